Source: an optimization exercise on an open RTL-to-GDS flow (aim: small area, a short achievable clock period and few clock cycles per item). Production flows keep margins and buffers that such runs may drop. At most, simulation tests tie the RTL to the original design; equivalence was not proved. Order is by start time. A run may have started before the one above it ended, and the first run may already hold edits. Some runs may be left out. An edit can pass the tests and still lose a function that they never use. Only the layout flow was run in runs 3, 4, 10 and 15; the RTL was not checked for function there. Power figures rest on the tool's default switching activity, not on a simulated workload.

--- design.v ---
module prime_finder(
	input              clk,
	input              rst,
	input              start,
	input      [15:0]  n,
	output             done,
	output             is_prime,
	output     [15:0]  prime
);
wire [12:0] h = n[15:3];
wire [29:0] hm = h * 17'd8739;
wire [9:0]  a_c = hm[26:17];                
wire [3:0]  r15 = h - a_c * 4'd15;           
wire [6:0]  m = {r15, n[2:0]};               
reg  [4:0]  p_c;    
reg         rc_c;   
always @(*) begin
	case (m)
		7'd0: begin p_c = 5'd0; rc_c = 1'b0; end
		7'd1: begin p_c = 5'd0; rc_c = 1'b1; end
		7'd2: begin p_c = 5'd1; rc_c = 1'b0; end
		7'd3: begin p_c = 5'd1; rc_c = 1'b0; end
		7'd4: begin p_c = 5'd1; rc_c = 1'b0; end
		7'd5: begin p_c = 5'd1; rc_c = 1'b0; end
		7'd6: begin p_c = 5'd1; rc_c = 1'b0; end
		7'd7: begin p_c = 5'd1; rc_c = 1'b1; end
		7'd8: begin p_c = 5'd2; rc_c = 1'b0; end
		7'd9: begin p_c = 5'd2; rc_c = 1'b0; end
		7'd10: begin p_c = 5'd2; rc_c = 1'b0; end
		7'd11: begin p_c = 5'd2; rc_c = 1'b1; end
		7'd12: begin p_c = 5'd3; rc_c = 1'b0; end
		7'd13: begin p_c = 5'd3; rc_c = 1'b1; end
		7'd14: begin p_c = 5'd4; rc_c = 1'b0; end
		7'd15: begin p_c = 5'd4; rc_c = 1'b0; end
		7'd16: begin p_c = 5'd4; rc_c = 1'b0; end
		7'd17: begin p_c = 5'd4; rc_c = 1'b1; end
		7'd18: begin p_c = 5'd5; rc_c = 1'b0; end
		7'd19: begin p_c = 5'd5; rc_c = 1'b1; end
		7'd20: begin p_c = 5'd6; rc_c = 1'b0; end
		7'd21: begin p_c = 5'd6; rc_c = 1'b0; end
		7'd22: begin p_c = 5'd6; rc_c = 1'b0; end
		7'd23: begin p_c = 5'd6; rc_c = 1'b1; end
		7'd24: begin p_c = 5'd7; rc_c = 1'b0; end
		7'd25: begin p_c = 5'd7; rc_c = 1'b0; end
		7'd26: begin p_c = 5'd7; rc_c = 1'b0; end
		7'd27: begin p_c = 5'd7; rc_c = 1'b0; end
		7'd28: begin p_c = 5'd7; rc_c = 1'b0; end
		7'd29: begin p_c = 5'd7; rc_c = 1'b1; end
		7'd30: begin p_c = 5'd8; rc_c = 1'b0; end
		7'd31: begin p_c = 5'd8; rc_c = 1'b1; end
		7'd32: begin p_c = 5'd9; rc_c = 1'b0; end
		7'd33: begin p_c = 5'd9; rc_c = 1'b0; end
		7'd34: begin p_c = 5'd9; rc_c = 1'b0; end
		7'd35: begin p_c = 5'd9; rc_c = 1'b0; end
		7'd36: begin p_c = 5'd9; rc_c = 1'b0; end
		7'd37: begin p_c = 5'd9; rc_c = 1'b1; end
		7'd38: begin p_c = 5'd10; rc_c = 1'b0; end
		7'd39: begin p_c = 5'd10; rc_c = 1'b0; end
		7'd40: begin p_c = 5'd10; rc_c = 1'b0; end
		7'd41: begin p_c = 5'd10; rc_c = 1'b1; end
		7'd42: begin p_c = 5'd11; rc_c = 1'b0; end
		7'd43: begin p_c = 5'd11; rc_c = 1'b1; end
		7'd44: begin p_c = 5'd12; rc_c = 1'b0; end
		7'd45: begin p_c = 5'd12; rc_c = 1'b0; end
		7'd46: begin p_c = 5'd12; rc_c = 1'b0; end
		7'd47: begin p_c = 5'd12; rc_c = 1'b1; end
		7'd48: begin p_c = 5'd13; rc_c = 1'b0; end
		7'd49: begin p_c = 5'd13; rc_c = 1'b1; end
		7'd50: begin p_c = 5'd14; rc_c = 1'b0; end
		7'd51: begin p_c = 5'd14; rc_c = 1'b0; end
		7'd52: begin p_c = 5'd14; rc_c = 1'b0; end
		7'd53: begin p_c = 5'd14; rc_c = 1'b1; end
		7'd54: begin p_c = 5'd15; rc_c = 1'b0; end
		7'd55: begin p_c = 5'd15; rc_c = 1'b0; end
		7'd56: begin p_c = 5'd15; rc_c = 1'b0; end
		7'd57: begin p_c = 5'd15; rc_c = 1'b0; end
		7'd58: begin p_c = 5'd15; rc_c = 1'b0; end
		7'd59: begin p_c = 5'd15; rc_c = 1'b1; end
		7'd60: begin p_c = 5'd16; rc_c = 1'b0; end
		7'd61: begin p_c = 5'd16; rc_c = 1'b1; end
		7'd62: begin p_c = 5'd17; rc_c = 1'b0; end
		7'd63: begin p_c = 5'd17; rc_c = 1'b0; end
		7'd64: begin p_c = 5'd17; rc_c = 1'b0; end
		7'd65: begin p_c = 5'd17; rc_c = 1'b0; end
		7'd66: begin p_c = 5'd17; rc_c = 1'b0; end
		7'd67: begin p_c = 5'd17; rc_c = 1'b1; end
		7'd68: begin p_c = 5'd18; rc_c = 1'b0; end
		7'd69: begin p_c = 5'd18; rc_c = 1'b0; end
		7'd70: begin p_c = 5'd18; rc_c = 1'b0; end
		7'd71: begin p_c = 5'd18; rc_c = 1'b1; end
		7'd72: begin p_c = 5'd19; rc_c = 1'b0; end
		7'd73: begin p_c = 5'd19; rc_c = 1'b1; end
		7'd74: begin p_c = 5'd20; rc_c = 1'b0; end
		7'd75: begin p_c = 5'd20; rc_c = 1'b0; end
		7'd76: begin p_c = 5'd20; rc_c = 1'b0; end
		7'd77: begin p_c = 5'd20; rc_c = 1'b1; end
		7'd78: begin p_c = 5'd21; rc_c = 1'b0; end
		7'd79: begin p_c = 5'd21; rc_c = 1'b1; end
		7'd80: begin p_c = 5'd22; rc_c = 1'b0; end
		7'd81: begin p_c = 5'd22; rc_c = 1'b0; end
		7'd82: begin p_c = 5'd22; rc_c = 1'b0; end
		7'd83: begin p_c = 5'd22; rc_c = 1'b1; end
		7'd84: begin p_c = 5'd23; rc_c = 1'b0; end
		7'd85: begin p_c = 5'd23; rc_c = 1'b0; end
		7'd86: begin p_c = 5'd23; rc_c = 1'b0; end
		7'd87: begin p_c = 5'd23; rc_c = 1'b0; end
		7'd88: begin p_c = 5'd23; rc_c = 1'b0; end
		7'd89: begin p_c = 5'd23; rc_c = 1'b1; end
		7'd90: begin p_c = 5'd24; rc_c = 1'b0; end
		7'd91: begin p_c = 5'd24; rc_c = 1'b1; end
		7'd92: begin p_c = 5'd25; rc_c = 1'b0; end
		7'd93: begin p_c = 5'd25; rc_c = 1'b0; end
		7'd94: begin p_c = 5'd25; rc_c = 1'b0; end
		7'd95: begin p_c = 5'd25; rc_c = 1'b0; end
		7'd96: begin p_c = 5'd25; rc_c = 1'b0; end
		7'd97: begin p_c = 5'd25; rc_c = 1'b1; end
		7'd98: begin p_c = 5'd26; rc_c = 1'b0; end
		7'd99: begin p_c = 5'd26; rc_c = 1'b0; end
		7'd100: begin p_c = 5'd26; rc_c = 1'b0; end
		7'd101: begin p_c = 5'd26; rc_c = 1'b1; end
		7'd102: begin p_c = 5'd27; rc_c = 1'b0; end
		7'd103: begin p_c = 5'd27; rc_c = 1'b1; end
		7'd104: begin p_c = 5'd28; rc_c = 1'b0; end
		7'd105: begin p_c = 5'd28; rc_c = 1'b0; end
		7'd106: begin p_c = 5'd28; rc_c = 1'b0; end
		7'd107: begin p_c = 5'd28; rc_c = 1'b1; end
		7'd108: begin p_c = 5'd29; rc_c = 1'b0; end
		7'd109: begin p_c = 5'd29; rc_c = 1'b1; end
		7'd110: begin p_c = 5'd30; rc_c = 1'b0; end
		7'd111: begin p_c = 5'd30; rc_c = 1'b0; end
		7'd112: begin p_c = 5'd30; rc_c = 1'b0; end
		7'd113: begin p_c = 5'd30; rc_c = 1'b1; end
		7'd114: begin p_c = 5'd31; rc_c = 1'b0; end
		7'd115: begin p_c = 5'd31; rc_c = 1'b0; end
		7'd116: begin p_c = 5'd31; rc_c = 1'b0; end
		7'd117: begin p_c = 5'd31; rc_c = 1'b0; end
		7'd118: begin p_c = 5'd31; rc_c = 1'b0; end
		7'd119: begin p_c = 5'd31; rc_c = 1'b1; end
		default: begin p_c = 5'd0; rc_c = 1'b0; end
	endcase
end
wire       nsmall = (n < 16'd6);
wire       nwrap  = (n > 16'd65521);
wire [1:0] sp_c  = nwrap ? 2'd1 : !nsmall ? 2'd0 : (n <= 16'd2) ? 2'd1 : (n == 16'd3) ? 2'd2 : 2'd3;
wire       spp_c = (n == 16'd2) | (n == 16'd3) | (n == 16'd5);
reg [9:0] A;
reg [4:0] p;
reg       rc;
reg [1:0] sp;
reg       spp;
reg       busy;
reg       done_q, isp_q;
reg [15:0] prime_q;
always @(posedge clk) begin
	if (start) begin
		A   <= a_c;
		p   <= p_c;
		rc  <= rc_c;
		sp  <= sp_c;
		spp <= spp_c;
	end
end
wire [1:0] s = p[4:3];
wire [9:0] A1 = A + 10'd1;
wire [9:0] row0 = (s > 2'd0) ? A1 : A;
wire [9:0] row1 = (s > 2'd1) ? A1 : A;
wire [9:0] row2 = (s > 2'd2) ? A1 : A;
wire [9:0] row3 = A;
wire [7:0] w0, w1, w2, w3;
prime_rom0 rom0(.a(row0), .d(w0));
prime_rom1 rom1(.a(row1), .d(w1));
prime_rom2 rom2(.a(row2), .d(w2));
prime_rom3 rom3(.a(row3), .d(w3));
wire [31:0] v = {w3, w2, w1, w0};
wire [31:0] vm = v & ({32{1'b1}} << p);    
function [5:0] ffs32(input [31:0] x);
	integer i;
	begin
		ffs32 = 6'd0;
		for (i = 31; i >= 0; i = i - 1)
			if (x[i]) ffs32 = {1'b1, i[4:0]};
	end
endfunction
wire [5:0] f1 = ffs32(vm);
wire [5:0] f0 = ffs32(v);
wire [4:0] k  = f1[5] ? f1[4:0] : f0[4:0];
wire [1:0] kb = k[4:3];
wire       wk = (kb < s);                   
reg  [6:0] c;                                
always @(*) begin
	case (k)
		5'd0: c = 7'd1;
		5'd1: c = 7'd7;
		5'd2: c = 7'd11;
		5'd3: c = 7'd13;
		5'd4: c = 7'd17;
		5'd5: c = 7'd19;
		5'd6: c = 7'd23;
		5'd7: c = 7'd29;
		5'd8: c = 7'd31;
		5'd9: c = 7'd37;
		5'd10: c = 7'd41;
		5'd11: c = 7'd43;
		5'd12: c = 7'd47;
		5'd13: c = 7'd49;
		5'd14: c = 7'd53;
		5'd15: c = 7'd59;
		5'd16: c = 7'd61;
		5'd17: c = 7'd67;
		5'd18: c = 7'd71;
		5'd19: c = 7'd73;
		5'd20: c = 7'd77;
		5'd21: c = 7'd79;
		5'd22: c = 7'd83;
		5'd23: c = 7'd89;
		5'd24: c = 7'd91;
		5'd25: c = 7'd97;
		5'd26: c = 7'd101;
		5'd27: c = 7'd103;
		5'd28: c = 7'd107;
		5'd29: c = 7'd109;
		5'd30: c = 7'd113;
		5'd31: c = 7'd119;
	endcase
end
wire [12:0] a15 = {A, 4'd0} - {4'd0, A};    
wire [12:0] hi = a15 + {8'd0, c[6:3]} + (wk ? 13'd15 : 13'd0);
wire [15:0] prime_c = (sp == 2'd0) ? {hi, c[2:0]} : (sp == 2'd1) ? 16'd2 : (sp == 2'd2) ? 16'd3 : 16'd5;
wire        isp_c = (sp == 2'd0) ? (rc & f1[5] & (f1[4:0] == p)) : spp;
always @(posedge clk) begin
	busy    <= start & ~rst;
	done_q  <= rst ? 1'b0 : start ? 1'b0 : (done_q | busy);
	prime_q <= prime_c;
	isp_q   <= isp_c;
end
assign done = done_q;
assign is_prime = isp_q;
assign prime = prime_q;
endmodule
module prime_rom0(input [9:0] a, output reg [7:0] d);
always @(*) begin
	case (a)
		10'd0: d = 8'hfe;
		10'd1: d = 8'hb6;
		10'd2: d = 8'hd5;
		10'd3: d = 8'hea;
		10'd4: d = 8'he6;
		10'd5: d = 8'h3b;
		10'd6: d = 8'h6a;
		10'd7: d = 8'h78;
		10'd8: d = 8'h56;
		10'd9: d = 8'hde;
		10'd10: d = 8'hd9;
		10'd11: d = 8'h03;
		10'd12: d = 8'h2e;
		10'd13: d = 8'h66;
		10'd14: d = 8'hb8;
		10'd15: d = 8'h45;
		10'd16: d = 8'h8c;
		10'd17: d = 8'hc8;
		10'd18: d = 8'h21;
		10'd19: d = 8'h9b;
		10'd20: d = 8'h54;
		10'd21: d = 8'he5;
		10'd22: d = 8'h72;
		10'd23: d = 8'h92;
		10'd24: d = 8'hd2;
		10'd25: d = 8'h65;
		10'd26: d = 8'h11;
		10'd27: d = 8'h3c;
		10'd28: d = 8'h8d;
		10'd29: d = 8'h24;
		10'd30: d = 8'h5a;
		10'd31: d = 8'h2a;
		10'd32: d = 8'h4e;
		10'd33: d = 8'h82;
		10'd34: d = 8'h2c;
		10'd35: d = 8'hb5;
		10'd36: d = 8'hb2;
		10'd37: d = 8'h57;
		10'd38: d = 8'h43;
		10'd39: d = 8'h44;
		10'd40: d = 8'h19;
		10'd41: d = 8'h5c;
		10'd42: d = 8'h24;
		10'd43: d = 8'ha6;
		10'd44: d = 8'hd1;
		10'd45: d = 8'h3a;
		10'd46: d = 8'h07;
		10'd47: d = 8'hbf;
		10'd48: d = 8'h60;
		10'd49: d = 8'h51;
		10'd50: d = 8'h86;
		10'd51: d = 8'h4d;
		10'd52: d = 8'hd2;
		10'd53: d = 8'hab;
		10'd54: d = 8'h05;
		10'd55: d = 8'h22;
		10'd56: d = 8'h18;
		10'd57: d = 8'hd1;
		10'd58: d = 8'h57;
		10'd59: d = 8'hc0;
		10'd60: d = 8'hae;
		10'd61: d = 8'h8d;
		10'd62: d = 8'h34;
		10'd63: d = 8'hd9;
		10'd64: d = 8'h67;
		10'd65: d = 8'hd0;
		10'd66: d = 8'h9a;
		10'd67: d = 8'ha8;
		10'd68: d = 8'h27;
		10'd69: d = 8'h1e;
		10'd70: d = 8'he0;
		10'd71: d = 8'h73;
		10'd72: d = 8'hc3;
		10'd73: d = 8'h61;
		10'd74: d = 8'h0a;
		10'd75: d = 8'h8f;
		10'd76: d = 8'h1a;
		10'd77: d = 8'h11;
		10'd78: d = 8'h14;
		10'd79: d = 8'h14;
		10'd80: d = 8'he9;
		10'd81: d = 8'he9;
		10'd82: d = 8'h34;
		10'd83: d = 8'h0a;
		10'd84: d = 8'h6c;
		10'd85: d = 8'h44;
		10'd86: d = 8'h5d;
		10'd87: d = 8'h78;
		10'd88: d = 8'h82;
		10'd89: d = 8'h86;
		10'd90: d = 8'h00;
		10'd91: d = 8'hb0;
		10'd92: d = 8'hb2;
		10'd93: d = 8'h1d;
		10'd94: d = 8'h22;
		10'd95: d = 8'h44;
		10'd96: d = 8'h82;
		10'd97: d = 8'h10;
		10'd98: d = 8'hf0;
		10'd99: d = 8'hd2;
		10'd100: d = 8'h06;
		10'd101: d = 8'hc0;
		10'd102: d = 8'hcd;
		10'd103: d = 8'h38;
		10'd104: d = 8'h56;
		10'd105: d = 8'h2d;
		10'd106: d = 8'h61;
		10'd107: d = 8'h09;
		10'd108: d = 8'h6a;
		10'd109: d = 8'he8;
		10'd110: d = 8'hb0;
		10'd111: d = 8'h36;
		10'd112: d = 8'hd5;
		10'd113: d = 8'h12;
		10'd114: d = 8'h9f;
		10'd115: d = 8'h82;
		10'd116: d = 8'h0d;
		10'd117: d = 8'h14;
		10'd118: d = 8'h18;
		10'd119: d = 8'h49;
		10'd120: d = 8'h67;
		10'd121: d = 8'hd8;
		10'd122: d = 8'h98;
		10'd123: d = 8'h66;
		10'd124: d = 8'h16;
		10'd125: d = 8'h18;
		10'd126: d = 8'hb5;
		10'd127: d = 8'he1;
		10'd128: d = 8'h59;
		10'd129: d = 8'h18;
		10'd130: d = 8'ha3;
		10'd131: d = 8'hbe;
		10'd132: d = 8'h20;
		10'd133: d = 8'h0c;
		10'd134: d = 8'h56;
		10'd135: d = 8'hd0;
		10'd136: d = 8'ha8;
		10'd137: d = 8'h0e;
		10'd138: d = 8'h0b;
		10'd139: d = 8'h6c;
		10'd140: d = 8'hc4;
		10'd141: d = 8'h57;
		10'd142: d = 8'h0b;
		10'd143: d = 8'hc2;
		10'd144: d = 8'h2c;
		10'd145: d = 8'h31;
		10'd146: d = 8'h20;
		10'd147: d = 8'hb0;
		10'd148: d = 8'hc1;
		10'd149: d = 8'hc5;
		10'd150: d = 8'h08;
		10'd151: d = 8'hcf;
		10'd152: d = 8'h9c;
		10'd153: d = 8'h26;
		10'd154: d = 8'h49;
		10'd155: d = 8'h10;
		10'd156: d = 8'hc4;
		10'd157: d = 8'ha0;
		10'd158: d = 8'h28;
		10'd159: d = 8'h03;
		10'd160: d = 8'h2e;
		10'd161: d = 8'h08;
		10'd162: d = 8'hd3;
		10'd163: d = 8'h54;
		10'd164: d = 8'hb3;
		10'd165: d = 8'h29;
		10'd166: d = 8'h92;
		10'd167: d = 8'h46;
		10'd168: d = 8'h59;
		10'd169: d = 8'h12;
		10'd170: d = 8'h06;
		10'd171: d = 8'hc9;
		10'd172: d = 8'h41;
		10'd173: d = 8'h8c;
		10'd174: d = 8'h72;
		10'd175: d = 8'h7d;
		10'd176: d = 8'he1;
		10'd177: d = 8'h82;
		10'd178: d = 8'h70;
		10'd179: d = 8'h6f;
		10'd180: d = 8'h1d;
		10'd181: d = 8'h32;
		10'd182: d = 8'h65;
		10'd183: d = 8'h11;
		10'd184: d = 8'h8c;
		10'd185: d = 8'h80;
		10'd186: d = 8'hc0;
		10'd187: d = 8'h8b;
		10'd188: d = 8'h0e;
		10'd189: d = 8'hb4;
		10'd190: d = 8'h16;
		10'd191: d = 8'h51;
		10'd192: d = 8'h79;
		10'd193: d = 8'h8a;
		10'd194: d = 8'h1c;
		10'd195: d = 8'h10;
		10'd196: d = 8'hb4;
		10'd197: d = 8'hc0;
		10'd198: d = 8'h8b;
		10'd199: d = 8'haa;
		10'd200: d = 8'he3;
		10'd201: d = 8'h19;
		10'd202: d = 8'h06;
		10'd203: d = 8'h2c;
		10'd204: d = 8'ha1;
		10'd205: d = 8'h44;
		10'd206: d = 8'h88;
		10'd207: d = 8'h27;
		10'd208: d = 8'hb6;
		10'd209: d = 8'h12;
		10'd210: d = 8'ha0;
		10'd211: d = 8'he1;
		10'd212: d = 8'hda;
		10'd213: d = 8'hf1;
		10'd214: d = 8'h48;
		10'd215: d = 8'h21;
		10'd216: d = 8'h6c;
		10'd217: d = 8'h09;
		10'd218: d = 8'hd5;
		10'd219: d = 8'h98;
		10'd220: d = 8'h52;
		10'd221: d = 8'h20;
		10'd222: d = 8'h83;
		10'd223: d = 8'h50;
		10'd224: d = 8'h4d;
		10'd225: d = 8'h14;
		10'd226: d = 8'h42;
		10'd227: d = 8'h29;
		10'd228: d = 8'h03;
		10'd229: d = 8'h83;
		10'd230: d = 8'h14;
		10'd231: d = 8'hf8;
		10'd232: d = 8'h06;
		10'd233: d = 8'h43;
		10'd234: d = 8'hb3;
		10'd235: d = 8'ha5;
		10'd236: d = 8'h80;
		10'd237: d = 8'h42;
		10'd238: d = 8'h2c;
		10'd239: d = 8'h52;
		10'd240: d = 8'h1a;
		10'd241: d = 8'h8b;
		10'd242: d = 8'h60;
		10'd243: d = 8'h2a;
		10'd244: d = 8'h52;
		10'd245: d = 8'hc5;
		10'd246: d = 8'h16;
		10'd247: d = 8'hc1;
		10'd248: d = 8'h81;
		10'd249: d = 8'h01;
		10'd250: d = 8'h8c;
		10'd251: d = 8'h38;
		10'd252: d = 8'ha9;
		10'd253: d = 8'h82;
		10'd254: d = 8'h9c;
		10'd255: d = 8'h00;
		10'd256: d = 8'h02;
		10'd257: d = 8'had;
		10'd258: d = 8'h54;
		10'd259: d = 8'h05;
		10'd260: d = 8'h60;
		10'd261: d = 8'h1b;
		10'd262: d = 8'h80;
		10'd263: d = 8'h4a;
		10'd264: d = 8'h22;
		10'd265: d = 8'h10;
		10'd266: d = 8'h00;
		10'd267: d = 8'hf4;
		10'd268: d = 8'hc8;
		10'd269: d = 8'hf0;
		10'd270: d = 8'hcd;
		10'd271: d = 8'h1c;
		10'd272: d = 8'h0a;
		10'd273: d = 8'he4;
		10'd274: d = 8'h82;
		10'd275: d = 8'hc8;
		10'd276: d = 8'h80;
		10'd277: d = 8'h02;
		10'd278: d = 8'h10;
		10'd279: d = 8'h4a;
		10'd280: d = 8'hf9;
		10'd281: d = 8'ha1;
		10'd282: d = 8'h54;
		10'd283: d = 8'h03;
		10'd284: d = 8'h00;
		10'd285: d = 8'h1c;
		10'd286: d = 8'h12;
		10'd287: d = 8'h90;
		10'd288: d = 8'hc0;
		10'd289: d = 8'h4a;
		10'd290: d = 8'h22;
		10'd291: d = 8'ha0;
		10'd292: d = 8'hac;
		10'd293: d = 8'h04;
		10'd294: d = 8'h05;
		10'd295: d = 8'h63;
		10'd296: d = 8'h5f;
		10'd297: d = 8'h00;
		10'd298: d = 8'h04;
		10'd299: d = 8'h30;
		10'd300: d = 8'h1e;
		10'd301: d = 8'h14;
		10'd302: d = 8'hc5;
		10'd303: d = 8'hc8;
		10'd304: d = 8'h18;
		10'd305: d = 8'h82;
		10'd306: d = 8'ha1;
		10'd307: d = 8'h12;
		10'd308: d = 8'h28;
		10'd309: d = 8'h12;
		10'd310: d = 8'h51;
		10'd311: d = 8'h31;
		10'd312: d = 8'h43;
		10'd313: d = 8'haf;
		10'd314: d = 8'h2c;
		10'd315: d = 8'h0c;
		10'd316: d = 8'h00;
		10'd317: d = 8'h8a;
		10'd318: d = 8'hd2;
		10'd319: d = 8'h63;
		10'd320: d = 8'h00;
		10'd321: d = 8'h40;
		10'd322: d = 8'h8c;
		10'd323: d = 8'h42;
		10'd324: d = 8'h44;
		10'd325: d = 8'h60;
		10'd326: d = 8'h28;
		10'd327: d = 8'h05;
		10'd328: d = 8'h4e;
		10'd329: d = 8'he0;
		10'd330: d = 8'h62;
		10'd331: d = 8'h8a;
		10'd332: d = 8'hd3;
		10'd333: d = 8'he4;
		10'd334: d = 8'h2a;
		10'd335: d = 8'h08;
		10'd336: d = 8'h40;
		10'd337: d = 8'h20;
		10'd338: d = 8'h50;
		10'd339: d = 8'hb8;
		10'd340: d = 8'he9;
		10'd341: d = 8'haa;
		10'd342: d = 8'h16;
		10'd343: d = 8'hf1;
		10'd344: d = 8'h21;
		10'd345: d = 8'h0c;
		10'd346: d = 8'he1;
		10'd347: d = 8'ha7;
		10'd348: d = 8'h15;
		10'd349: d = 8'h5a;
		10'd350: d = 8'h78;
		10'd351: d = 8'h24;
		10'd352: d = 8'h10;
		10'd353: d = 8'h28;
		10'd354: d = 8'ha6;
		10'd355: d = 8'h04;
		10'd356: d = 8'h52;
		10'd357: d = 8'h69;
		10'd358: d = 8'ha3;
		10'd359: d = 8'h48;
		10'd360: d = 8'h43;
		10'd361: d = 8'h05;
		10'd362: d = 8'h15;
		10'd363: d = 8'h38;
		10'd364: d = 8'h04;
		10'd365: d = 8'h01;
		10'd366: d = 8'h48;
		10'd367: d = 8'h29;
		10'd368: d = 8'ha4;
		10'd369: d = 8'h09;
		10'd370: d = 8'h10;
		10'd371: d = 8'hdc;
		10'd372: d = 8'h17;
		10'd373: d = 8'h9c;
		10'd374: d = 8'h8a;
		10'd375: d = 8'h0a;
		10'd376: d = 8'h37;
		10'd377: d = 8'h62;
		10'd378: d = 8'h91;
		10'd379: d = 8'h55;
		10'd380: d = 8'h08;
		10'd381: d = 8'h10;
		10'd382: d = 8'hc9;
		10'd383: d = 8'ha4;
		10'd384: d = 8'h6c;
		10'd385: d = 8'ha0;
		10'd386: d = 8'h92;
		10'd387: d = 8'h17;
		10'd388: d = 8'h8a;
		10'd389: d = 8'h47;
		10'd390: d = 8'hb6;
		10'd391: d = 8'h08;
		10'd392: d = 8'h35;
		10'd393: d = 8'h81;
		10'd394: d = 8'hda;
		10'd395: d = 8'h32;
		10'd396: d = 8'h4b;
		10'd397: d = 8'h38;
		10'd398: d = 8'h30;
		10'd399: d = 8'h41;
		10'd400: d = 8'hd0;
		10'd401: d = 8'h05;
		10'd402: d = 8'h22;
		10'd403: d = 8'h44;
		10'd404: d = 8'h17;
		10'd405: d = 8'h64;
		10'd406: d = 8'h0c;
		10'd407: d = 8'hb2;
		10'd408: d = 8'h88;
		10'd409: d = 8'hc1;
		10'd410: d = 8'h47;
		10'd411: d = 8'h2c;
		10'd412: d = 8'h64;
		10'd413: d = 8'h00;
		10'd414: d = 8'h11;
		10'd415: d = 8'h47;
		10'd416: d = 8'h73;
		10'd417: d = 8'h8e;
		10'd418: d = 8'h10;
		10'd419: d = 8'h06;
		10'd420: d = 8'h54;
		10'd421: d = 8'he2;
		10'd422: d = 8'h06;
		10'd423: d = 8'h9a;
		10'd424: d = 8'h8c;
		10'd425: d = 8'h01;
		10'd426: d = 8'h1c;
		10'd427: d = 8'h51;
		10'd428: d = 8'h41;
		10'd429: d = 8'h43;
		10'd430: d = 8'h0a;
		10'd431: d = 8'h81;
		10'd432: d = 8'ha8;
		10'd433: d = 8'h1c;
		10'd434: d = 8'h41;
		10'd435: d = 8'h41;
		10'd436: d = 8'h01;
		10'd437: d = 8'h18;
		10'd438: d = 8'h67;
		10'd439: d = 8'h94;
		10'd440: d = 8'h1a;
		10'd441: d = 8'h10;
		10'd442: d = 8'h86;
		10'd443: d = 8'h8d;
		10'd444: d = 8'ha1;
		10'd445: d = 8'h27;
		10'd446: d = 8'h82;
		10'd447: d = 8'h18;
		10'd448: d = 8'h58;
		10'd449: d = 8'h37;
		10'd450: d = 8'h0d;
		10'd451: d = 8'h29;
		10'd452: d = 8'h84;
		10'd453: d = 8'h17;
		10'd454: d = 8'h78;
		10'd455: d = 8'hd1;
		10'd456: d = 8'h03;
		10'd457: d = 8'h84;
		10'd458: d = 8'h68;
		10'd459: d = 8'hc0;
		10'd460: d = 8'hbb;
		10'd461: d = 8'h7c;
		10'd462: d = 8'h91;
		10'd463: d = 8'ha0;
		10'd464: d = 8'h15;
		10'd465: d = 8'hfa;
		10'd466: d = 8'h8f;
		10'd467: d = 8'h09;
		10'd468: d = 8'h26;
		10'd469: d = 8'h20;
		10'd470: d = 8'h11;
		10'd471: d = 8'h4e;
		10'd472: d = 8'h60;
		10'd473: d = 8'h6a;
		10'd474: d = 8'h9c;
		10'd475: d = 8'h00;
		10'd476: d = 8'he4;
		10'd477: d = 8'ha5;
		10'd478: d = 8'hca;
		10'd479: d = 8'h4a;
		10'd480: d = 8'h01;
		10'd481: d = 8'h16;
		10'd482: d = 8'h2a;
		10'd483: d = 8'h18;
		10'd484: d = 8'ha0;
		10'd485: d = 8'h96;
		10'd486: d = 8'h11;
		10'd487: d = 8'h0d;
		10'd488: d = 8'h2a;
		10'd489: d = 8'h2a;
		10'd490: d = 8'h00;
		10'd491: d = 8'h51;
		10'd492: d = 8'hcc;
		10'd493: d = 8'h42;
		10'd494: d = 8'h01;
		10'd495: d = 8'h32;
		10'd496: d = 8'h20;
		10'd497: d = 8'he4;
		10'd498: d = 8'h24;
		10'd499: d = 8'h02;
		10'd500: d = 8'h98;
		10'd501: d = 8'haa;
		10'd502: d = 8'h34;
		10'd503: d = 8'h48;
		10'd504: d = 8'h98;
		10'd505: d = 8'h57;
		10'd506: d = 8'h1a;
		10'd507: d = 8'ha0;
		10'd508: d = 8'h01;
		10'd509: d = 8'h24;
		10'd510: d = 8'h44;
		10'd511: d = 8'h6c;
		10'd512: d = 8'hc1;
		10'd513: d = 8'h41;
		10'd514: d = 8'h43;
		10'd515: d = 8'h28;
		10'd516: d = 8'h8a;
		10'd517: d = 8'h1a;
		10'd518: d = 8'h84;
		10'd519: d = 8'h70;
		10'd520: d = 8'h51;
		10'd521: d = 8'ha8;
		10'd522: d = 8'h28;
		10'd523: d = 8'h09;
		10'd524: d = 8'h50;
		10'd525: d = 8'h80;
		10'd526: d = 8'h86;
		10'd527: d = 8'h03;
		10'd528: d = 8'h93;
		10'd529: d = 8'h2a;
		10'd530: d = 8'h97;
		10'd531: d = 8'h52;
		10'd532: d = 8'h59;
		10'd533: d = 8'h10;
		10'd534: d = 8'h85;
		10'd535: d = 8'h50;
		10'd536: d = 8'h0a;
		10'd537: d = 8'h0c;
		10'd538: d = 8'h32;
		10'd539: d = 8'h88;
		10'd540: d = 8'h14;
		10'd541: d = 8'h13;
		10'd542: d = 8'h48;
		10'd543: d = 8'h6e;
		10'd544: d = 8'h8a;
		10'd545: d = 8'h6a;
		10'd546: d = 8'h01;
		default: d = 8'h00;
	endcase
end
endmodule
module prime_rom1(input [9:0] a, output reg [7:0] d);
always @(*) begin
	case (a)
		10'd0: d = 8'hdf;
		10'd1: d = 8'hdb;
		10'd2: d = 8'h4f;
		10'd3: d = 8'ha6;
		10'd4: d = 8'h0c;
		10'd5: d = 8'hdd;
		10'd6: d = 8'h67;
		10'd7: d = 8'h1e;
		10'd8: d = 8'he3;
		10'd9: d = 8'h2a;
		10'd10: d = 8'ha3;
		10'd11: d = 8'h54;
		10'd12: d = 8'hfd;
		10'd13: d = 8'hf6;
		10'd14: d = 8'h4c;
		10'd15: d = 8'h11;
		10'd16: d = 8'hc1;
		10'd17: d = 8'hbc;
		10'd18: d = 8'h58;
		10'd19: d = 8'hc1;
		10'd20: d = 8'h96;
		10'd21: d = 8'h83;
		10'd22: d = 8'hfb;
		10'd23: d = 8'h8f;
		10'd24: d = 8'h92;
		10'd25: d = 8'h26;
		10'd26: d = 8'h38;
		10'd27: d = 8'h81;
		10'd28: d = 8'h51;
		10'd29: d = 8'hf3;
		10'd30: d = 8'h8b;
		10'd31: d = 8'hb4;
		10'd32: d = 8'h26;
		10'd33: d = 8'hdc;
		10'd34: d = 8'hf1;
		10'd35: d = 8'hcd;
		10'd36: d = 8'h4a;
		10'd37: d = 8'h4c;
		10'd38: d = 8'h0b;
		10'd39: d = 8'h6c;
		10'd40: d = 8'h01;
		10'd41: d = 8'h73;
		10'd42: d = 8'h96;
		10'd43: d = 8'h22;
		10'd44: d = 8'h48;
		10'd45: d = 8'h2f;
		10'd46: d = 8'h6a;
		10'd47: d = 8'h68;
		10'd48: d = 8'h55;
		10'd49: d = 8'h98;
		10'd50: d = 8'h5a;
		10'd51: d = 8'h49;
		10'd52: d = 8'h93;
		10'd53: d = 8'h02;
		10'd54: d = 8'h24;
		10'd55: d = 8'hc2;
		10'd56: d = 8'h8c;
		10'd57: d = 8'h89;
		10'd58: d = 8'hc7;
		10'd59: d = 8'h34;
		10'd60: d = 8'h5a;
		10'd61: d = 8'h21;
		10'd62: d = 8'hb6;
		10'd63: d = 8'h19;
		10'd64: d = 8'h1a;
		10'd65: d = 8'h44;
		10'd66: d = 8'h09;
		10'd67: d = 8'h74;
		10'd68: d = 8'ha1;
		10'd69: d = 8'h23;
		10'd70: d = 8'h19;
		10'd71: d = 8'h48;
		10'd72: d = 8'he6;
		10'd73: d = 8'h98;
		10'd74: d = 8'h68;
		10'd75: d = 8'hac;
		10'd76: d = 8'h47;
		10'd77: d = 8'h4e;
		10'd78: d = 8'hcb;
		10'd79: d = 8'hc5;
		10'd80: d = 8'h29;
		10'd81: d = 8'h30;
		10'd82: d = 8'h19;
		10'd83: d = 8'h30;
		10'd84: d = 8'hc1;
		10'd85: d = 8'hd8;
		10'd86: d = 8'h22;
		10'd87: d = 8'h92;
		10'd88: d = 8'h56;
		10'd89: d = 8'he9;
		10'd90: d = 8'hd3;
		10'd91: d = 8'hc2;
		10'd92: d = 8'h59;
		10'd93: d = 8'h42;
		10'd94: d = 8'h27;
		10'd95: d = 8'h1a;
		10'd96: d = 8'h81;
		10'd97: d = 8'ha6;
		10'd98: d = 8'h54;
		10'd99: d = 8'hd8;
		10'd100: d = 8'h2e;
		10'd101: d = 8'h0e;
		10'd102: d = 8'h26;
		10'd103: d = 8'h65;
		10'd104: d = 8'h93;
		10'd105: d = 8'hd6;
		10'd106: d = 8'h0a;
		10'd107: d = 8'he0;
		10'd108: d = 8'h3c;
		10'd109: d = 8'h14;
		10'd110: d = 8'ha4;
		10'd111: d = 8'h10;
		10'd112: d = 8'h92;
		10'd113: d = 8'hc3;
		10'd114: d = 8'h2d;
		10'd115: d = 8'h85;
		10'd116: d = 8'h18;
		10'd117: d = 8'h1d;
		10'd118: d = 8'h12;
		10'd119: d = 8'h1c;
		10'd120: d = 8'h33;
		10'd121: d = 8'h0f;
		10'd122: d = 8'h88;
		10'd123: d = 8'h42;
		10'd124: d = 8'ha8;
		10'd125: d = 8'h41;
		10'd126: d = 8'h44;
		10'd127: d = 8'hb3;
		10'd128: d = 8'h45;
		10'd129: d = 8'h11;
		10'd130: d = 8'h3c;
		10'd131: d = 8'h54;
		10'd132: d = 8'h36;
		10'd133: d = 8'h15;
		10'd134: d = 8'h91;
		10'd135: d = 8'h61;
		10'd136: d = 8'h2c;
		10'd137: d = 8'h56;
		10'd138: d = 8'h98;
		10'd139: d = 8'h20;
		10'd140: d = 8'h09;
		10'd141: d = 8'h88;
		10'd142: d = 8'hc2;
		10'd143: d = 8'h39;
		10'd144: d = 8'h56;
		10'd145: d = 8'h29;
		10'd146: d = 8'he1;
		10'd147: d = 8'h0c;
		10'd148: d = 8'h11;
		10'd149: d = 8'had;
		10'd150: d = 8'hbc;
		10'd151: d = 8'h20;
		10'd152: d = 8'h30;
		10'd153: d = 8'h46;
		10'd154: d = 8'h8e;
		10'd155: d = 8'h02;
		10'd156: d = 8'h42;
		10'd157: d = 8'h80;
		10'd158: d = 8'h64;
		10'd159: d = 8'h84;
		10'd160: d = 8'ha3;
		10'd161: d = 8'hc0;
		10'd162: d = 8'h2b;
		10'd163: d = 8'h2a;
		10'd164: d = 8'h92;
		10'd165: d = 8'h4c;
		10'd166: d = 8'hcc;
		10'd167: d = 8'h21;
		10'd168: d = 8'h84;
		10'd169: d = 8'h58;
		10'd170: d = 8'h0d;
		10'd171: d = 8'h09;
		10'd172: d = 8'h44;
		10'd173: d = 8'h30;
		10'd174: d = 8'ha4;
		10'd175: d = 8'h81;
		10'd176: d = 8'haa;
		10'd177: d = 8'h0a;
		10'd178: d = 8'h97;
		10'd179: d = 8'h2e;
		10'd180: d = 8'h30;
		10'd181: d = 8'h53;
		10'd182: d = 8'h45;
		10'd183: d = 8'h4b;
		10'd184: d = 8'h69;
		10'd185: d = 8'h90;
		10'd186: d = 8'h30;
		10'd187: d = 8'h0c;
		10'd188: d = 8'hc0;
		10'd189: d = 8'h96;
		10'd190: d = 8'hc0;
		10'd191: d = 8'h4c;
		10'd192: d = 8'h95;
		10'd193: d = 8'h2e;
		10'd194: d = 8'hd5;
		10'd195: d = 8'h91;
		10'd196: d = 8'h1e;
		10'd197: d = 8'h33;
		10'd198: d = 8'hc4;
		10'd199: d = 8'h23;
		10'd200: d = 8'h28;
		10'd201: d = 8'ha1;
		10'd202: d = 8'h04;
		10'd203: d = 8'hd1;
		10'd204: d = 8'h52;
		10'd205: d = 8'h81;
		10'd206: d = 8'h18;
		10'd207: d = 8'h22;
		10'd208: d = 8'h40;
		10'd209: d = 8'h17;
		10'd210: d = 8'h5a;
		10'd211: d = 8'h52;
		10'd212: d = 8'h01;
		10'd213: d = 8'h2c;
		10'd214: d = 8'h42;
		10'd215: d = 8'h34;
		10'd216: d = 8'h21;
		10'd217: d = 8'h88;
		10'd218: d = 8'h28;
		10'd219: d = 8'h86;
		10'd220: d = 8'ha3;
		10'd221: d = 8'h46;
		10'd222: d = 8'hdc;
		10'd223: d = 8'h44;
		10'd224: d = 8'h14;
		10'd225: d = 8'h89;
		10'd226: d = 8'h80;
		10'd227: d = 8'h8f;
		10'd228: d = 8'h32;
		10'd229: d = 8'hb0;
		10'd230: d = 8'h51;
		10'd231: d = 8'hd9;
		10'd232: d = 8'h48;
		10'd233: d = 8'h86;
		10'd234: d = 8'h09;
		10'd235: d = 8'h00;
		10'd236: d = 8'h01;
		10'd237: d = 8'hc2;
		10'd238: d = 8'h9b;
		10'd239: d = 8'h29;
		10'd240: d = 8'h8a;
		10'd241: d = 8'h84;
		10'd242: d = 8'h02;
		10'd243: d = 8'h35;
		10'd244: d = 8'hd1;
		10'd245: d = 8'h4a;
		10'd246: d = 8'h70;
		10'd247: d = 8'h09;
		10'd248: d = 8'h88;
		10'd249: d = 8'h16;
		10'd250: d = 8'h90;
		10'd251: d = 8'h24;
		10'd252: d = 8'h41;
		10'd253: d = 8'h09;
		10'd254: d = 8'ha2;
		10'd255: d = 8'h2b;
		10'd256: d = 8'h4a;
		10'd257: d = 8'h45;
		10'd258: d = 8'hc0;
		10'd259: d = 8'h8c;
		10'd260: d = 8'hf3;
		10'd261: d = 8'h82;
		10'd262: d = 8'h26;
		10'd263: d = 8'h14;
		10'd264: d = 8'h3c;
		10'd265: d = 8'hb0;
		10'd266: d = 8'h4a;
		10'd267: d = 8'haa;
		10'd268: d = 8'h49;
		10'd269: d = 8'h1c;
		10'd270: d = 8'h0c;
		10'd271: d = 8'hec;
		10'd272: d = 8'h50;
		10'd273: d = 8'h0e;
		10'd274: d = 8'hc3;
		10'd275: d = 8'h62;
		10'd276: d = 8'h85;
		10'd277: d = 8'h30;
		10'd278: d = 8'h69;
		10'd279: d = 8'h64;
		10'd280: d = 8'h16;
		10'd281: d = 8'h73;
		10'd282: d = 8'h61;
		10'd283: d = 8'h82;
		10'd284: d = 8'h38;
		10'd285: d = 8'hc1;
		10'd286: d = 8'h35;
		10'd287: d = 8'h99;
		10'd288: d = 8'h59;
		10'd289: d = 8'ha4;
		10'd290: d = 8'h3c;
		10'd291: d = 8'h0c;
		10'd292: d = 8'hac;
		10'd293: d = 8'h04;
		10'd294: d = 8'h9b;
		10'd295: d = 8'h32;
		10'd296: d = 8'h60;
		10'd297: d = 8'h03;
		10'd298: d = 8'h2e;
		10'd299: d = 8'h49;
		10'd300: d = 8'h02;
		10'd301: d = 8'h05;
		10'd302: d = 8'hc2;
		10'd303: d = 8'h00;
		10'd304: d = 8'h38;
		10'd305: d = 8'h4a;
		10'd306: d = 8'h94;
		10'd307: d = 8'h93;
		10'd308: d = 8'hca;
		10'd309: d = 8'h8a;
		10'd310: d = 8'h48;
		10'd311: d = 8'hae;
		10'd312: d = 8'h68;
		10'd313: d = 8'h91;
		10'd314: d = 8'h02;
		10'd315: d = 8'h51;
		10'd316: d = 8'h1b;
		10'd317: d = 8'h08;
		10'd318: d = 8'h86;
		10'd319: d = 8'h76;
		10'd320: d = 8'hf1;
		10'd321: d = 8'h36;
		10'd322: d = 8'hc3;
		10'd323: d = 8'h09;
		10'd324: d = 8'h4e;
		10'd325: d = 8'h1c;
		10'd326: d = 8'h0e;
		10'd327: d = 8'h40;
		10'd328: d = 8'ha2;
		10'd329: d = 8'h05;
		10'd330: d = 8'h81;
		10'd331: d = 8'ha4;
		10'd332: d = 8'h1a;
		10'd333: d = 8'h60;
		10'd334: d = 8'h39;
		10'd335: d = 8'h47;
		10'd336: d = 8'h07;
		10'd337: d = 8'hd9;
		10'd338: d = 8'h23;
		10'd339: d = 8'h80;
		10'd340: d = 8'h74;
		10'd341: d = 8'h44;
		10'd342: d = 8'h06;
		10'd343: d = 8'h4c;
		10'd344: d = 8'h40;
		10'd345: d = 8'h48;
		10'd346: d = 8'h80;
		10'd347: d = 8'h14;
		10'd348: d = 8'h64;
		10'd349: d = 8'h11;
		10'd350: d = 8'h08;
		10'd351: d = 8'ha2;
		10'd352: d = 8'hcc;
		10'd353: d = 8'h3b;
		10'd354: d = 8'h40;
		10'd355: d = 8'h2c;
		10'd356: d = 8'h51;
		10'd357: d = 8'h80;
		10'd358: d = 8'hc8;
		10'd359: d = 8'h42;
		10'd360: d = 8'h02;
		10'd361: d = 8'h00;
		10'd362: d = 8'h94;
		10'd363: d = 8'h73;
		10'd364: d = 8'h07;
		10'd365: d = 8'h40;
		10'd366: d = 8'h6d;
		10'd367: d = 8'h31;
		10'd368: d = 8'h1c;
		10'd369: d = 8'h00;
		10'd370: d = 8'h60;
		10'd371: d = 8'h88;
		10'd372: d = 8'h98;
		10'd373: d = 8'ha2;
		10'd374: d = 8'h92;
		10'd375: d = 8'h40;
		10'd376: d = 8'h84;
		10'd377: d = 8'h64;
		10'd378: d = 8'h48;
		10'd379: d = 8'h48;
		10'd380: d = 8'h85;
		10'd381: d = 8'h9b;
		10'd382: d = 8'h50;
		10'd383: d = 8'h00;
		10'd384: d = 8'h40;
		10'd385: d = 8'h02;
		10'd386: d = 8'h01;
		10'd387: d = 8'ha3;
		10'd388: d = 8'h85;
		10'd389: d = 8'h18;
		10'd390: d = 8'h41;
		10'd391: d = 8'h02;
		10'd392: d = 8'h50;
		10'd393: d = 8'h10;
		10'd394: d = 8'h82;
		10'd395: d = 8'h85;
		10'd396: d = 8'h28;
		10'd397: d = 8'h84;
		10'd398: d = 8'hb3;
		10'd399: d = 8'hc3;
		10'd400: d = 8'h20;
		10'd401: d = 8'h8a;
		10'd402: d = 8'h85;
		10'd403: d = 8'h72;
		10'd404: d = 8'hd8;
		10'd405: d = 8'h30;
		10'd406: d = 8'h97;
		10'd407: d = 8'h29;
		10'd408: d = 8'ha9;
		10'd409: d = 8'h8e;
		10'd410: d = 8'h40;
		10'd411: d = 8'h38;
		10'd412: d = 8'h86;
		10'd413: d = 8'h4a;
		10'd414: d = 8'h91;
		10'd415: d = 8'h49;
		10'd416: d = 8'h02;
		10'd417: d = 8'h52;
		10'd418: d = 8'h10;
		10'd419: d = 8'h65;
		10'd420: d = 8'h84;
		10'd421: d = 8'h01;
		10'd422: d = 8'h09;
		10'd423: d = 8'h00;
		10'd424: d = 8'h28;
		10'd425: d = 8'h99;
		10'd426: d = 8'h23;
		10'd427: d = 8'h18;
		10'd428: d = 8'hd0;
		10'd429: d = 8'h87;
		10'd430: d = 8'h93;
		10'd431: d = 8'h30;
		10'd432: d = 8'hc1;
		10'd433: d = 8'h21;
		10'd434: d = 8'h14;
		10'd435: d = 8'he2;
		10'd436: d = 8'hac;
		10'd437: d = 8'h20;
		10'd438: d = 8'h20;
		10'd439: d = 8'h55;
		10'd440: d = 8'h82;
		10'd441: d = 8'h5b;
		10'd442: d = 8'h72;
		10'd443: d = 8'h06;
		10'd444: d = 8'h18;
		10'd445: d = 8'h46;
		10'd446: d = 8'h21;
		10'd447: d = 8'hc4;
		10'd448: d = 8'hc1;
		10'd449: d = 8'h9a;
		10'd450: d = 8'ha2;
		10'd451: d = 8'h19;
		10'd452: d = 8'h52;
		10'd453: d = 8'hec;
		10'd454: d = 8'h86;
		10'd455: d = 8'h11;
		10'd456: d = 8'hd1;
		10'd457: d = 8'h06;
		10'd458: d = 8'h24;
		10'd459: d = 8'h12;
		10'd460: d = 8'ha8;
		10'd461: d = 8'h41;
		10'd462: d = 8'h10;
		10'd463: d = 8'ha8;
		10'd464: d = 8'h47;
		10'd465: d = 8'h2a;
		10'd466: d = 8'h10;
		10'd467: d = 8'hd4;
		10'd468: d = 8'h32;
		10'd469: d = 8'h41;
		10'd470: d = 8'h4b;
		10'd471: d = 8'h20;
		10'd472: d = 8'h15;
		10'd473: d = 8'h70;
		10'd474: d = 8'h2d;
		10'd475: d = 8'h96;
		10'd476: d = 8'hc8;
		10'd477: d = 8'h19;
		10'd478: d = 8'h42;
		10'd479: d = 8'h30;
		10'd480: d = 8'h66;
		10'd481: d = 8'h41;
		10'd482: d = 8'h84;
		10'd483: d = 8'h41;
		10'd484: d = 8'h21;
		10'd485: d = 8'h0b;
		10'd486: d = 8'hb8;
		10'd487: d = 8'h06;
		10'd488: d = 8'h4c;
		10'd489: d = 8'h51;
		10'd490: d = 8'h01;
		10'd491: d = 8'h98;
		10'd492: d = 8'h4a;
		10'd493: d = 8'hb2;
		10'd494: d = 8'h40;
		10'd495: d = 8'h5c;
		10'd496: d = 8'h16;
		10'd497: d = 8'hc1;
		10'd498: d = 8'h23;
		10'd499: d = 8'h24;
		10'd500: d = 8'h06;
		10'd501: d = 8'h34;
		10'd502: d = 8'h61;
		10'd503: d = 8'h42;
		10'd504: d = 8'h94;
		10'd505: d = 8'hb3;
		10'd506: d = 8'hce;
		10'd507: d = 8'hb0;
		10'd508: d = 8'h14;
		10'd509: d = 8'h24;
		10'd510: d = 8'h41;
		10'd511: d = 8'h8a;
		10'd512: d = 8'h59;
		10'd513: d = 8'h68;
		10'd514: d = 8'h2a;
		10'd515: d = 8'h0a;
		10'd516: d = 8'h94;
		10'd517: d = 8'h85;
		10'd518: d = 8'hd5;
		10'd519: d = 8'h19;
		10'd520: d = 8'h80;
		10'd521: d = 8'h08;
		10'd522: d = 8'h18;
		10'd523: d = 8'h85;
		10'd524: d = 8'hb4;
		10'd525: d = 8'h81;
		10'd526: d = 8'h80;
		10'd527: d = 8'h86;
		10'd528: d = 8'ha3;
		10'd529: d = 8'h54;
		10'd530: d = 8'hb0;
		10'd531: d = 8'h44;
		10'd532: d = 8'h00;
		10'd533: d = 8'hd2;
		10'd534: d = 8'h08;
		10'd535: d = 8'h03;
		10'd536: d = 8'h40;
		10'd537: d = 8'ha8;
		10'd538: d = 8'h65;
		10'd539: d = 8'h02;
		10'd540: d = 8'h60;
		10'd541: d = 8'h21;
		10'd542: d = 8'ha1;
		10'd543: d = 8'h48;
		10'd544: d = 8'h18;
		10'd545: d = 8'h32;
		10'd546: d = 8'h00;
		default: d = 8'h00;
	endcase
end
endmodule
module prime_rom2(input [9:0] a, output reg [7:0] d);
always @(*) begin
	case (a)
		10'd0: d = 8'hef;
		10'd1: d = 8'h3d;
		10'd2: d = 8'h1e;
		10'd3: d = 8'hed;
		10'd4: d = 8'hd3;
		10'd5: d = 8'h59;
		10'd6: d = 8'h92;
		10'd7: d = 8'ha6;
		10'd8: d = 8'had;
		10'd9: d = 8'h4c;
		10'd10: d = 8'hf0;
		10'd11: d = 8'ha1;
		10'd12: d = 8'h44;
		10'd13: d = 8'h13;
		10'd14: d = 8'h2b;
		10'd15: d = 8'hbf;
		10'd16: d = 8'h7a;
		10'd17: d = 8'h8c;
		10'd18: d = 8'h71;
		10'd19: d = 8'h17;
		10'd20: d = 8'h1a;
		10'd21: d = 8'h8c;
		10'd22: d = 8'hae;
		10'd23: d = 8'h58;
		10'd24: d = 8'hd8;
		10'd25: d = 8'he3;
		10'd26: d = 8'hc7;
		10'd27: d = 8'heb;
		10'd28: d = 8'h88;
		10'd29: d = 8'h33;
		10'd30: d = 8'h1c;
		10'd31: d = 8'h58;
		10'd32: d = 8'hf6;
		10'd33: d = 8'h83;
		10'd34: d = 8'h38;
		10'd35: d = 8'hcd;
		10'd36: d = 8'h94;
		10'd37: d = 8'h7a;
		10'd38: d = 8'hf1;
		10'd39: d = 8'h24;
		10'd40: d = 8'h95;
		10'd41: d = 8'hea;
		10'd42: d = 8'h2b;
		10'd43: d = 8'h1e;
		10'd44: d = 8'h06;
		10'd45: d = 8'h74;
		10'd46: d = 8'h05;
		10'd47: d = 8'h15;
		10'd48: d = 8'he3;
		10'd49: d = 8'h08;
		10'd50: d = 8'haa;
		10'd51: d = 8'h70;
		10'd52: d = 8'hd5;
		10'd53: d = 8'h83;
		10'd54: d = 8'hce;
		10'd55: d = 8'ha9;
		10'd56: d = 8'h4d;
		10'd57: d = 8'h16;
		10'd58: d = 8'h62;
		10'd59: d = 8'h24;
		10'd60: d = 8'h40;
		10'd61: d = 8'h08;
		10'd62: d = 8'hd2;
		10'd63: d = 8'he1;
		10'd64: d = 8'h39;
		10'd65: d = 8'h7a;
		10'd66: d = 8'h88;
		10'd67: d = 8'h55;
		10'd68: d = 8'h5d;
		10'd69: d = 8'hc8;
		10'd70: d = 8'h03;
		10'd71: d = 8'hb1;
		10'd72: d = 8'h2a;
		10'd73: d = 8'hb5;
		10'd74: d = 8'hc5;
		10'd75: d = 8'h02;
		10'd76: d = 8'he3;
		10'd77: d = 8'h64;
		10'd78: d = 8'h3d;
		10'd79: d = 8'h06;
		10'd80: d = 8'hb1;
		10'd81: d = 8'h47;
		10'd82: d = 8'hc3;
		10'd83: d = 8'h30;
		10'd84: d = 8'he5;
		10'd85: d = 8'h8e;
		10'd86: d = 8'h24;
		10'd87: d = 8'h89;
		10'd88: d = 8'h26;
		10'd89: d = 8'h08;
		10'd90: d = 8'hc3;
		10'd91: d = 8'h4a;
		10'd92: d = 8'h38;
		10'd93: d = 8'h60;
		10'd94: d = 8'h8c;
		10'd95: d = 8'hc6;
		10'd96: d = 8'h1a;
		10'd97: d = 8'h31;
		10'd98: d = 8'h2f;
		10'd99: d = 8'ha9;
		10'd100: d = 8'h0c;
		10'd101: d = 8'h50;
		10'd102: d = 8'hc1;
		10'd103: d = 8'h19;
		10'd104: d = 8'h8b;
		10'd105: d = 8'h84;
		10'd106: d = 8'ha5;
		10'd107: d = 8'h76;
		10'd108: d = 8'hd8;
		10'd109: d = 8'h66;
		10'd110: d = 8'h02;
		10'd111: d = 8'h31;
		10'd112: d = 8'h48;
		10'd113: d = 8'h8a;
		10'd114: d = 8'h74;
		10'd115: d = 8'h78;
		10'd116: d = 8'hb0;
		10'd117: d = 8'h02;
		10'd118: d = 8'hc1;
		10'd119: d = 8'h83;
		10'd120: d = 8'ha1;
		10'd121: d = 8'h0c;
		10'd122: d = 8'h58;
		10'd123: d = 8'h47;
		10'd124: d = 8'h96;
		10'd125: d = 8'h59;
		10'd126: d = 8'h2a;
		10'd127: d = 8'haa;
		10'd128: d = 8'h62;
		10'd129: d = 8'ha5;
		10'd130: d = 8'h67;
		10'd131: d = 8'hd6;
		10'd132: d = 8'h6b;
		10'd133: d = 8'h08;
		10'd134: d = 8'h01;
		10'd135: d = 8'h0a;
		10'd136: d = 8'h01;
		10'd137: d = 8'ha0;
		10'd138: d = 8'h8c;
		10'd139: d = 8'h63;
		10'd140: d = 8'he4;
		10'd141: d = 8'h0b;
		10'd142: d = 8'h52;
		10'd143: d = 8'h24;
		10'd144: d = 8'h25;
		10'd145: d = 8'hd6;
		10'd146: d = 8'hb1;
		10'd147: d = 8'h8a;
		10'd148: d = 8'h32;
		10'd149: d = 8'h30;
		10'd150: d = 8'h91;
		10'd151: d = 8'h25;
		10'd152: d = 8'h8f;
		10'd153: d = 8'h6a;
		10'd154: d = 8'h09;
		10'd155: d = 8'h25;
		10'd156: d = 8'h5a;
		10'd157: d = 8'h3c;
		10'd158: d = 8'h14;
		10'd159: d = 8'h51;
		10'd160: d = 8'h8a;
		10'd161: d = 8'h47;
		10'd162: d = 8'h03;
		10'd163: d = 8'h00;
		10'd164: d = 8'h6c;
		10'd165: d = 8'h83;
		10'd166: d = 8'h1c;
		10'd167: d = 8'hdb;
		10'd168: d = 8'h8c;
		10'd169: d = 8'hbb;
		10'd170: d = 8'h70;
		10'd171: d = 8'h28;
		10'd172: d = 8'h32;
		10'd173: d = 8'h80;
		10'd174: d = 8'h62;
		10'd175: d = 8'h83;
		10'd176: d = 8'h0e;
		10'd177: d = 8'h78;
		10'd178: d = 8'h08;
		10'd179: d = 8'hf0;
		10'd180: d = 8'h49;
		10'd181: d = 8'h62;
		10'd182: d = 8'h84;
		10'd183: d = 8'h36;
		10'd184: d = 8'h3a;
		10'd185: d = 8'h7c;
		10'd186: d = 8'h95;
		10'd187: d = 8'h05;
		10'd188: d = 8'h71;
		10'd189: d = 8'h85;
		10'd190: d = 8'h15;
		10'd191: d = 8'h48;
		10'd192: d = 8'h10;
		10'd193: d = 8'h02;
		10'd194: d = 8'h90;
		10'd195: d = 8'h08;
		10'd196: d = 8'he9;
		10'd197: d = 8'h20;
		10'd198: d = 8'h0e;
		10'd199: d = 8'h10;
		10'd200: d = 8'h55;
		10'd201: d = 8'h51;
		10'd202: d = 8'h90;
		10'd203: d = 8'h61;
		10'd204: d = 8'h06;
		10'd205: d = 8'h54;
		10'd206: d = 8'ha9;
		10'd207: d = 8'h72;
		10'd208: d = 8'h1c;
		10'd209: d = 8'hca;
		10'd210: d = 8'h01;
		10'd211: d = 8'h84;
		10'd212: d = 8'h40;
		10'd213: d = 8'h69;
		10'd214: d = 8'h63;
		10'd215: d = 8'h8a;
		10'd216: d = 8'h71;
		10'd217: d = 8'h2e;
		10'd218: d = 8'h92;
		10'd219: d = 8'h12;
		10'd220: d = 8'ha0;
		10'd221: d = 8'h14;
		10'd222: d = 8'hdd;
		10'd223: d = 8'ha9;
		10'd224: d = 8'h2e;
		10'd225: d = 8'h1b;
		10'd226: d = 8'h14;
		10'd227: d = 8'h80;
		10'd228: d = 8'h96;
		10'd229: d = 8'h05;
		10'd230: d = 8'h88;
		10'd231: d = 8'hec;
		10'd232: d = 8'h31;
		10'd233: d = 8'h06;
		10'd234: d = 8'h44;
		10'd235: d = 8'hf0;
		10'd236: d = 8'hca;
		10'd237: d = 8'h18;
		10'd238: d = 8'hc7;
		10'd239: d = 8'h2c;
		10'd240: d = 8'h26;
		10'd241: d = 8'h80;
		10'd242: d = 8'hc1;
		10'd243: d = 8'h45;
		10'd244: d = 8'h42;
		10'd245: d = 8'h48;
		10'd246: d = 8'h23;
		10'd247: d = 8'h50;
		10'd248: d = 8'h18;
		10'd249: d = 8'h22;
		10'd250: d = 8'h84;
		10'd251: d = 8'h53;
		10'd252: d = 8'h6a;
		10'd253: d = 8'h86;
		10'd254: d = 8'h38;
		10'd255: d = 8'h95;
		10'd256: d = 8'hc1;
		10'd257: d = 8'h04;
		10'd258: d = 8'h28;
		10'd259: d = 8'h2e;
		10'd260: d = 8'h16;
		10'd261: d = 8'h1e;
		10'd262: d = 8'h1c;
		10'd263: d = 8'hc2;
		10'd264: d = 8'h85;
		10'd265: d = 8'h48;
		10'd266: d = 8'hc5;
		10'd267: d = 8'h30;
		10'd268: d = 8'h18;
		10'd269: d = 8'he9;
		10'd270: d = 8'h22;
		10'd271: d = 8'hc2;
		10'd272: d = 8'h3a;
		10'd273: d = 8'h6c;
		10'd274: d = 8'h91;
		10'd275: d = 8'h4c;
		10'd276: d = 8'h65;
		10'd277: d = 8'h95;
		10'd278: d = 8'h02;
		10'd279: d = 8'hc2;
		10'd280: d = 8'h20;
		10'd281: d = 8'h94;
		10'd282: d = 8'h44;
		10'd283: d = 8'h2c;
		10'd284: d = 8'h33;
		10'd285: d = 8'h4b;
		10'd286: d = 8'h41;
		10'd287: d = 8'h2d;
		10'd288: d = 8'h84;
		10'd289: d = 8'h72;
		10'd290: d = 8'h54;
		10'd291: d = 8'h01;
		10'd292: d = 8'h96;
		10'd293: d = 8'h03;
		10'd294: d = 8'h48;
		10'd295: d = 8'h01;
		10'd296: d = 8'h5c;
		10'd297: d = 8'h80;
		10'd298: d = 8'h34;
		10'd299: d = 8'hc4;
		10'd300: d = 8'h4b;
		10'd301: d = 8'h86;
		10'd302: d = 8'h2a;
		10'd303: d = 8'h08;
		10'd304: d = 8'h65;
		10'd305: d = 8'h54;
		10'd306: d = 8'h8f;
		10'd307: d = 8'he9;
		10'd308: d = 8'ha1;
		10'd309: d = 8'h20;
		10'd310: d = 8'h18;
		10'd311: d = 8'h90;
		10'd312: d = 8'h97;
		10'd313: d = 8'hc8;
		10'd314: d = 8'h02;
		10'd315: d = 8'ha5;
		10'd316: d = 8'h1e;
		10'd317: d = 8'h28;
		10'd318: d = 8'h34;
		10'd319: d = 8'h04;
		10'd320: d = 8'h01;
		10'd321: d = 8'hc8;
		10'd322: d = 8'hce;
		10'd323: d = 8'h29;
		10'd324: d = 8'h28;
		10'd325: d = 8'ha0;
		10'd326: d = 8'ha5;
		10'd327: d = 8'h59;
		10'd328: d = 8'h60;
		10'd329: d = 8'hc5;
		10'd330: d = 8'h26;
		10'd331: d = 8'h24;
		10'd332: d = 8'h81;
		10'd333: d = 8'h34;
		10'd334: d = 8'hcc;
		10'd335: d = 8'hd0;
		10'd336: d = 8'h02;
		10'd337: d = 8'ha2;
		10'd338: d = 8'h32;
		10'd339: d = 8'h64;
		10'd340: d = 8'h62;
		10'd341: d = 8'h08;
		10'd342: d = 8'h18;
		10'd343: d = 8'h4f;
		10'd344: d = 8'h15;
		10'd345: d = 8'h22;
		10'd346: d = 8'hd8;
		10'd347: d = 8'ha0;
		10'd348: d = 8'hc0;
		10'd349: d = 8'hbb;
		10'd350: d = 8'hcd;
		10'd351: d = 8'h9b;
		10'd352: d = 8'h42;
		10'd353: d = 8'h58;
		10'd354: d = 8'h90;
		10'd355: d = 8'hd2;
		10'd356: d = 8'h1a;
		10'd357: d = 8'hc1;
		10'd358: d = 8'h90;
		10'd359: d = 8'h24;
		10'd360: d = 8'h45;
		10'd361: d = 8'h74;
		10'd362: d = 8'h10;
		10'd363: d = 8'h8a;
		10'd364: d = 8'h28;
		10'd365: d = 8'h82;
		10'd366: d = 8'h16;
		10'd367: d = 8'he5;
		10'd368: d = 8'h81;
		10'd369: d = 8'h14;
		10'd370: d = 8'h40;
		10'd371: d = 8'h02;
		10'd372: d = 8'h85;
		10'd373: d = 8'h60;
		10'd374: d = 8'h68;
		10'd375: d = 8'h51;
		10'd376: d = 8'h15;
		10'd377: d = 8'hb2;
		10'd378: d = 8'h2a;
		10'd379: d = 8'h99;
		10'd380: d = 8'h1a;
		10'd381: d = 8'h00;
		10'd382: d = 8'h00;
		10'd383: d = 8'h83;
		10'd384: d = 8'h0b;
		10'd385: d = 8'h2d;
		10'd386: d = 8'h21;
		10'd387: d = 8'h46;
		10'd388: d = 8'he8;
		10'd389: d = 8'h96;
		10'd390: d = 8'h93;
		10'd391: d = 8'h18;
		10'd392: d = 8'he4;
		10'd393: d = 8'h11;
		10'd394: d = 8'h4c;
		10'd395: d = 8'h00;
		10'd396: d = 8'ha5;
		10'd397: d = 8'h1d;
		10'd398: d = 8'h50;
		10'd399: d = 8'hc6;
		10'd400: d = 8'h28;
		10'd401: d = 8'h1a;
		10'd402: d = 8'h0c;
		10'd403: d = 8'h90;
		10'd404: d = 8'h41;
		10'd405: d = 8'h39;
		10'd406: d = 8'ha3;
		10'd407: d = 8'h02;
		10'd408: d = 8'h5c;
		10'd409: d = 8'h90;
		10'd410: d = 8'h31;
		10'd411: d = 8'h8c;
		10'd412: d = 8'hc0;
		10'd413: d = 8'h2a;
		10'd414: d = 8'h13;
		10'd415: d = 8'h14;
		10'd416: d = 8'h2c;
		10'd417: d = 8'he5;
		10'd418: d = 8'h07;
		10'd419: d = 8'h61;
		10'd420: d = 8'h01;
		10'd421: d = 8'h2f;
		10'd422: d = 8'h42;
		10'd423: d = 8'ha9;
		10'd424: d = 8'h94;
		10'd425: d = 8'h05;
		10'd426: d = 8'h78;
		10'd427: d = 8'h82;
		10'd428: d = 8'hb7;
		10'd429: d = 8'h44;
		10'd430: d = 8'h68;
		10'd431: d = 8'h52;
		10'd432: d = 8'h8a;
		10'd433: d = 8'h03;
		10'd434: d = 8'h4a;
		10'd435: d = 8'h82;
		10'd436: d = 8'h06;
		10'd437: d = 8'h95;
		10'd438: d = 8'h26;
		10'd439: d = 8'h92;
		10'd440: d = 8'he1;
		10'd441: d = 8'h61;
		10'd442: d = 8'h99;
		10'd443: d = 8'h2c;
		10'd444: d = 8'h28;
		10'd445: d = 8'h20;
		10'd446: d = 8'h9c;
		10'd447: d = 8'h30;
		10'd448: d = 8'h84;
		10'd449: d = 8'h24;
		10'd450: d = 8'h40;
		10'd451: d = 8'h09;
		10'd452: d = 8'h64;
		10'd453: d = 8'hd1;
		10'd454: d = 8'h63;
		10'd455: d = 8'h2a;
		10'd456: d = 8'h22;
		10'd457: d = 8'h32;
		10'd458: d = 8'h81;
		10'd459: d = 8'h42;
		10'd460: d = 8'h00;
		10'd461: d = 8'h21;
		10'd462: d = 8'h85;
		10'd463: d = 8'h2d;
		10'd464: d = 8'h40;
		10'd465: d = 8'h84;
		10'd466: d = 8'hd2;
		10'd467: d = 8'h49;
		10'd468: d = 8'hb0;
		10'd469: d = 8'ha0;
		10'd470: d = 8'hba;
		10'd471: d = 8'h34;
		10'd472: d = 8'h0d;
		10'd473: d = 8'h43;
		10'd474: d = 8'h55;
		10'd475: d = 8'h98;
		10'd476: d = 8'h4c;
		10'd477: d = 8'h81;
		10'd478: d = 8'h02;
		10'd479: d = 8'h30;
		10'd480: d = 8'ha2;
		10'd481: d = 8'hcf;
		10'd482: d = 8'h51;
		10'd483: d = 8'hc6;
		10'd484: d = 8'h8e;
		10'd485: d = 8'h04;
		10'd486: d = 8'h4c;
		10'd487: d = 8'h04;
		10'd488: d = 8'h04;
		10'd489: d = 8'h51;
		10'd490: d = 8'h80;
		10'd491: d = 8'h94;
		10'd492: d = 8'h6a;
		10'd493: d = 8'h69;
		10'd494: d = 8'hb5;
		10'd495: d = 8'h0e;
		10'd496: d = 8'h01;
		10'd497: d = 8'hc2;
		10'd498: d = 8'h08;
		10'd499: d = 8'h14;
		10'd500: d = 8'hd0;
		10'd501: d = 8'h80;
		10'd502: d = 8'h10;
		10'd503: d = 8'hc2;
		10'd504: d = 8'h00;
		10'd505: d = 8'ha1;
		10'd506: d = 8'h08;
		10'd507: d = 8'h79;
		10'd508: d = 8'h46;
		10'd509: d = 8'h8d;
		10'd510: d = 8'h41;
		10'd511: d = 8'hc1;
		10'd512: d = 8'h26;
		10'd513: d = 8'h56;
		10'd514: d = 8'h14;
		10'd515: d = 8'h25;
		10'd516: d = 8'h47;
		10'd517: d = 8'ha0;
		10'd518: d = 8'h08;
		10'd519: d = 8'h06;
		10'd520: d = 8'h5a;
		10'd521: d = 8'h55;
		10'd522: d = 8'h41;
		10'd523: d = 8'h02;
		10'd524: d = 8'h80;
		10'd525: d = 8'h2a;
		10'd526: d = 8'h30;
		10'd527: d = 8'h1c;
		10'd528: d = 8'h61;
		10'd529: d = 8'h21;
		10'd530: d = 8'h86;
		10'd531: d = 8'he9;
		10'd532: d = 8'h8b;
		10'd533: d = 8'h18;
		10'd534: d = 8'h1c;
		10'd535: d = 8'h64;
		10'd536: d = 8'h61;
		10'd537: d = 8'h08;
		10'd538: d = 8'h0b;
		10'd539: d = 8'h42;
		10'd540: d = 8'h34;
		10'd541: d = 8'h50;
		10'd542: d = 8'he5;
		10'd543: d = 8'h20;
		10'd544: d = 8'h18;
		10'd545: d = 8'h20;
		10'd546: d = 8'h00;
		default: d = 8'h00;
	endcase
end
endmodule
module prime_rom3(input [9:0] a, output reg [7:0] d);
always @(*) begin
	case (a)
		10'd0: d = 8'h7e;
		10'd1: d = 8'hf9;
		10'd2: d = 8'hf3;
		10'd3: d = 8'h9e;
		10'd4: d = 8'hd3;
		10'd5: d = 8'ha5;
		10'd6: d = 8'hbd;
		10'd7: d = 8'h56;
		10'd8: d = 8'h2d;
		10'd9: d = 8'h55;
		10'd10: d = 8'h9f;
		10'd11: d = 8'hf8;
		10'd12: d = 8'he9;
		10'd13: d = 8'h3a;
		10'd14: d = 8'h3a;
		10'd15: d = 8'h54;
		10'd16: d = 8'hb3;
		10'd17: d = 8'h4f;
		10'd18: d = 8'h71;
		10'd19: d = 8'hef;
		10'd20: d = 8'h08;
		10'd21: d = 8'h46;
		10'd22: d = 8'h65;
		10'd23: d = 8'h87;
		10'd24: d = 8'h81;
		10'd25: d = 8'ha0;
		10'd26: d = 8'h26;
		10'd27: d = 8'h99;
		10'd28: d = 8'h3e;
		10'd29: d = 8'h4d;
		10'd30: d = 8'ha7;
		10'd31: d = 8'h4c;
		10'd32: d = 8'h19;
		10'd33: d = 8'hc3;
		10'd34: d = 8'h02;
		10'd35: d = 8'h02;
		10'd36: d = 8'h0c;
		10'd37: d = 8'h30;
		10'd38: d = 8'hcb;
		10'd39: d = 8'hf8;
		10'd40: d = 8'ha8;
		10'd41: d = 8'h8d;
		10'd42: d = 8'h50;
		10'd43: d = 8'hc4;
		10'd44: d = 8'hd4;
		10'd45: d = 8'h9c;
		10'd46: d = 8'h88;
		10'd47: d = 8'h2e;
		10'd48: d = 8'hb7;
		10'd49: d = 8'h14;
		10'd50: d = 8'h45;
		10'd51: d = 8'h27;
		10'd52: d = 8'hca;
		10'd53: d = 8'h61;
		10'd54: d = 8'h87;
		10'd55: d = 8'had;
		10'd56: d = 8'h78;
		10'd57: d = 8'hb0;
		10'd58: d = 8'ha2;
		10'd59: d = 8'h52;
		10'd60: d = 8'h32;
		10'd61: d = 8'h43;
		10'd62: d = 8'hb6;
		10'd63: d = 8'h60;
		10'd64: d = 8'h60;
		10'd65: d = 8'h94;
		10'd66: d = 8'h83;
		10'd67: d = 8'h10;
		10'd68: d = 8'h68;
		10'd69: d = 8'h32;
		10'd70: d = 8'h44;
		10'd71: d = 8'h38;
		10'd72: d = 8'h57;
		10'd73: d = 8'h1c;
		10'd74: d = 8'h81;
		10'd75: d = 8'h29;
		10'd76: d = 8'h94;
		10'd77: d = 8'h2e;
		10'd78: d = 8'hdc;
		10'd79: d = 8'h10;
		10'd80: d = 8'h82;
		10'd81: d = 8'he3;
		10'd82: d = 8'h25;
		10'd83: d = 8'hb4;
		10'd84: d = 8'h46;
		10'd85: d = 8'h4c;
		10'd86: d = 8'h70;
		10'd87: d = 8'h81;
		10'd88: d = 8'h1b;
		10'd89: d = 8'ha5;
		10'd90: d = 8'h29;
		10'd91: d = 8'h10;
		10'd92: d = 8'ha1;
		10'd93: d = 8'hc7;
		10'd94: d = 8'hc8;
		10'd95: d = 8'h8b;
		10'd96: d = 8'h46;
		10'd97: d = 8'h09;
		10'd98: d = 8'h18;
		10'd99: d = 8'h15;
		10'd100: d = 8'hf6;
		10'd101: d = 8'h91;
		10'd102: d = 8'h18;
		10'd103: d = 8'hc3;
		10'd104: d = 8'h2a;
		10'd105: d = 8'h4a;
		10'd106: d = 8'h2c;
		10'd107: d = 8'hc4;
		10'd108: d = 8'h08;
		10'd109: d = 8'h1b;
		10'd110: d = 8'h63;
		10'd111: d = 8'h07;
		10'd112: d = 8'h42;
		10'd113: d = 8'ha0;
		10'd114: d = 8'ha4;
		10'd115: d = 8'h5c;
		10'd116: d = 8'h61;
		10'd117: d = 8'he8;
		10'd118: d = 8'h01;
		10'd119: d = 8'h30;
		10'd120: d = 8'h88;
		10'd121: d = 8'hf4;
		10'd122: d = 8'hd7;
		10'd123: d = 8'hb1;
		10'd124: d = 8'h08;
		10'd125: d = 8'h15;
		10'd126: d = 8'h52;
		10'd127: d = 8'ha1;
		10'd128: d = 8'h55;
		10'd129: d = 8'h0c;
		10'd130: d = 8'h00;
		10'd131: d = 8'h0a;
		10'd132: d = 8'h82;
		10'd133: d = 8'h7e;
		10'd134: d = 8'h78;
		10'd135: d = 8'h84;
		10'd136: d = 8'h57;
		10'd137: d = 8'h50;
		10'd138: d = 8'h47;
		10'd139: d = 8'h10;
		10'd140: d = 8'h0c;
		10'd141: d = 8'h75;
		10'd142: d = 8'h82;
		10'd143: d = 8'h02;
		10'd144: d = 8'h7a;
		10'd145: d = 8'ha3;
		10'd146: d = 8'h18;
		10'd147: d = 8'h32;
		10'd148: d = 8'h09;
		10'd149: d = 8'h37;
		10'd150: d = 8'h82;
		10'd151: d = 8'h6b;
		10'd152: d = 8'h44;
		10'd153: d = 8'h07;
		10'd154: d = 8'h58;
		10'd155: d = 8'hc5;
		10'd156: d = 8'h80;
		10'd157: d = 8'h90;
		10'd158: d = 8'he1;
		10'd159: d = 8'h0c;
		10'd160: d = 8'ha4;
		10'd161: d = 8'h7e;
		10'd162: d = 8'hcd;
		10'd163: d = 8'h04;
		10'd164: d = 8'h42;
		10'd165: d = 8'hc1;
		10'd166: d = 8'h2d;
		10'd167: d = 8'h38;
		10'd168: d = 8'h24;
		10'd169: d = 8'he0;
		10'd170: d = 8'h30;
		10'd171: d = 8'h91;
		10'd172: d = 8'hf9;
		10'd173: d = 8'hc2;
		10'd174: d = 8'h0c;
		10'd175: d = 8'h14;
		10'd176: d = 8'h15;
		10'd177: d = 8'h14;
		10'd178: d = 8'h10;
		10'd179: d = 8'hb2;
		10'd180: d = 8'h44;
		10'd181: d = 8'h86;
		10'd182: d = 8'h0a;
		10'd183: d = 8'hd9;
		10'd184: d = 8'h61;
		10'd185: d = 8'h19;
		10'd186: d = 8'h40;
		10'd187: d = 8'h2d;
		10'd188: d = 8'ha1;
		10'd189: d = 8'h1a;
		10'd190: d = 8'h14;
		10'd191: d = 8'hb7;
		10'd192: d = 8'h89;
		10'd193: d = 8'ha1;
		10'd194: d = 8'h81;
		10'd195: d = 8'h22;
		10'd196: d = 8'h78;
		10'd197: d = 8'h5c;
		10'd198: d = 8'he2;
		10'd199: d = 8'h47;
		10'd200: d = 8'h7b;
		10'd201: d = 8'ha8;
		10'd202: d = 8'h82;
		10'd203: d = 8'h60;
		10'd204: d = 8'h41;
		10'd205: d = 8'h23;
		10'd206: d = 8'h04;
		10'd207: d = 8'h48;
		10'd208: d = 8'h42;
		10'd209: d = 8'h29;
		10'd210: d = 8'h3c;
		10'd211: d = 8'h89;
		10'd212: d = 8'h06;
		10'd213: d = 8'hd2;
		10'd214: d = 8'hc1;
		10'd215: d = 8'hc8;
		10'd216: d = 8'h26;
		10'd217: d = 8'h44;
		10'd218: d = 8'h1d;
		10'd219: d = 8'hd1;
		10'd220: d = 8'h46;
		10'd221: d = 8'h50;
		10'd222: d = 8'h83;
		10'd223: d = 8'h8c;
		10'd224: d = 8'h54;
		10'd225: d = 8'h39;
		10'd226: d = 8'h81;
		10'd227: d = 8'h02;
		10'd228: d = 8'h82;
		10'd229: d = 8'h0c;
		10'd230: d = 8'h07;
		10'd231: d = 8'h1a;
		10'd232: d = 8'h5c;
		10'd233: d = 8'h23;
		10'd234: d = 8'h0c;
		10'd235: d = 8'hb2;
		10'd236: d = 8'he1;
		10'd237: d = 8'hb6;
		10'd238: d = 8'h2e;
		10'd239: d = 8'h61;
		10'd240: d = 8'h24;
		10'd241: d = 8'h5e;
		10'd242: d = 8'h53;
		10'd243: d = 8'h21;
		10'd244: d = 8'hb8;
		10'd245: d = 8'h04;
		10'd246: d = 8'h61;
		10'd247: d = 8'hc4;
		10'd248: d = 8'hd9;
		10'd249: d = 8'h28;
		10'd250: d = 8'heb;
		10'd251: d = 8'h09;
		10'd252: d = 8'h14;
		10'd253: d = 8'h30;
		10'd254: d = 8'h42;
		10'd255: d = 8'h5a;
		10'd256: d = 8'ha2;
		10'd257: d = 8'h27;
		10'd258: d = 8'ha9;
		10'd259: d = 8'h6e;
		10'd260: d = 8'h90;
		10'd261: d = 8'h00;
		10'd262: d = 8'h1d;
		10'd263: d = 8'h1a;
		10'd264: d = 8'hc1;
		10'd265: d = 8'h11;
		10'd266: d = 8'h30;
		10'd267: d = 8'h8c;
		10'd268: d = 8'h07;
		10'd269: d = 8'h07;
		10'd270: d = 8'h1b;
		10'd271: d = 8'h45;
		10'd272: d = 8'h20;
		10'd273: d = 8'h20;
		10'd274: d = 8'hd9;
		10'd275: d = 8'hd1;
		10'd276: d = 8'h09;
		10'd277: d = 8'hf9;
		10'd278: d = 8'ha6;
		10'd279: d = 8'hb6;
		10'd280: d = 8'h48;
		10'd281: d = 8'h31;
		10'd282: d = 8'h07;
		10'd283: d = 8'h06;
		10'd284: d = 8'h09;
		10'd285: d = 8'hce;
		10'd286: d = 8'ha4;
		10'd287: d = 8'h2a;
		10'd288: d = 8'hd1;
		10'd289: d = 8'h04;
		10'd290: d = 8'hc2;
		10'd291: d = 8'h18;
		10'd292: d = 8'he4;
		10'd293: d = 8'h93;
		10'd294: d = 8'h44;
		10'd295: d = 8'h31;
		10'd296: d = 8'h02;
		10'd297: d = 8'hd1;
		10'd298: d = 8'ha9;
		10'd299: d = 8'hca;
		10'd300: d = 8'h32;
		10'd301: d = 8'h22;
		10'd302: d = 8'h4c;
		10'd303: d = 8'hf3;
		10'd304: d = 8'h99;
		10'd305: d = 8'h63;
		10'd306: d = 8'h44;
		10'd307: d = 8'h19;
		10'd308: d = 8'h06;
		10'd309: d = 8'ha5;
		10'd310: d = 8'h70;
		10'd311: d = 8'h08;
		10'd312: d = 8'h32;
		10'd313: d = 8'h0a;
		10'd314: d = 8'h8c;
		10'd315: d = 8'h12;
		10'd316: d = 8'h81;
		10'd317: d = 8'h60;
		10'd318: d = 8'h44;
		10'd319: d = 8'h43;
		10'd320: d = 8'h04;
		10'd321: d = 8'ha1;
		10'd322: d = 8'h32;
		10'd323: d = 8'h55;
		10'd324: d = 8'h43;
		10'd325: d = 8'hda;
		10'd326: d = 8'hf2;
		10'd327: d = 8'h8c;
		10'd328: d = 8'h05;
		10'd329: d = 8'h04;
		10'd330: d = 8'ha8;
		10'd331: d = 8'hb4;
		10'd332: d = 8'h42;
		10'd333: d = 8'h08;
		10'd334: d = 8'h62;
		10'd335: d = 8'h00;
		10'd336: d = 8'h78;
		10'd337: d = 8'h89;
		10'd338: d = 8'h00;
		10'd339: d = 8'h11;
		10'd340: d = 8'h0a;
		10'd341: d = 8'h8b;
		10'd342: d = 8'h2d;
		10'd343: d = 8'h2a;
		10'd344: d = 8'hb4;
		10'd345: d = 8'hd1;
		10'd346: d = 8'h17;
		10'd347: d = 8'h82;
		10'd348: d = 8'h89;
		10'd349: d = 8'h8c;
		10'd350: d = 8'h04;
		10'd351: d = 8'h9c;
		10'd352: d = 8'ha3;
		10'd353: d = 8'h5f;
		10'd354: d = 8'h23;
		10'd355: d = 8'hae;
		10'd356: d = 8'ha4;
		10'd357: d = 8'h4a;
		10'd358: d = 8'h19;
		10'd359: d = 8'h22;
		10'd360: d = 8'hc1;
		10'd361: d = 8'h11;
		10'd362: d = 8'h0c;
		10'd363: d = 8'h25;
		10'd364: d = 8'h7e;
		10'd365: d = 8'h41;
		10'd366: d = 8'h36;
		10'd367: d = 8'h81;
		10'd368: d = 8'hfa;
		10'd369: d = 8'h2d;
		10'd370: d = 8'h97;
		10'd371: d = 8'h4e;
		10'd372: d = 8'h44;
		10'd373: d = 8'h91;
		10'd374: d = 8'h19;
		10'd375: d = 8'h80;
		10'd376: d = 8'h40;
		10'd377: d = 8'h0e;
		10'd378: d = 8'h00;
		10'd379: d = 8'hb0;
		10'd380: d = 8'h13;
		10'd381: d = 8'h5e;
		10'd382: d = 8'he8;
		10'd383: d = 8'h45;
		10'd384: d = 8'h9d;
		10'd385: d = 8'h34;
		10'd386: d = 8'h81;
		10'd387: d = 8'ha0;
		10'd388: d = 8'h88;
		10'd389: d = 8'h01;
		10'd390: d = 8'h84;
		10'd391: d = 8'h02;
		10'd392: d = 8'h3a;
		10'd393: d = 8'ha1;
		10'd394: d = 8'h34;
		10'd395: d = 8'h57;
		10'd396: d = 8'ha8;
		10'd397: d = 8'h0e;
		10'd398: d = 8'h22;
		10'd399: d = 8'h06;
		10'd400: d = 8'ha1;
		10'd401: d = 8'h84;
		10'd402: d = 8'h46;
		10'd403: d = 8'hc8;
		10'd404: d = 8'h61;
		10'd405: d = 8'h00;
		10'd406: d = 8'h0e;
		10'd407: d = 8'h50;
		10'd408: d = 8'h22;
		10'd409: d = 8'hc3;
		10'd410: d = 8'h12;
		10'd411: d = 8'h63;
		10'd412: d = 8'hb3;
		10'd413: d = 8'h38;
		10'd414: d = 8'h38;
		10'd415: d = 8'h81;
		10'd416: d = 8'h4c;
		10'd417: d = 8'hd1;
		10'd418: d = 8'h4c;
		10'd419: d = 8'h1a;
		10'd420: d = 8'h4a;
		10'd421: d = 8'h10;
		10'd422: d = 8'h44;
		10'd423: d = 8'h52;
		10'd424: d = 8'h61;
		10'd425: d = 8'h20;
		10'd426: d = 8'ha2;
		10'd427: d = 8'h3c;
		10'd428: d = 8'hc4;
		10'd429: d = 8'hc6;
		10'd430: d = 8'hc1;
		10'd431: d = 8'hb2;
		10'd432: d = 8'h24;
		10'd433: d = 8'h33;
		10'd434: d = 8'h2e;
		10'd435: d = 8'h45;
		10'd436: d = 8'h40;
		10'd437: d = 8'h4c;
		10'd438: d = 8'h50;
		10'd439: d = 8'h08;
		10'd440: d = 8'h8c;
		10'd441: d = 8'h02;
		10'd442: d = 8'h30;
		10'd443: d = 8'hb0;
		10'd444: d = 8'h06;
		10'd445: d = 8'h18;
		10'd446: d = 8'heb;
		10'd447: d = 8'h81;
		10'd448: d = 8'h06;
		10'd449: d = 8'h50;
		10'd450: d = 8'h05;
		10'd451: d = 8'h02;
		10'd452: d = 8'h11;
		10'd453: d = 8'h20;
		10'd454: d = 8'h0e;
		10'd455: d = 8'h60;
		10'd456: d = 8'h60;
		10'd457: d = 8'ha4;
		10'd458: d = 8'hc7;
		10'd459: d = 8'h01;
		10'd460: d = 8'h41;
		10'd461: d = 8'h81;
		10'd462: d = 8'h14;
		10'd463: d = 8'h5c;
		10'd464: d = 8'hd0;
		10'd465: d = 8'h0e;
		10'd466: d = 8'h80;
		10'd467: d = 8'h21;
		10'd468: d = 8'h38;
		10'd469: d = 8'h4a;
		10'd470: d = 8'hac;
		10'd471: d = 8'h61;
		10'd472: d = 8'h13;
		10'd473: d = 8'h42;
		10'd474: d = 8'he8;
		10'd475: d = 8'h92;
		10'd476: d = 8'h0c;
		10'd477: d = 8'h31;
		10'd478: d = 8'h12;
		10'd479: d = 8'h51;
		10'd480: d = 8'he2;
		10'd481: d = 8'ha0;
		10'd482: d = 8'h18;
		10'd483: d = 8'h56;
		10'd484: d = 8'he1;
		10'd485: d = 8'h60;
		10'd486: d = 8'h93;
		10'd487: d = 8'h2a;
		10'd488: d = 8'h86;
		10'd489: d = 8'h31;
		10'd490: d = 8'h76;
		10'd491: d = 8'h2d;
		10'd492: d = 8'ha4;
		10'd493: d = 8'h48;
		10'd494: d = 8'hd2;
		10'd495: d = 8'h62;
		10'd496: d = 8'h37;
		10'd497: d = 8'h58;
		10'd498: d = 8'h88;
		10'd499: d = 8'h85;
		10'd500: d = 8'h1d;
		10'd501: d = 8'h0a;
		10'd502: d = 8'h4b;
		10'd503: d = 8'h02;
		10'd504: d = 8'h20;
		10'd505: d = 8'h88;
		10'd506: d = 8'h05;
		10'd507: d = 8'h4a;
		10'd508: d = 8'h03;
		10'd509: d = 8'h00;
		10'd510: d = 8'h03;
		10'd511: d = 8'h02;
		10'd512: d = 8'hd8;
		10'd513: d = 8'h53;
		10'd514: d = 8'h04;
		10'd515: d = 8'h20;
		10'd516: d = 8'h83;
		10'd517: d = 8'h0f;
		10'd518: d = 8'h40;
		10'd519: d = 8'h08;
		10'd520: d = 8'h16;
		10'd521: d = 8'hd2;
		10'd522: d = 8'h49;
		10'd523: d = 8'h65;
		10'd524: d = 8'h3d;
		10'd525: d = 8'h4a;
		10'd526: d = 8'h01;
		10'd527: d = 8'h53;
		10'd528: d = 8'h58;
		10'd529: d = 8'hb2;
		10'd530: d = 8'hab;
		10'd531: d = 8'h88;
		10'd532: d = 8'h20;
		10'd533: d = 8'h18;
		10'd534: d = 8'h31;
		10'd535: d = 8'h8c;
		10'd536: d = 8'hc0;
		10'd537: d = 8'h40;
		10'd538: d = 8'h9c;
		10'd539: d = 8'h4c;
		10'd540: d = 8'h85;
		10'd541: d = 8'h71;
		10'd542: d = 8'h14;
		10'd543: d = 8'h32;
		10'd544: d = 8'h45;
		10'd545: d = 8'h82;
		10'd546: d = 8'h00;
		default: d = 8'h00;
	endcase
end
endmodule
--- run.sh ---
#!/bin/bash
# synth_recipe.tcl (not shown) runs the flow's synth.tcl, then flattens the netlist and writes it again
# the make line also repeats each setting of config.mk as NAME=value (left out here)
make -C /OpenROAD-flow-scripts/flow DESIGN_CONFIG=/design/flow/config.mk WORK_HOME=/design/flow/orfs CLKGATE_MAP_FILE= SYNTH_SCRIPT=/design/flow/synth_recipe.tcl finish
--- config.mk ---
export PLATFORM = sky130hd
export DESIGN_NAME = prime_finder
export DESIGN_NICKNAME = prime_finder
export VERILOG_FILES = /design/flow/design.v
export SDC_FILE = /design/flow/constraint.sdc
export NUM_CORES = 4
export LEC_CHECK = 0
export CAP_MARGIN = 20
export CORE_MARGIN = 2
export CORE_UTILIZATION = 45
export PLACE_DENSITY = 0.6
export SLEW_MARGIN = 20
--- constraint.sdc ---
create_clock -name core_clock -period 8.0 [get_ports {clk}]
set_input_delay 1.6000 -clock core_clock [delete_from_list [all_inputs] [get_ports {clk}]]
set_output_delay 1.6000 -clock core_clock [all_outputs]
set_load 0.01 [all_outputs]
==> summary.txt, run 1 <==
Status
  – Stopped at: synthesis (1_2_yosys)
  – Error message: ERROR: TCL interpreter returned an error: Source files actually used in the design:
  – Outcome: aborted with a tool error

Synth
  – Yosys warns: 5
Testbench counts, summed over its fixed seeds: cycles 144, items 72.
==> run 2, diff against run 1 <==
==> design.v (replaced) <==
module prime_finder(
	input              clk,
	input              rst,
	input              start,
	input      [15:0]  n,
	output             done,
	output             is_prime,
	output     [15:0]  prime
);
wire [12:0] h = n[15:3];
wire [17:0] ht = {5'd0, h} + {1'b0, h, 4'd0};                
wire [25:0] hu = {8'd0, ht} + {ht, 8'd0} + 26'd1023;    
wire [9:0]  a_c = hu[25:16];                             
wire [3:0]  r15 = h[3:0] + a_c[3:0];                     
wire [6:0]  m = {r15, n[2:0]};               
reg  [4:0]  p_c;    
reg         rc_c;   
always @(*) begin
	case (m)
		7'd0: begin p_c = 5'd0; rc_c = 1'b0; end
		7'd1: begin p_c = 5'd0; rc_c = 1'b1; end
		7'd2: begin p_c = 5'd1; rc_c = 1'b0; end
		7'd3: begin p_c = 5'd1; rc_c = 1'b0; end
		7'd4: begin p_c = 5'd1; rc_c = 1'b0; end
		7'd5: begin p_c = 5'd1; rc_c = 1'b0; end
		7'd6: begin p_c = 5'd1; rc_c = 1'b0; end
		7'd7: begin p_c = 5'd1; rc_c = 1'b1; end
		7'd8: begin p_c = 5'd2; rc_c = 1'b0; end
		7'd9: begin p_c = 5'd2; rc_c = 1'b0; end
		7'd10: begin p_c = 5'd2; rc_c = 1'b0; end
		7'd11: begin p_c = 5'd2; rc_c = 1'b1; end
		7'd12: begin p_c = 5'd3; rc_c = 1'b0; end
		7'd13: begin p_c = 5'd3; rc_c = 1'b1; end
		7'd14: begin p_c = 5'd4; rc_c = 1'b0; end
		7'd15: begin p_c = 5'd4; rc_c = 1'b0; end
		7'd16: begin p_c = 5'd4; rc_c = 1'b0; end
		7'd17: begin p_c = 5'd4; rc_c = 1'b1; end
		7'd18: begin p_c = 5'd5; rc_c = 1'b0; end
		7'd19: begin p_c = 5'd5; rc_c = 1'b1; end
		7'd20: begin p_c = 5'd6; rc_c = 1'b0; end
		7'd21: begin p_c = 5'd6; rc_c = 1'b0; end
		7'd22: begin p_c = 5'd6; rc_c = 1'b0; end
		7'd23: begin p_c = 5'd6; rc_c = 1'b1; end
		7'd24: begin p_c = 5'd7; rc_c = 1'b0; end
		7'd25: begin p_c = 5'd7; rc_c = 1'b0; end
		7'd26: begin p_c = 5'd7; rc_c = 1'b0; end
		7'd27: begin p_c = 5'd7; rc_c = 1'b0; end
		7'd28: begin p_c = 5'd7; rc_c = 1'b0; end
		7'd29: begin p_c = 5'd7; rc_c = 1'b1; end
		7'd30: begin p_c = 5'd8; rc_c = 1'b0; end
		7'd31: begin p_c = 5'd8; rc_c = 1'b1; end
		7'd32: begin p_c = 5'd9; rc_c = 1'b0; end
		7'd33: begin p_c = 5'd9; rc_c = 1'b0; end
		7'd34: begin p_c = 5'd9; rc_c = 1'b0; end
		7'd35: begin p_c = 5'd9; rc_c = 1'b0; end
		7'd36: begin p_c = 5'd9; rc_c = 1'b0; end
		7'd37: begin p_c = 5'd9; rc_c = 1'b1; end
		7'd38: begin p_c = 5'd10; rc_c = 1'b0; end
		7'd39: begin p_c = 5'd10; rc_c = 1'b0; end
		7'd40: begin p_c = 5'd10; rc_c = 1'b0; end
		7'd41: begin p_c = 5'd10; rc_c = 1'b1; end
		7'd42: begin p_c = 5'd11; rc_c = 1'b0; end
		7'd43: begin p_c = 5'd11; rc_c = 1'b1; end
		7'd44: begin p_c = 5'd12; rc_c = 1'b0; end
		7'd45: begin p_c = 5'd12; rc_c = 1'b0; end
		7'd46: begin p_c = 5'd12; rc_c = 1'b0; end
		7'd47: begin p_c = 5'd12; rc_c = 1'b1; end
		7'd48: begin p_c = 5'd13; rc_c = 1'b0; end
		7'd49: begin p_c = 5'd13; rc_c = 1'b1; end
		7'd50: begin p_c = 5'd14; rc_c = 1'b0; end
		7'd51: begin p_c = 5'd14; rc_c = 1'b0; end
		7'd52: begin p_c = 5'd14; rc_c = 1'b0; end
		7'd53: begin p_c = 5'd14; rc_c = 1'b1; end
		7'd54: begin p_c = 5'd15; rc_c = 1'b0; end
		7'd55: begin p_c = 5'd15; rc_c = 1'b0; end
		7'd56: begin p_c = 5'd15; rc_c = 1'b0; end
		7'd57: begin p_c = 5'd15; rc_c = 1'b0; end
		7'd58: begin p_c = 5'd15; rc_c = 1'b0; end
		7'd59: begin p_c = 5'd15; rc_c = 1'b1; end
		7'd60: begin p_c = 5'd16; rc_c = 1'b0; end
		7'd61: begin p_c = 5'd16; rc_c = 1'b1; end
		7'd62: begin p_c = 5'd17; rc_c = 1'b0; end
		7'd63: begin p_c = 5'd17; rc_c = 1'b0; end
		7'd64: begin p_c = 5'd17; rc_c = 1'b0; end
		7'd65: begin p_c = 5'd17; rc_c = 1'b0; end
		7'd66: begin p_c = 5'd17; rc_c = 1'b0; end
		7'd67: begin p_c = 5'd17; rc_c = 1'b1; end
		7'd68: begin p_c = 5'd18; rc_c = 1'b0; end
		7'd69: begin p_c = 5'd18; rc_c = 1'b0; end
		7'd70: begin p_c = 5'd18; rc_c = 1'b0; end
		7'd71: begin p_c = 5'd18; rc_c = 1'b1; end
		7'd72: begin p_c = 5'd19; rc_c = 1'b0; end
		7'd73: begin p_c = 5'd19; rc_c = 1'b1; end
		7'd74: begin p_c = 5'd20; rc_c = 1'b0; end
		7'd75: begin p_c = 5'd20; rc_c = 1'b0; end
		7'd76: begin p_c = 5'd20; rc_c = 1'b0; end
		7'd77: begin p_c = 5'd20; rc_c = 1'b1; end
		7'd78: begin p_c = 5'd21; rc_c = 1'b0; end
		7'd79: begin p_c = 5'd21; rc_c = 1'b1; end
		7'd80: begin p_c = 5'd22; rc_c = 1'b0; end
		7'd81: begin p_c = 5'd22; rc_c = 1'b0; end
		7'd82: begin p_c = 5'd22; rc_c = 1'b0; end
		7'd83: begin p_c = 5'd22; rc_c = 1'b1; end
		7'd84: begin p_c = 5'd23; rc_c = 1'b0; end
		7'd85: begin p_c = 5'd23; rc_c = 1'b0; end
		7'd86: begin p_c = 5'd23; rc_c = 1'b0; end
		7'd87: begin p_c = 5'd23; rc_c = 1'b0; end
		7'd88: begin p_c = 5'd23; rc_c = 1'b0; end
		7'd89: begin p_c = 5'd23; rc_c = 1'b1; end
		7'd90: begin p_c = 5'd24; rc_c = 1'b0; end
		7'd91: begin p_c = 5'd24; rc_c = 1'b1; end
		7'd92: begin p_c = 5'd25; rc_c = 1'b0; end
		7'd93: begin p_c = 5'd25; rc_c = 1'b0; end
		7'd94: begin p_c = 5'd25; rc_c = 1'b0; end
		7'd95: begin p_c = 5'd25; rc_c = 1'b0; end
		7'd96: begin p_c = 5'd25; rc_c = 1'b0; end
		7'd97: begin p_c = 5'd25; rc_c = 1'b1; end
		7'd98: begin p_c = 5'd26; rc_c = 1'b0; end
		7'd99: begin p_c = 5'd26; rc_c = 1'b0; end
		7'd100: begin p_c = 5'd26; rc_c = 1'b0; end
		7'd101: begin p_c = 5'd26; rc_c = 1'b1; end
		7'd102: begin p_c = 5'd27; rc_c = 1'b0; end
		7'd103: begin p_c = 5'd27; rc_c = 1'b1; end
		7'd104: begin p_c = 5'd28; rc_c = 1'b0; end
		7'd105: begin p_c = 5'd28; rc_c = 1'b0; end
		7'd106: begin p_c = 5'd28; rc_c = 1'b0; end
		7'd107: begin p_c = 5'd28; rc_c = 1'b1; end
		7'd108: begin p_c = 5'd29; rc_c = 1'b0; end
		7'd109: begin p_c = 5'd29; rc_c = 1'b1; end
		7'd110: begin p_c = 5'd30; rc_c = 1'b0; end
		7'd111: begin p_c = 5'd30; rc_c = 1'b0; end
		7'd112: begin p_c = 5'd30; rc_c = 1'b0; end
		7'd113: begin p_c = 5'd30; rc_c = 1'b1; end
		7'd114: begin p_c = 5'd31; rc_c = 1'b0; end
		7'd115: begin p_c = 5'd31; rc_c = 1'b0; end
		7'd116: begin p_c = 5'd31; rc_c = 1'b0; end
		7'd117: begin p_c = 5'd31; rc_c = 1'b0; end
		7'd118: begin p_c = 5'd31; rc_c = 1'b0; end
		7'd119: begin p_c = 5'd31; rc_c = 1'b1; end
		default: begin p_c = 5'd0; rc_c = 1'b0; end
	endcase
end
wire       n_small = (n < 16'd6);
wire       n_wrap  = (n > 16'd65521);
wire [1:0] sp_c  = n_wrap ? 2'd1 : !n_small ? 2'd0 : (n <= 16'd2) ? 2'd1 : (n == 16'd3) ? 2'd2 : 2'd3;
wire       spp_c = (n == 16'd2) | (n == 16'd3) | (n == 16'd5);
reg [9:0]  A;
reg [4:0]  p;
reg        rc;
reg [1:0]  sp;
reg        spp;
reg        busy;
reg        done_q, isp_q;
reg [15:0] prime_q;
wire [9:0] ra = {A[0], A[1], A[2], A[3], A[4], A[5], A[6], A[7], A[8], A[9]};
wire [31:0] v;
prime_rom rom(.a(ra), .d(v));
wire [31:0] vm = v & ({32{1'b1}} << p);    
function [5:0] ffs32(input [31:0] x);
	integer i;
	begin
		ffs32 = 6'd0;
		for (i = 31; i >= 0; i = i - 1)
			if (x[i]) ffs32 = {1'b1, i[4:0]};
	end
endfunction
wire [5:0] f = ffs32(vm);
wire       found = f[5] | (sp != 2'd0);
reg  [6:0] c;                                
always @(*) begin
	case (f[4:0])
		5'd0: c = 7'd1;
		5'd1: c = 7'd7;
		5'd2: c = 7'd11;
		5'd3: c = 7'd13;
		5'd4: c = 7'd17;
		5'd5: c = 7'd19;
		5'd6: c = 7'd23;
		5'd7: c = 7'd29;
		5'd8: c = 7'd31;
		5'd9: c = 7'd37;
		5'd10: c = 7'd41;
		5'd11: c = 7'd43;
		5'd12: c = 7'd47;
		5'd13: c = 7'd49;
		5'd14: c = 7'd53;
		5'd15: c = 7'd59;
		5'd16: c = 7'd61;
		5'd17: c = 7'd67;
		5'd18: c = 7'd71;
		5'd19: c = 7'd73;
		5'd20: c = 7'd77;
		5'd21: c = 7'd79;
		5'd22: c = 7'd83;
		5'd23: c = 7'd89;
		5'd24: c = 7'd91;
		5'd25: c = 7'd97;
		5'd26: c = 7'd101;
		5'd27: c = 7'd103;
		5'd28: c = 7'd107;
		5'd29: c = 7'd109;
		5'd30: c = 7'd113;
		5'd31: c = 7'd119;
	endcase
end
wire [13:0] hi = {A, c[6:3]} - {4'd0, A};   
wire [15:0] prime_c = (sp == 2'd0) ? {hi[12:0], c[2:0]} : (sp == 2'd1) ? 16'd2 : (sp == 2'd2) ? 16'd3 : 16'd5;
wire        isp_c = (sp == 2'd0) ? (rc & (f[4:0] == p)) : spp;
always @(posedge clk) begin
	if (start) begin
		A   <= a_c;
		p   <= p_c;
		rc  <= rc_c;
		sp  <= sp_c;
		spp <= spp_c;
	end else if (busy & ~found) begin    
		A   <= A + 10'd1;
		p   <= 5'd0;
		rc  <= 1'b0;
	end
	busy    <= ~rst & (start | (busy & ~found));
	done_q  <= ~rst & ~start & (done_q | (busy & found));
	prime_q <= prime_c;
	isp_q   <= isp_c;
end
assign done = done_q;
assign is_prime = isp_q;
assign prime = prime_q;
endmodule
module prime_rom(input [9:0] a, output reg [31:0] d);
always @(*) begin
	case (a)
		10'd0: d = 32'h7eefdffe;
		10'd512: d = 32'hf93ddbb6;
		10'd256: d = 32'hf31e4fd5;
		10'd768: d = 32'h9eeda6ea;
		10'd128: d = 32'hd3d30ce6;
		10'd640: d = 32'ha559dd3b;
		10'd384: d = 32'hbd92676a;
		10'd896: d = 32'h56a61e78;
		10'd64: d = 32'h2dade356;
		10'd576: d = 32'h554c2ade;
		10'd320: d = 32'h9ff0a3d9;
		10'd832: d = 32'hf8a15403;
		10'd192: d = 32'he944fd2e;
		10'd704: d = 32'h3a13f666;
		10'd448: d = 32'h3a2b4cb8;
		10'd960: d = 32'h54bf1145;
		10'd32: d = 32'hb37ac18c;
		10'd544: d = 32'h4f8cbcc8;
		10'd288: d = 32'h71715821;
		10'd800: d = 32'hef17c19b;
		10'd160: d = 32'h081a9654;
		10'd672: d = 32'h468c83e5;
		10'd416: d = 32'h65aefb72;
		10'd928: d = 32'h87588f92;
		10'd96: d = 32'h81d892d2;
		10'd608: d = 32'ha0e32665;
		10'd352: d = 32'h26c73811;
		10'd864: d = 32'h99eb813c;
		10'd224: d = 32'h3e88518d;
		10'd736: d = 32'h4d33f324;
		10'd480: d = 32'ha71c8b5a;
		10'd992: d = 32'h4c58b42a;
		10'd16: d = 32'h19f6264e;
		10'd528: d = 32'hc383dc82;
		10'd272: d = 32'h0238f12c;
		10'd784: d = 32'h02cdcdb5;
		10'd144: d = 32'h0c944ab2;
		10'd656: d = 32'h307a4c57;
		10'd400: d = 32'hcbf10b43;
		10'd912: d = 32'hf8246c44;
		10'd80: d = 32'ha8950119;
		10'd592: d = 32'h8dea735c;
		10'd336: d = 32'h502b9624;
		10'd848: d = 32'hc41e22a6;
		10'd208: d = 32'hd40648d1;
		10'd720: d = 32'h9c742f3a;
		10'd464: d = 32'h88056a07;
		10'd976: d = 32'h2e1568bf;
		10'd48: d = 32'hb7e35560;
		10'd560: d = 32'h14089851;
		10'd304: d = 32'h45aa5a86;
		10'd816: d = 32'h2770494d;
		10'd176: d = 32'hcad593d2;
		10'd688: d = 32'h618302ab;
		10'd432: d = 32'h87ce2405;
		10'd944: d = 32'hada9c222;
		10'd112: d = 32'h784d8c18;
		10'd624: d = 32'hb01689d1;
		10'd368: d = 32'ha262c757;
		10'd880: d = 32'h522434c0;
		10'd240: d = 32'h32405aae;
		10'd752: d = 32'h4308218d;
		10'd496: d = 32'hb6d2b634;
		10'd1008: d = 32'h60e119d9;
		10'd8: d = 32'h60391a67;
		10'd520: d = 32'h947a44d0;
		10'd264: d = 32'h8388099a;
		10'd776: d = 32'h105574a8;
		10'd136: d = 32'h685da127;
		10'd648: d = 32'h32c8231e;
		10'd392: d = 32'h440319e0;
		10'd904: d = 32'h38b14873;
		10'd72: d = 32'h572ae6c3;
		10'd584: d = 32'h1cb59861;
		10'd328: d = 32'h81c5680a;
		10'd840: d = 32'h2902ac8f;
		10'd200: d = 32'h94e3471a;
		10'd712: d = 32'h2e644e11;
		10'd456: d = 32'hdc3dcb14;
		10'd968: d = 32'h1006c514;
		10'd40: d = 32'h82b129e9;
		10'd552: d = 32'he34730e9;
		10'd296: d = 32'h25c31934;
		10'd808: d = 32'hb430300a;
		10'd168: d = 32'h46e5c16c;
		10'd680: d = 32'h4c8ed844;
		10'd424: d = 32'h7024225d;
		10'd936: d = 32'h81899278;
		10'd104: d = 32'h1b265682;
		10'd616: d = 32'ha508e986;
		10'd360: d = 32'h29c3d300;
		10'd872: d = 32'h104ac2b0;
		10'd232: d = 32'ha13859b2;
		10'd744: d = 32'hc760421d;
		10'd488: d = 32'hc88c2722;
		10'd1000: d = 32'h8bc61a44;
		10'd24: d = 32'h461a8182;
		10'd536: d = 32'h0931a610;
		10'd280: d = 32'h182f54f0;
		10'd792: d = 32'h15a9d8d2;
		10'd152: d = 32'hf60c2e06;
		10'd664: d = 32'h91500ec0;
		10'd408: d = 32'h18c126cd;
		10'd920: d = 32'hc3196538;
		10'd88: d = 32'h2a8b9356;
		10'd600: d = 32'h4a84d62d;
		10'd344: d = 32'h2ca50a61;
		10'd856: d = 32'hc476e009;
		10'd216: d = 32'h08d83c6a;
		10'd728: d = 32'h1b6614e8;
		10'd472: d = 32'h6302a4b0;
		10'd984: d = 32'h07311036;
		10'd56: d = 32'h424892d5;
		10'd568: d = 32'ha08ac312;
		10'd312: d = 32'ha4742d9f;
		10'd824: d = 32'h5c788582;
		10'd184: d = 32'h61b0180d;
		10'd696: d = 32'he8021d14;
		10'd440: d = 32'h01c11218;
		10'd952: d = 32'h30831c49;
		10'd120: d = 32'h88a13367;
		10'd632: d = 32'hf40c0fd8;
		10'd376: d = 32'hd7588898;
		10'd888: d = 32'hb1474266;
		10'd248: d = 32'h0896a816;
		10'd760: d = 32'h15594118;
		10'd504: d = 32'h522a44b5;
		10'd1016: d = 32'ha1aab3e1;
		10'd4: d = 32'h55624559;
		10'd516: d = 32'h0ca51118;
		10'd260: d = 32'h00673ca3;
		10'd772: d = 32'h0ad654be;
		10'd132: d = 32'h826b3620;
		10'd644: d = 32'h7e08150c;
		10'd388: d = 32'h78019156;
		10'd900: d = 32'h840a61d0;
		10'd68: d = 32'h57012ca8;
		10'd580: d = 32'h50a0560e;
		10'd324: d = 32'h478c980b;
		10'd836: d = 32'h1063206c;
		10'd196: d = 32'h0ce409c4;
		10'd708: d = 32'h750b8857;
		10'd452: d = 32'h8252c20b;
		10'd964: d = 32'h022439c2;
		10'd36: d = 32'h7a25562c;
		10'd548: d = 32'ha3d62931;
		10'd292: d = 32'h18b1e120;
		10'd804: d = 32'h328a0cb0;
		10'd164: d = 32'h093211c1;
		10'd676: d = 32'h3730adc5;
		10'd420: d = 32'h8291bc08;
		10'd932: d = 32'h6b2520cf;
		10'd100: d = 32'h448f309c;
		10'd612: d = 32'h076a4626;
		10'd356: d = 32'h58098e49;
		10'd868: d = 32'hc5250210;
		10'd228: d = 32'h805a42c4;
		10'd740: d = 32'h903c80a0;
		10'd484: d = 32'he1146428;
		10'd996: d = 32'h0c518403;
		10'd20: d = 32'ha48aa32e;
		10'd532: d = 32'h7e47c008;
		10'd276: d = 32'hcd032bd3;
		10'd788: d = 32'h04002a54;
		10'd148: d = 32'h426c92b3;
		10'd660: d = 32'hc1834c29;
		10'd404: d = 32'h2d1ccc92;
		10'd916: d = 32'h38db2146;
		10'd84: d = 32'h248c8459;
		10'd596: d = 32'he0bb5812;
		10'd340: d = 32'h30700d06;
		10'd852: d = 32'h912809c9;
		10'd212: d = 32'hf9324441;
		10'd724: d = 32'hc280308c;
		10'd468: d = 32'h0c62a472;
		10'd980: d = 32'h1483817d;
		10'd52: d = 32'h150eaae1;
		10'd564: d = 32'h14780a82;
		10'd308: d = 32'h10089770;
		10'd820: d = 32'hb2f02e6f;
		10'd180: d = 32'h4449301d;
		10'd692: d = 32'h86625332;
		10'd436: d = 32'h0a844565;
		10'd948: d = 32'hd9364b11;
		10'd116: d = 32'h613a698c;
		10'd628: d = 32'h197c9080;
		10'd372: d = 32'h409530c0;
		10'd884: d = 32'h2d050c8b;
		10'd244: d = 32'ha171c00e;
		10'd756: d = 32'h1a8596b4;
		10'd500: d = 32'h1415c016;
		10'd1012: d = 32'hb7484c51;
		10'd12: d = 32'h89109579;
		10'd524: d = 32'ha1022e8a;
		10'd268: d = 32'h8190d51c;
		10'd780: d = 32'h22089110;
		10'd140: d = 32'h78e91eb4;
		10'd652: d = 32'h5c2033c0;
		10'd396: d = 32'he20ec48b;
		10'd908: d = 32'h471023aa;
		10'd76: d = 32'h7b5528e3;
		10'd588: d = 32'ha851a119;
		10'd332: d = 32'h82900406;
		10'd844: d = 32'h6061d12c;
		10'd204: d = 32'h410652a1;
		10'd716: d = 32'h23548144;
		10'd460: d = 32'h04a91888;
		10'd972: d = 32'h48722227;
		10'd44: d = 32'h421c40b6;
		10'd556: d = 32'h29ca1712;
		10'd300: d = 32'h3c015aa0;
		10'd812: d = 32'h898452e1;
		10'd172: d = 32'h064001da;
		10'd684: d = 32'hd2692cf1;
		10'd428: d = 32'hc1634248;
		10'd940: d = 32'hc88a3421;
		10'd108: d = 32'h2671216c;
		10'd620: d = 32'h442e8809;
		10'd364: d = 32'h1d9228d5;
		10'd876: d = 32'hd1128698;
		10'd236: d = 32'h46a0a352;
		10'd748: d = 32'h50144620;
		10'd492: d = 32'h83dddc83;
		10'd1004: d = 32'h8ca94450;
		10'd28: d = 32'h542e144d;
		10'd540: d = 32'h391b8914;
		10'd284: d = 32'h81148042;
		10'd796: d = 32'h02808f29;
		10'd156: d = 32'h82963203;
		10'd668: d = 32'h0c05b083;
		10'd412: d = 32'h07885114;
		10'd924: d = 32'h1aecd9f8;
		10'd92: d = 32'h5c314806;
		10'd604: d = 32'h23068643;
		10'd348: d = 32'h0c4409b3;
		10'd860: d = 32'hb2f000a5;
		10'd220: d = 32'he1ca0180;
		10'd732: d = 32'hb618c242;
		10'd476: d = 32'h2ec79b2c;
		10'd988: d = 32'h612c2952;
		10'd60: d = 32'h24268a1a;
		10'd572: d = 32'h5e80848b;
		10'd316: d = 32'h53c10260;
		10'd828: d = 32'h2145352a;
		10'd188: d = 32'hb842d152;
		10'd700: d = 32'h04484ac5;
		10'd444: d = 32'h61237016;
		10'd956: d = 32'hc45009c1;
		10'd124: d = 32'hd9188881;
		10'd636: d = 32'h28221601;
		10'd380: d = 32'heb84908c;
		10'd892: d = 32'h09532438;
		10'd252: d = 32'h146a41a9;
		10'd764: d = 32'h30860982;
		10'd508: d = 32'h4238a29c;
		10'd1020: d = 32'h5a952b00;
		10'd2: d = 32'ha2c14a02;
		10'd514: d = 32'h270445ad;
		10'd258: d = 32'ha928c054;
		10'd770: d = 32'h6e2e8c05;
		10'd130: d = 32'h9016f360;
		10'd642: d = 32'h001e821b;
		10'd386: d = 32'h1d1c2680;
		10'd898: d = 32'h1ac2144a;
		10'd66: d = 32'hc1853c22;
		10'd578: d = 32'h1148b010;
		10'd322: d = 32'h30c54a00;
		10'd834: d = 32'h8c30aaf4;
		10'd194: d = 32'h071849c8;
		10'd706: d = 32'h07e91cf0;
		10'd450: d = 32'h1b220ccd;
		10'd962: d = 32'h45c2ec1c;
		10'd34: d = 32'h203a500a;
		10'd546: d = 32'h206c0ee4;
		10'd290: d = 32'hd991c382;
		10'd802: d = 32'hd14c62c8;
		10'd162: d = 32'h09658580;
		10'd674: d = 32'hf9953002;
		10'd418: d = 32'ha6026910;
		10'd930: d = 32'hb6c2644a;
		10'd98: d = 32'h482016f9;
		10'd610: d = 32'h319473a1;
		10'd354: d = 32'h07446154;
		10'd866: d = 32'h062c8203;
		10'd226: d = 32'h09333800;
		10'd738: d = 32'hce4bc11c;
		10'd482: d = 32'ha4413512;
		10'd994: d = 32'h2a2d9990;
		10'd18: d = 32'hd18459c0;
		10'd530: d = 32'h0472a44a;
		10'd274: d = 32'hc2543c22;
		10'd786: d = 32'h18010ca0;
		10'd146: d = 32'he496acac;
		10'd658: d = 32'h93030404;
		10'd402: d = 32'h44489b05;
		10'd914: d = 32'h31013263;
		10'd82: d = 32'h025c605f;
		10'd594: d = 32'hd1800300;
		10'd338: d = 32'ha9342e04;
		10'd850: d = 32'hcac44930;
		10'd210: d = 32'h324b021e;
		10'd722: d = 32'h22860514;
		10'd466: d = 32'h4c2ac2c5;
		10'd978: d = 32'hf30800c8;
		10'd50: d = 32'h99653818;
		10'd562: d = 32'h63544a82;
		10'd306: d = 32'h448f94a1;
		10'd818: d = 32'h19e99312;
		10'd178: d = 32'h06a1ca28;
		10'd690: d = 32'ha5208a12;
		10'd434: d = 32'h70184851;
		10'd946: d = 32'h0890ae31;
		10'd114: d = 32'h32976843;
		10'd626: d = 32'h0ac891af;
		10'd370: d = 32'h8c02022c;
		10'd882: d = 32'h12a5510c;
		10'd242: d = 32'h811e1b00;
		10'd754: d = 32'h6028088a;
		10'd498: d = 32'h443486d2;
		10'd1010: d = 32'h43047663;
		10'd10: d = 32'h0401f100;
		10'd522: d = 32'ha1c83640;
		10'd266: d = 32'h32cec38c;
		10'd778: d = 32'h55290942;
		10'd138: d = 32'h43284e44;
		10'd650: d = 32'hdaa01c60;
		10'd394: d = 32'hf2a50e28;
		10'd906: d = 32'h8c594005;
		10'd74: d = 32'h0560a24e;
		10'd586: d = 32'h04c505e0;
		10'd330: d = 32'ha8268162;
		10'd842: d = 32'hb424a48a;
		10'd202: d = 32'h42811ad3;
		10'd714: d = 32'h083460e4;
		10'd458: d = 32'h62cc392a;
		10'd970: d = 32'h00d04708;
		10'd42: d = 32'h78020740;
		10'd554: d = 32'h89a2d920;
		10'd298: d = 32'h00322350;
		10'd810: d = 32'h116480b8;
		10'd170: d = 32'h0a6274e9;
		10'd682: d = 32'h8b0844aa;
		10'd426: d = 32'h2d180616;
		10'd938: d = 32'h2a4f4cf1;
		10'd106: d = 32'hb4154021;
		10'd618: d = 32'hd122480c;
		10'd362: d = 32'h17d880e1;
		10'd874: d = 32'h82a014a7;
		10'd234: d = 32'h89c06415;
		10'd746: d = 32'h8cbb115a;
		10'd490: d = 32'h04cd0878;
		10'd1002: d = 32'h9c9ba224;
		10'd26: d = 32'ha342cc10;
		10'd538: d = 32'h5f583b28;
		10'd282: d = 32'h239040a6;
		10'd794: d = 32'haed22c04;
		10'd154: d = 32'ha41a5152;
		10'd666: d = 32'h4ac18069;
		10'd410: d = 32'h1990c8a3;
		10'd922: d = 32'h22244248;
		10'd90: d = 32'hc1450243;
		10'd602: d = 32'h11740005;
		10'd346: d = 32'h0c109415;
		10'd858: d = 32'h258a7338;
		10'd218: d = 32'h7e280704;
		10'd730: d = 32'h41824001;
		10'd474: d = 32'h36166d48;
		10'd986: d = 32'h81e53129;
		10'd58: d = 32'hfa811ca4;
		10'd570: d = 32'h2d140009;
		10'd314: d = 32'h97406010;
		10'd826: d = 32'h4e0288dc;
		10'd186: d = 32'h44859817;
		10'd698: d = 32'h9160a29c;
		10'd442: d = 32'h1968928a;
		10'd954: d = 32'h8051400a;
		10'd122: d = 32'h40158437;
		10'd634: d = 32'h0eb26462;
		10'd378: d = 32'h002a4891;
		10'd890: d = 32'hb0994855;
		10'd250: d = 32'h131a8508;
		10'd762: d = 32'h5e009b10;
		10'd506: d = 32'he80050c9;
		10'd1018: d = 32'h458300a4;
		10'd6: d = 32'h9d0b406c;
		10'd518: d = 32'h342d02a0;
		10'd262: d = 32'h81210192;
		10'd774: d = 32'ha046a317;
		10'd134: d = 32'h88e8858a;
		10'd646: d = 32'h01961847;
		10'd390: d = 32'h849341b6;
		10'd902: d = 32'h02180208;
		10'd70: d = 32'h3ae45035;
		10'd582: d = 32'ha1111081;
		10'd326: d = 32'h344c82da;
		10'd838: d = 32'h57008532;
		10'd198: d = 32'ha8a5284b;
		10'd710: d = 32'h0e1d8438;
		10'd454: d = 32'h2250b330;
		10'd966: d = 32'h06c6c341;
		10'd38: d = 32'ha12820d0;
		10'd550: d = 32'h841a8a05;
		10'd294: d = 32'h460c8522;
		10'd806: d = 32'hc8907244;
		10'd166: d = 32'h6141d817;
		10'd678: d = 32'h00393064;
		10'd422: d = 32'h0ea3970c;
		10'd934: d = 32'h500229b2;
		10'd102: d = 32'h225ca988;
		10'd614: d = 32'hc3908ec1;
		10'd358: d = 32'h12314047;
		10'd870: d = 32'h638c382c;
		10'd230: d = 32'hb3c08664;
		10'd742: d = 32'h382a4a00;
		10'd486: d = 32'h38139111;
		10'd998: d = 32'h81144947;
		10'd22: d = 32'h4c2c0273;
		10'd534: d = 32'hd1e5528e;
		10'd278: d = 32'h4c071010;
		10'd790: d = 32'h1a616506;
		10'd150: d = 32'h4a018454;
		10'd662: d = 32'h102f01e2;
		10'd406: d = 32'h44420906;
		10'd918: d = 32'h52a9009a;
		10'd86: d = 32'h6194288c;
		10'd598: d = 32'h20059901;
		10'd342: d = 32'ha278231c;
		10'd854: d = 32'h3c821851;
		10'd214: d = 32'hc4b7d041;
		10'd726: d = 32'hc6448743;
		10'd470: d = 32'hc168930a;
		10'd982: d = 32'hb2523081;
		10'd54: d = 32'h248ac1a8;
		10'd566: d = 32'h3303211c;
		10'd310: d = 32'h2e4a1441;
		10'd822: d = 32'h4582e241;
		10'd182: d = 32'h4006ac01;
		10'd694: d = 32'h4c952018;
		10'd438: d = 32'h50262067;
		10'd950: d = 32'h08925594;
		10'd118: d = 32'h8ce1821a;
		10'd630: d = 32'h02615b10;
		10'd374: d = 32'h30997286;
		10'd886: d = 32'hb02c068d;
		10'd246: d = 32'h062818a1;
		10'd758: d = 32'h18204627;
		10'd502: d = 32'heb9c2182;
		10'd1014: d = 32'h8130c418;
		10'd14: d = 32'h0684c158;
		10'd526: d = 32'h50249a37;
		10'd270: d = 32'h0540a20d;
		10'd782: d = 32'h02091929;
		10'd142: d = 32'h11645284;
		10'd654: d = 32'h20d1ec17;
		10'd398: d = 32'h0e638678;
		10'd910: d = 32'h602a11d1;
		10'd78: d = 32'h6022d103;
		10'd590: d = 32'ha4320684;
		10'd334: d = 32'hc7812468;
		10'd846: d = 32'h014212c0;
		10'd206: d = 32'h4100a8bb;
		10'd718: d = 32'h8121417c;
		10'd462: d = 32'h14851091;
		10'd974: d = 32'h5c2da8a0;
		10'd46: d = 32'hd0404715;
		10'd558: d = 32'h0e842afa;
		10'd302: d = 32'h80d2108f;
		10'd814: d = 32'h2149d409;
		10'd174: d = 32'h38b03226;
		10'd686: d = 32'h4aa04120;
		10'd430: d = 32'hacba4b11;
		10'd942: d = 32'h6134204e;
		10'd110: d = 32'h130d1560;
		10'd622: d = 32'h4243706a;
		10'd366: d = 32'he8552d9c;
		10'd878: d = 32'h92989600;
		10'd238: d = 32'h0c4cc8e4;
		10'd750: d = 32'h318119a5;
		10'd494: d = 32'h120242ca;
		10'd1006: d = 32'h5130304a;
		10'd30: d = 32'he2a26601;
		10'd542: d = 32'ha0cf4116;
		10'd286: d = 32'h1851842a;
		10'd798: d = 32'h56c64118;
		10'd158: d = 32'he18e21a0;
		10'd670: d = 32'h60040b96;
		10'd414: d = 32'h934cb811;
		10'd926: d = 32'h2a04060d;
		10'd94: d = 32'h86044c2a;
		10'd606: d = 32'h3151512a;
		10'd350: d = 32'h76800100;
		10'd862: d = 32'h2d949851;
		10'd222: d = 32'ha46a4acc;
		10'd734: d = 32'h4869b242;
		10'd478: d = 32'hd2b54001;
		10'd990: d = 32'h620e5c32;
		10'd62: d = 32'h37011620;
		10'd574: d = 32'h58c2c1e4;
		10'd318: d = 32'h88082324;
		10'd830: d = 32'h85142402;
		10'd190: d = 32'h1dd00698;
		10'd702: d = 32'h0a8034aa;
		10'd446: d = 32'h4b106134;
		10'd958: d = 32'h02c24248;
		10'd126: d = 32'h20009498;
		10'd638: d = 32'h88a1b357;
		10'd382: d = 32'h0508ce1a;
		10'd894: d = 32'h4a79b0a0;
		10'd254: d = 32'h03461401;
		10'd766: d = 32'h008d2424;
		10'd510: d = 32'h03414144;
		10'd1022: d = 32'h02c18a6c;
		10'd1: d = 32'hd82659c1;
		10'd513: d = 32'h53566841;
		10'd257: d = 32'h04142a43;
		10'd769: d = 32'h20250a28;
		10'd129: d = 32'h8347948a;
		10'd641: d = 32'h0fa0851a;
		10'd385: d = 32'h4008d584;
		10'd897: d = 32'h08061970;
		10'd65: d = 32'h165a8051;
		10'd577: d = 32'hd25508a8;
		10'd321: d = 32'h49411828;
		10'd833: d = 32'h65028509;
		10'd193: d = 32'h3d80b450;
		10'd705: d = 32'h4a2a8180;
		10'd449: d = 32'h01308086;
		10'd961: d = 32'h531c8603;
		10'd33: d = 32'h5861a393;
		10'd545: d = 32'hb221542a;
		10'd289: d = 32'hab86b097;
		10'd801: d = 32'h88e94452;
		10'd161: d = 32'h208b0059;
		10'd673: d = 32'h1818d210;
		10'd417: d = 32'h311c0885;
		10'd929: d = 32'h8c640350;
		10'd97: d = 32'hc061400a;
		10'd609: d = 32'h4008a80c;
		10'd353: d = 32'h9c0b6532;
		10'd865: d = 32'h4c420288;
		10'd225: d = 32'h85346014;
		10'd737: d = 32'h71502113;
		10'd481: d = 32'h14e5a148;
		10'd993: d = 32'h3220486e;
		10'd17: d = 32'h4518188a;
		10'd529: d = 32'h8220326a;
		10'd273: d = 32'h00000001;
		default: d = 32'h00000000;
	endcase
end
endmodule
--- a/config.mk
+++ b/config.mk
@@ -10,3 +10,4 @@
 export CORE_UTILIZATION = 45
 export PLACE_DENSITY = 0.6
 export SLEW_MARGIN = 20
+export SYNTH_MEMORY_MAX_BITS = 65536
==> run 2 against run 1 <==
Against the previous run:
- the flow stops in global routing (5_1_grt)
==> summary.txt, run 2 <==
CTS
  – CTS Buf Count: 9
  – H-tree depth: 3
  – Hold buffers post-CTS: 0
  – Clock Tree Buf Depth: 2
  – Clock sinks: 70
  – CTS root buffer: clkbuf_16

Floorplan
  – Effective utilization at floorplan: 45.8%
  – Die Y: 217 microns
  – IO Count: 37
  – Standard-cell row count: 77
  – Horiz. Die Dim: 217 microns

Global routing
  – Global-route wire length before repair: 353000 microns
  – Global Route Usage Sum: 105%
  – Grt ovf: 5450
  – Vias in the first global route: 44800
  – Pin count of the biggest net entering global routing: 59

Status
  – Stopped at: global routing (5_1_grt)
  – Error message: [ERROR GRT-0116] Global routing finished with congestion. Check the congestion regions in the DRC Viewer.
  – Outcome: aborted with a tool error

Place
  – IO Port Bufs: 36
  – Post-placement cell count: 4824
  – Dpl cell area: 0.0314 sq mm
  – Hpwl dp: 163000 microns
  – Gpl congestion: 2.08

Synth
  – #FFs+latches synth: 70
  – Seq/Total Area, Yosys: 7.82%
  – Netlist cell types: 110
  – Syn Inst Count: 3179
  – Syn nets: 3272
  – Synthesized area: 0.0204 sq mm
  – Yosys warns: 2
  – Synth Area per Inst: 6.40 sq um
  – Most common cell in the synthesized netlist: nand2_1
  – Synth async-reset ratio: 0%
  – Synth top area share: 6.37%
  – Top post-synthesis cells by area: a21oi_1, nand2_1, nor2_1
  – Number of synthesized flops with an enable pin: 19
  – Synth top cells by count: nand2_1, nor2_1, a21oi_1
  – Synth area leader: a21oi_1
  – Synth Flop Type: dfxtp_1
-- run 2: worst max path at each step --
stage                        to  slack [ns]  depth (start not counted)
after floorplan           v[10]        0.01                         29
after global placement     v[7]       -1.20                         36
after detailed placement  v[22]       -0.99                         33
after CTS                 v[22]       -0.06                         34
-- run 2: cell families after synthesis --
kind of cell	share of synthesized area (%)
AOI/OAI and AO/OA	47.1
xor gates and xnor gates	1.98
adders and majority gates	4.66
buffers and inverters	7.55
DFF	7.82
muxes	1.32
and+or+nand+nor	29.6
-- run 2: through the flow --
stage | power (mW) | util [%] | worst slack, ns
after CTS | 10.2 | 72.1 | -0.0603
after floorplan | 4.95 | - | 0.0135
after detailed placement | 9.57 | 70.8 | -0.985
after global placement | 9.37 | 70.8 | -1.20
-- run 2: power groups by stage --
stage | clock [mW] | sequential (mW) | combinational [mW]
2_1_floorplan | 0 | 0.601 | 4.35
3_3_place_gp | 0 | 0.723 | 8.65
3_5_place_dp | 0 | 0.728 | 8.84
4_1_cts | 0.435 | 0.721 | 9.01
-- run 2: timing repair --
item / CTS
endpoints found under the setup margin: 32
resized for setup: 58
pin swaps: 7
buffers inserted: 4
-- run 2: routing by layer --
layer / track usage, % / overflow
met5: 84.0 / 115
met3: 94.1 / 676
met1: 98.1 / 1130
met4: 106 / 887
met2: 122 / 2642
Testbench counts for the RTL of run 2, summed over its fixed seeds: cycles 153, items 72.
--- run 3: outline of the changes from run 2 ---
design.v: 783 -> 2670 lines; modules unchanged: 0
  prime_finder: edited, 229 -> 229 lines
  prime_rom: edited, 554 -> 2441 lines, shown in part
==> module prime_finder, changes in run 3 <==
@@ -152,7 +152,7 @@
 reg        busy;
 reg        done_q, isp_q;
 reg [15:0] prime_q;
-wire [9:0] ra = {A[0], A[1], A[2], A[3], A[4], A[5], A[6], A[7], A[8], A[9]};
+wire [9:0] ra = A;
 wire [31:0] v;
 prime_rom rom(.a(ra), .d(v));
 wire [31:0] vm = v & ({32{1'b1}} << p);    
==> module prime_rom as of run 3, first 67 of 2441 lines <==
module prime_rom(input [9:0] a, output [31:0] d);
wire r0 = a[9];
wire r1 = ~a[8] & r0;
wire r2 = ~a[9];
wire r3 = ~a[8] & r2;
wire r4 = a[7] ? r3 : r1;
wire r5 = a[6] ? r3 : r4;
wire r6 = a[8] & r2;
wire r7 = a[7] & r6;
wire r8 = a[7] & r2;
wire r9 = a[6] ? r8 : r7;
wire r10 = a[5] ? r9 : r5;
wire r11 = ~a[7] & r1;
wire r12 = a[7] ? r6 : r3;
wire r13 = a[6] ? r12 : r11;
wire r14 = a[7] & r3;
wire r15 = ~a[7] & r3;
wire r16 = a[6] ? r15 : r14;
wire r17 = a[5] ? r16 : r13;
wire r18 = a[4] ? r17 : r10;
wire r19 = a[7] ? r6 : r1;
wire r20 = a[7] ? r2 : r3;
wire r21 = a[6] ? r20 : r19;
wire r22 = a[7] ? r3 : r2;
wire r23 = ~a[7] & r6;
wire r24 = a[6] ? r23 : r22;
wire r25 = a[5] ? r24 : r21;
wire r26 = a[6] ? r22 : r23;
wire r27 = a[5] ? r26 : r23;
wire r28 = a[4] ? r27 : r25;
wire r29 = a[3] ? r28 : r18;
wire r30 = a[6] & r15;
wire r31 = a[5] ? r14 : r30;
wire r32 = a[7] ? r2 : r1;
wire r33 = a[6] ? r23 : r32;
wire r34 = ~a[7] & r2;
wire r35 = a[6] ? r34 : r8;
wire r36 = a[5] ? r35 : r33;
wire r37 = a[4] ? r36 : r31;
wire r38 = a[7] ? r2 : r6;
wire r39 = a[6] ? r38 : r7;
wire r40 = ~a[6] & r20;
wire r41 = a[5] ? r40 : r39;
wire r42 = a[6] ? r23 : r15;
wire r43 = a[5] ? r9 : r42;
wire r44 = a[4] ? r43 : r41;
wire r45 = a[3] ? r44 : r37;
wire r46 = a[2] ? r45 : r29;
wire r47 = ~a[8];
wire r48 = a[7] ? r3 : r47;
wire r49 = a[6] ? r7 : r48;
wire r50 = ~a[6] & r4;
wire r51 = a[5] ? r50 : r49;
wire r52 = ~a[7] & r47;
wire r53 = a[6] ? r7 : r52;
wire r54 = a[6] ? r15 : r6;
wire r55 = a[5] ? r54 : r53;
wire r56 = a[4] ? r55 : r51;
wire r57 = ~a[6] & r3;
wire r58 = a[6] & r22;
wire r59 = a[5] ? r58 : r57;
wire r60 = a[7] ? r3 : r6;
wire r61 = a[6] ? r60 : r20;
wire r62 = a[5] ? r42 : r61;
wire r63 = a[4] ? r62 : r59;
wire r64 = a[3] ? r63 : r56;
wire r65 = a[6] & r14;
--- a/config.mk
+++ b/config.mk
@@ -7,7 +7,6 @@
 export LEC_CHECK = 0
 export CAP_MARGIN = 20
 export CORE_MARGIN = 2
-export CORE_UTILIZATION = 45
-export PLACE_DENSITY = 0.6
+export CORE_UTILIZATION = 20
+export PLACE_DENSITY = 0.45
 export SLEW_MARGIN = 20
-export SYNTH_MEMORY_MAX_BITS = 65536
==> run 3 against run 2 <==
Against the previous run:
- the flow again stops in global routing (5_1_grt)
- synthesized cell count rose by 15%
- synthesized area rose by 18%
==> summary.txt, run 3 <==
Place
  – Gpl congestion: 1.35
  – Post-placement cell count: 6981
  – Hpwl dp: 365000 microns
  – Place WS: -1.04 ns
  – Dpl cell area: 0.0429 sq mm
  – IO Port Bufs: 36

CTS
  – CTS root buffer: clkbuf_16
  – CTS Buf Count: 5
  – Clock Tree Buf Depth: 2
  – Clock sinks: 38
  – H-tree depth: 2

Synth
  – Syn nets: 3754
  – Synth async-reset ratio: 0%
  – Synth top area share: 7.26%
  – Netlist cell types: 127
  – Top post-synthesis cells by area: a21oi_1, o21ai_0, nand2_1
  – #FFs+latches synth: 38
  – Yosys warns: 1
  – Combinational family with the most area after synthesis: compound AO/OA/AOI/OAI gates
  – Post-synthesis mux area share: 2.04%
  – Fraction of the mapped netlist area in adder cells: 4.05%
  – Synthesized area: 0.0241 sq mm
  – Synth Flop Type: edfxtp_1
  – Seq/Total Area, Yosys: 3.95%
  – Most common cell in the synthesized netlist: a21oi_1
  – Synth area leader: a21oi_1
  – Syn Inst Count: 3659
  – Synth top cells by count: a21oi_1, o21ai_0, nand2_1
  – Simple-Gate Fraction of Synth Area: 28.7%
  – Number of synthesized flops with an enable pin: 19
  – Synth Area per Inst: 6.58 sq um
  – Compound-Gate Fraction of Synth Area: 47.7%
  – Synth Area in XOR/XNOR: 2.10%

Global routing
  – Global Route Usage Sum: 80.4%
  – Pin count of the biggest net entering global routing: 46
  – Vias in the first global route: 56600
  – Global-route wire length before repair: 663000 microns
  – Grt ovf: 2289

Floorplan
  – Standard-cell row count: 127
  – IO Count: 37
  – Die Y: 351 microns
  – Horiz. Die Dim: 351 microns
  – Effective utilization at floorplan: 20.1%

Status
  – Error message: [ERROR GRT-0116] Global routing finished with congestion. Check the congestion regions in the DRC Viewer.
  – Stopped at: global routing (5_1_grt)
  – Outcome: aborted with a tool error
[run 3: changes by cell type after synthesis, sizes merged, moves of 45 or more]
cell	delta
a21oi	+92
buf	+189
nand2	-67
nand2b	+45
nor2	-75
nor3	-62
o21ai	+98
[run 3: per-layer routing]
| metal | overflow | GRT usage, % |
|---|---|---|
| met1 | 79 | 82.3 |
| met2 | 1517 | 90.9 |
| met3 | 86 | 73.9 |
| met4 | 594 | 68.5 |
| met5 | 13 | 56.1 |
[run 3: worst min-delay path by stage]
stage,start,end,slack (ns),cells past startpoint
after floorplan,spp,isp_q,0.42,2
after global placement,done_q,done_q,0.45,2
after detailed placement,done_q,done_q,0.46,2
after CTS,done_q,done_q,0.47,2
[run 3: logic make-up after synthesis]
| kind of cell | count (synthesis) |
|---|---|
| adder cells (fa/ha/maj) | 76 |
| multiplexers | 41 |
| flip-flops | 38 |
| XOR/XNOR | 55 |
| buffers and inverters | 532 |
| AND/OR/NAND/NOR | 1249 |
| AO/OA/AOI/OAI | 1668 |
[run 3: timing repair]
item,4_1_cts
endpoints found under the setup margin,7
gates resized for setup,165
hold endpoints to repair,0
pin swaps,17
hold buffers,0
buffers inserted,7
gates cloned,0
[run 3: power by group through the flow]
stage                     clock network, mW  registers, mW  logic (mW)
after floorplan                           0          0.308        4.30
after global placement                    0          0.317        12.4
after CTS                             0.266          0.314        12.5
after detailed placement                  0          0.318        12.2
==> run 4, diff against run 3 <==
--- a/config.mk
+++ b/config.mk
@@ -7,6 +7,6 @@
 export LEC_CHECK = 0
 export CAP_MARGIN = 20
 export CORE_MARGIN = 2
-export CORE_UTILIZATION = 20
-export PLACE_DENSITY = 0.45
+export CORE_UTILIZATION = 30
+export PLACE_DENSITY = 0.55
 export SLEW_MARGIN = 20
==> run 4 against run 3 <==
Against the previous run:
- the flow again stops in global routing (5_1_grt)
- synthesized area unchanged
- synthesized cell count stayed put
==> summary.txt, run 4 <==
Synth
  – #FFs+latches synth: 38
  – Yosys warns: 1
  – Most common cell in the synthesized netlist: a21oi_1
  – Synth Flop Type: edfxtp_1
  – Syn nets: 3754
  – Netlist cell types: 127
  – Syn Inst Count: 3659
  – Synth Area per Inst: 6.58 sq um
  – Top post-synthesis cells by area: a21oi_1, o21ai_0, nand2_1
  – Synth area leader: a21oi_1
  – Synthesized area: 0.0241 sq mm
  – Number of synthesized flops with an enable pin: 19
  – Synth top area share: 7.26%
  – Synth async-reset ratio: 0%
  – Synth top cells by count: a21oi_1, o21ai_0, nand2_1
  – Seq/Total Area, Yosys: 3.95%

Status
  – Outcome: aborted with a tool error
  – Error message: [ERROR GRT-0116] Global routing finished with congestion. Check the congestion regions in the DRC Viewer.
  – Stopped at: global routing (5_1_grt)

Global routing
  – Global Route Usage Sum: 87.3%
  – Vias in the first global route: 50500
  – Pin count of the biggest net entering global routing: 59
  – Global-route wire length before repair: 492000 microns
  – Grt ovf: 2266

CTS
  – Clock sinks: 38
  – CTS Buf Count: 5
  – CTS root buffer: clkbuf_16
  – H-tree depth: 2
  – Clock Tree Buf Depth: 2
  – Hold buffers post-CTS: 0

Floorplan
  – Effective utilization at floorplan: 30.4%
  – Die Y: 287 microns
  – Horiz. Die Dim: 287 microns
  – Standard-cell row count: 103
  – IO Count: 37

Place
  – IO Port Bufs: 36
  – Dpl cell area: 0.0365 sq mm
  – Hpwl dp: 277000 microns
  – Gpl congestion: 1.55
## run 4: cell counts after synthesis
No cell type changed its count.
## run 4: layer usage
layer / track usage (%) / overflow
met1: 85.8 / 92
met2: 101 / 1465
met3: 75.5 / 94
met4: 87.2 / 605
met5: 62.8 / 10
## run 4: worst max-delay path by stage
stage / cells past startpoint / endpoint / start / slack (ns)
3_5_place_dp: 37 / prime_q[15] / A[9] / -0.36
4_1_cts: 36 / prime_q[15] / A[6] / 0.003
2_1_floorplan: 39 / prime_q[15] / A[9] / 0.63
3_3_place_gp: 36 / prime_q[15] / A[9] / -1.40
## run 4: cells by family after synthesis
group / after synthesis / synth area share [%]
and+or+nand+nor: 1249 / 28.7
xor gates and xnor gates: 55 / 2.10
buffers and inverters: 532 / 11.4
adders and majority gates: 76 / 4.05
DFF: 38 / 3.95
muxes: 41 / 2.04
AOI/OAI and AO/OA: 1668 / 47.7
## run 4: what timing repair did
item                                    4_1_cts
setup buffers                                 6
resized for setup                            28
cloned                                        1
endpoints found under the setup margin        4
pin swaps                                     2
## run 4: metrics by stage
step	instances	setup TNS (ns)	setup WS, ns
CTS	5818	0	0.00287
detailed placement	5803	-0.833	-0.360
global placement	5802	-7.44	-1.40
floorplan	3659	0	0.634
## run 4: power by group through the flow
stage	combinational [mW]	clock (mW)	sequential (mW)
2_1_floorplan	4.30	0	0.308
3_3_place_gp	10.2	0	0.335
3_5_place_dp	10.1	0	0.336
4_1_cts	10.2	0.250	0.333
==> run 5, diff against run 4 <==
--- a/design.v
+++ b/design.v
@@ -7,139 +7,24 @@
 	output             is_prime,
 	output     [15:0]  prime
 );
-wire [12:0] h = n[15:3];
-wire [17:0] ht = {5'd0, h} + {1'b0, h, 4'd0};                
-wire [25:0] hu = {8'd0, ht} + {ht, 8'd0} + 26'd1023;    
-wire [9:0]  a_c = hu[25:16];                             
-wire [3:0]  r15 = h[3:0] + a_c[3:0];                     
-wire [6:0]  m = {r15, n[2:0]};               
-reg  [4:0]  p_c;    
-reg         rc_c;   
-always @(*) begin
-	case (m)
-		7'd0: begin p_c = 5'd0; rc_c = 1'b0; end
-		7'd1: begin p_c = 5'd0; rc_c = 1'b1; end
-		7'd2: begin p_c = 5'd1; rc_c = 1'b0; end
-		7'd3: begin p_c = 5'd1; rc_c = 1'b0; end
-		7'd4: begin p_c = 5'd1; rc_c = 1'b0; end
-		7'd5: begin p_c = 5'd1; rc_c = 1'b0; end
-		7'd6: begin p_c = 5'd1; rc_c = 1'b0; end
-		7'd7: begin p_c = 5'd1; rc_c = 1'b1; end
-		7'd8: begin p_c = 5'd2; rc_c = 1'b0; end
-		7'd9: begin p_c = 5'd2; rc_c = 1'b0; end
-		7'd10: begin p_c = 5'd2; rc_c = 1'b0; end
-		7'd11: begin p_c = 5'd2; rc_c = 1'b1; end
-		7'd12: begin p_c = 5'd3; rc_c = 1'b0; end
-		7'd13: begin p_c = 5'd3; rc_c = 1'b1; end
-		7'd14: begin p_c = 5'd4; rc_c = 1'b0; end
-		7'd15: begin p_c = 5'd4; rc_c = 1'b0; end
-		7'd16: begin p_c = 5'd4; rc_c = 1'b0; end
-		7'd17: begin p_c = 5'd4; rc_c = 1'b1; end
-		7'd18: begin p_c = 5'd5; rc_c = 1'b0; end
-		7'd19: begin p_c = 5'd5; rc_c = 1'b1; end
-		7'd20: begin p_c = 5'd6; rc_c = 1'b0; end
-		7'd21: begin p_c = 5'd6; rc_c = 1'b0; end
-		7'd22: begin p_c = 5'd6; rc_c = 1'b0; end
-		7'd23: begin p_c = 5'd6; rc_c = 1'b1; end
-		7'd24: begin p_c = 5'd7; rc_c = 1'b0; end
-		7'd25: begin p_c = 5'd7; rc_c = 1'b0; end
-		7'd26: begin p_c = 5'd7; rc_c = 1'b0; end
-		7'd27: begin p_c = 5'd7; rc_c = 1'b0; end
-		7'd28: begin p_c = 5'd7; rc_c = 1'b0; end
-		7'd29: begin p_c = 5'd7; rc_c = 1'b1; end
-		7'd30: begin p_c = 5'd8; rc_c = 1'b0; end
-		7'd31: begin p_c = 5'd8; rc_c = 1'b1; end
-		7'd32: begin p_c = 5'd9; rc_c = 1'b0; end
-		7'd33: begin p_c = 5'd9; rc_c = 1'b0; end
-		7'd34: begin p_c = 5'd9; rc_c = 1'b0; end
-		7'd35: begin p_c = 5'd9; rc_c = 1'b0; end
-		7'd36: begin p_c = 5'd9; rc_c = 1'b0; end
-		7'd37: begin p_c = 5'd9; rc_c = 1'b1; end
-		7'd38: begin p_c = 5'd10; rc_c = 1'b0; end
-		7'd39: begin p_c = 5'd10; rc_c = 1'b0; end
-		7'd40: begin p_c = 5'd10; rc_c = 1'b0; end
-		7'd41: begin p_c = 5'd10; rc_c = 1'b1; end
-		7'd42: begin p_c = 5'd11; rc_c = 1'b0; end
-		7'd43: begin p_c = 5'd11; rc_c = 1'b1; end
-		7'd44: begin p_c = 5'd12; rc_c = 1'b0; end
-		7'd45: begin p_c = 5'd12; rc_c = 1'b0; end
-		7'd46: begin p_c = 5'd12; rc_c = 1'b0; end
-		7'd47: begin p_c = 5'd12; rc_c = 1'b1; end
-		7'd48: begin p_c = 5'd13; rc_c = 1'b0; end
-		7'd49: begin p_c = 5'd13; rc_c = 1'b1; end
-		7'd50: begin p_c = 5'd14; rc_c = 1'b0; end
-		7'd51: begin p_c = 5'd14; rc_c = 1'b0; end
-		7'd52: begin p_c = 5'd14; rc_c = 1'b0; end
-		7'd53: begin p_c = 5'd14; rc_c = 1'b1; end
-		7'd54: begin p_c = 5'd15; rc_c = 1'b0; end
-		7'd55: begin p_c = 5'd15; rc_c = 1'b0; end
-		7'd56: begin p_c = 5'd15; rc_c = 1'b0; end
-		7'd57: begin p_c = 5'd15; rc_c = 1'b0; end
-		7'd58: begin p_c = 5'd15; rc_c = 1'b0; end
-		7'd59: begin p_c = 5'd15; rc_c = 1'b1; end
-		7'd60: begin p_c = 5'd16; rc_c = 1'b0; end
-		7'd61: begin p_c = 5'd16; rc_c = 1'b1; end
-		7'd62: begin p_c = 5'd17; rc_c = 1'b0; end
-		7'd63: begin p_c = 5'd17; rc_c = 1'b0; end
-		7'd64: begin p_c = 5'd17; rc_c = 1'b0; end
-		7'd65: begin p_c = 5'd17; rc_c = 1'b0; end
-		7'd66: begin p_c = 5'd17; rc_c = 1'b0; end
-		7'd67: begin p_c = 5'd17; rc_c = 1'b1; end
-		7'd68: begin p_c = 5'd18; rc_c = 1'b0; end
-		7'd69: begin p_c = 5'd18; rc_c = 1'b0; end
-		7'd70: begin p_c = 5'd18; rc_c = 1'b0; end
-		7'd71: begin p_c = 5'd18; rc_c = 1'b1; end
-		7'd72: begin p_c = 5'd19; rc_c = 1'b0; end
-		7'd73: begin p_c = 5'd19; rc_c = 1'b1; end
-		7'd74: begin p_c = 5'd20; rc_c = 1'b0; end
-		7'd75: begin p_c = 5'd20; rc_c = 1'b0; end
-		7'd76: begin p_c = 5'd20; rc_c = 1'b0; end
-		7'd77: begin p_c = 5'd20; rc_c = 1'b1; end
-		7'd78: begin p_c = 5'd21; rc_c = 1'b0; end
-		7'd79: begin p_c = 5'd21; rc_c = 1'b1; end
-		7'd80: begin p_c = 5'd22; rc_c = 1'b0; end
-		7'd81: begin p_c = 5'd22; rc_c = 1'b0; end
-		7'd82: begin p_c = 5'd22; rc_c = 1'b0; end
-		7'd83: begin p_c = 5'd22; rc_c = 1'b1; end
-		7'd84: begin p_c = 5'd23; rc_c = 1'b0; end
-		7'd85: begin p_c = 5'd23; rc_c = 1'b0; end
-		7'd86: begin p_c = 5'd23; rc_c = 1'b0; end
-		7'd87: begin p_c = 5'd23; rc_c = 1'b0; end
-		7'd88: begin p_c = 5'd23; rc_c = 1'b0; end
-		7'd89: begin p_c = 5'd23; rc_c = 1'b1; end
-		7'd90: begin p_c = 5'd24; rc_c = 1'b0; end
-		7'd91: begin p_c = 5'd24; rc_c = 1'b1; end
-		7'd92: begin p_c = 5'd25; rc_c = 1'b0; end
-		7'd93: begin p_c = 5'd25; rc_c = 1'b0; end
-		7'd94: begin p_c = 5'd25; rc_c = 1'b0; end
-		7'd95: begin p_c = 5'd25; rc_c = 1'b0; end
-		7'd96: begin p_c = 5'd25; rc_c = 1'b0; end
-		7'd97: begin p_c = 5'd25; rc_c = 1'b1; end
-		7'd98: begin p_c = 5'd26; rc_c = 1'b0; end
-		7'd99: begin p_c = 5'd26; rc_c = 1'b0; end
-		7'd100: begin p_c = 5'd26; rc_c = 1'b0; end
-		7'd101: begin p_c = 5'd26; rc_c = 1'b1; end
-		7'd102: begin p_c = 5'd27; rc_c = 1'b0; end
-		7'd103: begin p_c = 5'd27; rc_c = 1'b1; end
-		7'd104: begin p_c = 5'd28; rc_c = 1'b0; end
-		7'd105: begin p_c = 5'd28; rc_c = 1'b0; end
-		7'd106: begin p_c = 5'd28; rc_c = 1'b0; end
-		7'd107: begin p_c = 5'd28; rc_c = 1'b1; end
-		7'd108: begin p_c = 5'd29; rc_c = 1'b0; end
-		7'd109: begin p_c = 5'd29; rc_c = 1'b1; end
-		7'd110: begin p_c = 5'd30; rc_c = 1'b0; end
-		7'd111: begin p_c = 5'd30; rc_c = 1'b0; end
-		7'd112: begin p_c = 5'd30; rc_c = 1'b0; end
-		7'd113: begin p_c = 5'd30; rc_c = 1'b1; end
-		7'd114: begin p_c = 5'd31; rc_c = 1'b0; end
-		7'd115: begin p_c = 5'd31; rc_c = 1'b0; end
-		7'd116: begin p_c = 5'd31; rc_c = 1'b0; end
-		7'd117: begin p_c = 5'd31; rc_c = 1'b0; end
-		7'd118: begin p_c = 5'd31; rc_c = 1'b0; end
-		7'd119: begin p_c = 5'd31; rc_c = 1'b1; end
-		default: begin p_c = 5'd0; rc_c = 1'b0; end
-	endcase
-end
+wire       h3 = n[15];
+wire [3:0] h2 = n[14:11];
+wire [3:0] h1 = n[10:7];
+wire [3:0] h0 = n[6:3];
+wire [4:0] t01 = {1'b0, h0} + {1'b0, h1};
+wire [4:0] t23 = {1'b0, h2} + {4'd0, h3};
+wire [5:0] tt = {1'b0, t01} + {1'b0, t23};
+wire [1:0] tu;     
+wire [3:0] mh;     
+tab_t15 t_t15(.a(tt), .d({tu, mh}));
+wire [4:0] b21 = {1'b0, h2} + {1'b0, h1} + {4'd0, h3};
+wire [9:0] nb = {1'b0, h3, 3'd0, h3, 4'd0} + {2'd0, h2, 4'd0} + {5'd0, b21};    
+wire [2:0] alo = {1'b0, nb[1:0]} + {1'b0, tu};
+wire [7:0] abh = nb[9:2] + 8'd1;
+wire [9:0] a_c = {alo[2] ? abh : nb[9:2], alo[1:0]};     
+wire [4:0] p_c;    
+wire       rc_c;   
+tab_pos t_pos(.a({mh, n[2:0]}), .d({rc_c, p_c}));
 wire       n_small = (n < 16'd6);
 wire       n_wrap  = (n > 16'd65521);
 wire [1:0] sp_c  = n_wrap ? 2'd1 : !n_small ? 2'd0 : (n <= 16'd2) ? 2'd1 : (n == 16'd3) ? 2'd2 : 2'd3;
@@ -151,61 +36,41 @@
 reg        spp;
 reg        busy;
 reg        done_q, isp_q;
-reg [15:0] prime_q;
-wire [9:0] ra = A;
+reg [6:0]  c_q;      
 wire [31:0] v;
-prime_rom rom(.a(ra), .d(v));
+prime_rom rom(.a(A), .d(v));
 wire [31:0] vm = v & ({32{1'b1}} << p);    
-function [5:0] ffs32(input [31:0] x);
-	integer i;
-	begin
-		ffs32 = 6'd0;
-		for (i = 31; i >= 0; i = i - 1)
-			if (x[i]) ffs32 = {1'b1, i[4:0]};
+wire [15:0] e1a; wire [15:0] e1i;
+wire [7:0]  e2a; wire [15:0] e2i;
+wire [3:0]  e3a; wire [11:0] e3i;
+wire [1:0]  e4a; wire [7:0]  e4i;
+genvar g;
+generate
+	for (g = 0; g < 16; g = g + 1) begin : l1
+		assign e1a[g] = vm[2*g] | vm[2*g+1];
+		assign e1i[g] = ~vm[2*g];
 	end
-endfunction
-wire [5:0] f = ffs32(vm);
-wire       found = f[5] | (sp != 2'd0);
-reg  [6:0] c;                                
-always @(*) begin
-	case (f[4:0])
-		5'd0: c = 7'd1;
-		5'd1: c = 7'd7;
-		5'd2: c = 7'd11;
-		5'd3: c = 7'd13;
-		5'd4: c = 7'd17;
-		5'd5: c = 7'd19;
-		5'd6: c = 7'd23;
-		5'd7: c = 7'd29;
-		5'd8: c = 7'd31;
-		5'd9: c = 7'd37;
-		5'd10: c = 7'd41;
-		5'd11: c = 7'd43;
-		5'd12: c = 7'd47;
-		5'd13: c = 7'd49;
-		5'd14: c = 7'd53;
-		5'd15: c = 7'd59;
-		5'd16: c = 7'd61;
-		5'd17: c = 7'd67;
-		5'd18: c = 7'd71;
-		5'd19: c = 7'd73;
-		5'd20: c = 7'd77;
-		5'd21: c = 7'd79;
-		5'd22: c = 7'd83;
-		5'd23: c = 7'd89;
-		5'd24: c = 7'd91;
-		5'd25: c = 7'd97;
-		5'd26: c = 7'd101;
-		5'd27: c = 7'd103;
-		5'd28: c = 7'd107;
-		5'd29: c = 7'd109;
-		5'd30: c = 7'd113;
-		5'd31: c = 7'd119;
-	endcase
-end
-wire [13:0] hi = {A, c[6:3]} - {4'd0, A};   
-wire [15:0] prime_c = (sp == 2'd0) ? {hi[12:0], c[2:0]} : (sp == 2'd1) ? 16'd2 : (sp == 2'd2) ? 16'd3 : 16'd5;
-wire        isp_c = (sp == 2'd0) ? (rc & (f[4:0] == p)) : spp;
+	for (g = 0; g < 8; g = g + 1) begin : l2
+		assign e2a[g] = e1a[2*g] | e1a[2*g+1];
+		assign e2i[2*g+1:2*g] = e1a[2*g] ? {1'b0, e1i[2*g]} : {1'b1, e1i[2*g+1]};
+	end
+	for (g = 0; g < 4; g = g + 1) begin : l3
+		assign e3a[g] = e2a[2*g] | e2a[2*g+1];
+		assign e3i[3*g+2:3*g] = e2a[2*g] ? {1'b0, e2i[4*g+1:4*g]} : {1'b1, e2i[4*g+3:4*g+2]};
+	end
+	for (g = 0; g < 2; g = g + 1) begin : l4
+		assign e4a[g] = e3a[2*g] | e3a[2*g+1];
+		assign e4i[4*g+3:4*g] = e3a[2*g] ? {1'b0, e3i[6*g+2:6*g]} : {1'b1, e3i[6*g+5:6*g+3]};
+	end
+endgenerate
+wire       fany = e4a[0] | e4a[1];
+wire [4:0] fk = e4a[0] ? {1'b0, e4i[3:0]} : {1'b1, e4i[7:4]};
+wire       found = fany | (sp != 2'd0);
+wire [6:0] c;                                
+tab_off t_off(.a(fk), .d(c));
+wire        isp_c = (sp == 2'd0) ? (rc & fany & (fk == p)) : spp;
+wire [13:0] phi = {A, c_q[6:3]} - {4'd0, A};    
+wire [15:0] prime_o = (sp == 2'd0) ? {phi[12:0], c_q[2:0]} : (sp == 2'd1) ? 16'd2 : (sp == 2'd2) ? 16'd3 : 16'd5;
 always @(posedge clk) begin
 	if (start) begin
 		A   <= a_c;
@@ -220,12 +85,12 @@
 	end
 	busy    <= ~rst & (start | (busy & ~found));
 	done_q  <= ~rst & ~start & (done_q | (busy & found));
-	prime_q <= prime_c;
+	c_q     <= c;
 	isp_q   <= isp_c;
 end
 assign done = done_q;
 assign is_prime = isp_q;
-assign prime = prime_q;
+assign prime = prime_o;
 endmodule
 module prime_rom(input [9:0] a, output [31:0] d);
 wire r0 = a[9];
@@ -2668,3 +2533,214 @@
 assign d[30] = r2342;
 assign d[31] = r2406;
 endmodule
+module tab_t15(input [5:0] a, output [5:0] d);
+wire t0 = a[4];
+wire t1 = ~a[5];
+wire t2 = a[4] & t1;
+wire t3 = a[3] ? t2 : t0;
+wire t4 = a[2] ? t3 : t0;
+wire t5 = a[5];
+wire t6 = ~a[4] & t5;
+wire t7 = a[3] ? t6 : t0;
+wire t8 = a[2] ? t7 : t0;
+wire t9 = a[1] ? t8 : t4;
+wire t10 = ~a[4];
+wire t11 = a[4] ? t5 : t1;
+wire t12 = a[3] ? t11 : t10;
+wire t13 = a[2] ? t12 : t10;
+wire t14 = a[3] ? t0 : t10;
+wire t15 = a[2] ? t14 : t10;
+wire t16 = a[1] ? t15 : t13;
+wire t17 = a[0] ? t16 : t9;
+wire t18 = a[3] ? t6 : t5;
+wire t19 = a[2] ? t18 : t5;
+wire t20 = a[3] ? t11 : t1;
+wire t21 = a[2] ? t20 : t1;
+wire t22 = a[1] ? t21 : t19;
+wire t23 = a[4] ? t1 : t5;
+wire t24 = a[3] ? t2 : t23;
+wire t25 = a[2] ? t24 : t23;
+wire t26 = a[3] ? t5 : t11;
+wire t27 = a[2] ? t26 : t11;
+wire t28 = a[1] ? t27 : t25;
+wire t29 = a[0] ? t28 : t22;
+wire t30 = ~a[4] | t1;
+wire t31 = ~a[3] | t30;
+wire t32 = a[2] & t31;
+wire t33 = ~a[4] & t1;
+wire t34 = a[3] ? t33 : t1;
+wire t35 = a[2] ? t34 : t5;
+wire t36 = a[1] ? t35 : t32;
+wire t37 = a[4] & t5;
+wire t38 = a[3] ? t1 : t30;
+wire t39 = a[2] ? t38 : t37;
+wire t40 = a[4] | t5;
+wire t41 = ~a[3] & t33;
+wire t42 = a[2] ? t41 : t40;
+wire t43 = a[1] ? t42 : t39;
+wire t44 = a[0] ? t43 : t36;
+wire t45 = a[3];
+wire t46 = a[3] & t30;
+wire t47 = a[2] ? t46 : t45;
+wire t48 = a[3] ? t33 : t5;
+wire t49 = a[2] ? t48 : t45;
+wire t50 = a[1] ? t49 : t47;
+wire t51 = a[3] ? t1 : t37;
+wire t52 = a[2] ? t51 : t45;
+wire t53 = ~a[3] & t40;
+wire t54 = a[2] ? t53 : t45;
+wire t55 = a[1] ? t54 : t52;
+wire t56 = a[0] ? t55 : t50;
+wire t57 = a[3] ? t23 : t0;
+wire t58 = a[2] ? t57 : t0;
+wire t59 = a[3] ? t10 : t0;
+wire t60 = a[2] ? t59 : t0;
+wire t61 = a[1] ? t60 : t58;
+wire t62 = a[0] ? t61 : t9;
+wire t63 = a[3] ? t23 : t5;
+wire t64 = a[2] ? t63 : t5;
+wire t65 = a[1] ? t64 : t19;
+assign d[0] = t17;
+assign d[1] = t29;
+assign d[2] = t44;
+assign d[3] = t56;
+assign d[4] = t62;
+assign d[5] = t65;
+endmodule
+module tab_pos(input [6:0] a, output [5:0] d);
+wire p0 = a[6];
+wire p1 = a[5] | p0;
+wire p2 = ~a[6];
+wire p3 = a[5] & p2;
+wire p4 = a[4] ? p3 : p1;
+wire p5 = ~a[5] & p0;
+wire p6 = ~a[5] | p2;
+wire p7 = a[4] ? p6 : p5;
+wire p8 = a[3] ? p7 : p4;
+wire p9 = a[4] ? p0 : p2;
+wire p10 = a[5] ? p0 : p2;
+wire p11 = ~a[5];
+wire p12 = a[4] ? p11 : p10;
+wire p13 = a[3] ? p12 : p9;
+wire p14 = a[2] ? p13 : p8;
+wire p15 = a[4] ? p10 : p6;
+wire p16 = a[4] ? p2 : p3;
+wire p17 = a[3] ? p16 : p15;
+wire p18 = a[4] ? p1 : p10;
+wire p19 = a[5] ? p2 : p0;
+wire p20 = a[4] ? p19 : p5;
+wire p21 = a[3] ? p20 : p18;
+wire p22 = a[2] ? p21 : p17;
+wire p23 = a[1] ? p22 : p14;
+wire p24 = a[4] & p0;
+wire p25 = a[3] ? p6 : p24;
+wire p26 = a[4] | p0;
+wire p27 = ~a[5] & p2;
+wire p28 = a[3] ? p27 : p26;
+wire p29 = a[2] ? p28 : p25;
+wire p30 = a[5] & p0;
+wire p31 = a[4] ? p1 : p30;
+wire p32 = a[3] ? p2 : p31;
+wire p33 = a[4] | p1;
+wire p34 = ~a[4] & p30;
+wire p35 = a[3] ? p34 : p33;
+wire p36 = a[2] ? p35 : p32;
+wire p37 = a[1] ? p36 : p29;
+wire p38 = a[4];
+wire p39 = a[4] ? p6 : p30;
+wire p40 = a[3] ? p39 : p38;
+wire p41 = a[4] ? p27 : p1;
+wire p42 = a[3] ? p41 : p38;
+wire p43 = a[2] ? p42 : p40;
+wire p44 = a[4] ? p2 : p0;
+wire p45 = a[3] ? p44 : p38;
+wire p46 = ~a[4];
+wire p47 = a[3] ? p46 : p38;
+wire p48 = a[2] ? p47 : p45;
+wire p49 = a[1] ? p48 : p43;
+wire p50 = a[5];
+wire p51 = a[4] ? p3 : p50;
+wire p52 = a[3] ? p51 : p50;
+wire p53 = a[4] ? p5 : p50;
+wire p54 = a[3] ? p53 : p50;
+wire p55 = a[2] ? p54 : p52;
+wire p56 = a[4] ? p19 : p50;
+wire p57 = a[3] ? p56 : p50;
+wire p58 = a[4] ? p11 : p50;
+wire p59 = a[3] ? p58 : p50;
+wire p60 = a[2] ? p59 : p57;
+wire p61 = a[1] ? p60 : p55;
+wire p62 = a[4] ? p5 : p0;
+wire p63 = a[3] ? p62 : p0;
+wire p64 = a[4] ? p19 : p0;
+wire p65 = a[3] ? p64 : p0;
+wire p66 = a[2] ? p65 : p63;
+wire p67 = a[5] | p2;
+wire p68 = a[4] ? p67 : p10;
+wire p69 = a[4] ? p5 : p19;
+wire p70 = a[3] ? p69 : p68;
+wire p71 = ~a[5] | p0;
+wire p72 = a[4] ? p2 : p71;
+wire p73 = a[3] ? p72 : p51;
+wire p74 = a[2] ? p73 : p70;
+wire p75 = a[4] ? p11 : p5;
+wire p76 = a[4] ? p19 : p67;
+wire p77 = a[3] ? p76 : p75;
+wire p78 = a[4] ? p10 : p71;
+wire p79 = a[4] ? p27 : p19;
+wire p80 = a[3] ? p79 : p78;
+wire p81 = a[2] ? p80 : p77;
+wire p82 = a[1] ? p81 : p74;
+wire p83 = a[0] & p82;
+assign d[0] = p23;
+assign d[1] = p37;
+assign d[2] = p49;
+assign d[3] = p61;
+assign d[4] = p66;
+assign d[5] = p83;
+endmodule
+module tab_off(input [4:0] a, output [6:0] d);
+wire c0 = a[3];
+wire c1 = ~a[3];
+wire c2 = a[1] ? c1 : c0;
+wire c3 = a[1] ? c0 : c1;
+wire c4 = a[0] ? c3 : c2;
+wire c5 = a[4];
+wire c6 = ~a[4];
+wire c7 = a[3] ? c6 : c5;
+wire c8 = a[2] ? c6 : c5;
+wire c9 = a[1] ? c8 : c7;
+wire c10 = a[2] ? c5 : c6;
+wire c11 = a[3] ? c5 : c6;
+wire c12 = a[1] ? c11 : c10;
+wire c13 = a[0] ? c12 : c9;
+wire c14 = a[3] | c5;
+wire c15 = ~a[2] & c6;
+wire c16 = a[1] ? c15 : c14;
+wire c17 = a[2] & c5;
+wire c18 = ~a[3] | c6;
+wire c19 = a[1] ? c18 : c17;
+wire c20 = a[0] ? c19 : c16;
+wire c21 = ~a[3] & c6;
+wire c22 = a[2] ? c21 : c14;
+wire c23 = a[2];
+wire c24 = a[1] ? c23 : c22;
+wire c25 = a[2] & c6;
+wire c26 = a[1] ? c23 : c25;
+wire c27 = a[0] ? c26 : c24;
+wire c28 = ~a[3] & c5;
+wire c29 = a[2] ? c0 : c28;
+wire c30 = a[1] ? c0 : c29;
+wire c31 = a[0] ? c0 : c30;
+wire c32 = a[3] & c5;
+wire c33 = a[2] ? c5 : c32;
+wire c34 = a[1] ? c5 : c33;
+wire c35 = a[0] ? c5 : c34;
+assign d[0] = 1'b1;
+assign d[1] = c4;
+assign d[2] = c13;
+assign d[3] = c20;
+assign d[4] = c27;
+assign d[5] = c31;
+assign d[6] = c35;
+endmodule
--- a/config.mk
+++ b/config.mk
@@ -5,8 +5,9 @@
 export SDC_FILE = /design/flow/constraint.sdc
 export NUM_CORES = 4
 export LEC_CHECK = 0
+export ABC_AREA = 1
 export CAP_MARGIN = 20
 export CORE_MARGIN = 2
 export CORE_UTILIZATION = 30
-export PLACE_DENSITY = 0.55
+export PLACE_DENSITY = 0.6
 export SLEW_MARGIN = 20
==> run 5 against run 4 <==
Against the previous run:
- the flow again stops in global routing (5_1_grt)
- synthesized area down 16%
- synthesized cell count up 16%
==> summary.txt, run 5 <==
Status
  – Outcome: aborted with a tool error
  – Stopped at: global routing (5_1_grt)
  – Error message: [ERROR GRT-0116] Global routing finished with congestion. Check the congestion regions in the DRC Viewer.

Synth
  – Number of synthesized flops with an enable pin: 19
  – Synth Area in XOR/XNOR: 0.519%
  – Seq/Total Area, Yosys: 3.71%
  – Combinational family with the most area after synthesis: simple AND/OR/NAND/NOR gates
  – #FFs+latches synth: 28
  – Post-synthesis mux area share: 0%
  – Simple-Gate Fraction of Synth Area: 68.3%
  – Syn nets: 4324
  – Synth top cells by count: nand2_1, nand3_1, nor2_1
  – Synth area leader: nand2_1
  – Synth Flop Type: edfxtp_1
  – Netlist cell types: 59
  – Top post-synthesis cells by area: nand2_1, nand3_1, nor2_1
  – Synth Area per Inst: 4.77 sq um
  – Synthesized area: 0.0203 sq mm
  – Syn Inst Count: 4246
  – Yosys warns: 1
  – Most common cell in the synthesized netlist: nand2_1
  – Fraction of the mapped netlist area in adder cells: 3.98%
  – Synth top area share: 26.7%
  – Synth async-reset ratio: 0%
  – Compound-Gate Fraction of Synth Area: 11.5%

CTS
  – Post-cts sizing count: 0
  – Clock Tree Buf Depth: 2
  – Hold buffers post-CTS: 0
  – CTS Buf Count: 3
  – CTS root buffer: clkbuf_16
  – Clock sinks: 28
  – H-tree depth: 1
  – Setup bufs post-CTS: 0

Global routing
  – Grt ovf: 398
  – Pin count of the biggest net entering global routing: 153
  – Global-route wire length before repair: 409000 microns
  – Global Route Usage Sum: 83.8%
  – Vias in the first global route: 40700

Place
  – Place WS: 1.10 ns
  – Hpwl dp: 195000 microns
  – IO Port Bufs: 36
  – Gpl congestion: 1.43

Floorplan
  – IO Count: 37
  – Die Y: 264 microns
  – Standard-cell row count: 95
  – Horiz. Die Dim: 264 microns
  – Effective utilization at floorplan: 30.2%
==> run 5: cell count changes after synthesis, sizes merged, moves of 104 or more <==
cell,previous run,this run
a21oi,356,223
nand2,250,1493
a31oi,125,9
inv,52,300
nand3,158,1077
o21ai,347,140
buf,294,190
clkbuf,178,68
nor2,236,488
==> run 5: power by group through the flow <==
stage | registers [mW] | logic [mW] | clock network (mW)
after floorplan | 0.225 | 3.30 | 0
after detailed placement | 0.266 | 5.98 | 0
after global placement | 0.266 | 6.08 | 0
after CTS | 0.264 | 6.00 | 0.153
==> run 5: worst min-delay path by stage <==
stage / startpoint / end / slack, ns / depth (start not counted)
after floorplan: spp / isp_q / 0.42 / 2
after CTS: spp / isp_q / 0.45 / 2
after global placement: spp / isp_q / 0.42 / 2
after detailed placement: spp / isp_q / 0.44 / 2
==> run 5: stage by stage <==
| step | cells | area [sq um] | hold WS, ns |
|---|---|---|---|
| floorplan | 4246 | 20300 | 0.419 |
| global placement | 5070 | 21900 | 0.425 |
| detailed placement | 5070 | 21900 | 0.443 |
| CTS | 5074 | 22000 | 0.448 |
==> run 5: cells by family after synthesis <==
group	Yosys count
flops	28
compound gates	429
fa+ha+maj	59
simple gates	3154
xor+xnor	12
buf+inv	564
==> run 5: per-layer routing <==
metal / global-route usage [%] / GRT overflow
met1: 85.1 / 28
met5: 58.0 / 4
met2: 92.2 / 189
met3: 77.7 / 51
met4: 77.9 / 126
Testbench counts for the RTL of run 5, summed over its fixed seeds: cycles 153, items 72.
==> run 6, diff against run 5 <==
--- a/config.mk
+++ b/config.mk
@@ -8,6 +8,7 @@
 export ABC_AREA = 1
 export CAP_MARGIN = 20
 export CORE_MARGIN = 2
-export CORE_UTILIZATION = 30
-export PLACE_DENSITY = 0.6
+export CORE_UTILIZATION = 15
+export GPL_ROUTABILITY_DRIVEN = 1
+export PLACE_DENSITY = 0.22
 export SLEW_MARGIN = 20
==> run 6 against run 5 <==
Against the previous run:
- now clean on timing, DRC and antenna
- synthesized area did not move
- synthesized cell count is the same
==> summary.txt, run 6 <==
Cells and area
  – Post-route insts no fill: 6130
  – Fraction of layout cells with a size suffix above 1: 10.7%
  – Final Cell Area: 0.0243 sq mm
  – Number of fill cells: 16400
  – Most common cell after layout, fill and taps aside: nand2_1
  – Layout area overhead: 19.8%
  – Final Core Density: 18.1%
  – Area occupied by multi-input gates: 0.0172 sq mm
  – Largest register FFs: 10
  – Register area: 751 sq um
  – Largest regs: A: 10 flops, c_q: 6 flops, p: 5 flops
  – Nets: 4391
  – Top reg by flops: A
  – Most frequent cells in the layout: nand2_1, nand3_1, nor2_1

Place
  – Hpwl dp: 273000 microns
  – IO Port Bufs: 36
  – Dpl cell area: 0.0239 sq mm
  – Post-placement cell count: 6073
  – Gpl congestion: 1.16

Status
  – Outcome: finished clean

Power
  – Clock Power Share: 2.0%
  – Internal cell power: 1.85 mW
  – PwrDens: 335 mW/mm^2
  – Comb pwr share: 94.8%
  – Reg power frac: 3.1%
  – Total power: 8.13 mW
  – Worst VDD drop: 0.166 mV
  – Static Leak: 12.6 nW
  – Sw Pwr: 6.29 mW
  – Switching Fraction: 77.3%

Timing
  – Fmax: 0.146 GHz
  – Final TNS setup: 0 ns
  – Min cycle time layout: 6.87 ns
  – Slew Limit Fails: 0
  – Final period utilization: 85.9%
  – Slew margin rel.: 11.8%
  – Final Hold Fails: 0
  – RSZ-0062 raised after global routing: false
  – Tightest Pin Transition: 1.32 ns
  – # setup viols final: 0
  – Layout Skew: 0.0157 ns

CTS
  – Post-cts sizing count: 0
  – Setup bufs post-CTS: 0
  – TritonCTS clock tree: yes
  – CTS root buffer: clkbuf_16
  – Hold buffers post-CTS: 0
  – Clock Tree Buf Depth: 2
  – CTS Buf Count: 3
  – H-tree depth: 1
  – Clk pin slew, worst setup/hold paths: 0.10 ns
  – Clock Latency Late Sink: 0.31 ns
  – Clock sinks: 28

Worst setup path
  – CP max stage cell: inv_1
  – CP Max Fanout: 12
  – CP Launch Type: flip-flop
  – Top Family by Delay on Critical Path: simple AND/OR/NAND/NOR gates
  – Crit path capture type: flip-flop
  – Max stage delay on crit path: 0.90 ns
  – Cell mode on critical path: nand2_1
  – CP required: 8.19 ns
  – Arr. time, crit path: 7.06 ns
  – Crit path kind: flip-flop to flip-flop
  – Buffers & Inverters on Critical Path: 5

Floorplan
  – DIE AREA: 0.138 sq mm
  – Standard-cell row count: 134
  – Die Y: 371 microns
  – Effective utilization at floorplan: 15.1%
  – Core footprint: 0.134 sq mm
  – Horiz. Die Dim: 371 microns
  – IO Count: 37

Synth
  – Synthesized area: 0.0203 sq mm
  – Synth async-reset ratio: 0%
  – Synth top cells by count: nand2_1, nand3_1, nor2_1
  – Netlist cell types: 59
  – Synth Area per Inst: 4.77 sq um
  – Synth area leader: nand2_1
  – Syn Inst Count: 4246
  – Top post-synthesis cells by area: nand2_1, nand3_1, nor2_1
  – Synth top area share: 26.7%
  – Syn nets: 4324
  – Number of synthesized flops with an enable pin: 19
  – Most common cell in the synthesized netlist: nand2_1
  – Seq/Total Area, Yosys: 3.71%
  – Yosys warns: 1
  – #FFs+latches synth: 28
  – Synth Flop Type: edfxtp_1

Detailed routing
  – Drt initial violations: 7124
  – Via/cell ratio: 6.25
  – Vias post-DR: 38300
  – Wire per inst: 57.0 microns
  – DRT Pass-1 Iters: 6
  – # DRC: 0
  – Final WL: 349000 microns
  – Remaining antenna violation count: 0

Global routing
  – Grt ovf: 0
  – Antenna violations before repair: 75
  – Vias in the first global route: 34700
  – Pin count of the biggest net entering global routing: 104
  – Global-route wire length before repair: 429000 microns
  – Global Route Usage Sum: 49.4%

Worst hold path
  – Hold/Removal Path Class: flip-flop to flip-flop

Job
  – Maxcap violations: 0
-- run 6: cell counts after synthesis --
No cell type changed its count.
-- run 6: kinds of logic (layout without fill, tap and decap cells) --
family | count (synthesis) | in the layout | share of synthesized area [%]
AO/OA/AOI/OAI | 429 | 429 | 11.5
XOR/XNOR | 12 | 12 | 0.519
adder cells (fa/ha/maj) | 59 | 59 | 3.98
buffers and inverters | 564 | 630 | 12.1
flip-flops | 28 | 28 | 3.71
other | 0 | 50 | 0
AND/OR/NAND/NOR | 3154 | 3154 | 68.3
-- run 6: final timing paths --
path,startpoint,endpoint,slack [ns],depth (start not counted)
min,spp,isp_q,0.51,2
max,A[8],c_q[2],1.13,27
min reg2reg,spp,isp_q,0.51,2
max reg2reg,A[8],c_q[2],1.13,27
-- run 6: layout make-up --
cell class	count	area share, %
Multi-Input combinational cell	3654	71.0
Antenna cell	50	0.516
Tap cell	1768	9.12
Clock buffer	4	0.413
Timing Repair Buffer	320	11.0
Sequential cell	28	3.09
Inverter	306	4.87
-- run 6: worst reg2reg max path: stages, from the launching register on --
cell      delay [ns]
edfxtp_1        0.33
buf_4           0.20
inv_1           0.28
ha_1            0.32
nand2_1         0.56
inv_2           0.23
nand2_2         0.73
nand2_1         0.24
inv_1           0.90
nand2_1         0.46
nand2_1         0.19
nand2_1         0.08
nand2_1         0.09
nand2_1         0.05
nand3_1         0.18
nand3_1         0.27
nand3_1         0.18
nand2_1         0.10
nor2_2          0.18
nand2_2         0.14
nor2_8          0.18
nand2_1         0.10
nand2_2         0.12
inv_1           0.09
ha_1            0.28
nand3_1         0.08
nand3_1         0.10
o21ai_1         0.09
-- run 6: routing by layer --
metal	up-vias	part of all wire, %	GRT usage, %
met5	-	0.079	0
met4	34	12	46.1
met3	1226	12	22.8
met2	3789	39	67.5
met1	19000	37	56.2
li1	14300	-	-
-- run 6: power by group through the flow --
stage	Sequential, mW	Clock (mW)	Combinational [mW]
2_1_floorplan	0.225	0	3.30
3_3_place_gp	0.261	0	7.22
3_5_place_dp	0.258	0	7.08
4_1_cts	0.256	0.171	7.11
5_1_grt	0.258	0.171	7.66
6_report	0.254	0.165	7.71
-- run 6: per-stage QoR --
| step | hold WS, ns | setup WS [ns] |
|---|---|---|
| 2_1_floorplan | 0.419 | 2.29 |
| 3_3_place_gp | 0.461 | 0.833 |
| 3_5_place_dp | 0.469 | 0.995 |
| 4_1_cts | 0.500 | 1.36 |
| 5_1_grt | 0.525 | 0.827 |
| 6_report | 0.509 | 1.13 |
==> run 7, diff against run 6 <==
--- a/config.mk
+++ b/config.mk
@@ -11,4 +11,5 @@
 export CORE_UTILIZATION = 15
 export GPL_ROUTABILITY_DRIVEN = 1
 export PLACE_DENSITY = 0.22
+export SETUP_SLACK_MARGIN = 3.0
 export SLEW_MARGIN = 20
==> run 7 against run 6 <==
Against the previous run:
- critical endpoint is now A[4]
- sequential cell count did not move
- largest power group unchanged
- utilization grew 2.9 points
- clock-buffer cell count unchanged
- non-clock buffer count is 108 higher
- die area unchanged
- synthesized area unchanged
- worst setup slack better by 1.5 ns
==> summary.txt, run 7 <==
Place
  – IO Port Bufs: 36
  – Dpl cell area: 0.0233 sq mm
  – Place WS: 1.33 ns
  – Gpl congestion: 1.20
  – Hpwl dp: 248000 microns
  – Post-placement cell count: 5997

Cells and area
  – Layout area overhead: 38.8%
  – Fraction of layout cells with a size suffix above 1: 21.9%
  – Final Cell Area: 0.0281 sq mm
  – Most common cell after layout, fill and taps aside: nand2_1
  – Most frequent cells in the layout: nand2_1, nand3_1, nor2_1
  – Largest regs: A: 10 flops, c_q: 6 flops, p: 5 flops
  – Top reg by flops: A
  – Largest register FFs: 10
  – Post-route insts no fill: 6246
  – Nets: 4500

Timing
  – Slew margin rel.: 15.9%
  – # setup viols final: 0
  – RSZ-0062 raised after global routing: true
  – Slew Limit Fails: 0
  – Fmax: 0.187 GHz
  – Final TNS setup: 0 ns
  – Min cycle time layout: 5.33 ns
  – Worst setup margin: 2.67 ns
  – Tightest Pin Transition: 1.26 ns
  – Final Hold Fails: 0
  – Layout Skew: 0.0124 ns
  – Final period utilization: 66.7%

Global routing
  – Most Crowded Layer GR: met2
  – Vias in the first global route: 35000
  – Global-route wire length before repair: 404000 microns
  – Global Route Usage Sum: 45.7%
  – Antenna violations before repair: 50
  – GR Layer Usage met1: 51.7%
  – Grt met2 use: 60.2%
  – Grt ovf: 0
  – Pin count of the biggest net entering global routing: 123
  – GRT met3 Usage: 25.1%

Detailed routing
  – Remaining antenna violation count: 0
  – # DRC: 0
  – Final WL: 325000 microns
  – Drt initial violations: 7263
  – Via/cell ratio: 6.28
  – DRT Pass-1 Iters: 7
  – Vias post-DR: 39200
  – Wire per inst: 52.0 microns

Worst setup path
  – Arr. time, crit path: 5.40 ns
  – Crit path capture type: flip-flop
  – Crit path kind: input port to flip-flop
  – CP Max Fanout: 4
  – Worst path cell trace: buf_8, fa_1, ha_2, inv_2, fa_2, o21ai_2, xor2_2, inv_2, ha_4, o21ai_2, o21ai_2, o21ai_1, inv_1, ha_2, inv_2, fa_2, nor3_2, inv_1, buf_4, buf_6, buf_6, a32o_2
  – CP max stage cell: fa_1
  – Max stage delay on crit path: 0.53 ns
  – CP required: 8.06 ns
  – CP Launch Type: input port

CTS
  – Clock sinks: 28
  – CTS Buf Count: 3
  – H-tree depth: 1
  – TritonCTS clock tree: yes
  – Clock Tree Buf Depth: 2
  – CTS root buffer: clkbuf_16
  – Clock Latency Late Sink: 0.30 ns
  – Clk pin slew, worst setup/hold paths: 0.10 ns

Synth
  – Netlist cell types: 59
  – Synth Area per Inst: 4.77 sq um
  – Yosys warns: 1
  – Synth async-reset ratio: 0%
  – Top post-synthesis cells by area: nand2_1, nand3_1, nor2_1
  – Synth area leader: nand2_1
  – Seq/Total Area, Yosys: 3.71%
  – Synth Flop Type: edfxtp_1
  – #FFs+latches synth: 28
  – Syn Inst Count: 4246
  – Syn nets: 4324
  – Most common cell in the synthesized netlist: nand2_1
  – Synthesized area: 0.0203 sq mm
  – Synth top cells by count: nand2_1, nand3_1, nor2_1
  – Synth top area share: 26.7%
  – Number of synthesized flops with an enable pin: 19

Status
  – Outcome: finished clean

Worst hold path
  – Hold/Removal Path Class: flip-flop to flip-flop

Floorplan
  – Horiz. Die Dim: 371 microns
  – Effective utilization at floorplan: 15.1%
  – Core footprint: 0.134 sq mm
  – IO Count: 37
  – Die Y: 371 microns
  – Standard-cell row count: 134
  – DIE AREA: 0.138 sq mm

Power
  – PwrDens: 309 mW/mm^2
  – Worst VDD drop: 0.123 mV
  – Static Leak: 13.8 nW

Job
  – Maxcap violations: 0
run 7: cells by family (layout without fill, tap and decap cells):
| logic type | count (synthesis) | after routing | synth area share, % |
|---|---|---|---|
| AOI/OAI and AO/OA | 429 | 429 | 11.5 |
| buffers and inverters | 564 | 739 | 12.1 |
| and+or+nand+nor | 3154 | 3154 | 68.3 |
| DFF | 28 | 28 | 3.71 |
| adders and majority gates | 59 | 59 | 3.98 |
| xor gates and xnor gates | 12 | 12 | 0.519 |
| other | 0 | 57 | 0 |
run 7: path summary, 6_finish.rpt:
check	from	end	slack (ns)	cells after the start
worst min register to register	spp	isp_q	0.48	2
worst max-delay path	n[7]	A[4]	2.67	22
worst min-delay path	spp	isp_q	0.48	2
worst max register to register	A[8]	c_q[2]	2.91	24
run 7: metrics by stage:
stage                     power [mW]  utilization [%]  hold slack (ns)
after floorplan                 3.53                -            0.419
after global placement          7.13             17.4            0.445
after detailed placement        6.99             17.4            0.453
after CTS                       7.72             19.7            0.491
after global routing            8.66             20.9            0.520
final                           8.69             21.0            0.485
run 7: cell type report:
type / count / area (sq um)
Fill cell: 16000 / 106000
Multi-Input combinational cell: 3654 / 19500
Timing Repair Buffer: 428 / 3990
Tap cell: 1768 / 2210
Inverter: 306 / 1400
Sequential cell: 28 / 751
Antenna cell: 57 / 143
Clock buffer: 4 / 100
Timing Repair inverter: 1 / 8.76
run 7: power breakdown:
| part | leakage, nW | total, mW | switching, mW | internal, mW |
|---|---|---|---|---|
| sequential | 0.263 | 0.244 | 0.0397 | 0.204 |
| combinational | 13.5 | 8.28 | 6.32 | 1.96 |
| clock | 0.0497 | 0.162 | 0.0736 | 0.0882 |
| total | 13.8 | 8.69 | 6.44 | 2.25 |
run 7: worst max-delay path: cells and delay by family:
kind,cells,cell delay [ns]
buffers and inverters,9,0.74
xor gates and xnor gates,1,0.21
adders and majority gates,6,1.97
and+or+nand+nor,1,0.17
AOI/OAI and AO/OA,5,0.70
run 7: timing repair:
item,4_1_cts,5_1_grt
endpoints found under the setup margin,48,43
hold buffers,0,0
setup buffers,124,63
cloned,1,0
pin swaps,70,54
gates resized for setup,480,260
run 7: metal layers:
metal / wire length, microns / part of all wire (%)
met1: 119000 / 37
met2: 121000 / 37
met3: 47000 / 14
met4: 37500 / 12
met5: 447 / 0.14
==> run 8, diff against run 7 <==
--- a/config.mk
+++ b/config.mk
@@ -11,5 +11,5 @@
 export CORE_UTILIZATION = 15
 export GPL_ROUTABILITY_DRIVEN = 1
 export PLACE_DENSITY = 0.22
-export SETUP_SLACK_MARGIN = 3.0
+export SETUP_SLACK_MARGIN = 5.0
 export SLEW_MARGIN = 20
==> run 8 against run 7 <==
Against the previous run:
- utilization grew 5.0 points
- first-iteration DRC count up 1.6%
- non-clock buffer count rose by 289
- sequential share of layout area is 0.51 points lower
- critical path type unchanged
- synthesized cell count stayed put
- power grew 22%
- clock skew increased by 0.0060 ns
- sequential power increased by 2%
- synthesized area unchanged
==> summary.txt, run 8 <==
Status
  – Outcome: finished clean

Global routing
  – Pin count of the biggest net entering global routing: 96
  – Antenna violations before repair: 67
  – Vias in the first global route: 37100
  – Global-route wire length before repair: 447000 microns
  – Global Route Usage Sum: 51.2%
  – Grt ovf: 0

Place
  – Dpl cell area: 0.0241 sq mm
  – Hpwl dp: 268000 microns
  – Place WS: 1.32 ns
  – Gpl congestion: 1.14
  – IO Port Bufs: 36
  – Post-placement cell count: 6015

Cells and area
  – Nets: 4795
  – Final Cell Area: 0.0348 sq mm
  – Fraction of layout cells with a size suffix above 1: 35.5%
  – Most common cell after layout, fill and taps aside: nand2_1
  – Final Core Density: 26.0%
  – Most frequent cells in the layout: nand2_1, nand3_1, buf_4
  – Largest regs: A: 10 flops, c_q: 6 flops, p: 5 flops
  – Top reg by flops: A
  – Layout area overhead: 71.7%
  – Largest register FFs: 10
  – Post-route insts no fill: 6525

Detailed routing
  – Remaining antenna violation count: 0
  – Drt initial violations: 7377
  – # DRC: 0
  – Final WL: 365000 microns
  – Via/cell ratio: 6.29
  – Vias post-DR: 41000
  – Wire per inst: 55.9 microns
  – DRT Pass-1 Iters: 7

Worst setup path
  – CP Max Fanout: 3
  – CP Launch Type: input port
  – CP required: 8.07 ns
  – Crit path kind: input port to flip-flop
  – Worst R2R End: p[4]
  – Flop2flop setup slack: 3.51 ns
  – Critical Path Source: n[7]
  – Reg2reg path depth: 21
  – R2R Path Start: A[7]
  – Crit path capture type: flip-flop
  – Arr. time, crit path: 5.43 ns
  – Crit path to: A[4]

Floorplan
  – DIE AREA: 0.138 sq mm
  – IO Count: 37
  – Standard-cell row count: 134
  – Core footprint: 0.134 sq mm
  – Die Y: 371 microns
  – Horiz. Die Dim: 371 microns
  – Effective utilization at floorplan: 15.1%

Timing
  – Layout Skew: 0.0184 ns
  – Worst setup margin: 2.65 ns
  – Fmax: 0.187 GHz
  – Worst hold slack: 0.515 ns
  – Final TNS setup: 0 ns
  – Slew margin rel.: 28.9%
  – RSZ-0062 raised after global routing: true
  – Slew Limit Fails: 0
  – Tightest Pin Transition: 1.06 ns
  – Final period utilization: 66.9%
  – # setup viols final: 0
  – Final Hold Fails: 0
  – Min cycle time layout: 5.35 ns

CTS
  – Clock sinks: 28
  – CTS root buffer: clkbuf_16
  – TritonCTS clock tree: yes
  – Clock Tree Buf Depth: 2
  – H-tree depth: 1
  – Clk pin slew, worst setup/hold paths: 0.10 ns
  – CTS Buf Count: 3
  – Clock Latency Late Sink: 0.31 ns

Synth
  – Top post-synthesis cells by area: nand2_1, nand3_1, nor2_1
  – Synth Area per Inst: 4.77 sq um
  – Number of synthesized flops with an enable pin: 19
  – Most common cell in the synthesized netlist: nand2_1
  – Synth async-reset ratio: 0%
  – Yosys warns: 1
  – Netlist cell types: 59
  – Synthesized area: 0.0203 sq mm
  – Synth top cells by count: nand2_1, nand3_1, nor2_1
  – Synth Flop Type: edfxtp_1
  – Seq/Total Area, Yosys: 3.71%
  – Syn Inst Count: 4246
  – #FFs+latches synth: 28
  – Syn nets: 4324
  – Synth area leader: nand2_1
  – Synth top area share: 26.7%

Job
  – Maxcap violations: 0

Power
  – Worst VDD drop: 0.129 mV
  – Total power: 10.6 mW
  – Static Leak: 16.5 nW
  – PwrDens: 305 mW/mm^2

Worst hold path
  – Hold/Removal Path Class: flip-flop to flip-flop
  – Min-delay src: done_q
## run 8: worst max-delay path: stages
cell     delay [ns]
buf_8          0.10
fa_1           0.53
ha_2           0.18
inv_2          0.04
fa_2           0.39
o21ai_2        0.17
xor2_2         0.22
inv_2          0.10
ha_4           0.29
o21ai_2        0.06
o21ai_2        0.15
o21ai_1        0.09
inv_1          0.10
ha_4           0.14
inv_2          0.03
fa_2           0.40
nor3_2         0.19
inv_1          0.07
buf_4          0.13
buf_4          0.12
buf_4          0.12
a32o_1         0.21
## run 8: cells by family (layout without fill, tap and decap cells)
| logic type | count (synthesis) | in the layout | synth area share (%) |
|---|---|---|---|
| AO/OA/AOI/OAI | 429 | 429 | 11.5 |
| XOR/XNOR | 12 | 12 | 0.519 |
| adder cells (fa/ha/maj) | 59 | 59 | 3.98 |
| buffers and inverters | 564 | 1033 | 12.1 |
| flip-flops | 28 | 28 | 3.71 |
| other | 0 | 41 | 0 |
| AND/OR/NAND/NOR | 3154 | 3155 | 68.3 |
## run 8: area by class of cell
class | instances | area [sq um]
fillers | 15500 | 99000
multi-input cells | 3655 | 22200
repair buffers | 717 | 7840
well taps | 1768 | 2210
inverters | 306 | 1550
flip-flops and latches | 28 | 751
diodes | 41 | 103
clock buffers | 4 | 100
repair inverters | 6 | 50.0
## run 8: where the power goes
| part | leakage, nW | total, mW | internal (mW) | switching, mW |
|---|---|---|---|---|
| sequential | 0.263 | 0.248 | 0.204 | 0.0438 |
| combinational | 16.2 | 10.2 | 2.88 | 7.32 |
| clock | 0.0496 | 0.165 | 0.0883 | 0.0768 |
## run 8: what timing repair did
item	4_1_cts	5_1_grt
hold endpoints to repair	0	0
gates resized for setup	1165	300
setup endpoints to repair	60	60
gates cloned	16	1
buffers inserted	365	82
pin swaps	180	124
hold buffers	0	0
## run 8: worst min path at each step
| stage | slack [ns] | cells past startpoint | to |
|---|---|---|---|
| after floorplan | 0.41 | 2 | isp_q |
| after global placement | 0.52 | 2 | done_q |
| after detailed placement | 0.51 | 2 | done_q |
| after CTS | 0.52 | 2 | done_q |
| after global routing | 0.55 | 2 | done_q |
| final | 0.52 | 2 | done_q |
## run 8: routing by layer
layer  global-route usage (%)  up-vias  wire length [microns]
met4                     49.4       46                  42800
met2                     68.6     4037                 139000
met1                     56.2    20500                 131000
met5                     2.38        -                    453
met3                     27.7     1375                  51300
li1                         -    15100                      -
==> run 9, diff against run 8 <==
--- a/config.mk
+++ b/config.mk
@@ -8,8 +8,8 @@
 export ABC_AREA = 1
 export CAP_MARGIN = 20
 export CORE_MARGIN = 2
-export CORE_UTILIZATION = 15
+export CORE_UTILIZATION = 25
 export GPL_ROUTABILITY_DRIVEN = 1
-export PLACE_DENSITY = 0.22
-export SETUP_SLACK_MARGIN = 5.0
+export PLACE_DENSITY = 0.35
+export SETUP_SLACK_MARGIN = 3.0
 export SLEW_MARGIN = 20
==> run 9 against run 8 <==
Against the previous run:
- the run now fails in global routing (5_1_grt)
- synthesized area did not move
- synthesized cell count stayed put
==> summary.txt, run 9 <==
Synth
  – Synth async-reset ratio: 0%
  – Simple-Gate Fraction of Synth Area: 68.3%
  – Top post-synthesis cells by area: nand2_1, nand3_1, nor2_1
  – Number of synthesized flops with an enable pin: 19
  – Synth top area share: 26.7%
  – Synth Flop Type: edfxtp_1
  – Seq/Total Area, Yosys: 3.71%
  – Syn nets: 4324
  – Fraction of the mapped netlist area in adder cells: 3.98%
  – Yosys warns: 1
  – Synthesized area: 0.0203 sq mm
  – Synth area leader: nand2_1
  – Syn Inst Count: 4246
  – Netlist cell types: 59
  – Most common cell in the synthesized netlist: nand2_1
  – Compound-Gate Fraction of Synth Area: 11.5%
  – #FFs+latches synth: 28
  – Synth top cells by count: nand2_1, nand3_1, nor2_1
  – Post-synthesis mux area share: 0%
  – Synth Area in XOR/XNOR: 0.519%
  – Combinational family with the most area after synthesis: simple AND/OR/NAND/NOR gates
  – Synth Area per Inst: 4.77 sq um

Global routing
  – Pin count of the biggest net entering global routing: 95
  – Grt ovf: 27
  – Global Route Usage Sum: 73.1%
  – Vias in the first global route: 38200
  – Global-route wire length before repair: 403000 microns

CTS
  – CTS root buffer: clkbuf_16
  – CTS Buf Count: 3
  – Clock sinks: 28
  – H-tree depth: 1
  – Clock Tree Buf Depth: 2
  – Hold buffers post-CTS: 0

Place
  – Hpwl dp: 215000 microns
  – IO Port Bufs: 36
  – Gpl congestion: 1.32

Floorplan
  – Die Y: 289 microns
  – Horiz. Die Dim: 289 microns
  – Standard-cell row count: 104
  – IO Count: 37
  – Effective utilization at floorplan: 25.2%

Status
  – Error message: [ERROR GRT-0116] Global routing finished with congestion. Check the congestion regions in the DRC Viewer.
  – Outcome: aborted with a tool error
  – Stopped at: global routing (5_1_grt)
[run 9: cell counts after synthesis]
No cell type changed its count.
[run 9: logic make-up after synthesis]
family          after synthesis
simple gates               3154
fa+ha+maj                    59
flops                        28
xor+xnor                     12
compound gates              429
buf+inv                     564
[run 9: per-layer routing]
layer,overflow,global-route usage (%)
met1,1,75.5
met2,15,84.3
met3,0,63.3
met4,11,65.9
met5,0,39.7
[run 9: through the flow]
stage	hold WS [ns]	instance area, sq um	setup WS, ns	instances	power [mW]
after floorplan	0.419	20300	2.59	4246	3.53
after global placement	0.516	22100	1.35	5255	6.62
after CTS	0.537	23700	2.65	5323	6.99
after detailed placement	0.519	22100	1.45	5255	6.52
[run 9: what timing repair did]
action,in CTS
setup buffers,63
endpoints found under the setup margin,47
resized for setup,288
cloned,1
endpoints found under the hold margin,0
pin swaps,28
[run 9: worst max path at each step]
| stage | from | to | cells after the start | slack (ns) |
|---|---|---|---|---|
| 2_1_floorplan | n[3] | A[8] | 22 | 2.59 |
| 3_5_place_dp | n[15] | p[0] | 19 | 1.45 |
| 3_3_place_gp | n[15] | p[0] | 19 | 1.35 |
| 4_1_cts | n[7] | A[8] | 23 | 2.65 |
[run 9: power groups by stage]
| stage | Combinational, mW | Sequential (mW) | Clock (mW) |
|---|---|---|---|
| floorplan | 3.31 | 0.225 | 0 |
| detailed placement | 6.26 | 0.265 | 0 |
| CTS | 6.58 | 0.252 | 0.156 |
| global placement | 6.35 | 0.267 | 0 |
## Run 10: large edit since run 9, in outline
design.v: 2746 -> 2857 lines; modules unchanged: 1
  prime_finder: edited, 94 -> 96 lines
  prime_rom: edited, 2441 -> 2441 lines, shown in part
  tab_pos: edited, 92 -> 171 lines
  tab_off: edited, 45 -> 75 lines
==> module prime_finder as of run 10 <==
module prime_finder(
	input              clk,
	input              rst,
	input              start,
	input      [15:0]  n,
	output             done,
	output             is_prime,
	output     [15:0]  prime
);
wire [3:0] h2 = n[15:12];
wire [3:0] h1 = n[11:8];
wire [3:0] h0 = n[7:4];
wire [4:0] t01 = {1'b0, h0} + {1'b0, h1};
wire [5:0] tt = {1'b0, t01} + {2'b0, h2};
wire [1:0] tu;     
wire [3:0] mh;     
tab_t15 t_t15(.a(tt), .d({tu, mh}));
wire [8:0] nb = {1'b0, h2, 4'd0} + {5'd0, h2} + {5'd0, h1};    
wire [2:0] alo = {1'b0, nb[1:0]} + {1'b0, tu};
wire [6:0] abh = nb[8:2] + 7'd1;
wire [8:0] a_c = {alo[2] ? abh : nb[8:2], alo[1:0]};     
wire [5:0] p_c;    
wire       rc_c;   
tab_pos t_pos(.a({mh, n[3:0]}), .d({rc_c, p_c}));
wire       n_small = (n < 16'd6);
wire       n_wrap  = (n > 16'd65521);
wire [1:0] sp_c  = n_wrap ? 2'd1 : !n_small ? 2'd0 : (n <= 16'd2) ? 2'd1 : (n == 16'd3) ? 2'd2 : 2'd3;
wire       spp_c = (n == 16'd2) | (n == 16'd3) | (n == 16'd5);
reg [8:0]  A;
reg [5:0]  p;
reg        rc;
reg [1:0]  sp;
reg        spp;
reg        busy;
reg        done_q, isp_q;
reg [7:0]  c_q;      
wire [63:0] v;
prime_rom rom(.a(A), .d(v));
wire [63:0] vm = v & ({64{1'b1}} << p);    
wire [31:0] e1a; wire [31:0] e1i;
wire [15:0] e2a; wire [31:0] e2i;
wire [7:0]  e3a; wire [23:0] e3i;
wire [3:0]  e4a; wire [15:0] e4i;
wire [1:0]  e5a; wire [9:0]  e5i;
genvar g;
generate
	for (g = 0; g < 32; g = g + 1) begin : l1
		assign e1a[g] = vm[2*g] | vm[2*g+1];
		assign e1i[g] = ~vm[2*g];
	end
	for (g = 0; g < 16; g = g + 1) begin : l2
		assign e2a[g] = e1a[2*g] | e1a[2*g+1];
		assign e2i[2*g+1:2*g] = e1a[2*g] ? {1'b0, e1i[2*g]} : {1'b1, e1i[2*g+1]};
	end
	for (g = 0; g < 8; g = g + 1) begin : l3
		assign e3a[g] = e2a[2*g] | e2a[2*g+1];
		assign e3i[3*g+2:3*g] = e2a[2*g] ? {1'b0, e2i[4*g+1:4*g]} : {1'b1, e2i[4*g+3:4*g+2]};
	end
	for (g = 0; g < 4; g = g + 1) begin : l4
		assign e4a[g] = e3a[2*g] | e3a[2*g+1];
		assign e4i[4*g+3:4*g] = e3a[2*g] ? {1'b0, e3i[6*g+2:6*g]} : {1'b1, e3i[6*g+5:6*g+3]};
	end
	for (g = 0; g < 2; g = g + 1) begin : l5
		assign e5a[g] = e4a[2*g] | e4a[2*g+1];
		assign e5i[5*g+4:5*g] = e4a[2*g] ? {1'b0, e4i[8*g+3:8*g]} : {1'b1, e4i[8*g+7:8*g+4]};
	end
endgenerate
wire       fany = e5a[0] | e5a[1];
wire [5:0] fk = e5a[0] ? {1'b0, e5i[4:0]} : {1'b1, e5i[9:5]};
wire       found = fany | (sp != 2'd0);
wire [7:0] c;                                
tab_off t_off(.a(fk), .d(c));
wire        isp_c = (sp == 2'd0) ? (rc & fany & (fk == p)) : spp;
wire [12:0] phi = {A, c_q[7:4]} - {4'd0, A};    
wire [15:0] prime_o = (sp == 2'd0) ? {phi[11:0], c_q[3:0]} : (sp == 2'd1) ? 16'd2 : (sp == 2'd2) ? 16'd3 : 16'd5;
always @(posedge clk) begin
	if (start) begin
		A   <= a_c;
		p   <= p_c;
		rc  <= rc_c;
		sp  <= sp_c;
		spp <= spp_c;
	end else if (busy & ~found) begin    
		A   <= A + 9'd1;
		p   <= 6'd0;
		rc  <= 1'b0;
	end
	busy    <= ~rst & (start | (busy & ~found));
	done_q  <= ~rst & ~start & (done_q | (busy & found));
	c_q     <= c;
	isp_q   <= isp_c;
end
assign done = done_q;
assign is_prime = isp_q;
assign prime = prime_o;
endmodule
==> module prime_rom as of run 10, first 67 of 2441 lines <==
module prime_rom(input [8:0] a, output [63:0] d);
wire r0 = a[8];
wire r1 = ~a[7] & r0;
wire r2 = ~a[8];
wire r3 = ~a[7] & r2;
wire r4 = a[6] ? r3 : r1;
wire r5 = a[5] ? r3 : r4;
wire r6 = a[7] & r2;
wire r7 = a[6] & r6;
wire r8 = a[6] & r2;
wire r9 = a[5] ? r8 : r7;
wire r10 = a[4] ? r9 : r5;
wire r11 = ~a[6] & r1;
wire r12 = a[6] ? r6 : r3;
wire r13 = a[5] ? r12 : r11;
wire r14 = a[6] & r3;
wire r15 = ~a[6] & r3;
wire r16 = a[5] ? r15 : r14;
wire r17 = a[4] ? r16 : r13;
wire r18 = a[3] ? r17 : r10;
wire r19 = a[6] ? r6 : r1;
wire r20 = a[6] ? r2 : r3;
wire r21 = a[5] ? r20 : r19;
wire r22 = a[6] ? r3 : r2;
wire r23 = ~a[6] & r6;
wire r24 = a[5] ? r23 : r22;
wire r25 = a[4] ? r24 : r21;
wire r26 = a[5] ? r22 : r23;
wire r27 = a[4] ? r26 : r23;
wire r28 = a[3] ? r27 : r25;
wire r29 = a[2] ? r28 : r18;
wire r30 = a[5] & r15;
wire r31 = a[4] ? r14 : r30;
wire r32 = a[6] ? r2 : r1;
wire r33 = a[5] ? r23 : r32;
wire r34 = ~a[6] & r2;
wire r35 = a[5] ? r34 : r8;
wire r36 = a[4] ? r35 : r33;
wire r37 = a[3] ? r36 : r31;
wire r38 = a[6] ? r2 : r6;
wire r39 = a[5] ? r38 : r7;
wire r40 = ~a[5] & r20;
wire r41 = a[4] ? r40 : r39;
wire r42 = a[5] ? r23 : r15;
wire r43 = a[4] ? r9 : r42;
wire r44 = a[3] ? r43 : r41;
wire r45 = a[2] ? r44 : r37;
wire r46 = a[1] ? r45 : r29;
wire r47 = ~a[7];
wire r48 = a[6] ? r3 : r47;
wire r49 = a[5] ? r7 : r48;
wire r50 = ~a[5] & r4;
wire r51 = a[4] ? r50 : r49;
wire r52 = ~a[6] & r47;
wire r53 = a[5] ? r7 : r52;
wire r54 = a[5] ? r15 : r6;
wire r55 = a[4] ? r54 : r53;
wire r56 = a[3] ? r55 : r51;
wire r57 = ~a[5] & r3;
wire r58 = a[5] & r22;
wire r59 = a[4] ? r58 : r57;
wire r60 = a[6] ? r3 : r6;
wire r61 = a[5] ? r60 : r20;
wire r62 = a[4] ? r42 : r61;
wire r63 = a[3] ? r62 : r59;
wire r64 = a[2] ? r63 : r56;
wire r65 = a[5] & r14;
==> module tab_pos as of run 10 <==
module tab_pos(input [7:0] a, output [6:0] d);
wire p0 = a[6];
wire p1 = ~a[7];
wire p2 = a[5] ? p1 : p0;
wire p3 = a[7];
wire p4 = ~a[6];
wire p5 = a[5] ? p4 : p3;
wire p6 = a[4] ? p5 : p2;
wire p7 = a[6] & p1;
wire p8 = ~a[6] & p3;
wire p9 = a[5] ? p8 : p7;
wire p10 = ~a[5] | p4;
wire p11 = a[4] ? p10 : p9;
wire p12 = a[3] ? p11 : p6;
wire p13 = a[6] ? p3 : p1;
wire p14 = a[5] ? p13 : p4;
wire p15 = a[6] | p3;
wire p16 = a[5] ? p7 : p15;
wire p17 = a[4] ? p16 : p14;
wire p18 = a[5] ? p0 : p13;
wire p19 = ~a[6] | p1;
wire p20 = a[5] ? p7 : p19;
wire p21 = a[4] ? p20 : p18;
wire p22 = a[3] ? p21 : p17;
wire p23 = a[2] ? p22 : p12;
wire p24 = a[5] ? p4 : p1;
wire p25 = a[6] ? p1 : p3;
wire p26 = a[5] ? p25 : p4;
wire p27 = a[4] ? p26 : p24;
wire p28 = a[5] ? p13 : p8;
wire p29 = a[5] ? p19 : p4;
wire p30 = a[4] ? p29 : p28;
wire p31 = a[3] ? p30 : p27;
wire p32 = a[5] ? p7 : p13;
wire p33 = a[5] ? p19 : p0;
wire p34 = a[4] ? p33 : p32;
wire p35 = a[5] ? p3 : p0;
wire p36 = a[4] ? p2 : p35;
wire p37 = a[3] ? p36 : p34;
wire p38 = a[2] ? p37 : p31;
wire p39 = a[1] ? p38 : p23;
wire p40 = a[5] ? p8 : p3;
wire p41 = a[5] ? p25 : p15;
wire p42 = a[4] ? p41 : p40;
wire p43 = a[6] | p1;
wire p44 = a[5] ? p13 : p43;
wire p45 = ~a[6] & p1;
wire p46 = a[5] ? p45 : p1;
wire p47 = a[4] ? p46 : p44;
wire p48 = a[3] ? p47 : p42;
wire p49 = a[5] ? p7 : p25;
wire p50 = a[5] ? p1 : p19;
wire p51 = a[4] ? p50 : p49;
wire p52 = ~a[6] | p3;
wire p53 = a[5] ? p3 : p52;
wire p54 = a[5] ? p8 : p13;
wire p55 = a[4] ? p54 : p53;
wire p56 = a[3] ? p55 : p51;
wire p57 = a[2] ? p56 : p48;
wire p58 = a[5] ? p25 : p8;
wire p59 = a[5] ? p19 : p25;
wire p60 = a[4] ? p59 : p58;
wire p61 = a[5] ? p52 : p13;
wire p62 = a[5] ? p45 : p13;
wire p63 = a[4] ? p62 : p61;
wire p64 = a[3] ? p63 : p60;
wire p65 = a[5] ? p43 : p7;
wire p66 = a[4] ? p1 : p65;
wire p67 = a[5] ? p15 : p3;
wire p68 = a[4] ? p40 : p67;
wire p69 = a[3] ? p68 : p66;
wire p70 = a[2] ? p69 : p64;
wire p71 = a[1] ? p70 : p57;
wire p72 = a[6] & p3;
wire p73 = a[5] & p72;
wire p74 = ~a[5] | p19;
wire p75 = a[4] ? p74 : p73;
wire p76 = a[4] ? p46 : p67;
wire p77 = a[3] ? p76 : p75;
wire p78 = a[5] ? p3 : p72;
wire p79 = a[4] ? p50 : p78;
wire p80 = a[5] | p15;
wire p81 = ~a[5] & p45;
wire p82 = a[4] ? p81 : p80;
wire p83 = a[3] ? p82 : p79;
wire p84 = a[2] ? p83 : p77;
wire p85 = a[4] ? p19 : p72;
wire p86 = a[4] ? p45 : p15;
wire p87 = a[3] ? p86 : p85;
wire p88 = a[4] ? p1 : p3;
wire p89 = ~a[4];
wire p90 = a[3] ? p89 : p88;
wire p91 = a[2] ? p90 : p87;
wire p92 = a[1] ? p91 : p84;
wire p93 = a[5];
wire p94 = a[5] & p19;
wire p95 = a[4] ? p94 : p93;
wire p96 = a[5] ? p45 : p3;
wire p97 = a[4] ? p96 : p93;
wire p98 = a[3] ? p97 : p95;
wire p99 = a[5] ? p1 : p72;
wire p100 = a[4] ? p99 : p93;
wire p101 = ~a[5] & p15;
wire p102 = a[4] ? p101 : p93;
wire p103 = a[3] ? p102 : p100;
wire p104 = a[2] ? p103 : p98;
wire p105 = a[5] ? p19 : p72;
wire p106 = a[4] ? p105 : p93;
wire p107 = a[5] ? p45 : p15;
wire p108 = a[4] ? p107 : p93;
wire p109 = a[3] ? p108 : p106;
wire p110 = a[5] ? p1 : p3;
wire p111 = a[4] ? p110 : p93;
wire p112 = ~a[5];
wire p113 = a[4] ? p112 : p93;
wire p114 = a[3] ? p113 : p111;
wire p115 = a[2] ? p114 : p109;
wire p116 = a[1] ? p115 : p104;
wire p117 = a[5] ? p7 : p0;
wire p118 = a[4] ? p117 : p0;
wire p119 = a[5] ? p8 : p0;
wire p120 = a[4] ? p119 : p0;
wire p121 = a[3] ? p120 : p118;
wire p122 = a[5] ? p25 : p0;
wire p123 = a[4] ? p122 : p0;
wire p124 = a[5] ? p4 : p0;
wire p125 = a[4] ? p124 : p0;
wire p126 = a[3] ? p125 : p123;
wire p127 = a[2] ? p126 : p121;
wire p128 = a[4] ? p40 : p3;
wire p129 = a[5] ? p25 : p3;
wire p130 = a[4] ? p129 : p3;
wire p131 = a[3] ? p130 : p128;
wire p132 = a[5] ? p25 : p13;
wire p133 = a[5] ? p1 : p13;
wire p134 = a[4] ? p133 : p132;
wire p135 = a[5] ? p52 : p25;
wire p136 = a[4] ? p117 : p135;
wire p137 = a[3] ? p136 : p134;
wire p138 = a[5] ? p43 : p3;
wire p139 = a[5] ? p4 : p8;
wire p140 = a[4] ? p139 : p138;
wire p141 = a[5] ? p25 : p1;
wire p142 = a[5] ? p45 : p52;
wire p143 = a[4] ? p142 : p141;
wire p144 = a[3] ? p143 : p140;
wire p145 = a[2] ? p144 : p137;
wire p146 = a[5] ? p3 : p25;
wire p147 = a[5] ? p8 : p43;
wire p148 = a[4] ? p147 : p146;
wire p149 = a[5] ? p1 : p52;
wire p150 = a[5] ? p4 : p7;
wire p151 = a[4] ? p150 : p149;
wire p152 = a[3] ? p151 : p148;
wire p153 = a[5] ? p25 : p43;
wire p154 = a[5] ? p7 : p4;
wire p155 = a[4] ? p154 : p153;
wire p156 = a[5] ? p13 : p25;
wire p157 = a[4] ? p132 : p156;
wire p158 = a[3] ? p157 : p155;
wire p159 = a[2] ? p158 : p152;
wire p160 = a[1] ? p159 : p145;
wire p161 = a[0] & p160;
assign d[0] = p39;
assign d[1] = p71;
assign d[2] = p92;
assign d[3] = p116;
assign d[4] = p127;
assign d[5] = p131;
assign d[6] = p161;
endmodule
==> module tab_off as of run 10 <==
module tab_off(input [5:0] a, output [7:0] d);
wire c0 = a[3];
wire c1 = ~a[3];
wire c2 = a[1] ? c1 : c0;
wire c3 = a[1] ? c0 : c1;
wire c4 = a[0] ? c3 : c2;
wire c5 = a[4];
wire c6 = ~a[4];
wire c7 = a[3] ? c6 : c5;
wire c8 = a[2] ? c6 : c5;
wire c9 = a[1] ? c8 : c7;
wire c10 = a[2] ? c5 : c6;
wire c11 = a[3] ? c5 : c6;
wire c12 = a[1] ? c11 : c10;
wire c13 = a[0] ? c12 : c9;
wire c14 = a[5];
wire c15 = ~a[5];
wire c16 = a[4] ? c15 : c14;
wire c17 = a[3] ? c15 : c16;
wire c18 = a[4] ? c14 : c15;
wire c19 = a[2] ? c14 : c18;
wire c20 = a[1] ? c19 : c17;
wire c21 = a[2] ? c16 : c14;
wire c22 = a[3] ? c18 : c15;
wire c23 = a[1] ? c22 : c21;
wire c24 = a[0] ? c23 : c20;
wire c25 = a[4] | c14;
wire c26 = a[3] | c25;
wire c27 = ~a[4] & c15;
wire c28 = ~a[3] & c27;
wire c29 = a[2] ? c28 : c26;
wire c30 = a[4] & c14;
wire c31 = a[2] ? c15 : c30;
wire c32 = a[1] ? c31 : c29;
wire c33 = a[2] ? c27 : c14;
wire c34 = a[3] & c30;
wire c35 = ~a[4] | c15;
wire c36 = ~a[3] | c35;
wire c37 = a[2] ? c36 : c34;
wire c38 = a[1] ? c37 : c33;
wire c39 = a[0] ? c38 : c32;
wire c40 = ~a[3] & c25;
wire c41 = a[2] ? c0 : c40;
wire c42 = a[3] ? c35 : c30;
wire c43 = a[2] ? c0 : c42;
wire c44 = a[1] ? c43 : c41;
wire c45 = a[3] ? c15 : c14;
wire c46 = a[2] ? c0 : c45;
wire c47 = a[3] & c35;
wire c48 = a[2] ? c0 : c47;
wire c49 = a[1] ? c48 : c46;
wire c50 = a[0] ? c49 : c44;
wire c51 = ~a[4] & c14;
wire c52 = a[3] ? c5 : c51;
wire c53 = a[2] ? c5 : c52;
wire c54 = a[4] & c15;
wire c55 = a[3] ? c5 : c54;
wire c56 = a[2] ? c5 : c55;
wire c57 = a[1] ? c56 : c53;
wire c58 = a[3] ? c5 : c16;
wire c59 = a[2] ? c5 : c58;
wire c60 = a[1] ? c5 : c59;
wire c61 = a[0] ? c60 : c57;
wire c62 = a[3] ? c14 : c30;
wire c63 = a[2] ? c14 : c62;
wire c64 = a[1] ? c14 : c63;
assign d[0] = 1'b1;
assign d[1] = c4;
assign d[2] = c13;
assign d[3] = c24;
assign d[4] = c39;
assign d[5] = c50;
assign d[6] = c61;
assign d[7] = c64;
endmodule
--- a/config.mk
+++ b/config.mk
@@ -8,8 +8,8 @@
 export ABC_AREA = 1
 export CAP_MARGIN = 20
 export CORE_MARGIN = 2
-export CORE_UTILIZATION = 25
+export CORE_UTILIZATION = 15
 export GPL_ROUTABILITY_DRIVEN = 1
-export PLACE_DENSITY = 0.35
+export PLACE_DENSITY = 0.22
 export SETUP_SLACK_MARGIN = 3.0
 export SLEW_MARGIN = 20
==> run 10 against run 9 <==
Against the previous run:
- now clean on timing, DRC and antenna
- synthesized cell count grew 6.8%
- synthesized area grew 4.5%
==> summary.txt, run 10 <==
Timing
  – RSZ-0062 raised after global routing: true
  – Final TNS setup: 0 ns
  – Final period utilization: 64.3%
  – # setup viols final: 0
  – Fmax: 0.194 GHz
  – Slew margin rel.: 15.8%
  – Worst hold slack: 0.538 ns
  – Slew Limit Fails: 0
  – Tightest Pin Transition: 1.26 ns
  – Min cycle time layout: 5.15 ns
  – Final Hold Fails: 0
  – Layout Skew: 0.0160 ns

Place
  – Dpl cell area: 0.0256 sq mm
  – IO Port Bufs: 36
  – Gpl congestion: 1.18
  – Hpwl dp: 284000 microns

Synth
  – Synth Area per Inst: 4.67 sq um
  – Synth area leader: nand2_1
  – Synthesized area: 0.0212 sq mm
  – Most common cell in the synthesized netlist: nand2_1
  – Number of synthesized flops with an enable pin: 19
  – Top post-synthesis cells by area: nand2_1, nand3_1, nor2_1
  – Netlist cell types: 56
  – Synth top area share: 30.6%
  – #FFs+latches synth: 29
  – Seq/Total Area, Yosys: 3.64%
  – Synth Flop Type: edfxtp_1
  – Synth top cells by count: nand2_1, nand3_1, nor2_1
  – Yosys warns: 1
  – Syn Inst Count: 4536
  – Synth async-reset ratio: 0%
  – Syn nets: 4615

Floorplan
  – Standard-cell row count: 137
  – Die Y: 380 microns
  – Core footprint: 0.140 sq mm
  – IO Count: 37
  – Effective utilization at floorplan: 15.1%
  – DIE AREA: 0.144 sq mm
  – Horiz. Die Dim: 380 microns

Power
  – Clock Power Share: 2.6%
  – Worst VDD drop: 0.167 mV
  – PwrDens: 348 mW/mm^2
  – Static Leak: 16.1 nW
  – Comb pwr share: 95.1%
  – Sw Pwr: 8.02 mW
  – Reg power frac: 2.4%
  – Switching Fraction: 72.7%
  – Internal cell power: 3.02 mW

Cells and area
  – Nets: 4969
  – Layout area overhead: 49.6%
  – Most frequent cells in the layout: nand2_1, nand3_1, buf_4
  – Final Cell Area: 0.0317 sq mm
  – Largest regs: A: 9 flops, c_q: 7 flops, p: 6 flops
  – Most common cell after layout, fill and taps aside: nand2_1
  – Fraction of layout cells with a size suffix above 1: 25.3%
  – Largest register FFs: 9
  – Top reg by flops: A
  – Number of fill cells: 16800
  – Final Core Density: 22.6%

Detailed routing
  – Remaining antenna violation count: 0
  – # DRC: 0
  – DRT Pass-1 Iters: 7
  – Wire per inst: 54.2 microns
  – Final WL: 369000 microns
  – Via/cell ratio: 6.14
  – Drt initial violations: 7562
  – Vias post-DR: 41800

CTS
  – CTS Buf Count: 5
  – Hold buffers post-CTS: 0
  – Clock sinks: 29
  – Clock Latency Late Sink: 0.36 ns
  – Clk pin slew, worst setup/hold paths: 0.08 ns
  – H-tree depth: 2
  – Clock Tree Buf Depth: 2
  – CTS root buffer: clkbuf_16
  – TritonCTS clock tree: yes

Worst setup path
  – Buffers & Inverters on Critical Path: 7
  – Cell mode on critical path: inv_2
  – Crit path capture type: flip-flop
  – Crit path kind: input port to flip-flop
  – CP Max Fanout: 5
  – Top Family by Delay on Critical Path: adder cells
  – Max stage delay on crit path: 0.54 ns
  – Arr. time, crit path: 5.35 ns
  – CP Launch Type: input port
  – CP max stage cell: fa_1
  – Worst path cell trace: buf_8, inv_4, fa_1, inv_2, ha_4, fa_2, nand2_4, inv_2, nor2_4, nand2_4, inv_4, nand2_2, o211ai_1, nor2_1, nor2_2, ha_2, inv_2, fa_2, buf_6, nor3_4, nand4_1, o22ai_1, nand2_1, o21ai_1
  – CP required: 8.20 ns

Global routing
  – Global-route wire length before repair: 448000 microns
  – Antenna violations before repair: 78
  – Global Route Usage Sum: 48.5%
  – Vias in the first global route: 36900
  – Pin count of the biggest net entering global routing: 97
  – Grt ovf: 0

Status
  – Outcome: finished clean

Worst hold path
  – Hold/Removal Path Class: flip-flop to flip-flop

Job
  – Maxcap violations: 0
## run 10: worst register-to-register path, stage by stage (launching register included)
cell and delay, ns:
edfxtp_1 0.45, buf_4 0.18, buf_12 0.16, buf_6 0.29, nor2_4 0.48, clkinvlp_4 0.46, buf_4 0.31, a21oi_1 0.36
nand2_1 0.25, nand3_1 0.38, nor2_4 0.14, nor2_1 0.11, nand2_1 0.06, nand2_1 0.09, inv_1 0.06, nand2_1 0.05
nand2_1 0.04, nand3_1 0.05, nand2_1 0.18, a21oi_4 0.30, nand2_8 0.12, buf_4 0.15, buf_4 0.12, nand3_1 0.06
nand3_1 0.11, nand2_1 0.09
## run 10: final timing paths
kind	from	end	slack (ns)	cells after the start
max	n[9]	A[8]	2.85	24
min	done_q	done_q	0.54	2
max reg2reg	A[2]	c_q[4]	2.86	25
min reg2reg	done_q	done_q	0.54	2
## run 10: through the flow
stage	setup WS, ns	cells	power (mW)
after global placement	1.06	6530	8.92
after CTS	2.78	6633	9.59
final	2.85	6810	11.0
after global routing	2.71	6770	11.0
after floorplan	2.87	4536	4.10
after detailed placement	1.23	6530	8.69
## run 10: layout make-up
type	instances	area (sq um)	share of cell area, %
clock buffers	7	143	0.450
clock inverters	1	30.0	0.0948
multi-input cells	3951	21000	66.3
well taps	1876	2350	7.41
repair buffers	593	5890	18.6
flip-flops and latches	29	771	2.43
diodes	43	108	0.340
inverters	310	1400	4.42
## run 10: what timing repair did
action	in CTS	in global routing
gates cloned	2	10
setup buffers	93	124
pin swaps	79	97
endpoints found under the setup margin	49	44
resized for setup	524	463
## run 10: power groups by stage
| stage | clock, mW | combinational (mW) | sequential, mW |
|---|---|---|---|
| global route | 0.290 | 10.5 | 0.264 |
| finish | 0.282 | 10.5 | 0.262 |
| global placement | 0 | 8.64 | 0.274 |
| detailed placement | 0 | 8.41 | 0.271 |
| floorplan | 0 | 3.87 | 0.227 |
| CTS | 0.289 | 9.04 | 0.266 |
## run 10: logic make-up (layout without fill, tap and decap cells)
group	Yosys count	after routing	share of synthesized area [%]
fa+ha+maj	60	60	3.83
buf+inv	558	911	11.4
flops	29	29	3.64
simple gates	3401	3403	68.5
other cells	0	43	0
compound gates	478	478	12.2
xor+xnor	10	10	0.414
## run 10: per-layer routing
metal	routed length (microns)	vias up	GRT usage, %
met1	141000	20800	57.5
li1	-	15700	-
met2	137000	4014	63.2
met4	39800	66	43.3
met3	51300	1325	24.1
met5	596	-	0.0331
==> run 11, diff against run 10 <==
==> design.v: back to that of run 5 <==
--- a/config.mk
+++ b/config.mk
@@ -11,5 +11,5 @@
 export CORE_UTILIZATION = 15
 export GPL_ROUTABILITY_DRIVEN = 1
 export PLACE_DENSITY = 0.22
-export SETUP_SLACK_MARGIN = 3.0
+export SETUP_SLACK_MARGIN = 2.0
 export SLEW_MARGIN = 20
==> run 11 against run 10 <==
Against the previous run:
- cell count fell by 9.6%
- global-route usage rose by 0.93 points
- worst setup slack got worse by 1.0 ns
- non-clock buffer count fell by 252
- power fell by 25%
- sequential cell count fell by 1
- maximum frequency fell by 16%
- clock skew fell by 0.0016 ns
- sequential share of layout area rose by 0.59 points
- first-iteration DRC count fell by 7.2%
- clock-buffer cell count fell by 3
==> summary.txt, run 11 <==
CTS
  – Clk pin slew, worst setup/hold paths: 0.10 ns
  – Clock sinks: 28
  – TritonCTS clock tree: yes
  – Clock Tree Buf Depth: 2
  – CTS root buffer: clkbuf_16
  – Hold buffers post-CTS: 0
  – CTS Buf Count: 3
  – Clock Latency Late Sink: 0.31 ns
  – H-tree depth: 1

Worst setup path
  – Reg2reg path depth: 24
  – Flop2flop setup slack: 1.84 ns
  – CP required: 8.19 ns
  – Crit path capture type: flip-flop
  – Arr. time, crit path: 6.35 ns
  – CP Launch Type: flip-flop
  – Crit path kind: flip-flop to flip-flop
  – Critical Path Source: A[6]
  – Worst R2R End: c_q[2]
  – Crit path to: c_q[2]
  – CP Max Fanout: 46
  – R2R Path Start: A[6]

Synth
  – Compound-Gate Fraction of Synth Area: 11.5%
  – Synth Flop Type: edfxtp_1
  – Synth top area share: 26.7%
  – Syn Inst Count: 4246
  – Number of synthesized flops with an enable pin: 19
  – Syn nets: 4324
  – Combinational family with the most area after synthesis: simple AND/OR/NAND/NOR gates
  – Synth top cells by count: nand2_1, nand3_1, nor2_1
  – Synth area leader: nand2_1
  – Synthesized area: 0.0203 sq mm
  – #FFs+latches synth: 28
  – Seq/Total Area, Yosys: 3.71%
  – Simple-Gate Fraction of Synth Area: 68.3%
  – Synth Area per Inst: 4.77 sq um
  – Fraction of the mapped netlist area in adder cells: 3.98%
  – Synth Area in XOR/XNOR: 0.519%
  – Netlist cell types: 59
  – Most common cell in the synthesized netlist: nand2_1
  – Post-synthesis mux area share: 0%
  – Synth async-reset ratio: 0%
  – Top post-synthesis cells by area: nand2_1, nand3_1, nor2_1
  – Yosys warns: 1

Timing
  – Layout Skew: 0.0144 ns
  – Slew Limit Fails: 0
  – RSZ-0062 raised after global routing: true
  – # setup viols final: 0
  – Final TNS setup: 0 ns
  – Slew margin rel.: 10.6%
  – Fmax: 0.162 GHz
  – Tightest Pin Transition: 1.34 ns
  – Final period utilization: 77.0%
  – Final Hold Fails: 0
  – Min cycle time layout: 6.16 ns

Place
  – IO Port Bufs: 36
  – Hpwl dp: 273000 microns
  – Post-placement cell count: 6073
  – Dpl cell area: 0.0239 sq mm
  – Gpl congestion: 1.16

Cells and area
  – Register area: 751 sq um
  – Area occupied by multi-input gates: 0.0175 sq mm
  – Most frequent cells in the layout: nand2_1, nand3_1, nor2_1
  – Top reg by flops: A
  – Largest regs: A: 10 flops, c_q: 6 flops, p: 5 flops
  – Most common cell after layout, fill and taps aside: nand2_1
  – Number of fill cells: 16300
  – Nets: 4412
  – Largest register FFs: 10
  – Fraction of layout cells with a size suffix above 1: 12.6%
  – Final Cell Area: 0.0248 sq mm
  – Post-route insts no fill: 6153
  – Layout area overhead: 22.6%

Global routing
  – Global Route Usage Sum: 49.5%
  – Pin count of the biggest net entering global routing: 104
  – Antenna violations before repair: 68
  – Grt ovf: 0
  – Vias in the first global route: 34900
  – Global-route wire length before repair: 430000 microns

Power
  – Worst VDD drop: 0.168 mV
  – PwrDens: 333 mW/mm^2
  – Reg power frac: 3.0%
  – Comb pwr share: 95.0%
  – Clock Power Share: 2.0%
  – Sw Pwr: 6.34 mW
  – Switching Fraction: 76.8%
  – Static Leak: 12.8 nW
  – Internal cell power: 1.91 mW

Worst hold path
  – Hold/Removal Path Class: flip-flop to flip-flop

Floorplan
  – Effective utilization at floorplan: 15.1%
  – Die Y: 371 microns
  – Horiz. Die Dim: 371 microns
  – Core footprint: 0.134 sq mm
  – DIE AREA: 0.138 sq mm
  – IO Count: 37
  – Standard-cell row count: 134

Detailed routing
  – Wire per inst: 56.8 microns
  – DRT Pass-1 Iters: 9
  – # DRC: 0
  – Vias post-DR: 38200
  – Final WL: 349000 microns
  – Via/cell ratio: 6.21
  – Drt initial violations: 7016
  – Remaining antenna violation count: 0

Status
  – Outcome: finished clean

Job
  – Maxcap violations: 0
-- run 11: cell count changes in the layout (fill, tap and decap cells not counted), sizes merged, moves of 12 or more --
cell / change
a21oi: -34
buf: -253
clkinvlp: -18
nand2: -274
nand3: +153
nor2: -119
o211ai: +12
o21ai: -15
-- run 11: power groups by stage --
stage / sequential [mW] / combinational, mW / clock [mW]
2_1_floorplan: 0.225 / 3.30 / 0
3_3_place_gp: 0.261 / 7.22 / 0
3_5_place_dp: 0.258 / 7.08 / 0
4_1_cts: 0.257 / 7.13 / 0.171
5_1_grt: 0.255 / 7.79 / 0.171
6_report: 0.251 / 7.84 / 0.164
-- run 11: kinds of logic after synthesis --
logic type / Yosys count
XOR/XNOR: 12
adder cells (fa/ha/maj): 59
buffers and inverters: 564
AO/OA/AOI/OAI: 429
AND/OR/NAND/NOR: 3154
flip-flops: 28
-- run 11: critical path, stage by stage (launching register included) --
cell and delay [ns]:
edfxtp_1 0.43, buf_12 0.18, buf_4 0.15, inv_6 0.42, nor2_4 0.05, nand2_1 0.66, nand2_1 0.23, inv_1 0.62
nand2_1 0.33, o21ai_1 0.49, nand3_1 0.28, nand3_1 0.16, nand3_1 0.23, nand3_1 0.23, nand2_1 0.11, nor2_2 0.25
nand2_4 0.13, nor2_8 0.16, nand2_1 0.10, nand2_2 0.12, inv_1 0.09, ha_1 0.28, nand3_1 0.08, nand3_1 0.10
o21ai_1 0.08
-- run 11: layout make-up --
cell class | count | share of cell area, %
Timing Repair Buffer | 341 | 11.6
Tap cell | 1768 | 8.91
Clock buffer | 4 | 0.403
Multi-Input combinational cell | 3654 | 70.6
Sequential cell | 28 | 3.02
Antenna cell | 52 | 0.524
Inverter | 306 | 4.97
-- run 11: routing by layer --
layer / wire (microns) / track usage, % / vias up / part of all wire [%]
li1: - / - / 14300 / -
met1: 129000 / 56.0 / 18900 / 37
met2: 134000 / 67.0 / 3678 / 38
met3: 44300 / 23.4 / 1256 / 13
met4: 41400 / 47.6 / 42 / 12
met5: 276 / 0.0699 / - / 0.079
-- run 11: metrics by stage --
stage                     power, mW  utilization (%)  setup WS [ns]  hold slack, ns
after global routing           8.22             18.5           1.96           0.525
after detailed placement       7.34             17.9          0.995           0.469
after floorplan                3.52                -           2.29           0.419
after global placement         7.48             17.9          0.833           0.461
final                          8.26             18.6           1.84           0.515
after CTS                      7.56             18.0           1.98           0.500
-- run 11: how the worst min path moves through the flow --
stage	from	endpoint	slack, ns	cells after the start
6_report	spp	isp_q	0.52	2
5_1_grt	spp	isp_q	0.52	2
4_1_cts	spp	isp_q	0.50	2
3_5_place_dp	spp	isp_q	0.47	2
3_3_place_gp	spp	isp_q	0.46	2
2_1_floorplan	spp	isp_q	0.42	2
-- run 11: timing repair --
| action | CTS | global route |
|---|---|---|
| setup endpoints to repair | 38 | 37 |
| pin swaps | 3 | 11 |
| setup buffers | 3 | 19 |
| resized for setup | 28 | 79 |
Testbench counts for the RTL of run 11, summed over its fixed seeds: cycles 153, items 72.
==> run 12, diff against run 11 <==
--- a/design.v
+++ b/design.v
@@ -19,9 +19,10 @@
 tab_t15 t_t15(.a(tt), .d({tu, mh}));
 wire [4:0] b21 = {1'b0, h2} + {1'b0, h1} + {4'd0, h3};
 wire [9:0] nb = {1'b0, h3, 3'd0, h3, 4'd0} + {2'd0, h2, 4'd0} + {5'd0, b21};    
-wire [2:0] alo = {1'b0, nb[1:0]} + {1'b0, tu};
-wire [7:0] abh = nb[9:2] + 8'd1;
-wire [9:0] a_c = {alo[2] ? abh : nb[9:2], alo[1:0]};     
+wire [9:0] nb1 = nb + 10'd1;
+wire [9:0] nb2 = nb + 10'd2;
+wire [9:0] nb3 = nb + 10'd3;
+wire [9:0] a_c = tu[1] ? (tu[0] ? nb3 : nb2) : (tu[0] ? nb1 : nb);     
 wire [4:0] p_c;    
 wire       rc_c;   
 tab_pos t_pos(.a({mh, n[2:0]}), .d({rc_c, p_c}));
--- a/config.mk
+++ b/config.mk
@@ -10,6 +10,6 @@
 export CORE_MARGIN = 2
 export CORE_UTILIZATION = 15
 export GPL_ROUTABILITY_DRIVEN = 1
-export PLACE_DENSITY = 0.22
-export SETUP_SLACK_MARGIN = 2.0
+export PLACE_DENSITY = 0.28
+export SETUP_SLACK_MARGIN = 3.0
 export SLEW_MARGIN = 20
==> run 12 against run 11 <==
Against the previous run:
- still clean on timing, DRC and antenna
- combinational power grew 22%
- clock-buffer cell count unchanged
- synthesized area hardly changed
- critical path type unchanged
==> summary.txt, run 12 <==
Floorplan
  – IO Count: 37
  – Effective utilization at floorplan: 15.1%
  – Standard-cell row count: 134
  – Die Y: 372 microns
  – Core footprint: 0.134 sq mm
  – Horiz. Die Dim: 372 microns
  – DIE AREA: 0.138 sq mm

Worst setup path
  – CP Max Fanout: 10
  – Arr. time, crit path: 5.36 ns
  – Crit path capture type: flip-flop
  – Reg2reg path depth: 25
  – CP required: 8.20 ns
  – CP Launch Type: flip-flop
  – Crit path kind: flip-flop to flip-flop

Power
  – Worst VDD drop: 0.259 mV
  – Static Leak: 15.0 nW
  – PwrDens: 346 mW/mm^2

Synth
  – Synth top area share: 30.9%
  – Seq/Total Area, Yosys: 3.70%
  – Synthesized area: 0.0203 sq mm
  – Number of synthesized flops with an enable pin: 19
  – Synth Area per Inst: 4.60 sq um
  – #FFs+latches synth: 28
  – Netlist cell types: 47
  – Top post-synthesis cells by area: nand2_1, nand3_1, nor2_1
  – Synth area leader: nand2_1
  – Most common cell in the synthesized netlist: nand2_1
  – Synth async-reset ratio: 0%
  – Synth Flop Type: edfxtp_1
  – Syn nets: 4486
  – Yosys warns: 1
  – Syn Inst Count: 4407
  – Synth top cells by count: nand2_1, nand3_1, nor2_1

Timing
  – Tightest Pin Transition: 1.15 ns
  – RSZ-0062 raised after global routing: true
  – Layout Skew: 0.0181 ns
  – Slew Limit Fails: 0
  – Slew margin rel.: 22.5%
  – Worst setup margin: 2.84 ns
  – Final period utilization: 64.5%
  – # setup viols final: 0
  – Fmax: 0.194 GHz
  – Min cycle time layout: 5.16 ns
  – Worst hold slack: 0.508 ns
  – Final Hold Fails: 0
  – Final TNS setup: 0 ns

Detailed routing
  – Drt initial violations: 7246
  – Vias post-DR: 41300
  – Wire per inst: 57.0 microns
  – Final WL: 371000 microns
  – DRT Pass-1 Iters: 9
  – # DRC: 0
  – Via/cell ratio: 6.35
  – Remaining antenna violation count: 0

Place
  – IO Port Bufs: 36
  – Dpl cell area: 0.0252 sq mm
  – Hpwl dp: 284000 microns
  – Gpl congestion: 1.20
  – Place WS: 1.55 ns

Cells and area
  – Top reg by flops: A
  – Most frequent cells in the layout: nand2_1, nand3_1, nor2_1
  – Final Cell Area: 0.0287 sq mm
  – Largest regs: A: 10 flops, c_q: 6 flops, p: 5 flops
  – Fraction of layout cells with a size suffix above 1: 20.8%
  – Most common cell after layout, fill and taps aside: nand2_1
  – Layout area overhead: 41.7%
  – Nets: 4751
  – Largest register FFs: 10

Job
  – Maxcap violations: 0

CTS
  – Clock Latency Late Sink: 0.31 ns
  – TritonCTS clock tree: yes
  – Clk pin slew, worst setup/hold paths: 0.10 ns
  – CTS root buffer: clkbuf_16
  – Hold buffers post-CTS: 0
  – CTS Buf Count: 3
  – H-tree depth: 1
  – Clock Tree Buf Depth: 2
  – Clock sinks: 28

Global routing
  – Global Route Usage Sum: 52.2%
  – Grt met2 use: 69.1%
  – Grt ovf: 0
  – GR Layer Usage met1: 58.4%
  – Antenna violations before repair: 81
  – Vias in the first global route: 37200
  – Most Crowded Layer GR: met2
  – Global-route wire length before repair: 456000 microns
  – Pin count of the biggest net entering global routing: 74
  – GRT met3 Usage: 27.5%

Worst hold path
  – Hold path cells: 2
  – Hold/Removal Path Class: flip-flop to flip-flop

Status
  – Outcome: finished clean
==> run 12: final timing paths <==
path	slack, ns	to	start
max	2.84	c_q[2]	A[9]
max reg2reg	2.84	c_q[2]	A[9]
min reg2reg	0.51	isp_q	spp
min	0.51	isp_q	spp
==> run 12: logic make-up (layout without fill, tap and decap cells) <==
logic type	after synthesis	count (layout)	share of synthesized area (%)
other cells	0	59	0
buf+inv	570	833	11.2
xor+xnor	15	15	0.648
fa+ha+maj	60	60	4.00
flops	28	28	3.70
compound gates	598	598	15.6
simple gates	3136	3137	64.9
==> run 12: timing repair <==
action | CTS | global route
pin swaps | 42 | 38
endpoints found under the setup margin | 49 | 44
setup buffers | 67 | 53
gates resized for setup | 318 | 314
gates cloned | 1 | 0
==> run 12: cell type report <==
class | count | area, sq um
inverters | 302 | 1290
repair buffers | 527 | 4820
fillers | 16100 | 105000
diodes | 59 | 148
clock buffers | 4 | 100
multi-input cells | 3810 | 19400
flip-flops and latches | 28 | 751
well taps | 1768 | 2210
==> run 12: layer usage <==
metal | wire (microns) | share of wire (%) | vias up
li1 | - | - | 15100
met1 | 135000 | 36 | 20400
met2 | 139000 | 37 | 4230
met3 | 52200 | 14 | 1483
met4 | 44600 | 12 | 44
met5 | 303 | 0.082 | -
==> run 12: worst max-delay path, stage by stage (launching register included) <==
cell	delay (ns)
edfxtp_1	0.46
buf_4	0.17
buf_4	0.21
nand2_1	0.42
nand2_1	0.17
nor2_4	0.37
nand2_2	0.39
buf_4	0.35
nand2_1	0.10
nand3_1	0.08
nand3_1	0.31
nand3_1	0.12
nand2_1	0.43
nand3_1	0.13
nand2_1	0.12
inv_1	0.06
nand2_1	0.07
nand2_1	0.05
nand2_1	0.22
nand2_1	0.12
nand2_1	0.14
inv_2	0.07
ha_1	0.27
nand2_1	0.05
nand3_1	0.06
nand2_1	0.05
==> run 12: where the power goes <==
group	switching, mW	internal [mW]
logic	7.27	2.25
clock network	0.0737	0.0881
registers	0.0472	0.205
total	7.40	2.54
==> run 12: metrics by stage <==
stage	cells	util, %	power [mW]
finish	6498	21.5	9.94
global route	6445	21.4	9.83
CTS	6385	20.1	8.81
detailed placement	6313	18.8	8.25
global placement	6311	18.8	8.46
floorplan	4407	-	3.66
Testbench counts for the RTL of run 12, summed over its fixed seeds: cycles 153, items 72.
==> run 13, diff against run 12 <==
--- a/config.mk
+++ b/config.mk
@@ -10,6 +10,6 @@
 export CORE_MARGIN = 2
 export CORE_UTILIZATION = 15
 export GPL_ROUTABILITY_DRIVEN = 1
-export PLACE_DENSITY = 0.28
+export PLACE_DENSITY = 0.22
 export SETUP_SLACK_MARGIN = 3.0
 export SLEW_MARGIN = 20
==> run 13 against run 12 <==
Against the previous run:
- still clean on timing, DRC and antenna
- clock-buffer cell count is the same
- utilization shrank 0.29 points
- clock power grew 4%
- combinational power shrank 2.7%
- synthesized area is the same
- critical endpoint is now A[9]
- largest power group unchanged
- highest routed layer unchanged
==> summary.txt, run 13 <==
CTS
  – Clk pin slew, worst setup/hold paths: 0.10 ns
  – Clock sinks: 28
  – CTS root buffer: clkbuf_16
  – H-tree depth: 1
  – TritonCTS clock tree: yes
  – Clock Tree Buf Depth: 2
  – CTS Buf Count: 3
  – Clock Latency Late Sink: 0.31 ns

Worst hold path
  – Hold worst-path end: done_q
  – Hold/Removal Path Class: flip-flop to flip-flop
  – Hold path cells: 2
  – Min-delay src: done_q

Worst setup path
  – R2R Path Start: A[5]
  – Worst R2R End: A[9]
  – Crit path capture type: flip-flop
  – Cell mode on critical path: nand2_1
  – Buffers & Inverters on Critical Path: 5
  – CP required: 8.03 ns
  – CP Max Fanout: 24
  – CP Launch Type: flip-flop
  – Flop2flop setup slack: 2.84 ns
  – Max stage delay on crit path: 0.44 ns
  – CP max stage cell: edfxtp_1
  – Arr. time, crit path: 5.18 ns
  – Top Family by Delay on Critical Path: simple AND/OR/NAND/NOR gates
  – Worst path cell trace: buf_12, inv_16, nor2_4, buf_4, nand2_4, nand2_1, nor2_2, buf_4, nand3_1, nand2_1, nand2_1, nand2_1, nand3_1, nand2_1, nand2_1, nand3_1, nand2_1, nor2_1, nand2_2, nor2_4, nand4_1, nand2_1, buf_12
  – Crit path kind: flip-flop to flip-flop
  – Reg2reg path depth: 23

Cells and area
  – Number of fill cells: 16100
  – Post-route insts no fill: 6443
  – Largest regs: A: 10 flops, c_q: 6 flops, p: 5 flops
  – Top reg by flops: A
  – Most common cell after layout, fill and taps aside: nand2_1
  – Fraction of layout cells with a size suffix above 1: 19.6%
  – Layout area overhead: 39.8%
  – Final Cell Area: 0.0283 sq mm
  – Largest register FFs: 10
  – Final Core Density: 21.2%
  – Nets: 4695
  – Most frequent cells in the layout: nand2_1, nand3_1, nor2_1

Power
  – Total power: 9.70 mW
  – PwrDens: 342 mW/mm^2
  – Worst VDD drop: 0.132 mV
  – Static Leak: 14.8 nW

Place
  – Place WS: 1.45 ns
  – IO Port Bufs: 36
  – Post-placement cell count: 6243
  – Hpwl dp: 276000 microns
  – Dpl cell area: 0.0245 sq mm
  – Gpl congestion: 1.18

Status
  – Outcome: finished clean

Detailed routing
  – Remaining antenna violation count: 0
  – Final WL: 364000 microns
  – Wire per inst: 56.5 microns
  – DRT Pass-1 Iters: 8
  – # DRC: 0
  – Vias post-DR: 40500
  – Drt initial violations: 7523
  – Via/cell ratio: 6.29

Global routing
  – Antenna violations before repair: 71
  – Vias in the first global route: 36100
  – Pin count of the biggest net entering global routing: 81
  – Grt ovf: 0
  – Global Route Usage Sum: 51.1%
  – Global-route wire length before repair: 445000 microns

Timing
  – RSZ-0062 raised after global routing: true
  – Final Hold Fails: 0
  – # setup viols final: 0
  – Tightest Pin Transition: 1.27 ns
  – Fmax: 0.194 GHz
  – Worst setup margin: 2.84 ns
  – Slew Limit Fails: 0
  – Layout Skew: 0.00949 ns
  – Final TNS setup: 0 ns
  – Worst hold slack: 0.527 ns
  – Final period utilization: 64.5%
  – Slew margin rel.: 15.3%
  – Min cycle time layout: 5.16 ns

Synth
  – Synthesized area: 0.0203 sq mm
  – Synth top area share: 30.9%
  – Synth top cells by count: nand2_1, nand3_1, nor2_1
  – Most common cell in the synthesized netlist: nand2_1
  – Number of synthesized flops with an enable pin: 19
  – Netlist cell types: 47
  – Synth async-reset ratio: 0%
  – #FFs+latches synth: 28
  – Yosys warns: 1
  – Synth area leader: nand2_1
  – Seq/Total Area, Yosys: 3.70%
  – Synth Flop Type: edfxtp_1
  – Syn nets: 4486
  – Syn Inst Count: 4407
  – Top post-synthesis cells by area: nand2_1, nand3_1, nor2_1
  – Synth Area per Inst: 4.60 sq um

Floorplan
  – Horiz. Die Dim: 372 microns
  – Core footprint: 0.134 sq mm
  – IO Count: 37
  – Die Y: 372 microns
  – Effective utilization at floorplan: 15.1%
  – Standard-cell row count: 134
  – DIE AREA: 0.138 sq mm

Job
  – Maxcap violations: 0
run 13: cell counts after synthesis:
No cell type changed its count.
run 13: worst max-delay path by stage:
stage | start | slack (ns) | endpoint | depth (start not counted)
floorplan | n[15] | 2.85 | A[7] | 18
global placement | n[15] | 1.42 | p[2] | 21
detailed placement | n[15] | 1.45 | p[2] | 21
CTS | A[6] | 2.93 | c_q[2] | 26
global route | n[15] | 2.84 | rc | 25
finish | A[5] | 2.84 | A[9] | 23
run 13: cell type report:
cell class	count	area (sq um)	share of cell area, %
multi-input combinational	3809	19300	68.2
antenna	60	150	0.530
inverter	302	1360	4.78
sequential	28	751	2.65
timing repair inverter	1	8.76	0.0309
clock buffer	4	100	0.353
tap	1768	2210	7.81
timing repair buffer	471	4430	15.7
run 13: timing repair:
| item | 4_1_cts | 5_1_grt |
|---|---|---|
| buffers inserted | 79 | 53 |
| endpoints found under the setup margin | 51 | 43 |
| gates cloned | 1 | 2 |
| pin swaps | 39 | 48 |
| gates resized for setup | 374 | 273 |
| hold buffers | 0 | 0 |
run 13: cell families (layout without fill, tap and decap cells):
| kind of cell | count (synthesis) | count (layout) | share of synthesized area (%) |
|---|---|---|---|
| DFF | 28 | 28 | 3.70 |
| adders and majority gates | 60 | 60 | 4.00 |
| other | 0 | 60 | 0 |
| AOI/OAI and AO/OA | 598 | 598 | 15.6 |
| buffers and inverters | 570 | 778 | 11.2 |
| and+or+nand+nor | 3136 | 3136 | 64.9 |
| xor gates and xnor gates | 15 | 15 | 0.648 |
run 13: metal layers:
metal | up-vias | GRT usage (%) | routed length (microns)
li1 | 15000 | - | -
met1 | 19900 | 57.5 | 134000
met2 | 4194 | 67.6 | 136000
met3 | 1334 | 27.5 | 51300
met4 | 44 | 47.5 | 41300
met5 | - | 3.01 | 962
run 13: tightest hold or removal path, cell delays in order, from the launching register on:
cell and delay, ns:
dfxtp_1 0.32, a21oi_1 0.12, nor3_1 0.05
run 13: where the power goes:
group	internal [mW]	switching, mW	total (mW)
clock	0.0884	0.0792	0.168
combinational	2.12	7.15	9.27
sequential	0.205	0.0553	0.260
total	2.41	7.29	9.70
==> run 14, diff against run 13 <==
--- a/config.mk
+++ b/config.mk
@@ -13,3 +13,4 @@
 export PLACE_DENSITY = 0.22
 export SETUP_SLACK_MARGIN = 3.0
 export SLEW_MARGIN = 20
+export TNS_END_PERCENT = 0
==> run 14 against run 13 <==
Against the previous run:
- synthesized area did not move
- cell count fell by 0.42%
- clock-buffer cell count stayed put
==> summary.txt, run 14 <==
Synth
  – Netlist cell types: 47
  – Synth async-reset ratio: 0%
  – Synth area leader: nand2_1
  – Top post-synthesis cells by area: nand2_1, nand3_1, nor2_1
  – Syn Inst Count: 4407
  – Seq/Total Area, Yosys: 3.70%
  – Synth Flop Type: edfxtp_1
  – Most common cell in the synthesized netlist: nand2_1
  – Synth top cells by count: nand2_1, nand3_1, nor2_1
  – Synthesized area: 0.0203 sq mm
  – Synth top area share: 30.9%
  – Yosys warns: 1
  – Syn nets: 4486
  – Number of synthesized flops with an enable pin: 19
  – Synth Area per Inst: 4.60 sq um
  – #FFs+latches synth: 28

Global routing
  – Global-route wire length before repair: 442000 microns
  – GR Layer Usage met1: 56.2%
  – Grt met2 use: 67.0%
  – Vias in the first global route: 36400
  – Global Route Usage Sum: 50.5%
  – GRT met3 Usage: 26.7%
  – Most Crowded Layer GR: met2
  – Pin count of the biggest net entering global routing: 99
  – Antenna violations before repair: 71
  – Grt ovf: 0

Detailed routing
  – Remaining antenna violation count: 0
  – Wire per inst: 56.1 microns
  – # DRC: 0
  – Final WL: 360000 microns
  – Via/cell ratio: 6.33
  – DRT Pass-1 Iters: 8
  – Vias post-DR: 40600
  – Drt initial violations: 7576

CTS
  – TritonCTS clock tree: yes
  – H-tree depth: 1
  – CTS root buffer: clkbuf_16
  – Clk pin slew, worst setup/hold paths: 0.10 ns
  – Clock sinks: 28
  – Clock Latency Late Sink: 0.31 ns
  – Clock Tree Buf Depth: 2
  – CTS Buf Count: 3
  – Hold buffers post-CTS: 0

Timing
  – Slew margin rel.: 9.75%
  – Tightest Pin Transition: 1.35 ns
  – Final TNS setup: 0 ns
  – Final period utilization: 67.6%
  – Final Hold Fails: 0
  – # setup viols final: 0
  – Layout Skew: 0.0173 ns
  – Min cycle time layout: 5.41 ns
  – RSZ-0062 raised after global routing: true
  – Fmax: 0.185 GHz
  – Slew Limit Fails: 0

Worst setup path
  – CP Max Fanout: 81
  – CP required: 8.18 ns
  – Crit path capture type: flip-flop
  – Arr. time, crit path: 5.58 ns
  – CP Launch Type: flip-flop
  – Crit path kind: flip-flop to flip-flop

Floorplan
  – Standard-cell row count: 134
  – IO Count: 37
  – Die Y: 372 microns
  – Core footprint: 0.134 sq mm
  – Horiz. Die Dim: 372 microns
  – Effective utilization at floorplan: 15.1%
  – DIE AREA: 0.138 sq mm

Cells and area
  – Final Core Density: 20.2%
  – Area occupied by multi-input gates: 0.0185 sq mm
  – Largest register FFs: 10
  – Most common cell after layout, fill and taps aside: nand2_1
  – Nets: 4676
  – Layout area overhead: 33.7%
  – Top reg by flops: A
  – Fraction of layout cells with a size suffix above 1: 16.2%
  – Most frequent cells in the layout: nand2_1, nand3_1, nor2_1
  – Largest regs: A: 10 flops, c_q: 6 flops, p: 5 flops
  – Number of fill cells: 16200
  – Register area: 751 sq um

Place
  – Gpl congestion: 1.15
  – Hpwl dp: 269000 microns
  – IO Port Bufs: 36

Job
  – Maxcap violations: 0

Power
  – Static Leak: 14.5 nW
  – PwrDens: 352 mW/mm^2
  – Worst VDD drop: 0.139 mV

Worst hold path
  – Hold/Removal Path Class: flip-flop to flip-flop

Status
  – Outcome: finished clean
## run 14: worst paths after layout
check                             from      to  slack [ns]  cells after the start
worst max-delay path              A[3]  c_q[1]        2.59                     22
worst max register to register    A[3]  c_q[1]        2.59                     22
worst min register to register  done_q  done_q        0.53                      2
worst min-delay path            done_q  done_q        0.53                      2
## run 14: where the power goes
part	switching, mW	internal [mW]	total, mW
logic	7.03	2.10	9.12
clock network	0.0743	0.0882	0.162
registers	0.0537	0.205	0.258
## run 14: metal layers
| layer | share of wire (%) | vias to the layer above |
|---|---|---|
| met5 | 0.16 | - |
| met4 | 12 | 52 |
| met3 | 14 | 1511 |
| met2 | 38 | 4171 |
| met1 | 36 | 19900 |
| li1 | - | 14900 |
## run 14: cell families (layout without fill, tap and decap cells)
group	after synthesis	in the layout	share of synthesized area, %
AND/OR/NAND/NOR	3136	3136	64.9
AO/OA/AOI/OAI	598	598	15.6
buffers and inverters	570	759	11.2
adder cells (fa/ha/maj)	60	60	4.00
flip-flops	28	28	3.70
XOR/XNOR	15	15	0.648
other	0	52	0
## run 14: critical path, stage by stage, from the launching register on
cell and delay [ns]:
edfxtp_1 0.50, buf_4 0.20, buf_4 0.19, buf_12 0.21, nor2_4 0.38, buf_4 0.49, buf_4 0.46, a21oi_1 0.14
nand3_1 0.37, nand3_1 0.28, nand3_1 0.32, nand3_1 0.15, nand2_1 0.18, nor2_2 0.07, buf_4 0.14, a21oi_1 0.13
o21a_1 0.17, nand2_2 0.15, buf_4 0.18, nand2_1 0.06, nand2_1 0.05, nand2_1 0.05, nand2_1 0.09
## run 14: final cells by class
| type | count | share of cell area (%) |
|---|---|---|
| Multi-Input combinational cell | 3809 | 68.2 |
| Timing Repair Buffer | 453 | 15.4 |
| Tap cell | 1768 | 8.17 |
| Inverter | 302 | 4.59 |
| Sequential cell | 28 | 2.77 |
| Antenna cell | 52 | 0.480 |
| Clock buffer | 4 | 0.369 |
## run 14: timing repair
item,in CTS,in global routing
buffers inserted,30,18
pin swaps,12,20
resized for setup,175,178
gates cloned,5,1
endpoints found under the setup margin,49,47
## run 14: metrics by stage
step	power, mW	cells	cell area [sq um]	hold WS, ns	worst slack (ns)
2_1_floorplan	3.61	4407	20300	0.419	2.85
3_3_place_gp	8.28	6304	25000	0.525	1.49
3_5_place_dp	8.12	6305	25000	0.515	1.70
4_1_cts	8.63	6344	26000	0.535	2.76
5_1_grt	9.47	6374	27000	0.582	2.62
6_report	9.54	6416	27100	0.529	2.59
--- run 15: outline of the changes from run 14 ---
design.v: 2747 -> 2858 lines; modules unchanged: 1
  prime_finder: edited, 95 -> 97 lines
  prime_rom: edited, 2441 -> 2441 lines, shown in part
  tab_pos: edited, 92 -> 171 lines
  tab_off: edited, 45 -> 75 lines
==> module prime_finder as of run 15 <==
module prime_finder(
	input              clk,
	input              rst,
	input              start,
	input      [15:0]  n,
	output             done,
	output             is_prime,
	output     [15:0]  prime
);
wire [3:0] h2 = n[15:12];
wire [3:0] h1 = n[11:8];
wire [3:0] h0 = n[7:4];
wire [4:0] t01 = {1'b0, h0} + {1'b0, h1};
wire [5:0] tt = {1'b0, t01} + {2'b0, h2};
wire [1:0] tu;     
wire [3:0] mh;     
tab_t15 t_t15(.a(tt), .d({tu, mh}));
wire [8:0] nb = {1'b0, h2, 4'd0} + {5'd0, h2} + {5'd0, h1};    
wire [8:0] nb1 = nb + 9'd1;
wire [8:0] nb2 = nb + 9'd2;
wire [8:0] nb3 = nb + 9'd3;
wire [8:0] a_c = tu[1] ? (tu[0] ? nb3 : nb2) : (tu[0] ? nb1 : nb);     
wire [5:0] p_c;    
wire       rc_c;   
tab_pos t_pos(.a({mh, n[3:0]}), .d({rc_c, p_c}));
wire       n_small = (n < 16'd6);
wire       n_wrap  = (n > 16'd65521);
wire [1:0] sp_c  = n_wrap ? 2'd1 : !n_small ? 2'd0 : (n <= 16'd2) ? 2'd1 : (n == 16'd3) ? 2'd2 : 2'd3;
wire       spp_c = (n == 16'd2) | (n == 16'd3) | (n == 16'd5);
reg [8:0]  A;
reg [5:0]  p;
reg        rc;
reg [1:0]  sp;
reg        spp;
reg        busy;
reg        done_q, isp_q;
reg [7:0]  c_q;      
wire [63:0] v;
prime_rom rom(.a(A), .d(v));
wire [63:0] vm = v & ({64{1'b1}} << p);    
wire [31:0] e1a; wire [31:0] e1i;
wire [15:0] e2a; wire [31:0] e2i;
wire [7:0]  e3a; wire [23:0] e3i;
wire [3:0]  e4a; wire [15:0] e4i;
wire [1:0]  e5a; wire [9:0]  e5i;
genvar g;
generate
	for (g = 0; g < 32; g = g + 1) begin : l1
		assign e1a[g] = vm[2*g] | vm[2*g+1];
		assign e1i[g] = ~vm[2*g];
	end
	for (g = 0; g < 16; g = g + 1) begin : l2
		assign e2a[g] = e1a[2*g] | e1a[2*g+1];
		assign e2i[2*g+1:2*g] = e1a[2*g] ? {1'b0, e1i[2*g]} : {1'b1, e1i[2*g+1]};
	end
	for (g = 0; g < 8; g = g + 1) begin : l3
		assign e3a[g] = e2a[2*g] | e2a[2*g+1];
		assign e3i[3*g+2:3*g] = e2a[2*g] ? {1'b0, e2i[4*g+1:4*g]} : {1'b1, e2i[4*g+3:4*g+2]};
	end
	for (g = 0; g < 4; g = g + 1) begin : l4
		assign e4a[g] = e3a[2*g] | e3a[2*g+1];
		assign e4i[4*g+3:4*g] = e3a[2*g] ? {1'b0, e3i[6*g+2:6*g]} : {1'b1, e3i[6*g+5:6*g+3]};
	end
	for (g = 0; g < 2; g = g + 1) begin : l5
		assign e5a[g] = e4a[2*g] | e4a[2*g+1];
		assign e5i[5*g+4:5*g] = e4a[2*g] ? {1'b0, e4i[8*g+3:8*g]} : {1'b1, e4i[8*g+7:8*g+4]};
	end
endgenerate
wire       fany = e5a[0] | e5a[1];
wire [5:0] fk = e5a[0] ? {1'b0, e5i[4:0]} : {1'b1, e5i[9:5]};
wire       found = fany | (sp != 2'd0);
wire [7:0] c;                                
tab_off t_off(.a(fk), .d(c));
wire        isp_c = (sp == 2'd0) ? (rc & fany & (fk == p)) : spp;
wire [12:0] phi = {A, c_q[7:4]} - {4'd0, A};    
wire [15:0] prime_o = (sp == 2'd0) ? {phi[11:0], c_q[3:0]} : (sp == 2'd1) ? 16'd2 : (sp == 2'd2) ? 16'd3 : 16'd5;
always @(posedge clk) begin
	if (start) begin
		A   <= a_c;
		p   <= p_c;
		rc  <= rc_c;
		sp  <= sp_c;
		spp <= spp_c;
	end else if (busy & ~found) begin    
		A   <= A + 9'd1;
		p   <= 6'd0;
		rc  <= 1'b0;
	end
	busy    <= ~rst & (start | (busy & ~found));
	done_q  <= ~rst & ~start & (done_q | (busy & found));
	c_q     <= c;
	isp_q   <= isp_c;
end
assign done = done_q;
assign is_prime = isp_q;
assign prime = prime_o;
endmodule
==> module prime_rom as of run 15, first 67 of 2441 lines <==
module prime_rom(input [8:0] a, output [63:0] d);
wire r0 = a[8];
wire r1 = ~a[7] & r0;
wire r2 = ~a[8];
wire r3 = ~a[7] & r2;
wire r4 = a[6] ? r3 : r1;
wire r5 = a[5] ? r3 : r4;
wire r6 = a[7] & r2;
wire r7 = a[6] & r6;
wire r8 = a[6] & r2;
wire r9 = a[5] ? r8 : r7;
wire r10 = a[4] ? r9 : r5;
wire r11 = ~a[6] & r1;
wire r12 = a[6] ? r6 : r3;
wire r13 = a[5] ? r12 : r11;
wire r14 = a[6] & r3;
wire r15 = ~a[6] & r3;
wire r16 = a[5] ? r15 : r14;
wire r17 = a[4] ? r16 : r13;
wire r18 = a[3] ? r17 : r10;
wire r19 = a[6] ? r6 : r1;
wire r20 = a[6] ? r2 : r3;
wire r21 = a[5] ? r20 : r19;
wire r22 = a[6] ? r3 : r2;
wire r23 = ~a[6] & r6;
wire r24 = a[5] ? r23 : r22;
wire r25 = a[4] ? r24 : r21;
wire r26 = a[5] ? r22 : r23;
wire r27 = a[4] ? r26 : r23;
wire r28 = a[3] ? r27 : r25;
wire r29 = a[2] ? r28 : r18;
wire r30 = a[5] & r15;
wire r31 = a[4] ? r14 : r30;
wire r32 = a[6] ? r2 : r1;
wire r33 = a[5] ? r23 : r32;
wire r34 = ~a[6] & r2;
wire r35 = a[5] ? r34 : r8;
wire r36 = a[4] ? r35 : r33;
wire r37 = a[3] ? r36 : r31;
wire r38 = a[6] ? r2 : r6;
wire r39 = a[5] ? r38 : r7;
wire r40 = ~a[5] & r20;
wire r41 = a[4] ? r40 : r39;
wire r42 = a[5] ? r23 : r15;
wire r43 = a[4] ? r9 : r42;
wire r44 = a[3] ? r43 : r41;
wire r45 = a[2] ? r44 : r37;
wire r46 = a[1] ? r45 : r29;
wire r47 = ~a[7];
wire r48 = a[6] ? r3 : r47;
wire r49 = a[5] ? r7 : r48;
wire r50 = ~a[5] & r4;
wire r51 = a[4] ? r50 : r49;
wire r52 = ~a[6] & r47;
wire r53 = a[5] ? r7 : r52;
wire r54 = a[5] ? r15 : r6;
wire r55 = a[4] ? r54 : r53;
wire r56 = a[3] ? r55 : r51;
wire r57 = ~a[5] & r3;
wire r58 = a[5] & r22;
wire r59 = a[4] ? r58 : r57;
wire r60 = a[6] ? r3 : r6;
wire r61 = a[5] ? r60 : r20;
wire r62 = a[4] ? r42 : r61;
wire r63 = a[3] ? r62 : r59;
wire r64 = a[2] ? r63 : r56;
wire r65 = a[5] & r14;
==> module tab_pos as of run 15 <==
module tab_pos(input [7:0] a, output [6:0] d);
wire p0 = a[6];
wire p1 = ~a[7];
wire p2 = a[5] ? p1 : p0;
wire p3 = a[7];
wire p4 = ~a[6];
wire p5 = a[5] ? p4 : p3;
wire p6 = a[4] ? p5 : p2;
wire p7 = a[6] & p1;
wire p8 = ~a[6] & p3;
wire p9 = a[5] ? p8 : p7;
wire p10 = ~a[5] | p4;
wire p11 = a[4] ? p10 : p9;
wire p12 = a[3] ? p11 : p6;
wire p13 = a[6] ? p3 : p1;
wire p14 = a[5] ? p13 : p4;
wire p15 = a[6] | p3;
wire p16 = a[5] ? p7 : p15;
wire p17 = a[4] ? p16 : p14;
wire p18 = a[5] ? p0 : p13;
wire p19 = ~a[6] | p1;
wire p20 = a[5] ? p7 : p19;
wire p21 = a[4] ? p20 : p18;
wire p22 = a[3] ? p21 : p17;
wire p23 = a[2] ? p22 : p12;
wire p24 = a[5] ? p4 : p1;
wire p25 = a[6] ? p1 : p3;
wire p26 = a[5] ? p25 : p4;
wire p27 = a[4] ? p26 : p24;
wire p28 = a[5] ? p13 : p8;
wire p29 = a[5] ? p19 : p4;
wire p30 = a[4] ? p29 : p28;
wire p31 = a[3] ? p30 : p27;
wire p32 = a[5] ? p7 : p13;
wire p33 = a[5] ? p19 : p0;
wire p34 = a[4] ? p33 : p32;
wire p35 = a[5] ? p3 : p0;
wire p36 = a[4] ? p2 : p35;
wire p37 = a[3] ? p36 : p34;
wire p38 = a[2] ? p37 : p31;
wire p39 = a[1] ? p38 : p23;
wire p40 = a[5] ? p8 : p3;
wire p41 = a[5] ? p25 : p15;
wire p42 = a[4] ? p41 : p40;
wire p43 = a[6] | p1;
wire p44 = a[5] ? p13 : p43;
wire p45 = ~a[6] & p1;
wire p46 = a[5] ? p45 : p1;
wire p47 = a[4] ? p46 : p44;
wire p48 = a[3] ? p47 : p42;
wire p49 = a[5] ? p7 : p25;
wire p50 = a[5] ? p1 : p19;
wire p51 = a[4] ? p50 : p49;
wire p52 = ~a[6] | p3;
wire p53 = a[5] ? p3 : p52;
wire p54 = a[5] ? p8 : p13;
wire p55 = a[4] ? p54 : p53;
wire p56 = a[3] ? p55 : p51;
wire p57 = a[2] ? p56 : p48;
wire p58 = a[5] ? p25 : p8;
wire p59 = a[5] ? p19 : p25;
wire p60 = a[4] ? p59 : p58;
wire p61 = a[5] ? p52 : p13;
wire p62 = a[5] ? p45 : p13;
wire p63 = a[4] ? p62 : p61;
wire p64 = a[3] ? p63 : p60;
wire p65 = a[5] ? p43 : p7;
wire p66 = a[4] ? p1 : p65;
wire p67 = a[5] ? p15 : p3;
wire p68 = a[4] ? p40 : p67;
wire p69 = a[3] ? p68 : p66;
wire p70 = a[2] ? p69 : p64;
wire p71 = a[1] ? p70 : p57;
wire p72 = a[6] & p3;
wire p73 = a[5] & p72;
wire p74 = ~a[5] | p19;
wire p75 = a[4] ? p74 : p73;
wire p76 = a[4] ? p46 : p67;
wire p77 = a[3] ? p76 : p75;
wire p78 = a[5] ? p3 : p72;
wire p79 = a[4] ? p50 : p78;
wire p80 = a[5] | p15;
wire p81 = ~a[5] & p45;
wire p82 = a[4] ? p81 : p80;
wire p83 = a[3] ? p82 : p79;
wire p84 = a[2] ? p83 : p77;
wire p85 = a[4] ? p19 : p72;
wire p86 = a[4] ? p45 : p15;
wire p87 = a[3] ? p86 : p85;
wire p88 = a[4] ? p1 : p3;
wire p89 = ~a[4];
wire p90 = a[3] ? p89 : p88;
wire p91 = a[2] ? p90 : p87;
wire p92 = a[1] ? p91 : p84;
wire p93 = a[5];
wire p94 = a[5] & p19;
wire p95 = a[4] ? p94 : p93;
wire p96 = a[5] ? p45 : p3;
wire p97 = a[4] ? p96 : p93;
wire p98 = a[3] ? p97 : p95;
wire p99 = a[5] ? p1 : p72;
wire p100 = a[4] ? p99 : p93;
wire p101 = ~a[5] & p15;
wire p102 = a[4] ? p101 : p93;
wire p103 = a[3] ? p102 : p100;
wire p104 = a[2] ? p103 : p98;
wire p105 = a[5] ? p19 : p72;
wire p106 = a[4] ? p105 : p93;
wire p107 = a[5] ? p45 : p15;
wire p108 = a[4] ? p107 : p93;
wire p109 = a[3] ? p108 : p106;
wire p110 = a[5] ? p1 : p3;
wire p111 = a[4] ? p110 : p93;
wire p112 = ~a[5];
wire p113 = a[4] ? p112 : p93;
wire p114 = a[3] ? p113 : p111;
wire p115 = a[2] ? p114 : p109;
wire p116 = a[1] ? p115 : p104;
wire p117 = a[5] ? p7 : p0;
wire p118 = a[4] ? p117 : p0;
wire p119 = a[5] ? p8 : p0;
wire p120 = a[4] ? p119 : p0;
wire p121 = a[3] ? p120 : p118;
wire p122 = a[5] ? p25 : p0;
wire p123 = a[4] ? p122 : p0;
wire p124 = a[5] ? p4 : p0;
wire p125 = a[4] ? p124 : p0;
wire p126 = a[3] ? p125 : p123;
wire p127 = a[2] ? p126 : p121;
wire p128 = a[4] ? p40 : p3;
wire p129 = a[5] ? p25 : p3;
wire p130 = a[4] ? p129 : p3;
wire p131 = a[3] ? p130 : p128;
wire p132 = a[5] ? p25 : p13;
wire p133 = a[5] ? p1 : p13;
wire p134 = a[4] ? p133 : p132;
wire p135 = a[5] ? p52 : p25;
wire p136 = a[4] ? p117 : p135;
wire p137 = a[3] ? p136 : p134;
wire p138 = a[5] ? p43 : p3;
wire p139 = a[5] ? p4 : p8;
wire p140 = a[4] ? p139 : p138;
wire p141 = a[5] ? p25 : p1;
wire p142 = a[5] ? p45 : p52;
wire p143 = a[4] ? p142 : p141;
wire p144 = a[3] ? p143 : p140;
wire p145 = a[2] ? p144 : p137;
wire p146 = a[5] ? p3 : p25;
wire p147 = a[5] ? p8 : p43;
wire p148 = a[4] ? p147 : p146;
wire p149 = a[5] ? p1 : p52;
wire p150 = a[5] ? p4 : p7;
wire p151 = a[4] ? p150 : p149;
wire p152 = a[3] ? p151 : p148;
wire p153 = a[5] ? p25 : p43;
wire p154 = a[5] ? p7 : p4;
wire p155 = a[4] ? p154 : p153;
wire p156 = a[5] ? p13 : p25;
wire p157 = a[4] ? p132 : p156;
wire p158 = a[3] ? p157 : p155;
wire p159 = a[2] ? p158 : p152;
wire p160 = a[1] ? p159 : p145;
wire p161 = a[0] & p160;
assign d[0] = p39;
assign d[1] = p71;
assign d[2] = p92;
assign d[3] = p116;
assign d[4] = p127;
assign d[5] = p131;
assign d[6] = p161;
endmodule
==> module tab_off as of run 15 <==
module tab_off(input [5:0] a, output [7:0] d);
wire c0 = a[3];
wire c1 = ~a[3];
wire c2 = a[1] ? c1 : c0;
wire c3 = a[1] ? c0 : c1;
wire c4 = a[0] ? c3 : c2;
wire c5 = a[4];
wire c6 = ~a[4];
wire c7 = a[3] ? c6 : c5;
wire c8 = a[2] ? c6 : c5;
wire c9 = a[1] ? c8 : c7;
wire c10 = a[2] ? c5 : c6;
wire c11 = a[3] ? c5 : c6;
wire c12 = a[1] ? c11 : c10;
wire c13 = a[0] ? c12 : c9;
wire c14 = a[5];
wire c15 = ~a[5];
wire c16 = a[4] ? c15 : c14;
wire c17 = a[3] ? c15 : c16;
wire c18 = a[4] ? c14 : c15;
wire c19 = a[2] ? c14 : c18;
wire c20 = a[1] ? c19 : c17;
wire c21 = a[2] ? c16 : c14;
wire c22 = a[3] ? c18 : c15;
wire c23 = a[1] ? c22 : c21;
wire c24 = a[0] ? c23 : c20;
wire c25 = a[4] | c14;
wire c26 = a[3] | c25;
wire c27 = ~a[4] & c15;
wire c28 = ~a[3] & c27;
wire c29 = a[2] ? c28 : c26;
wire c30 = a[4] & c14;
wire c31 = a[2] ? c15 : c30;
wire c32 = a[1] ? c31 : c29;
wire c33 = a[2] ? c27 : c14;
wire c34 = a[3] & c30;
wire c35 = ~a[4] | c15;
wire c36 = ~a[3] | c35;
wire c37 = a[2] ? c36 : c34;
wire c38 = a[1] ? c37 : c33;
wire c39 = a[0] ? c38 : c32;
wire c40 = ~a[3] & c25;
wire c41 = a[2] ? c0 : c40;
wire c42 = a[3] ? c35 : c30;
wire c43 = a[2] ? c0 : c42;
wire c44 = a[1] ? c43 : c41;
wire c45 = a[3] ? c15 : c14;
wire c46 = a[2] ? c0 : c45;
wire c47 = a[3] & c35;
wire c48 = a[2] ? c0 : c47;
wire c49 = a[1] ? c48 : c46;
wire c50 = a[0] ? c49 : c44;
wire c51 = ~a[4] & c14;
wire c52 = a[3] ? c5 : c51;
wire c53 = a[2] ? c5 : c52;
wire c54 = a[4] & c15;
wire c55 = a[3] ? c5 : c54;
wire c56 = a[2] ? c5 : c55;
wire c57 = a[1] ? c56 : c53;
wire c58 = a[3] ? c5 : c16;
wire c59 = a[2] ? c5 : c58;
wire c60 = a[1] ? c5 : c59;
wire c61 = a[0] ? c60 : c57;
wire c62 = a[3] ? c14 : c30;
wire c63 = a[2] ? c14 : c62;
wire c64 = a[1] ? c14 : c63;
assign d[0] = 1'b1;
assign d[1] = c4;
assign d[2] = c13;
assign d[3] = c24;
assign d[4] = c39;
assign d[5] = c50;
assign d[6] = c61;
assign d[7] = c64;
endmodule
--- a/config.mk
+++ b/config.mk
@@ -13,4 +13,3 @@
 export PLACE_DENSITY = 0.22
 export SETUP_SLACK_MARGIN = 3.0
 export SLEW_MARGIN = 20
-export TNS_END_PERCENT = 0
==> run 15 against run 14 <==
Against the previous run:
- critical endpoint is now p[4]
- register-to-register slack improved by 0.31 ns
- synthesized cell count rose by 3.6%
- design area rose by 14%
- largest power group unchanged
- wire length rose by 3.1%
- still clean
- clock-buffer cell count rose by 4
- via count rose by 2.5%
- clock power rose by 51%
- clock skew rose by 0.0055 ns
- global-route usage fell by 1.4 points
- first-iteration DRC count fell by 8.8%
==> summary.txt, run 15 <==
Place
  – Gpl congestion: 1.14
  – Dpl cell area: 0.0261 sq mm
  – IO Port Bufs: 36
  – Hpwl dp: 286000 microns

Worst setup path
  – Max stage delay on crit path: 0.52 ns
  – Critical Path Source: n[11]
  – CP Max Fanout: 4
  – CP required: 8.04 ns
  – Arr. time, crit path: 5.24 ns
  – Reg2reg path depth: 26
  – Flop2flop setup slack: 2.90 ns
  – Top Family by Delay on Critical Path: adder cells
  – R2R Path Start: A[6]
  – Crit path kind: input port to flip-flop
  – CP max stage cell: fa_1
  – Crit path capture type: flip-flop
  – CP Launch Type: input port
  – Worst R2R End: c_q[6]
  – Buffers & Inverters on Critical Path: 7
  – Worst path cell trace: clkdlybuf4s15_2, fa_1, ha_4, inv_1, o21ai_2, xor2_2, buf_4, ha_2, inv_1, o2111ai_1, nand2_1, o21ai_4, inv_4, ha_4, nor2_4, buf_4, buf_4, o31ai_1, a31oi_1
  – Cell mode on critical path: buf_4

CTS
  – H-tree depth: 2
  – Hold buffers post-CTS: 0
  – Clock Tree Buf Depth: 2
  – TritonCTS clock tree: yes
  – Clk pin slew, worst setup/hold paths: 0.06 ns
  – CTS Buf Count: 5
  – CTS root buffer: clkbuf_16
  – Clock sinks: 29
  – Clock Latency Late Sink: 0.33 ns

Cells and area
  – Largest regs: A: 9 flops, c_q: 7 flops, p: 6 flops
  – Most common cell after layout, fill and taps aside: nand2_1
  – Top reg by flops: A
  – Most frequent cells in the layout: nand2_1, nand3_1, buf_4
  – Nets: 4981
  – Largest register FFs: 9
  – Layout area overhead: 45.4%
  – Fraction of layout cells with a size suffix above 1: 23.8%
  – Final Cell Area: 0.0309 sq mm

Detailed routing
  – Final WL: 371000 microns
  – # DRC: 0
  – Drt initial violations: 6908
  – DRT Pass-1 Iters: 8
  – Via/cell ratio: 6.09
  – Remaining antenna violation count: 0
  – Wire per inst: 54.3 microns
  – Vias post-DR: 41600

Worst hold path
  – Hold/Removal Path Class: flip-flop to flip-flop
  – Hold path cells: 2
  – Hold worst-path end: isp_q
  – Min-delay src: spp

Global routing
  – Pin count of the biggest net entering global routing: 87
  – Grt ovf: 0
  – Antenna violations before repair: 80
  – Global Route Usage Sum: 49.1%
  – Global-route wire length before repair: 455000 microns
  – Vias in the first global route: 37800

Timing
  – Slew margin rel.: 26.4%
  – Slew Limit Fails: 0
  – Layout Skew: 0.0228 ns
  – # setup viols final: 0
  – Fmax: 0.193 GHz
  – Min cycle time layout: 5.19 ns
  – RSZ-0062 raised after global routing: true
  – Worst hold slack: 0.452 ns
  – Tightest Pin Transition: 1.09 ns
  – Final TNS setup: 0 ns
  – Final Hold Fails: 0
  – Final period utilization: 64.9%

Synth
  – Number of synthesized flops with an enable pin: 19
  – Synth area leader: nand2_1
  – Synthesized area: 0.0213 sq mm
  – Seq/Total Area, Yosys: 3.63%
  – Synth async-reset ratio: 0%
  – Synth top cells by count: nand2_1, nand3_1, nor2_1
  – Yosys warns: 1
  – Syn Inst Count: 4564
  – Top post-synthesis cells by area: nand2_1, nand3_1, nor2_1
  – Synth Flop Type: edfxtp_1
  – Synth Area per Inst: 4.66 sq um
  – Netlist cell types: 55
  – #FFs+latches synth: 29
  – Syn nets: 4644
  – Most common cell in the synthesized netlist: nand2_1
  – Synth top area share: 31.2%

Floorplan
  – Horiz. Die Dim: 380 microns
  – Effective utilization at floorplan: 15.1%
  – Die Y: 380 microns
  – Standard-cell row count: 138
  – IO Count: 37
  – Core footprint: 0.141 sq mm
  – DIE AREA: 0.145 sq mm

Power
  – Worst VDD drop: 0.155 mV
  – Total power: 10.6 mW
  – Static Leak: 15.8 nW
  – PwrDens: 342 mW/mm^2

Status
  – Outcome: finished clean

Job
  – Maxcap violations: 0
==> run 15: logic make-up after synthesis <==
group           count (synthesis)  share of synthesized area (%)
simple gates                 3353                           67.1
flops                          29                           3.63
fa+ha+maj                      61                           3.84
buf+inv                       608                           12.3
xor+xnor                        8                          0.330
compound gates                505                           12.8
==> run 15: metrics by stage <==
step | util (%) | std cells | worst slack (ns)
finish | 21.9 | 6837 | 2.81
global route | 21.8 | 6795 | 2.64
CTS | 20.2 | 6708 | 2.84
detailed placement | 18.5 | 6621 | 1.37
global placement | 18.5 | 6621 | 1.21
floorplan | - | 4564 | 2.73
==> run 15: worst max-delay path by stage <==
stage / end / slack, ns / cells past startpoint
2_1_floorplan: p[2] / 2.73 / 20
3_3_place_gp: p[1] / 1.21 / 20
3_5_place_dp: rc / 1.37 / 20
4_1_cts: rc / 2.84 / 26
5_1_grt: rc / 2.64 / 26
6_report: p[4] / 2.81 / 19
==> run 15: repair_timing <==
item | CTS | global route
setup endpoints to repair | 49 | 42
buffers inserted | 72 | 81
pin swaps | 63 | 68
resized for setup | 457 | 374
cloned | 7 | 3
==> run 15: area by class of cell <==
class                           count  area (sq um)
Fill cell                       16900        110000
Tap cell                         1890          2360
Antenna cell                       45           113
Inverter                          347          1570
Multi-Input combinational cell   3927         20300
Timing Repair inverter              4          33.8
Timing Repair Buffer              587          5610
Clock buffer                        8           168
Sequential cell                    29           771
==> run 15: worst min-delay path: stages (launching register included) <==
cell      delay, ns
edfxtp_1       0.32
nand2_1        0.05
nand2_1        0.05
==> run 15: power breakdown <==
group | switching (mW) | internal, mW
registers | 0.0423 | 0.208
logic | 7.52 | 2.55
clock network | 0.100 | 0.144
==> run 15: metal layers <==
metal,routed length [microns],track usage (%)
met1,139000,57.0
met3,49900,23.4
met5,593,0.0661
met4,42300,45.6
met2,139000,65.2
==> run 16: too many edits to list; what changed since run 15 <==
design.v: 2858 -> 2747 lines; modules unchanged: 1
  prime_finder: edited, 97 -> 95 lines
  prime_rom: edited, 2441 -> 2441 lines, shown in part
  tab_pos: edited, 171 -> 92 lines
  tab_off: edited, 75 -> 45 lines
==> module prime_finder as of run 16 <==
module prime_finder(
	input              clk,
	input              rst,
	input              start,
	input      [15:0]  n,
	output             done,
	output             is_prime,
	output     [15:0]  prime
);
wire       h3 = n[15];
wire [3:0] h2 = n[14:11];
wire [3:0] h1 = n[10:7];
wire [3:0] h0 = n[6:3];
wire [4:0] t01 = {1'b0, h0} + {1'b0, h1};
wire [4:0] t23 = {1'b0, h2} + {4'd0, h3};
wire [5:0] tt = {1'b0, t01} + {1'b0, t23};
wire [1:0] tu;     
wire [3:0] mh;     
tab_t15 t_t15(.a(tt), .d({tu, mh}));
wire [4:0] b21 = {1'b0, h2} + {1'b0, h1} + {4'd0, h3};
wire [9:0] nb = {1'b0, h3, 3'd0, h3, 4'd0} + {2'd0, h2, 4'd0} + {5'd0, b21};    
wire [9:0] nb1 = nb + 10'd1;
wire [9:0] nb2 = nb + 10'd2;
wire [9:0] nb3 = nb + 10'd3;
wire [9:0] a_c = tu[1] ? (tu[0] ? nb3 : nb2) : (tu[0] ? nb1 : nb);     
wire [4:0] p_c;    
wire       rc_c;   
tab_pos t_pos(.a({mh, n[2:0]}), .d({rc_c, p_c}));
wire       n_small = (n < 16'd6);
wire       n_wrap  = (n > 16'd65521);
wire [1:0] sp_c  = n_wrap ? 2'd1 : !n_small ? 2'd0 : (n <= 16'd2) ? 2'd1 : (n == 16'd3) ? 2'd2 : 2'd3;
wire       spp_c = (n == 16'd2) | (n == 16'd3) | (n == 16'd5);
reg [9:0]  A;
reg [4:0]  p;
reg        rc;
reg [1:0]  sp;
reg        spp;
reg        busy;
reg        done_q, isp_q;
reg [4:0]  k_q;      
wire [31:0] v;
prime_rom rom(.a(A), .d(v));
wire [31:0] vm = v & ({32{1'b1}} << p);    
wire [15:0] e1a; wire [15:0] e1i;
wire [7:0]  e2a; wire [15:0] e2i;
wire [3:0]  e3a; wire [11:0] e3i;
wire [1:0]  e4a; wire [7:0]  e4i;
genvar g;
generate
	for (g = 0; g < 16; g = g + 1) begin : l1
		assign e1a[g] = vm[2*g] | vm[2*g+1];
		assign e1i[g] = ~vm[2*g];
	end
	for (g = 0; g < 8; g = g + 1) begin : l2
		assign e2a[g] = e1a[2*g] | e1a[2*g+1];
		assign e2i[2*g+1:2*g] = e1a[2*g] ? {1'b0, e1i[2*g]} : {1'b1, e1i[2*g+1]};
	end
	for (g = 0; g < 4; g = g + 1) begin : l3
		assign e3a[g] = e2a[2*g] | e2a[2*g+1];
		assign e3i[3*g+2:3*g] = e2a[2*g] ? {1'b0, e2i[4*g+1:4*g]} : {1'b1, e2i[4*g+3:4*g+2]};
	end
	for (g = 0; g < 2; g = g + 1) begin : l4
		assign e4a[g] = e3a[2*g] | e3a[2*g+1];
		assign e4i[4*g+3:4*g] = e3a[2*g] ? {1'b0, e3i[6*g+2:6*g]} : {1'b1, e3i[6*g+5:6*g+3]};
	end
endgenerate
wire       fany = e4a[0] | e4a[1];
wire [4:0] fk = e4a[0] ? {1'b0, e4i[3:0]} : {1'b1, e4i[7:4]};
wire       found = fany | (sp != 2'd0);
wire [6:0] c;                                
tab_off t_off(.a(k_q), .d(c));
wire        isp_c = (sp == 2'd0) ? (rc & fany & (fk == p)) : spp;
wire [13:0] phi = {A, c[6:3]} - {4'd0, A};    
wire [15:0] prime_o = (sp == 2'd0) ? {phi[12:0], c[2:0]} : (sp == 2'd1) ? 16'd2 : (sp == 2'd2) ? 16'd3 : 16'd5;
always @(posedge clk) begin
	if (start) begin
		A   <= a_c;
		p   <= p_c;
		rc  <= rc_c;
		sp  <= sp_c;
		spp <= spp_c;
	end else if (busy & ~found) begin    
		A   <= A + 10'd1;
		p   <= 5'd0;
		rc  <= 1'b0;
	end
	busy    <= ~rst & (start | (busy & ~found));
	done_q  <= ~rst & ~start & (done_q | (busy & found));
	k_q     <= fk;
	isp_q   <= isp_c;
end
assign done = done_q;
assign is_prime = isp_q;
assign prime = prime_o;
endmodule
==> module prime_rom as of run 16, first 67 of 2441 lines <==
module prime_rom(input [9:0] a, output [31:0] d);
wire r0 = a[9];
wire r1 = ~a[8] & r0;
wire r2 = ~a[9];
wire r3 = ~a[8] & r2;
wire r4 = a[7] ? r3 : r1;
wire r5 = a[6] ? r3 : r4;
wire r6 = a[8] & r2;
wire r7 = a[7] & r6;
wire r8 = a[7] & r2;
wire r9 = a[6] ? r8 : r7;
wire r10 = a[5] ? r9 : r5;
wire r11 = ~a[7] & r1;
wire r12 = a[7] ? r6 : r3;
wire r13 = a[6] ? r12 : r11;
wire r14 = a[7] & r3;
wire r15 = ~a[7] & r3;
wire r16 = a[6] ? r15 : r14;
wire r17 = a[5] ? r16 : r13;
wire r18 = a[4] ? r17 : r10;
wire r19 = a[7] ? r6 : r1;
wire r20 = a[7] ? r2 : r3;
wire r21 = a[6] ? r20 : r19;
wire r22 = a[7] ? r3 : r2;
wire r23 = ~a[7] & r6;
wire r24 = a[6] ? r23 : r22;
wire r25 = a[5] ? r24 : r21;
wire r26 = a[6] ? r22 : r23;
wire r27 = a[5] ? r26 : r23;
wire r28 = a[4] ? r27 : r25;
wire r29 = a[3] ? r28 : r18;
wire r30 = a[6] & r15;
wire r31 = a[5] ? r14 : r30;
wire r32 = a[7] ? r2 : r1;
wire r33 = a[6] ? r23 : r32;
wire r34 = ~a[7] & r2;
wire r35 = a[6] ? r34 : r8;
wire r36 = a[5] ? r35 : r33;
wire r37 = a[4] ? r36 : r31;
wire r38 = a[7] ? r2 : r6;
wire r39 = a[6] ? r38 : r7;
wire r40 = ~a[6] & r20;
wire r41 = a[5] ? r40 : r39;
wire r42 = a[6] ? r23 : r15;
wire r43 = a[5] ? r9 : r42;
wire r44 = a[4] ? r43 : r41;
wire r45 = a[3] ? r44 : r37;
wire r46 = a[2] ? r45 : r29;
wire r47 = ~a[8];
wire r48 = a[7] ? r3 : r47;
wire r49 = a[6] ? r7 : r48;
wire r50 = ~a[6] & r4;
wire r51 = a[5] ? r50 : r49;
wire r52 = ~a[7] & r47;
wire r53 = a[6] ? r7 : r52;
wire r54 = a[6] ? r15 : r6;
wire r55 = a[5] ? r54 : r53;
wire r56 = a[4] ? r55 : r51;
wire r57 = ~a[6] & r3;
wire r58 = a[6] & r22;
wire r59 = a[5] ? r58 : r57;
wire r60 = a[7] ? r3 : r6;
wire r61 = a[6] ? r60 : r20;
wire r62 = a[5] ? r42 : r61;
wire r63 = a[4] ? r62 : r59;
wire r64 = a[3] ? r63 : r56;
wire r65 = a[6] & r14;
==> module tab_pos as of run 16 <==
module tab_pos(input [6:0] a, output [5:0] d);
wire p0 = a[6];
wire p1 = a[5] | p0;
wire p2 = ~a[6];
wire p3 = a[5] & p2;
wire p4 = a[4] ? p3 : p1;
wire p5 = ~a[5] & p0;
wire p6 = ~a[5] | p2;
wire p7 = a[4] ? p6 : p5;
wire p8 = a[3] ? p7 : p4;
wire p9 = a[4] ? p0 : p2;
wire p10 = a[5] ? p0 : p2;
wire p11 = ~a[5];
wire p12 = a[4] ? p11 : p10;
wire p13 = a[3] ? p12 : p9;
wire p14 = a[2] ? p13 : p8;
wire p15 = a[4] ? p10 : p6;
wire p16 = a[4] ? p2 : p3;
wire p17 = a[3] ? p16 : p15;
wire p18 = a[4] ? p1 : p10;
wire p19 = a[5] ? p2 : p0;
wire p20 = a[4] ? p19 : p5;
wire p21 = a[3] ? p20 : p18;
wire p22 = a[2] ? p21 : p17;
wire p23 = a[1] ? p22 : p14;
wire p24 = a[4] & p0;
wire p25 = a[3] ? p6 : p24;
wire p26 = a[4] | p0;
wire p27 = ~a[5] & p2;
wire p28 = a[3] ? p27 : p26;
wire p29 = a[2] ? p28 : p25;
wire p30 = a[5] & p0;
wire p31 = a[4] ? p1 : p30;
wire p32 = a[3] ? p2 : p31;
wire p33 = a[4] | p1;
wire p34 = ~a[4] & p30;
wire p35 = a[3] ? p34 : p33;
wire p36 = a[2] ? p35 : p32;
wire p37 = a[1] ? p36 : p29;
wire p38 = a[4];
wire p39 = a[4] ? p6 : p30;
wire p40 = a[3] ? p39 : p38;
wire p41 = a[4] ? p27 : p1;
wire p42 = a[3] ? p41 : p38;
wire p43 = a[2] ? p42 : p40;
wire p44 = a[4] ? p2 : p0;
wire p45 = a[3] ? p44 : p38;
wire p46 = ~a[4];
wire p47 = a[3] ? p46 : p38;
wire p48 = a[2] ? p47 : p45;
wire p49 = a[1] ? p48 : p43;
wire p50 = a[5];
wire p51 = a[4] ? p3 : p50;
wire p52 = a[3] ? p51 : p50;
wire p53 = a[4] ? p5 : p50;
wire p54 = a[3] ? p53 : p50;
wire p55 = a[2] ? p54 : p52;
wire p56 = a[4] ? p19 : p50;
wire p57 = a[3] ? p56 : p50;
wire p58 = a[4] ? p11 : p50;
wire p59 = a[3] ? p58 : p50;
wire p60 = a[2] ? p59 : p57;
wire p61 = a[1] ? p60 : p55;
wire p62 = a[4] ? p5 : p0;
wire p63 = a[3] ? p62 : p0;
wire p64 = a[4] ? p19 : p0;
wire p65 = a[3] ? p64 : p0;
wire p66 = a[2] ? p65 : p63;
wire p67 = a[5] | p2;
wire p68 = a[4] ? p67 : p10;
wire p69 = a[4] ? p5 : p19;
wire p70 = a[3] ? p69 : p68;
wire p71 = ~a[5] | p0;
wire p72 = a[4] ? p2 : p71;
wire p73 = a[3] ? p72 : p51;
wire p74 = a[2] ? p73 : p70;
wire p75 = a[4] ? p11 : p5;
wire p76 = a[4] ? p19 : p67;
wire p77 = a[3] ? p76 : p75;
wire p78 = a[4] ? p10 : p71;
wire p79 = a[4] ? p27 : p19;
wire p80 = a[3] ? p79 : p78;
wire p81 = a[2] ? p80 : p77;
wire p82 = a[1] ? p81 : p74;
wire p83 = a[0] & p82;
assign d[0] = p23;
assign d[1] = p37;
assign d[2] = p49;
assign d[3] = p61;
assign d[4] = p66;
assign d[5] = p83;
endmodule
==> module tab_off as of run 16 <==
module tab_off(input [4:0] a, output [6:0] d);
wire c0 = a[3];
wire c1 = ~a[3];
wire c2 = a[1] ? c1 : c0;
wire c3 = a[1] ? c0 : c1;
wire c4 = a[0] ? c3 : c2;
wire c5 = a[4];
wire c6 = ~a[4];
wire c7 = a[3] ? c6 : c5;
wire c8 = a[2] ? c6 : c5;
wire c9 = a[1] ? c8 : c7;
wire c10 = a[2] ? c5 : c6;
wire c11 = a[3] ? c5 : c6;
wire c12 = a[1] ? c11 : c10;
wire c13 = a[0] ? c12 : c9;
wire c14 = a[3] | c5;
wire c15 = ~a[2] & c6;
wire c16 = a[1] ? c15 : c14;
wire c17 = a[2] & c5;
wire c18 = ~a[3] | c6;
wire c19 = a[1] ? c18 : c17;
wire c20 = a[0] ? c19 : c16;
wire c21 = ~a[3] & c6;
wire c22 = a[2] ? c21 : c14;
wire c23 = a[2];
wire c24 = a[1] ? c23 : c22;
wire c25 = a[2] & c6;
wire c26 = a[1] ? c23 : c25;
wire c27 = a[0] ? c26 : c24;
wire c28 = ~a[3] & c5;
wire c29 = a[2] ? c0 : c28;
wire c30 = a[1] ? c0 : c29;
wire c31 = a[0] ? c0 : c30;
wire c32 = a[3] & c5;
wire c33 = a[2] ? c5 : c32;
wire c34 = a[1] ? c5 : c33;
wire c35 = a[0] ? c5 : c34;
assign d[0] = 1'b1;
assign d[1] = c4;
assign d[2] = c13;
assign d[3] = c20;
assign d[4] = c27;
assign d[5] = c31;
assign d[6] = c35;
endmodule
==> run 16 against run 15 <==
Against the previous run:
- global-route usage grew 1.6 points
- clock skew shrank 0.011 ns
- register-to-register slack gained 0.02 ns
- critical path depth grew 1
- hold slack gained 0.079 ns
- design area shrank 5.0%
- sequential cell count shrank 2
- critical path type unchanged
- sequential power grew 8.0%
- synthesized cell count shrank 6.9%
- wire length shrank 3.1%
==> summary.txt, run 16 <==
Place
  – Gpl congestion: 1.15
  – Hpwl dp: 274000 microns
  – IO Port Bufs: 36
  – Dpl cell area: 0.0242 sq mm

Timing
  – Layout Skew: 0.0122 ns
  – Tightest Pin Transition: 1.21 ns
  – # setup viols final: 0
  – Fmax: 0.195 GHz
  – Slew margin rel.: 19.3%
  – Final period utilization: 64.1%
  – Slew Limit Fails: 0
  – Final TNS setup: 0 ns
  – RSZ-0062 raised after global routing: true
  – Final Hold Fails: 0
  – Min cycle time layout: 5.13 ns

Cells and area
  – Most common cell after layout, fill and taps aside: nand2_1
  – Largest register FFs: 10
  – Layout area overhead: 47.0%
  – Register area: 738 sq um
  – Area occupied by multi-input gates: 0.0198 sq mm
  – Most frequent cells in the layout: nand2_1, nand3_1, buf_4
  – Nets: 4598
  – Final Core Density: 22.3%
  – Number of fill cells: 15800
  – Fraction of layout cells with a size suffix above 1: 24.9%
  – Top reg by flops: A
  – Final Cell Area: 0.0294 sq mm
  – Largest regs: A: 10 flops, k_q: 5 flops, p: 5 flops

CTS
  – TritonCTS clock tree: yes
  – Clock Latency Late Sink: 0.31 ns
  – H-tree depth: 1
  – Clock Tree Buf Depth: 2
  – Clock sinks: 27
  – CTS Buf Count: 3
  – CTS root buffer: clkbuf_16
  – Hold buffers post-CTS: 0
  – Clk pin slew, worst setup/hold paths: 0.09 ns

Global routing
  – GRT met3 Usage: 25.9%
  – Vias in the first global route: 35800
  – Grt met2 use: 68.2%
  – Pin count of the biggest net entering global routing: 112
  – Antenna violations before repair: 63
  – Global Route Usage Sum: 50.7%
  – GR Layer Usage met1: 56.9%
  – Grt ovf: 0
  – Global-route wire length before repair: 439000 microns
  – Most Crowded Layer GR: met2

Power
  – PwrDens: 335 mW/mm^2
  – Comb pwr share: 95.8%
  – Worst VDD drop: 0.156 mV
  – Reg power frac: 2.7%
  – Clock Power Share: 1.5%
  – Switching Fraction: 73.9%
  – Sw Pwr: 7.26 mW
  – Internal cell power: 2.56 mW
  – Static Leak: 14.4 nW

Detailed routing
  – Final WL: 359000 microns
  – DRT Pass-1 Iters: 9
  – Remaining antenna violation count: 0
  – Drt initial violations: 7028
  – Vias post-DR: 40300
  – Via/cell ratio: 6.37
  – # DRC: 0
  – Wire per inst: 56.8 microns

Floorplan
  – DIE AREA: 0.136 sq mm
  – IO Count: 37
  – Die Y: 369 microns
  – Effective utilization at floorplan: 15.2%
  – Core footprint: 0.132 sq mm
  – Standard-cell row count: 133
  – Horiz. Die Dim: 369 microns

Synth
  – Number of synthesized flops with an enable pin: 19
  – Seq/Total Area, Yosys: 3.66%
  – Synth area leader: nand3_1
  – Synth top cells by count: nand2_1, nand3_1, nor2_1
  – Most common cell in the synthesized netlist: nand2_1
  – Synth Flop Type: edfxtp_1
  – Syn nets: 4329
  – Synth top area share: 28.2%
  – Netlist cell types: 50
  – Yosys warns: 1
  – Synth Area per Inst: 4.70 sq um
  – Syn Inst Count: 4247
  – Synth async-reset ratio: 0%
  – #FFs+latches synth: 27
  – Synthesized area: 0.0200 sq mm
  – Top post-synthesis cells by area: nand3_1, nand2_1, nor2_1

Worst setup path
  – Crit path capture type: flip-flop
  – Crit path kind: input port to flip-flop
  – CP Max Fanout: 5
  – CP required: 8.02 ns
  – Arr. time, crit path: 5.15 ns
  – R2R Path Start: A[6]
  – Critical Path Source: n[7]
  – CP Launch Type: input port

Worst hold path
  – Hold/Removal Path Class: flip-flop to flip-flop
  – Min-delay src: done_q

Status
  – Outcome: finished clean

Job
  – Maxcap violations: 0
-- run 16: critical path: stages --
cell,delay [ns]
buf_8,0.10
fa_1,0.47
ha_2,0.21
fa_2,0.36
a21oi_2,0.16
o21ai_2,0.09
xor2_2,0.26
inv_2,0.13
ha_4,0.19
nor2_4,0.08
a21oi_2,0.04
o21a_1,0.17
o31a_1,0.10
a32o_2,0.32
inv_4,0.11
ha_4,0.16
ha_4,0.19
or2_4,0.22
a21oi_2,0.12
a221oi_2,0.06
-- run 16: path summary, 6_finish.rpt --
path	depth (start not counted)	slack [ns]	endpoint
max	20	2.87	p[2]
min	2	0.53	done_q
max reg2reg	23	2.92	p[2]
min reg2reg	2	0.53	done_q
-- run 16: metal layers --
layer / wire (microns) / share of wire [%] / up-vias
li1: - / - / 14800
met1: 131000 / 36 / 19800
met2: 135000 / 38 / 4155
met4: 42600 / 12 / 34
met3: 50000 / 14 / 1476
met5: 632 / 0.18 / -
-- run 16: stage by stage --
stage	hold WS, ns	instances	setup slack, ns	total power [mW]
after floorplan	0.419	4247	2.74	3.56
after global placement	0.528	6081	1.34	8.02
after detailed placement	0.517	6082	1.45	7.84
after CTS	0.532	6164	2.81	8.52
after global routing	0.587	6272	2.70	9.69
final	0.531	6330	2.87	9.82
-- run 16: cell type report --
cell class | count | area share [%]
diodes | 60 | 0.511
clock buffers | 3 | 0.256
clock inverters | 1 | 0.0213
inverters | 273 | 4.27
multi-input cells | 3675 | 67.6
flip-flops and latches | 27 | 2.51
well taps | 1755 | 7.48
repair buffers | 535 | 17.3
repair inverters | 1 | 0.0298
-- run 16: power by group through the flow --
| stage | logic, mW | registers, mW | clock network, mW |
|---|---|---|---|
| CTS | 8.09 | 0.267 | 0.155 |
| global route | 9.27 | 0.272 | 0.152 |
| global placement | 7.75 | 0.269 | 0 |
| detailed placement | 7.57 | 0.267 | 0 |
| finish | 9.41 | 0.270 | 0.144 |
| floorplan | 3.35 | 0.218 | 0 |
-- run 16: logic make-up (layout without fill, tap and decap cells) --
| kind of cell | count (synthesis) | after routing | synth area share, % |
|---|---|---|---|
| AO/OA/AOI/OAI | 434 | 434 | 11.8 |
| XOR/XNOR | 15 | 15 | 0.658 |
| adder cells (fa/ha/maj) | 63 | 63 | 4.25 |
| buffers and inverters | 546 | 813 | 11.3 |
| flip-flops | 27 | 27 | 3.66 |
| other | 0 | 60 | 0 |
| AND/OR/NAND/NOR | 3162 | 3163 | 68.3 |
-- run 16: repair_timing --
item / 4_1_cts / 5_1_grt
pin swaps: 61 / 86
gates cloned: 1 / 4
resized for setup: 392 / 493
endpoints found under the setup margin: 48 / 45
buffers inserted: 77 / 102
Testbench counts for the RTL of run 16, summed over its fixed seeds: cycles 153, items 72.
==> run 17, diff against run 16 <==
--- a/config.mk
+++ b/config.mk
@@ -6,10 +6,11 @@
 export NUM_CORES = 4
 export LEC_CHECK = 0
 export ABC_AREA = 1
-export CAP_MARGIN = 20
+export CAP_MARGIN = 5
 export CORE_MARGIN = 2
 export CORE_UTILIZATION = 15
 export GPL_ROUTABILITY_DRIVEN = 1
 export PLACE_DENSITY = 0.22
 export SETUP_SLACK_MARGIN = 3.0
-export SLEW_MARGIN = 20
+export SLEW_MARGIN = 5
+export TNS_END_PERCENT = 0
==> run 17 against run 16 <==
Against the previous run:
- still clean on timing, DRC and antenna
- worst setup slack worse by 0.27 ns
- critical path depth up 3
- hold slack lost 0.0090 ns
- design area decreased by 8.0%
- synthesized cell count did not move
==> summary.txt, run 17 <==
Status
  – Outcome: finished clean

Place
  – Place WS: 1.47 ns
  – Post-placement cell count: 6106
  – IO Port Bufs: 36
  – Hpwl dp: 265000 microns
  – Dpl cell area: 0.0243 sq mm
  – Gpl congestion: 1.14

Timing
  – RSZ-0062 raised after global routing: true
  – Final period utilization: 67.4%
  – Layout Skew: 0.00761 ns
  – Tightest Pin Transition: 1.34 ns
  – # setup viols final: 0
  – Slew Limit Fails: 0
  – Final TNS setup: 0 ns
  – Final Hold Fails: 0
  – Min cycle time layout: 5.39 ns
  – Slew margin rel.: 10.3%
  – Worst setup margin: 2.61 ns
  – Fmax: 0.185 GHz

Synth
  – Synth top area share: 28.2%
  – Synth async-reset ratio: 0%
  – Netlist cell types: 50
  – Synth area leader: nand3_1
  – Simple-Gate Fraction of Synth Area: 68.3%
  – Synthesized area: 0.0200 sq mm
  – Post-synthesis mux area share: 0%
  – Most common cell in the synthesized netlist: nand2_1
  – Synth Area in XOR/XNOR: 0.658%
  – #FFs+latches synth: 27
  – Top post-synthesis cells by area: nand3_1, nand2_1, nor2_1
  – Synth Flop Type: edfxtp_1
  – Syn nets: 4329
  – Combinational family with the most area after synthesis: simple AND/OR/NAND/NOR gates
  – Compound-Gate Fraction of Synth Area: 11.8%
  – Synth top cells by count: nand2_1, nand3_1, nor2_1
  – Syn Inst Count: 4247
  – Synth Area per Inst: 4.70 sq um
  – Yosys warns: 1
  – Number of synthesized flops with an enable pin: 19
  – Seq/Total Area, Yosys: 3.66%
  – Fraction of the mapped netlist area in adder cells: 4.25%

Power
  – Internal cell power: 2.41 mW
  – Switching Fraction: 74.1%
  – Clock Power Share: 1.6%
  – Reg power frac: 3.0%
  – Static Leak: 13.6 nW
  – Sw Pwr: 6.88 mW
  – Worst VDD drop: 0.145 mV
  – Comb pwr share: 95.4%
  – PwrDens: 344 mW/mm^2

CTS
  – CTS root buffer: clkbuf_16
  – TritonCTS clock tree: yes
  – Clk pin slew, worst setup/hold paths: 0.09 ns
  – H-tree depth: 1
  – Clock sinks: 27
  – CTS Buf Count: 3
  – Clock Latency Late Sink: 0.30 ns
  – Clock Tree Buf Depth: 2

Detailed routing
  – DRT Pass-1 Iters: 6
  – Wire per inst: 55.1 microns
  – Drt initial violations: 6767
  – Remaining antenna violation count: 0
  – Via/cell ratio: 6.26
  – Vias post-DR: 39100
  – # DRC: 0
  – Final WL: 345000 microns

Cells and area
  – Fraction of layout cells with a size suffix above 1: 18.9%
  – Nets: 4534
  – Final Core Density: 20.5%
  – Number of fill cells: 15900
  – Most common cell after layout, fill and taps aside: nand2_1
  – Largest register FFs: 10
  – Post-route insts no fill: 6250
  – Largest regs: A: 10 flops, k_q: 5 flops, p: 5 flops
  – Layout area overhead: 35.2%
  – Most frequent cells in the layout: nand2_1, nand3_1, nor2_1
  – Top reg by flops: A
  – Final Cell Area: 0.0270 sq mm

Floorplan
  – Core footprint: 0.132 sq mm
  – Horiz. Die Dim: 369 microns
  – DIE AREA: 0.136 sq mm
  – Standard-cell row count: 133
  – Die Y: 369 microns
  – IO Count: 37
  – Effective utilization at floorplan: 15.2%

Global routing
  – Antenna violations before repair: 68
  – Global Route Usage Sum: 49.1%
  – Vias in the first global route: 35500
  – Pin count of the biggest net entering global routing: 96
  – Grt ovf: 0
  – Global-route wire length before repair: 427000 microns

Worst setup path
  – Worst path cell trace: buf_4, inv_6, nand2_1, buf_4, nand2_2, nand2_4, inv_1, nor2_2, nand3_1, nand3_1, nand3_1, nand3_1, nand3_1, nand3_2, nand2_1, nor2_1, nand2_1, nor2_4, nand2_1, inv_1, nand3_1, nand2_1, buf_12
  – CP required: 8.02 ns
  – CP Max Fanout: 25
  – Crit path capture type: flip-flop
  – CP max stage cell: nor2_2
  – Crit path kind: flip-flop to flip-flop
  – CP Launch Type: flip-flop
  – Cell mode on critical path: nand3_1
  – Flop2flop setup slack: 2.61 ns
  – Arr. time, crit path: 5.41 ns
  – Max stage delay on crit path: 0.56 ns

Job
  – Maxcap violations: 0

Worst hold path
  – Hold/Removal Path Class: flip-flop to flip-flop
## run 17: cell types whose count changed in the layout (fill, tap and decap cells not counted), sizes merged
cell           change
clkinv             +1
buf               -63
dlymetal6s2s       +1
inv               +16
bufinv             -1
clkdlybuf4s15      -1
clkdlybuf4s50      +3
dlygate4sd2        -2
nand2              -1
diode             -16
clkinvlp          -17
## run 17: cell type report
type	instances	area, sq um	share of cell area (%)
well taps	1755	2200	8.13
clock inverters	1	6.26	0.0232
multi-input cells	3674	18600	68.8
diodes	44	110	0.408
flip-flops and latches	27	741	2.74
inverters	273	1160	4.31
clock buffers	3	75.1	0.278
repair buffers	473	4130	15.3
## run 17: metrics by stage
stage,power [mW],hold slack (ns)
after floorplan,3.55,0.419
after CTS,8.35,0.524
final,9.28,0.522
after detailed placement,7.79,0.504
after global routing,9.26,0.552
after global placement,7.96,0.521
## run 17: worst max-delay path: cells and delay by family, from the launching register on
kind                   cells  cell delay (ns)
and+or+nand+nor           17             3.41
buffers and inverters      6             1.27
DFF                        1             0.34
## run 17: final timing paths
check	to	startpoint	cells past startpoint
hold reg to reg	busy	busy	2
setup reg to reg	A[9]	A[7]	23
setup / recovery	A[9]	A[7]	23
hold / removal	busy	busy	2
## run 17: cells by family (layout without fill, tap and decap cells)
family                   after synthesis  count (layout)
AO/OA/AOI/OAI                        434             434
AND/OR/NAND/NOR                     3162            3162
XOR/XNOR                              15              15
other                                  0              44
adder cells (fa/ha/maj)               63              63
buffers and inverters                546             750
flip-flops                            27              27
## run 17: what timing repair did
| action | CTS | global route |
|---|---|---|
| gates resized for setup | 291 | 242 |
| setup buffers | 41 | 53 |
| hold buffers | 0 | 0 |
| pin swaps | 39 | 68 |
| setup endpoints to repair | 49 | 47 |
## run 17: power by group through the flow
| stage | Clock, mW | Combinational, mW | Sequential [mW] |
|---|---|---|---|
| 5_1_grt | 0.153 | 8.82 | 0.286 |
| 4_1_cts | 0.151 | 7.92 | 0.280 |
| 2_1_floorplan | 0 | 3.33 | 0.218 |
| 6_report | 0.144 | 8.86 | 0.282 |
| 3_3_place_gp | 0 | 7.68 | 0.287 |
| 3_5_place_dp | 0 | 7.51 | 0.284 |
## run 17: routing by layer
metal	global-route usage, %	part of all wire (%)	vias up
met5	0	0.070	-
met1	57.4	38	19400
met2	65.0	38	3817
li1	-	-	14600
met4	46.9	12	38
met3	22.4	13	1269
==> run 18, diff against run 17 <==
--- a/config.mk
+++ b/config.mk
@@ -13,4 +13,3 @@
 export PLACE_DENSITY = 0.22
 export SETUP_SLACK_MARGIN = 3.0
 export SLEW_MARGIN = 5
-export TNS_END_PERCENT = 0
==> run 18 against run 17 <==
Against the previous run:
- still clean on timing, DRC and antenna
- synthesized area unchanged
- die area unchanged
- first-iteration DRC count grew 5.0%
- wire length up 3.7%
- clock skew up 0.0052 ns
- critical endpoint unchanged
==> summary.txt, run 18 <==
Floorplan
  – IO Count: 37
  – Die Y: 369 microns
  – Standard-cell row count: 133
  – Effective utilization at floorplan: 15.2%
  – DIE AREA: 0.136 sq mm
  – Core footprint: 0.132 sq mm
  – Horiz. Die Dim: 369 microns

Synth
  – Syn Inst Count: 4247
  – Most common cell in the synthesized netlist: nand2_1
  – Syn nets: 4329
  – Netlist cell types: 50
  – Seq/Total Area, Yosys: 3.66%
  – Synth top area share: 28.2%
  – Synth area leader: nand3_1
  – Synth Flop Type: edfxtp_1
  – Synth async-reset ratio: 0%
  – #FFs+latches synth: 27
  – Synth Area per Inst: 4.70 sq um
  – Synthesized area: 0.0200 sq mm
  – Synth top cells by count: nand2_1, nand3_1, nor2_1
  – Top post-synthesis cells by area: nand3_1, nand2_1, nor2_1
  – Yosys warns: 1
  – Number of synthesized flops with an enable pin: 19

Job
  – Maxcap violations: 0

Detailed routing
  – Remaining antenna violation count: 0
  – # DRC: 0
  – DRT Pass-1 Iters: 7
  – Final WL: 357000 microns
  – Via/cell ratio: 6.38
  – Vias post-DR: 40100
  – Drt initial violations: 7106
  – Wire per inst: 56.8 microns

CTS
  – Hold buffers post-CTS: 0
  – Clock sinks: 27
  – Clk pin slew, worst setup/hold paths: 0.09 ns
  – Clock Latency Late Sink: 0.31 ns
  – TritonCTS clock tree: yes
  – Clock Tree Buf Depth: 2
  – H-tree depth: 1
  – CTS Buf Count: 3
  – CTS root buffer: clkbuf_16

Place
  – IO Port Bufs: 36
  – Gpl congestion: 1.15
  – Dpl cell area: 0.0242 sq mm
  – Hpwl dp: 274000 microns

Worst hold path
  – Hold/Removal Path Class: flip-flop to flip-flop

Timing
  – Final TNS setup: 0 ns
  – Slew margin rel.: 5.68%
  – # setup viols final: 0
  – RSZ-0062 raised after global routing: true
  – Final Hold Fails: 0
  – Slew Limit Fails: 0
  – Tightest Pin Transition: 1.41 ns
  – Fmax: 0.194 GHz
  – Min cycle time layout: 5.16 ns
  – Layout Skew: 0.0128 ns
  – Final period utilization: 64.5%

Power
  – Worst VDD drop: 0.164 mV
  – Static Leak: 14.0 nW
  – PwrDens: 343 mW/mm^2

Global routing
  – Global-route wire length before repair: 439000 microns
  – Grt ovf: 0
  – Vias in the first global route: 36000
  – Antenna violations before repair: 70
  – Pin count of the biggest net entering global routing: 112
  – Global Route Usage Sum: 50.7%

Cells and area
  – Layout area overhead: 40.9%
  – Largest regs: A: 10 flops, k_q: 5 flops, p: 5 flops
  – Fraction of layout cells with a size suffix above 1: 22.1%
  – Nets: 4563
  – Most common cell after layout, fill and taps aside: nand2_1
  – Largest register FFs: 10
  – Final Cell Area: 0.0281 sq mm
  – Top reg by flops: A
  – Most frequent cells in the layout: nand2_1, nand3_1, buf_4

Worst setup path
  – CP Launch Type: flip-flop
  – CP Max Fanout: 16
  – Crit path kind: flip-flop to flip-flop
  – CP required: 8.03 ns
  – Arr. time, crit path: 5.19 ns
  – Crit path capture type: flip-flop

Status
  – Outcome: finished clean
==> run 18: metrics by stage <==
stage / instances / power [mW] / worst slack (ns) / hold slack [ns] / utilization [%]
6_report: 6290 / 9.66 / 2.84 / 0.522 / 21.4
3_5_place_dp: 6081 / 7.83 / 1.43 / 0.515 / 18.3
4_1_cts: 6176 / 8.56 / 2.81 / 0.532 / 20.0
5_1_grt: 6238 / 9.57 / 2.68 / 0.573 / 21.3
3_3_place_gp: 6081 / 8.02 / 1.34 / 0.528 / 18.3
2_1_floorplan: 4247 / 3.56 / 2.74 / 0.419 / -
==> run 18: final timing paths <==
check                               to  slack, ns  cells past startpoint  startpoint
worst max-delay path              A[9]       2.84                     21        A[8]
worst min-delay path            done_q       0.52                      2      done_q
worst max register to register    A[9]       2.84                     21        A[8]
worst min register to register  done_q       0.52                      2      done_q
==> run 18: cell type report <==
class,instances,area [sq um]
antenna,55,138
tap,1755,2200
timing repair buffer,501,4510
clock buffer,3,75.1
fill,15800,104000
sequential,27,741
clock inverter,1,6.26
multi-input combinational,3675,19300
inverter,273,1200
==> run 18: cells by family after synthesis <==
group,Yosys count,share of synthesized area [%]
AOI/OAI and AO/OA,434,11.8
xor gates and xnor gates,15,0.658
adders and majority gates,63,4.25
buffers and inverters,546,11.3
DFF,27,3.66
and+or+nand+nor,3162,68.3
==> run 18: per-layer routing <==
metal / up-vias / share of wire [%] / GRT usage, %
met2: 4069 / 38 / 67.6
met1: 19800 / 36 / 56.5
met5: - / 0.26 / 1.18
met3: 1462 / 14 / 26.7
met4: 62 / 12 / 48.4
li1: 14700 / - / -
==> run 18: critical path, cell delays in order (launching register included) <==
cell,delay (ns)
edfxtp_1,0.48
buf_4,0.20
ha_1,0.21
buf_8,0.18
nand2_4,0.21
nor2_4,0.10
nor2_4,0.53
nand3_1,0.54
nand3_1,0.35
nand3_1,0.22
nand3_1,0.27
nand3_1,0.14
nand3_1,0.21
nand2_1,0.09
nor2_2,0.15
nand2_1,0.13
nor2_4,0.13
nand2_1,0.10
inv_2,0.12
nand3_1,0.12
nand2_2,0.15
buf_12,0.18
==> run 18: power breakdown <==
part	total, mW	internal, mW	switching, mW	leakage (nW)
registers	0.272	0.198	0.0738	0.256
clock network	0.143	0.0693	0.0733	0.0418
logic	9.25	2.23	7.02	13.7
==> run 18: repair_timing <==
item	in CTS	in global routing
setup buffers	91	55
setup endpoints to repair	48	46
gates resized for setup	442	264
cloned	0	3
pin swaps	69	49
==> run 19, diff against run 18 <==
--- a/config.mk
+++ b/config.mk
@@ -11,5 +11,5 @@
 export CORE_UTILIZATION = 15
 export GPL_ROUTABILITY_DRIVEN = 1
 export PLACE_DENSITY = 0.22
-export SETUP_SLACK_MARGIN = 3.0
+export SETUP_SLACK_MARGIN = 3.5
 export SLEW_MARGIN = 5
==> run 19 against run 18 <==
Against the previous run:
- still clean
- maximum frequency up 2.2%
- synthesized cell count unchanged
- hold slack better by 0.0062 ns
- utilization up 3.1 points
- sequential cell count unchanged
- critical path depth down 1
- sequential share of layout area down 0.32 points
==> summary.txt, run 19 <==
Global routing
  – Grt ovf: 0
  – Antenna violations before repair: 44
  – Global Route Usage Sum: 47.9%
  – Global-route wire length before repair: 420000 microns
  – Vias in the first global route: 36000
  – Pin count of the biggest net entering global routing: 118

Synth
  – Synth top cells by count: nand2_1, nand3_1, nor2_1
  – Synth Flop Type: edfxtp_1
  – Syn Inst Count: 4247
  – Synth area leader: nand3_1
  – Synth async-reset ratio: 0%
  – Yosys warns: 1
  – Netlist cell types: 50
  – Synthesized area: 0.0200 sq mm
  – #FFs+latches synth: 27
  – Top post-synthesis cells by area: nand3_1, nand2_1, nor2_1
  – Seq/Total Area, Yosys: 3.66%
  – Synth Area per Inst: 4.70 sq um
  – Most common cell in the synthesized netlist: nand2_1
  – Syn nets: 4329
  – Number of synthesized flops with an enable pin: 19
  – Synth top area share: 28.2%

Floorplan
  – DIE AREA: 0.136 sq mm
  – Standard-cell row count: 133
  – Horiz. Die Dim: 369 microns
  – IO Count: 37
  – Effective utilization at floorplan: 15.2%
  – Core footprint: 0.132 sq mm
  – Die Y: 369 microns

Cells and area
  – Most common cell after layout, fill and taps aside: nand2_1
  – Number of fill cells: 15500
  – Top reg by flops: A
  – Nets: 4762
  – Layout area overhead: 61.3%
  – Register area: 743 sq um
  – Most frequent cells in the layout: nand2_1, nand3_1, buf_4
  – Area occupied by multi-input gates: 0.0206 sq mm
  – Largest register FFs: 10
  – Fraction of layout cells with a size suffix above 1: 29.8%
  – Largest regs: A: 10 flops, k_q: 5 flops, p: 5 flops

Job
  – Maxcap violations: 0

CTS
  – CTS root buffer: clkbuf_16
  – Clock Tree Buf Depth: 2
  – Clk pin slew, worst setup/hold paths: 0.09 ns
  – CTS Buf Count: 3
  – H-tree depth: 1
  – Clock sinks: 27
  – TritonCTS clock tree: yes
  – Hold buffers post-CTS: 0
  – Clock Latency Late Sink: 0.30 ns

Worst setup path
  – CP Max Fanout: 4
  – Arr. time, crit path: 5.09 ns
  – Crit path capture type: flip-flop
  – CP required: 8.05 ns
  – Flop2flop setup slack: 3.44 ns
  – Reg2reg path depth: 23
  – Crit path kind: input port to flip-flop
  – CP Launch Type: input port

Timing
  – Final Hold Fails: 0
  – Min cycle time layout: 5.05 ns
  – Worst setup margin: 2.95 ns
  – Tightest Pin Transition: 1.03 ns
  – Final period utilization: 63.1%
  – # setup viols final: 0
  – Worst hold slack: 0.528 ns
  – Final TNS setup: 0 ns
  – Layout Skew: 0.00661 ns
  – Fmax: 0.198 GHz
  – Slew margin rel.: 31.4%
  – Slew Limit Fails: 0
  – RSZ-0062 raised after global routing: true

Detailed routing
  – Final WL: 342000 microns
  – Remaining antenna violation count: 0
  – Via/cell ratio: 6.22
  – Drt initial violations: 7129
  – # DRC: 0
  – Vias post-DR: 40300
  – Wire per inst: 52.9 microns
  – DRT Pass-1 Iters: 9

Power
  – Total power: 10.4 mW
  – Worst VDD drop: 0.182 mV
  – Static Leak: 15.7 nW
  – PwrDens: 323 mW/mm^2

Place
  – Hpwl dp: 258000 microns
  – Gpl congestion: 1.12
  – Place WS: 1.67 ns
  – IO Port Bufs: 36

Status
  – Outcome: finished clean

Worst hold path
  – Hold path cells: 2
  – Hold/Removal Path Class: flip-flop to flip-flop
-- run 19: cell count changes in the layout (fill, tap and decap cells not counted), sizes merged --
cell	before	now
dlymetal6s2s	1	0
clkdlybuf4s50	15	13
diode	55	40
bufbuf	0	1
dlygate4sd2	6	3
clkinv	1	6
bufinv	0	1
clkbuf	7	13
buf	473	671
inv	243	238
clkinvlp	30	29
-- run 19: power breakdown --
part	switching (mW)	internal, mW
clock network	0.0703	0.0692
registers	0.0726	0.199
logic	7.16	2.83
-- run 19: logic make-up (layout without fill, tap and decap cells) --
family                     Yosys count  in the layout  share of synthesized area [%]
and+or+nand+nor                   3162           3163                           68.3
buffers and inverters              546            977                           11.3
AOI/OAI and AO/OA                  434            434                           11.8
adders and majority gates           63             63                           4.25
DFF                                 27             27                           3.66
xor gates and xnor gates            15             15                          0.658
other                                0             40                              0
-- run 19: through the flow --
stage | cells | utilization (%) | instance area (sq um)
after floorplan | 4247 | - | 20100
after global placement | 6135 | 18.6 | 24500
after detailed placement | 6135 | 18.6 | 24500
after CTS | 6273 | 21.2 | 28000
after global routing | 6441 | 24.4 | 32100
final | 6474 | 24.4 | 32200
-- run 19: final timing paths --
path              startpoint     end
setup reg to reg        A[8]    A[1]
setup / recovery        n[7]    p[2]
hold / removal        done_q  done_q
hold reg to reg       done_q  done_q
-- run 19: repair_timing --
item	4_1_cts	5_1_grt
pin swaps	107	111
buffers inserted	132	151
endpoints found under the setup margin	52	48
cloned	2	10
gates resized for setup	700	575
-- run 19: layout make-up --
type	instances	share of cell area, %
diodes	40	0.311
clock buffers	3	0.233
clock inverters	1	0.0194
well taps	1755	6.82
repair buffers	700	22.2
flip-flops and latches	27	2.31
inverters	273	4.03
multi-input cells	3675	64.0
-- run 19: per-layer routing --
metal,track usage (%),routed length (microns)
met5,1.67,764
met4,45.2,41800
met3,22.5,47300
met2,63.5,127000
met1,55.6,126000
-- run 19: worst max-delay path, cell delays in order --
cell and delay, ns:
buf_8 0.10, fa_1 0.47, ha_2 0.21, fa_2 0.36, a21oi_2 0.14, o21ai_2 0.08, xor2_2 0.23, inv_2 0.12
ha_4 0.19, nor2_4 0.11, a21oi_2 0.04, o21a_1 0.17, o31a_1 0.09, a32o_2 0.29, inv_4 0.10, ha_4 0.17
ha_4 0.20, or2_4 0.22, a21oi_2 0.13, a221oi_2 0.07

## re-timing with driven ports
No port has a modelled driver above. Below, the same layouts with a new extraction and two added sets of constraints.
Step 1 sets driving cells, clkbuf_16 on the clock port and buf_2 on the other inputs (assumed; they add their load-dependent delay and slew).
Step 2 adds t to the input delays and takes it off the output delays; t is the mean of the earliest and latest rising clock arrival at the registers after step 1. Input paths then give back, and output paths get back, about the clock's delay inside the block.
Slacks: ideal / step 1 / step 2; pairs: ideal / step 1.
| run | t, ns | setup slack, ns | hold slack, ns | worst data-port slew with drivers (ns) | cell pins on the clock port's net |
|---|---|---|---|---|---|
| run 6 | 0.349 | 1.131 / 1.131 / 1.078 | 0.509 / 0.509 / 0.509 | 0.03 | 1 |
| run 7 | 0.350 | 2.665 / 2.676 / 2.326 | 0.485 / 0.485 / 0.485 | 0.05 | 1 |
| run 8 | 0.351 | 2.647 / 2.655 / 2.305 | 0.515 / 0.515 / 0.515 | 0.05 | 1 |
| run 10 | 0.405 | 2.853 / 2.855 / 2.455 | 0.538 / 0.538 / 0.538 | 0.08 | 1 |
| run 11 | 0.344 | 1.840 / 1.840 / 1.840 | 0.515 / 0.515 / 0.515 | 0.03 | 1 |
| run 12 | 0.341 | 2.844 / 2.844 / 2.646 | 0.508 / 0.508 / 0.508 | 0.06 | 1 |
| run 13 | 0.360 | 2.840 / 2.840 / 2.673 | 0.527 / 0.527 / 0.527 | 0.06 | 1 |
| run 14 | 0.352 | 2.592 / 2.592 / 2.590 | 0.529 / 0.529 / 0.529 | 0.05 | 1 |
| run 15 | 0.378 | 2.806 / 2.823 / 2.445 | 0.452 / 0.452 / 0.452 | 0.06 | 1 |
| run 16 | 0.357 | 2.875 / 2.862 / 2.532 | 0.531 / 0.531 / 0.531 | 0.06 | 1 |
| run 17 | 0.351 | 2.606 / 2.606 / 2.592 | 0.522 / 0.522 / 0.522 | 0.04 | 1 |
| run 18 | 0.358 | 2.842 / 2.842 / 2.547 | 0.522 / 0.522 / 0.522 | 0.06 | 1 |
| run 19 | 0.341 | 2.953 / 2.952 / 2.617 | 0.528 / 0.528 / 0.528 | 0.06 | 1 |
After both steps every run listed still meets setup and hold. The setup slack of run 10, which loses most, moves by +0.002 ns with the drivers and by -0.398 ns with both steps.
